This is an optimization exercise on Yosys and OpenROAD, whose aim is small area, a short achievable clock period and few clock cycles per item, not a production implementation. Where RTL was checked, it was by simulation tests only, not by an equivalence proof against the original. Runs are listed by start time; runs that overlapped did not see each other's results, and the first one shown may already differ from the original design. The series may have gaps, and a smaller design here may also do less where the tests do not look. Function not checked in runs 1, 7, 9, 10, 13, 16, 24 and 32 to 34: the RTL went through the layout flow alone.

## flow/design.v

```verilog
module alu_multi_cycle #(
    parameter OPERAND_BUS_WIDTH = 8,
    parameter OPERAND_MAX_DATA_WIDTH = 32,
    parameter RESULT_BUS_WIDTH = 16,
    parameter RESULT_MAX_DATA_WIDTH = 64
) (
    input   wire                            clk,
    input   wire                            rst,  
    input   wire                            operand_valid,
    input   wire [2:0]                      op,
    input   wire [OPERAND_BUS_WIDTH-1:0]    a,
    input   wire [OPERAND_BUS_WIDTH-1:0]    b,
    input   wire                            operand_last,
    output  reg                             ready,
    output  reg                             result_valid,
    output  reg  [RESULT_BUS_WIDTH-1:0]     result,
    output  reg                             result_last,
    output  reg                             result_rst
);
    typedef enum logic [1:0] {
        IDLE,
        RECEIVE,
        EXECUTE,
        SEND
    } state_t;
    state_t state, next_state;
    reg [OPERAND_MAX_DATA_WIDTH-1:0] operand_a, operand_b;
    reg [RESULT_MAX_DATA_WIDTH-1:0] result_full;
    reg [$clog2(OPERAND_MAX_DATA_WIDTH/OPERAND_BUS_WIDTH):0] operand_shift_cnt;
    reg [$clog2(RESULT_MAX_DATA_WIDTH/RESULT_BUS_WIDTH):0] result_shift_cnt;
    reg [2:0] op_reg;
    always @( * ) begin
        result = result_full[result_shift_cnt*RESULT_BUS_WIDTH +: RESULT_BUS_WIDTH];
        ready = state == IDLE || state == RECEIVE;
    end
    always @(posedge clk) begin
        if (op == 3'b111 && operand_valid || (!rst)) begin
            state <= IDLE;
            result_rst          <= 1'b1;
            result_valid        <= 1'b0;
            result_last         <= 1'b0;
            operand_a           <= '0;
            operand_b           <= '0;
            result_full         <= '0;
            operand_shift_cnt   <= 0;
            result_shift_cnt    <= 0;
            op_reg              <= 3'b000;
        end else begin
            result_rst <= 1'b0;
            case (state)
                IDLE: begin
                    operand_shift_cnt <= 0;
                    operand_a <= '0;
                    operand_b <= '0;
                    result_valid <= 0;
                    result_last <= 0;
                    result_shift_cnt <= 0;
                    result_full         <= '0;
                    if (operand_valid) begin
                        operand_a[OPERAND_BUS_WIDTH-1:0] <= a;
                        operand_b[OPERAND_BUS_WIDTH-1:0] <= b;
                        op_reg <= op;
                        operand_shift_cnt <= 1;
                        if (op == 0) begin
                            state <= IDLE;
                        end else if (operand_last) begin
                            state <= EXECUTE;
                        end else begin 
                            state <= RECEIVE;
                        end
                    end
                end
                RECEIVE: begin
                    if (operand_valid) begin
                        operand_a[operand_shift_cnt*OPERAND_BUS_WIDTH +: OPERAND_BUS_WIDTH] <= a;
                        operand_b[operand_shift_cnt*OPERAND_BUS_WIDTH +: OPERAND_BUS_WIDTH] <= b;
                        operand_shift_cnt <= operand_shift_cnt + 1;
                        if (operand_last) begin
                            state <= EXECUTE;
                        end
                    end
                end
                EXECUTE: begin
                    case (op_reg)
                        3'b000: result_full <= 0;  
                        3'b001: result_full <= operand_a + operand_b;  
                        3'b010: result_full <= operand_a & operand_b;  
                        3'b011: result_full <= operand_a ^ operand_b;  
                        3'b100: result_full <= operand_a * operand_b;  
                        3'b111: result_full <= 0;  
                        default: result_full <= 0;
                    endcase
                    result_shift_cnt <= 0;
                    result_valid <= 1;               
                    if (RESULT_MAX_DATA_WIDTH <= RESULT_BUS_WIDTH) begin 
                        state <= IDLE;
                        result_last <= 1;
                    end else begin 
                        state <= SEND;
                    end
                end
                SEND: begin
                    result_shift_cnt <= result_shift_cnt + 1;
                    result_valid <= 1;
                    if (result_full >> (result_shift_cnt+2)*RESULT_BUS_WIDTH == 0) begin 
                        state <= IDLE;
                        result_last <= 1;
                    end
                end
            endcase
        end
    end
endmodule
```

## flow/run.sh

```bash
#!/bin/bash
# synth_recipe.tcl (not shown) runs the flow's synth.tcl, then flattens the netlist and writes it again
# the make line also repeats each setting of config.mk as NAME=value (left out here)
make -C /OpenROAD-flow-scripts/flow DESIGN_CONFIG=/design/flow/config.mk WORK_HOME=/design/flow/orfs CLKGATE_MAP_FILE= SYNTH_SCRIPT=/design/flow/synth_recipe.tcl finish
```

## flow/config.mk

```make
export PLATFORM = sky130hd
export DESIGN_NAME = alu_multi_cycle
export DESIGN_NICKNAME = alu_multi_cycle
export VERILOG_FILES = /design/flow/design.v
export SDC_FILE = /design/flow/constraint.sdc
export NUM_CORES = 4
export LEC_CHECK = 0
export CAP_MARGIN = 20
export CORE_MARGIN = 2
export CORE_UTILIZATION = 40
export SLEW_MARGIN = 20
```

## flow/constraint.sdc

```tcl
create_clock -name core_clock -period 10.0 [get_ports {clk}]
set_input_delay 2.0000 -clock core_clock [delete_from_list [all_inputs] [get_ports {clk}]]
set_output_delay 2.0000 -clock core_clock [all_outputs]
set_load 0.01 [all_outputs]
```

==> out/qor.tcl, run 1 <==
set qor(layout_overhead_on_the_synthesized_area_pct) 5.91
set qor(tns_ns) 0
set qor(cts.path.max_buffers) 2
set qor(finish.net_count) 5731
set qor(synth_seq_cells) 142
set qor(detail_route.wl_per_cell_um) 21.5
set qor(finalHoldViolCount) 0
set qor(rsz0062_at_grt) {no}
set qor(placement_rows) 117
set qor(worst_clock_skew_ns) 0.0183
set qor(detail-route-antenna-nets) 0
set qor(worstSetupPathType) {flip-flop to flip-flop}
set qor(postPlaceCellArea_um2) 43000
set qor(clock-root-buffer) {clkbuf_16}
set qor(synth.cells.most_frequent) {901 x inv_1, 896 x fa_1, 579 x and2_1, 552 x nand2_1, 308 x ha_1}
set qor(grt_antenna_before_repair) 3
set qor(tritoncts_num_sinks) 142
set qor(timing_max_transition_violations_final) 0
set qor(stdcell_area_um2) 43600
set qor(run_status) {timing/DRC/antenna clean}
set qor(synth.largest_area_cell) {fa_1}
set qor(number_of_drc_violations_after_detailed_routing_iteration_0) 2418
set qor(largest_register_ffs) 64
set qor(vias) 31500
set qor(synthMostInstantiatedCell) {inv_1}
set qor(rr_startpoint) {operand_a[13]}
set qor(registers.top_by_ff_count) {result_full}
set qor(hold_path_startpoint) {result_full[13]}
set qor(startpoint_types) {flip-flop}
set qor(post_synth_and_or_nand_nor_area_fraction) 0.176
set qor(synth_nets) 5853
set qor(postCtsSetupBuffers) 0
set qor(synth_xor_xnor_area_share) 0.0183
set qor(clock_tree.htree_level_count) 4
set qor(post_cts_resized) 0
set qor(critPathLaunch) {operand_a[13]}
set qor(worstReg2RegEnd) {result_full[60]}
set qor(drt_via_density) 5.35
set qor(core_area_um2) 102000
set qor(port-buffer-count) 42
set qor(syn-cell-area_um2) 41200
set qor(cp_data_required_time_ns) 10.32
set qor(global_route.usage.total) 0.246
set qor(number_of_synthesized_flops_with_an_enable_pin) 0
set qor(detailed_place_hpwl_um) 103000
set qor(timing.fmax_ghz) 0.114
set qor(worstSetupEndpointType) {flip-flop}
set qor(die_width_um) 325
set qor(grt_pass1_vias) 33200
set qor(tritoncts.num_buffers) 17
set qor(period_needed_ns) 8.80
set qor(detail_route.first_pass.iterations) 5
set qor(postRouteWirelength_um) 126000
set qor(gp_congestion) 0.969
set qor(io-pin-count) 43
set qor(arrival_ns) 9.13
set qor(layout-drive-gt1-share) 0.0401
set qor(drc) 0
set qor(worst-path-max-fanout) 18
set qor(yosys-mux-area-fraction) 0.0157
set qor(effective_utilization_at_floorplan) 0.404
set qor(clkTransAtPathRegs_ns) 0.08
set qor(grt_first_pass_wirelength_um) 200000
set qor(synthTopCellsByArea) {fa_1 44%, ha_1 9.4%, and2_1 8.8%, inv_1 8.2%, dfxtp_1 6.9%}
set qor(synth.lib_cells_used.distinct) 76
set qor(post_synth.cell_area_avg_um2) 8.91
set qor(global_route.overflow_total) 0
set qor(synth_fa_ha_area_frac) 0.529
set qor(dieHeight_um) 325
set qor(timing.hold.worst.class) {flip-flop to flip-flop}
set qor(clock_insertion_delay_worst_skew_ns) 0.47
set qor(dominant_combinational_cell_family_by_area_after_synthesis) {adder cells}
set qor(postSynthCellCount) 4626
set qor(largest_registers) {result_full: 64 flops, operand_a: 32 flops, operand_b: 32 flops}
set qor(finalSetupViolCount) 0
set qor(synth_sequential_area_ratio) 0.0690
set qor(synth_largest_type_area_fraction) 0.435
set qor(cts_tree) {done}
set qor(crit_path_end) {result_full[60]}
set qor(min_period_over_period) 0.880
set qor(grt_max_degree) 85
set qor(async_reset_ff_frac) 0
set qor(worst_pin_slew_ns) 1.17
set qor(cts.hold.buffers_added) 0
set qor(synth_compound_gate_area_share) 0.0846
set qor(floorplan.die_area_um2) 106000
set qor(ys_warn_count) 1
set qor(cap_violations) 0
set qor(post-route-util) 0.428
set qor(worst-r2r-cell-count) 26
set qor(rrSetupSlack_ns) 1.20
set qor(synth_flop_cell) {dfxtp_1}
set qor(slew_headroom) 0.221
## metal layers
layer  routed length (um)  share of wire  global-route usage  up-vias
li1                     -              -                   -    13900
met1                55200           0.44               0.343    16400
met2                59400           0.47               0.405     1031
met3                 7690          0.061              0.0273      180
met4                 4090          0.032              0.0705        0
met5                    0              0                   0        -
## per-stage QoR
stage / cells / worst slack, ns / hold slack, ns
2_1_floorplan: 4626 / 2.82 / 0.420
3_5_place_dp: 5853 / 1.21 / 0.443
5_1_grt: 5885 / 0.864 / 0.502
3_3_place_gp: 5853 / 1.28 / 0.436
4_1_cts: 5885 / 1.23 / 0.461
6_report: 5887 / 1.20 / 0.464
## kinds of logic (layout without fill, tap and decap cells)
group,Yosys count,in the layout
other cells,0,2
mux,44,44
buf+inv,1179,1070
compound gates,525,525
xor+xnor,86,86
fa+ha+maj,1204,1204
simple gates,1446,1446
flops,142,142
## worst min-delay path by stage
stage | cells after the start | endpoint | slack, ns
final | 2 | result_full[13] | 0.46
after global routing | 2 | result_full[26] | 0.50
after CTS | 2 | result_full[13] | 0.46
after detailed placement | 2 | result_full[13] | 0.44
after global placement | 2 | result_full[13] | 0.44
after floorplan | 2 | result_full[22] | 0.42
## worst max-delay path, stage by stage (launching register included)
cell	delay (ns)
dfxtp_1	1.10
buf_4	0.40
and2_1	0.19
fa_1	0.43
fa_1	0.50
fa_1	0.53
inv_1	0.05
fa_1	0.48
inv_1	0.06
fa_1	0.50
inv_1	0.05
fa_1	0.53
inv_1	0.05
fa_1	0.48
fa_1	0.42
ha_1	0.41
a21oi_1	0.24
o21ai_2	0.10
a21o_1	0.21
a2111oi_4	0.35
a211oi_2	0.17
nor4_1	0.64
nor2_1	0.10
a21oi_1	0.31
o21bai_1	0.14
xnor2_1	0.15
o21ai_1	0.07
## cells in the final DEF, fill, tap and decap left out, types with 11 or more instances in the layout
master and count:
a211oi_1 13, a21o_1 40, a21oi_1 132, a22o_1 11, a22oi_1 70, a31oi_1 12, and2_1 579, and3_1 11
buf_4 95, clkbuf_16 17, clkdlybuf4s50_1 42, dfxtp_1 136, fa_1 896, ha_1 308, inv_1 900, mux2i_1 23
mux4_2 16, nand2_1 552, nand3_1 33, nand4_1 21, nor2_1 154, nor2b_1 31, nor3_1 22, nor4_1 11
o21a_1 13, o21ai_0 92, o21ai_1 27, o21bai_1 15, o22ai_1 18, xnor2_1 57, xor2_1 29
## final cells by class
type,count,area (um^2)
Inverter,901,3380
Timing Repair Buffer,137,1130
Clock buffer,17,425
Fill cell,10200,58400
Antenna cell,2,5.00
Tap cell,1368,1710
Multi-Input combinational cell,3305,33900
Clock inverter,15,211
Sequential cell,142,2850
Power of run 1 is not shown: the default activity estimate is doubtful for this run.
==> run 2: changes to the inputs <==
==> flow/design.v (replaced) <==
module alu_multi_cycle #(
    parameter OPERAND_BUS_WIDTH = 8,
    parameter OPERAND_MAX_DATA_WIDTH = 32,
    parameter RESULT_BUS_WIDTH = 16,
    parameter RESULT_MAX_DATA_WIDTH = 64
) (
    input   wire                            clk,
    input   wire                            rst,  
    input   wire                            operand_valid,
    input   wire [2:0]                      op,
    input   wire [OPERAND_BUS_WIDTH-1:0]    a,
    input   wire [OPERAND_BUS_WIDTH-1:0]    b,
    input   wire                            operand_last,
    output  reg                             ready,
    output  reg                             result_valid,
    output  reg  [RESULT_BUS_WIDTH-1:0]     result,
    output  reg                             result_last,
    output  reg                             result_rst
);
    localparam R = 8;                  
    localparam ND = 32 / R;            
    localparam DPB = 8 / R;            
    reg [31:0] opa, opb;               
    reg [2:0]  opc;                    
    reg [1:0]  nb;                     
    reg        s_recv;                 
    reg        s_full;                 
    reg [63:0] o;                      
    reg        m_busy;                 
    reg [$clog2(ND)-1:0] m_dig;        
    wire flush  = !rst || (operand_valid && op == 3'b111);
    wire accept = operand_valid && ready;    
    wire o_free  = !m_busy && (!result_valid || result_last);
    wire is_mul  = (opc == 3'b100);
    wire xfer    = s_full && o_free;
    wire m_last  = m_busy && (m_dig == 0);
    always @(*) begin
        ready  = !s_full || (xfer && (!is_mul || top_dig == 0)) || m_last;
        result = o[15:0];
    end
    wire [$clog2(ND)-1:0] top_dig = (nb + 1) * DPB - 1;
    wire [$clog2(ND)-1:0] dsel    = xfer ? top_dig : m_dig;
    wire [R-1:0]  digit = opa[dsel*R +: R];
    wire [63:0]   acc   = xfer ? 64'd0 : o;
    wire [R+31:0] pp    = digit * opb;
    wire [63:0]   macc  = {acc[63-R:0], {R{1'b0}}} + {{(32-R){1'b0}}, pp};
    reg [63:0] res;
    always @(*) begin
        case (opc)
            3'b001: res = {31'd0, {1'b0, opa} + {1'b0, opb}};
            3'b010: res = {32'd0, opa & opb};
            3'b011: res = {32'd0, opa ^ opb};
            default: res = 64'd0;
        endcase
    end
    always @(posedge clk) begin
        if (flush) begin
            result_rst   <= 1'b1;
            result_valid <= 1'b0;
            result_last  <= 1'b0;
            s_recv       <= 1'b0;
            s_full       <= 1'b0;
            m_busy       <= 1'b0;
        end else begin
            result_rst <= 1'b0;
            if (result_valid && !result_last) begin
                o           <= o >> 16;
                result_last <= (o[63:32] == 32'd0);
            end else begin
                result_valid <= 1'b0;
                result_last  <= 1'b0;
            end
            if (m_busy) begin
                o     <= macc;
                m_dig <= m_dig - 1'b1;
                if (m_last) begin
                    m_busy       <= 1'b0;
                    s_full       <= 1'b0;
                    result_valid <= 1'b1;
                    result_last  <= 1'b0;
                end
            end
            if (xfer) begin
                if (is_mul) begin
                    o <= macc;
                    if (top_dig == 0) begin
                        s_full       <= 1'b0;
                        result_valid <= 1'b1;
                        result_last  <= 1'b0;
                    end else begin
                        m_busy <= 1'b1;
                        m_dig  <= top_dig - 1'b1;
                    end
                end else begin
                    o            <= res;
                    s_full       <= 1'b0;
                    result_valid <= 1'b1;
                    result_last  <= 1'b0;
                end
            end
            if (accept) begin
                if (!s_recv) begin
                    opa <= {24'd0, a};
                    opb <= {24'd0, b};
                    opc <= op;
                    nb  <= 2'd0;
                    if (op != 3'b000) begin
                        if (operand_last) s_full <= 1'b1;
                        else              s_recv <= 1'b1;
                    end
                end else begin
                    opa[(nb+1)*8 +: 8] <= a;
                    opb[(nb+1)*8 +: 8] <= b;
                    nb <= nb + 1'b1;
                    if (operand_last) begin
                        s_recv <= 1'b0;
                        s_full <= 1'b1;
                    end
                end
            end
        end
    end
endmodule
==> run 2 against run 1 <==
Net effect:
- routed wire length down 51%
- core utilization up 0.72 points
- still clean
- critical endpoint is now o[39]
- sequential share of layout area up 14 points
- count of clock-buffer cells in the layout up 1
- highest routed layer is now met5
- cell count down 55%
- area after synthesis down 54%
- via count down 51%
- die area down 54%
==> out/qor.tcl, run 2 <==
set qor(run_status) {timing/DRC/antenna clean}
set qor(tritoncts_num_sinks) 141 ;# -0.70%
set qor(arrival_ns) 8.76 ;# -0.37 ns
set qor(layout_setup_ws_ns) 1.44 ;# +0.244 ns
set qor(clock-root-buffer) {clkbuf_16}
set qor(finalSetupViolCount) 0 ;# unchanged
set qor(number_of_synthesized_flops_with_an_enable_pin) 135 ;# +135
set qor(drc) 0 ;# unchanged
set qor(timing_max_transition_violations_final) 0 ;# unchanged
set qor(synth_compound_gate_area_share) 0.145 ;# +0.0606
set qor(placement_rows) 79 ;# -32%
set qor(tns_ns) 0 ;# unchanged
set qor(yosys-mux-area-fraction) 0.0361 ;# +0.0204
set qor(dieHeight_um) 221 ;# -32%
set qor(registers.top_by_ff_count) {o}
set qor(synth_xor_xnor_area_share) 0.0285 ;# +0.0102
set qor(post-route-util) 0.435 ;# +0.00724
set qor(synth.largest_area_cell) {fa_1}
set qor(detail_route.first_pass.iterations) 5 ;# unchanged
set qor(largest_register_ffs) 64 ;# unchanged
set qor(io-pin-count) 43 ;# unchanged
set qor(synthTopCellsByArea) {fa_1 23%, edfxtp_1 22%, ha_1 7.1%, and2_1 6.7%, inv_1 5.3%}
set qor(largest_registers) {o: 64 flops, opa: 32 flops, opb: 32 flops}
set qor(post_cts_resized) 0 ;# unchanged
set qor(post_synth.cell_area_avg_um2) 9.19 ;# +3.2%
set qor(worstSetupPathType) {flip-flop to flip-flop}
set qor(cts.path.max_buffers) 2 ;# unchanged
set qor(post_synth_and_or_nand_nor_area_fraction) 0.190 ;# +0.0144
set qor(detail-route-antenna-nets) 0 ;# unchanged
set qor(min_period_over_period) 0.856 ;# -0.0244
set qor(cp_data_required_time_ns) 10.21 ;# -0.11 ns
set qor(finalHoldViolCount) 0 ;# unchanged
set qor(preCtsSetupSlack_ns) 1.50 ;# +0.293 ns
set qor(grt_pass1_vias) 15600 ;# -53%
set qor(timing.fmax_ghz) 0.117 ;# +2.8%
set qor(grt_antenna_before_repair) 2 ;# -1
set qor(synth_flop_cell) {edfxtp_1}
set qor(grt_max_degree) 67 ;# -21%
set qor(syn-cell-area_um2) 18800 ;# -54%
set qor(startpoint_types) {flip-flop}
set qor(synth_seq_cells) 141 ;# -0.70%
set qor(postSynthCellCount) 2041 ;# -56%
set qor(port-buffer-count) 42 ;# unchanged
set qor(ys_warn_count) 1 ;# unchanged
set qor(tritoncts.num_buffers) 17 ;# unchanged
set qor(worst_pin_slew_ns) 0.952 ;# -0.215 ns
set qor(synth_largest_type_area_fraction) 0.226 ;# -0.209
set qor(cts.hold.buffers_added) 0 ;# unchanged
set qor(layout.cells.most_common_list) {263 x inv_1, 212 x fa_1, 205 x nand2_1}
set qor(layout_overhead_on_the_synthesized_area_pct) 7.73
set qor(dominant_combinational_cell_family_by_area_after_synthesis) {adder cells}
set qor(global_route.usage.total) 0.262 ;# +0.0165
set qor(async_reset_ff_frac) 0 ;# unchanged
set qor(layout-drive-gt1-share) 0.0490 ;# +0.00889
set qor(floorplan.die_area_um2) 48600 ;# -54%
set qor(timing.hold.worst.class) {flip-flop to flip-flop}
set qor(slew_headroom) 0.365 ;# +0.144
set qor(number_of_drc_violations_after_detailed_routing_iteration_0) 1600 ;# -34%
set qor(effective_utilization_at_floorplan) 0.404 ;# about the same
set qor(cap_violations) 0 ;# unchanged
set qor(synth_nets) 2383 ;# -59%
set qor(clock_tree.htree_level_count) 4 ;# unchanged
set qor(detail_route.wl_per_cell_um) 23.4 ;# +8.8%
set qor(die_width_um) 221 ;# -32%
set qor(drt_via_density) 5.88 ;# +9.8%
set qor(global_route.overflow_total) 0 ;# unchanged
set qor(synth.cells.most_frequent) {263 x inv_1, 212 x fa_1, 205 x nand2_1, 201 x and2_1, 135 x edfxtp_1}
set qor(synth_sequential_area_ratio) 0.223 ;# +0.154
set qor(postCtsSetupBuffers) 0 ;# unchanged
set qor(detailed_place_hpwl_um) 47100 ;# -54%
set qor(synthMostInstantiatedCell) {inv_1}
set qor(worst-path-max-fanout) 32 ;# +14
set qor(finish.net_count) 2351 ;# -59%
set qor(period_needed_ns) 8.56 ;# -0.244 ns
set qor(vias) 15500 ;# -51%
set qor(core_area_um2) 46500 ;# -54%
set qor(clkTransAtPathRegs_ns) 0.07 ;# about the same
set qor(postRouteWirelength_um) 61500 ;# -51%
set qor(cts_tree) {done}
set qor(grt_first_pass_wirelength_um) 95600 ;# -52%
set qor(rsz0062_at_grt) {no}
set qor(worstSetupEndpointType) {flip-flop}
set qor(worst_clock_skew_ns) 0.0123 ;# -0.00601 ns
set qor(final_common_cell) {inv_1}
set qor(synth_fa_ha_area_frac) 0.298 ;# -0.231
set qor(synth.lib_cells_used.distinct) 81 ;# +6.6%
set qor(gp_congestion) 0.978 ;# +0.93%
set qor(clock_insertion_delay_worst_skew_ns) 0.46 ;# about the same
[run 2: cell types whose count changed in the layout (fill, tap and decap cells not counted), sizes merged, moves of 136 or more]
cell   before  now
and2      579  202
dfxtp     142    6
fa        896  212
ha        308  107
inv       906  273
nand2     552  205
[run 2: kinds of logic (layout without fill, tap and decap cells)]
logic type	count (synthesis)	in the layout
AND/OR/NAND/NOR	689	689
AO/OA/AOI/OAI	402	402
buffers and inverters	373	354
adder cells (fa/ha/maj)	319	319
flip-flops	141	141
XOR/XNOR	61	61
multiplexers	55	55
other	1	3
[run 2: critical path: stages (launching register included)]
cell       delay (ns)
edfxtp_1         0.66
inv_1            0.21
ha_1             0.49
xnor2_1          0.15
nor2_1           0.06
a21oi_2          0.51
mux4_2           0.90
and2_1           0.30
fa_1             0.50
fa_1             0.52
fa_1             0.55
inv_1            0.06
fa_1             0.53
inv_1            0.05
ha_1             0.42
nand4_1          0.26
nor2_1           0.08
a32oi_1          0.53
a2111oi_1        0.26
or4b_1           0.56
a31o_2           0.29
mux2i_1          0.14
a32o_1           0.25
[run 2: final timing paths]
kind / start / end / slack (ns) / cells past startpoint
min reg2reg: o[60] / o[44] / 0.56 / 2
max reg2reg: nb[0] / o[39] / 1.44 / 22
min: o[60] / o[44] / 0.56 / 2
max: nb[0] / o[39] / 1.44 / 22
[run 2: metal layers]
layer	track usage	routed length (um)	share of wire	vias to the layer above
met4	0.0849	1960	0.032	2
li1	-	-	-	6865
met3	0.0337	4140	0.067	115
met1	0.364	26800	0.44	7874
met5	0	12	0.00020	-
met2	0.426	28500	0.46	616
[run 2: per-stage QoR]
stage	std cells	hold slack [ns]	area (um^2)
6_report	2631	0.562	20200
5_1_grt	2629	0.590	20200
4_1_cts	2629	0.564	20200
3_5_place_dp	2597	0.548	19600
3_3_place_gp	2597	0.543	19600
2_1_floorplan	2041	0.511	18800
[run 2: layout make-up]
class / instances / area (um^2)
Clock inverter: 14 / 188
Fill cell: 4634 / 26300
Timing Repair Buffer: 58 / 541
Sequential cell: 141 / 4170
Antenna cell: 2 / 5.00
Inverter: 264 / 991
Tap cell: 607 / 759
Multi-Input combinational cell: 1527 / 13100
Clock buffer: 18 / 429
Testbench counts for the RTL of run 2, summed over its fixed seeds: cycles 25,963, items 8,000.
Power of run 2 is not shown: the default activity estimate is doubtful for this run.
==> run 3: changes to the inputs <==
--- a/flow/config.mk
+++ b/flow/config.mk
@@ -7,2 +7,3 @@
 export LEC_CHECK = 0
+export ABC_CLOCK_PERIOD_IN_PS = 4000
 export CAP_MARGIN = 20
@@ -10,2 +11,3 @@
 export CORE_UTILIZATION = 40
+export SETUP_SLACK_MARGIN = 4
 export SLEW_MARGIN = 20
==> run 3 against run 2 <==
Net effect:
- global-route usage rose by 3.1 points
- flip-flop and latch count did not move
- maximum frequency rose by 22%
- critical path type unchanged
- sequential share of layout area fell by 3.2 points
- die area did not move
- count of clock-buffer cells in the layout fell by 1
==> out/qor.tcl, run 3 <==
set qor(grt_pass1_vias) 17400 ;# +11%
set qor(clock_insertion_delay_worst_skew_ns) 0.46 ;# about the same
set qor(synth_compound_gate_area_share) 0.145 ;# unchanged
set qor(timing.hold.worst.class) {flip-flop to flip-flop}
set qor(whs_path_depth) 2 ;# unchanged
set qor(layout.cells.most_common_list) {241 x inv_1, 203 x fa_1, 192 x nand2_1}
set qor(postSynthCellCount) 2041 ;# unchanged
set qor(detail_route.first_pass.iterations) 5 ;# unchanged
set qor(cts.path.max_buffers) 2 ;# unchanged
set qor(period_needed_ns) 7.02 ;# -1.54 ns
set qor(layout-drive-gt1-share) 0.228 ;# +0.179
set qor(timing.fmax_ghz) 0.142 ;# +22%
set qor(floorplan.die_area_um2) 48600 ;# unchanged
set qor(gp_congestion) 0.933 ;# -4.7%
set qor(rsz0062_at_grt) {yes}
set qor(finalSetupViolCount) 0 ;# unchanged
set qor(number_of_drc_violations_after_detailed_routing_iteration_0) 1854 ;# +16%
set qor(worst_pin_slew_ns) 1.19 ;# +0.233 ns
set qor(port-buffer-count) 42 ;# unchanged
set qor(tritoncts_num_sinks) 141 ;# unchanged
set qor(vias) 17000 ;# +10%
set qor(synth_flop_cell) {edfxtp_1}
set qor(postRouteWirelength_um) 69800 ;# +14%
set qor(detailed_place_hpwl_um) 45900 ;# -2.5%
set qor(grt_antenna_before_repair) 3 ;# +1
set qor(grt_max_degree) 67 ;# unchanged
set qor(detail_route.wl_per_cell_um) 24.9 ;# +6.5%
set qor(global_route.overflow_total) 0 ;# unchanged
set qor(largest_registers) {o: 64 flops, opa: 32 flops, opb: 32 flops}
set qor(synth_xor_xnor_area_share) 0.0285 ;# unchanged
set qor(drt_via_density) 6.08 ;# +3.3%
set qor(yosys-mux-area-fraction) 0.0361 ;# unchanged
set qor(clock_tree.htree_level_count) 4 ;# unchanged
set qor(synth_seq_cells) 141 ;# unchanged
set qor(largest_register_ffs) 64 ;# unchanged
set qor(layout_overhead_on_the_synthesized_area_pct) 27.3
set qor(drc) 0 ;# unchanged
set qor(synthTopCellsByArea) {fa_1 23%, edfxtp_1 22%, ha_1 7.1%, and2_1 6.7%, inv_1 5.3%}
set qor(rrSetupSlack_ns) 2.98 ;# +1.54 ns
set qor(syn-cell-area_um2) 18800 ;# unchanged
set qor(effective_utilization_at_floorplan) 0.404 ;# unchanged
set qor(hold_path_startpoint) {o[60]}
set qor(post_synth_and_or_nand_nor_area_fraction) 0.190 ;# unchanged
set qor(grt_first_pass_wirelength_um) 106000 ;# +10%
set qor(worst-r2r-cell-count) 24 ;# +9.1%
set qor(global_route.usage.total) 0.294 ;# +0.0312
set qor(clkTransAtPathRegs_ns) 0.07 ;# about the same
set qor(synth_nets) 2383 ;# unchanged
set qor(ys_warn_count) 1 ;# unchanged
set qor(final_common_cell) {inv_1}
set qor(worst_clock_skew_ns) 0.0146 ;# +0.00236 ns
set qor(worstReg2RegEnd) {o[39]}
set qor(core_area_um2) 46500 ;# unchanged
set qor(dieHeight_um) 221 ;# unchanged
set qor(synth_fa_ha_area_frac) 0.298 ;# unchanged
set qor(cts.hold.buffers_added) 0 ;# unchanged
set qor(finalHoldViolCount) 0 ;# unchanged
set qor(placement_rows) 79 ;# unchanged
set qor(tns_ns) 0 ;# unchanged
set qor(die_width_um) 221 ;# unchanged
set qor(dominant_combinational_cell_family_by_area_after_synthesis) {adder cells}
set qor(worst_hold_path.endpoint) {o[44]}
set qor(clock-root-buffer) {clkbuf_16}
set qor(worstSetupPathType) {flip-flop to flip-flop}
set qor(startpoint_types) {flip-flop}
set qor(registers.top_by_ff_count) {o}
set qor(critPathLaunch) {nb[0]}
set qor(min_period_over_period) 0.702 ;# -0.154
set qor(finish.net_count) 2522 ;# +7.3%
set qor(arrival_ns) 7.23 ;# -1.53 ns
set qor(worst-path-max-fanout) 8 ;# -75%
set qor(worstSetupEndpointType) {flip-flop}
set qor(number_of_synthesized_flops_with_an_enable_pin) 135 ;# unchanged
set qor(rr_startpoint) {nb[0]}
set qor(synth.cells.most_frequent) {263 x inv_1, 212 x fa_1, 205 x nand2_1, 201 x and2_1, 135 x edfxtp_1}
set qor(io-pin-count) 43 ;# unchanged
set qor(detail-route-antenna-nets) 0 ;# unchanged
set qor(async_reset_ff_frac) 0 ;# unchanged
set qor(cts_tree) {done}
set qor(synth_largest_type_area_fraction) 0.226 ;# unchanged
set qor(slew_headroom) 0.210 ;# -0.156
set qor(synthMostInstantiatedCell) {inv_1}
set qor(cap_violations) 0 ;# unchanged
set qor(cp_data_required_time_ns) 10.21 ;# about the same
set qor(timing_max_transition_violations_final) 0 ;# unchanged
set qor(synth_sequential_area_ratio) 0.223 ;# unchanged
set qor(synth.largest_area_cell) {fa_1}
set qor(synth.lib_cells_used.distinct) 81 ;# unchanged
set qor(post_synth.cell_area_avg_um2) 9.19 ;# unchanged
set qor(tritoncts.num_buffers) 17 ;# unchanged
set qor(run_status) {timing/DRC/antenna clean}
run 3: worst max-delay path by stage:
| stage | to | slack (ns) |
|---|---|---|
| floorplan | o[39] | 3.14 |
| global placement | o[42] | 1.98 |
| detailed placement | o[42] | 1.89 |
| CTS | o[39] | 3.11 |
| global route | o[39] | 2.81 |
| finish | o[39] | 2.98 |
run 3: cell type report:
class / instances / area [um^2]
clock inverters: 14 / 200
well taps: 607 / 759
fillers: 4133 / 22600
multi-input cells: 1539 / 15100
diodes: 6 / 15.0
flip-flops and latches: 141 / 4170
repair buffers: 217 / 2170
clock buffers: 17 / 425
inverters: 264 / 996
run 3: timing repair:
action,CTS,global route
endpoints found under the setup margin,58,56
buffers inserted,110,50
cloned,16,0
resized for setup,212,109
pin swaps,87,98
run 3: cell families (layout without fill, tap and decap cells):
family                     count (synthesis)  after routing
muxes                                     55             67
other                                      1              7
DFF                                      141            141
and+or+nand+nor                          689            689
xor gates and xnor gates                  61             61
buffers and inverters                    373            512
AOI/OAI and AO/OA                        402            402
adders and majority gates                319            319
run 3: per-layer routing:
layer | global-route usage | vias up | part of all wire
met4 | 0.130 | 2 | 0.048
met5 | 0 | - | 0.00019
met1 | 0.390 | 8583 | 0.40
li1 | - | 7261 | -
met3 | 0.0718 | 226 | 0.11
met2 | 0.456 | 974 | 0.45
run 3: critical path, cell delays in order (launching register included):
cell	delay (ns)
edfxtp_1	0.41
clkinv_4	0.08
ha_4	0.31
xnor2_4	0.12
nor2_2	0.07
a21oi_4	0.18
buf_4	0.15
buf_8	0.14
mux4_2	0.67
and2_4	0.23
fa_1	0.55
fa_2	0.45
fa_1	0.56
inv_2	0.05
fa_1	0.53
inv_1	0.06
ha_4	0.24
a21oi_4	0.21
o31ai_1	0.11
a21o_1	0.19
a31o_1	0.24
or4b_4	0.55
a31o_4	0.27
mux2i_1	0.13
a32o_1	0.24
run 3: per-stage QoR:
step | worst slack (ns) | std cells | area, um^2 | hold WS [ns] | utilization
final | 2.98 | 2805 | 23900 | 0.576 | 0.514
after global routing | 2.81 | 2799 | 23900 | 0.620 | 0.514
after CTS | 3.11 | 2749 | 23000 | 0.570 | 0.494
after detailed placement | 1.89 | 2592 | 19900 | 0.550 | 0.429
after global placement | 1.98 | 2591 | 19900 | 0.576 | 0.429
after floorplan | 3.14 | 2041 | 19300 | 0.511 | -
Power of run 3 is left out: the tool's default activity adds up to more than one toggle a clock period on the data nets, which glitch-free logic cannot reach.
==> run 4: changes to the inputs <==
==> flow/design.v (replaced) <==
module alu_multi_cycle #(
    parameter OPERAND_BUS_WIDTH = 8,
    parameter OPERAND_MAX_DATA_WIDTH = 32,
    parameter RESULT_BUS_WIDTH = 16,
    parameter RESULT_MAX_DATA_WIDTH = 64
) (
    input   wire                            clk,
    input   wire                            rst,  
    input   wire                            operand_valid,
    input   wire [2:0]                      op,
    input   wire [OPERAND_BUS_WIDTH-1:0]    a,
    input   wire [OPERAND_BUS_WIDTH-1:0]    b,
    input   wire                            operand_last,
    output  reg                             ready,
    output  reg                             result_valid,
    output  reg  [RESULT_BUS_WIDTH-1:0]     result,
    output  reg                             result_last,
    output  reg                             result_rst
);
    reg [31:0] opa;       
    reg [31:0] opb;       
    reg        c32;       
    reg [2:0]  opc;       
    reg [1:0]  nb;        
    reg        s_recv;    
    reg        s_full;    
    reg        m_busy;    
    reg [2:0]  didx;      
    reg [1:0]  d_one, d_two, d_neg;    
    reg        d_top;     
    reg [63:0] o;         
    wire flush = !rst || (operand_valid && op == 3'b111);
    always @(*) result = o[15:0];
    wire is_mul  = (opc == 3'b100);
    wire o_free  = !m_busy && (!result_valid || result_last);
    wire xfer    = s_full && o_free;
    wire step    = m_busy || (xfer && is_mul);
    wire m_done  = (didx == 3'd0);
    wire accept  = operand_valid && ready;
    wire first   = !s_recv;
    wire lastb   = operand_last || !first && nb == 2'd3;
    wire o_hi0   = (o[63:32] == 32'd0);
    wire [2:0] cur_op = first ? op : opc;
    wire       cin    = !first && opa[{nb, 3'b000}];    
    wire [8:0] bsum   = {1'b0, a} + {1'b0, b} + {8'd0, cin};
    reg  [7:0] rbyte;
    reg        rcarry;
    always @(*) begin
        rcarry = 1'b0;
        case (cur_op)
            3'b001: {rcarry, rbyte} = bsum;
            3'b010: rbyte = a & b;
            3'b011: rbyte = a ^ b;
            3'b100: rbyte = a;
            default: rbyte = 8'd0;
        endcase
    end
    function automatic [6:0] benc(input [4:0] x);    
        integer m;
        reg b2, b1, b0;
        begin
            benc = 7'd0;
            for (m = 0; m < 2; m = m + 1) begin
                b2 = x[2*m+2]; b1 = x[2*m+1]; b0 = x[2*m];
                benc[m]   = b1 ^ b0;
                benc[2+m] = (b2 & !b1 & !b0) | (!b2 & b1 & b0);
                benc[4+m] = b2 & !(b1 & b0);
            end
            benc[6] = x[4];
        end
    endfunction
    wire [2:0] nd_idx = didx - 3'd1;
    wire [4:0] nd_x   = {opa[{nd_idx, 2'b00} +: 4], (nd_idx == 3'd0) ? 1'b0 : opa[{nd_idx, 2'b00} - 1]};
    wire [4:0] fd_x   = {a[7:4], a[3]};
    reg [41:0] row0, row1;
    always @(*) begin
        row0 = {8'd0, !d_neg[0], ((({33{d_one[0]}} & {1'b0, opb}) | ({33{d_two[0]}} & {opb, 1'b0})) ^ {33{d_neg[0]}})};
        row1 = {6'd0, !d_neg[1], ((({33{d_one[1]}} & {1'b0, opb}) | ({33{d_two[1]}} & {opb, 1'b0})) ^ {33{d_neg[1]}}), 2'b00};
    end
    wire [41:0] kon  = 42'h3ffffffffff - 42'h00a00000000 + 42'd1;   
    wire [39:0] accl = m_busy ? {o[35:0], 4'd0} : (d_top ? {4'd0, opb, 4'd0} : 40'd0);
    wire [41:0] arow = {2'd0, accl[39:4], 1'b0, d_neg[1], 1'b0, d_neg[0]};
    function automatic [83:0] csa(input [41:0] x, input [41:0] y, input [41:0] z);
        csa = {((x & y) | (x & z) | (y & z)) << 1, x ^ y ^ z};
    endfunction
    wire [83:0] l1   = csa(row0, row1, arow);
    wire [83:0] l2   = csa(l1[41:0], l1[83:42], kon);
    wire [41:0] lsum = l2[41:0] + l2[83:42];
    wire [23:0] acch = m_busy ? o[59:36] : 24'd0;
    wire [23:0] hinc = acch + 24'd1;
    wire [23:0] hdec = acch - 24'd1;
    wire [23:0] hsum = lsum[41] ? hdec : (lsum[40] ? hinc : acch);
    wire [63:0] macc = {hsum, lsum[39:0]};
    always @(posedge clk) begin
        if (step)
            o <= macc;
        else if (xfer)
            o <= {31'd0, c32, opa};
        else
            o <= {16'd0, o[63:16]};
    end
    always @(posedge clk) begin
        if (accept) begin
            if (first) begin
                opa <= {16'd0, 7'd0, rcarry, rbyte};
                opb <= {24'd0, b};
                c32 <= 1'b0;
            end else begin
                case (nb)
                    2'd1: begin opa[15:8]  <= rbyte; opa[23:16] <= {7'd0, rcarry}; opb[15:8]  <= b; end
                    2'd2: begin opa[23:16] <= rbyte; opa[31:24] <= {7'd0, rcarry}; opb[23:16] <= b; end
                    default: begin opa[31:24] <= rbyte; c32 <= rcarry; opb[31:24] <= b; end
                endcase
            end
        end
    end
    reg        s_recv_n, s_full_n, m_busy_n, rv_n, rl_n;
    reg [2:0]  didx_n, opc_n;
    reg [1:0]  nb_n;
    reg [6:0]  dsel_n;
    always @(*) begin
        s_recv_n = s_recv;
        s_full_n = s_full;
        m_busy_n = m_busy;
        didx_n   = didx;
        opc_n    = opc;
        nb_n     = nb;
        dsel_n   = {d_top, d_neg, d_two, d_one};
        if (result_valid && !result_last) begin
            rv_n = 1'b1;
            rl_n = o_hi0;
        end else begin
            rv_n = 1'b0;
            rl_n = 1'b0;
        end
        if (step) begin
            didx_n   = nd_idx;
            dsel_n   = benc(nd_x);
            m_busy_n = !m_done;
            if (m_done) begin
                s_full_n = 1'b0;
                rv_n     = 1'b1;
                rl_n     = 1'b0;
            end
        end else if (xfer) begin
            s_full_n = 1'b0;
            rv_n     = 1'b1;
            rl_n     = 1'b0;
        end
        if (accept) begin
            if (first) begin
                opc_n = op;
                nb_n  = 2'd1;
                if (op != 3'b000) begin
                    if (operand_last) s_full_n = 1'b1;
                    else              s_recv_n = 1'b1;
                end
            end else begin
                nb_n = nb + 2'd1;
                if (lastb) begin
                    s_recv_n = 1'b0;
                    s_full_n = 1'b1;
                end
            end
            if (lastb) begin
                didx_n = {nb, 1'b1} & {first ? 2'b00 : 2'b11, 1'b1};
                dsel_n = benc(fd_x);
            end
        end
        if (flush) begin
            s_recv_n = 1'b0;
            s_full_n = 1'b0;
            m_busy_n = 1'b0;
            rv_n     = 1'b0;
            rl_n     = 1'b0;
        end
    end
    wire o_free_n = !m_busy_n && (!rv_n || rl_n);
    wire ready_n  = !s_full_n || (o_free_n && opc_n != 3'b100) || (m_busy_n && didx_n == 3'd0);
    always @(posedge clk) begin
        s_recv       <= s_recv_n;
        s_full       <= s_full_n;
        m_busy       <= m_busy_n;
        didx         <= didx_n;
        opc          <= opc_n;
        nb           <= nb_n;
        {d_top, d_neg, d_two, d_one} <= dsel_n;
        result_valid <= rv_n;
        result_last  <= rl_n;
        ready        <= ready_n;
        result_rst   <= flush;
    end
endmodule
--- a/flow/config.mk
+++ b/flow/config.mk
@@ -7,3 +7,2 @@
 export LEC_CHECK = 0
-export ABC_CLOCK_PERIOD_IN_PS = 4000
 export CAP_MARGIN = 20
@@ -11,3 +10,2 @@
 export CORE_UTILIZATION = 40
-export SETUP_SLACK_MARGIN = 4
 export SLEW_MARGIN = 20
==> run 4 against run 3 <==
Net effect:
- design area fell by 43%
- maximum frequency rose by 19%
- hold slack got worse by 0.060 ns
- first-iteration DRC count fell by 41%
- sequential share of layout area rose by 9.5 points
- critical endpoint is now o[58]
- setup slack improved by 1.1 ns
- cell count fell by 37%
==> out/qor.tcl, run 4 <==
set qor(run_status) {timing/DRC/antenna clean}
set qor(synth_sequential_area_ratio) 0.295 ;# +0.0722
set qor(grt_antenna_before_repair) 0 ;# -3
set qor(postCtsSetupBuffers) 0 ;# -100%
set qor(synth_flop_cell) {dfxtp_1}
set qor(clkTransAtPathRegs_ns) 0.07 ;# about the same
set qor(timing.hold.worst.class) {flip-flop to flip-flop}
set qor(clock_tree.htree_level_count) 4 ;# unchanged
set qor(fin_worst_hold_slack_ns) 0.516 ;# -0.0599 ns
set qor(tns_ns) 0 ;# unchanged
set qor(global_route.usage.total) 0.232 ;# -0.0613
set qor(number_of_drc_violations_after_detailed_routing_iteration_0) 1103 ;# -41%
set qor(syn-cell-area_um2) 12500 ;# -33%
set qor(startpoint_types) {flip-flop}
set qor(detail-route-antenna-nets) 0 ;# unchanged
set qor(cts.hold.buffers_added) 0 ;# unchanged
set qor(detailed_place_hpwl_um) 29600 ;# -36%
set qor(clock_insertion_delay_worst_skew_ns) 0.44 ;# -0.02 ns
set qor(synth.largest_area_cell) {edfxtp_1}
set qor(post_cts_resized) 0 ;# -100%
set qor(grt_pass1_vias) 10400 ;# -40%
set qor(wl_met3_um) 2830 ;# -63%
set qor(largest_registers) {o: 64 flops, opa: 32 flops, opb: 32 flops}
set qor(detail_route.wl_per_cell_um) 21.7 ;# -13%
set qor(synth_nets) 1535 ;# -36%
set qor(floorplan.die_area_um2) 32800 ;# -33%
set qor(rrSetupSlack_ns) 4.11 ;# +1.13 ns
set qor(dieHeight_um) 181 ;# -18%
set qor(finalHoldViolCount) 0 ;# unchanged
set qor(drt_via_density) 6.14 ;# +1.0%
set qor(arrival_ns) 6.23 ;# -1.00 ns
set qor(synth.lib_cells_used.distinct) 83 ;# +2.5%
set qor(io-pin-count) 43 ;# unchanged
set qor(vias) 10800 ;# -37%
set qor(period_needed_ns) 5.89 ;# -1.13 ns
set qor(largest_register_ffs) 64 ;# unchanged
set qor(layout_setup_ws_ns) 4.11 ;# +1.13 ns
set qor(preCtsSetupSlack_ns) 4.22 ;# +2.33 ns
set qor(layout.cells.most_common_list) {114 x nand2_1, 100 x a22oi_1, 99 x ha_1}
set qor(route.met2.wl_um) 17300 ;# -45%
set qor(synthMostInstantiatedCell) {nand2_1}
set qor(rr_startpoint) {m_busy}
set qor(async_reset_ff_frac) 0 ;# unchanged
set qor(worstReg2RegEnd) {o[58]}
set qor(worst_pin_slew_ns) 1.09 ;# -0.0936 ns
set qor(core_area_um2) 30700 ;# -34%
set qor(slew_headroom) 0.272 ;# +0.0616
set qor(detail_route.first_pass.iterations) 6 ;# +1
set qor(layout_overhead_on_the_synthesized_area_pct) 9.41
set qor(die_width_um) 181 ;# -18%
set qor(cts_tree) {done}
set qor(grt_max_degree) 60 ;# -10%
set qor(worst_clock_skew_ns) 0.00888 ;# -0.00575 ns
set qor(worstSetupEndpointType) {flip-flop}
set qor(synth.cells.most_frequent) {114 x nand2_1, 100 x a22oi_1, 99 x ha_1, 88 x xnor2_1, 85 x o21ai_0}
set qor(rsz0062_at_grt) {no}
set qor(postRouteWirelength_um) 38200 ;# -45%
set qor(worstSetupPathType) {flip-flop to flip-flop}
set qor(grt_first_pass_wirelength_um) 59600 ;# -44%
set qor(worst-r2r-cell-count) 15 ;# -38%
set qor(final_common_cell) {nand2_1}
set qor(clock-root-buffer) {clkbuf_16}
set qor(number_of_synthesized_flops_with_an_enable_pin) 67 ;# -50%
set qor(placement_rows) 64 ;# -19%
set qor(synth_seq_cells) 151 ;# +7.1%
set qor(effective_utilization_at_floorplan) 0.408 ;# +0.00385
set qor(tritoncts.num_buffers) 17 ;# unchanged
set qor(cts.path.max_buffers) 2 ;# unchanged
set qor(antenna_cells_inserted) 0 ;# -6
set qor(gp_congestion) 0.917 ;# -1.7%
set qor(min_period_over_period) 0.589 ;# -0.113
set qor(synthTopCellsByArea) {edfxtp_1 16%, dfxtp_1 13%, ha_1 9.9%, xnor2_1 6.1%, a22oi_1 6.0%}
set qor(whs_path_depth) 2 ;# unchanged
set qor(layout-drive-gt1-share) 0.0696 ;# -0.158
set qor(registers.top_by_ff_count) {o}
set qor(worst_hold_path.endpoint) {o[39]}
set qor(top_layer_used) {met4}
set qor(port-buffer-count) 42 ;# unchanged
set qor(drc) 0 ;# unchanged
set qor(fillCellCount) 3026 ;# -27%
set qor(finalSetupViolCount) 0 ;# unchanged
set qor(ys_warn_count) 1 ;# unchanged
set qor(worst-path-max-fanout) 36 ;# +28
set qor(timing.fmax_ghz) 0.170 ;# +19%
set qor(hold_path_startpoint) {o[55]}
set qor(synth_largest_type_area_fraction) 0.161 ;# -0.0657
set qor(timing_max_transition_violations_final) 0 ;# unchanged
set qor(global_route.overflow_total) 0 ;# unchanged
set qor(cap_violations) 0 ;# unchanged
set qor(finish.net_count) 1505 ;# -40%
set qor(wl_met1_um) 17000 ;# -38%
set qor(cp_data_required_time_ns) 10.33 ;# +0.12 ns
set qor(postSynthCellCount) 1381 ;# -32%
set qor(post_synth.cell_area_avg_um2) 9.08 ;# -1.2%
set qor(tritoncts_num_sinks) 151 ;# +7.1%
## run 4: changes by cell type in the layout (fill, tap and decap cells not counted), moves of 36 or more
| cell | previous run | this run |
|---|---|---|
| dfxtp_1 | 6 | 81 |
| xnor2_1 | 25 | 88 |
| buf_4 | 118 | 14 |
| nor2b_1 | 44 | 6 |
| fa_1 | 203 | 32 |
| a22oi_1 | 15 | 100 |
| and2_1 | 179 | 19 |
| edfxtp_1 | 135 | 67 |
| o21ai_0 | 37 | 85 |
| buf_6 | 36 | 0 |
| nand2_1 | 192 | 114 |
| inv_1 | 241 | 60 |
## run 4: how the worst max path moves through the flow
stage / endpoint / from / cells past startpoint / slack (ns)
finish: o[58] / m_busy / 15 / 4.11
global route: o[58] / m_busy / 15 / 3.84
CTS: o[58] / m_busy / 15 / 4.19
detailed placement: o[58] / m_busy / 15 / 4.22
global placement: o[58] / m_busy / 15 / 4.33
floorplan: o[58] / m_busy / 20 / 4.71
## run 4: layer usage
layer  vias up  global-route usage
met5         -                   0
met4         0              0.0836
met3        60              0.0351
li1       5057                   -
met2       457               0.370
met1      5231               0.321
## run 4: cell type report
cell class	instances	area, um^2	area share
inverters	61	229	0.0167
repair buffers	56	526	0.0383
clock buffers	17	425	0.0310
multi-input cells	1064	8160	0.595
well taps	396	495	0.0361
flip-flops and latches	151	3700	0.270
clock inverters	15	184	0.0134
## run 4: stage by stage
step	area, um^2	instances	utilization
floorplan	12500	1381	-
global placement	13100	1727	0.426
detailed placement	13100	1728	0.426
CTS	13700	1760	0.446
global route	13700	1760	0.446
finish	13700	1760	0.446
## run 4: worst max-delay path: stages (launching register included)
cell	delay, ns
dfxtp_2	0.91
nor2b_2	0.32
buf_4	0.31
a22o_1	0.24
fa_1	0.44
ha_1	0.31
ha_1	0.44
nand4_1	0.22
nor4_4	0.30
nand3_1	0.12
or4b_4	0.57
a31oi_4	0.28
or2_1	0.49
nand2_4	0.18
o31a_1	0.34
a211o_1	0.26
## run 4: kinds of logic after synthesis
group | synth area share
AO/OA/AOI/OAI | 0.244
multiplexers | 0.0385
XOR/XNOR | 0.0762
adder cells (fa/ha/maj) | 0.150
AND/OR/NAND/NOR | 0.139
flip-flops | 0.295
buffers and inverters | 0.0572
Testbench counts for the RTL of run 4, summed over its fixed seeds: cycles 31,033, items 8,000.
Power of run 4 is not shown: the default activity estimate is doubtful for this run.
==> run 5: changes to the inputs <==
--- a/flow/config.mk
+++ b/flow/config.mk
@@ -10,2 +10,3 @@
 export CORE_UTILIZATION = 40
+export SETUP_SLACK_MARGIN = 5
 export SLEW_MARGIN = 20
==> run 5 against run 4 <==
Net effect:
- critical path type unchanged
- critical endpoint is now o[63]
- highest routed layer is now met5
- design area grew 2.9%
- core utilization increased by 1.3 points
- still clean on timing, DRC and antenna
- clock skew is 0.0040 ns higher
- area after synthesis did not move
==> out/qor.tcl, run 5 <==
set qor(detail_route.first_pass.iterations) 6 ;# unchanged
set qor(layout_overhead_on_the_synthesized_area_pct) 12.6
set qor(drt_via_density) 6.09 ;# -0.85%
set qor(global_route.usage.total) 0.233 ;# +0.000623
set qor(largest_registers) {o: 64 flops, opa: 32 flops, opb: 32 flops}
set qor(grt_pass1_vias) 10200 ;# -2.2%
set qor(detailed_place_hpwl_um) 29100 ;# -1.4%
set qor(startpoint_types) {flip-flop}
set qor(syn-cell-area_um2) 12500 ;# unchanged
set qor(worstSetupPathType) {flip-flop to flip-flop}
set qor(postRouteWirelength_um) 39000 ;# +2.1%
set qor(synth_flop_cell) {dfxtp_1}
set qor(stdcell_area_um2) 14100 ;# +2.9%
set qor(clock_tree.htree_level_count) 4 ;# unchanged
set qor(floorplan.die_area_um2) 32800 ;# unchanged
set qor(clock-root-buffer) {clkbuf_16}
set qor(synth.lib_cells_used.distinct) 83 ;# unchanged
set qor(number_of_drc_violations_after_detailed_routing_iteration_0) 1219 ;# +11%
set qor(detail-route-antenna-nets) 0 ;# unchanged
set qor(fillCellCount) 2966 ;# -2.0%
set qor(cap_violations) 0 ;# unchanged
set qor(rsz0062_at_grt) {yes}
set qor(antenna_cells_inserted) 0 ;# unchanged
set qor(clkTransAtPathRegs_ns) 0.06 ;# about the same
set qor(number_of_synthesized_flops_with_an_enable_pin) 67 ;# unchanged
set qor(timing.fmax_ghz) 0.203 ;# +20%
set qor(io-pin-count) 43 ;# unchanged
set qor(postSynthCellCount) 1381 ;# unchanged
set qor(vias) 10900 ;# +0.73%
set qor(finalHoldViolCount) 0 ;# unchanged
set qor(timing_max_transition_violations_final) 0 ;# unchanged
set qor(global_route.overflow_total) 0 ;# unchanged
set qor(run_status) {timing/DRC/antenna clean}
set qor(grt_max_degree) 63 ;# +5.0%
set qor(grt_first_pass_wirelength_um) 59500 ;# about the same
set qor(cp_data_required_time_ns) 10.29 ;# -0.04 ns
set qor(timing.hold.worst.class) {flip-flop to flip-flop}
set qor(clock_insertion_delay_worst_skew_ns) 0.44 ;# about the same
set qor(synth_nets) 1535 ;# unchanged
set qor(effective_utilization_at_floorplan) 0.408 ;# unchanged
set qor(core_area_um2) 30700 ;# unchanged
set qor(finalSetupViolCount) 0 ;# unchanged
set qor(gp_congestion) 0.906 ;# -1.2%
set qor(synth.cells.most_frequent) {114 x nand2_1, 100 x a22oi_1, 99 x ha_1, 88 x xnor2_1, 85 x o21ai_0}
set qor(detail_route.wl_per_cell_um) 21.8 ;# +0.47%
set qor(slew_headroom) 0.306 ;# +0.0345
set qor(worstSetupEndpointType) {flip-flop}
set qor(cts_tree) {done}
set qor(drc) 0 ;# unchanged
set qor(worst_clock_skew_ns) 0.0129 ;# +0.00403 ns
set qor(synthTopCellsByArea) {edfxtp_1 16%, dfxtp_1 13%, ha_1 9.9%, xnor2_1 6.1%, a22oi_1 6.0%}
set qor(finish.net_count) 1533 ;# +1.9%
set qor(synth.largest_area_cell) {edfxtp_1}
set qor(cts.path.max_buffers) 2 ;# unchanged
set qor(cts.hold.buffers_added) 0 ;# unchanged
set qor(port-buffer-count) 42 ;# unchanged
set qor(tritoncts.num_buffers) 17 ;# unchanged
set qor(die_width_um) 181 ;# unchanged
set qor(postPlaceCellArea_um2) 13100 ;# about the same
set qor(synthMostInstantiatedCell) {nand2_1}
set qor(min_period_over_period) 0.491 ;# -0.0980
set qor(synth_seq_cells) 151 ;# unchanged
set qor(grt_antenna_before_repair) 1 ;# +1
set qor(tns_ns) 0 ;# unchanged
set qor(period_needed_ns) 4.91 ;# -0.980 ns
set qor(dieHeight_um) 181 ;# unchanged
set qor(layout-drive-gt1-share) 0.0991 ;# +0.0295
set qor(layout.cells.most_common_list) {114 x nand2_1, 98 x a22oi_1, 91 x ha_1}
set qor(placement_rows) 64 ;# unchanged
set qor(synth_largest_type_area_fraction) 0.161 ;# unchanged
set qor(post_synth.cell_area_avg_um2) 9.08 ;# unchanged
set qor(arrival_ns) 5.20 ;# -1.03 ns
set qor(ys_warn_count) 1 ;# unchanged
set qor(async_reset_ff_frac) 0 ;# unchanged
set qor(worst_pin_slew_ns) 1.04 ;# -0.0544 ns
set qor(tritoncts_num_sinks) 151 ;# unchanged
set qor(registers.top_by_ff_count) {o}
set qor(final_common_cell) {nand2_1}
set qor(worst-path-max-fanout) 33 ;# -8.3%
set qor(largest_register_ffs) 64 ;# unchanged
set qor(synth_sequential_area_ratio) 0.295 ;# unchanged
==> run 5: cell counts after synthesis <==
Identical to the previous run, type by type.
==> run 5: kinds of logic (layout without fill, tap and decap cells) <==
| family | Yosys count | after routing | synth area share |
|---|---|---|---|
| simple gates | 348 | 349 | 0.139 |
| compound gates | 441 | 441 | 0.244 |
| buf+inv | 166 | 176 | 0.0572 |
| fa+ha+maj | 131 | 131 | 0.150 |
| xor+xnor | 109 | 109 | 0.0762 |
| flops | 151 | 151 | 0.295 |
| mux | 35 | 35 | 0.0385 |
==> run 5: routing by layer <==
layer / up-vias / GRT usage / part of all wire
met1: 5249 / 0.335 / 0.46
met5: - / 0 / 0.00031
met4: 2 / 0.0517 / 0.018
li1: 5129 / - / -
met3: 53 / 0.0320 / 0.070
met2: 451 / 0.372 / 0.46
==> run 5: final cells by class <==
cell class	instances	area, um^2	area share
Clock inverter	14	174	0.0123
Sequential cell	151	3720	0.264
Timing Repair Buffer	83	841	0.0596
Tap cell	396	495	0.0351
Inverter	61	229	0.0162
Clock buffer	18	429	0.0304
Multi-Input combinational cell	1065	8220	0.583
==> run 5: stage by stage <==
step	utilization	hold WS [ns]	setup slack, ns	std cells
after global routing	0.459	0.542	4.94	1788
after global placement	0.426	0.498	4.43	1729
final	0.459	0.517	5.09	1788
after detailed placement	0.426	0.504	4.37	1729
after CTS	0.449	0.513	5.01	1764
after floorplan	-	0.429	5.10	1381
==> run 5: path summary, 6_finish.rpt <==
path                               start    end  slack (ns)  cells past startpoint
worst min-delay path               o[60]  o[44]        0.52                      1
worst max-delay path            d_one[0]  o[63]        5.09                     17
worst min register to register     o[60]  o[44]        0.52                      1
worst max register to register  d_one[0]  o[63]        5.09                     17
==> run 5: critical path, cell delays in order, from the launching register on <==
cell      delay (ns)
dfxtp_1         0.33
buf_12          0.18
a22oi_2         0.25
xnor2_1         0.13
fa_1            0.55
inv_1           0.05
ha_1            0.29
ha_1            0.34
a31oi_2         0.15
a221oi_2        0.37
a311o_2         0.32
or4b_4          0.51
a31oi_4         0.34
nor2_4          0.16
nor3_4          0.36
buf_4           0.18
a31o_2          0.14
a32oi_1         0.10
==> run 5: what timing repair did <==
item                                   CTS  global route
pin swaps                                1             9
gates resized for setup                 15            23
setup endpoints to repair               28            26
cloned                                   0             1
setup buffers                            3            23
endpoints found under the hold margin    0             0
Power of run 5 is not shown: the default activity estimate is doubtful for this run.
==> run 6: changes to the inputs <==
==> flow/flow/run.sh (new file) <==
#!/bin/bash
set -e
cp standard.sh standard_copy.txt
cp config.mk config_orig.txt
echo "export SETUP_SLACK_MARGIN = 6.5" >> config.mk
bash standard.sh > standard.log 2>&1
==> flow/standard.sh (new file) <==
#!/bin/bash
# synth_recipe.tcl (not shown) runs the flow's synth.tcl, then flattens the netlist and writes it again
# the make line also repeats each setting of config.mk as NAME=value (left out here)
make -C /OpenROAD-flow-scripts/flow DESIGN_CONFIG=/design/flow/config.mk WORK_HOME=/design/flow/orfs CLKGATE_MAP_FILE= SYNTH_SCRIPT=/design/flow/synth_recipe.tcl "${@:-finish}"
--- a/flow/config.mk
+++ b/flow/config.mk
@@ -10,3 +10,3 @@
 export CORE_UTILIZATION = 40
-export SETUP_SLACK_MARGIN = 5
 export SLEW_MARGIN = 20
+export SETUP_SLACK_MARGIN = 6.5
removed: flow/run.sh
==> run 6 against run 5 <==
Net effect:
- still clean on timing, DRC and antenna
- synthesized cell count unchanged
- setup slack better by 0.44 ns
- non-clock buffer count grew 81
- die area stayed put
- area after synthesis unchanged
- critical path type unchanged
- highest routed layer unchanged
==> out/qor.tcl, run 6 <==
set qor(run_status) {timing/DRC/antenna clean}
set qor(synth.cells.most_frequent) {114 x nand2_1, 100 x a22oi_1, 99 x ha_1, 88 x xnor2_1, 85 x o21ai_0}
set qor(worst_clock_skew_ns) 0.0104 ;# -0.00251 ns
set qor(grt_antenna_before_repair) 2 ;# +1
set qor(worstSetupEndpointType) {flip-flop}
set qor(layout_overhead_on_the_synthesized_area_pct) 31.5
set qor(worst_pin_slew_ns) 0.938 ;# -0.0993 ns
set qor(async_reset_ff_frac) 0 ;# unchanged
set qor(crit_buf_inv) 3 ;# unchanged
set qor(post_layout_nonfiller_instances) 1872 ;# +4.7%
set qor(arrival_ns) 4.80 ;# -0.40 ns
set qor(detail_route.wl_per_cell_um) 23.2 ;# +6.3%
set qor(fillCellCount) 2652 ;# -11%
set qor(post_synth.cell_area_avg_um2) 9.08 ;# unchanged
set qor(synth.largest_area_cell) {edfxtp_1}
set qor(drt_via_density) 6.22 ;# +2.2%
set qor(tns_ns) 0 ;# unchanged
set qor(cts.path.max_buffers) 2 ;# unchanged
set qor(cp_data_required_time_ns) 10.32 ;# +0.03 ns
set qor(finalHoldViolCount) 0 ;# unchanged
set qor(min_period_over_period) 0.448 ;# -0.0438
set qor(rsz0062_at_grt) {yes}
set qor(cp_cell_sequence) {nor2b_4, buf_12, buf_16, a22o_1, fa_1, ha_4, ha_4, a21o_1, a21o_1, a311o_2, or4b_4, a31oi_4, buf_4, or4_1, o211ai_1, a21oi_2, a311o_1}
set qor(post-route-util) 0.536 ;# +0.0770
set qor(synth_largest_type_area_fraction) 0.161 ;# unchanged
set qor(finalSetupViolCount) 0 ;# unchanged
set qor(synth_nets) 1535 ;# unchanged
set qor(effective_utilization_at_floorplan) 0.408 ;# unchanged
set qor(number_of_drc_violations_after_detailed_routing_iteration_0) 1467 ;# +20%
set qor(grt_pass1_vias) 10800 ;# +5.7%
set qor(die_width_um) 181 ;# unchanged
set qor(grt_first_pass_wirelength_um) 64700 ;# +8.6%
set qor(clkTransAtPathRegs_ns) 0.07 ;# about the same
set qor(slew_headroom) 0.374 ;# +0.0680
set qor(detailed_place_hpwl_um) 29400 ;# +0.92%
set qor(critPathSlowestCell) {or4_1}
set qor(worstSetupPathType) {flip-flop to flip-flop}
set qor(clock_insertion_delay_worst_skew_ns) 0.43 ;# about the same
set qor(largest_registers) {o: 64 flops, opa: 32 flops, opb: 32 flops}
set qor(drc) 0 ;# unchanged
set qor(multiInputGateArea_um2) 9690 ;# +18%
set qor(cts_tree) {done}
set qor(cap_violations) 0 ;# unchanged
set qor(number_of_synthesized_flops_with_an_enable_pin) 67 ;# unchanged
set qor(dpl.cell_count) 1726 ;# -0.17%
set qor(global_route.usage.total) 0.257 ;# +0.0239
set qor(detail-route-antenna-nets) 0 ;# unchanged
set qor(startpoint_types) {flip-flop}
set qor(period_needed_ns) 4.48 ;# -0.438 ns
set qor(postSynthCellCount) 1381 ;# unchanged
set qor(largest_register_ffs) 64 ;# unchanged
set qor(finish.net_count) 1616 ;# +5.4%
set qor(cp_slowest_stage_delay_ns) 0.53 ;# -0.02 ns
set qor(worst-path-max-fanout) 7 ;# -79%
set qor(timing.hold.worst.class) {flip-flop to flip-flop}
set qor(port-buffer-count) 42 ;# unchanged
set qor(timing.fmax_ghz) 0.223 ;# +9.8%
set qor(cts.hold.buffers_added) 0 ;# unchanged
set qor(synth_sequential_area_ratio) 0.295 ;# unchanged
set qor(syn-cell-area_um2) 12500 ;# unchanged
set qor(area.sequential_um2) 3720 ;# +0.17%
set qor(floorplan.die_area_um2) 32800 ;# unchanged
set qor(detail_route.first_pass.iterations) 7 ;# +1
set qor(registers.top_by_ff_count) {o}
set qor(timing_max_transition_violations_final) 0 ;# unchanged
set qor(grt_max_degree) 60 ;# -4.8%
set qor(core_area_um2) 30700 ;# unchanged
set qor(tritoncts.num_buffers) 17 ;# unchanged
set qor(clock-root-buffer) {clkbuf_16}
set qor(layout_setup_ws_ns) 5.52 ;# +0.438 ns
set qor(vias) 11600 ;# +7.0%
set qor(final_common_cell) {nand2_1}
set qor(global_route.overflow_total) 0 ;# unchanged
set qor(kind_of_cell_adding_the_most_delay_to_the_critical_path) {compound AO/OA/AOI/OAI gates}
set qor(gp_congestion) 0.902 ;# -0.45%
set qor(synthTopCellsByArea) {edfxtp_1 16%, dfxtp_1 13%, ha_1 9.9%, xnor2_1 6.1%, a22oi_1 6.0%}
set qor(synth.lib_cells_used.distinct) 83 ;# unchanged
set qor(synthMostInstantiatedCell) {nand2_1}
set qor(dieHeight_um) 181 ;# unchanged
set qor(clock_tree.htree_level_count) 4 ;# unchanged
set qor(placement_rows) 64 ;# unchanged
set qor(ys_warn_count) 1 ;# unchanged
set qor(postRouteWirelength_um) 43400 ;# +11%
set qor(tritoncts_num_sinks) 151 ;# unchanged
set qor(preCtsSetupSlack_ns) 4.47 ;# +0.0988 ns
set qor(layout.cells.most_common_list) {106 x nand2_1, 88 x a22oi_1, 77 x xnor2_1}
set qor(io-pin-count) 43 ;# unchanged
set qor(layout-drive-gt1-share) 0.282 ;# +0.183
set qor(synth_seq_cells) 151 ;# unchanged
set qor(synth_flop_cell) {dfxtp_1}
## run 6: cell counts after synthesis
Identical to the previous run, type by type.
## run 6: through the flow
step / instance area, um^2 / hold WS [ns]
floorplan: 13000 / 0.429
global placement: 13400 / 0.460
detailed placement: 13400 / 0.468
CTS: 15600 / 0.485
global route: 16500 / 0.522
finish: 16500 / 0.480
## run 6: final timing paths
kind	end	slack [ns]	startpoint	cells past startpoint
hold reg to reg	o[32]	0.48	c32	2
setup / recovery	o[55]	5.52	m_busy	17
setup reg to reg	o[55]	5.52	m_busy	17
hold / removal	o[32]	0.48	c32	2
## run 6: routing by layer
metal / up-vias / GRT usage / wire length (um)
met4: 2 / 0.0826 / 1080
met1: 5723 / 0.365 / 19100
li1: 5279 / - / -
met5: - / 0 / 13
met3: 66 / 0.0377 / 3250
met2: 579 / 0.403 / 20000
## run 6: worst register-to-register path: cells and delay by family, from the launching register on
kind,cells,cell delay (ns)
AOI/OAI and AO/OA,8,1.64
and+or+nand+nor,3,0.95
adders and majority gates,3,0.94
buffers and inverters,3,0.45
DFF,1,0.37
## run 6: logic make-up (layout without fill, tap and decap cells)
family                   after synthesis  in the layout  synth area share
buffers and inverters                166            257            0.0572
XOR/XNOR                             109            109            0.0762
AND/OR/NAND/NOR                      348            351             0.139
adder cells (fa/ha/maj)              131            131             0.150
AO/OA/AOI/OAI                        441            441             0.244
other                                  0              1                 0
multiplexers                          35             35            0.0385
flip-flops                           151            151             0.295
## run 6: repair_timing
item / 4_1_cts / 5_1_grt
pin swaps: 80 / 70
setup endpoints to repair: 113 / 100
setup buffers: 73 / 34
cloned: 4 / 2
resized for setup: 192 / 124
## run 6: area by class of cell
| type | instances | share of cell area |
|---|---|---|
| Antenna cell | 1 | 0.000152 |
| Clock buffer | 21 | 0.0292 |
| Timing Repair Buffer | 164 | 0.105 |
| Sequential cell | 151 | 0.226 |
| Multi-Input combinational cell | 1067 | 0.588 |
| Inverter | 61 | 0.0139 |
| Clock inverter | 11 | 0.00813 |
| Tap cell | 396 | 0.0301 |
Power of run 6 is not shown: the default activity estimate is doubtful for this run.
==> run 7: changes to the inputs <==
--- a/flow/design.v
+++ b/flow/design.v
@@ -21,3 +21,3 @@
     reg [31:0] opb;       
-    reg        c32;       
+    reg        cy;        
     reg [2:0]  opc;       
@@ -43,4 +43,5 @@
     wire [2:0] cur_op = first ? op : opc;
-    wire       cin    = !first && opa[{nb, 3'b000}];    
-    wire [8:0] bsum   = {1'b0, a} + {1'b0, b} + {8'd0, cin};
+    wire       cin    = !first && cy;
+    wire [9:0] bsum_x = {1'b0, a, 1'b1} + {1'b0, b, cin};
+    wire [8:0] bsum   = bsum_x[9:1];
     reg  [7:0] rbyte;
@@ -79,16 +80,11 @@
     end
-    wire [41:0] kon  = 42'h3ffffffffff - 42'h00a00000000 + 42'd1;   
-    wire [39:0] accl = m_busy ? {o[35:0], 4'd0} : (d_top ? {4'd0, opb, 4'd0} : 40'd0);
-    wire [41:0] arow = {2'd0, accl[39:4], 1'b0, d_neg[1], 1'b0, d_neg[0]};
-    function automatic [83:0] csa(input [41:0] x, input [41:0] y, input [41:0] z);
+    wire [63:0] kon  = 64'hffffffffffffffff - 64'h0000000a00000000 + 64'd1;   
+    wire [63:0] arow = m_busy ? {o[59:0], 1'b0, d_neg[1], 1'b0, d_neg[0]}
+                              : {24'd0, (d_top ? opb : 32'd0), 1'b0, d_neg[1], 1'b0, d_neg[0]};
+    function automatic [127:0] csa(input [63:0] x, input [63:0] y, input [63:0] z);
         csa = {((x & y) | (x & z) | (y & z)) << 1, x ^ y ^ z};
     endfunction
-    wire [83:0] l1   = csa(row0, row1, arow);
-    wire [83:0] l2   = csa(l1[41:0], l1[83:42], kon);
-    wire [41:0] lsum = l2[41:0] + l2[83:42];
-    wire [23:0] acch = m_busy ? o[59:36] : 24'd0;
-    wire [23:0] hinc = acch + 24'd1;
-    wire [23:0] hdec = acch - 24'd1;
-    wire [23:0] hsum = lsum[41] ? hdec : (lsum[40] ? hinc : acch);
-    wire [63:0] macc = {hsum, lsum[39:0]};
+    wire [127:0] l1  = csa({22'd0, row0}, {22'd0, row1}, arow);
+    wire [127:0] l2  = csa(l1[63:0], l1[127:64], kon);
+    wire [63:0] macc = l2[63:0] + l2[127:64];
     always @(posedge clk) begin
@@ -97,3 +93,4 @@
         else if (xfer)
-            o <= {31'd0, c32, opa};
+            o <= {31'd0, cy && nb == 2'd0, opa[31:25], opa[24] | (cy && nb == 2'd3),
+                  opa[23:17], opa[16] | (cy && nb == 2'd2), opa[15:9], opa[8] | (cy && nb == 2'd1), opa[7:0]};
         else
@@ -103,11 +100,11 @@
         if (accept) begin
+            cy <= rcarry;
             if (first) begin
-                opa <= {16'd0, 7'd0, rcarry, rbyte};
+                opa <= {24'd0, rbyte};
                 opb <= {24'd0, b};
-                c32 <= 1'b0;
             end else begin
                 case (nb)
-                    2'd1: begin opa[15:8]  <= rbyte; opa[23:16] <= {7'd0, rcarry}; opb[15:8]  <= b; end
-                    2'd2: begin opa[23:16] <= rbyte; opa[31:24] <= {7'd0, rcarry}; opb[23:16] <= b; end
-                    default: begin opa[31:24] <= rbyte; c32 <= rcarry; opb[31:24] <= b; end
+                    2'd1: begin opa[15:8]  <= rbyte; opb[15:8]  <= b; end
+                    2'd2: begin opa[23:16] <= rbyte; opb[23:16] <= b; end
+                    default: begin opa[31:24] <= rbyte; opb[31:24] <= b; end
                 endcase
==> flow/run.sh (new file) <==
#!/bin/bash
# synth_recipe.tcl (not shown) runs the flow's synth.tcl, then flattens the netlist and writes it again
# the make line also repeats each setting of config.mk as NAME=value (left out here)
make -C /OpenROAD-flow-scripts/flow DESIGN_CONFIG=/design/flow/config.mk WORK_HOME=/design/flow/orfs CLKGATE_MAP_FILE= SYNTH_SCRIPT=/design/flow/synth_recipe.tcl finish
--- a/flow/config.mk
+++ b/flow/config.mk
@@ -10,3 +10,3 @@
 export CORE_UTILIZATION = 40
+export SETUP_SLACK_MARGIN = 5
 export SLEW_MARGIN = 20
-export SETUP_SLACK_MARGIN = 6.5
removed: flow/flow/run.sh
removed: flow/standard.sh
==> run 7 against run 6 <==
Net effect:
- routed wire length shrank 8.9%
- cell count rose by 0.16%
- critical path depth unchanged
- non-clock buffer count decreased by 101
- area after synthesis is 2.8% higher
- via count shrank 3.5%
- hold slack lost 0.015 ns
- die area increased by 2.7%
- maximum frequency down 5.7%
- global-route usage decreased by 2.4 points
- critical path type unchanged
- critical endpoint is now o[63]
==> out/qor.tcl, run 7 <==
set qor(worst_clock_skew_ns) 0.00776 ;# -0.00264 ns
set qor(number_of_drc_violations_after_detailed_routing_iteration_0) 1160 ;# -21%
set qor(largest_register_ffs) 64 ;# unchanged
set qor(worstSetupEndpointType) {flip-flop}
set qor(synth_sequential_area_ratio) 0.287 ;# -0.00793
set qor(tritoncts.num_buffers) 17 ;# unchanged
set qor(timing.fmax_ghz) 0.211 ;# -5.7%
set qor(fillCellCount) 3100 ;# +17%
set qor(post_synth.cell_area_avg_um2) 8.67 ;# -4.4%
set qor(multiInputGateArea_um2) 8470 ;# -13%
set qor(area.sequential_um2) 3700 ;# -0.64%
set qor(grt_first_pass_wirelength_um) 60400 ;# -6.5%
set qor(postRouteWirelength_um) 39500 ;# -8.9%
set qor(grt_antenna_before_repair) 0 ;# -2
set qor(global_route.usage.total) 0.233 ;# -0.0243
set qor(finalHoldViolCount) 0 ;# unchanged
set qor(dieHeight_um) 183 ;# +1.3%
set qor(cts.hold.buffers_added) 0 ;# unchanged
set qor(grt_max_degree) 68 ;# +13%
set qor(gp_congestion) 0.914 ;# +1.2%
set qor(final_common_cell) {nand2_1}
set qor(registers.top_by_ff_count) {o}
set qor(synth_seq_cells) 151 ;# unchanged
set qor(postSynthCellCount) 1485 ;# +7.5%
set qor(clock_tree.htree_level_count) 4 ;# unchanged
set qor(synth_nets) 1659 ;# +8.1%
set qor(worst_pin_slew_ns) 0.993 ;# +0.0548 ns
set qor(layout.cells.most_common_list) {168 x nand2_1, 120 x ha_1, 112 x a21oi_1}
set qor(drc) 0 ;# unchanged
set qor(detail_route.first_pass.iterations) 6 ;# -1
set qor(syn-cell-area_um2) 12900 ;# +2.8%
set qor(vias) 11200 ;# -3.5%
set qor(finalSetupViolCount) 0 ;# unchanged
set qor(period_needed_ns) 4.75 ;# +0.271 ns
set qor(clock_insertion_delay_worst_skew_ns) 0.43 ;# about the same
set qor(clock-root-buffer) {clkbuf_16}
set qor(effective_utilization_at_floorplan) 0.407 ;# -0.000474
set qor(io-pin-count) 43 ;# unchanged
set qor(number_of_synthesized_flops_with_an_enable_pin) 67 ;# unchanged
set qor(synth.largest_area_cell) {edfxtp_1}
set qor(finish.net_count) 1634 ;# +1.1%
set qor(detail-route-antenna-nets) 0 ;# unchanged
set qor(fin_worst_hold_slack_ns) 0.465 ;# -0.0155 ns
set qor(cts_tree) {done}
set qor(cp_data_required_time_ns) 10.36 ;# +0.04 ns
set qor(timing.hold.worst.class) {flip-flop to flip-flop}
set qor(dpl.cell_count) 1840 ;# +6.6%
set qor(detailed_place_hpwl_um) 30700 ;# +4.5%
set qor(die_width_um) 183 ;# +1.3%
set qor(placement_rows) 65 ;# +1.6%
set qor(synth.lib_cells_used.distinct) 73 ;# -12%
set qor(grt_pass1_vias) 10500 ;# -2.4%
set qor(min_period_over_period) 0.475 ;# +0.0271
set qor(cap_violations) 0 ;# unchanged
set qor(arrival_ns) 5.10 ;# +0.30 ns
set qor(slew_headroom) 0.338 ;# -0.0365
set qor(layout_overhead_on_the_synthesized_area_pct) 10.1
set qor(ys_warn_count) 1 ;# unchanged
set qor(layout-drive-gt1-share) 0.0665 ;# -0.216
set qor(post_layout_nonfiller_instances) 1875 ;# +0.16%
set qor(synthMostInstantiatedCell) {nand2_1}
set qor(synth_largest_type_area_fraction) 0.156 ;# -0.00432
set qor(core_area_um2) 31600 ;# +2.9%
set qor(clkTransAtPathRegs_ns) 0.06 ;# about the same
set qor(global_route.overflow_total) 0 ;# unchanged
set qor(timing_max_transition_violations_final) 0 ;# unchanged
set qor(tritoncts_num_sinks) 151 ;# unchanged
set qor(antenna_cells_inserted) 0 ;# -1
set qor(run_status) {timing/DRC/antenna clean}
set qor(detail_route.wl_per_cell_um) 21.1 ;# -9.1%
set qor(worstSetupPathType) {flip-flop to flip-flop}
set qor(worst-path-max-fanout) 33 ;# +26
set qor(post-route-util) 0.448 ;# -0.0874
set qor(synthTopCellsByArea) {edfxtp_1 16%, dfxtp_1 13%, ha_1 12%, xnor2_1 6.8%, nand2_1 4.9%}
set qor(synth.cells.most_frequent) {168 x nand2_1, 120 x ha_1, 114 x a21oi_1, 100 x xnor2_1, 93 x o21ai_0}
set qor(tns_ns) 0 ;# unchanged
set qor(largest_registers) {o: 64 flops, opa: 32 flops, opb: 32 flops}
set qor(cts.path.max_buffers) 2 ;# unchanged
set qor(rsz0062_at_grt) {no}
set qor(port-buffer-count) 42 ;# unchanged
set qor(floorplan.die_area_um2) 33700 ;# +2.7%
set qor(drt_via_density) 5.99 ;# -3.7%
set qor(async_reset_ff_frac) 0 ;# unchanged
set qor(synth_flop_cell) {dfxtp_1}
set qor(startpoint_types) {flip-flop}
## run 7: cell types whose count changed in the layout (fill, tap and decap cells not counted), sizes merged, moves of 11 or more
cell / delta
nand4: +11
a21oi: +43
and3: -11
a21o: +13
clkdlybuf4s50: +11
buf: -103
o21ai: +15
nor2: +18
a22oi: -22
nand3: -16
xnor2: +12
ha: +21
o21bai: +14
nand2: +52
## run 7: worst paths after layout
path | from | end | slack (ns) | depth (start not counted)
min | o[62] | o[46] | 0.46 | 2
max | d_two[0] | o[63] | 5.25 | 17
max reg2reg | d_two[0] | o[63] | 5.25 | 17
min reg2reg | o[62] | o[46] | 0.46 | 2
## run 7: critical path, stage by stage, from the launching register on
cell and delay, ns:
dfxtp_1 0.31, buf_4 0.34, a22oi_1 0.19, xnor2_1 0.18, fa_1 0.54, inv_1 0.05
ha_1 0.29, ha_1 0.33, a31o_2 0.26, o221ai_2 0.29, o21ai_2 0.18, a311o_1 0.36
o211a_1 0.28, o21a_4 0.24, o21ai_4 0.19, o21ai_2 0.12, a221oi_2 0.29, mux2i_1 0.22
## run 7: through the flow
stage               area (um^2)  setup slack, ns
global placement          13500             4.86
floorplan                 12900             5.68
CTS                       14100             5.08
global route              14200             5.01
detailed placement        13500             4.80
finish                    14200             5.25
## run 7: area by class of cell
type	count	share of cell area
Clock buffer	17	0.0300
Clock inverter	15	0.0125
Inverter	69	0.0183
Multi-Input combinational cell	1158	0.597
Sequential cell	151	0.261
Tap cell	402	0.0355
Timing Repair Buffer	63	0.0456
## run 7: repair_timing
action,CTS,global route
pin swaps,0,1
buffers inserted,0,2
gates cloned,0,1
resized for setup,4,9
setup endpoints to repair,10,18
## run 7: metal layers
metal	wire length [um]	global-route usage	vias to the layer above
li1	-	-	5311
met3	2660	0.0404	54
met2	18100	0.374	401
met4	655	0.0525	0
met1	18100	0.326	5470
met5	0	0	-
## run 7: cell families after synthesis
| group | synth area share |
|---|---|
| adders and majority gates | 0.165 |
| buffers and inverters | 0.0571 |
| xor gates and xnor gates | 0.0836 |
| and+or+nand+nor | 0.139 |
| AOI/OAI and AO/OA | 0.236 |
| muxes | 0.0323 |
| DFF | 0.287 |
Power of run 7 is not shown: the default activity estimate is doubtful for this run.
==> run 8: changes to the inputs <==
--- a/flow/design.v
+++ b/flow/design.v
@@ -75,16 +75,16 @@
     wire [4:0] fd_x   = {a[7:4], a[3]};
-    reg [41:0] row0, row1;
-    always @(*) begin
-        row0 = {8'd0, !d_neg[0], ((({33{d_one[0]}} & {1'b0, opb}) | ({33{d_two[0]}} & {opb, 1'b0})) ^ {33{d_neg[0]}})};
-        row1 = {6'd0, !d_neg[1], ((({33{d_one[1]}} & {1'b0, opb}) | ({33{d_two[1]}} & {opb, 1'b0})) ^ {33{d_neg[1]}}), 2'b00};
-    end
-    wire [63:0] kon  = 64'hffffffffffffffff - 64'h0000000a00000000 + 64'd1;   
-    wire [63:0] arow = m_busy ? {o[59:0], 1'b0, d_neg[1], 1'b0, d_neg[0]}
-                              : {24'd0, (d_top ? opb : 32'd0), 1'b0, d_neg[1], 1'b0, d_neg[0]};
-    function automatic [127:0] csa(input [63:0] x, input [63:0] y, input [63:0] z);
-        csa = {((x & y) | (x & z) | (y & z)) << 1, x ^ y ^ z};
-    endfunction
-    wire [127:0] l1  = csa({22'd0, row0}, {22'd0, row1}, arow);
-    wire [127:0] l2  = csa(l1[63:0], l1[127:64], kon);
-    wire [63:0] macc = l2[63:0] + l2[127:64];
+    wire [32:0] pp0 = (({33{d_one[0]}} & {1'b0, opb}) | ({33{d_two[0]}} & {opb, 1'b0})) ^ {33{d_neg[0]}};
+    wire [32:0] pp1 = (({33{d_one[1]}} & {1'b0, opb}) | ({33{d_two[1]}} & {opb, 1'b0})) ^ {33{d_neg[1]}};
+    wire [41:0] row0 = {6'b111111, !d_neg[0], d_neg[0], d_neg[0], pp0};
+    wire [41:0] row1 = {6'd0, !d_neg[1], pp1, 2'b00};
+    wire [39:0] accl = m_busy ? {o[35:0], 4'd0} : (d_top ? {4'd0, opb, 4'd0} : 40'd0);
+    wire [41:0] arow = {2'd0, accl[39:4], 1'b0, d_neg[1], 1'b0, d_neg[0]};
+    wire [41:0] c1s  = row0 ^ row1 ^ arow;
+    wire [41:0] c1c  = ((row0 & row1) | (row0 & arow) | (row1 & arow)) << 1;
+    wire [41:0] lsum = c1s + c1c;
+    wire [23:0] acch = m_busy ? o[59:36] : 24'd0;
+    wire [23:0] hinc = acch + 24'd1;
+    wire [23:0] hdec = acch - 24'd1;
+    wire [23:0] hsum = lsum[41] ? hdec : (lsum[40] ? hinc : acch);
+    wire [63:0] macc = {hsum, lsum[39:0]};
     always @(posedge clk) begin
==> run 8 against run 7 <==
Net effect:
- clock skew up 0.0086 ns
- maximum frequency fell by 1.3%
- design area is 4.6% lower
- register-to-register slack got worse by 0.06 ns
- via count fell by 1.5%
- critical endpoint is now o[44]
- die area decreased by 4.6%
- highest routed layer unchanged
- area after synthesis is 4.7% lower
- still clean on timing, DRC and antenna
- count of clock-buffer cells in the layout up 1
==> out/qor.tcl, run 8 <==
set qor(min_period_over_period) 0.481 ;# +0.00612
set qor(final_common_cell) {nand2_1}
set qor(drc) 0 ;# unchanged
set qor(synth.cells.most_frequent) {146 x nand2_1, 103 x a21oi_1, 103 x a22oi_1, 95 x nor2_1, 92 x inv_1}
set qor(cts.hold.buffers_added) 0 ;# unchanged
set qor(drt_via_density) 6.06 ;# +1.1%
set qor(timing.fmax_ghz) 0.208 ;# -1.3%
set qor(tritoncts.num_buffers) 17 ;# unchanged
set qor(floorplan.die_area_um2) 32100 ;# -4.6%
set qor(gp_congestion) 0.917 ;# +0.43%
set qor(cap_violations) 0 ;# unchanged
set qor(grt_pass1_vias) 10400 ;# -1.3%
set qor(tns_ns) 0 ;# unchanged
set qor(run_status) {timing/DRC/antenna clean}
set qor(worstSetupEndpointType) {flip-flop}
set qor(detail_route.wl_per_cell_um) 21.6 ;# +2.6%
set qor(number_of_drc_violations_after_detailed_routing_iteration_0) 1108 ;# -4.5%
set qor(multiInputGateArea_um2) 7830 ;# -7.6%
set qor(syn-cell-area_um2) 12300 ;# -4.7%
set qor(synthTopCellsByArea) {edfxtp_1 16%, dfxtp_1 14%, ha_1 6.5%, a22oi_1 6.3%, xor2_1 5.5%}
set qor(worstSetupPathType) {flip-flop to flip-flop}
set qor(synth.lib_cells_used.distinct) 79 ;# +8.2%
set qor(area.sequential_um2) 3700 ;# unchanged
set qor(cp_data_required_time_ns) 10.32 ;# -0.04 ns
set qor(tritoncts_num_sinks) 151 ;# unchanged
set qor(cts_tree) {done}
set qor(post_synth.cell_area_avg_um2) 8.50 ;# -1.9%
set qor(largest_register_ffs) 64 ;# unchanged
set qor(io-pin-count) 43 ;# unchanged
set qor(layout_overhead_on_the_synthesized_area_pct) 10.3
set qor(post_cts_resized) 8 ;# +4
set qor(slew_headroom) 0.337 ;# -0.000374
set qor(global_route.usage.total) 0.249 ;# +0.0159
set qor(vias) 11100 ;# -1.5%
set qor(detail-route-antenna-nets) 0 ;# unchanged
set qor(grt_first_pass_wirelength_um) 60900 ;# +0.78%
set qor(worst-path-max-fanout) 57 ;# +73%
set qor(rr_startpoint) {m_busy}
set qor(worst_clock_skew_ns) 0.0164 ;# +0.00859 ns
set qor(core_area_um2) 30400 ;# -3.8%
set qor(layout.cells.most_common_list) {145 x nand2_1, 103 x a22oi_1, 100 x a21oi_1}
set qor(dieHeight_um) 179 ;# -2.3%
set qor(rsz0062_at_grt) {no}
set qor(postRouteWirelength_um) 39500 ;# about the same
set qor(period_needed_ns) 4.81 ;# +0.0612 ns
set qor(startpoint_types) {flip-flop}
set qor(timing.hold.worst.class) {flip-flop to flip-flop}
set qor(number_of_synthesized_flops_with_an_enable_pin) 67 ;# unchanged
set qor(cts.path.max_buffers) 2 ;# unchanged
set qor(placement_rows) 64 ;# -1.5%
set qor(synthMostInstantiatedCell) {nand2_1}
set qor(hold_path_startpoint) {o[31]}
set qor(postCtsSetupBuffers) 0 ;# unchanged
set qor(arrival_ns) 5.13 ;# +0.03 ns
set qor(synth_nets) 1563 ;# -5.8%
set qor(clock_insertion_delay_worst_skew_ns) 0.43 ;# about the same
set qor(registers.top_by_ff_count) {o}
set qor(grt_antenna_before_repair) 1 ;# +1
set qor(clock_tree.htree_level_count) 4 ;# unchanged
set qor(detailed_place_hpwl_um) 29500 ;# -3.9%
set qor(postSynthCellCount) 1443 ;# -2.8%
set qor(finalSetupViolCount) 0 ;# unchanged
set qor(critPathLaunch) {m_busy}
set qor(finalHoldViolCount) 0 ;# unchanged
set qor(timing_max_transition_violations_final) 0 ;# unchanged
set qor(clkTransAtPathRegs_ns) 0.07 ;# about the same
set qor(clock-root-buffer) {clkbuf_16}
set qor(synth_sequential_area_ratio) 0.301 ;# +0.0142
set qor(synth.largest_area_cell) {edfxtp_1}
set qor(fillCellCount) 3018 ;# -2.6%
set qor(async_reset_ff_frac) 0 ;# unchanged
set qor(synth_largest_type_area_fraction) 0.164 ;# +0.00774
set qor(finish.net_count) 1537 ;# -5.9%
set qor(synth_seq_cells) 151 ;# unchanged
set qor(grt_max_degree) 58 ;# -15%
set qor(layout-drive-gt1-share) 0.0699 ;# +0.00340
set qor(port-buffer-count) 42 ;# unchanged
set qor(worst_pin_slew_ns) 0.985 ;# -0.00746 ns
set qor(largest_registers) {o: 64 flops, opa: 32 flops, opb: 32 flops}
set qor(detail_route.first_pass.iterations) 5 ;# -1
set qor(synth_flop_cell) {dfxtp_1}
set qor(global_route.overflow_total) 0 ;# unchanged
set qor(ys_warn_count) 1 ;# unchanged
set qor(die_width_um) 179 ;# -2.3%
set qor(effective_utilization_at_floorplan) 0.403 ;# -0.00383
run 8: logic make-up after synthesis:
logic type	synth area share
XOR/XNOR	0.0783
AO/OA/AOI/OAI	0.236
flip-flops	0.301
adder cells (fa/ha/maj)	0.119
multiplexers	0.0360
AND/OR/NAND/NOR	0.162
buffers and inverters	0.0671
run 8: layer usage:
layer  global-route usage  routed length (um)  vias up
li1                     -                   -     5161
met1                0.362               17800     5350
met3               0.0390                3220       59
met2                0.384               17700      494
met4               0.0615                 750        0
met5                    0                   0        -
run 8: final cells by class:
cell class | instances | share of cell area
repair buffers | 61 | 0.0430
diodes | 1 | 0.000185
inverters | 92 | 0.0255
well taps | 396 | 0.0366
flip-flops and latches | 151 | 0.273
multi-input cells | 1094 | 0.579
clock buffers | 18 | 0.0317
clock inverters | 14 | 0.0109
run 8: worst paths after layout:
kind | slack (ns) | cells after the start | endpoint
max reg2reg | 5.19 | 15 | o[44]
max | 5.19 | 15 | o[44]
min reg2reg | 0.50 | 2 | o[15]
min | 0.50 | 2 | o[15]
run 8: through the flow:
stage	instance area, um^2	setup WS, ns	utilization	cells	hold slack [ns]
after CTS	13500	5.01	0.443	1826	0.498
after floorplan	12300	5.08	-	1443	0.426
after global routing	13500	5.02	0.445	1826	0.527
final	13500	5.19	0.445	1827	0.505
after detailed placement	12900	4.54	0.423	1794	0.487
after global placement	12900	4.66	0.423	1794	0.476
run 8: critical path, stage by stage (launching register included):
cell and delay [ns]:
dfxtp_4 0.55, buf_8 0.36, a22oi_1 0.20, fa_1 0.51, inv_1 0.04, ha_1 0.39, and2_1 0.23, nand3_1 0.10
or4_1 0.49, or3_1 0.42, a21oi_2 0.24, o21bai_1 0.11, buf_4 0.21, a2111o_1 0.37, o211a_1 0.13, a221o_1 0.32
Testbench counts for the RTL of run 8, summed over its fixed seeds: cycles 31,033, items 8,000.
Power of run 8 is not shown: the default activity estimate is doubtful for this run.
==> run 9: changes to the inputs <==
--- a/flow/design.v
+++ b/flow/design.v
@@ -31,2 +31,6 @@
     reg [63:0] o;         
+    reg        ir_v;      
+    reg [7:0]  ir_a, ir_b;
+    reg [2:0]  ir_op;
+    reg        ir_last;
     wire flush = !rst || (operand_valid && op == 3'b111);
@@ -38,9 +42,11 @@
     wire m_done  = (didx == 3'd0);
-    wire accept  = operand_valid && ready;
+    wire accept  = operand_valid && ready;           
+    wire s_can   = !s_full || (xfer && !is_mul) || (step && m_done);
+    wire take    = ir_v && s_can;                      
     wire first   = !s_recv;
-    wire lastb   = operand_last || !first && nb == 2'd3;
+    wire lastb   = ir_last || !first && nb == 2'd3;
     wire o_hi0   = (o[63:32] == 32'd0);
-    wire [2:0] cur_op = first ? op : opc;
+    wire [2:0] cur_op = first ? ir_op : opc;
     wire       cin    = !first && cy;
-    wire [9:0] bsum_x = {1'b0, a, 1'b1} + {1'b0, b, cin};
+    wire [9:0] bsum_x = {1'b0, ir_a, 1'b1} + {1'b0, ir_b, cin};
     wire [8:0] bsum   = bsum_x[9:1];
@@ -52,5 +58,5 @@
             3'b001: {rcarry, rbyte} = bsum;
-            3'b010: rbyte = a & b;
-            3'b011: rbyte = a ^ b;
-            3'b100: rbyte = a;
+            3'b010: rbyte = ir_a & ir_b;
+            3'b011: rbyte = ir_a ^ ir_b;
+            3'b100: rbyte = ir_a;
             default: rbyte = 8'd0;
@@ -74,3 +80,3 @@
     wire [4:0] nd_x   = {opa[{nd_idx, 2'b00} +: 4], (nd_idx == 3'd0) ? 1'b0 : opa[{nd_idx, 2'b00} - 1]};
-    wire [4:0] fd_x   = {a[7:4], a[3]};
+    wire [4:0] fd_x   = {ir_a[7:4], ir_a[3]};
     wire [32:0] pp0 = (({33{d_one[0]}} & {1'b0, opb}) | ({33{d_two[0]}} & {opb, 1'b0})) ^ {33{d_neg[0]}};
@@ -99,3 +105,9 @@
     always @(posedge clk) begin
-        if (accept) begin
+        if (ready) begin
+            ir_a    <= a;
+            ir_b    <= b;
+            ir_op   <= op;
+            ir_last <= operand_last;
+        end
+        if (take) begin
             cy <= rcarry;
@@ -103,8 +115,8 @@
                 opa <= {24'd0, rbyte};
-                opb <= {24'd0, b};
+                opb <= {24'd0, ir_b};
             end else begin
                 case (nb)
-                    2'd1: begin opa[15:8]  <= rbyte; opb[15:8]  <= b; end
-                    2'd2: begin opa[23:16] <= rbyte; opb[23:16] <= b; end
-                    default: begin opa[31:24] <= rbyte; opb[31:24] <= b; end
+                    2'd1: begin opa[15:8]  <= rbyte; opb[15:8]  <= ir_b; end
+                    2'd2: begin opa[23:16] <= rbyte; opb[23:16] <= ir_b; end
+                    default: begin opa[31:24] <= rbyte; opb[31:24] <= ir_b; end
                 endcase
@@ -146,8 +158,8 @@
         end
-        if (accept) begin
+        if (take) begin
             if (first) begin
-                opc_n = op;
+                opc_n = ir_op;
                 nb_n  = 2'd1;
-                if (op != 3'b000) begin
-                    if (operand_last) s_full_n = 1'b1;
+                if (ir_op != 3'b000) begin
+                    if (ir_last) s_full_n = 1'b1;
                     else              s_recv_n = 1'b1;
@@ -175,3 +187,4 @@
     wire o_free_n = !m_busy_n && (!rv_n || rl_n);
-    wire ready_n  = !s_full_n || (o_free_n && opc_n != 3'b100) || (m_busy_n && didx_n == 3'd0);
+    wire ir_v_n   = !flush && (accept || (ir_v && !take));
+    wire ready_n  = !ir_v_n || !s_full_n || (o_free_n && opc_n != 3'b100) || (m_busy_n && didx_n == 3'd0);
     always @(posedge clk) begin
@@ -187,2 +200,3 @@
         ready        <= ready_n;
+        ir_v         <= ir_v_n;
         result_rst   <= flush;
==> run 9 against run 8 <==
Net effect:
- critical path depth is 1 lower
- sequential share of layout area is 3.3 points higher
- cell count is 2.0% lower
- critical path type unchanged
- routed wire length is 4.0% lower
- non-clock buffer count is 2 lower
- flip-flop and latch count is 21 higher
==> out/qor.tcl, run 9 <==
set qor(grt_max_degree) 71 ;# +22%
set qor(synth.lib_cells_used.distinct) 76 ;# -3.8%
set qor(worst-r2r-cell-count) 14 ;# -1
set qor(placement_rows) 65 ;# +1.6%
set qor(cts.path.max_buffers) 2 ;# unchanged
set qor(synth_seq_cells) 172 ;# +14%
set qor(tritoncts.num_buffers) 17 ;# unchanged
set qor(detail_route.wl_per_cell_um) 21.2 ;# -2.0%
set qor(rrSetupSlack_ns) 5.16 ;# -0.03 ns
set qor(area.sequential_um2) 4320 ;# +17%
set qor(layout_overhead_on_the_synthesized_area_pct) 9.99
set qor(floorplan.die_area_um2) 33500 ;# +4.4%
set qor(preCtsSetupSlack_ns) 4.65 ;# +0.112 ns
set qor(startpoint_types) {flip-flop}
set qor(synth.cells.most_frequent) {132 x nand2_1, 95 x inv_1, 94 x a22oi_1, 87 x edfxtp_1, 85 x dfxtp_1}
set qor(min_period_over_period) 0.484 ;# +0.00299
set qor(ys_warn_count) 1 ;# unchanged
set qor(rsz0062_at_grt) {yes}
set qor(worst-path-max-fanout) 70 ;# +23%
set qor(synth_flop_cell) {edfxtp_1}
set qor(whs_path_depth) 2 ;# unchanged
set qor(tritoncts_num_sinks) 172 ;# +14%
set qor(cap_violations) 0 ;# unchanged
set qor(largest_register_ffs) 64 ;# unchanged
set qor(slew_headroom) 0.278 ;# -0.0589
set qor(worstSetupEndpointType) {flip-flop}
set qor(number_of_synthesized_flops_with_an_enable_pin) 87 ;# +30%
set qor(async_reset_ff_frac) 0 ;# unchanged
set qor(synth_nets) 1513 ;# -3.2%
set qor(finish.net_count) 1494 ;# -2.8%
set qor(tns_ns) 0 ;# unchanged
set qor(layout-drive-gt1-share) 0.0757 ;# +0.00577
set qor(grt_pass1_vias) 10300 ;# -0.71%
set qor(clkTransAtPathRegs_ns) 0.07 ;# about the same
set qor(worst_clock_skew_ns) 0.0182 ;# +0.00180 ns
set qor(fillCellCount) 3025 ;# +0.23%
set qor(cts_tree) {done}
set qor(timing.hold.worst.class) {flip-flop to flip-flop}
set qor(number_of_drc_violations_after_detailed_routing_iteration_0) 1182 ;# +6.7%
set qor(timing.fmax_ghz) 0.207 ;# -0.62%
set qor(synth_sequential_area_ratio) 0.336 ;# +0.0354
set qor(global_route.usage.total) 0.230 ;# -0.0187
set qor(period_needed_ns) 4.84 ;# +0.0299 ns
set qor(worst_pin_slew_ns) 1.08 ;# +0.0974 ns
set qor(crit_path_end) {o[53]}
set qor(clock-root-buffer) {clkbuf_16}
set qor(post_synth.cell_area_avg_um2) 9.21 ;# +8.3%
set qor(worstReg2RegEnd) {o[53]}
set qor(cp_data_required_time_ns) 10.34 ;# +0.02 ns
set qor(drt_via_density) 6.03 ;# -0.38%
set qor(multiInputGateArea_um2) 7750 ;# -0.99%
set qor(detail_route.first_pass.iterations) 6 ;# +1
set qor(run_status) {timing/DRC/antenna clean}
set qor(critPathLaunch) {m_busy}
set qor(port-buffer-count) 42 ;# unchanged
set qor(final_common_cell) {nand2_1}
set qor(finalHoldViolCount) 0 ;# unchanged
set qor(global_route.overflow_total) 0 ;# unchanged
set qor(layout_setup_ws_ns) 5.16 ;# -0.0299 ns
set qor(io-pin-count) 43 ;# unchanged
set qor(postRouteWirelength_um) 37900 ;# -4.0%
set qor(vias) 10800 ;# -2.4%
set qor(gp_congestion) 0.875 ;# -4.6%
set qor(cts.hold.buffers_added) 0 ;# unchanged
set qor(clock_tree.htree_level_count) 4 ;# unchanged
set qor(finalSetupViolCount) 0 ;# unchanged
set qor(grt_antenna_before_repair) 0 ;# -1
set qor(clock_insertion_delay_worst_skew_ns) 0.45 ;# +0.02 ns
set qor(dieHeight_um) 183 ;# +2.2%
set qor(arrival_ns) 5.17 ;# +0.04 ns
set qor(die_width_um) 183 ;# +2.2%
set qor(core_area_um2) 31600 ;# +3.7%
set qor(synth.largest_area_cell) {edfxtp_1}
set qor(syn-cell-area_um2) 12800 ;# +4.5%
set qor(post-route-util) 0.447 ;# +0.00233
set qor(drc) 0 ;# unchanged
set qor(synthMostInstantiatedCell) {nand2_1}
set qor(worstSetupPathType) {flip-flop to flip-flop}
set qor(timing_max_transition_violations_final) 0 ;# unchanged
set qor(postSynthCellCount) 1393 ;# -3.5%
set qor(synth_largest_type_area_fraction) 0.204 ;# +0.0397
set qor(detail-route-antenna-nets) 0 ;# unchanged
set qor(layout.cells.most_common_list) {132 x nand2_1, 95 x inv_1, 94 x a22oi_1}
set qor(synthTopCellsByArea) {edfxtp_1 20%, dfxtp_1 13%, ha_1 6.2%, a22oi_1 5.5%, xor2_1 5.3%}
set qor(dpl.cell_count) 1756 ;# -2.1%
set qor(grt_first_pass_wirelength_um) 59900 ;# -1.7%
set qor(post_layout_nonfiller_instances) 1790 ;# -2.0%
set qor(largest_registers) {o: 64 flops, opa: 32 flops, opb: 32 flops}
set qor(detailed_place_hpwl_um) 28200 ;# -4.6%
set qor(effective_utilization_at_floorplan) 0.406 ;# +0.00317
set qor(rr_startpoint) {m_busy}
set qor(registers.top_by_ff_count) {o}
-- run 9: kinds of logic after synthesis --
| logic type | share of synthesized area |
|---|---|
| AOI/OAI and AO/OA | 0.205 |
| and+or+nand+nor | 0.145 |
| buffers and inverters | 0.0621 |
| DFF | 0.336 |
| xor gates and xnor gates | 0.0783 |
| adders and majority gates | 0.114 |
| muxes | 0.0586 |
-- run 9: critical path: stages, from the launching register on --
cell	delay [ns]
dfxtp_4	0.56
buf_8	0.39
a22oi_1	0.19
fa_1	0.51
inv_1	0.04
ha_1	0.44
and4_1	0.28
nand3_1	0.08
or3b_1	0.38
a31oi_1	0.42
a211oi_2	0.22
mux2_4	0.38
nand4_2	0.17
and4_1	0.24
or3_1	0.35
-- run 9: through the flow --
step | hold slack, ns | cell area [um^2]
after global routing | 0.503 | 14100
after global placement | 0.461 | 13500
after detailed placement | 0.463 | 13500
final | 0.475 | 14100
after CTS | 0.477 | 14100
after floorplan | 0.418 | 12800
-- run 9: final cells by class --
| cell class | instances | share of cell area |
|---|---|---|
| multi-input combinational | 1029 | 0.550 |
| sequential | 172 | 0.307 |
| timing repair buffer | 59 | 0.0399 |
| tap | 402 | 0.0357 |
| clock buffer | 17 | 0.0302 |
| inverter | 95 | 0.0253 |
| clock inverter | 15 | 0.0127 |
| antenna | 1 | 0.000177 |
-- run 9: worst min-delay path by stage --
| stage | to | startpoint | slack [ns] |
|---|---|---|---|
| 3_3_place_gp | d_one[0] | d_one[0] | 0.46 |
| 3_5_place_dp | d_one[0] | d_one[0] | 0.46 |
| 6_report | d_one[0] | d_one[0] | 0.48 |
| 4_1_cts | d_one[0] | d_one[0] | 0.48 |
| 5_1_grt | o[45] | o[61] | 0.50 |
| 2_1_floorplan | o[46] | o[62] | 0.42 |
-- run 9: metal layers --
layer	share of wire	GRT usage	up-vias
met5	0	0	-
met3	0.072	0.0363	58
met2	0.44	0.348	464
met1	0.46	0.334	5236
li1	-	-	5041
met4	0.027	0.0765	0
-- run 9: what timing repair did --
item                       4_1_cts  5_1_grt
setup buffers                    0        1
pin swaps                        0        1
gates resized for setup          4        8
setup endpoints to repair       18       25
Power of run 9 is not shown: the default activity estimate is doubtful for this run.
==> run 10: changes to the inputs <==
--- a/flow/design.v
+++ b/flow/design.v
@@ -31,6 +31,2 @@
     reg [63:0] o;         
-    reg        ir_v;      
-    reg [7:0]  ir_a, ir_b;
-    reg [2:0]  ir_op;
-    reg        ir_last;
     wire flush = !rst || (operand_valid && op == 3'b111);
@@ -42,11 +38,9 @@
     wire m_done  = (didx == 3'd0);
-    wire accept  = operand_valid && ready;           
-    wire s_can   = !s_full || (xfer && !is_mul) || (step && m_done);
-    wire take    = ir_v && s_can;                      
+    wire accept  = operand_valid && ready;
     wire first   = !s_recv;
-    wire lastb   = ir_last || !first && nb == 2'd3;
+    wire lastb   = operand_last || !first && nb == 2'd3;
     wire o_hi0   = (o[63:32] == 32'd0);
-    wire [2:0] cur_op = first ? ir_op : opc;
+    wire [2:0] cur_op = first ? op : opc;
     wire       cin    = !first && cy;
-    wire [9:0] bsum_x = {1'b0, ir_a, 1'b1} + {1'b0, ir_b, cin};
+    wire [9:0] bsum_x = {1'b0, a, 1'b1} + {1'b0, b, cin};
     wire [8:0] bsum   = bsum_x[9:1];
@@ -58,5 +52,5 @@
             3'b001: {rcarry, rbyte} = bsum;
-            3'b010: rbyte = ir_a & ir_b;
-            3'b011: rbyte = ir_a ^ ir_b;
-            3'b100: rbyte = ir_a;
+            3'b010: rbyte = a & b;
+            3'b011: rbyte = a ^ b;
+            3'b100: rbyte = a;
             default: rbyte = 8'd0;
@@ -80,17 +74,12 @@
     wire [4:0] nd_x   = {opa[{nd_idx, 2'b00} +: 4], (nd_idx == 3'd0) ? 1'b0 : opa[{nd_idx, 2'b00} - 1]};
-    wire [4:0] fd_x   = {ir_a[7:4], ir_a[3]};
+    wire [4:0] fd_x   = {a[7:4], a[3]};
     wire [32:0] pp0 = (({33{d_one[0]}} & {1'b0, opb}) | ({33{d_two[0]}} & {opb, 1'b0})) ^ {33{d_neg[0]}};
     wire [32:0] pp1 = (({33{d_one[1]}} & {1'b0, opb}) | ({33{d_two[1]}} & {opb, 1'b0})) ^ {33{d_neg[1]}};
-    wire [41:0] row0 = {6'b111111, !d_neg[0], d_neg[0], d_neg[0], pp0};
-    wire [41:0] row1 = {6'd0, !d_neg[1], pp1, 2'b00};
-    wire [39:0] accl = m_busy ? {o[35:0], 4'd0} : (d_top ? {4'd0, opb, 4'd0} : 40'd0);
-    wire [41:0] arow = {2'd0, accl[39:4], 1'b0, d_neg[1], 1'b0, d_neg[0]};
-    wire [41:0] c1s  = row0 ^ row1 ^ arow;
-    wire [41:0] c1c  = ((row0 & row1) | (row0 & arow) | (row1 & arow)) << 1;
-    wire [41:0] lsum = c1s + c1c;
-    wire [23:0] acch = m_busy ? o[59:36] : 24'd0;
-    wire [23:0] hinc = acch + 24'd1;
-    wire [23:0] hdec = acch - 24'd1;
-    wire [23:0] hsum = lsum[41] ? hdec : (lsum[40] ? hinc : acch);
-    wire [63:0] macc = {hsum, lsum[39:0]};
+    wire [63:0] row0 = {28'hfffffff, !d_neg[0], d_neg[0], d_neg[0], pp0};
+    wire [63:0] row1 = {28'd0, !d_neg[1], pp1, 2'b00};
+    wire [63:0] arow = m_busy ? {o[59:0], 1'b0, d_neg[1], 1'b0, d_neg[0]}
+                              : {24'd0, (d_top ? opb : 32'd0), 1'b0, d_neg[1], 1'b0, d_neg[0]};
+    wire [63:0] c1s  = row0 ^ row1 ^ arow;
+    wire [63:0] c1c  = ((row0 & row1) | (row0 & arow) | (row1 & arow)) << 1;
+    wire [63:0] macc = c1s + c1c;
     always @(posedge clk) begin
@@ -105,9 +94,3 @@
     always @(posedge clk) begin
-        if (ready) begin
-            ir_a    <= a;
-            ir_b    <= b;
-            ir_op   <= op;
-            ir_last <= operand_last;
-        end
-        if (take) begin
+        if (accept) begin
             cy <= rcarry;
@@ -115,8 +98,8 @@
                 opa <= {24'd0, rbyte};
-                opb <= {24'd0, ir_b};
+                opb <= {24'd0, b};
             end else begin
                 case (nb)
-                    2'd1: begin opa[15:8]  <= rbyte; opb[15:8]  <= ir_b; end
-                    2'd2: begin opa[23:16] <= rbyte; opb[23:16] <= ir_b; end
-                    default: begin opa[31:24] <= rbyte; opb[31:24] <= ir_b; end
+                    2'd1: begin opa[15:8]  <= rbyte; opb[15:8]  <= b; end
+                    2'd2: begin opa[23:16] <= rbyte; opb[23:16] <= b; end
+                    default: begin opa[31:24] <= rbyte; opb[31:24] <= b; end
                 endcase
@@ -158,8 +141,8 @@
         end
-        if (take) begin
+        if (accept) begin
             if (first) begin
-                opc_n = ir_op;
+                opc_n = op;
                 nb_n  = 2'd1;
-                if (ir_op != 3'b000) begin
-                    if (ir_last) s_full_n = 1'b1;
+                if (op != 3'b000) begin
+                    if (operand_last) s_full_n = 1'b1;
                     else              s_recv_n = 1'b1;
@@ -187,4 +170,3 @@
     wire o_free_n = !m_busy_n && (!rv_n || rl_n);
-    wire ir_v_n   = !flush && (accept || (ir_v && !take));
-    wire ready_n  = !ir_v_n || !s_full_n || (o_free_n && opc_n != 3'b100) || (m_busy_n && didx_n == 3'd0);
+    wire ready_n  = !s_full_n || (o_free_n && opc_n != 3'b100) || (m_busy_n && didx_n == 3'd0);
     always @(posedge clk) begin
@@ -200,3 +182,2 @@
         ready        <= ready_n;
-        ir_v         <= ir_v_n;
         result_rst   <= flush;
==> run 10 against run 9 <==
Net effect:
- register-to-register slack improved by 0.13 ns
- hold slack got worse by 0.013 ns
- core utilization fell by 0.49 points
- cell count rose by 3.9%
- clock skew fell by 0.0083 ns
- maximum frequency rose by 2.7%
- design area fell by 1.6%
- die area fell by 1.0%
- global-route usage rose by 0.97 points
- via count rose by 3.6%
- routed wire length rose by 5.1%
==> out/qor.tcl, run 10 <==
set qor(min_period_over_period) 0.471 ;# -0.0128
set qor(drt_via_density) 6.01 ;# -0.33%
set qor(layout.cells.most_common_list) {132 x nand2_1, 117 x a22oi_1, 109 x inv_1}
set qor(finish.net_count) 1585 ;# +6.1%
set qor(area.sequential_um2) 3710 ;# -14%
set qor(largest_registers) {o: 64 flops, opa: 32 flops, opb: 32 flops}
set qor(detailed_place_hpwl_um) 30700 ;# +8.9%
set qor(timing.fmax_ghz) 0.212 ;# +2.7%
set qor(vias) 11200 ;# +3.6%
set qor(synth_nets) 1615 ;# +6.7%
set qor(clock-root-buffer) {clkbuf_16}
set qor(clock_insertion_delay_worst_skew_ns) 0.43 ;# -0.02 ns
set qor(synthMostInstantiatedCell) {nand2_1}
set qor(floorplan.die_area_um2) 33200 ;# -1.0%
set qor(effective_utilization_at_floorplan) 0.404 ;# -0.00220
set qor(fin_worst_hold_slack_ns) 0.463 ;# -0.0126 ns
set qor(clock_tree.htree_level_count) 4 ;# unchanged
set qor(period_needed_ns) 4.71 ;# -0.128 ns
set qor(post_synth.cell_area_avg_um2) 8.60 ;# -6.6%
set qor(synth.lib_cells_used.distinct) 75 ;# -1.3%
set qor(grt_antenna_before_repair) 0 ;# unchanged
set qor(layout_setup_ws_ns) 5.29 ;# +0.128 ns
set qor(global_route.overflow_total) 0 ;# unchanged
set qor(layout-drive-gt1-share) 0.0624 ;# -0.0133
set qor(rsz0062_at_grt) {no}
set qor(synthTopCellsByArea) {edfxtp_1 16%, dfxtp_1 13%, ha_1 8.3%, a22oi_1 6.9%, xor2_1 5.6%}
set qor(detail-route-antenna-nets) 0 ;# unchanged
set qor(postPlaceCellArea_um2) 13300 ;# -1.2%
set qor(tritoncts_num_sinks) 151 ;# -12%
set qor(run_status) {timing/DRC/antenna clean}
set qor(synth_largest_type_area_fraction) 0.159 ;# -0.0452
set qor(grt_pass1_vias) 10600 ;# +2.6%
set qor(ys_warn_count) 1 ;# unchanged
set qor(kind_of_cell_adding_the_most_delay_to_the_critical_path) {compound AO/OA/AOI/OAI gates}
set qor(worst-path-max-fanout) 22 ;# -69%
set qor(worst_clock_skew_ns) 0.00982 ;# -0.00834 ns
set qor(slew_headroom) 0.350 ;# +0.0715
set qor(postRouteWirelength_um) 39900 ;# +5.1%
set qor(worst_pin_slew_ns) 0.974 ;# -0.108 ns
set qor(timing.hold.worst.class) {flip-flop to flip-flop}
set qor(finalHoldViolCount) 0 ;# unchanged
set qor(postSynthCellCount) 1475 ;# +5.9%
set qor(grt_first_pass_wirelength_um) 61800 ;# +3.1%
set qor(multiInputGateArea_um2) 8170 ;# +5.4%
set qor(synth_sequential_area_ratio) 0.291 ;# -0.0453
set qor(cp_slowest_stage_delay_ns) 0.61 ;# +0.05 ns
set qor(crit_buf_inv) 3 ;# +1
set qor(die_width_um) 182 ;# -0.52%
set qor(cts.hold.buffers_added) 0 ;# unchanged
set qor(placement_rows) 65 ;# unchanged
set qor(gp_congestion) 0.905 ;# +3.4%
set qor(detail_route.wl_per_cell_um) 21.4 ;# +1.1%
set qor(cap_violations) 0 ;# unchanged
set qor(clkTransAtPathRegs_ns) 0.07 ;# about the same
set qor(preCtsSetupSlack_ns) 4.93 ;# +0.281 ns
set qor(timing_max_transition_violations_final) 0 ;# unchanged
set qor(arrival_ns) 5.01 ;# -0.16 ns
set qor(tns_ns) 0 ;# unchanged
set qor(startpoint_types) {flip-flop}
set qor(cts.path.max_buffers) 2 ;# unchanged
set qor(fillCellCount) 3067 ;# +1.4%
set qor(final_common_cell) {nand2_1}
set qor(crit_path_frequent_cell) {buf_4}
set qor(cp_cell_sequence) {buf_4, a22oi_1, xor2_1, fa_1, inv_1, ha_1, nand4_1, or3_1, o311a_1, o211a_1, o41ai_4, buf_4, a21oi_2, o21ai_0, o311ai_1}
set qor(port-buffer-count) 42 ;# unchanged
set qor(finalSetupViolCount) 0 ;# unchanged
set qor(antenna_cells_inserted) 0 ;# -1
set qor(synth.largest_area_cell) {edfxtp_1}
set qor(worstSetupEndpointType) {flip-flop}
set qor(drc) 0 ;# unchanged
set qor(dieHeight_um) 182 ;# -0.52%
set qor(tritoncts.num_buffers) 17 ;# unchanged
set qor(io-pin-count) 43 ;# unchanged
set qor(core_area_um2) 31400 ;# -0.52%
set qor(syn-cell-area_um2) 12700 ;# -1.1%
set qor(cp_data_required_time_ns) 10.30 ;# -0.04 ns
set qor(layout_overhead_on_the_synthesized_area_pct) 9.38
set qor(worstSetupPathType) {flip-flop to flip-flop}
set qor(grt_max_degree) 74 ;# +4.2%
set qor(synth.cells.most_frequent) {132 x nand2_1, 117 x a22oi_1, 109 x inv_1, 99 x a21oi_1, 91 x o21ai_0}
set qor(cts_tree) {done}
set qor(synth_seq_cells) 151 ;# -12%
set qor(detail_route.first_pass.iterations) 6 ;# unchanged
set qor(global_route.usage.total) 0.240 ;# +0.00973
set qor(registers.top_by_ff_count) {o}
set qor(largest_register_ffs) 64 ;# unchanged
set qor(async_reset_ff_frac) 0 ;# unchanged
set qor(critPathSlowestCell) {fa_1}
set qor(number_of_synthesized_flops_with_an_enable_pin) 67 ;# -23%
set qor(stdcell_area_um2) 13900 ;# -1.6%
set qor(synth_flop_cell) {dfxtp_1}
set qor(number_of_drc_violations_after_detailed_routing_iteration_0) 1164 ;# -1.5%
-- run 10: kinds of logic (layout without fill, tap and decap cells) --
| logic type | Yosys count | in the layout | share of synthesized area |
|---|---|---|---|
| simple gates | 375 | 375 | 0.141 |
| compound gates | 463 | 463 | 0.245 |
| mux | 27 | 27 | 0.0310 |
| flops | 151 | 151 | 0.291 |
| buf+inv | 216 | 199 | 0.0693 |
| fa+ha+maj | 117 | 117 | 0.135 |
| xor+xnor | 126 | 126 | 0.0881 |
-- run 10: repair_timing --
action	CTS	global route
setup endpoints to repair	2	18
pin swaps	0	1
buffers inserted	0	2
gates resized for setup	3	8
-- run 10: metal layers --
metal	vias up	part of all wire	track usage
met2	427	0.45	0.370
met5	-	0	0
met1	5446	0.47	0.355
li1	5283	-	-
met4	0	0.012	0.0494
met3	28	0.069	0.0357
-- run 10: per-stage QoR --
step	instances	util
after floorplan	1475	-
after global placement	1826	0.423
after detailed placement	1826	0.423
after CTS	1858	0.441
after global routing	1860	0.442
final	1860	0.442
-- run 10: layout make-up --
cell class                 count  area share
inverter                     109      0.0295
multi-input combinational   1108       0.589
clock buffer                  18      0.0309
sequential                   151       0.267
clock inverter                14     0.00829
tap                          402      0.0362
timing repair buffer          58      0.0392
-- run 10: worst register-to-register path, stage by stage (launching register included) --
cell	delay (ns)
dfxtp_2	0.48
buf_4	0.34
a22oi_1	0.15
xor2_1	0.19
fa_1	0.61
inv_1	0.05
ha_1	0.39
nand4_1	0.22
or3_1	0.38
o311a_1	0.40
o211a_1	0.33
o41ai_4	0.33
buf_4	0.19
a21oi_2	0.07
o21ai_0	0.30
o311ai_1	0.14
-- run 10: worst paths after layout --
| path | from | to | slack, ns | depth (start not counted) |
|---|---|---|---|---|
| worst max-delay path | d_two[0] | o[62] | 5.29 | 15 |
| worst max register to register | d_two[0] | o[62] | 5.29 | 15 |
| worst min register to register | o[60] | o[44] | 0.46 | 2 |
| worst min-delay path | o[60] | o[44] | 0.46 | 2 |
Power of run 10 is not shown: the default activity estimate is doubtful for this run.
==> run 11: changes to the inputs <==
--- a/flow/design.v
+++ b/flow/design.v
@@ -77,9 +77,14 @@
     wire [32:0] pp1 = (({33{d_one[1]}} & {1'b0, opb}) | ({33{d_two[1]}} & {opb, 1'b0})) ^ {33{d_neg[1]}};
-    wire [63:0] row0 = {28'hfffffff, !d_neg[0], d_neg[0], d_neg[0], pp0};
-    wire [63:0] row1 = {28'd0, !d_neg[1], pp1, 2'b00};
-    wire [63:0] arow = m_busy ? {o[59:0], 1'b0, d_neg[1], 1'b0, d_neg[0]}
-                              : {24'd0, (d_top ? opb : 32'd0), 1'b0, d_neg[1], 1'b0, d_neg[0]};
-    wire [63:0] c1s  = row0 ^ row1 ^ arow;
-    wire [63:0] c1c  = ((row0 & row1) | (row0 & arow) | (row1 & arow)) << 1;
-    wire [63:0] macc = c1s + c1c;
+    wire [41:0] row0 = {6'b111111, !d_neg[0], d_neg[0], d_neg[0], pp0};
+    wire [41:0] row1 = {6'd0, !d_neg[1], pp1, 2'b00};
+    wire [39:0] accl = m_busy ? {o[35:0], 4'd0} : (d_top ? {4'd0, opb, 4'd0} : 40'd0);
+    wire [41:0] arow = {2'd0, accl[39:4], 1'b0, d_neg[1], 1'b0, d_neg[0]};
+    wire [41:0] c1s  = row0 ^ row1 ^ arow;
+    wire [41:0] c1c  = ((row0 & row1) | (row0 & arow) | (row1 & arow)) << 1;
+    wire [41:0] lsum = c1s + c1c;
+    wire [23:0] acch = m_busy ? o[59:36] : 24'd0;
+    wire [23:0] hinc = acch + 24'd1;
+    wire [23:0] hdec = acch - 24'd1;
+    wire [23:0] hsum = lsum[41] ? hdec : (lsum[40] ? hinc : acch);
+    wire [63:0] macc = {hsum, lsum[39:0]};
     always @(posedge clk) begin
--- a/flow/config.mk
+++ b/flow/config.mk
@@ -9,3 +9,4 @@
 export CORE_MARGIN = 2
-export CORE_UTILIZATION = 40
+export CORE_UTILIZATION = 70
+export PLACE_DENSITY = 0.8
 export SETUP_SLACK_MARGIN = 5
==> run 11 against run 10 <==
Net effect:
- hold slack better by 0.050 ns
- critical endpoint is now o[44]
- cell count is 11% lower
- setup slack worse by 0.11 ns
- clock skew is 0.012 ns higher
- via count is 3.4% higher
- synthesized cell count is 2.2% lower
- register-to-register slack worse by 0.11 ns
- flip-flop and latch count stayed put
- still clean
- first-iteration DRC count is 55% higher
- critical path type unchanged
- count of clock-buffer cells in the layout is 1 lower
- area after synthesis is 3.3% lower
==> out/qor.tcl, run 11 <==
set qor(detail_route.wl_per_cell_um) 23.6 ;# +10%
set qor(gp_congestion) 0.983 ;# +8.6%
set qor(die_width_um) 136 ;# -25%
set qor(fillCellCount) 1214 ;# -60%
set qor(vias) 11600 ;# +3.4%
set qor(grt_first_pass_wirelength_um) 59200 ;# -4.2%
set qor(detail-route-antenna-nets) 0 ;# unchanged
set qor(synth.lib_cells_used.distinct) 79 ;# +5.3%
set qor(synth_sequential_area_ratio) 0.301 ;# +0.00994
set qor(cts.path.max_buffers) 2 ;# unchanged
set qor(layout_overhead_on_the_synthesized_area_pct) 8.90
set qor(placement_rows) 48 ;# -26%
set qor(slew_headroom) 0.288 ;# -0.0616
set qor(largest_register_ffs) 64 ;# unchanged
set qor(min_period_over_period) 0.482 ;# +0.0115
set qor(kind_of_cell_adding_the_most_delay_to_the_critical_path) {compound AO/OA/AOI/OAI gates}
set qor(cp_slowest_stage_delay_ns) 0.56 ;# -0.05 ns
set qor(critPathSlowestCell) {fa_1}
set qor(tritoncts_num_sinks) 151 ;# unchanged
set qor(drt_via_density) 6.99 ;# +16%
set qor(antenna_cells_inserted) 0 ;# unchanged
set qor(global_route.overflow_total) 0 ;# unchanged
set qor(crit_buf_inv) 2 ;# -1
set qor(synthTopCellsByArea) {edfxtp_1 16%, dfxtp_1 14%, ha_1 6.5%, a22oi_1 6.3%, xor2_1 5.5%}
set qor(dpl.cell_count) 1620 ;# -11%
set qor(detailed_place_hpwl_um) 27800 ;# -9.5%
set qor(number_of_synthesized_flops_with_an_enable_pin) 67 ;# unchanged
set qor(dieHeight_um) 136 ;# -25%
set qor(finish.net_count) 1536 ;# -3.1%
set qor(synth.cells.most_frequent) {146 x nand2_1, 103 x a21oi_1, 103 x a22oi_1, 95 x nor2_1, 92 x inv_1}
set qor(syn-cell-area_um2) 12300 ;# -3.3%
set qor(layout.cells.most_common_list) {145 x nand2_1, 103 x a22oi_1, 100 x a21oi_1}
set qor(period_needed_ns) 4.82 ;# +0.115 ns
set qor(core_area_um2) 17200 ;# -45%
set qor(worstSetupEndpointType) {flip-flop}
set qor(grt_antenna_before_repair) 0 ;# unchanged
set qor(postRouteWirelength_um) 39000 ;# -2.0%
set qor(number_of_drc_violations_after_detailed_routing_iteration_0) 1800 ;# +55%
set qor(clock_insertion_delay_worst_skew_ns) 0.45 ;# +0.02 ns
set qor(timing_max_transition_violations_final) 0 ;# unchanged
set qor(tns_ns) 0 ;# unchanged
set qor(port-buffer-count) 42 ;# unchanged
set qor(io-pin-count) 43 ;# unchanged
set qor(run_status) {timing/DRC/antenna clean}
set qor(final_common_cell) {nand2_1}
set qor(post_layout_nonfiller_instances) 1654 ;# -11%
set qor(cts.hold.buffers_added) 0 ;# unchanged
set qor(timing.fmax_ghz) 0.207 ;# -2.4%
set qor(synth.largest_area_cell) {edfxtp_1}
set qor(postSynthCellCount) 1443 ;# -2.2%
set qor(post_synth.cell_area_avg_um2) 8.50 ;# -1.2%
set qor(synth_seq_cells) 151 ;# unchanged
set qor(drc) 0 ;# unchanged
set qor(synth_nets) 1563 ;# -3.2%
set qor(layout-drive-gt1-share) 0.0742 ;# +0.0118
set qor(finalHoldViolCount) 0 ;# unchanged
set qor(largest_registers) {o: 64 flops, opa: 32 flops, opb: 32 flops}
set qor(worst_pin_slew_ns) 1.07 ;# +0.0920 ns
set qor(cp_data_required_time_ns) 10.33 ;# +0.03 ns
set qor(synth_largest_type_area_fraction) 0.164 ;# +0.00541
set qor(timing.hold.worst.class) {flip-flop to flip-flop}
set qor(tritoncts.num_buffers) 17 ;# unchanged
set qor(rsz0062_at_grt) {no}
set qor(clock_tree.htree_level_count) 4 ;# unchanged
set qor(rrSetupSlack_ns) 5.18 ;# -0.11 ns
set qor(startpoint_types) {flip-flop}
set qor(async_reset_ff_frac) 0 ;# unchanged
set qor(worst-path-max-fanout) 24 ;# +9.1%
set qor(ys_warn_count) 1 ;# unchanged
set qor(global_route.usage.total) 0.421 ;# +0.182
set qor(synthMostInstantiatedCell) {nand2_1}
set qor(detail_route.first_pass.iterations) 9 ;# +3
set qor(clkTransAtPathRegs_ns) 0.08 ;# about the same
set qor(finalSetupViolCount) 0 ;# unchanged
set qor(cap_violations) 0 ;# unchanged
set qor(grt_pass1_vias) 10500 ;# -0.96%
set qor(grt_max_degree) 59 ;# -20%
set qor(registers.top_by_ff_count) {o}
set qor(worstSetupPathType) {flip-flop to flip-flop}
set qor(worst_clock_skew_ns) 0.0219 ;# +0.0121 ns
set qor(synth_flop_cell) {dfxtp_1}
set qor(cp_cell_sequence) {buf_6, a22oi_1, xor2_1, fa_1, inv_1, ha_1, and2_1, nand3_1, or4_1, or3_1, a21oi_2, o21bai_4, a2111o_1, o211a_1, a221o_1}
set qor(effective_utilization_at_floorplan) 0.712 ;# +0.308
set qor(cts_tree) {done}
set qor(arrival_ns) 5.15 ;# +0.14 ns
set qor(floorplan.die_area_um2) 18600 ;# -44%
set qor(clock-root-buffer) {clkbuf_16}
run 11: cell types whose count changed in the layout (fill, tap and decap cells not counted), sizes merged, moves of 9 or more:
cell,before,now
a22oi,118,103
o21ai,92,82
ha,84,64
or3,10,20
nand2,132,147
nor2,71,95
nor4,16,7
a21o,38,23
nand4,21,11
a31oi,8,17
xnor2,44,30
nor3,28,19
inv,116,100
run 11: path summary, 6_finish.rpt:
path | to | from | cells after the start
setup / recovery | o[44] | d_one[0] | 15
hold / removal | o[15] | o[31] | 2
setup reg to reg | o[44] | d_one[0] | 15
hold reg to reg | o[15] | o[31] | 2
run 11: stage by stage:
step | worst slack [ns] | hold slack, ns | instance area [um^2] | utilization
after floorplan | 5.08 | 0.426 | 12300 | -
after global placement | 4.30 | 0.495 | 12600 | 0.733
after detailed placement | 4.43 | 0.493 | 12600 | 0.733
after CTS | 5.01 | 0.506 | 13300 | 0.771
after global routing | 5.04 | 0.528 | 13400 | 0.775
final | 5.18 | 0.513 | 13400 | 0.775
run 11: kinds of logic (layout without fill, tap and decap cells):
group	after synthesis	count (layout)	synth area share
XOR/XNOR	108	108	0.0783
AND/OR/NAND/NOR	417	417	0.162
AO/OA/AOI/OAI	440	440	0.236
adder cells (fa/ha/maj)	97	97	0.119
flip-flops	151	151	0.301
buffers and inverters	198	184	0.0671
multiplexers	32	32	0.0360
run 11: per-layer routing:
metal / wire [um] / track usage / part of all wire
met5: 0 / 0 / 0
met2: 16900 / 0.630 / 0.43
met3: 5230 / 0.123 / 0.13
met1: 15100 / 0.580 / 0.39
met4: 1750 / 0.159 / 0.045
run 11: worst register-to-register path: cells and delay by family, from the launching register on:
kind / cells / cell delay (ns)
flops: 1 / 0.48
simple gates: 4 / 1.19
xor+xnor: 1 / 0.19
buf+inv: 2 / 0.33
compound gates: 6 / 1.59
fa+ha+maj: 2 / 0.96
run 11: area by class of cell:
| type | instances | area [um^2] | area share |
|---|---|---|---|
| clock buffer | 17 | 425 | 0.0318 |
| clock inverter | 15 | 188 | 0.0140 |
| inverter | 92 | 345 | 0.0258 |
| multi-input combinational | 1094 | 7840 | 0.587 |
| sequential | 151 | 3710 | 0.278 |
| tap | 225 | 282 | 0.0211 |
| timing repair buffer | 60 | 574 | 0.0430 |
run 11: what timing repair did:
item | 4_1_cts | 5_1_grt
resized for setup | 9 | 11
setup endpoints to repair | 24 | 19
setup buffers | 0 | 1
Testbench counts for the RTL of run 11, summed over its fixed seeds: cycles 31,033, items 8,000.
Power of run 11 is not shown: the default activity estimate is doubtful for this run.
==> run 12: changes to the inputs <==
--- a/flow/design.v
+++ b/flow/design.v
@@ -75,2 +75,23 @@
     wire [4:0] fd_x   = {a[7:4], a[3]};
+    function automatic [41:0] add42(input [41:0] x, input [41:0] y);
+        reg [41:0] g, p, g0, p0;
+        integer i, l, j;
+        begin
+            g0 = x & y;
+            p0 = x ^ y;
+            g = g0;
+            p = p0;
+            for (l = 0; l < 6; l = l + 1) begin
+                for (i = 41; i >= 0; i = i - 1) begin
+                    if ((i >> l) & 1) begin
+                        j = ((i >> l) << l) - 1;
+                        g[i] = g[i] | (p[i] & g[j]);
+                        p[i] = p[i] & p[j];
+                    end
+                end
+            end
+            add42[0] = p0[0];
+            for (i = 1; i < 42; i = i + 1) add42[i] = p0[i] ^ g[i-1];
+        end
+    endfunction
     wire [32:0] pp0 = (({33{d_one[0]}} & {1'b0, opb}) | ({33{d_two[0]}} & {opb, 1'b0})) ^ {33{d_neg[0]}};
@@ -83,3 +104,3 @@
     wire [41:0] c1c  = ((row0 & row1) | (row0 & arow) | (row1 & arow)) << 1;
-    wire [41:0] lsum = c1s + c1c;
+    wire [41:0] lsum = add42(c1s, c1c);
     wire [23:0] acch = m_busy ? o[59:36] : 24'd0;
--- a/flow/config.mk
+++ b/flow/config.mk
@@ -9,4 +9,3 @@
 export CORE_MARGIN = 2
-export CORE_UTILIZATION = 70
-export PLACE_DENSITY = 0.8
+export CORE_UTILIZATION = 40
 export SETUP_SLACK_MARGIN = 5
==> run 12 against run 11 <==
Net effect:
- synthesized cell count decreased by 14%
- cell count decreased by 1.7%
- register-to-register slack improved by 0.11 ns
- critical path depth decreased by 1
- critical path type unchanged
- die area increased by 61%
- global-route usage decreased by 19 points
- routed wire length decreased by 9.6%
- flip-flop and latch count unchanged
- clock skew decreased by 0.0089 ns
- still clean
==> out/qor.tcl, run 12 <==
set qor(clock-root-buffer) {clkbuf_16}
set qor(synthMostInstantiatedCell) {a22oi_1}
set qor(synth_nets) 1367 ;# -13%
set qor(rsz0062_at_grt) {yes}
set qor(clkTransAtPathRegs_ns) 0.06 ;# -0.02 ns
set qor(finish.net_count) 1358 ;# -12%
set qor(global_route.usage.total) 0.236 ;# -0.186
set qor(rr_startpoint) {d_neg[0]}
set qor(critPathSlowestCell) {dfxtp_2}
set qor(worst_clock_skew_ns) 0.0131 ;# -0.00885 ns
set qor(largest_registers) {o: 64 flops, opa: 32 flops, opb: 32 flops}
set qor(stdcell_area_um2) 12700 ;# -5.2%
set qor(cts_tree) {done}
set qor(gp_congestion) 0.904 ;# -8.0%
set qor(grt_pass1_vias) 9384 ;# -10%
set qor(min_period_over_period) 0.472 ;# -0.0107
set qor(largest_register_ffs) 64 ;# unchanged
set qor(synth_flop_cell) {dfxtp_1}
set qor(synth_sequential_area_ratio) 0.323 ;# +0.0223
set qor(cp_cell_sequence) {inv_4, xnor2_1, fa_1, inv_1, ha_1, a21oi_1, o221ai_1, a41oi_2, nor3_1, o21ai_2, nand3_2, or4_1, a211o_1, nand3_1}
set qor(detail-route-antenna-nets) 0 ;# unchanged
set qor(postRouteWirelength_um) 35300 ;# -9.6%
set qor(antenna_cells_inserted) 0 ;# unchanged
set qor(floorplan.die_area_um2) 29900 ;# +61%
set qor(finalSetupViolCount) 0 ;# unchanged
set qor(worst-r2r-cell-count) 14 ;# -1
set qor(ys_warn_count) 1 ;# unchanged
set qor(worstSetupEndpointType) {flip-flop}
set qor(die_width_um) 173 ;# +27%
set qor(post-route-util) 0.454 ;# -0.322
set qor(placement_rows) 61 ;# +27%
set qor(registers.top_by_ff_count) {o}
set qor(layout_overhead_on_the_synthesized_area_pct) 10.9
set qor(timing_max_transition_violations_final) 0 ;# unchanged
set qor(grt_first_pass_wirelength_um) 55100 ;# -7.0%
set qor(io-pin-count) 43 ;# unchanged
set qor(cp_data_required_time_ns) 10.36 ;# +0.03 ns
set qor(worstSetupPathType) {flip-flop to flip-flop}
set qor(postSynthCellCount) 1244 ;# -14%
set qor(drc) 0 ;# unchanged
set qor(detailed_place_hpwl_um) 26200 ;# -5.7%
set qor(timing.fmax_ghz) 0.212 ;# +2.3%
set qor(async_reset_ff_frac) 0 ;# unchanged
set qor(clock_tree.htree_level_count) 4 ;# unchanged
set qor(effective_utilization_at_floorplan) 0.409 ;# -0.303
set qor(tritoncts_num_sinks) 151 ;# unchanged
set qor(whs_path_depth) 2 ;# unchanged
set qor(vias) 9768 ;# -16%
set qor(cap_violations) 0 ;# unchanged
set qor(hold_path_startpoint) {o[63]}
set qor(rrSetupSlack_ns) 5.28 ;# +0.11 ns
set qor(startpoint_types) {flip-flop}
set qor(drt_via_density) 6.01 ;# -14%
set qor(timing.hold.worst.class) {flip-flop to flip-flop}
set qor(clock_insertion_delay_worst_skew_ns) 0.43 ;# -0.02 ns
set qor(global_route.overflow_total) 0 ;# unchanged
set qor(synth_largest_type_area_fraction) 0.176 ;# +0.0121
set qor(synth.lib_cells_used.distinct) 73 ;# -7.6%
set qor(final_common_cell) {a22oi_1}
set qor(synthTopCellsByArea) {edfxtp_1 18%, dfxtp_1 15%, a22oi_1 8.0%, ha_1 6.9%, xnor2_1 6.8%}
set qor(dieHeight_um) 173 ;# +27%
set qor(tns_ns) 0 ;# unchanged
set qor(worst_hold_path.endpoint) {o[47]}
set qor(post_synth.cell_area_avg_um2) 9.18 ;# +8.0%
set qor(layout-drive-gt1-share) 0.0713 ;# -0.00286
set qor(finalHoldViolCount) 0 ;# unchanged
set qor(synth.cells.most_frequent) {121 x a22oi_1, 98 x nand2_1, 89 x xnor2_1, 84 x dfxtp_1, 83 x inv_1}
set qor(synth_seq_cells) 151 ;# unchanged
set qor(slew_headroom) 0.349 ;# +0.0603
set qor(number_of_synthesized_flops_with_an_enable_pin) 67 ;# unchanged
set qor(grt_antenna_before_repair) 0 ;# unchanged
set qor(arrival_ns) 5.08 ;# -0.07 ns
set qor(worst-path-max-fanout) 25 ;# +4.2%
set qor(run_status) {timing/DRC/antenna clean}
set qor(cts.path.max_buffers) 2 ;# unchanged
set qor(worstReg2RegEnd) {o[53]}
set qor(synth.largest_area_cell) {edfxtp_1}
set qor(layout.cells.most_common_list) {121 x a22oi_1, 97 x nand2_1, 89 x xnor2_1}
set qor(syn-cell-area_um2) 11400 ;# -6.9%
set qor(worst_pin_slew_ns) 0.976 ;# -0.0901 ns
set qor(period_needed_ns) 4.72 ;# -0.107 ns
set qor(detail_route.wl_per_cell_um) 21.7 ;# -8.0%
set qor(detail_route.first_pass.iterations) 6 ;# -3
set qor(number_of_drc_violations_after_detailed_routing_iteration_0) 1038 ;# -42%
set qor(tritoncts.num_buffers) 17 ;# unchanged
set qor(grt_max_degree) 63 ;# +6.8%
set qor(port-buffer-count) 42 ;# unchanged
set qor(core_area_um2) 27900 ;# +62%
set qor(cp_slowest_stage_delay_ns) 0.65 ;# +0.09 ns
set qor(postPlaceCellArea_um2) 12100 ;# -4.6%
## run 12: logic make-up after synthesis
logic type,count (synthesis),synth area share
xor+xnor,111,0.0864
buf+inv,170,0.0620
fa+ha+maj,100,0.134
simple gates,305,0.134
flops,151,0.323
mux,30,0.0369
compound gates,377,0.224
## run 12: how the worst max path moves through the flow
stage	startpoint	end	slack, ns
floorplan	m_busy	o[53]	5.28
global placement	d_neg[0]	o[58]	4.63
detailed placement	d_neg[0]	o[54]	4.52
CTS	m_busy	o[45]	5.06
global route	d_one[1]	o[43]	4.97
finish	d_neg[0]	o[53]	5.28
## run 12: critical path, delay by kind of cell, from the launching register on
family | cells | cell delay [ns]
adders and majority gates | 2 | 0.93
and+or+nand+nor | 4 | 1.04
AOI/OAI and AO/OA | 5 | 1.39
DFF | 1 | 0.65
xor gates and xnor gates | 1 | 0.26
buffers and inverters | 2 | 0.38
## run 12: layout make-up
| cell class | count | area, um^2 |
|---|---|---|
| fillers | 2732 | 15300 |
| multi-input cells | 923 | 7060 |
| flip-flops and latches | 151 | 3700 |
| repair buffers | 57 | 537 |
| clock buffers | 22 | 497 |
| well taps | 378 | 473 |
| inverters | 85 | 324 |
| clock inverters | 10 | 82.6 |
## run 12: stage by stage
stage	hold slack (ns)	std cells	setup WS (ns)
2_1_floorplan	0.428	1244	5.28
3_3_place_gp	0.470	1593	4.63
3_5_place_dp	0.465	1593	4.52
4_1_cts	0.481	1625	5.06
5_1_grt	0.526	1626	4.97
6_report	0.481	1626	5.28
## run 12: what timing repair did
item,4_1_cts,5_1_grt
setup endpoints to repair,43,30
setup buffers,0,1
pin swaps,0,1
gates resized for setup,5,6
hold buffers,0,0
## run 12: per-layer routing
layer / part of all wire / GRT usage / vias up
li1: - / - / 4518
met2: 0.45 / 0.363 / 459
met4: 0.037 / 0.101 / 0
met5: 0 / 0 / -
met1: 0.43 / 0.324 / 4723
met3: 0.083 / 0.0446 / 68
Testbench counts for the RTL of run 12, summed over its fixed seeds: cycles 31,033, items 8,000.
Power of run 12 is not shown: the default activity estimate is doubtful for this run.
==> run 13: changes to the inputs <==
--- a/flow/design.v
+++ b/flow/design.v
@@ -42,6 +42,25 @@
     wire o_hi0   = (o[63:32] == 32'd0);
+    function automatic [8:0] addc8(input [7:0] x, input [7:0] y, input ci);
+        reg [8:0] g, p, p0;
+        integer i, l, j;
+        begin
+            g  = {x & y, ci};
+            p0 = {x ^ y, 1'b0};
+            p  = p0;
+            for (l = 0; l < 4; l = l + 1) begin
+                for (i = 8; i >= 0; i = i - 1) begin
+                    if ((i >> l) & 1) begin
+                        j = ((i >> l) << l) - 1;
+                        g[i] = g[i] | (p[i] & g[j]);
+                        p[i] = p[i] & p[j];
+                    end
+                end
+            end
+            for (i = 1; i < 9; i = i + 1) addc8[i-1] = p0[i] ^ g[i-1];
+            addc8[8] = g[8];
+        end
+    endfunction
     wire [2:0] cur_op = first ? op : opc;
     wire       cin    = !first && cy;
-    wire [9:0] bsum_x = {1'b0, a, 1'b1} + {1'b0, b, cin};
-    wire [8:0] bsum   = bsum_x[9:1];
+    wire [8:0] bsum   = addc8(a, b, cin);
     reg  [7:0] rbyte;
@@ -100,3 +119,4 @@
     wire [41:0] row1 = {6'd0, !d_neg[1], pp1, 2'b00};
-    wire [39:0] accl = m_busy ? {o[35:0], 4'd0} : (d_top ? {4'd0, opb, 4'd0} : 40'd0);
+    wire        dfirst = !m_busy && d_top;
+    wire [39:0] accl = {o[35:16], o[15:0] & {16{m_busy}}, 4'd0} | {4'd0, opb & {32{dfirst}}, 4'd0};
     wire [41:0] arow = {2'd0, accl[39:4], 1'b0, d_neg[1], 1'b0, d_neg[0]};
@@ -105,3 +125,3 @@
     wire [41:0] lsum = add42(c1s, c1c);
-    wire [23:0] acch = m_busy ? o[59:36] : 24'd0;
+    wire [23:0] acch = o[59:36];
     wire [23:0] hinc = acch + 24'd1;
@@ -116,2 +136,4 @@
                   opa[23:17], opa[16] | (cy && nb == 2'd2), opa[15:9], opa[8] | (cy && nb == 2'd1), opa[7:0]};
+        else if (result_rst)
+            o <= 64'd0;      
         else
==> run 13 against run 12 <==
Net effect:
- maximum frequency fell by 2.4%
- global-route usage fell by 1.7 points
- count of clock-buffer cells in the layout fell by 5
- critical path depth fell by 1
- critical path type is now primary input to flip-flop
==> out/qor.tcl, run 13 <==
set qor(run_status) {timing/DRC/antenna clean}
set qor(slew_headroom) 0.305 ;# -0.0434
set qor(detail_route.wl_per_cell_um) 20.7 ;# -4.9%
set qor(layout_overhead_on_the_synthesized_area_pct) 10.7
set qor(tns_ns) 0 ;# unchanged
set qor(async_reset_ff_frac) 0 ;# unchanged
set qor(cts.hold.buffers_added) 0 ;# unchanged
set qor(grt_max_degree) 53 ;# -16%
set qor(antenna_cells_inserted) 0 ;# unchanged
set qor(post_synth.cell_area_avg_um2) 9.51 ;# +3.6%
set qor(grt_first_pass_wirelength_um) 51700 ;# -6.2%
set qor(global_route.overflow_total) 0 ;# unchanged
set qor(clock-root-buffer) {clkbuf_16}
set qor(worst-path-max-fanout) 4 ;# -84%
set qor(core_area_um2) 28500 ;# +2.2%
set qor(effective_utilization_at_floorplan) 0.403 ;# -0.00580
set qor(die_width_um) 174 ;# +0.36%
set qor(io-pin-count) 43 ;# unchanged
set qor(worst_hold_path.endpoint) {o[26]}
set qor(detail_route.first_pass.iterations) 7 ;# +1
set qor(vias) 9385 ;# -3.9%
set qor(finalSetupViolCount) 0 ;# unchanged
set qor(cts_tree) {done}
set qor(cap_violations) 0 ;# unchanged
set qor(synth.lib_cells_used.distinct) 83 ;# +14%
set qor(timing_max_transition_violations_final) 0 ;# unchanged
set qor(synth_largest_type_area_fraction) 0.175 ;# -0.00130
set qor(finish.net_count) 1328 ;# -2.2%
set qor(registers.top_by_ff_count) {o}
set qor(whs_path_depth) 2 ;# unchanged
set qor(drt_via_density) 5.88 ;# -2.1%
set qor(rsz0062_at_grt) {no}
set qor(worstSetupEndpointType) {flip-flop}
set qor(startpoint_types) {primary input}
set qor(ys_warn_count) 1 ;# unchanged
set qor(global_route.usage.total) 0.219 ;# -0.0167
set qor(worstSetupPathType) {primary input to flip-flop}
set qor(port-buffer-count) 42 ;# unchanged
set qor(floorplan.die_area_um2) 30200 ;# +0.73%
set qor(timing.fmax_ghz) 0.207 ;# -2.4%
set qor(layout-drive-gt1-share) 0.0842 ;# +0.0128
set qor(postRouteWirelength_um) 33000 ;# -6.6%
set qor(timing.hold.worst.class) {flip-flop to flip-flop}
set qor(dieHeight_um) 174 ;# +0.36%
set qor(synth.cells.most_frequent) {99 x a22oi_1, 84 x dfxtp_1, 83 x inv_1, 82 x nand2_1, 67 x edfxtp_1}
set qor(synth_seq_cells) 151 ;# unchanged
set qor(largest_register_ffs) 64 ;# unchanged
set qor(detailed_place_hpwl_um) 24500 ;# -6.3%
set qor(layout.cells.most_common_list) {99 x a22oi_1, 83 x inv_1, 82 x nand2_1}
set qor(fillCellCount) 2803 ;# +2.6%
set qor(multiInputGateArea_um2) 7130 ;# +1.1%
set qor(largest_registers) {o: 64 flops, opa: 32 flops, opb: 32 flops}
set qor(synthTopCellsByArea) {edfxtp_1 17%, dfxtp_1 15%, ha_1 7.2%, fa_1 7.0%, a22oi_1 6.5%}
set qor(gp_congestion) 0.892 ;# -1.3%
set qor(period_needed_ns) 4.83 ;# +0.115 ns
set qor(arrival_ns) 5.02 ;# -0.06 ns
set qor(postSynthCellCount) 1210 ;# -2.7%
set qor(clock_insertion_delay_worst_skew_ns) 0.45 ;# +0.02 ns
set qor(detail-route-antenna-nets) 0 ;# unchanged
set qor(clock_tree.htree_level_count) 4 ;# unchanged
set qor(number_of_drc_violations_after_detailed_routing_iteration_0) 785 ;# -24%
set qor(rr_startpoint) {m_busy}
set qor(grt_pass1_vias) 9062 ;# -3.4%
set qor(worst-r2r-cell-count) 13 ;# -1
set qor(synth_sequential_area_ratio) 0.321 ;# -0.00239
set qor(final_common_cell) {a22oi_1}
set qor(cts.path.max_buffers) 2 ;# unchanged
set qor(hold_path_startpoint) {opa[26]}
set qor(syn-cell-area_um2) 11500 ;# +0.74%
set qor(worst_clock_skew_ns) 0.0209 ;# +0.00780 ns
set qor(rrSetupSlack_ns) 5.22 ;# -0.06 ns
set qor(worst_pin_slew_ns) 1.01 ;# +0.0371 ns
set qor(synth.largest_area_cell) {edfxtp_1}
set qor(cp_data_required_time_ns) 10.19 ;# -0.17 ns
set qor(tritoncts_num_sinks) 151 ;# unchanged
set qor(min_period_over_period) 0.483 ;# +0.0115
set qor(synthMostInstantiatedCell) {a22oi_1}
set qor(placement_rows) 62 ;# +1.6%
set qor(finalHoldViolCount) 0 ;# unchanged
set qor(synth_nets) 1339 ;# -2.0%
set qor(drc) 0 ;# unchanged
set qor(tritoncts.num_buffers) 17 ;# unchanged
set qor(area.sequential_um2) 3700 ;# about the same
set qor(clkTransAtPathRegs_ns) 0.07 ;# about the same
set qor(worstReg2RegEnd) {o[45]}
set qor(number_of_synthesized_flops_with_an_enable_pin) 67 ;# unchanged
set qor(synth_flop_cell) {dfxtp_1}
set qor(grt_antenna_before_repair) 0 ;# unchanged
[run 13: cell count changes after synthesis, moves of 8 or more]
cell,change
a221o_1,+9
a22oi_1,-22
nand2_1,-16
nor2_1,-13
nor3_1,+20
o21a_1,+8
o21ai_0,-22
xnor2_1,-50
xor2_1,+29
[run 13: timing repair]
action / in CTS / in global routing
buffers inserted: 0 / 0
cloned: 0 / 1
setup endpoints to repair: 23 / 18
resized for setup: 2 / 5
pin swaps: 0 / 1
[run 13: critical path, cell delays in order]
cell             delay, ns
clkdlybuf4s50_1       0.53
fa_1                  0.46
a21o_1                0.17
a21oi_1               0.24
o21bai_1              0.13
a21o_1                0.21
a21oi_2               0.20
o21bai_1              0.10
fa_1                  0.43
nand2_1               0.06
o21ai_0               0.08
a22o_1                0.21
and2_1                0.18
[run 13: metal layers]
metal  track usage  up-vias  part of all wire
li1              -     4427                 -
met1         0.289     4559              0.43
met2         0.358      336              0.48
met3        0.0406       63             0.061
met4        0.0823        0             0.033
met5             0        -                 0
[run 13: cell families after synthesis]
kind of cell | count (synthesis) | share of synthesized area
multiplexers | 37 | 0.0428
buffers and inverters | 170 | 0.0640
XOR/XNOR | 91 | 0.0717
AND/OR/NAND/NOR | 308 | 0.143
adder cells (fa/ha/maj) | 106 | 0.141
flip-flops | 151 | 0.321
AO/OA/AOI/OAI | 347 | 0.216
[run 13: area by class of cell]
cell class / instances / area share
clock inverters: 15 / 0.0129
inverters: 83 / 0.0245
flip-flops and latches: 151 / 0.290
repair buffers: 56 / 0.0412
clock buffers: 17 / 0.0334
multi-input cells: 890 / 0.560
well taps: 384 / 0.0377
[run 13: metrics by stage]
step / utilization / setup slack (ns) / hold WS [ns] / cell area (um^2) / cells
after floorplan: - / 5.52 / 0.418 / 11500 / 1210
after global placement: 0.424 / 4.64 / 0.467 / 12100 / 1563
after detailed placement: 0.424 / 4.52 / 0.471 / 12100 / 1563
after CTS: 0.445 / 5.02 / 0.496 / 12700 / 1595
after global routing: 0.446 / 5.03 / 0.521 / 12700 / 1596
final: 0.446 / 5.17 / 0.498 / 12700 / 1596
[run 13: worst max path at each step]
stage,startpoint,endpoint,slack (ns),cells past startpoint
floorplan,a[0],opa[15],5.52,12
finish,b[0],opa[23],5.17,13
global placement,m_busy,o[46],4.64,14
detailed placement,m_busy,o[45],4.52,14
global route,m_busy,o[45],5.03,13
CTS,d_one[1],o[45],5.02,14
Power of run 13 is not shown: the default activity estimate is doubtful for this run.
==> run 14: changes to the inputs <==
--- a/flow/design.v
+++ b/flow/design.v
@@ -42,25 +42,6 @@
     wire o_hi0   = (o[63:32] == 32'd0);
-    function automatic [8:0] addc8(input [7:0] x, input [7:0] y, input ci);
-        reg [8:0] g, p, p0;
-        integer i, l, j;
-        begin
-            g  = {x & y, ci};
-            p0 = {x ^ y, 1'b0};
-            p  = p0;
-            for (l = 0; l < 4; l = l + 1) begin
-                for (i = 8; i >= 0; i = i - 1) begin
-                    if ((i >> l) & 1) begin
-                        j = ((i >> l) << l) - 1;
-                        g[i] = g[i] | (p[i] & g[j]);
-                        p[i] = p[i] & p[j];
-                    end
-                end
-            end
-            for (i = 1; i < 9; i = i + 1) addc8[i-1] = p0[i] ^ g[i-1];
-            addc8[8] = g[8];
-        end
-    endfunction
     wire [2:0] cur_op = first ? op : opc;
     wire       cin    = !first && cy;
-    wire [8:0] bsum   = addc8(a, b, cin);
+    wire [9:0] bsum_x = {1'b0, a, 1'b1} + {1'b0, b, cin};
+    wire [8:0] bsum   = bsum_x[9:1];
     reg  [7:0] rbyte;
@@ -119,4 +100,3 @@
     wire [41:0] row1 = {6'd0, !d_neg[1], pp1, 2'b00};
-    wire        dfirst = !m_busy && d_top;
-    wire [39:0] accl = {o[35:16], o[15:0] & {16{m_busy}}, 4'd0} | {4'd0, opb & {32{dfirst}}, 4'd0};
+    wire [39:0] accl = m_busy ? {o[35:0], 4'd0} : (d_top ? {4'd0, opb, 4'd0} : 40'd0);
     wire [41:0] arow = {2'd0, accl[39:4], 1'b0, d_neg[1], 1'b0, d_neg[0]};
@@ -125,3 +105,3 @@
     wire [41:0] lsum = add42(c1s, c1c);
-    wire [23:0] acch = o[59:36];
+    wire [23:0] acch = m_busy ? o[59:36] : 24'd0;
     wire [23:0] hinc = acch + 24'd1;
@@ -136,4 +116,2 @@
                   opa[23:17], opa[16] | (cy && nb == 2'd2), opa[15:9], opa[8] | (cy && nb == 2'd1), opa[7:0]};
-        else if (result_rst)
-            o <= 64'd0;      
         else
==> flow/flow/run.sh (new file) <==
#!/bin/bash
set -e
echo "export SETUP_SLACK_MARGIN = 5.5" >> config.mk
bash standard.sh > standard.log 2>&1
==> flow/standard.sh (new file) <==
#!/bin/bash
# synth_recipe.tcl (not shown) runs the flow's synth.tcl, then flattens the netlist and writes it again
# the make line also repeats each setting of config.mk as NAME=value (left out here)
make -C /OpenROAD-flow-scripts/flow DESIGN_CONFIG=/design/flow/config.mk WORK_HOME=/design/flow/orfs CLKGATE_MAP_FILE= SYNTH_SCRIPT=/design/flow/synth_recipe.tcl "${@:-finish}"
--- a/flow/config.mk
+++ b/flow/config.mk
@@ -10,3 +10,3 @@
 export CORE_UTILIZATION = 40
-export SETUP_SLACK_MARGIN = 5
 export SLEW_MARGIN = 20
+export SETUP_SLACK_MARGIN = 5.5
removed: flow/run.sh
==> run 14 against run 13 <==
Net effect:
- critical path depth down 2
- register-to-register slack better by 0.46 ns
- maximum frequency up 11%
- synthesized cell count up 2.8%
- first-iteration DRC count up 30%
- cell count up 2.2%
- routed wire length up 9.2%
- area after synthesis down 0.74%
- die area down 0.72%
- non-clock buffer count up 6
- critical endpoint is now opa[29]
==> out/qor.tcl, run 14 <==
set qor(port-buffer-count) 42 ;# unchanged
set qor(largest_register_ffs) 64 ;# unchanged
set qor(final_common_cell) {a22oi_1}
set qor(whs_path_depth) 2 ;# unchanged
set qor(cp_slowest_stage_delay_ns) 0.49 ;# -0.04 ns
set qor(worstSetupEndpointType) {flip-flop}
set qor(layout_overhead_on_the_synthesized_area_pct) 12.0
set qor(post_layout_nonfiller_instances) 1631 ;# +2.2%
set qor(vias) 9776 ;# +4.2%
set qor(detailed_place_hpwl_um) 26200 ;# +6.8%
set qor(worstSetupPathType) {primary input to flip-flop}
set qor(detail_route.wl_per_cell_um) 22.1 ;# +6.9%
set qor(global_route.usage.total) 0.235 ;# +0.0160
set qor(drt_via_density) 5.99 ;# +1.9%
set qor(layout-drive-gt1-share) 0.0822 ;# -0.00196
set qor(worst_pin_slew_ns) 0.935 ;# -0.0783 ns
set qor(synth.lib_cells_used.distinct) 73 ;# -12%
set qor(timing.hold.worst.class) {flip-flop to flip-flop}
set qor(registers.top_by_ff_count) {o}
set qor(worst-path-max-fanout) 3 ;# -1
set qor(layout_setup_ws_ns) 5.66 ;# +0.490 ns
set qor(cap_violations) 0 ;# unchanged
set qor(worst_hold_path.endpoint) {o[45]}
set qor(clock-root-buffer) {clkbuf_16}
set qor(cts_tree) {done}
set qor(synth.largest_area_cell) {edfxtp_1}
set qor(grt_max_degree) 54 ;# +1.9%
set qor(clkTransAtPathRegs_ns) 0.07 ;# about the same
set qor(post_synth.cell_area_avg_um2) 9.18 ;# -3.5%
set qor(gp_congestion) 0.929 ;# +4.1%
set qor(worstReg2RegEnd) {o[42]}
set qor(core_area_um2) 27900 ;# -2.1%
set qor(synth_sequential_area_ratio) 0.323 ;# +0.00239
set qor(die_width_um) 173 ;# -0.36%
set qor(finalHoldViolCount) 0 ;# unchanged
set qor(synth_flop_cell) {dfxtp_1}
set qor(syn-cell-area_um2) 11400 ;# -0.74%
set qor(cp_data_required_time_ns) 10.26 ;# +0.07 ns
set qor(effective_utilization_at_floorplan) 0.409 ;# +0.00580
set qor(rr_startpoint) {m_busy}
set qor(postSynthCellCount) 1244 ;# +2.8%
set qor(kind_of_cell_adding_the_most_delay_to_the_critical_path) {compound AO/OA/AOI/OAI gates}
set qor(ys_warn_count) 1 ;# unchanged
set qor(synth_nets) 1367 ;# +2.1%
set qor(global_route.overflow_total) 0 ;# unchanged
set qor(io-pin-count) 43 ;# unchanged
set qor(crit_buf_inv) 1 ;# unchanged
set qor(synthMostInstantiatedCell) {a22oi_1}
set qor(startpoint_types) {primary input}
set qor(synthTopCellsByArea) {edfxtp_1 18%, dfxtp_1 15%, a22oi_1 8.0%, ha_1 6.9%, xnor2_1 6.8%}
set qor(preCtsSetupSlack_ns) 4.81 ;# +0.290 ns
set qor(floorplan.die_area_um2) 29900 ;# -0.72%
set qor(hold_path_startpoint) {o[61]}
set qor(number_of_synthesized_flops_with_an_enable_pin) 67 ;# unchanged
set qor(async_reset_ff_frac) 0 ;# unchanged
set qor(dpl.cell_count) 1593 ;# +1.9%
set qor(finalSetupViolCount) 0 ;# unchanged
set qor(rrSetupSlack_ns) 5.68 ;# +0.46 ns
set qor(dieHeight_um) 173 ;# -0.36%
set qor(tritoncts_num_sinks) 151 ;# unchanged
set qor(tritoncts.num_buffers) 17 ;# unchanged
set qor(timing.fmax_ghz) 0.230 ;# +11%
set qor(detail-route-antenna-nets) 0 ;# unchanged
set qor(synth.cells.most_frequent) {121 x a22oi_1, 98 x nand2_1, 89 x xnor2_1, 84 x dfxtp_1, 83 x inv_1}
set qor(fillCellCount) 2741 ;# -2.2%
set qor(arrival_ns) 4.61 ;# -0.41 ns
set qor(post-route-util) 0.458 ;# +0.0120
set qor(worst-r2r-cell-count) 15 ;# +2
set qor(number_of_drc_violations_after_detailed_routing_iteration_0) 1018 ;# +30%
set qor(placement_rows) 61 ;# -1.6%
set qor(synth_seq_cells) 151 ;# unchanged
set qor(run_status) {timing/DRC/antenna clean}
set qor(grt_pass1_vias) 9486 ;# +4.7%
set qor(cts.hold.buffers_added) 0 ;# unchanged
set qor(layout.cells.most_common_list) {121 x a22oi_1, 97 x nand2_1, 89 x xnor2_1}
set qor(synth_largest_type_area_fraction) 0.176 ;# +0.00130
set qor(clock_insertion_delay_worst_skew_ns) 0.44 ;# about the same
set qor(largest_registers) {o: 64 flops, opa: 32 flops, opb: 32 flops}
set qor(timing_max_transition_violations_final) 0 ;# unchanged
set qor(grt_antenna_before_repair) 0 ;# unchanged
set qor(period_needed_ns) 4.34 ;# -0.490 ns
set qor(postRouteWirelength_um) 36000 ;# +9.2%
set qor(cp_cell_sequence) {clkdlybuf4s50_1, fa_1, a21o_1, a21o_1, a21o_1, a21o_1, nand2_1, xnor2_1, a22oi_1, o21ai_0, and2_1}
set qor(critPathSlowestCell) {clkdlybuf4s50_1}
set qor(crit_path_frequent_cell) {a21o_1}
set qor(worst_clock_skew_ns) 0.0188 ;# -0.00206 ns
set qor(clock_tree.htree_level_count) 4 ;# unchanged
set qor(detail_route.first_pass.iterations) 6 ;# -1
set qor(finish.net_count) 1363 ;# +2.6%
set qor(antenna_cells_inserted) 0 ;# unchanged
set qor(grt_first_pass_wirelength_um) 55000 ;# +6.5%
set qor(drc) 0 ;# unchanged
set qor(cts.path.max_buffers) 2 ;# unchanged
set qor(slew_headroom) 0.371 ;# +0.0658
set qor(rsz0062_at_grt) {no}
set qor(tns_ns) 0 ;# unchanged
set qor(min_period_over_period) 0.434 ;# -0.0490
==> run 14: cells by family (layout without fill, tap and decap cells) <==
logic type | count (synthesis) | after routing | share of synthesized area
DFF | 151 | 151 | 0.323
and+or+nand+nor | 305 | 305 | 0.134
buffers and inverters | 170 | 179 | 0.0620
muxes | 30 | 30 | 0.0369
xor gates and xnor gates | 111 | 111 | 0.0864
AOI/OAI and AO/OA | 377 | 377 | 0.224
adders and majority gates | 100 | 100 | 0.134
==> run 14: area by class of cell <==
cell class	instances	area [um^2]	area share
Inverter	85	327	0.0255
Multi-Input combinational cell	923	7110	0.555
Tap cell	378	473	0.0369
Clock inverter	15	120	0.00938
Clock buffer	17	425	0.0332
Timing Repair Buffer	62	634	0.0496
Sequential cell	151	3710	0.290
==> run 14: tightest hold or removal path: cells and delay by family (launching register included) <==
kind               cells  cell delay, ns
AOI/OAI and AO/OA      1            0.08
DFF                    1            0.33
and+or+nand+nor        1            0.07
==> run 14: stage by stage <==
stage	hold WS (ns)	area [um^2]
after floorplan	0.428	11400
after global placement	0.493	12100
after detailed placement	0.489	12100
after CTS	0.505	12600
after global routing	0.507	12800
final	0.515	12800
==> run 14: worst max path at each step <==
stage	startpoint	end	slack, ns	cells past startpoint
after detailed placement	d_neg[0]	o[58]	4.81	14
after CTS	m_busy	o[53]	5.49	14
after global placement	d_neg[0]	o[58]	4.95	14
final	a[0]	opa[29]	5.66	11
after floorplan	m_busy	o[53]	5.52	18
after global routing	m_busy	o[43]	5.50	11
==> run 14: routing by layer <==
layer / global-route usage / up-vias / wire length, um / part of all wire
met4: 0.0855 / 0 / 1220 / 0.034
met5: 0 / - / 0 / 0
met3: 0.0356 / 62 / 2870 / 0.080
met1: 0.329 / 4705 / 15700 / 0.44
li1: - / 4539 / - / -
met2: 0.369 / 470 / 16200 / 0.45
==> run 14: repair_timing <==
item,in CTS,in global routing
pin swaps,1,2
gates cloned,0,1
buffers inserted,1,4
setup endpoints to repair,49,37
gates resized for setup,12,21
Testbench counts for the RTL of run 14, summed over its fixed seeds: cycles 31,033, items 8,000.
Power of run 14 is not shown: the default activity estimate is doubtful for this run.
==> run 15: changes to the inputs <==
==> flow/flow/run.sh (replaced) <==
#!/bin/bash
set -e
echo "export SETUP_SLACK_MARGIN = 6.0" >> config.mk
bash standard.sh > standard.log 2>&1
--- a/flow/config.mk
+++ b/flow/config.mk
@@ -11,2 +11,2 @@
 export SLEW_MARGIN = 20
-export SETUP_SLACK_MARGIN = 5.5
+export SETUP_SLACK_MARGIN = 6.0
==> run 15 against run 14 <==
Net effect:
- still clean
- setup slack better by 0.24 ns
- synthesized cell count unchanged
- design area up 10%
- first-iteration DRC count up 21%
- global-route usage up 1.2 points
- critical endpoint is now o[50]
==> out/qor.tcl, run 15 <==
set qor(ys_warn_count) 1 ;# unchanged
set qor(detail_route.wl_per_cell_um) 22.7 ;# +2.8%
set qor(grt_first_pass_wirelength_um) 57600 ;# +4.7%
set qor(timing.hold.worst.class) {flip-flop to flip-flop}
set qor(fillCellCount) 2550 ;# -7.0%
set qor(worstSetupPathType) {flip-flop to flip-flop}
set qor(startpoint_types) {flip-flop}
set qor(post_synth_and_or_nand_nor_area_fraction) 0.134 ;# unchanged
set qor(grt_antenna_before_repair) 0 ;# unchanged
set qor(tritoncts_num_sinks) 151 ;# unchanged
set qor(drc) 0 ;# unchanged
set qor(slew_headroom) 0.315 ;# -0.0557
set qor(detail-route-antenna-nets) 0 ;# unchanged
set qor(dpl.cell_count) 1593 ;# unchanged
set qor(layout.cells.most_common_list) {103 x a22oi_1, 97 x nand2_1, 88 x xnor2_1}
set qor(synth.largest_area_cell) {edfxtp_1}
set qor(async_reset_ff_frac) 0 ;# unchanged
set qor(layout_setup_ws_ns) 5.89 ;# +0.236 ns
set qor(gp_congestion) 0.902 ;# -2.9%
set qor(cts.hold.buffers_added) 0 ;# unchanged
set qor(placement_rows) 61 ;# unchanged
set qor(clock-root-buffer) {clkbuf_16}
set qor(synth.lib_cells_used.distinct) 73 ;# unchanged
set qor(synth_nets) 1367 ;# unchanged
set qor(worst-path-max-fanout) 8 ;# +5
set qor(clock_tree.htree_level_count) 4 ;# unchanged
set qor(syn-cell-area_um2) 11400 ;# unchanged
set qor(cap_violations) 0 ;# unchanged
set qor(timing_max_transition_violations_final) 0 ;# unchanged
set qor(grt_pass1_vias) 9743 ;# +2.7%
set qor(synth.cells.most_frequent) {121 x a22oi_1, 98 x nand2_1, 89 x xnor2_1, 84 x dfxtp_1, 83 x inv_1}
set qor(clock_insertion_delay_worst_skew_ns) 0.43 ;# about the same
set qor(core_area_um2) 27900 ;# unchanged
set qor(post_synth.cell_area_avg_um2) 9.18 ;# unchanged
set qor(tns_ns) 0 ;# unchanged
set qor(grt_max_degree) 51 ;# -5.6%
set qor(number_of_synthesized_flops_with_an_enable_pin) 67 ;# unchanged
set qor(synthTopCellsByArea) {edfxtp_1 18%, dfxtp_1 15%, a22oi_1 8.0%, ha_1 6.9%, xnor2_1 6.8%}
set qor(vias) 10300 ;# +5.5%
set qor(postSynthCellCount) 1244 ;# unchanged
set qor(finish.net_count) 1428 ;# +4.8%
set qor(synth_fa_ha_area_frac) 0.134 ;# unchanged
set qor(cts.path.max_buffers) 2 ;# unchanged
set qor(synth_largest_type_area_fraction) 0.176 ;# unchanged
set qor(synth_flop_cell) {dfxtp_1}
set qor(registers.top_by_ff_count) {o}
set qor(rsz0062_at_grt) {yes}
set qor(worst_clock_skew_ns) 0.0145 ;# -0.00430 ns
set qor(layout_overhead_on_the_synthesized_area_pct) 23.5
set qor(arrival_ns) 4.46 ;# -0.15 ns
set qor(global_route.overflow_total) 0 ;# unchanged
set qor(finalSetupViolCount) 0 ;# unchanged
set qor(synth_xor_xnor_area_share) 0.0864 ;# unchanged
set qor(port-buffer-count) 42 ;# unchanged
set qor(antenna_cells_inserted) 0 ;# unchanged
set qor(global_route.usage.total) 0.247 ;# +0.0124
set qor(largest_register_ffs) 64 ;# unchanged
set qor(io-pin-count) 43 ;# unchanged
set qor(post_layout_nonfiller_instances) 1696 ;# +4.0%
set qor(die_width_um) 173 ;# unchanged
set qor(run_status) {timing/DRC/antenna clean}
set qor(tritoncts.num_buffers) 17 ;# unchanged
set qor(cts_tree) {done}
set qor(effective_utilization_at_floorplan) 0.409 ;# unchanged
set qor(dieHeight_um) 173 ;# unchanged
set qor(period_needed_ns) 4.11 ;# -0.236 ns
set qor(finalHoldViolCount) 0 ;# unchanged
set qor(preCtsSetupSlack_ns) 4.80 ;# -0.00911 ns
set qor(clkTransAtPathRegs_ns) 0.07 ;# about the same
set qor(timing.fmax_ghz) 0.244 ;# +5.8%
set qor(floorplan.die_area_um2) 29900 ;# unchanged
set qor(layout-drive-gt1-share) 0.194 ;# +0.112
set qor(min_period_over_period) 0.411 ;# -0.0236
set qor(final_common_cell) {a22oi_1}
set qor(synthMostInstantiatedCell) {a22oi_1}
set qor(largest_registers) {o: 64 flops, opa: 32 flops, opb: 32 flops}
set qor(number_of_drc_violations_after_detailed_routing_iteration_0) 1227 ;# +21%
set qor(postRouteWirelength_um) 38500 ;# +6.9%
set qor(detail_route.first_pass.iterations) 5 ;# -1
set qor(drt_via_density) 6.08 ;# +1.4%
set qor(synth_compound_gate_area_share) 0.224 ;# unchanged
set qor(worst_pin_slew_ns) 1.03 ;# +0.0911 ns
set qor(dominant_combinational_cell_family_by_area_after_synthesis) {compound AO/OA/AOI/OAI gates}
set qor(detailed_place_hpwl_um) 26500 ;# +1.2%
set qor(cp_data_required_time_ns) 10.35 ;# +0.09 ns
set qor(worstSetupEndpointType) {flip-flop}
set qor(yosys-mux-area-fraction) 0.0369 ;# unchanged
set qor(synth_sequential_area_ratio) 0.323 ;# unchanged
set qor(synth_seq_cells) 151 ;# unchanged
[run 15: changes by cell type in the layout (fill, tap and decap cells not counted), moves of 4 or more]
cell	change
nor2_1	-4
a22oi_2	+18
buf_12	+7
ha_4	+16
o21ai_0	-7
a22oi_1	-18
a21oi_2	+9
nor2_4	+4
ha_1	-19
clkdlybuf4s50_1	-4
buf_4	+49
a21oi_1	-12
[run 15: worst max-delay path, stage by stage, from the launching register on]
cell,delay (ns)
dfxtp_4,0.42
nor2b_4,0.23
clkbuf_16,0.21
a22oi_1,0.10
fa_1,0.58
inv_1,0.08
ha_4,0.30
nand3_2,0.13
nor4_4,0.31
nand3_2,0.16
or3_4,0.36
a21boi_4,0.36
buf_6,0.16
nor3_4,0.04
o2bb2ai_1,0.15
o2bb2a_1,0.28
a21oi_1,0.16
[run 15: path summary, 6_finish.rpt]
| kind | cells after the start | from | endpoint | slack [ns] |
|---|---|---|---|---|
| setup / recovery | 16 | m_busy | o[50] | 5.89 |
| hold / removal | 2 | o[61] | o[45] | 0.50 |
| setup reg to reg | 16 | m_busy | o[50] | 5.89 |
| hold reg to reg | 2 | o[61] | o[45] | 0.50 |
[run 15: layout make-up]
cell class                      instances  area [um^2]  area share
Multi-Input combinational cell        925         7740       0.548
Sequential cell                       151         3720       0.264
Timing Repair Buffer                  125         1300      0.0922
Tap cell                              378          473      0.0335
Clock buffer                           19          433      0.0307
Inverter                               85          332      0.0235
Clock inverter                         13          115     0.00816
[run 15: per-stage QoR]
step | hold WS, ns | util | cell area [um^2]
floorplan | 0.428 | - | 11600
global placement | 0.487 | 0.434 | 12100
detailed placement | 0.481 | 0.434 | 12100
CTS | 0.497 | 0.477 | 13300
global route | 0.550 | 0.505 | 14100
finish | 0.500 | 0.505 | 14100
[run 15: per-layer routing]
| metal | track usage | up-vias | part of all wire |
|---|---|---|---|
| met5 | 0 | - | 0 |
| met2 | 0.376 | 573 | 0.45 |
| li1 | - | 4677 | - |
| met4 | 0.0985 | 0 | 0.039 |
| met1 | 0.351 | 4975 | 0.42 |
| met3 | 0.0387 | 85 | 0.092 |
[run 15: kinds of logic after synthesis]
kind of cell	Yosys count
simple gates	305
buf+inv	170
compound gates	377
xor+xnor	111
flops	151
mux	30
fa+ha+maj	100
[run 15: timing repair]
item	CTS	global route
gates resized for setup	73	91
cloned	4	3
setup buffers	25	39
endpoints found under the setup margin	72	55
pin swaps	12	36
Power of run 15 is not shown: the default activity estimate is doubtful for this run.
==> run 16: changes to the inputs <==
--- a/flow/design.v
+++ b/flow/design.v
@@ -42,6 +42,25 @@
     wire o_hi0   = (o[63:32] == 32'd0);
+    function automatic [8:0] addc8(input [7:0] x, input [7:0] y, input ci);
+        reg [8:0] g, p, p0;
+        integer i, l, j;
+        begin
+            g  = {x & y, ci};
+            p0 = {x ^ y, 1'b0};
+            p  = p0;
+            for (l = 0; l < 4; l = l + 1) begin
+                for (i = 8; i >= 0; i = i - 1) begin
+                    if ((i >> l) & 1) begin
+                        j = ((i >> l) << l) - 1;
+                        g[i] = g[i] | (p[i] & g[j]);
+                        p[i] = p[i] & p[j];
+                    end
+                end
+            end
+            for (i = 1; i < 9; i = i + 1) addc8[i-1] = p0[i] ^ g[i-1];
+            addc8[8] = g[8];
+        end
+    endfunction
     wire [2:0] cur_op = first ? op : opc;
     wire       cin    = !first && cy;
-    wire [9:0] bsum_x = {1'b0, a, 1'b1} + {1'b0, b, cin};
-    wire [8:0] bsum   = bsum_x[9:1];
+    wire [8:0] bsum   = addc8(a, b, cin);
     reg  [7:0] rbyte;
@@ -100,3 +119,4 @@
     wire [41:0] row1 = {6'd0, !d_neg[1], pp1, 2'b00};
-    wire [39:0] accl = m_busy ? {o[35:0], 4'd0} : (d_top ? {4'd0, opb, 4'd0} : 40'd0);
+    wire        dfirst = !m_busy && d_top;
+    wire [39:0] accl = {o[35:16], o[15:0] & {16{m_busy}}, 4'd0} | {4'd0, opb & {32{dfirst}}, 4'd0};
     wire [41:0] arow = {2'd0, accl[39:4], 1'b0, d_neg[1], 1'b0, d_neg[0]};
@@ -105,3 +125,3 @@
     wire [41:0] lsum = add42(c1s, c1c);
-    wire [23:0] acch = m_busy ? o[59:36] : 24'd0;
+    wire [23:0] acch = o[59:36];
     wire [23:0] hinc = acch + 24'd1;
@@ -116,2 +136,4 @@
                   opa[23:17], opa[16] | (cy && nb == 2'd2), opa[15:9], opa[8] | (cy && nb == 2'd1), opa[7:0]};
+        else if (result_rst)
+            o <= 64'd0;      
         else
==> flow/flow/run.sh (replaced) <==
#!/bin/bash
set -e
echo "export SETUP_SLACK_MARGIN = 5.5" >> config.mk
bash standard.sh > standard.log 2>&1
--- a/flow/config.mk
+++ b/flow/config.mk
@@ -11,2 +11,2 @@
 export SLEW_MARGIN = 20
-export SETUP_SLACK_MARGIN = 6.0
+export SETUP_SLACK_MARGIN = 5.5
==> run 16 against run 15 <==
Net effect:
- critical path depth fell by 4
- synthesized cell count fell by 2.7%
- largest cell class unchanged
- still clean
- count of clock-buffer cells in the layout fell by 2
- maximum frequency fell by 6.6%
- design area fell by 8.0%
- via count fell by 8.0%
- highest routed layer unchanged
- setup slack got worse by 0.29 ns
- core utilization fell by 5.0 points
- die area rose by 0.73%
- non-clock buffer count fell by 55
==> out/qor.tcl, run 16 <==
set qor(startpoint_types) {primary input}
set qor(cp_slowest_stage_delay_ns) 0.48 ;# -0.10 ns
set qor(timing_max_transition_violations_final) 0 ;# unchanged
set qor(layout-drive-gt1-share) 0.0986 ;# -0.0956
set qor(ys_warn_count) 1 ;# unchanged
set qor(synth_flop_cell) {dfxtp_1}
set qor(dieHeight_um) 174 ;# +0.36%
set qor(finish.net_count) 1343 ;# -6.0%
set qor(layout.cells.most_common_list) {99 x a22oi_1, 83 x inv_1, 82 x nand2_1}
set qor(detailed_place_hpwl_um) 24500 ;# -7.4%
set qor(synth.largest_area_cell) {edfxtp_1}
set qor(syn-cell-area_um2) 11500 ;# +0.74%
set qor(grt_pass1_vias) 9100 ;# -6.6%
set qor(worstSetupPathType) {primary input to flip-flop}
set qor(tritoncts_num_sinks) 151 ;# unchanged
set qor(clock-root-buffer) {clkbuf_16}
set qor(slew_headroom) 0.303 ;# -0.0123
set qor(floorplan.die_area_um2) 30200 ;# +0.73%
set qor(synthMostInstantiatedCell) {a22oi_1}
set qor(postRouteWirelength_um) 33500 ;# -13%
set qor(grt_first_pass_wirelength_um) 52300 ;# -9.2%
set qor(detail_route.first_pass.iterations) 6 ;# +1
set qor(drt_via_density) 5.89 ;# -3.1%
set qor(gp_congestion) 0.892 ;# -1.1%
set qor(vias) 9489 ;# -8.0%
set qor(area.sequential_um2) 3710 ;# -0.47%
set qor(cp_cell_sequence) {clkdlybuf4s50_1, ha_1, a21oi_2, o21bai_1, a21o_1, a21oi_2, o21bai_1, fa_1, nand2_1, o21ai_0, a22o_1, and2_1}
set qor(cts.hold.buffers_added) 0 ;# unchanged
set qor(cts.path.max_buffers) 2 ;# unchanged
set qor(synth_sequential_area_ratio) 0.321 ;# -0.00239
set qor(finalSetupViolCount) 0 ;# unchanged
set qor(critPathSlowestCell) {clkdlybuf4s50_1}
set qor(synth.lib_cells_used.distinct) 83 ;# +14%
set qor(worst-path-max-fanout) 3 ;# -5
set qor(rsz0062_at_grt) {no}
set qor(largest_register_ffs) 64 ;# unchanged
set qor(io-pin-count) 43 ;# unchanged
set qor(grt_max_degree) 53 ;# +3.9%
set qor(synthTopCellsByArea) {edfxtp_1 17%, dfxtp_1 15%, ha_1 7.2%, fa_1 7.0%, a22oi_1 6.5%}
set qor(synth_seq_cells) 151 ;# unchanged
set qor(detail_route.wl_per_cell_um) 20.8 ;# -8.5%
set qor(core_area_um2) 28500 ;# +2.2%
set qor(detail-route-antenna-nets) 0 ;# unchanged
set qor(worst_clock_skew_ns) 0.0268 ;# +0.0123 ns
set qor(clock_tree.htree_level_count) 4 ;# unchanged
set qor(async_reset_ff_frac) 0 ;# unchanged
set qor(synth.cells.most_frequent) {99 x a22oi_1, 84 x dfxtp_1, 83 x inv_1, 82 x nand2_1, 67 x edfxtp_1}
set qor(placement_rows) 62 ;# +1.6%
set qor(final_common_cell) {a22oi_1}
set qor(port-buffer-count) 42 ;# unchanged
set qor(clkTransAtPathRegs_ns) 0.07 ;# about the same
set qor(run_status) {timing/DRC/antenna clean}
set qor(number_of_synthesized_flops_with_an_enable_pin) 67 ;# unchanged
set qor(post_synth.cell_area_avg_um2) 9.51 ;# +3.6%
set qor(drc) 0 ;# unchanged
set qor(antenna_cells_inserted) 0 ;# unchanged
set qor(registers.top_by_ff_count) {o}
set qor(number_of_drc_violations_after_detailed_routing_iteration_0) 749 ;# -39%
set qor(die_width_um) 174 ;# +0.36%
set qor(synth_largest_type_area_fraction) 0.175 ;# -0.00130
set qor(arrival_ns) 4.59 ;# +0.13 ns
set qor(grt_antenna_before_repair) 0 ;# unchanged
set qor(fillCellCount) 2791 ;# +9.5%
set qor(tns_ns) 0 ;# unchanged
set qor(timing.hold.worst.class) {flip-flop to flip-flop}
set qor(finalHoldViolCount) 0 ;# unchanged
set qor(effective_utilization_at_floorplan) 0.403 ;# -0.00580
set qor(worst_pin_slew_ns) 1.02 ;# -0.00947 ns
set qor(global_route.overflow_total) 0 ;# unchanged
set qor(cts_tree) {done}
set qor(period_needed_ns) 4.40 ;# +0.291 ns
set qor(min_period_over_period) 0.440 ;# +0.0291
set qor(clock_insertion_delay_worst_skew_ns) 0.45 ;# +0.02 ns
set qor(global_route.usage.total) 0.222 ;# -0.0250
set qor(layout_overhead_on_the_synthesized_area_pct) 12.8
set qor(cap_violations) 0 ;# unchanged
set qor(multiInputGateArea_um2) 7190 ;# -7.0%
set qor(timing.fmax_ghz) 0.227 ;# -6.6%
set qor(worstSetupEndpointType) {flip-flop}
set qor(cp_data_required_time_ns) 10.19 ;# -0.16 ns
set qor(synth_nets) 1339 ;# -2.0%
set qor(largest_registers) {o: 64 flops, opa: 32 flops, opb: 32 flops}
set qor(postSynthCellCount) 1210 ;# -2.7%
set qor(tritoncts.num_buffers) 17 ;# unchanged
==> run 16: stage by stage <==
step	worst slack [ns]	utilization	std cells	area, um^2	hold WS [ns]
after floorplan	5.52	-	1210	11500	0.418
after global routing	5.50	0.455	1611	13000	0.521
after detailed placement	4.52	0.424	1563	12100	0.471
final	5.60	0.455	1611	13000	0.500
after CTS	5.51	0.448	1598	12800	0.496
after global placement	4.64	0.424	1563	12100	0.467
==> run 16: metal layers <==
layer	vias to the layer above	part of all wire	routed length, um	track usage
li1	4461	-	-	-
met1	4619	0.43	14200	0.292
met2	361	0.49	16300	0.365
met3	48	0.062	2060	0.0428
met4	0	0.027	903	0.0826
met5	-	0	0	0
==> run 16: repair_timing <==
item / 4_1_cts / 5_1_grt
setup endpoints to repair: 47 / 26
resized for setup: 21 / 13
pin swaps: 3 / 6
setup buffers: 1 / 13
cloned: 2 / 0
endpoints found under the hold margin: 0 / 0
==> run 16: kinds of logic (layout without fill, tap and decap cells) <==
family / Yosys count / count (layout) / synth area share
AND/OR/NAND/NOR: 308 / 308 / 0.143
multiplexers: 37 / 37 / 0.0428
adder cells (fa/ha/maj): 106 / 106 / 0.141
flip-flops: 151 / 151 / 0.321
buffers and inverters: 170 / 185 / 0.0640
AO/OA/AOI/OAI: 347 / 349 / 0.216
XOR/XNOR: 91 / 91 / 0.0717
==> run 16: path summary, 6_finish.rpt <==
kind,start,to,slack (ns),cells after the start
hold reg to reg,opa[26],o[26],0.50,2
hold / removal,opa[26],o[26],0.50,2
setup reg to reg,m_busy,o[45],5.66,14
setup / recovery,b[2],opa[23],5.60,12
==> run 16: area by class of cell <==
type	count	share of cell area
Inverter	83	0.0240
Clock buffer	17	0.0328
Multi-Input combinational cell	891	0.554
Tap cell	384	0.0370
Timing Repair Buffer	70	0.0540
Clock inverter	15	0.0126
Sequential cell	151	0.285
==> run 16: worst max-delay path: cells and delay by family <==
family                   cells  cell delay, ns
AND/OR/NAND/NOR              2            0.24
buffers and inverters        1            0.48
AO/OA/AOI/OAI                7            1.09
adder cells (fa/ha/maj)      2            0.79
Power of run 16 is not shown: the default activity estimate is doubtful for this run.
==> run 17: changes to the inputs <==
--- a/flow/design.v
+++ b/flow/design.v
@@ -42,25 +42,6 @@
     wire o_hi0   = (o[63:32] == 32'd0);
-    function automatic [8:0] addc8(input [7:0] x, input [7:0] y, input ci);
-        reg [8:0] g, p, p0;
-        integer i, l, j;
-        begin
-            g  = {x & y, ci};
-            p0 = {x ^ y, 1'b0};
-            p  = p0;
-            for (l = 0; l < 4; l = l + 1) begin
-                for (i = 8; i >= 0; i = i - 1) begin
-                    if ((i >> l) & 1) begin
-                        j = ((i >> l) << l) - 1;
-                        g[i] = g[i] | (p[i] & g[j]);
-                        p[i] = p[i] & p[j];
-                    end
-                end
-            end
-            for (i = 1; i < 9; i = i + 1) addc8[i-1] = p0[i] ^ g[i-1];
-            addc8[8] = g[8];
-        end
-    endfunction
     wire [2:0] cur_op = first ? op : opc;
     wire       cin    = !first && cy;
-    wire [8:0] bsum   = addc8(a, b, cin);
+    wire [9:0] bsum_x = {1'b0, a, 1'b1} + {1'b0, b, cin};
+    wire [8:0] bsum   = bsum_x[9:1];
     reg  [7:0] rbyte;
@@ -119,4 +100,3 @@
     wire [41:0] row1 = {6'd0, !d_neg[1], pp1, 2'b00};
-    wire        dfirst = !m_busy && d_top;
-    wire [39:0] accl = {o[35:16], o[15:0] & {16{m_busy}}, 4'd0} | {4'd0, opb & {32{dfirst}}, 4'd0};
+    wire [39:0] accl = m_busy ? {o[35:0], 4'd0} : (d_top ? {4'd0, opb, 4'd0} : 40'd0);
     wire [41:0] arow = {2'd0, accl[39:4], 1'b0, d_neg[1], 1'b0, d_neg[0]};
@@ -125,3 +105,3 @@
     wire [41:0] lsum = add42(c1s, c1c);
-    wire [23:0] acch = o[59:36];
+    wire [23:0] acch = m_busy ? o[59:36] : 24'd0;
     wire [23:0] hinc = acch + 24'd1;
@@ -136,4 +116,2 @@
                   opa[23:17], opa[16] | (cy && nb == 2'd2), opa[15:9], opa[8] | (cy && nb == 2'd1), opa[7:0]};
-        else if (result_rst)
-            o <= 64'd0;      
         else
==> flow/flow/run.sh (replaced) <==
#!/bin/bash
set -e
echo "export SETUP_SLACK_MARGIN = 5.75" >> config.mk
bash standard.sh > standard.log 2>&1
--- a/flow/config.mk
+++ b/flow/config.mk
@@ -11,2 +11,2 @@
 export SLEW_MARGIN = 20
-export SETUP_SLACK_MARGIN = 5.5
+export SETUP_SLACK_MARGIN = 5.75
==> run 17 against run 16 <==
Net effect:
- cell count grew 1.7%
- sequential share of layout area rose by 0.11 points
- synthesized cell count is 2.8% higher
- via count is 4.9% higher
- setup slack gained 0.20 ns
- critical path depth is 1 lower
- first-iteration DRC count up 60%
- routed wire length rose by 11%
- global-route usage grew 1.9 points
- non-clock buffer count is the same
- die area is 0.72% lower
==> out/qor.tcl, run 17 <==
set qor(timing_max_transition_violations_final) 0 ;# unchanged
set qor(io-pin-count) 43 ;# unchanged
set qor(registers.top_by_ff_count) {o}
set qor(drt_via_density) 6.07 ;# +3.1%
set qor(slew_headroom) 0.331 ;# +0.0280
set qor(clkTransAtPathRegs_ns) 0.08 ;# about the same
set qor(drc) 0 ;# unchanged
set qor(run_status) {timing/DRC/antenna clean}
set qor(worstSetupPathType) {primary input to flip-flop}
set qor(finalSetupViolCount) 0 ;# unchanged
set qor(largest_registers) {o: 64 flops, opa: 32 flops, opb: 32 flops}
set qor(clock-root-buffer) {clkbuf_16}
set qor(grt_pass1_vias) 9571 ;# +5.2%
set qor(whs_path_depth) 2 ;# unchanged
set qor(detail_route.wl_per_cell_um) 22.6 ;# +8.9%
set qor(cts_tree) {done}
set qor(worst_hold_path.endpoint) {o[47]}
set qor(detailed_place_hpwl_um) 26600 ;# +8.5%
set qor(rr_startpoint) {d_top}
set qor(syn-cell-area_um2) 11400 ;# -0.74%
set qor(postRouteWirelength_um) 37100 ;# +11%
set qor(tns_ns) 0 ;# unchanged
set qor(worst_pin_slew_ns) 1.00 ;# -0.0140 ns
set qor(grt_antenna_before_repair) 0 ;# unchanged
set qor(global_route.usage.total) 0.241 ;# +0.0189
set qor(grt_max_degree) 65 ;# +23%
set qor(synth.lib_cells_used.distinct) 73 ;# -12%
set qor(number_of_synthesized_flops_with_an_enable_pin) 67 ;# unchanged
set qor(synthMostInstantiatedCell) {a22oi_1}
set qor(synth.cells.most_frequent) {121 x a22oi_1, 98 x nand2_1, 89 x xnor2_1, 84 x dfxtp_1, 83 x inv_1}
set qor(rrSetupSlack_ns) 5.88 ;# +0.22 ns
set qor(tritoncts_num_sinks) 151 ;# unchanged
set qor(hold_path_startpoint) {o[63]}
set qor(cap_violations) 0 ;# unchanged
set qor(effective_utilization_at_floorplan) 0.409 ;# +0.00580
set qor(detail-route-antenna-nets) 0 ;# unchanged
set qor(finalHoldViolCount) 0 ;# unchanged
set qor(worstReg2RegEnd) {o[53]}
set qor(worst-path-max-fanout) 3 ;# unchanged
set qor(final_common_cell) {a22oi_1}
set qor(worst-r2r-cell-count) 16 ;# +2
set qor(vias) 9950 ;# +4.9%
set qor(worst_clock_skew_ns) 0.0177 ;# -0.00912 ns
set qor(async_reset_ff_frac) 0 ;# unchanged
set qor(synth_seq_cells) 151 ;# unchanged
set qor(grt_first_pass_wirelength_um) 56200 ;# +7.5%
set qor(worstSetupEndpointType) {flip-flop}
set qor(core_area_um2) 27900 ;# -2.1%
set qor(synth.largest_area_cell) {edfxtp_1}
set qor(synth_nets) 1367 ;# +2.1%
set qor(startpoint_types) {primary input}
set qor(postSynthCellCount) 1244 ;# +2.8%
set qor(rsz0062_at_grt) {yes}
set qor(layout-drive-gt1-share) 0.0952 ;# -0.00345
set qor(min_period_over_period) 0.419 ;# -0.0204
set qor(timing.fmax_ghz) 0.239 ;# +4.9%
set qor(largest_register_ffs) 64 ;# unchanged
set qor(post_synth.cell_area_avg_um2) 9.18 ;# -3.5%
set qor(gp_congestion) 0.880 ;# -1.3%
set qor(clock_tree.htree_level_count) 4 ;# unchanged
set qor(synth_flop_cell) {dfxtp_1}
set qor(die_width_um) 173 ;# -0.36%
set qor(period_needed_ns) 4.19 ;# -0.204 ns
set qor(port-buffer-count) 42 ;# unchanged
set qor(cts.path.max_buffers) 2 ;# unchanged
set qor(tritoncts.num_buffers) 17 ;# unchanged
set qor(timing.hold.worst.class) {flip-flop to flip-flop}
set qor(antenna_cells_inserted) 0 ;# unchanged
set qor(cp_data_required_time_ns) 10.28 ;# +0.09 ns
set qor(synth_sequential_area_ratio) 0.323 ;# +0.00239
set qor(layout.cells.most_common_list) {120 x a22oi_1, 97 x nand2_1, 89 x xnor2_1}
set qor(floorplan.die_area_um2) 29900 ;# -0.72%
set qor(ys_warn_count) 1 ;# unchanged
set qor(finish.net_count) 1371 ;# +2.1%
set qor(layout_overhead_on_the_synthesized_area_pct) 13.6
set qor(arrival_ns) 4.47 ;# -0.12 ns
set qor(dieHeight_um) 173 ;# -0.36%
set qor(number_of_drc_violations_after_detailed_routing_iteration_0) 1198 ;# +60%
set qor(detail_route.first_pass.iterations) 7 ;# +1
set qor(clock_insertion_delay_worst_skew_ns) 0.44 ;# about the same
set qor(placement_rows) 61 ;# -1.6%
set qor(synthTopCellsByArea) {edfxtp_1 18%, dfxtp_1 15%, a22oi_1 8.0%, ha_1 6.9%, xnor2_1 6.8%}
set qor(synth_largest_type_area_fraction) 0.176 ;# +0.00130
set qor(global_route.overflow_total) 0 ;# unchanged
## run 17: changes by cell type in the layout (fill, tap and decap cells not counted), moves of 7 or more
cell and delta:
a22oi_1 +21, nand2_1 +15, nor3_1 -20, o21ai_0 +17, and3_1 -7, nor2_1 +8
o21a_1 -8, xnor2_1 +50, a221o_1 -9, xor2_1 -29
## run 17: kinds of logic (layout without fill, tap and decap cells)
| kind of cell | Yosys count | after routing | share of synthesized area |
|---|---|---|---|
| AND/OR/NAND/NOR | 305 | 305 | 0.134 |
| multiplexers | 30 | 30 | 0.0369 |
| flip-flops | 151 | 151 | 0.323 |
| buffers and inverters | 170 | 187 | 0.0620 |
| adder cells (fa/ha/maj) | 100 | 100 | 0.134 |
| XOR/XNOR | 111 | 111 | 0.0864 |
| AO/OA/AOI/OAI | 377 | 377 | 0.224 |
## run 17: worst max-delay path by stage
stage | start | slack, ns | depth (start not counted) | to
4_1_cts | d_one[1] | 5.75 | 15 | o[53]
2_1_floorplan | m_busy | 5.77 | 18 | o[53]
6_report | a[1] | 5.81 | 11 | opa[21]
3_3_place_gp | d_neg[0] | 4.95 | 14 | o[58]
3_5_place_dp | d_neg[0] | 4.85 | 14 | o[58]
5_1_grt | d_one[1] | 5.69 | 15 | o[38]
## run 17: repair_timing
action | CTS | global route
resized for setup | 30 | 32
hold buffers | 0 | 0
setup endpoints to repair | 66 | 39
pin swaps | 4 | 5
cloned | 0 | 3
buffers inserted | 2 | 9
## run 17: worst max-delay path, stage by stage
cell             delay [ns]
clkdlybuf4s50_1        0.46
ha_1                   0.36
a21o_1                 0.16
a21o_1                 0.18
a21o_1                 0.17
a21o_1                 0.18
nand2_1                0.08
xnor2_1                0.12
a22oi_1                0.08
o21ai_0                0.41
and2_1                 0.26
## run 17: cell type report
type	instances	area [um^2]
fill	2736	15000
multi-input combinational	923	7140
sequential	151	3720
timing repair buffer	70	769
tap	378	473
clock buffer	19	433
inverter	85	329
clock inverter	13	115
## run 17: layer usage
metal / up-vias / track usage / part of all wire
met4: 0 / 0.0989 / 0.033
li1: 4541 / - / -
met2: 507 / 0.375 / 0.44
met3: 71 / 0.0427 / 0.089
met5: - / 0 / 0
met1: 4831 / 0.332 / 0.43
## run 17: stage by stage
step | setup slack [ns] | hold WS (ns) | instances | area (um^2) | utilization
after floorplan | 5.77 | 0.428 | 1244 | 11400 | -
after global placement | 4.95 | 0.493 | 1593 | 12100 | 0.432
after detailed placement | 4.85 | 0.511 | 1593 | 12100 | 0.432
after CTS | 5.75 | 0.528 | 1627 | 12700 | 0.455
after global routing | 5.69 | 0.543 | 1639 | 13000 | 0.465
final | 5.81 | 0.533 | 1639 | 13000 | 0.465
Testbench counts for the RTL of run 17, summed over its fixed seeds: cycles 31,033, items 8,000.
Power of run 17 is not shown: the default activity estimate is doubtful for this run.
==> run 18: changes to the inputs <==
==> flow/flow/run.sh (replaced) <==
#!/bin/bash
set -e
echo "export SETUP_SLACK_MARGIN = 5.85" >> config.mk
bash standard.sh > standard.log 2>&1
--- a/flow/config.mk
+++ b/flow/config.mk
@@ -11,2 +11,2 @@
 export SLEW_MARGIN = 20
-export SETUP_SLACK_MARGIN = 5.75
+export SETUP_SLACK_MARGIN = 5.85
==> run 18 against run 17 <==
Net effect:
- largest cell class unchanged
- clock skew barely moved
- routed wire length rose by 1.6%
- flip-flop and latch count stayed put
- highest routed layer unchanged
- core utilization increased by 1.7 points
- global-route usage grew 0.20 points
- still clean on timing, DRC and antenna
- first-iteration DRC count shrank 8.0%
- count of clock-buffer cells in the layout is 2 higher
- area after synthesis is the same
- maximum frequency increased by 2.6%
- die area did not move
- sequential share of layout area is 0.97 points lower
- synthesized cell count stayed put
==> out/qor.tcl, run 18 <==
set qor(cp_cell_sequence) {dlygate4sd2_1, fa_2, a21o_1, a21o_1, a21o_1, a21o_1, a21o_1, a21oi_2, or3_1, a211oi_1, o21a_1}
set qor(detailed_place_hpwl_um) 26700 ;# +0.27%
set qor(worst-path-max-fanout) 4 ;# +1
set qor(timing.fmax_ghz) 0.245 ;# +2.6%
set qor(period_needed_ns) 4.08 ;# -0.108 ns
set qor(global_route.usage.total) 0.243 ;# +0.00195
set qor(final_common_cell) {a22oi_1}
set qor(postPlaceCellArea_um2) 12100 ;# about the same
set qor(layout-drive-gt1-share) 0.133 ;# +0.0381
set qor(gp_congestion) 0.915 ;# +3.9%
set qor(timing.hold.worst.class) {flip-flop to flip-flop}
set qor(finalSetupViolCount) 0 ;# unchanged
set qor(synth_flop_cell) {dfxtp_1}
set qor(tritoncts.num_buffers) 17 ;# unchanged
set qor(largest_registers) {o: 64 flops, opa: 32 flops, opb: 32 flops}
set qor(synth.cells.most_frequent) {121 x a22oi_1, 98 x nand2_1, 89 x xnor2_1, 84 x dfxtp_1, 83 x inv_1}
set qor(placement_rows) 61 ;# unchanged
set qor(finish.net_count) 1401 ;# +2.2%
set qor(port-buffer-count) 42 ;# unchanged
set qor(syn-cell-area_um2) 11400 ;# unchanged
set qor(dieHeight_um) 173 ;# unchanged
set qor(postRouteWirelength_um) 37700 ;# +1.6%
set qor(largest_register_ffs) 64 ;# unchanged
set qor(drt_via_density) 6.03 ;# -0.75%
set qor(finalHoldViolCount) 0 ;# unchanged
set qor(post_synth.cell_area_avg_um2) 9.18 ;# unchanged
set qor(layout_overhead_on_the_synthesized_area_pct) 17.7
set qor(dpl.cell_count) 1592 ;# -0.063%
set qor(worstSetupEndpointType) {flip-flop}
set qor(detail_route.wl_per_cell_um) 22.6 ;# -0.19%
set qor(synth.largest_area_cell) {edfxtp_1}
set qor(clkTransAtPathRegs_ns) 0.06 ;# -0.02 ns
set qor(effective_utilization_at_floorplan) 0.409 ;# unchanged
set qor(tritoncts_num_sinks) 151 ;# unchanged
set qor(synthTopCellsByArea) {edfxtp_1 18%, dfxtp_1 15%, a22oi_1 8.0%, ha_1 6.9%, xnor2_1 6.8%}
set qor(slew_headroom) 0.341 ;# +0.0103
set qor(clock-root-buffer) {clkbuf_16}
set qor(number_of_synthesized_flops_with_an_enable_pin) 67 ;# unchanged
set qor(min_period_over_period) 0.408 ;# -0.0108
set qor(post-route-util) 0.482 ;# +0.0169
set qor(grt_antenna_before_repair) 0 ;# unchanged
set qor(drc) 0 ;# unchanged
set qor(number_of_drc_violations_after_detailed_routing_iteration_0) 1102 ;# -8.0%
set qor(postSynthCellCount) 1244 ;# unchanged
set qor(crit_buf_inv) 1 ;# unchanged
set qor(post_layout_nonfiller_instances) 1669 ;# +1.8%
set qor(global_route.overflow_total) 0 ;# unchanged
set qor(synth.lib_cells_used.distinct) 73 ;# unchanged
set qor(ys_warn_count) 1 ;# unchanged
set qor(stdcell_area_um2) 13500 ;# +3.6%
set qor(clock_insertion_delay_worst_skew_ns) 0.44 ;# about the same
set qor(run_status) {timing/DRC/antenna clean}
set qor(die_width_um) 173 ;# unchanged
set qor(timing_max_transition_violations_final) 0 ;# unchanged
set qor(cp_data_required_time_ns) 10.17 ;# -0.11 ns
set qor(detail_route.first_pass.iterations) 6 ;# -1
set qor(synth_sequential_area_ratio) 0.323 ;# unchanged
set qor(synth_largest_type_area_fraction) 0.176 ;# unchanged
set qor(layout.cells.most_common_list) {115 x a22oi_1, 97 x nand2_1, 89 x xnor2_1}
set qor(rsz0062_at_grt) {yes}
set qor(floorplan.die_area_um2) 29900 ;# unchanged
set qor(worst_clock_skew_ns) 0.0180 ;# +0.000290 ns
set qor(cp_slowest_stage_delay_ns) 0.40 ;# -0.06 ns
set qor(worst_pin_slew_ns) 0.979 ;# -0.0234 ns
set qor(rrSetupSlack_ns) 5.94 ;# +0.06 ns
set qor(core_area_um2) 27900 ;# unchanged
set qor(worstSetupPathType) {primary input to flip-flop}
set qor(registers.top_by_ff_count) {o}
set qor(async_reset_ff_frac) 0 ;# unchanged
set qor(antenna_cells_inserted) 0 ;# unchanged
set qor(synth_nets) 1367 ;# unchanged
set qor(startpoint_types) {primary input}
set qor(io-pin-count) 43 ;# unchanged
set qor(cts.path.max_buffers) 2 ;# unchanged
set qor(cap_violations) 0 ;# unchanged
set qor(grt_first_pass_wirelength_um) 56400 ;# +0.27%
set qor(grt_max_degree) 65 ;# unchanged
set qor(crit_path_frequent_cell) {a21o_1}
set qor(kind_of_cell_adding_the_most_delay_to_the_critical_path) {compound AO/OA/AOI/OAI gates}
set qor(synth_seq_cells) 151 ;# unchanged
set qor(critPathSlowestCell) {fa_2}
set qor(cts_tree) {done}
set qor(grt_pass1_vias) 9512 ;# -0.62%
set qor(synthMostInstantiatedCell) {a22oi_1}
set qor(tns_ns) 0 ;# unchanged
set qor(clock_tree.htree_level_count) 4 ;# unchanged
set qor(arrival_ns) 4.26 ;# -0.21 ns
set qor(vias) 10100 ;# +1.1%
set qor(detail-route-antenna-nets) 0 ;# unchanged
-- run 18: worst paths after layout --
check,startpoint,end,cells after the start
setup reg to reg,m_busy,o[42],15
hold / removal,opa[26],o[26],2
hold reg to reg,opa[26],o[26],2
setup / recovery,b[0],opa[15],11
-- run 18: repair_timing --
item                                    4_1_cts  5_1_grt
gates cloned                                  1        1
hold buffers                                  0        0
pin swaps                                     5       18
buffers inserted                             13       30
endpoints found under the setup margin       68       44
resized for setup                            40       52
-- run 18: worst reg2reg max path, delay by kind of cell (launching register included) --
| family | cells | cell delay, ns |
|---|---|---|
| compound gates | 5 | 1.13 |
| fa+ha+maj | 2 | 0.86 |
| buf+inv | 2 | 0.30 |
| flops | 1 | 0.45 |
| simple gates | 6 | 1.21 |
-- run 18: kinds of logic after synthesis --
kind of cell,Yosys count,synth area share
mux,30,0.0369
simple gates,305,0.134
fa+ha+maj,100,0.134
xor+xnor,111,0.0864
flops,151,0.323
buf+inv,170,0.0620
compound gates,377,0.224
-- run 18: metal layers --
metal,wire (um),vias to the layer above,track usage
met5,0,-,0
li1,-,4607,-
met3,2950,60,0.0385
met4,1220,0,0.0925
met2,17300,466,0.386
met1,16200,4923,0.334
-- run 18: metrics by stage --
| stage | hold WS (ns) | worst slack [ns] |
|---|---|---|
| 2_1_floorplan | 0.428 | 5.85 |
| 3_3_place_gp | 0.486 | 4.92 |
| 6_report | 0.528 | 5.92 |
| 3_5_place_dp | 0.502 | 4.78 |
| 4_1_cts | 0.519 | 5.86 |
| 5_1_grt | 0.547 | 5.78 |
-- run 18: area by class of cell --
| cell class | instances | area [um^2] |
|---|---|---|
| clock buffers | 21 | 483 |
| clock inverters | 11 | 113 |
| fillers | 2663 | 14500 |
| inverters | 85 | 332 |
| multi-input cells | 924 | 7340 |
| flip-flops and latches | 151 | 3720 |
| well taps | 378 | 473 |
| repair buffers | 99 | 990 |
Power of run 18 is not shown: the default activity estimate is doubtful for this run.
==> run 19: changes to the inputs <==
==> flow/flow/run.sh (replaced) <==
#!/bin/bash
set -e
echo "export SETUP_SLACK_MARGIN = 5.75" >> config.mk
bash standard.sh > standard.log 2>&1
--- a/flow/config.mk
+++ b/flow/config.mk
@@ -10,3 +10,4 @@
 export CORE_UTILIZATION = 40
+export CTS_BUF_LIST = sky130_fd_sc_hd__clkbuf_4 sky130_fd_sc_hd__clkbuf_8
 export SLEW_MARGIN = 20
-export SETUP_SLACK_MARGIN = 5.85
+export SETUP_SLACK_MARGIN = 5.75
==> run 19 against run 18 <==
Net effect:
- flip-flop and latch count did not move
- first-iteration DRC count shrank 4.5%
- critical path type unchanged
- cell count is 1.7% lower
==> out/qor.tcl, run 19 <==
set qor(layout-drive-gt1-share) 0.0982 ;# -0.0351
set qor(port-buffer-count) 42 ;# unchanged
set qor(clkTransAtPathRegs_ns) 0.10 ;# +0.04 ns
set qor(tritoncts_num_sinks) 151 ;# unchanged
set qor(synth_sequential_area_ratio) 0.323 ;# unchanged
set qor(timing_max_transition_violations_final) 0 ;# unchanged
set qor(floorplan.die_area_um2) 29900 ;# unchanged
set qor(gp_congestion) 0.880 ;# -3.8%
set qor(drt_via_density) 6.03 ;# +0.15%
set qor(synthTopCellsByArea) {edfxtp_1 18%, dfxtp_1 15%, a22oi_1 8.0%, ha_1 6.9%, xnor2_1 6.8%}
set qor(async_reset_ff_frac) 0 ;# unchanged
set qor(detail_route.wl_per_cell_um) 22.3 ;# -1.1%
set qor(synth_flop_cell) {dfxtp_1}
set qor(clock_tree.htree_level_count) 4 ;# unchanged
set qor(number_of_synthesized_flops_with_an_enable_pin) 67 ;# unchanged
set qor(vias) 9902 ;# -1.5%
set qor(global_route.usage.total) 0.240 ;# -0.00370
set qor(tns_ns) 0 ;# unchanged
set qor(worstSetupPathType) {primary input to flip-flop}
set qor(core_area_um2) 27900 ;# unchanged
set qor(global_route.overflow_total) 0 ;# unchanged
set qor(finish.net_count) 1373 ;# -2.0%
set qor(cts.path.max_buffers) 2 ;# unchanged
set qor(grt_antenna_before_repair) 0 ;# unchanged
set qor(post-route-util) 0.458 ;# -0.0236
set qor(period_needed_ns) 4.13 ;# +0.0488 ns
set qor(timing.fmax_ghz) 0.242 ;# -1.2%
set qor(grt_pass1_vias) 9596 ;# +0.88%
set qor(largest_register_ffs) 64 ;# unchanged
set qor(registers.top_by_ff_count) {o}
set qor(startpoint_types) {primary input}
set qor(final_common_cell) {a22oi_1}
set qor(min_period_over_period) 0.413 ;# +0.00488
set qor(die_width_um) 173 ;# unchanged
set qor(drc) 0 ;# unchanged
set qor(arrival_ns) 4.42 ;# +0.16 ns
set qor(number_of_drc_violations_after_detailed_routing_iteration_0) 1052 ;# -4.5%
set qor(cp_data_required_time_ns) 10.29 ;# +0.12 ns
set qor(antenna_cells_inserted) 0 ;# unchanged
set qor(worst-path-max-fanout) 3 ;# -1
set qor(worst_pin_slew_ns) 1.00 ;# +0.0221 ns
set qor(run_status) {timing/DRC/antenna clean}
set qor(dieHeight_um) 173 ;# unchanged
set qor(timing.hold.worst.class) {flip-flop to flip-flop}
set qor(synth_seq_cells) 151 ;# unchanged
set qor(placement_rows) 61 ;# unchanged
set qor(layout.cells.most_common_list) {120 x a22oi_1, 97 x nand2_1, 89 x xnor2_1}
set qor(slew_headroom) 0.332 ;# -0.00944
set qor(detail_route.first_pass.iterations) 6 ;# unchanged
set qor(post_synth.cell_area_avg_um2) 9.18 ;# unchanged
set qor(finalHoldViolCount) 0 ;# unchanged
set qor(finalSetupViolCount) 0 ;# unchanged
set qor(synth_largest_type_area_fraction) 0.176 ;# unchanged
set qor(synthMostInstantiatedCell) {a22oi_1}
set qor(rsz0062_at_grt) {yes}
set qor(detail-route-antenna-nets) 0 ;# unchanged
set qor(io-pin-count) 43 ;# unchanged
set qor(cap_violations) 0 ;# unchanged
set qor(syn-cell-area_um2) 11400 ;# unchanged
set qor(clock_insertion_delay_worst_skew_ns) 0.47 ;# +0.03 ns
set qor(effective_utilization_at_floorplan) 0.409 ;# unchanged
set qor(worst_clock_skew_ns) 0.0271 ;# +0.00908 ns
set qor(synth.cells.most_frequent) {121 x a22oi_1, 98 x nand2_1, 89 x xnor2_1, 84 x dfxtp_1, 83 x inv_1}
set qor(worstSetupEndpointType) {flip-flop}
set qor(detailed_place_hpwl_um) 26600 ;# -0.27%
set qor(largest_registers) {o: 64 flops, opa: 32 flops, opb: 32 flops}
set qor(grt_first_pass_wirelength_um) 56000 ;# -0.62%
set qor(postSynthCellCount) 1244 ;# unchanged
set qor(ys_warn_count) 1 ;# unchanged
set qor(cts_tree) {done}
set qor(grt_max_degree) 65 ;# unchanged
set qor(clock-root-buffer) {clkbuf_8}
set qor(synth.largest_area_cell) {edfxtp_1}
set qor(synth_nets) 1367 ;# unchanged
set qor(tritoncts.num_buffers) 17 ;# unchanged
set qor(synth.lib_cells_used.distinct) 73 ;# unchanged
set qor(layout_overhead_on_the_synthesized_area_pct) 11.9
set qor(postRouteWirelength_um) 36700 ;# -2.7%
[run 19: changes by cell type in the layout (fill, tap and decap cells not counted), moves of 6 or more]
| cell | delta |
|---|---|
| clkbuf_16 | -18 |
| buf_4 | -25 |
| ha_1 | +6 |
| clkbuf_8 | +17 |
| ha_4 | -6 |
[run 19: cell type report]
type / instances / area, um^2
fill: 2768 / 15100
sequential: 151 / 3720
multi-input combinational: 923 / 7140
clock buffer: 19 / 249
tap: 378 / 473
timing repair buffer: 72 / 762
clock inverter: 13 / 115
inverter: 85 / 329
[run 19: path summary, 6_finish.rpt]
check | slack [ns] | end | start | cells after the start
max | 5.87 | opa[29] | a[1] | 11
min | 0.53 | o[45] | o[61] | 2
max reg2reg | 5.87 | o[53] | d_top | 16
min reg2reg | 0.53 | o[45] | o[61] | 2
[run 19: timing repair]
| item | 4_1_cts | 5_1_grt |
|---|---|---|
| setup endpoints to repair | 61 | 37 |
| resized for setup | 31 | 29 |
| pin swaps | 4 | 8 |
| gates cloned | 0 | 2 |
| hold buffers | 0 | 0 |
| setup buffers | 2 | 12 |
[run 19: metal layers]
layer / up-vias / wire [um] / global-route usage
met1: 4820 / 16100 / 0.330
met5: - / 0 / 0
met4: 0 / 1330 / 0.102
met3: 70 / 2940 / 0.0400
met2: 470 / 16300 / 0.372
li1: 4542 / - / -
[run 19: metrics by stage]
step,worst slack (ns),hold WS [ns],area [um^2],std cells
6_report,5.87,0.534,12800,1641
5_1_grt,5.67,0.535,12800,1641
4_1_cts,5.76,0.534,12500,1627
3_5_place_dp,4.85,0.511,12100,1593
3_3_place_gp,4.95,0.493,12100,1593
2_1_floorplan,5.77,0.428,11400,1244
[run 19: critical path, cell delays in order]
cell and delay, ns:
clkdlybuf4s50_1 0.46, ha_1 0.36, a21o_1 0.16, a21o_1 0.18, a21o_1 0.17, a21o_1 0.18
nand2_1 0.08, xnor2_1 0.12, a22oi_1 0.07, o21ai_0 0.38, and2_1 0.25
[run 19: logic make-up (layout without fill, tap and decap cells)]
| kind of cell | Yosys count | count (layout) | synth area share |
|---|---|---|---|
| simple gates | 305 | 305 | 0.134 |
| mux | 30 | 30 | 0.0369 |
| compound gates | 377 | 377 | 0.224 |
| buf+inv | 170 | 189 | 0.0620 |
| flops | 151 | 151 | 0.323 |
| fa+ha+maj | 100 | 100 | 0.134 |
| xor+xnor | 111 | 111 | 0.0864 |
Power of run 19 is not shown: the default activity estimate is doubtful for this run.
==> run 20: changes to the inputs <==
--- a/flow/config.mk
+++ b/flow/config.mk
@@ -11,2 +11,3 @@
 export CTS_BUF_LIST = sky130_fd_sc_hd__clkbuf_4 sky130_fd_sc_hd__clkbuf_8
+export CTS_CLUSTER_SIZE = 30
 export SLEW_MARGIN = 20
==> run 20 against run 19 <==
Net effect:
- non-clock buffer count did not move
- via count did not move
- flip-flop and latch count did not move
- count of clock-buffer cells in the layout did not move
- critical endpoint unchanged
- clock skew did not move
- core utilization did not move
- global-route usage did not move
- critical path depth did not move
- first-iteration DRC count did not move
- synthesized cell count did not move
==> out/qor.tcl, run 20 <==
set qor(run_status) {timing/DRC/antenna clean}
set qor(preCtsSetupSlack_ns) 4.85 ;# unchanged
set qor(yosys-mux-area-fraction) 0.0369 ;# unchanged
set qor(detail_route.wl_per_cell_um) 22.3 ;# unchanged
set qor(grt_max_degree) 65 ;# unchanged
set qor(fin_worst_hold_slack_ns) 0.534 ;# unchanged
set qor(hold_path_startpoint) {o[61]}
set qor(worst-path-max-fanout) 3 ;# unchanged
set qor(gp_congestion) 0.880 ;# unchanged
set qor(post_synth_and_or_nand_nor_area_fraction) 0.134 ;# unchanged
set qor(grt_pass1_vias) 9596 ;# unchanged
set qor(tritoncts.num_buffers) 17 ;# unchanged
set qor(clock_insertion_delay_worst_skew_ns) 0.47 ;# about the same
set qor(detail_route.first_pass.iterations) 6 ;# unchanged
set qor(worst_clock_skew_ns) 0.0271 ;# unchanged
set qor(drc) 0 ;# unchanged
set qor(finish.net_count) 1373 ;# unchanged
set qor(synth.cells.most_frequent) {121 x a22oi_1, 98 x nand2_1, 89 x xnor2_1, 84 x dfxtp_1, 83 x inv_1}
set qor(rr_startpoint) {d_top}
set qor(synth_nets) 1367 ;# unchanged
set qor(antenna_cells_inserted) 0 ;# unchanged
set qor(io-pin-count) 43 ;# unchanged
set qor(clkTransAtPathRegs_ns) 0.10 ;# about the same
set qor(worstSetupPathType) {primary input to flip-flop}
set qor(clock-root-buffer) {clkbuf_8}
set qor(tritoncts_num_sinks) 151 ;# unchanged
set qor(detailed_place_hpwl_um) 26600 ;# unchanged
set qor(post_synth.cell_area_avg_um2) 9.18 ;# unchanged
set qor(layout_overhead_on_the_synthesized_area_pct) 11.9 ;# unchanged
set qor(cts_tree) {done}
set qor(synth_compound_gate_area_share) 0.224 ;# unchanged
set qor(layout-drive-gt1-share) 0.0982 ;# unchanged
set qor(dieHeight_um) 173 ;# unchanged
set qor(clock_tree.htree_level_count) 4 ;# unchanged
set qor(core_area_um2) 27900 ;# unchanged
set qor(period_needed_ns) 4.13 ;# unchanged
set qor(startpoint_types) {primary input}
set qor(ys_warn_count) 1 ;# unchanged
set qor(registers.top_by_ff_count) {o}
set qor(rrSetupSlack_ns) 5.87 ;# about the same
set qor(rsz0062_at_grt) {yes}
set qor(synthTopCellsByArea) {edfxtp_1 18%, dfxtp_1 15%, a22oi_1 8.0%, ha_1 6.9%, xnor2_1 6.8%}
set qor(postSynthCellCount) 1244 ;# unchanged
set qor(worstReg2RegEnd) {o[53]}
set qor(layout.cells.most_common_list) {120 x a22oi_1, 97 x nand2_1, 89 x xnor2_1}
set qor(post_layout_nonfiller_instances) 1641 ;# unchanged
set qor(largest_register_ffs) 64 ;# unchanged
set qor(grt_antenna_before_repair) 0 ;# unchanged
set qor(finalHoldViolCount) 0 ;# unchanged
set qor(timing.fmax_ghz) 0.242 ;# unchanged
set qor(synth_seq_cells) 151 ;# unchanged
set qor(arrival_ns) 4.42 ;# about the same
set qor(effective_utilization_at_floorplan) 0.409 ;# unchanged
set qor(synth_fa_ha_area_frac) 0.134 ;# unchanged
set qor(synth.largest_area_cell) {edfxtp_1}
set qor(global_route.overflow_total) 0 ;# unchanged
set qor(async_reset_ff_frac) 0 ;# unchanged
set qor(fillCellCount) 2768 ;# unchanged
set qor(grt_first_pass_wirelength_um) 56000 ;# unchanged
set qor(final_common_cell) {a22oi_1}
set qor(cap_violations) 0 ;# unchanged
set qor(synth_flop_cell) {dfxtp_1}
set qor(placement_rows) 61 ;# unchanged
set qor(min_period_over_period) 0.413 ;# unchanged
set qor(dominant_combinational_cell_family_by_area_after_synthesis) {compound AO/OA/AOI/OAI gates}
set qor(largest_registers) {o: 64 flops, opa: 32 flops, opb: 32 flops}
set qor(layout_setup_ws_ns) 5.87 ;# unchanged
set qor(timing_max_transition_violations_final) 0 ;# unchanged
set qor(timing.hold.worst.class) {flip-flop to flip-flop}
set qor(tns_ns) 0 ;# unchanged
set qor(worstSetupEndpointType) {flip-flop}
set qor(finalSetupViolCount) 0 ;# unchanged
set qor(synth_largest_type_area_fraction) 0.176 ;# unchanged
set qor(drt_via_density) 6.03 ;# unchanged
set qor(global_route.usage.total) 0.240 ;# unchanged
set qor(die_width_um) 173 ;# unchanged
set qor(critPathLaunch) {a[1]}
set qor(postRouteWirelength_um) 36700 ;# unchanged
set qor(synth_sequential_area_ratio) 0.323 ;# unchanged
set qor(worst_pin_slew_ns) 1.00 ;# unchanged
set qor(cp_data_required_time_ns) 10.29 ;# about the same
set qor(detail-route-antenna-nets) 0 ;# unchanged
set qor(dpl.cell_count) 1593 ;# unchanged
set qor(vias) 9902 ;# unchanged
set qor(synthMostInstantiatedCell) {a22oi_1}
set qor(syn-cell-area_um2) 11400 ;# unchanged
set qor(synth_xor_xnor_area_share) 0.0864 ;# unchanged
set qor(number_of_synthesized_flops_with_an_enable_pin) 67 ;# unchanged
set qor(port-buffer-count) 42 ;# unchanged
set qor(floorplan.die_area_um2) 29900 ;# unchanged
set qor(cts.path.max_buffers) 2 ;# unchanged
set qor(worst-r2r-cell-count) 16 ;# unchanged
set qor(synth.lib_cells_used.distinct) 73 ;# unchanged
set qor(worst_hold_path.endpoint) {o[45]}
set qor(number_of_drc_violations_after_detailed_routing_iteration_0) 1052 ;# unchanged
set qor(slew_headroom) 0.332 ;# unchanged
set qor(whs_path_depth) 2 ;# unchanged
==> run 20: cell counts after synthesis <==
No cell type changed its count.
==> run 20: kinds of logic (layout without fill, tap and decap cells) <==
family / Yosys count / in the layout
compound gates: 377 / 377
simple gates: 305 / 305
buf+inv: 170 / 189
flops: 151 / 151
xor+xnor: 111 / 111
fa+ha+maj: 100 / 100
mux: 30 / 30
==> run 20: final cells by class <==
| class | count | area [um^2] | area share |
|---|---|---|---|
| flip-flops and latches | 151 | 3720 | 0.291 |
| repair buffers | 72 | 762 | 0.0596 |
| clock inverters | 13 | 115 | 0.00900 |
| inverters | 85 | 329 | 0.0257 |
| multi-input cells | 923 | 7140 | 0.559 |
| well taps | 378 | 473 | 0.0370 |
| clock buffers | 19 | 249 | 0.0195 |
==> run 20: worst max path at each step <==
stage / end / cells past startpoint / slack (ns)
floorplan: o[53] / 18 / 5.77
global placement: o[58] / 14 / 4.95
detailed placement: o[58] / 14 / 4.85
CTS: o[53] / 15 / 5.76
global route: o[42] / 15 / 5.67
finish: opa[29] / 11 / 5.87
==> run 20: metrics by stage <==
stage                     instance area (um^2)   util
after floorplan                          11400      -
after global placement                   12100  0.432
after detailed placement                 12100  0.432
after CTS                                12500  0.449
after global routing                     12800  0.458
final                                    12800  0.458
==> run 20: metal layers <==
| metal | share of wire | wire [um] | GRT usage | vias to the layer above |
|---|---|---|---|---|
| met5 | 0 | 0 | 0 | - |
| met1 | 0.44 | 16100 | 0.330 | 4820 |
| met2 | 0.45 | 16300 | 0.372 | 470 |
| met4 | 0.036 | 1330 | 0.102 | 0 |
| li1 | - | - | - | 4542 |
| met3 | 0.080 | 2940 | 0.0400 | 70 |
==> run 20: repair_timing <==
action,4_1_cts,5_1_grt
pin swaps,4,8
hold buffers,0,0
resized for setup,31,29
endpoints found under the setup margin,61,37
gates cloned,0,2
setup buffers,2,12
==> run 20: worst max-delay path: stages <==
cell,delay [ns]
clkdlybuf4s50_1,0.46
ha_1,0.36
a21o_1,0.16
a21o_1,0.18
a21o_1,0.17
a21o_1,0.18
nand2_1,0.08
xnor2_1,0.12
a22oi_1,0.07
o21ai_0,0.38
and2_1,0.25
Power of run 20 is not shown: the default activity estimate is doubtful for this run.
==> run 21: changes to the inputs <==
--- a/flow/config.mk
+++ b/flow/config.mk
@@ -9,5 +9,4 @@
 export CORE_MARGIN = 2
-export CORE_UTILIZATION = 40
+export CORE_UTILIZATION = 60
 export CTS_BUF_LIST = sky130_fd_sc_hd__clkbuf_4 sky130_fd_sc_hd__clkbuf_8
-export CTS_CLUSTER_SIZE = 30
 export SLEW_MARGIN = 20
==> run 21 against run 20 <==
Net effect:
- count of clock-buffer cells in the layout shrank 2
- highest routed layer unchanged
- global-route usage is 11 points higher
- routed wire length shrank 2.7%
- still clean
- maximum frequency decreased by 0.43%
- critical path depth increased by 6
==> out/qor.tcl, run 21 <==
set qor(drt_via_density) 6.63 ;# +9.9%
set qor(synth_largest_type_area_fraction) 0.176 ;# unchanged
set qor(cts.hold.buffers_added) 0 ;# unchanged
set qor(ys_warn_count) 1 ;# unchanged
set qor(global_route.usage.total) 0.349 ;# +0.109
set qor(grt_first_pass_wirelength_um) 53400 ;# -4.7%
set qor(synth_nets) 1367 ;# unchanged
set qor(timing.hold.worst.class) {flip-flop to flip-flop}
set qor(tritoncts.num_buffers) 17 ;# unchanged
set qor(synth_seq_cells) 151 ;# unchanged
set qor(core_area_um2) 18700 ;# -33%
set qor(largest_register_ffs) 64 ;# unchanged
set qor(grt_antenna_before_repair) 0 ;# unchanged
set qor(clock_insertion_delay_worst_skew_ns) 0.48 ;# about the same
set qor(synth.cells.most_frequent) {121 x a22oi_1, 98 x nand2_1, 89 x xnor2_1, 84 x dfxtp_1, 83 x inv_1}
set qor(grt_max_degree) 67 ;# +3.1%
set qor(detail_route.first_pass.iterations) 6 ;# unchanged
set qor(period_needed_ns) 4.15 ;# +0.0180 ns
set qor(min_period_over_period) 0.415 ;# +0.00180
set qor(synth.largest_area_cell) {edfxtp_1}
set qor(io-pin-count) 43 ;# unchanged
set qor(fillCellCount) 1445 ;# -48%
set qor(global_route.overflow_total) 0 ;# unchanged
set qor(drc) 0 ;# unchanged
set qor(synth.lib_cells_used.distinct) 73 ;# unchanged
set qor(dpl.cell_count) 1451 ;# -8.9%
set qor(cp_data_required_time_ns) 10.33 ;# +0.04 ns
set qor(number_of_drc_violations_after_detailed_routing_iteration_0) 1238 ;# +18%
set qor(syn-cell-area_um2) 11400 ;# unchanged
set qor(largest_registers) {o: 64 flops, opa: 32 flops, opb: 32 flops}
set qor(postRouteWirelength_um) 35700 ;# -2.7%
set qor(rsz0062_at_grt) {yes}
set qor(cap_violations) 0 ;# unchanged
set qor(die_width_um) 142 ;# -18%
set qor(detail-route-antenna-nets) 0 ;# unchanged
set qor(cts_tree) {done}
set qor(grt_pass1_vias) 9309 ;# -3.0%
set qor(finalSetupViolCount) 0 ;# unchanged
set qor(placement_rows) 50 ;# -18%
set qor(arrival_ns) 4.48 ;# +0.06 ns
set qor(startpoint_types) {flip-flop}
set qor(port-buffer-count) 42 ;# unchanged
set qor(synth_flop_cell) {dfxtp_1}
set qor(clkTransAtPathRegs_ns) 0.09 ;# about the same
set qor(dieHeight_um) 142 ;# -18%
set qor(worst-path-max-fanout) 9 ;# +6
set qor(timing_max_transition_violations_final) 0 ;# unchanged
set qor(finalHoldViolCount) 0 ;# unchanged
set qor(worst_pin_slew_ns) 0.828 ;# -0.174 ns
set qor(detailed_place_hpwl_um) 24900 ;# -6.5%
set qor(antenna_cells_inserted) 0 ;# unchanged
set qor(timing.fmax_ghz) 0.241 ;# -0.43%
set qor(layout-drive-gt1-share) 0.121 ;# +0.0224
set qor(run_status) {timing/DRC/antenna clean}
set qor(detail_route.wl_per_cell_um) 23.6 ;# +5.6%
set qor(synth_sequential_area_ratio) 0.323 ;# unchanged
set qor(cts.path.max_buffers) 2 ;# unchanged
set qor(synthMostInstantiatedCell) {a22oi_1}
set qor(final_common_cell) {a22oi_1}
set qor(vias) 10000 ;# +1.2%
set qor(tns_ns) 0 ;# unchanged
set qor(post_synth.cell_area_avg_um2) 9.18 ;# unchanged
set qor(synthTopCellsByArea) {edfxtp_1 18%, dfxtp_1 15%, a22oi_1 8.0%, ha_1 6.9%, xnor2_1 6.8%}
set qor(layout.cells.most_common_list) {118 x a22oi_1, 97 x nand2_1, 89 x xnor2_1}
set qor(effective_utilization_at_floorplan) 0.611 ;# +0.202
set qor(async_reset_ff_frac) 0 ;# unchanged
set qor(slew_headroom) 0.443 ;# +0.111
set qor(post_layout_nonfiller_instances) 1511 ;# -7.9%
set qor(clock-root-buffer) {clkbuf_8}
set qor(layout_overhead_on_the_synthesized_area_pct) 13.4
set qor(registers.top_by_ff_count) {o}
set qor(worstSetupPathType) {flip-flop to flip-flop}
set qor(postSynthCellCount) 1244 ;# unchanged
set qor(floorplan.die_area_um2) 20200 ;# -33%
set qor(worst_clock_skew_ns) 0.0172 ;# -0.00981 ns
set qor(clock_tree.htree_level_count) 4 ;# unchanged
set qor(tritoncts_num_sinks) 151 ;# unchanged
set qor(worstSetupEndpointType) {flip-flop}
set qor(finish.net_count) 1387 ;# +1.0%
set qor(number_of_synthesized_flops_with_an_enable_pin) 67 ;# unchanged
set qor(gp_congestion) 0.935 ;# +6.2%
## run 21: what timing repair did
item	4_1_cts	5_1_grt
resized for setup	34	57
setup buffers	6	19
cloned	1	2
pin swaps	3	15
setup endpoints to repair	60	42
## run 21: path summary, 6_finish.rpt
kind / slack [ns] / depth (start not counted) / to / startpoint
min: 0.51 / 2 / o[25] / opa[25]
max reg2reg: 5.85 / 17 / o[23] / d_top
max: 5.85 / 17 / o[23] / d_top
min reg2reg: 0.51 / 2 / o[25] / opa[25]
## run 21: critical path: stages (launching register included)
cell and delay (ns):
dfxtp_4 0.38, nor2b_4 0.19, buf_12 0.16, buf_6 0.16, a22oi_1 0.12, fa_1 0.58
inv_1 0.05, ha_1 0.33, a21oi_2 0.17, o221ai_1 0.15, a41oi_2 0.20, buf_6 0.17
o211ai_1 0.13, a31oi_1 0.34, nor2_1 0.09, a211oi_1 0.28, xor2_1 0.35, o21ai_0 0.15
## run 21: layer usage
layer	vias up	track usage	part of all wire
li1	4573	-	-
met1	4821	0.503	0.42
met2	544	0.528	0.45
met3	80	0.0619	0.10
met4	0	0.125	0.030
met5	-	0	0
## run 21: layout make-up
class,instances,area (um^2),share of cell area
clock inverter,15,160,0.0124
sequential,151,3710,0.286
clock buffer,17,234,0.0181
inverter,85,332,0.0256
multi-input combinational,923,7310,0.565
timing repair buffer,86,911,0.0703
tap,234,293,0.0226
## run 21: kinds of logic after synthesis
| kind of cell | share of synthesized area |
|---|---|
| compound gates | 0.224 |
| xor+xnor | 0.0864 |
| fa+ha+maj | 0.134 |
| buf+inv | 0.0620 |
| flops | 0.323 |
| mux | 0.0369 |
| simple gates | 0.134 |
## run 21: per-stage QoR
stage | hold slack [ns] | cell area (um^2) | util | setup WS, ns
6_report | 0.513 | 13000 | 0.693 | 5.85
4_1_cts | 0.511 | 12500 | 0.667 | 5.76
3_5_place_dp | 0.497 | 11900 | 0.636 | 4.87
3_3_place_gp | 0.483 | 11900 | 0.636 | 4.90
5_1_grt | 0.549 | 13000 | 0.693 | 5.70
2_1_floorplan | 0.428 | 11400 | - | 5.77
Power of run 21 is not shown: the default activity estimate is doubtful for this run.
==> run 22: changes to the inputs <==
==> flow/flow/run.sh (replaced) <==
#!/bin/bash
set -e
echo "export SETUP_SLACK_MARGIN = 5.9" >> config.mk
bash standard.sh > standard.log 2>&1
--- a/flow/config.mk
+++ b/flow/config.mk
@@ -9,5 +9,5 @@
 export CORE_MARGIN = 2
-export CORE_UTILIZATION = 60
+export CORE_UTILIZATION = 40
 export CTS_BUF_LIST = sky130_fd_sc_hd__clkbuf_4 sky130_fd_sc_hd__clkbuf_8
 export SLEW_MARGIN = 20
-export SETUP_SLACK_MARGIN = 5.75
+export SETUP_SLACK_MARGIN = 5.9
==> run 22 against run 21 <==
Net effect:
- still clean
- core utilization down 21 points
- hold slack better by 0.015 ns
- global-route usage down 11 points
- sequential share of layout area down 1.0 points
- synthesized cell count unchanged
- routed wire length up 7.1%
- first-iteration DRC count up 3.8%
- register-to-register slack worse by 0.03 ns
- flip-flop and latch count unchanged
- critical path depth down 1
- via count up 1.8%
- clock skew down 0.0026 ns
- critical path type unchanged
- critical endpoint is now o[42]
- highest routed layer unchanged
==> out/qor.tcl, run 22 <==
set qor(critPathSlowestCell) {fa_1}
set qor(detail_route.first_pass.iterations) 5 ;# -1
set qor(worst_clock_skew_ns) 0.0147 ;# -0.00258 ns
set qor(worst_pin_slew_ns) 1.03 ;# +0.197 ns
set qor(registers.top_by_ff_count) {o}
set qor(postRouteWirelength_um) 38200 ;# +7.1%
set qor(worstSetupPathType) {flip-flop to flip-flop}
set qor(startpoint_types) {flip-flop}
set qor(worst_hold_path.endpoint) {o[25]}
set qor(die_width_um) 173 ;# +22%
set qor(detail_route.wl_per_cell_um) 22.8 ;# -3.3%
set qor(drc) 0 ;# unchanged
set qor(tns_ns) 0 ;# unchanged
set qor(finalSetupViolCount) 0 ;# unchanged
set qor(placement_rows) 61 ;# +22%
set qor(largest_registers) {o: 64 flops, opa: 32 flops, opb: 32 flops}
set qor(layout-drive-gt1-share) 0.156 ;# +0.0353
set qor(run_status) {timing/DRC/antenna clean}
set qor(cts.path.max_buffers) 2 ;# unchanged
set qor(cp_slowest_stage_delay_ns) 0.49 ;# -0.09 ns
set qor(timing.fmax_ghz) 0.239 ;# -0.66%
set qor(cp_cell_sequence) {nor2b_4, buf_6, buf_16, a22o_4, fa_1, ha_4, nand4_1, nor4_4, nand3_2, or3_4, a21boi_4, buf_12, nor2_4, a22o_1, a32o_1, o21bai_1}
set qor(syn-cell-area_um2) 11400 ;# unchanged
set qor(post_layout_nonfiller_instances) 1674 ;# +11%
set qor(whs_path_depth) 2 ;# unchanged
set qor(layout.cells.most_common_list) {111 x a22oi_1, 97 x nand2_1, 89 x xnor2_1}
set qor(effective_utilization_at_floorplan) 0.409 ;# -0.202
set qor(grt_pass1_vias) 9353 ;# +0.47%
set qor(finalHoldViolCount) 0 ;# unchanged
set qor(clkTransAtPathRegs_ns) 0.10 ;# about the same
set qor(tritoncts_num_sinks) 151 ;# unchanged
set qor(hold_path_startpoint) {opa[25]}
set qor(grt_first_pass_wirelength_um) 56000 ;# +5.0%
set qor(worst-path-max-fanout) 15 ;# +6
set qor(finish.net_count) 1406 ;# +1.4%
set qor(grt_antenna_before_repair) 0 ;# unchanged
set qor(floorplan.die_area_um2) 29900 ;# +48%
set qor(synth_nets) 1367 ;# unchanged
set qor(clock-root-buffer) {clkbuf_8}
set qor(worstSetupEndpointType) {flip-flop}
set qor(io-pin-count) 43 ;# unchanged
set qor(timing.hold.worst.class) {flip-flop to flip-flop}
set qor(kind_of_cell_adding_the_most_delay_to_the_critical_path) {simple AND/OR/NAND/NOR gates}
set qor(clock_tree.htree_level_count) 4 ;# unchanged
set qor(drt_via_density) 6.09 ;# -8.1%
set qor(rsz0062_at_grt) {yes}
set qor(gp_congestion) 0.901 ;# -3.6%
set qor(synthTopCellsByArea) {edfxtp_1 18%, dfxtp_1 15%, a22oi_1 8.0%, ha_1 6.9%, xnor2_1 6.8%}
set qor(ys_warn_count) 1 ;# unchanged
set qor(detail-route-antenna-nets) 0 ;# unchanged
set qor(arrival_ns) 4.53 ;# +0.05 ns
set qor(number_of_synthesized_flops_with_an_enable_pin) 67 ;# unchanged
set qor(postSynthCellCount) 1244 ;# unchanged
set qor(cts.hold.buffers_added) 0 ;# unchanged
set qor(cts_tree) {done}
set qor(tritoncts.num_buffers) 17 ;# unchanged
set qor(dieHeight_um) 173 ;# +22%
set qor(antenna_cells_inserted) 0 ;# unchanged
set qor(synth.lib_cells_used.distinct) 73 ;# unchanged
set qor(largest_register_ffs) 64 ;# unchanged
set qor(slew_headroom) 0.316 ;# -0.127
set qor(post-route-util) 0.482 ;# -0.211
set qor(layout_overhead_on_the_synthesized_area_pct) 17.8
set qor(synth_flop_cell) {dfxtp_1}
set qor(synth_sequential_area_ratio) 0.323 ;# unchanged
set qor(dpl.cell_count) 1593 ;# +9.8%
set qor(crit_buf_inv) 3 ;# -1
set qor(synth_largest_type_area_fraction) 0.176 ;# unchanged
set qor(cp_data_required_time_ns) 10.36 ;# +0.03 ns
set qor(number_of_drc_violations_after_detailed_routing_iteration_0) 1285 ;# +3.8%
set qor(rr_startpoint) {m_busy}
set qor(async_reset_ff_frac) 0 ;# unchanged
set qor(core_area_um2) 27900 ;# +49%
set qor(vias) 10200 ;# +1.8%
set qor(port-buffer-count) 42 ;# unchanged
set qor(synth.largest_area_cell) {edfxtp_1}
set qor(min_period_over_period) 0.418 ;# +0.00277
set qor(period_needed_ns) 4.18 ;# +0.0277 ns
set qor(cap_violations) 0 ;# unchanged
set qor(final_common_cell) {a22oi_1}
set qor(clock_insertion_delay_worst_skew_ns) 0.46 ;# -0.02 ns
set qor(rrSetupSlack_ns) 5.82 ;# -0.03 ns
set qor(worstReg2RegEnd) {o[42]}
set qor(timing_max_transition_violations_final) 0 ;# unchanged
set qor(grt_max_degree) 63 ;# -6.0%
set qor(synth.cells.most_frequent) {121 x a22oi_1, 98 x nand2_1, 89 x xnor2_1, 84 x dfxtp_1, 83 x inv_1}
set qor(synthMostInstantiatedCell) {a22oi_1}
set qor(detailed_place_hpwl_um) 26500 ;# +6.6%
set qor(worst-r2r-cell-count) 16 ;# -1
set qor(global_route.overflow_total) 0 ;# unchanged
set qor(synth_seq_cells) 151 ;# unchanged
set qor(post_synth.cell_area_avg_um2) 9.18 ;# unchanged
set qor(global_route.usage.total) 0.240 ;# -0.108
run 22: cell counts after synthesis:
No cell type changed its count.
run 22: per-stage QoR:
step                setup WS (ns)  instance area (um^2)  hold WS [ns]
finish                       5.82                 13500         0.528
global route                 5.71                 13500         0.541
CTS                          5.86                 12700         0.526
detailed placement           4.85                 12100         0.506
global placement             4.94                 12100         0.495
floorplan                    5.92                 11500         0.428
run 22: final cells by class:
| cell class | instances | area [um^2] |
|---|---|---|
| fillers | 2697 | 14500 |
| multi-input cells | 924 | 7520 |
| flip-flops and latches | 151 | 3720 |
| repair buffers | 104 | 1070 |
| well taps | 378 | 473 |
| inverters | 85 | 332 |
| clock buffers | 17 | 234 |
| clock inverters | 15 | 120 |
run 22: layer usage:
| metal | vias to the layer above | global-route usage | part of all wire |
|---|---|---|---|
| li1 | 4613 | - | - |
| met1 | 4955 | 0.337 | 0.42 |
| met2 | 565 | 0.370 | 0.45 |
| met3 | 69 | 0.0409 | 0.094 |
| met4 | 0 | 0.0915 | 0.033 |
| met5 | - | 0 | 0 |
run 22: worst register-to-register path, delay by kind of cell (launching register included):
kind	cells	cell delay [ns]
AOI/OAI and AO/OA	5	1.15
adders and majority gates	2	0.80
buffers and inverters	3	0.45
DFF	1	0.41
and+or+nand+nor	6	1.27
run 22: worst max path at each step:
stage | start | depth (start not counted) | end | slack (ns)
6_report | m_busy | 16 | o[42] | 5.82
5_1_grt | opb[18] | 14 | o[42] | 5.71
4_1_cts | m_busy | 16 | o[57] | 5.86
3_5_place_dp | d_neg[0] | 14 | o[58] | 4.85
3_3_place_gp | m_busy | 14 | o[43] | 4.94
2_1_floorplan | m_busy | 19 | o[49] | 5.92
run 22: timing repair:
action / 4_1_cts / 5_1_grt
setup endpoints to repair: 68 / 45
gates resized for setup: 46 / 82
gates cloned: 1 / 4
pin swaps: 7 / 27
buffers inserted: 9 / 35
run 22: cell families after synthesis:
kind of cell             after synthesis  synth area share
buffers and inverters                170            0.0620
multiplexers                          30            0.0369
AND/OR/NAND/NOR                      305             0.134
flip-flops                           151             0.323
XOR/XNOR                             111            0.0864
adder cells (fa/ha/maj)              100             0.134
AO/OA/AOI/OAI                        377             0.224
Power of run 22 is not shown: the default activity estimate is doubtful for this run.
==> run 23: changes to the inputs <==
==> flow/flow/run.sh (replaced) <==
#!/bin/bash
set -e
echo "export SETUP_SLACK_MARGIN = 5.75" >> config.mk
echo "export BUFFER_PORTS_ARGS = -buffer_cell sky130_fd_sc_hd__buf_2" >> config.mk
bash standard.sh > standard.log 2>&1
--- a/flow/config.mk
+++ b/flow/config.mk
@@ -7,3 +7,3 @@
 export LEC_CHECK = 0
-export CAP_MARGIN = 20
+export CAP_MARGIN = 10
 export CORE_MARGIN = 2
@@ -11,3 +11,4 @@
 export CTS_BUF_LIST = sky130_fd_sc_hd__clkbuf_4 sky130_fd_sc_hd__clkbuf_8
-export SLEW_MARGIN = 20
-export SETUP_SLACK_MARGIN = 5.9
+export SLEW_MARGIN = 10
+export SETUP_SLACK_MARGIN = 5.75
+export BUFFER_PORTS_ARGS = -buffer_cell sky130_fd_sc_hd__buf_2
==> run 23 against run 22 <==
Net effect:
- clock skew increased by 0.0058 ns
- cell count decreased by 1.2%
- first-iteration DRC count decreased by 16%
- still clean on timing, DRC and antenna
- core utilization decreased by 2.6 points
- die area unchanged
- flip-flop and latch count unchanged
- largest cell class unchanged
- register-to-register slack improved by 0.05 ns
- setup slack improved by 0.050 ns
- non-clock buffer count decreased by 20
- critical path depth decreased by 2
- design area decreased by 5.4%
- via count decreased by 2.1%
==> out/qor.tcl, run 23 <==
set qor(worst-path-max-fanout) 16 ;# +1
set qor(layout.cells.most_common_list) {114 x a22oi_1, 97 x nand2_1, 89 x xnor2_1}
set qor(worst_clock_skew_ns) 0.0204 ;# +0.00577 ns
set qor(vias) 9984 ;# -2.1%
set qor(async_reset_ff_frac) 0 ;# unchanged
set qor(layout_overhead_on_the_synthesized_area_pct) 11.5
set qor(post_synth.cell_area_avg_um2) 9.18 ;# unchanged
set qor(tritoncts.num_buffers) 17 ;# unchanged
set qor(kind_of_cell_adding_the_most_delay_to_the_critical_path) {simple AND/OR/NAND/NOR gates}
set qor(gp_congestion) 0.918 ;# +1.9%
set qor(drc) 0 ;# unchanged
set qor(number_of_synthesized_flops_with_an_enable_pin) 67 ;# unchanged
set qor(synthMostInstantiatedCell) {a22oi_1}
set qor(run_status) {timing/DRC/antenna clean}
set qor(largest_registers) {o: 64 flops, opa: 32 flops, opb: 32 flops}
set qor(global_route.usage.total) 0.238 ;# -0.00267
set qor(worst_pin_slew_ns) 1.01 ;# -0.0141 ns
set qor(final_common_cell) {a22oi_1}
set qor(dieHeight_um) 173 ;# unchanged
set qor(clock-root-buffer) {clkbuf_8}
set qor(crit_buf_inv) 2 ;# -1
set qor(rrSetupSlack_ns) 5.87 ;# +0.05 ns
set qor(timing.hold.worst.class) {flip-flop to flip-flop}
set qor(timing_max_transition_violations_final) 0 ;# unchanged
set qor(cp_slowest_stage_delay_ns) 0.51 ;# +0.02 ns
set qor(synth.cells.most_frequent) {121 x a22oi_1, 98 x nand2_1, 89 x xnor2_1, 84 x dfxtp_1, 83 x inv_1}
set qor(timing.fmax_ghz) 0.242 ;# +1.2%
set qor(finalSetupViolCount) 0 ;# unchanged
set qor(detail_route.first_pass.iterations) 8 ;# +3
set qor(clock_tree.htree_level_count) 4 ;# unchanged
set qor(registers.top_by_ff_count) {o}
set qor(synth_seq_cells) 151 ;# unchanged
set qor(tritoncts_num_sinks) 151 ;# unchanged
set qor(number_of_drc_violations_after_detailed_routing_iteration_0) 1083 ;# -16%
set qor(detail_route.wl_per_cell_um) 22.2 ;# -2.8%
set qor(synthTopCellsByArea) {edfxtp_1 18%, dfxtp_1 15%, a22oi_1 8.0%, ha_1 6.9%, xnor2_1 6.8%}
set qor(critPathSlowestCell) {fa_1}
set qor(cts.hold.buffers_added) 0 ;# unchanged
set qor(area.sequential_um2) 3710 ;# -0.17%
set qor(placement_rows) 61 ;# unchanged
set qor(synth_flop_cell) {dfxtp_1}
set qor(startpoint_types) {flip-flop}
set qor(grt_pass1_vias) 9360 ;# +0.075%
set qor(fillCellCount) 2731 ;# +1.3%
set qor(cts_tree) {done}
set qor(arrival_ns) 4.54 ;# about the same
set qor(drt_via_density) 6.04 ;# -0.95%
set qor(core_area_um2) 27900 ;# unchanged
set qor(tns_ns) 0 ;# unchanged
set qor(postRouteWirelength_um) 36700 ;# -4.0%
set qor(layout-drive-gt1-share) 0.142 ;# -0.0140
set qor(finish.net_count) 1386 ;# -1.4%
set qor(worstSetupPathType) {flip-flop to flip-flop}
set qor(die_width_um) 173 ;# unchanged
set qor(cp_cell_sequence) {nor2b_4, buf_12, a22o_1, fa_1, ha_1, nand4_1, nor4_2, nand3_1, nor3_1, o21ai_2, buf_4, a21o_1, or4_1, nand3_1}
set qor(grt_antenna_before_repair) 0 ;# unchanged
set qor(synth.largest_area_cell) {edfxtp_1}
set qor(finalHoldViolCount) 0 ;# unchanged
set qor(synth_nets) 1367 ;# unchanged
set qor(syn-cell-area_um2) 11400 ;# unchanged
set qor(io-pin-count) 43 ;# unchanged
set qor(synth_largest_type_area_fraction) 0.176 ;# unchanged
set qor(clkTransAtPathRegs_ns) 0.10 ;# about the same
set qor(largest_register_ffs) 64 ;# unchanged
set qor(detailed_place_hpwl_um) 26100 ;# -1.6%
set qor(synth.lib_cells_used.distinct) 73 ;# unchanged
set qor(antenna_cells_inserted) 0 ;# unchanged
set qor(detail-route-antenna-nets) 0 ;# unchanged
set qor(cap_violations) 0 ;# unchanged
set qor(crit_path_frequent_cell) {nand3_1}
set qor(synth_sequential_area_ratio) 0.323 ;# unchanged
set qor(worstSetupEndpointType) {flip-flop}
set qor(grt_max_degree) 65 ;# +3.2%
set qor(effective_utilization_at_floorplan) 0.409 ;# unchanged
set qor(clock_insertion_delay_worst_skew_ns) 0.48 ;# +0.02 ns
set qor(global_route.overflow_total) 0 ;# unchanged
set qor(floorplan.die_area_um2) 29900 ;# unchanged
set qor(ys_warn_count) 1 ;# unchanged
set qor(postSynthCellCount) 1244 ;# unchanged
set qor(min_period_over_period) 0.413 ;# -0.00498
set qor(slew_headroom) 0.325 ;# +0.00941
set qor(cts.path.max_buffers) 2 ;# unchanged
set qor(cp_data_required_time_ns) 10.41 ;# +0.05 ns
set qor(multiInputGateArea_um2) 7190 ;# -4.3%
set qor(port-buffer-count) 42 ;# unchanged
set qor(rsz0062_at_grt) {yes}
set qor(grt_first_pass_wirelength_um) 55400 ;# -1.1%
set qor(period_needed_ns) 4.13 ;# -0.0498 ns
-- run 23: tightest hold or removal path, cell delays in order, from the launching register on --
cell and delay [ns]:
edfxtp_1 0.34, a22oi_1 0.08, o21ai_0 0.08
-- run 23: worst paths after layout --
| check | end | depth (start not counted) | start |
|---|---|---|---|
| max | o[60] | 14 | m_busy |
| min | o[22] | 2 | opa[22] |
| max reg2reg | o[60] | 14 | m_busy |
| min reg2reg | o[22] | 2 | opa[22] |
-- run 23: through the flow --
stage	setup slack (ns)	cells	util	hold slack, ns	instance area (um^2)
floorplan	5.77	1244	-	0.428	11400
global placement	4.91	1592	0.424	0.502	11800
detailed placement	4.80	1592	0.424	0.500	11800
CTS	5.75	1634	0.443	0.520	12400
global route	5.69	1654	0.456	0.543	12700
finish	5.87	1654	0.456	0.524	12700
-- run 23: cell type report --
cell class | count | share of cell area
multi-input combinational | 924 | 0.565
sequential | 151 | 0.292
timing repair buffer | 84 | 0.0523
tap | 378 | 0.0371
inverter | 85 | 0.0260
clock buffer | 18 | 0.0190
clock inverter | 14 | 0.00933
-- run 23: kinds of logic after synthesis --
logic type | count (synthesis) | share of synthesized area
and+or+nand+nor | 305 | 0.134
AOI/OAI and AO/OA | 377 | 0.224
buffers and inverters | 170 | 0.0620
xor gates and xnor gates | 111 | 0.0864
DFF | 151 | 0.323
muxes | 30 | 0.0369
adders and majority gates | 100 | 0.134
-- run 23: routing by layer --
metal,vias to the layer above,share of wire,routed length (um),track usage
li1,4566,-,-,-
met1,4812,0.43,15700,0.330
met2,529,0.45,16500,0.373
met3,77,0.091,3320,0.0433
met4,0,0.030,1120,0.0802
met5,-,0,0,0
-- run 23: timing repair --
item                       CTS  global route
setup buffers                9            17
cloned                       1             2
setup endpoints to repair   56            40
pin swaps                    1             7
resized for setup           24            38
hold endpoints to repair     0             0
Power of run 23 is not shown: the default activity estimate is doubtful for this run.
==> run 24: changes to the inputs <==
--- a/flow/design.v
+++ b/flow/design.v
@@ -31,2 +31,3 @@
     reg [63:0] o;         
+    reg [1:0]  corr;      
     wire flush = !rst || (operand_valid && op == 3'b111);
@@ -41,3 +42,5 @@
     wire lastb   = operand_last || !first && nb == 2'd3;
-    wire o_hi0   = (o[63:32] == 32'd0);
+    wire [23:0] ohi  = o[63:40];
+    wire [23:0] ofix = corr[1] ? ohi - 24'd1 : (corr[0] ? ohi + 24'd1 : ohi);
+    wire o_hi0   = ({ofix, o[39:32]} == 32'd0);
     wire [2:0] cur_op = first ? op : opc;
@@ -105,7 +108,4 @@
     wire [41:0] lsum = add42(c1s, c1c);
-    wire [23:0] acch = m_busy ? o[59:36] : 24'd0;
-    wire [23:0] hinc = acch + 24'd1;
-    wire [23:0] hdec = acch - 24'd1;
-    wire [23:0] hsum = lsum[41] ? hdec : (lsum[40] ? hinc : acch);
-    wire [63:0] macc = {hsum, lsum[39:0]};
+    wire [23:0] acch = m_busy ? {ofix[19:0], o[39:36]} : 24'd0;
+    wire [63:0] macc = {acch, lsum[39:0]};
     always @(posedge clk) begin
@@ -117,3 +117,7 @@
         else
-            o <= {16'd0, o[63:16]};
+            o <= {16'd0, ofix, o[39:16]};
+        if (flush || !step)
+            corr <= 2'b00;
+        else
+            corr <= lsum[41:40];
     end
--- a/flow/config.mk
+++ b/flow/config.mk
@@ -7,3 +7,3 @@
 export LEC_CHECK = 0
-export CAP_MARGIN = 10
+export CAP_MARGIN = 20
 export CORE_MARGIN = 2
@@ -11,3 +11,3 @@
 export CTS_BUF_LIST = sky130_fd_sc_hd__clkbuf_4 sky130_fd_sc_hd__clkbuf_8
-export SLEW_MARGIN = 10
+export SLEW_MARGIN = 20
 export SETUP_SLACK_MARGIN = 5.75
==> run 24 against run 23 <==
Net effect:
- die area decreased by 1.8%
- core utilization is 1.7 points lower
- critical path depth decreased by 1
- largest cell class unchanged
- cell count fell by 4.1%
- count of clock-buffer cells in the layout is the same
- flip-flop and latch count grew 2
==> out/qor.tcl, run 24 <==
set qor(run_status) {timing/DRC/antenna clean}
set qor(worstSetupPathType) {flip-flop to flip-flop}
set qor(floorplan.die_area_um2) 29400 ;# -1.8%
set qor(detail-route-antenna-nets) 0 ;# unchanged
set qor(largest_registers) {o: 64 flops, opa: 32 flops, opb: 32 flops}
set qor(synth_seq_cells) 153 ;# +1.3%
set qor(finish.net_count) 1318 ;# -4.9%
set qor(cp_data_required_time_ns) 10.37 ;# -0.04 ns
set qor(clock-root-buffer) {clkbuf_8}
set qor(antenna_cells_inserted) 0 ;# unchanged
set qor(rrSetupSlack_ns) 5.83 ;# -0.04 ns
set qor(clkTransAtPathRegs_ns) 0.11 ;# about the same
set qor(finalSetupViolCount) 0 ;# unchanged
set qor(async_reset_ff_frac) 0 ;# unchanged
set qor(dieHeight_um) 171 ;# -0.90%
set qor(worst_clock_skew_ns) 0.0199 ;# -0.000497 ns
set qor(detail_route.wl_per_cell_um) 20.9 ;# -5.5%
set qor(grt_max_degree) 61 ;# -6.2%
set qor(synth_largest_type_area_fraction) 0.179 ;# +0.00328
set qor(cts.path.max_buffers) 2 ;# unchanged
set qor(synth_nets) 1322 ;# -3.3%
set qor(cp_slowest_stage_delay_ns) 0.52 ;# about the same
set qor(synthMostInstantiatedCell) {nand2_1}
set qor(synth_sequential_area_ratio) 0.333 ;# +0.00959
set qor(number_of_drc_violations_after_detailed_routing_iteration_0) 1059 ;# -2.2%
set qor(drt_via_density) 5.83 ;# -3.4%
set qor(cp_cell_sequence) {clkbuf_8, a22o_1, fa_1, ha_1, a21oi_1, o21ai_0, o41ai_2, o21ai_0, a221oi_2, o21ai_1, a21oi_1, o21bai_1, mux2_1}
set qor(postSynthCellCount) 1199 ;# -3.6%
set qor(clock_insertion_delay_worst_skew_ns) 0.47 ;# about the same
set qor(crit_path_end) {corr[0]}
set qor(detail_route.first_pass.iterations) 6 ;# -2
set qor(drc) 0 ;# unchanged
set qor(cts_tree) {done}
set qor(critPathSlowestCell) {fa_1}
set qor(layout_overhead_on_the_synthesized_area_pct) 8.43
set qor(synth_flop_cell) {dfxtp_1}
set qor(layout-drive-gt1-share) 0.113 ;# -0.0284
set qor(worstReg2RegEnd) {corr[0]}
set qor(effective_utilization_at_floorplan) 0.405 ;# -0.00416
set qor(vias) 9248 ;# -7.4%
set qor(critPathLaunch) {m_busy}
set qor(ys_warn_count) 1 ;# unchanged
set qor(period_needed_ns) 4.17 ;# +0.0434 ns
set qor(port-buffer-count) 42 ;# unchanged
set qor(largest_register_ffs) 64 ;# unchanged
set qor(syn-cell-area_um2) 11200 ;# -1.8%
set qor(gp_congestion) 0.898 ;# -2.1%
set qor(fillCellCount) 2684 ;# -1.7%
set qor(timing_max_transition_violations_final) 0 ;# unchanged
set qor(post_synth.cell_area_avg_um2) 9.36 ;# +1.9%
set qor(io-pin-count) 43 ;# unchanged
set qor(cap_violations) 0 ;# unchanged
set qor(detailed_place_hpwl_um) 24800 ;# -5.0%
set qor(synth.lib_cells_used.distinct) 75 ;# +2.7%
set qor(die_width_um) 171 ;# -0.90%
set qor(timing.fmax_ghz) 0.240 ;# -1.0%
set qor(worst-r2r-cell-count) 13 ;# -1
set qor(global_route.usage.total) 0.232 ;# -0.00563
set qor(finalHoldViolCount) 0 ;# unchanged
set qor(tritoncts_num_sinks) 153 ;# +1.3%
set qor(timing.hold.worst.class) {flip-flop to flip-flop}
set qor(layout.cells.most_common_list) {116 x nand2_1, 103 x xnor2_1, 84 x dfxtp_1}
set qor(arrival_ns) 4.54 ;# about the same
set qor(rsz0062_at_grt) {yes}
set qor(startpoint_types) {flip-flop}
set qor(grt_antenna_before_repair) 0 ;# unchanged
set qor(core_area_um2) 27700 ;# -0.82%
set qor(worstSetupEndpointType) {flip-flop}
set qor(postRouteWirelength_um) 33200 ;# -9.4%
set qor(synth.cells.most_frequent) {116 x nand2_1, 103 x xnor2_1, 86 x dfxtp_1, 78 x a22oi_1, 68 x nor2_1}
set qor(clock_tree.htree_level_count) 4 ;# unchanged
set qor(cts.hold.buffers_added) 0 ;# unchanged
set qor(slew_headroom) 0.404 ;# +0.0786
set qor(rr_startpoint) {m_busy}
set qor(final_common_cell) {nand2_1}
set qor(worst-path-max-fanout) 60 ;# +44
set qor(placement_rows) 61 ;# unchanged
set qor(registers.top_by_ff_count) {o}
set qor(number_of_synthesized_flops_with_an_enable_pin) 67 ;# unchanged
set qor(synth.largest_area_cell) {edfxtp_1}
set qor(synthTopCellsByArea) {edfxtp_1 18%, dfxtp_1 15%, xnor2_1 8.0%, ha_1 7.0%, fa_1 6.6%}
set qor(global_route.overflow_total) 0 ;# unchanged
set qor(grt_first_pass_wirelength_um) 51800 ;# -6.4%
set qor(grt_pass1_vias) 8692 ;# -7.1%
set qor(worst_pin_slew_ns) 0.891 ;# -0.120 ns
set qor(tritoncts.num_buffers) 17 ;# unchanged
set qor(tns_ns) 0 ;# unchanged
set qor(min_period_over_period) 0.417 ;# +0.00434
==> run 24: logic make-up (layout without fill, tap and decap cells) <==
kind of cell               Yosys count  count (layout)  synth area share
buffers and inverters              131             140            0.0521
and+or+nand+nor                    345             345             0.155
xor gates and xnor gates           127             127             0.100
DFF                                153             153             0.333
AOI/OAI and AO/OA                  317             317             0.189
adders and majority gates          100             100             0.136
muxes                               26              26            0.0339
==> run 24: worst min-delay path by stage <==
stage,from,end,slack (ns),depth (start not counted)
detailed placement,o[23],o[7],0.51,2
global placement,o[39],o[43],0.51,2
global route,o[21],o[5],0.55,2
floorplan,o[39],o[43],0.44,2
CTS,o[29],o[13],0.52,2
finish,o[29],o[13],0.52,2
==> run 24: repair_timing <==
item | in CTS | in global routing
endpoints found under the setup margin | 25 | 12
gates resized for setup | 6 | 17
buffers inserted | 1 | 1
pin swaps | 0 | 0
endpoints found under the hold margin | 0 | 0
==> run 24: through the flow <==
| stage | instance area (um^2) | instances | setup WS [ns] | utilization | hold slack (ns) |
|---|---|---|---|---|---|
| final | 12200 | 1586 | 5.83 | 0.439 | 0.521 |
| after floorplan | 11200 | 1199 | 5.79 | - | 0.441 |
| after detailed placement | 11600 | 1552 | 5.03 | 0.420 | 0.510 |
| after global placement | 11600 | 1552 | 5.16 | 0.420 | 0.506 |
| after CTS | 12100 | 1585 | 5.67 | 0.437 | 0.520 |
| after global routing | 12200 | 1586 | 5.68 | 0.439 | 0.549 |
==> run 24: final cells by class <==
cell class	count	area [um^2]	area share
multi-input cells	915	6940	0.570
clock buffers	18	248	0.0204
well taps	378	473	0.0389
clock inverters	14	175	0.0144
repair buffers	61	414	0.0341
flip-flops and latches	153	3740	0.307
inverters	47	176	0.0145
==> run 24: layer usage <==
metal  track usage  vias up  wire length [um]
met5             0        -                 0
met4        0.0678        0               670
met3        0.0267       44              2070
met2         0.365      353             15300
met1         0.335     4520             15100
li1              -     4331                 -
==> run 24: critical path: cells and delay by family (launching register included) <==
kind            cells  cell delay (ns)
compound gates      9             2.22
fa+ha+maj           2             0.87
flops               1             0.35
mux                 1             0.32
buf+inv             1             0.29
Power of run 24 is not shown: the default activity estimate is doubtful for this run.
==> run 25: changes to the inputs <==
--- a/flow/design.v
+++ b/flow/design.v
@@ -31,3 +31,2 @@
     reg [63:0] o;         
-    reg [1:0]  corr;      
     wire flush = !rst || (operand_valid && op == 3'b111);
@@ -42,5 +41,3 @@
     wire lastb   = operand_last || !first && nb == 2'd3;
-    wire [23:0] ohi  = o[63:40];
-    wire [23:0] ofix = corr[1] ? ohi - 24'd1 : (corr[0] ? ohi + 24'd1 : ohi);
-    wire o_hi0   = ({ofix, o[39:32]} == 32'd0);
+    wire o_hi0   = (o[63:32] == 32'd0);
     wire [2:0] cur_op = first ? op : opc;
@@ -108,4 +105,7 @@
     wire [41:0] lsum = add42(c1s, c1c);
-    wire [23:0] acch = m_busy ? {ofix[19:0], o[39:36]} : 24'd0;
-    wire [63:0] macc = {acch, lsum[39:0]};
+    wire [23:0] acch = m_busy ? o[59:36] : 24'd0;
+    wire [23:0] hinc = acch + 24'd1;
+    wire [23:0] hdec = acch - 24'd1;
+    wire [23:0] hsum = lsum[41] ? hdec : (lsum[40] ? hinc : acch);
+    wire [63:0] macc = {hsum, lsum[39:0]};
     always @(posedge clk) begin
@@ -117,7 +117,3 @@
         else
-            o <= {16'd0, ofix, o[39:16]};
-        if (flush || !step)
-            corr <= 2'b00;
-        else
-            corr <= lsum[41:40];
+            o <= {16'd0, o[63:16]};
     end
==> run 25 against run 24 <==
Net effect:
- still clean on timing, DRC and antenna
- design area grew 4.6%
- non-clock buffer count grew 18
- first-iteration DRC count shrank 1.1%
- critical path depth grew 3
- critical path type unchanged
- hold slack is essentially flat
- core utilization grew 1.6 points
- register-to-register slack gained 0.03 ns
==> out/qor.tcl, run 25 <==
set qor(run_status) {timing/DRC/antenna clean}
set qor(grt_first_pass_wirelength_um) 55700 ;# +7.5%
set qor(largest_registers) {o: 64 flops, opa: 32 flops, opb: 32 flops}
set qor(layout_overhead_on_the_synthesized_area_pct) 11.3
set qor(clkTransAtPathRegs_ns) 0.10 ;# about the same
set qor(period_needed_ns) 4.14 ;# -0.0300 ns
set qor(detail_route.wl_per_cell_um) 22.0 ;# +5.0%
set qor(finalHoldViolCount) 0 ;# unchanged
set qor(finish.net_count) 1381 ;# +4.8%
set qor(cts.hold.buffers_added) 0 ;# unchanged
set qor(core_area_um2) 27900 ;# +0.83%
set qor(global_route.overflow_total) 0 ;# unchanged
set qor(postSynthCellCount) 1244 ;# +3.8%
set qor(synth_sequential_area_ratio) 0.323 ;# -0.00959
set qor(synth.cells.most_frequent) {121 x a22oi_1, 98 x nand2_1, 89 x xnor2_1, 84 x dfxtp_1, 83 x inv_1}
set qor(global_route.usage.met3) 0.0350 ;# +0.00827
set qor(timing_max_transition_violations_final) 0 ;# unchanged
set qor(detailed_place_hpwl_um) 26100 ;# +5.2%
set qor(synth.largest_area_cell) {edfxtp_1}
set qor(grt_max_degree) 65 ;# +6.6%
set qor(async_reset_ff_frac) 0 ;# unchanged
set qor(drc) 0 ;# unchanged
set qor(synth.lib_cells_used.distinct) 73 ;# -2.7%
set qor(layout-drive-gt1-share) 0.141 ;# +0.0274
set qor(die_width_um) 173 ;# +0.90%
set qor(cts_tree) {done}
set qor(whs_path_depth) 2 ;# unchanged
set qor(detail_route.first_pass.iterations) 6 ;# unchanged
set qor(synthTopCellsByArea) {edfxtp_1 18%, dfxtp_1 15%, a22oi_1 8.0%, ha_1 6.9%, xnor2_1 6.8%}
set qor(ys_warn_count) 1 ;# unchanged
set qor(tritoncts.num_buffers) 17 ;# unchanged
set qor(final_common_cell) {a22oi_1}
set qor(slew_headroom) 0.318 ;# -0.0856
set qor(startpoint_types) {flip-flop}
set qor(cap_violations) 0 ;# unchanged
set qor(clock-root-buffer) {clkbuf_8}
set qor(global_route.usage.total) 0.238 ;# +0.00579
set qor(synthMostInstantiatedCell) {a22oi_1}
set qor(synth_nets) 1367 ;# +3.4%
set qor(groute.layer.met2.usage) 0.377 ;# +0.0115
set qor(clock_tree.htree_level_count) 4 ;# unchanged
set qor(vias) 9983 ;# +7.9%
set qor(registers.top_by_ff_count) {o}
set qor(critPathSlowestCell) {fa_1}
set qor(placement_rows) 61 ;# unchanged
set qor(postRouteWirelength_um) 36200 ;# +9.1%
set qor(number_of_synthesized_flops_with_an_enable_pin) 67 ;# unchanged
set qor(io-pin-count) 43 ;# unchanged
set qor(port-buffer-count) 42 ;# unchanged
set qor(floorplan.die_area_um2) 29900 ;# +1.8%
set qor(finalSetupViolCount) 0 ;# unchanged
set qor(timing.fmax_ghz) 0.241 ;# +0.73%
set qor(worst-path-max-fanout) 16 ;# -73%
set qor(min_period_over_period) 0.414 ;# -0.00300
set qor(synth_seq_cells) 151 ;# -1.3%
set qor(cts.path.max_buffers) 2 ;# unchanged
set qor(tns_ns) 0 ;# unchanged
set qor(cp_data_required_time_ns) 10.40 ;# +0.03 ns
set qor(grt_busiest_layer) {met2}
set qor(effective_utilization_at_floorplan) 0.409 ;# +0.00416
set qor(post_synth.cell_area_avg_um2) 9.18 ;# -1.8%
set qor(timing.hold.worst.class) {flip-flop to flip-flop}
set qor(worst_clock_skew_ns) 0.0240 ;# +0.00404 ns
set qor(gp_congestion) 0.918 ;# +2.2%
set qor(crit_path_frequent_cell) {buf_12}
set qor(synth_flop_cell) {dfxtp_1}
set qor(largest_register_ffs) 64 ;# unchanged
set qor(worstSetupEndpointType) {flip-flop}
set qor(number_of_drc_violations_after_detailed_routing_iteration_0) 1047 ;# -1.1%
set qor(grt_pass1_vias) 9324 ;# +7.3%
set qor(crit_buf_inv) 4 ;# +3
set qor(rsz0062_at_grt) {no}
set qor(cp_slowest_stage_delay_ns) 0.55 ;# +0.03 ns
set qor(arrival_ns) 4.55 ;# about the same
set qor(worst-r2r-cell-count) 16 ;# +3
set qor(worst_pin_slew_ns) 1.02 ;# +0.130 ns
set qor(dieHeight_um) 173 ;# +0.90%
set qor(layout.cells.most_common_list) {119 x a22oi_1, 97 x nand2_1, 89 x xnor2_1}
set qor(groute.layer.met1.usage) 0.339 ;# +0.00403
set qor(detail-route-antenna-nets) 0 ;# unchanged
set qor(cp.depth) 16 ;# +3
set qor(syn-cell-area_um2) 11400 ;# +1.9%
set qor(kind_of_cell_adding_the_most_delay_to_the_critical_path) {simple AND/OR/NAND/NOR gates}
set qor(clock_insertion_delay_worst_skew_ns) 0.48 ;# about the same
set qor(antenna_cells_inserted) 0 ;# unchanged
set qor(drt_via_density) 6.05 ;# +3.8%
set qor(synth_largest_type_area_fraction) 0.176 ;# -0.00328
set qor(grt_antenna_before_repair) 0 ;# unchanged
set qor(rrSetupSlack_ns) 5.86 ;# +0.03 ns
set qor(worstSetupPathType) {flip-flop to flip-flop}
set qor(cp_cell_sequence) {buf_12, nor2b_4, buf_12, a22oi_1, fa_1, inv_1, ha_1, nand4_1, nor4_4, nand3_2, o211ai_1, o21ai_2, buf_4, a21o_1, or4_1, nand3_1}
set qor(tritoncts_num_sinks) 151 ;# -1.3%
run 25: cell count changes in the layout (fill, tap and decap cells not counted), moves of 6 or more:
cell	change
a21oi_1	-8
a22o_1	-17
a22oi_1	+41
a31oi_1	-10
and2_1	-6
buf_4	+15
dfxtp_1	-6
inv_1	+38
nand2_1	-19
nor2_1	-18
o211ai_1	+6
o21ai_0	+21
xnor2_1	-14
run 25: final timing paths:
check          start  endpoint
max           m_busy     o[60]
min          opa[26]     o[26]
max reg2reg   m_busy     o[60]
min reg2reg  opa[26]     o[26]
run 25: kinds of logic after synthesis:
| kind of cell | Yosys count | share of synthesized area |
|---|---|---|
| compound gates | 377 | 0.224 |
| xor+xnor | 111 | 0.0864 |
| simple gates | 305 | 0.134 |
| flops | 151 | 0.323 |
| fa+ha+maj | 100 | 0.134 |
| mux | 30 | 0.0369 |
| buf+inv | 170 | 0.0620 |
run 25: stage by stage:
step	hold WS [ns]	std cells	setup slack, ns	area (um^2)	util
after global routing	0.545	1649	5.70	12700	0.455
after floorplan	0.428	1244	5.77	11400	-
after CTS	0.516	1635	5.75	12400	0.444
after detailed placement	0.499	1592	4.79	11900	0.424
final	0.521	1649	5.86	12700	0.455
after global placement	0.502	1592	4.91	11800	0.424
run 25: per-layer routing:
metal  vias to the layer above  routed length [um]
met1                      4882               15900
li1                       4562                   -
met5                         -                   0
met2                       489               16500
met4                         0                 783
met3                        50                2960
run 25: worst min-delay path: cells and delay by family (launching register included):
family / cells / cell delay (ns)
flops: 1 / 0.36
compound gates: 2 / 0.13
run 25: final cells by class:
type                       count  area [um^2]
clock buffer                  18          241
inverter                      85          332
sequential                   151         3710
fill                        2718        15200
timing repair buffer          79          613
multi-input combinational    924         7230
tap                          378          473
clock inverter                14          119
run 25: what timing repair did:
item                                    CTS  global route
buffers inserted                         10            14
gates resized for setup                  24            41
endpoints found under the setup margin   56            41
gates cloned                              1             0
pin swaps                                 1             6
Testbench counts for the RTL of run 25, summed over its fixed seeds: cycles 31,033, items 8,000.
Power of run 25 is not shown: the default activity estimate is doubtful for this run.
==> run 26: changes to the inputs <==
--- a/flow/design.v
+++ b/flow/design.v
@@ -31,2 +31,3 @@
     reg [63:0] o;         
+    reg [1:0]  corr;      
     wire flush = !rst || (operand_valid && op == 3'b111);
@@ -41,3 +42,5 @@
     wire lastb   = operand_last || !first && nb == 2'd3;
-    wire o_hi0   = (o[63:32] == 32'd0);
+    wire [23:0] ohi  = o[63:40];
+    wire [23:0] ofix = corr[1] ? ohi - 24'd1 : (corr[0] ? ohi + 24'd1 : ohi);
+    wire o_hi0   = ({ofix, o[39:32]} == 32'd0);
     wire [2:0] cur_op = first ? op : opc;
@@ -100,3 +103,3 @@
     wire [41:0] row1 = {6'd0, !d_neg[1], pp1, 2'b00};
-    wire [39:0] accl = m_busy ? {o[35:0], 4'd0} : (d_top ? {4'd0, opb, 4'd0} : 40'd0);
+    wire [39:0] accl = {o[35:16], o[15:0] & {16{m_busy}}, 4'd0} | {4'd0, opb & {32{d_top}}, 4'd0};
     wire [41:0] arow = {2'd0, accl[39:4], 1'b0, d_neg[1], 1'b0, d_neg[0]};
@@ -105,7 +108,4 @@
     wire [41:0] lsum = add42(c1s, c1c);
-    wire [23:0] acch = m_busy ? o[59:36] : 24'd0;
-    wire [23:0] hinc = acch + 24'd1;
-    wire [23:0] hdec = acch - 24'd1;
-    wire [23:0] hsum = lsum[41] ? hdec : (lsum[40] ? hinc : acch);
-    wire [63:0] macc = {hsum, lsum[39:0]};
+    wire [23:0] acch = {ofix[19:0], o[39:36]};
+    wire [63:0] macc = {acch, lsum[39:0]};
     always @(posedge clk) begin
@@ -116,4 +116,10 @@
                   opa[23:17], opa[16] | (cy && nb == 2'd2), opa[15:9], opa[8] | (cy && nb == 2'd1), opa[7:0]};
+        else if (result_rst)
+            o <= 64'd0;      
         else
-            o <= {16'd0, o[63:16]};
+            o <= {16'd0, ofix, o[39:16]};
+        if (flush || !step)
+            corr <= 2'b00;
+        else
+            corr <= lsum[41:40];
     end
@@ -155,3 +161,3 @@
             didx_n   = nd_idx;
-            dsel_n   = benc(nd_x);
+            dsel_n   = benc(nd_x) & 7'b0111111;
             m_busy_n = !m_done;
@@ -195,4 +201,23 @@
     end
-    wire o_free_n = !m_busy_n && (!rv_n || rl_n);
-    wire ready_n  = !s_full_n || (o_free_n && opc_n != 3'b100) || (m_busy_n && didx_n == 3'd0);
+    reg rv_k, rl_k;
+    always @(*) begin
+        if (step && m_done || xfer && !is_mul) begin
+            rv_k = 1'b1;
+            rl_k = 1'b0;
+        end else if (result_valid && !result_last) begin
+            rv_k = 1'b1;
+            rl_k = o_hi0;
+        end else begin
+            rv_k = 1'b0;
+            rl_k = 1'b0;
+        end
+    end
+    wire mb_k     = step ? !m_done : m_busy;
+    wire mdone_k  = step && !m_done && didx == 3'd1;
+    wire o_free_k = !mb_k && (!rv_k || rl_k);
+    wire s_keep   = s_full && !(xfer && !is_mul) && !(step && m_done);
+    wire comp     = accept && (first ? (op != 3'b000 && operand_last) : lastb);
+    wire newmul   = (cur_op == 3'b100);
+    wire ready_n  = flush || (comp ? (!newmul && o_free_k) || mdone_k
+                                   : !s_keep || (!is_mul && o_free_k) || mdone_k);
     always @(posedge clk) begin
==> run 26 against run 25 <==
Net effect:
- largest cell class unchanged
- critical path type unchanged
- via count shrank 9.8%
- global-route usage shrank 1.1 points
- cell count shrank 6.4%
- first-iteration DRC count shrank 16%
- routed wire length shrank 10%
==> out/qor.tcl, run 26 <==
set qor(die_width_um) 170 ;# -1.5%
set qor(async_reset_ff_frac) 0 ;# unchanged
set qor(antenna_cells_inserted) 0 ;# unchanged
set qor(worstReg2RegEnd) {o[33]}
set qor(worst-r2r-cell-count) 15 ;# -1
set qor(detailed_place_hpwl_um) 24200 ;# -7.3%
set qor(ys_warn_count) 1 ;# unchanged
set qor(timing.fmax_ghz) 0.245 ;# +1.5%
set qor(drc) 0 ;# unchanged
set qor(io-pin-count) 43 ;# unchanged
set qor(fin_worst_hold_slack_ns) 0.521 ;# +0.000173 ns
set qor(post_synth.cell_area_avg_um2) 9.52 ;# +3.7%
set qor(core_area_um2) 27100 ;# -3.0%
set qor(dieHeight_um) 170 ;# -1.5%
set qor(crit_buf_inv) 1 ;# -3
set qor(whs_path_depth) 2 ;# unchanged
set qor(number_of_synthesized_flops_with_an_enable_pin) 70 ;# +4.5%
set qor(fillCellCount) 2629 ;# -3.3%
set qor(cp_cell_sequence) {buf_6, a22oi_1, xnor2_1, fa_1, ha_1, a21o_1, a21o_1, a2111o_1, nand4_1, nand2_2, nand4_1, nand2_1, fa_1, xnor2_1, o22ai_1}
set qor(critPathSlowestCell) {fa_1}
set qor(finalHoldViolCount) 0 ;# unchanged
set qor(registers.top_by_ff_count) {o}
set qor(timing_max_transition_violations_final) 0 ;# unchanged
set qor(cp_data_required_time_ns) 10.34 ;# -0.06 ns
set qor(drt_via_density) 5.83 ;# -3.7%
set qor(synth.lib_cells_used.distinct) 74 ;# +1.4%
set qor(worst_pin_slew_ns) 0.977 ;# -0.0448 ns
set qor(synth_seq_cells) 153 ;# +1.3%
set qor(tritoncts.num_buffers) 17 ;# unchanged
set qor(kind_of_cell_adding_the_most_delay_to_the_critical_path) {adder cells}
set qor(rr_startpoint) {d_two[1]}
set qor(worstSetupPathType) {flip-flop to flip-flop}
set qor(synth_largest_type_area_fraction) 0.190 ;# +0.0135
set qor(tns_ns) 0 ;# unchanged
set qor(finish.net_count) 1284 ;# -7.0%
set qor(cts.hold.buffers_added) 0 ;# unchanged
set qor(slew_headroom) 0.347 ;# +0.0292
set qor(tritoncts_num_sinks) 153 ;# +1.3%
set qor(grt_antenna_before_repair) 0 ;# unchanged
set qor(synth.largest_area_cell) {edfxtp_1}
set qor(finalSetupViolCount) 0 ;# unchanged
set qor(min_period_over_period) 0.408 ;# -0.00630
set qor(largest_register_ffs) 64 ;# unchanged
set qor(worstSetupEndpointType) {flip-flop}
set qor(cts.path.max_buffers) 2 ;# unchanged
set qor(global_route.overflow_total) 0 ;# unchanged
set qor(synthMostInstantiatedCell) {a22oi_1}
set qor(synthTopCellsByArea) {edfxtp_1 19%, dfxtp_1 15%, ha_1 7.3%, fa_1 6.7%, a22oi_1 6.4%}
set qor(placement_rows) 60 ;# -1.6%
set qor(synth.cells.most_frequent) {94 x a22oi_1, 90 x inv_1, 83 x dfxtp_1, 70 x edfxtp_1, 69 x nand2_1}
set qor(detail_route.wl_per_cell_um) 21.1 ;# -4.2%
set qor(run_status) {timing/DRC/antenna clean}
set qor(number_of_drc_violations_after_detailed_routing_iteration_0) 880 ;# -16%
set qor(startpoint_types) {flip-flop}
set qor(cts_tree) {done}
set qor(period_needed_ns) 4.08 ;# -0.0630 ns
set qor(final_common_cell) {a22oi_1}
set qor(layout-drive-gt1-share) 0.113 ;# -0.0282
set qor(clkTransAtPathRegs_ns) 0.10 ;# about the same
set qor(floorplan.die_area_um2) 29100 ;# -2.9%
set qor(timing.hold.worst.class) {flip-flop to flip-flop}
set qor(clock-root-buffer) {clkbuf_8}
set qor(detail-route-antenna-nets) 0 ;# unchanged
set qor(global_route.usage.total) 0.227 ;# -0.0112
set qor(syn-cell-area_um2) 11100 ;# -3.0%
set qor(arrival_ns) 4.42 ;# -0.13 ns
set qor(layout.cells.most_common_list) {94 x a22oi_1, 90 x inv_1, 80 x dfxtp_1}
set qor(layout_overhead_on_the_synthesized_area_pct) 8.13
set qor(worst-path-max-fanout) 32 ;# +16
set qor(grt_pass1_vias) 8543 ;# -8.4%
set qor(vias) 9001 ;# -9.8%
set qor(clock_insertion_delay_worst_skew_ns) 0.49 ;# about the same
set qor(gp_congestion) 0.934 ;# +1.7%
set qor(port-buffer-count) 42 ;# unchanged
set qor(cp_slowest_stage_delay_ns) 0.49 ;# -0.06 ns
set qor(grt_first_pass_wirelength_um) 50000 ;# -10%
set qor(postRouteWirelength_um) 32500 ;# -10%
set qor(worst_hold_path.endpoint) {o[43]}
set qor(detail_route.first_pass.iterations) 6 ;# unchanged
set qor(cap_violations) 0 ;# unchanged
set qor(worst_clock_skew_ns) 0.0293 ;# +0.00535 ns
set qor(rrSetupSlack_ns) 5.92 ;# +0.06 ns
set qor(synth_flop_cell) {dfxtp_1}
set qor(hold_path_startpoint) {o[39]}
set qor(postSynthCellCount) 1164 ;# -6.4%
set qor(synth_sequential_area_ratio) 0.339 ;# +0.0162
set qor(rsz0062_at_grt) {yes}
set qor(clock_tree.htree_level_count) 4 ;# unchanged
set qor(largest_registers) {o: 64 flops, opa: 32 flops, opb: 32 flops}
set qor(synth_nets) 1289 ;# -5.7%
set qor(effective_utilization_at_floorplan) 0.409 ;# about the same
set qor(grt_max_degree) 51 ;# -22%
[run 26: changes by cell type in the layout (fill, tap and decap cells not counted), moves of 8 or more]
cell / change
inv_1: +8
nor2_1: +9
xnor2_1: -34
a22oi_1: -25
o22ai_1: +12
o21ai_0: -21
nand2_1: -29
xor2_1: +45
buf_4: -18
[run 26: worst max path at each step]
stage | startpoint | endpoint | slack [ns] | depth (start not counted)
6_report | d_two[1] | o[33] | 5.92 | 15
5_1_grt | d_two[1] | o[33] | 5.69 | 15
3_5_place_dp | a[0] | opa[31] | 5.37 | 11
4_1_cts | d_one[1] | o[33] | 5.78 | 15
2_1_floorplan | d_neg[0] | o[33] | 5.77 | 15
3_3_place_gp | d_one[0] | o[36] | 5.23 | 14
[run 26: per-layer routing]
layer,vias up,track usage,routed length (um)
met5,-,0,0
met2,343,0.365,15200
met3,62,0.0279,1990
met1,4375,0.312,14300
met4,0,0.0847,1030
li1,4221,-,-
[run 26: cell families after synthesis]
family / share of synthesized area
flip-flops: 0.339
XOR/XNOR: 0.0976
adder cells (fa/ha/maj): 0.140
AO/OA/AOI/OAI: 0.200
buffers and inverters: 0.0633
multiplexers: 0.0344
AND/OR/NAND/NOR: 0.125
[run 26: through the flow]
stage               cell area, um^2  worst slack [ns]   util  instances
global route                  12000              5.69  0.442       1544
CTS                           11900              5.78  0.440       1542
detailed placement            11500              5.37  0.425       1510
global placement              11500              5.23  0.425       1510
finish                        12000              5.92  0.442       1544
floorplan                     11100              5.77      -       1164
[run 26: worst reg2reg max path, stage by stage, from the launching register on]
cell and delay [ns]:
dfxtp_1 0.35, buf_6 0.29, a22oi_1 0.14, xnor2_1 0.21
fa_1 0.49, ha_1 0.34, a21o_1 0.17, a21o_1 0.19
a2111o_1 0.46, nand4_1 0.23, nand2_2 0.17, nand4_1 0.13
nand2_1 0.09, fa_1 0.44, xnor2_1 0.16, o22ai_1 0.09
[run 26: layout make-up]
cell class	instances	area [um^2]	area share
inverters	90	338	0.0282
clock inverters	14	158	0.0132
multi-input cells	841	6670	0.556
flip-flops and latches	153	3770	0.315
repair buffers	56	347	0.0289
clock buffers	18	241	0.0201
well taps	372	465	0.0388
[run 26: repair_timing]
action                                  4_1_cts  5_1_grt
buffers inserted                              0        2
resized for setup                             4        6
pin swaps                                     0        0
endpoints found under the setup margin       19       15
gates cloned                                  0        0
Testbench counts for the RTL of run 26, summed over its fixed seeds: cycles 31,033, items 8,000.
Power of run 26 is not shown: the default activity estimate is doubtful for this run.
==> run 27: changes to the inputs <==
==> flow/flow/run.sh (replaced) <==
#!/bin/bash
set -e
echo "export SETUP_SLACK_MARGIN = 6.25" >> config.mk
echo "export BUFFER_PORTS_ARGS = -buffer_cell sky130_fd_sc_hd__buf_2" >> config.mk
bash standard.sh > standard.log 2>&1
--- a/flow/config.mk
+++ b/flow/config.mk
@@ -12,3 +12,3 @@
 export SLEW_MARGIN = 20
-export SETUP_SLACK_MARGIN = 5.75
+export SETUP_SLACK_MARGIN = 6.25
 export BUFFER_PORTS_ARGS = -buffer_cell sky130_fd_sc_hd__buf_2
==> run 27 against run 26 <==
Net effect:
- still clean on timing, DRC and antenna
- die area stayed put
- synthesized cell count stayed put
- hold slack lost 0.033 ns
- critical path type is now primary input to flip-flop
- highest routed layer unchanged
==> out/qor.tcl, run 27 <==
set qor(run_status) {timing/DRC/antenna clean}
set qor(synth_largest_type_area_fraction) 0.190 ;# unchanged
set qor(detail_route.wl_per_cell_um) 21.9 ;# +4.0%
set qor(cts.path.max_buffers) 2 ;# unchanged
set qor(global_route.usage.total) 0.238 ;# +0.0109
set qor(layout.cells.most_common_list) {85 x inv_1, 74 x dfxtp_1, 71 x a22oi_1}
set qor(number_of_drc_violations_after_detailed_routing_iteration_0) 945 ;# +7.4%
set qor(clock_tree.htree_level_count) 4 ;# unchanged
set qor(effective_utilization_at_floorplan) 0.409 ;# unchanged
set qor(timing_max_transition_violations_final) 0 ;# unchanged
set qor(global_route.overflow_total) 0 ;# unchanged
set qor(io-pin-count) 43 ;# unchanged
set qor(drc) 0 ;# unchanged
set qor(synthTopCellsByArea) {edfxtp_1 19%, dfxtp_1 15%, ha_1 7.3%, fa_1 6.7%, a22oi_1 6.4%}
set qor(synth_seq_cells) 153 ;# unchanged
set qor(placement_rows) 60 ;# unchanged
set qor(tns_ns) 0 ;# unchanged
set qor(largest_registers) {o: 64 flops, opa: 32 flops, opb: 32 flops}
set qor(grt_first_pass_wirelength_um) 52300 ;# +4.5%
set qor(number_of_synthesized_flops_with_an_enable_pin) 70 ;# unchanged
set qor(detail_route.first_pass.iterations) 7 ;# +1
set qor(postSynthCellCount) 1164 ;# unchanged
set qor(worst_clock_skew_ns) 0.0271 ;# -0.00223 ns
set qor(postRouteWirelength_um) 34900 ;# +7.5%
set qor(synthMostInstantiatedCell) {a22oi_1}
set qor(layout_setup_ws_ns) 6.17 ;# +0.253 ns
set qor(post_synth.cell_area_avg_um2) 9.52 ;# unchanged
set qor(core_area_um2) 27100 ;# unchanged
set qor(preCtsSetupSlack_ns) 5.46 ;# +0.0862 ns
set qor(antenna_cells_inserted) 0 ;# unchanged
set qor(slew_headroom) 0.266 ;# -0.0817
set qor(drt_via_density) 5.95 ;# +2.0%
set qor(synth_sequential_area_ratio) 0.339 ;# unchanged
set qor(grt_pass1_vias) 8940 ;# +4.6%
set qor(cap_violations) 0 ;# unchanged
set qor(syn-cell-area_um2) 11100 ;# unchanged
set qor(worst_pin_slew_ns) 1.10 ;# +0.123 ns
set qor(period_needed_ns) 3.83 ;# -0.253 ns
set qor(worst-path-max-fanout) 4 ;# -88%
set qor(clkTransAtPathRegs_ns) 0.09 ;# about the same
set qor(die_width_um) 170 ;# unchanged
set qor(cp_data_required_time_ns) 10.34 ;# about the same
set qor(min_period_over_period) 0.383 ;# -0.0253
set qor(startpoint_types) {primary input}
set qor(cp_cell_sequence) {buf_12, fa_2, a21o_1, a21oi_2, o21bai_1, a21o_1, a21o_1, a21oi_2, xnor2_1, nand3_1, a311oi_2, buf_4}
set qor(ys_warn_count) 1 ;# unchanged
set qor(finish.net_count) 1336 ;# +4.0%
set qor(async_reset_ff_frac) 0 ;# unchanged
set qor(critPathSlowestCell) {fa_2}
set qor(arrival_ns) 4.17 ;# -0.25 ns
set qor(synth.lib_cells_used.distinct) 74 ;# unchanged
set qor(layout_overhead_on_the_synthesized_area_pct) 18.4
set qor(tritoncts_num_sinks) 153 ;# unchanged
set qor(clock_insertion_delay_worst_skew_ns) 0.48 ;# about the same
set qor(rrSetupSlack_ns) 6.24 ;# +0.32 ns
set qor(cts.hold.buffers_added) 0 ;# unchanged
set qor(detailed_place_hpwl_um) 24400 ;# +0.73%
set qor(tritoncts.num_buffers) 17 ;# unchanged
set qor(whs_path_depth) 2 ;# unchanged
set qor(synth_nets) 1289 ;# unchanged
set qor(fillCellCount) 2506 ;# -4.7%
set qor(largest_register_ffs) 64 ;# unchanged
set qor(layout-drive-gt1-share) 0.217 ;# +0.105
set qor(floorplan.die_area_um2) 29100 ;# unchanged
set qor(worst-r2r-cell-count) 11 ;# -4
set qor(vias) 9489 ;# +5.4%
set qor(timing.fmax_ghz) 0.261 ;# +6.6%
set qor(worstSetupPathType) {primary input to flip-flop}
set qor(worstSetupEndpointType) {flip-flop}
set qor(dieHeight_um) 170 ;# unchanged
set qor(gp_congestion) 0.909 ;# -2.6%
set qor(clock-root-buffer) {clkbuf_8}
set qor(crit_path_frequent_cell) {a21o_1}
set qor(registers.top_by_ff_count) {o}
set qor(grt_antenna_before_repair) 0 ;# unchanged
set qor(timing.hold.worst.class) {flip-flop to flip-flop}
set qor(cp_slowest_stage_delay_ns) 0.36 ;# -0.13 ns
set qor(synth.cells.most_frequent) {94 x a22oi_1, 90 x inv_1, 83 x dfxtp_1, 70 x edfxtp_1, 69 x nand2_1}
set qor(post-route-util) 0.484 ;# +0.0419
set qor(grt_max_degree) 59 ;# +16%
set qor(rsz0062_at_grt) {yes}
set qor(synth.largest_area_cell) {edfxtp_1}
set qor(port-buffer-count) 42 ;# unchanged
set qor(cts_tree) {done}
set qor(finalHoldViolCount) 0 ;# unchanged
set qor(finalSetupViolCount) 0 ;# unchanged
set qor(final_common_cell) {inv_1}
set qor(detail-route-antenna-nets) 0 ;# unchanged
set qor(synth_flop_cell) {dfxtp_1}
==> run 27: changes by cell type in the layout (fill, tap and decap cells not counted), moves of 8 or more <==
cell / before / now
buf_4: 8 / 47
a22oi_1: 94 / 71
ha_4: 0 / 12
o21ai_0: 55 / 45
a22oi_2: 0 / 23
a21oi_1: 55 / 47
ha_1: 65 / 52
==> run 27: what timing repair did <==
item,CTS,global route
cloned,4,1
setup endpoints to repair,52,46
pin swaps,15,56
buffers inserted,26,24
hold endpoints to repair,0,0
gates resized for setup,56,80
==> run 27: area by class of cell <==
cell class,count,area [um^2],area share
timing repair buffer,108,975,0.0743
inverter,90,338,0.0257
tap,372,465,0.0355
clock inverter,13,131,0.0100
clock buffer,19,255,0.0195
multi-input combinational,841,7170,0.547
sequential,153,3780,0.288
==> run 27: metrics by stage <==
step	hold slack (ns)	instance area, um^2	instances
after floorplan	0.430	11100	1164
after global placement	0.466	11600	1509
after detailed placement	0.478	11600	1509
after CTS	0.484	12500	1571
after global routing	0.510	13100	1596
final	0.488	13100	1596
==> run 27: cells by family after synthesis <==
family                   count (synthesis)  synth area share
multiplexers                            26            0.0344
buffers and inverters                  170            0.0633
adder cells (fa/ha/maj)                102             0.140
AO/OA/AOI/OAI                          323             0.200
XOR/XNOR                               122            0.0976
flip-flops                             153             0.339
AND/OR/NAND/NOR                        268             0.125
==> run 27: worst paths after layout <==
path                 start      end
hold / removal     opa[26]    o[26]
setup / recovery      b[0]  opa[23]
hold reg to reg    opa[26]    o[26]
setup reg to reg  d_one[0]     o[8]
==> run 27: metal layers <==
| layer | GRT usage | part of all wire | vias to the layer above |
|---|---|---|---|
| met5 | 0 | 0 | - |
| met3 | 0.0374 | 0.063 | 77 |
| met2 | 0.378 | 0.47 | 415 |
| met4 | 0.104 | 0.040 | 0 |
| li1 | - | - | 4319 |
| met1 | 0.320 | 0.43 | 4678 |
==> run 27: critical path, delay by kind of cell <==
family          cells  cell delay, ns
simple gates        1            0.13
xor+xnor            1            0.15
buf+inv             2            0.29
fa+ha+maj           1            0.36
compound gates      7            1.23
Power of run 27 is not shown: the default activity estimate is doubtful for this run.
==> run 28: changes to the inputs <==
==> flow/flow/run.sh (replaced) <==
#!/bin/bash
set -e
echo "export SETUP_SLACK_MARGIN = 6.0" >> config.mk
echo "export BUFFER_PORTS_ARGS = -buffer_cell sky130_fd_sc_hd__buf_2" >> config.mk
bash standard.sh > standard.log 2>&1
--- a/flow/config.mk
+++ b/flow/config.mk
@@ -12,3 +12,3 @@
 export SLEW_MARGIN = 20
-export SETUP_SLACK_MARGIN = 6.25
+export SETUP_SLACK_MARGIN = 6.0
 export BUFFER_PORTS_ARGS = -buffer_cell sky130_fd_sc_hd__buf_2
==> run 28 against run 27 <==
Net effect:
- still clean on timing, DRC and antenna
- cell count down 2.9%
- sequential share of layout area up 2.2 points
- die area unchanged
- count of clock-buffer cells in the layout down 2
- setup slack worse by 0.10 ns
- maximum frequency down 2.6%
- critical path type is now flip-flop to flip-flop
- critical endpoint is now o[22]
==> out/qor.tcl, run 28 <==
set qor(run_status) {timing/DRC/antenna clean}
set qor(cts_tree) {done}
set qor(period_needed_ns) 3.93 ;# +0.102 ns
set qor(clock-root-buffer) {clkbuf_8}
set qor(post_synth.cell_area_avg_um2) 9.52 ;# unchanged
set qor(port-buffer-count) 42 ;# unchanged
set qor(postRouteWirelength_um) 32800 ;# -6.1%
set qor(layout-drive-gt1-share) 0.124 ;# -0.0934
set qor(grt_max_degree) 59 ;# unchanged
set qor(placement_rows) 60 ;# unchanged
set qor(floorplan.die_area_um2) 29100 ;# unchanged
set qor(worst_clock_skew_ns) 0.0208 ;# -0.00626 ns
set qor(synth_sequential_area_ratio) 0.339 ;# unchanged
set qor(worstSetupEndpointType) {flip-flop}
set qor(critPathSlowestCell) {fa_1}
set qor(number_of_drc_violations_after_detailed_routing_iteration_0) 774 ;# -18%
set qor(registers.top_by_ff_count) {o}
set qor(tritoncts_num_sinks) 153 ;# unchanged
set qor(synth_nets) 1289 ;# unchanged
set qor(synthMostInstantiatedCell) {a22oi_1}
set qor(antenna_cells_inserted) 0 ;# unchanged
set qor(cp_cell_sequence) {buf_12, a22oi_1, xor2_1, fa_1, inv_1, ha_1, and4_1, a2111o_1, nand2_1, o31ai_1, a21oi_1, nor2b_1, o311ai_0, nand2_1}
set qor(worstSetupPathType) {flip-flop to flip-flop}
set qor(fin_worst_hold_slack_ns) 0.494 ;# +0.00645 ns
set qor(drt_via_density) 5.85 ;# -1.6%
set qor(finalSetupViolCount) 0 ;# unchanged
set qor(worst_pin_slew_ns) 1.07 ;# -0.0342 ns
set qor(timing.hold.worst.class) {flip-flop to flip-flop}
set qor(tritoncts.num_buffers) 17 ;# unchanged
set qor(largest_registers) {o: 64 flops, opa: 32 flops, opb: 32 flops}
set qor(grt_antenna_before_repair) 0 ;# unchanged
set qor(multiInputGateArea_um2) 6710 ;# -6.5%
set qor(largest_register_ffs) 64 ;# unchanged
set qor(kind_of_cell_adding_the_most_delay_to_the_critical_path) {compound AO/OA/AOI/OAI gates}
set qor(synthTopCellsByArea) {edfxtp_1 19%, dfxtp_1 15%, ha_1 7.3%, fa_1 6.7%, a22oi_1 6.4%}
set qor(final_common_cell) {a22oi_1}
set qor(arrival_ns) 4.25 ;# +0.08 ns
set qor(vias) 9071 ;# -4.4%
set qor(tns_ns) 0 ;# unchanged
set qor(detail_route.wl_per_cell_um) 21.2 ;# -3.4%
set qor(min_period_over_period) 0.393 ;# +0.0102
set qor(cp_slowest_stage_delay_ns) 0.54 ;# +0.18 ns
set qor(synth_largest_type_area_fraction) 0.190 ;# unchanged
set qor(slew_headroom) 0.288 ;# +0.0220
set qor(clock_tree.htree_level_count) 4 ;# unchanged
set qor(timing_max_transition_violations_final) 0 ;# unchanged
set qor(grt_first_pass_wirelength_um) 50700 ;# -3.1%
set qor(layout_overhead_on_the_synthesized_area_pct) 9.41
set qor(synth_seq_cells) 153 ;# unchanged
set qor(startpoint_types) {flip-flop}
set qor(detailed_place_hpwl_um) 24100 ;# -0.97%
set qor(syn-cell-area_um2) 11100 ;# unchanged
set qor(gp_congestion) 0.844 ;# -7.2%
set qor(global_route.usage.total) 0.230 ;# -0.00783
set qor(cts.hold.buffers_added) 0 ;# unchanged
set qor(timing.fmax_ghz) 0.255 ;# -2.6%
set qor(finish.net_count) 1290 ;# -3.4%
set qor(grt_pass1_vias) 8765 ;# -2.0%
set qor(clock_insertion_delay_worst_skew_ns) 0.47 ;# about the same
set qor(area.sequential_um2) 3770 ;# -0.40%
set qor(async_reset_ff_frac) 0 ;# unchanged
set qor(cp_data_required_time_ns) 10.32 ;# -0.02 ns
set qor(die_width_um) 170 ;# unchanged
set qor(core_area_um2) 27100 ;# unchanged
set qor(fillCellCount) 2643 ;# +5.5%
set qor(dieHeight_um) 170 ;# unchanged
set qor(worst-path-max-fanout) 17 ;# +13
set qor(cts.path.max_buffers) 2 ;# unchanged
set qor(post-route-util) 0.448 ;# -0.0366
set qor(drc) 0 ;# unchanged
set qor(crit_buf_inv) 2 ;# unchanged
set qor(detail_route.first_pass.iterations) 7 ;# unchanged
set qor(layout.cells.most_common_list) {92 x a22oi_1, 90 x inv_1, 80 x dfxtp_1}
set qor(finalHoldViolCount) 0 ;# unchanged
set qor(io-pin-count) 43 ;# unchanged
set qor(effective_utilization_at_floorplan) 0.409 ;# unchanged
set qor(detail-route-antenna-nets) 0 ;# unchanged
set qor(global_route.overflow_total) 0 ;# unchanged
set qor(rsz0062_at_grt) {yes}
set qor(cap_violations) 0 ;# unchanged
set qor(crit_path_frequent_cell) {nand2_1}
set qor(clkTransAtPathRegs_ns) 0.11 ;# +0.02 ns
set qor(ys_warn_count) 1 ;# unchanged
set qor(synth_flop_cell) {dfxtp_1}
set qor(synth.largest_area_cell) {edfxtp_1}
set qor(number_of_synthesized_flops_with_an_enable_pin) 70 ;# unchanged
set qor(postSynthCellCount) 1164 ;# unchanged
set qor(synth.lib_cells_used.distinct) 74 ;# unchanged
set qor(synth.cells.most_frequent) {94 x a22oi_1, 90 x inv_1, 83 x dfxtp_1, 70 x edfxtp_1, 69 x nand2_1}
run 28: worst reg2reg max path, stage by stage (launching register included):
cell and delay, ns:
dfxtp_4 0.38, buf_12 0.16, a22oi_1 0.22, xor2_1 0.12, fa_1 0.54, inv_1 0.04, ha_1 0.33, and4_1 0.22
a2111o_1 0.51, nand2_1 0.20, o31ai_1 0.15, a21oi_1 0.25, nor2b_1 0.08, o311ai_0 0.49, nand2_1 0.12
run 28: cell families (layout without fill, tap and decap cells):
kind of cell,count (synthesis),in the layout,share of synthesized area
xor+xnor,122,122,0.0976
fa+ha+maj,102,102,0.140
compound gates,323,323,0.200
buf+inv,170,184,0.0633
simple gates,268,268,0.125
flops,153,153,0.339
mux,26,26,0.0344
run 28: area by class of cell:
class | count | share of cell area
timing repair buffer | 62 | 0.0371
sequential | 153 | 0.311
tap | 372 | 0.0384
multi-input combinational | 841 | 0.553
inverter | 90 | 0.0278
clock buffer | 17 | 0.0193
clock inverter | 15 | 0.0134
run 28: worst paths after layout:
check | from | end | slack, ns | depth (start not counted)
setup / recovery | d_one[0] | o[22] | 6.07 | 14
hold / removal | o[39] | o[43] | 0.49 | 2
setup reg to reg | d_one[0] | o[22] | 6.07 | 14
hold reg to reg | o[39] | o[43] | 0.49 | 2
run 28: metrics by stage:
step	cells	setup WS, ns	instance area (um^2)
after floorplan	1164	6.04	11100
after global placement	1512	5.60	11500
after detailed placement	1512	5.60	11500
after CTS	1544	5.90	12000
after global routing	1550	5.91	12100
final	1550	6.07	12100
run 28: what timing repair did:
action                                  4_1_cts  5_1_grt
pin swaps                                     0        7
setup buffers                                 0        5
gates resized for setup                      11       22
cloned                                        0        1
endpoints found under the setup margin       19       36
run 28: routing by layer:
metal	global-route usage	part of all wire
met2	0.364	0.46
met3	0.0288	0.060
met1	0.311	0.44
met5	0	0
met4	0.111	0.042
Power of run 28 is not shown: the default activity estimate is doubtful for this run.
==> run 29: changes to the inputs <==
--- a/flow/config.mk
+++ b/flow/config.mk
@@ -11,2 +11,3 @@
 export CTS_BUF_LIST = sky130_fd_sc_hd__clkbuf_4 sky130_fd_sc_hd__clkbuf_8
+export PLACE_DENSITY = 0.5
 export SLEW_MARGIN = 20
==> run 29 against run 28 <==
Net effect:
- hold slack better by 0.012 ns
- count of clock-buffer cells in the layout is 2 higher
- design area is 1.5% higher
- core utilization is 0.67 points higher
==> out/qor.tcl, run 29 <==
set qor(cts_tree) {done}
set qor(stdcell_area_um2) 12300 ;# +1.5%
set qor(worst_clock_skew_ns) 0.0240 ;# +0.00315 ns
set qor(synth_flop_cell) {dfxtp_1}
set qor(syn-cell-area_um2) 11100 ;# unchanged
set qor(registers.top_by_ff_count) {o}
set qor(period_needed_ns) 3.90 ;# -0.0282 ns
set qor(clock-root-buffer) {clkbuf_8}
set qor(synth.lib_cells_used.distinct) 74 ;# unchanged
set qor(timing.hold.worst.class) {flip-flop to flip-flop}
set qor(arrival_ns) 4.27 ;# +0.02 ns
set qor(grt_max_degree) 39 ;# -34%
set qor(synth_xor_xnor_area_share) 0.0976 ;# unchanged
set qor(slew_headroom) 0.325 ;# +0.0367
set qor(dieHeight_um) 170 ;# unchanged
set qor(dominant_combinational_cell_family_by_area_after_synthesis) {compound AO/OA/AOI/OAI gates}
set qor(grt_pass1_vias) 8492 ;# -3.1%
set qor(synth.largest_area_cell) {edfxtp_1}
set qor(cts.path.max_buffers) 2 ;# unchanged
set qor(worstSetupPathType) {flip-flop to flip-flop}
set qor(final_common_cell) {inv_1}
set qor(layout-drive-gt1-share) 0.144 ;# +0.0201
set qor(vias) 8914 ;# -1.7%
set qor(tritoncts.num_buffers) 17 ;# unchanged
set qor(detail_route.wl_per_cell_um) 22.0 ;# +3.9%
set qor(core_area_um2) 27100 ;# unchanged
set qor(startpoint_types) {flip-flop}
set qor(effective_utilization_at_floorplan) 0.409 ;# unchanged
set qor(largest_registers) {o: 64 flops, opa: 32 flops, opb: 32 flops}
set qor(post_synth_and_or_nand_nor_area_fraction) 0.125 ;# unchanged
set qor(worst_pin_slew_ns) 1.01 ;# -0.0549 ns
set qor(floorplan.die_area_um2) 29100 ;# unchanged
set qor(postRouteWirelength_um) 34300 ;# +4.5%
set qor(synth_fa_ha_area_frac) 0.140 ;# unchanged
set qor(min_period_over_period) 0.390 ;# -0.00283
set qor(number_of_synthesized_flops_with_an_enable_pin) 70 ;# unchanged
set qor(rsz0062_at_grt) {yes}
set qor(placement_rows) 60 ;# unchanged
set qor(synthMostInstantiatedCell) {a22oi_1}
set qor(multiInputGateArea_um2) 6790 ;# +1.2%
set qor(largest_register_ffs) 64 ;# unchanged
set qor(detailed_place_hpwl_um) 25300 ;# +4.8%
set qor(run_status) {timing/DRC/antenna clean}
set qor(antenna_cells_inserted) 0 ;# unchanged
set qor(cap_violations) 0 ;# unchanged
set qor(layout_overhead_on_the_synthesized_area_pct) 11.0
set qor(layout.cells.most_common_list) {90 x inv_1, 87 x a22oi_1, 76 x dfxtp_1}
set qor(cp_data_required_time_ns) 10.37 ;# +0.05 ns
set qor(timing_max_transition_violations_final) 0 ;# unchanged
set qor(synth_seq_cells) 153 ;# unchanged
set qor(finalHoldViolCount) 0 ;# unchanged
set qor(port-buffer-count) 42 ;# unchanged
set qor(worstSetupEndpointType) {flip-flop}
set qor(grt_first_pass_wirelength_um) 51800 ;# +2.4%
set qor(detail_route.first_pass.iterations) 5 ;# -2
set qor(gp_congestion) 0.853 ;# +1.1%
set qor(worst-path-max-fanout) 17 ;# unchanged
set qor(drt_via_density) 5.72 ;# -2.3%
set qor(tritoncts_num_sinks) 153 ;# unchanged
set qor(postPlaceCellArea_um2) 11600 ;# about the same
set qor(number_of_drc_violations_after_detailed_routing_iteration_0) 859 ;# +11%
set qor(synthTopCellsByArea) {edfxtp_1 19%, dfxtp_1 15%, ha_1 7.3%, fa_1 6.7%, a22oi_1 6.4%}
set qor(postSynthCellCount) 1164 ;# unchanged
set qor(io-pin-count) 43 ;# unchanged
set qor(synth_compound_gate_area_share) 0.200 ;# unchanged
set qor(fillCellCount) 2659 ;# +0.61%
set qor(global_route.overflow_total) 0 ;# unchanged
set qor(grt_antenna_before_repair) 0 ;# unchanged
set qor(synth.cells.most_frequent) {94 x a22oi_1, 90 x inv_1, 83 x dfxtp_1, 70 x edfxtp_1, 69 x nand2_1}
set qor(global_route.usage.total) 0.238 ;# +0.00868
set qor(detail-route-antenna-nets) 0 ;# unchanged
set qor(synth_largest_type_area_fraction) 0.190 ;# unchanged
set qor(clock_insertion_delay_worst_skew_ns) 0.47 ;# about the same
set qor(finalSetupViolCount) 0 ;# unchanged
set qor(yosys-mux-area-fraction) 0.0344 ;# unchanged
set qor(clkTransAtPathRegs_ns) 0.10 ;# about the same
set qor(clock_tree.htree_level_count) 4 ;# unchanged
set qor(synth_nets) 1289 ;# unchanged
set qor(ys_warn_count) 1 ;# unchanged
set qor(tns_ns) 0 ;# unchanged
set qor(synth_sequential_area_ratio) 0.339 ;# unchanged
set qor(area.sequential_um2) 3780 ;# +0.33%
set qor(finish.net_count) 1299 ;# +0.70%
set qor(post_synth.cell_area_avg_um2) 9.52 ;# unchanged
set qor(die_width_um) 170 ;# unchanged
set qor(timing.fmax_ghz) 0.256 ;# +0.72%
set qor(drc) 0 ;# unchanged
set qor(cts.hold.buffers_added) 0 ;# unchanged
set qor(async_reset_ff_frac) 0 ;# unchanged
==> run 29: cell types whose count changed in the layout (fill, tap and decap cells not counted), moves of 3 or more <==
cell / change
a22oi_1: -5
a22oi_2: +5
buf_4: +5
dfxtp_1: -4
buf_8: +3
clkinv_4: -3
dfxtp_4: +3
ha_1: -3
ha_4: +3
inv_8: +3
==> run 29: metal layers <==
metal	track usage	routed length, um	share of wire	vias to the layer above
met3	0.0323	1650	0.048	35
met5	0	0	0	-
met1	0.332	15800	0.46	4353
met2	0.387	16100	0.47	277
li1	-	-	-	4249
met4	0.0687	745	0.022	0
==> run 29: cell type report <==
class	count	area share
Clock buffer	19	0.0207
Clock inverter	13	0.00894
Inverter	90	0.0274
Multi-Input combinational cell	841	0.552
Sequential cell	153	0.307
Tap cell	372	0.0378
Timing Repair Buffer	71	0.0462
==> run 29: timing repair <==
action | in CTS | in global routing
pin swaps | 3 | 15
hold endpoints to repair | 0 | 0
setup buffers | 1 | 10
setup endpoints to repair | 27 | 37
resized for setup | 23 | 34
gates cloned | 0 | 3
==> run 29: cells by family (layout without fill, tap and decap cells) <==
kind of cell    count (synthesis)  in the layout
compound gates                323            323
simple gates                  268            268
buf+inv                       170            193
flops                         153            153
xor+xnor                      122            122
fa+ha+maj                     102            102
mux                            26             26
==> run 29: through the flow <==
step                 util  setup WS [ns]  cells  hold WS [ns]
detailed placement  0.426           5.43   1513         0.493
global placement    0.426           5.44   1513         0.492
finish              0.454           6.10   1559         0.506
CTS                 0.443           6.05   1546         0.514
floorplan               -           6.04   1164         0.430
global route        0.454           5.95   1559         0.523
==> run 29: critical path: stages (launching register included) <==
cell and delay, ns:
dfxtp_4 0.38, buf_12 0.16, a22oi_2 0.16, xnor2_1 0.12
fa_1 0.62, ha_1 0.26, a21o_1 0.16, a21o_1 0.18
a2111o_1 0.45, nand3_1 0.13, o211ai_1 0.14, a21o_1 0.22
a31oi_1 0.22, mux2_2 0.39, o21ai_0 0.21
==> run 29: worst paths after layout <==
| path | startpoint | endpoint | slack, ns | cells past startpoint |
|---|---|---|---|---|
| setup / recovery | d_two[0] | o[19] | 6.10 | 14 |
| hold / removal | o[35] | corr[1] | 0.51 | 1 |
| setup reg to reg | d_two[0] | o[19] | 6.10 | 14 |
| hold reg to reg | o[35] | corr[1] | 0.51 | 1 |
Power of run 29 is not shown: the default activity estimate is doubtful for this run.
==> run 30: changes to the inputs <==
--- a/flow/config.mk
+++ b/flow/config.mk
@@ -11,3 +11,3 @@
 export CTS_BUF_LIST = sky130_fd_sc_hd__clkbuf_4 sky130_fd_sc_hd__clkbuf_8
-export PLACE_DENSITY = 0.5
+export PLACE_DENSITY = 0.7
 export SLEW_MARGIN = 20
==> run 30 against run 29 <==
Net effect:
- die area is the same
- sequential share of layout area shrank 0.18 points
- first-iteration DRC count grew 14%
- largest cell class unchanged
==> out/qor.tcl, run 30 <==
set qor(run_status) {timing/DRC/antenna clean}
set qor(vias) 9293 ;# +4.3%
set qor(min_period_over_period) 0.390 ;# -0.000535
set qor(registers.top_by_ff_count) {o}
set qor(port-buffer-count) 42 ;# unchanged
set qor(io-pin-count) 43 ;# unchanged
set qor(timing.hold.worst.class) {flip-flop to flip-flop}
set qor(synth.lib_cells_used.distinct) 74 ;# unchanged
set qor(worstReg2RegEnd) {o[32]}
set qor(detailed_place_hpwl_um) 23400 ;# -7.5%
set qor(rrSetupSlack_ns) 6.10 ;# about the same
set qor(cp_cell_sequence) {buf_4, a22oi_1, fa_1, inv_1, ha_1, and4_1, a2111o_1, nand4_1, buf_4, nand2_4, nand4_1, nand2_1, fa_1, nand2_1, o21ai_0}
set qor(rsz0062_at_grt) {yes}
set qor(antenna_cells_inserted) 0 ;# unchanged
set qor(drc) 0 ;# unchanged
set qor(worstSetupPathType) {flip-flop to flip-flop}
set qor(global_route.overflow_total) 0 ;# unchanged
set qor(detail_route.first_pass.iterations) 5 ;# unchanged
set qor(period_needed_ns) 3.90 ;# -0.00535 ns
set qor(postRouteWirelength_um) 32500 ;# -5.2%
set qor(synth.cells.most_frequent) {94 x a22oi_1, 90 x inv_1, 83 x dfxtp_1, 70 x edfxtp_1, 69 x nand2_1}
set qor(timing.fmax_ghz) 0.257 ;# +0.14%
set qor(synth.largest_area_cell) {edfxtp_1}
set qor(detail_route.wl_per_cell_um) 20.8 ;# -5.5%
set qor(grt_antenna_before_repair) 0 ;# unchanged
set qor(postPlaceCellArea_um2) 11500 ;# about the same
set qor(worst-r2r-cell-count) 15 ;# +1
set qor(fillCellCount) 2538 ;# -4.6%
set qor(clock_tree.htree_level_count) 4 ;# unchanged
set qor(cts.hold.buffers_added) 0 ;# unchanged
set qor(finalHoldViolCount) 0 ;# unchanged
set qor(finalSetupViolCount) 0 ;# unchanged
set qor(number_of_synthesized_flops_with_an_enable_pin) 70 ;# unchanged
set qor(worst_pin_slew_ns) 1.03 ;# +0.0167 ns
set qor(largest_register_ffs) 64 ;# unchanged
set qor(arrival_ns) 4.23 ;# -0.04 ns
set qor(grt_max_degree) 40 ;# +2.6%
set qor(timing_max_transition_violations_final) 0 ;# unchanged
set qor(core_area_um2) 27100 ;# unchanged
set qor(floorplan.die_area_um2) 29100 ;# unchanged
set qor(crit_path_end) {o[32]}
set qor(synth_sequential_area_ratio) 0.339 ;# unchanged
set qor(largest_registers) {o: 64 flops, opa: 32 flops, opb: 32 flops}
set qor(synth_largest_type_area_fraction) 0.190 ;# unchanged
set qor(dieHeight_um) 170 ;# unchanged
set qor(finish.net_count) 1304 ;# +0.38%
set qor(gp_congestion) 0.956 ;# +12%
set qor(ys_warn_count) 1 ;# unchanged
set qor(tns_ns) 0 ;# unchanged
set qor(grt_first_pass_wirelength_um) 49900 ;# -3.8%
set qor(slew_headroom) 0.314 ;# -0.0104
set qor(synthMostInstantiatedCell) {a22oi_1}
set qor(grt_pass1_vias) 8890 ;# +4.7%
set qor(clock-root-buffer) {clkbuf_8}
set qor(layout.cells.most_common_list) {90 x inv_1, 85 x a22oi_1, 76 x dfxtp_1}
set qor(worst_clock_skew_ns) 0.0142 ;# -0.00976 ns
set qor(async_reset_ff_frac) 0 ;# unchanged
set qor(layout-drive-gt1-share) 0.148 ;# +0.00359
set qor(startpoint_types) {flip-flop}
set qor(layout_overhead_on_the_synthesized_area_pct) 11.8
set qor(postSynthCellCount) 1164 ;# unchanged
set qor(cap_violations) 0 ;# unchanged
set qor(drt_via_density) 5.94 ;# +3.9%
set qor(critPathSlowestCell) {fa_1}
set qor(die_width_um) 170 ;# unchanged
set qor(synth_nets) 1289 ;# unchanged
set qor(placement_rows) 60 ;# unchanged
set qor(effective_utilization_at_floorplan) 0.409 ;# unchanged
set qor(number_of_drc_violations_after_detailed_routing_iteration_0) 975 ;# +14%
set qor(cp_data_required_time_ns) 10.33 ;# -0.04 ns
set qor(cp_slowest_stage_delay_ns) 0.52 ;# -0.10 ns
set qor(tritoncts.num_buffers) 17 ;# unchanged
set qor(synth_flop_cell) {dfxtp_1}
set qor(worst-path-max-fanout) 24 ;# +7
set qor(global_route.usage.total) 0.223 ;# -0.0155
set qor(post_synth.cell_area_avg_um2) 9.52 ;# unchanged
set qor(cts_tree) {done}
set qor(rr_startpoint) {m_busy}
set qor(fin_worst_hold_slack_ns) 0.503 ;# -0.00315 ns
set qor(clkTransAtPathRegs_ns) 0.09 ;# about the same
set qor(stdcell_area_um2) 12400 ;# +0.64%
set qor(final_common_cell) {inv_1}
set qor(worstSetupEndpointType) {flip-flop}
set qor(tritoncts_num_sinks) 153 ;# unchanged
set qor(critPathLaunch) {m_busy}
set qor(detail-route-antenna-nets) 0 ;# unchanged
set qor(cts.path.max_buffers) 2 ;# unchanged
set qor(clock_insertion_delay_worst_skew_ns) 0.48 ;# about the same
set qor(synth_seq_cells) 153 ;# unchanged
set qor(synthTopCellsByArea) {edfxtp_1 19%, dfxtp_1 15%, ha_1 7.3%, fa_1 6.7%, a22oi_1 6.4%}
set qor(syn-cell-area_um2) 11100 ;# unchanged
## run 30: worst min-delay path by stage
stage	startpoint	end	slack [ns]	cells past startpoint
after floorplan	o[35]	corr[1]	0.43	1
after global placement	opa[26]	o[26]	0.46	2
after detailed placement	opa[26]	o[26]	0.47	2
after CTS	opa[26]	o[26]	0.49	2
after global routing	o[35]	corr[1]	0.53	1
final	opa[26]	o[26]	0.50	2
## run 30: critical path, delay by kind of cell, from the launching register on
family | cells | cell delay (ns)
AO/OA/AOI/OAI | 3 | 0.83
adder cells (fa/ha/maj) | 3 | 1.34
buffers and inverters | 3 | 0.50
flip-flops | 1 | 0.31
AND/OR/NAND/NOR | 6 | 0.77
## run 30: layer usage
| layer | routed length [um] | vias up | global-route usage |
|---|---|---|---|
| met5 | 0 | - | 0 |
| met4 | 1390 | 0 | 0.112 |
| met3 | 2570 | 74 | 0.0326 |
| met2 | 14900 | 449 | 0.353 |
| met1 | 13600 | 4521 | 0.298 |
| li1 | - | 4249 | - |
## run 30: logic make-up (layout without fill, tap and decap cells)
logic type / count (synthesis) / count (layout) / share of synthesized area
adder cells (fa/ha/maj): 102 / 102 / 0.140
flip-flops: 153 / 153 / 0.339
buffers and inverters: 170 / 198 / 0.0633
AND/OR/NAND/NOR: 268 / 268 / 0.125
XOR/XNOR: 122 / 122 / 0.0976
multiplexers: 26 / 26 / 0.0344
AO/OA/AOI/OAI: 323 / 323 / 0.200
## run 30: what timing repair did
| item | CTS | global route |
|---|---|---|
| pin swaps | 1 | 11 |
| setup endpoints to repair | 19 | 33 |
| setup buffers | 0 | 16 |
| resized for setup | 19 | 40 |
| gates cloned | 0 | 4 |
## run 30: final cells by class
class                           instances  area (um^2)  area share
Clock buffer                           19          255      0.0206
Timing Repair Buffer                   76          613      0.0495
Inverter                               90          338      0.0273
Tap cell                              372          465      0.0376
Sequential cell                       153         3780       0.305
Multi-Input combinational cell        841         6790       0.548
Clock inverter                         13          143      0.0115
## run 30: stage by stage
step / cells / util / setup WS (ns)
5_1_grt: 1564 / 0.457 / 5.92
3_3_place_gp: 1512 / 0.426 / 5.66
3_5_place_dp: 1512 / 0.426 / 5.62
4_1_cts: 1544 / 0.444 / 6.01
6_report: 1564 / 0.457 / 6.10
2_1_floorplan: 1164 / - / 6.04
Power of run 30 is not shown: the default activity estimate is doubtful for this run.
==> run 31: changes to the inputs <==
==> flow/flow/run.sh (replaced) <==
#!/bin/bash
set -e
echo "export SETUP_SLACK_MARGIN = 6.1" >> config.mk
echo "export BUFFER_PORTS_ARGS = -buffer_cell sky130_fd_sc_hd__buf_2" >> config.mk
bash standard.sh > standard.log 2>&1
--- a/flow/config.mk
+++ b/flow/config.mk
@@ -11,5 +11,4 @@
 export CTS_BUF_LIST = sky130_fd_sc_hd__clkbuf_4 sky130_fd_sc_hd__clkbuf_8
-export PLACE_DENSITY = 0.7
 export SLEW_MARGIN = 20
-export SETUP_SLACK_MARGIN = 6.0
+export SETUP_SLACK_MARGIN = 6.1
 export BUFFER_PORTS_ARGS = -buffer_cell sky130_fd_sc_hd__buf_2
==> run 31 against run 30 <==
Net effect:
- flip-flop and latch count stayed put
- sequential share of layout area shrank 0.81 points
- clock skew up 0.0068 ns
- synthesized cell count did not move
- cell count is 0.64% higher
- non-clock buffer count rose by 10
- design area increased by 2.6%
- setup slack got worse by 0.0048 ns
- area after synthesis stayed put
==> out/qor.tcl, run 31 <==
set qor(preCtsSetupSlack_ns) 5.51 ;# -0.111 ns
set qor(synthMostInstantiatedCell) {a22oi_1}
set qor(cp_data_required_time_ns) 10.32 ;# about the same
set qor(synth_largest_type_area_fraction) 0.190 ;# unchanged
set qor(timing.fmax_ghz) 0.256 ;# -0.12%
set qor(layout_setup_ws_ns) 6.10 ;# -0.00481 ns
set qor(synth.largest_area_cell) {edfxtp_1}
set qor(dieHeight_um) 170 ;# unchanged
set qor(rr_startpoint) {d_one[1]}
set qor(postPlaceCellArea_um2) 11500 ;# about the same
set qor(detailed_place_hpwl_um) 24200 ;# +3.6%
set qor(cap_violations) 0 ;# unchanged
set qor(post_synth.cell_area_avg_um2) 9.52 ;# unchanged
set qor(syn-cell-area_um2) 11100 ;# unchanged
set qor(cts_tree) {done}
set qor(vias) 9386 ;# +1.0%
set qor(period_needed_ns) 3.90 ;# +0.00481 ns
set qor(finalHoldViolCount) 0 ;# unchanged
set qor(core_area_um2) 27100 ;# unchanged
set qor(clock_insertion_delay_worst_skew_ns) 0.48 ;# about the same
set qor(final_common_cell) {inv_1}
set qor(number_of_drc_violations_after_detailed_routing_iteration_0) 852 ;# -13%
set qor(placement_rows) 60 ;# unchanged
set qor(cts.path.max_buffers) 2 ;# unchanged
set qor(floorplan.die_area_um2) 29100 ;# unchanged
set qor(layout-drive-gt1-share) 0.181 ;# +0.0329
set qor(postSynthCellCount) 1164 ;# unchanged
set qor(startpoint_types) {flip-flop}
set qor(clock-root-buffer) {clkbuf_8}
set qor(layout.cells.most_common_list) {89 x inv_1, 77 x dfxtp_1, 76 x a22oi_1}
set qor(worst-path-max-fanout) 16 ;# -33%
set qor(tritoncts_num_sinks) 153 ;# unchanged
set qor(synth.cells.most_frequent) {94 x a22oi_1, 90 x inv_1, 83 x dfxtp_1, 70 x edfxtp_1, 69 x nand2_1}
set qor(synth_flop_cell) {dfxtp_1}
set qor(global_route.usage.total) 0.235 ;# +0.0123
set qor(timing.hold.worst.class) {flip-flop to flip-flop}
set qor(ys_warn_count) 1 ;# unchanged
set qor(min_period_over_period) 0.390 ;# +0.000481
set qor(async_reset_ff_frac) 0 ;# unchanged
set qor(largest_registers) {o: 64 flops, opa: 32 flops, opb: 32 flops}
set qor(number_of_synthesized_flops_with_an_enable_pin) 70 ;# unchanged
set qor(worstSetupPathType) {flip-flop to flip-flop}
set qor(detail_route.first_pass.iterations) 8 ;# +3
set qor(rsz0062_at_grt) {yes}
set qor(drt_via_density) 5.96 ;# +0.36%
set qor(kind_of_cell_adding_the_most_delay_to_the_critical_path) {adder cells}
set qor(critPathLaunch) {d_one[1]}
set qor(port-buffer-count) 42 ;# unchanged
set qor(grt_antenna_before_repair) 0 ;# unchanged
set qor(worst_clock_skew_ns) 0.0210 ;# +0.00676 ns
set qor(effective_utilization_at_floorplan) 0.409 ;# unchanged
set qor(synth_sequential_area_ratio) 0.339 ;# unchanged
set qor(largest_register_ffs) 64 ;# unchanged
set qor(registers.top_by_ff_count) {o}
set qor(gp_congestion) 0.936 ;# -2.1%
set qor(drc) 0 ;# unchanged
set qor(global_route.overflow_total) 0 ;# unchanged
set qor(tns_ns) 0 ;# unchanged
set qor(cp_slowest_stage_delay_ns) 0.49 ;# -0.03 ns
set qor(timing_max_transition_violations_final) 0 ;# unchanged
set qor(tritoncts.num_buffers) 17 ;# unchanged
set qor(clkTransAtPathRegs_ns) 0.09 ;# about the same
set qor(run_status) {timing/DRC/antenna clean}
set qor(detail-route-antenna-nets) 0 ;# unchanged
set qor(synth_nets) 1289 ;# unchanged
set qor(io-pin-count) 43 ;# unchanged
set qor(grt_pass1_vias) 9022 ;# +1.5%
set qor(layout_overhead_on_the_synthesized_area_pct) 14.7
set qor(slew_headroom) 0.265 ;# -0.0490
set qor(critPathSlowestCell) {fa_1}
set qor(die_width_um) 170 ;# unchanged
set qor(worst_pin_slew_ns) 1.10 ;# +0.0734 ns
set qor(finish.net_count) 1314 ;# +0.77%
set qor(postRouteWirelength_um) 34300 ;# +5.5%
set qor(worstSetupEndpointType) {flip-flop}
set qor(crit_buf_inv) 1 ;# -2
set qor(antenna_cells_inserted) 0 ;# unchanged
set qor(synthTopCellsByArea) {edfxtp_1 19%, dfxtp_1 15%, ha_1 7.3%, fa_1 6.7%, a22oi_1 6.4%}
set qor(synth.lib_cells_used.distinct) 74 ;# unchanged
set qor(detail_route.wl_per_cell_um) 21.8 ;# +4.8%
set qor(cp_cell_sequence) {buf_12, a22oi_2, xnor2_2, fa_1, ha_1, a21o_1, a21o_1, a2111o_1, nand4_1, nand2_4, nand4_1, nand2_1, fa_1, xnor2_1, o22ai_1}
set qor(synth_seq_cells) 153 ;# unchanged
set qor(grt_max_degree) 59 ;# +48%
set qor(arrival_ns) 4.22 ;# about the same
set qor(clock_tree.htree_level_count) 4 ;# unchanged
set qor(post-route-util) 0.469 ;# +0.0120
set qor(grt_first_pass_wirelength_um) 52300 ;# +4.8%
set qor(finalSetupViolCount) 0 ;# unchanged
set qor(hold_path_startpoint) {d_top}
set qor(stdcell_area_um2) 12700 ;# +2.6%
[run 31: cell counts after synthesis]
No cell type changed its count.
[run 31: logic make-up after synthesis]
group	Yosys count	share of synthesized area
compound gates	323	0.200
xor+xnor	122	0.0976
fa+ha+maj	102	0.140
buf+inv	170	0.0633
flops	153	0.339
mux	26	0.0344
simple gates	268	0.125
[run 31: cell type report]
class	count	area, um^2
Fill cell	2557	14400
Multi-Input combinational cell	841	6990
Sequential cell	153	3780
Timing Repair Buffer	86	747
Tap cell	372	465
Inverter	90	338
Clock buffer	17	234
Clock inverter	15	161
[run 31: routing by layer]
layer | part of all wire | global-route usage | wire [um] | vias to the layer above
met3 | 0.063 | 0.0298 | 2150 | 81
li1 | - | - | - | 4268
met1 | 0.43 | 0.321 | 14600 | 4616
met4 | 0.040 | 0.0907 | 1360 | 0
met2 | 0.47 | 0.381 | 16200 | 421
met5 | 0 | 0 | 0 | -
[run 31: final timing paths]
| path | endpoint | slack [ns] | cells past startpoint |
|---|---|---|---|
| setup reg to reg | o[33] | 6.10 | 15 |
| hold reg to reg | d_top | 0.48 | 2 |
| setup / recovery | o[33] | 6.10 | 15 |
| hold / removal | d_top | 0.48 | 2 |
[run 31: repair_timing]
item | CTS | global route
gates cloned | 4 | 0
setup endpoints to repair | 31 | 30
gates resized for setup | 25 | 71
pin swaps | 6 | 33
buffers inserted | 5 | 22
hold buffers | 0 | 0
[run 31: worst min-delay path: cells and delay by family, from the launching register on]
family             cells  cell delay (ns)
AOI/OAI and AO/OA      1             0.06
DFF                    1             0.32
and+or+nand+nor        1             0.05
[run 31: through the flow]
stage,hold slack (ns),instances
after global routing,0.521,1574
after CTS,0.467,1552
final,0.481,1574
after detailed placement,0.456,1511
after floorplan,0.430,1164
after global placement,0.446,1511
Power of run 31 is not shown: the default activity estimate is doubtful for this run.
==> run 32: changes to the inputs <==
--- a/flow/design.v
+++ b/flow/design.v
@@ -32,2 +32,6 @@
     reg [1:0]  corr;      
+    reg        ir_v;      
+    reg [7:0]  ir_a, ir_b;
+    reg [2:0]  ir_op;
+    reg        ir_last;
     wire flush = !rst || (operand_valid && op == 3'b111);
@@ -39,5 +43,7 @@
     wire m_done  = (didx == 3'd0);
-    wire accept  = operand_valid && ready;
+    wire accept  = operand_valid && ready;            
+    wire s_can   = !s_full || (xfer && !is_mul) || (step && m_done);
+    wire take    = ir_v && s_can;                       
     wire first   = !s_recv;
-    wire lastb   = operand_last || !first && nb == 2'd3;
+    wire lastb   = ir_last || !first && nb == 2'd3;
     wire [23:0] ohi  = o[63:40];
@@ -45,5 +51,5 @@
     wire o_hi0   = ({ofix, o[39:32]} == 32'd0);
-    wire [2:0] cur_op = first ? op : opc;
+    wire [2:0] cur_op = first ? ir_op : opc;
     wire       cin    = !first && cy;
-    wire [9:0] bsum_x = {1'b0, a, 1'b1} + {1'b0, b, cin};
+    wire [9:0] bsum_x = {1'b0, ir_a, 1'b1} + {1'b0, ir_b, cin};
     wire [8:0] bsum   = bsum_x[9:1];
@@ -55,5 +61,5 @@
             3'b001: {rcarry, rbyte} = bsum;
-            3'b010: rbyte = a & b;
-            3'b011: rbyte = a ^ b;
-            3'b100: rbyte = a;
+            3'b010: rbyte = ir_a & ir_b;
+            3'b011: rbyte = ir_a ^ ir_b;
+            3'b100: rbyte = ir_a;
             default: rbyte = 8'd0;
@@ -77,3 +83,3 @@
     wire [4:0] nd_x   = {opa[{nd_idx, 2'b00} +: 4], (nd_idx == 3'd0) ? 1'b0 : opa[{nd_idx, 2'b00} - 1]};
-    wire [4:0] fd_x   = {a[7:4], a[3]};
+    wire [4:0] fd_x   = {ir_a[7:4], ir_a[3]};
     function automatic [41:0] add42(input [41:0] x, input [41:0] y);
@@ -126,3 +132,9 @@
     always @(posedge clk) begin
-        if (accept) begin
+        if (ready) begin
+            ir_a    <= a;
+            ir_b    <= b;
+            ir_op   <= op;
+            ir_last <= operand_last;
+        end
+        if (take) begin
             cy <= rcarry;
@@ -130,8 +142,8 @@
                 opa <= {24'd0, rbyte};
-                opb <= {24'd0, b};
+                opb <= {24'd0, ir_b};
             end else begin
                 case (nb)
-                    2'd1: begin opa[15:8]  <= rbyte; opb[15:8]  <= b; end
-                    2'd2: begin opa[23:16] <= rbyte; opb[23:16] <= b; end
-                    default: begin opa[31:24] <= rbyte; opb[31:24] <= b; end
+                    2'd1: begin opa[15:8]  <= rbyte; opb[15:8]  <= ir_b; end
+                    2'd2: begin opa[23:16] <= rbyte; opb[23:16] <= ir_b; end
+                    default: begin opa[31:24] <= rbyte; opb[31:24] <= ir_b; end
                 endcase
@@ -173,8 +185,8 @@
         end
-        if (accept) begin
+        if (take) begin
             if (first) begin
-                opc_n = op;
+                opc_n = ir_op;
                 nb_n  = 2'd1;
-                if (op != 3'b000) begin
-                    if (operand_last) s_full_n = 1'b1;
+                if (ir_op != 3'b000) begin
+                    if (ir_last) s_full_n = 1'b1;
                     else              s_recv_n = 1'b1;
@@ -201,23 +213,6 @@
     end
-    reg rv_k, rl_k;
-    always @(*) begin
-        if (step && m_done || xfer && !is_mul) begin
-            rv_k = 1'b1;
-            rl_k = 1'b0;
-        end else if (result_valid && !result_last) begin
-            rv_k = 1'b1;
-            rl_k = o_hi0;
-        end else begin
-            rv_k = 1'b0;
-            rl_k = 1'b0;
-        end
-    end
-    wire mb_k     = step ? !m_done : m_busy;
-    wire mdone_k  = step && !m_done && didx == 3'd1;
-    wire o_free_k = !mb_k && (!rv_k || rl_k);
-    wire s_keep   = s_full && !(xfer && !is_mul) && !(step && m_done);
-    wire comp     = accept && (first ? (op != 3'b000 && operand_last) : lastb);
-    wire newmul   = (cur_op == 3'b100);
-    wire ready_n  = flush || (comp ? (!newmul && o_free_k) || mdone_k
-                                   : !s_keep || (!is_mul && o_free_k) || mdone_k);
+    wire ir_v_k   = accept || (ir_v && !take);
+    wire o_free_n = !m_busy_n && (!rv_n || rl_n);
+    wire ready_n  = flush || !ir_v_k || !s_full_n || (o_free_n && opc_n != 3'b100) ||
+                    (m_busy_n && didx_n == 3'd0);
     always @(posedge clk) begin
@@ -233,2 +228,3 @@
         ready        <= ready_n;
+        ir_v         <= !flush && ir_v_k;
         result_rst   <= flush;
==> flow/flow/run.sh (replaced) <==
#!/bin/bash
set -e
echo "export SETUP_SLACK_MARGIN = 6.0" >> config.mk
echo "export BUFFER_PORTS_ARGS = -buffer_cell sky130_fd_sc_hd__buf_2" >> config.mk
bash standard.sh > standard.log 2>&1
--- a/flow/config.mk
+++ b/flow/config.mk
@@ -12,3 +12,3 @@
 export SLEW_MARGIN = 20
-export SETUP_SLACK_MARGIN = 6.1
+export SETUP_SLACK_MARGIN = 6.0
 export BUFFER_PORTS_ARGS = -buffer_cell sky130_fd_sc_hd__buf_2
==> run 32 against run 31 <==
Net effect:
- global-route usage decreased by 2.5 points
- highest routed layer unchanged
- flip-flop and latch count rose by 21
- clock skew is 0.0018 ns higher
- synthesized cell count rose by 2.8%
==> out/qor.tcl, run 32 <==
set qor(effective_utilization_at_floorplan) 0.403 ;# -0.00597
set qor(clock_tree.htree_level_count) 4 ;# unchanged
set qor(synth_nets) 1322 ;# +2.6%
set qor(postPlaceCellArea_um2) 12300 ;# +6.6%
set qor(timing_max_transition_violations_final) 0 ;# unchanged
set qor(startpoint_types) {flip-flop}
set qor(post_synth.cell_area_avg_um2) 9.90 ;# +4.0%
set qor(finish.net_count) 1331 ;# +1.3%
set qor(detail_route.first_pass.iterations) 7 ;# -1
set qor(synthTopCellsByArea) {edfxtp_1 22%, dfxtp_1 15%, ha_1 6.9%, fa_1 6.2%, a22oi_1 6.2%}
set qor(cts.hold.buffers_added) 0 ;# unchanged
set qor(synth.cells.most_frequent) {98 x a22oi_1, 87 x dfxtp_1, 87 x edfxtp_1, 85 x inv_1, 75 x xor2_1}
set qor(wl_met3_um) 2150 ;# -0.32%
set qor(io-pin-count) 43 ;# unchanged
set qor(grt_antenna_before_repair) 0 ;# unchanged
set qor(fillCellCount) 2814 ;# +10%
set qor(largest_register_ffs) 64 ;# unchanged
set qor(synth.lib_cells_used.distinct) 76 ;# +2.7%
set qor(worstSetupPathType) {flip-flop to flip-flop}
set qor(port-buffer-count) 42 ;# unchanged
set qor(cap_violations) 0 ;# unchanged
set qor(min_period_over_period) 0.386 ;# -0.00442
set qor(final_common_cell) {a22oi_1}
set qor(synth_flop_cell) {edfxtp_1}
set qor(worstSetupEndpointType) {flip-flop}
set qor(detail_route.wl_per_cell_um) 20.4 ;# -6.4%
set qor(stdcell_area_um2) 13000 ;# +2.4%
set qor(finalSetupViolCount) 0 ;# unchanged
set qor(layout.cells.most_common_list) {94 x a22oi_1, 87 x edfxtp_1, 85 x inv_1}
set qor(core_area_um2) 29400 ;# +8.5%
set qor(synth_sequential_area_ratio) 0.367 ;# +0.0279
set qor(tns_ns) 0 ;# unchanged
set qor(async_reset_ff_frac) 0 ;# unchanged
set qor(syn-cell-area_um2) 11900 ;# +6.9%
set qor(drt_via_density) 5.77 ;# -3.2%
set qor(detail-route-antenna-nets) 0 ;# unchanged
set qor(die_width_um) 176 ;# +3.3%
set qor(number_of_synthesized_flops_with_an_enable_pin) 87 ;# +24%
set qor(timing.fmax_ghz) 0.259 ;# +1.1%
set qor(worst_clock_skew_ns) 0.0228 ;# +0.00180 ns
set qor(period_needed_ns) 3.86 ;# -0.0442 ns
set qor(grt_pass1_vias) 8938 ;# -0.93%
set qor(cts_tree) {done}
set qor(timing.hold.worst.class) {flip-flop to flip-flop}
set qor(rrSetupSlack_ns) 6.14 ;# +0.04 ns
set qor(ys_warn_count) 1 ;# unchanged
set qor(global_route.usage.total) 0.211 ;# -0.0245
set qor(synth_seq_cells) 174 ;# +14%
set qor(postRouteWirelength_um) 32800 ;# -4.4%
set qor(cp_data_required_time_ns) 10.34 ;# +0.02 ns
set qor(worst_pin_slew_ns) 0.992 ;# -0.109 ns
set qor(grt_max_degree) 61 ;# +3.4%
set qor(detailed_place_hpwl_um) 24300 ;# +0.34%
set qor(floorplan.die_area_um2) 31000 ;# +6.7%
set qor(synth_largest_type_area_fraction) 0.220 ;# +0.0308
set qor(dieHeight_um) 176 ;# +3.3%
set qor(gp_congestion) 0.900 ;# -3.8%
set qor(postSynthCellCount) 1197 ;# +2.8%
set qor(number_of_drc_violations_after_detailed_routing_iteration_0) 816 ;# -4.2%
set qor(slew_headroom) 0.337 ;# +0.0718
set qor(global_route.overflow_total) 0 ;# unchanged
set qor(cts.path.max_buffers) 2 ;# unchanged
set qor(grt_first_pass_wirelength_um) 50400 ;# -3.5%
set qor(registers.top_by_ff_count) {o}
set qor(placement_rows) 63 ;# +5.0%
set qor(drc) 0 ;# unchanged
set qor(run_status) {timing/DRC/antenna clean}
set qor(clock_insertion_delay_worst_skew_ns) 0.48 ;# about the same
set qor(largest_registers) {o: 64 flops, opa: 32 flops, opb: 32 flops}
set qor(finalHoldViolCount) 0 ;# unchanged
set qor(top_layer_used) {met4}
set qor(clock-root-buffer) {clkbuf_8}
set qor(rsz0062_at_grt) {no}
set qor(tritoncts.num_buffers) 17 ;# unchanged
set qor(clkTransAtPathRegs_ns) 0.10 ;# about the same
set qor(layout-drive-gt1-share) 0.138 ;# -0.0427
set qor(synth.largest_area_cell) {edfxtp_1}
set qor(worst-path-max-fanout) 5 ;# -11
set qor(wl_met1_um) 14900 ;# +2.1%
set qor(antenna_cells_inserted) 0 ;# unchanged
set qor(vias) 9285 ;# -1.1%
set qor(arrival_ns) 4.20 ;# -0.02 ns
set qor(route.met2.wl_um) 14800 ;# -8.7%
set qor(layout_overhead_on_the_synthesized_area_pct) 9.87
set qor(synthMostInstantiatedCell) {a22oi_1}
set qor(tritoncts_num_sinks) 174 ;# +14%
## run 32: cell count changes in the layout (fill, tap and decap cells not counted), sizes merged, moves of 5 or more
cell	previous run	this run
edfxtp	70	87
buf	82	69
xor2	66	75
nand2	69	61
nor3	11	18
a221o	1	7
xnor2	55	49
a22oi	94	99
nand4	17	12
nor2b	4	9
## run 32: routing by layer
metal | vias up | global-route usage
met3 | 42 | 0.0295
met5 | - | 0
met4 | 0 | 0.0799
met2 | 366 | 0.327
met1 | 4513 | 0.299
li1 | 4364 | -
## run 32: layout make-up
type / count / area [um^2] / area share
multi-input cells: 857 / 6940 / 0.533
flip-flops and latches: 174 / 4380 / 0.336
repair buffers: 71 / 508 / 0.0390
well taps: 390 / 488 / 0.0375
inverters: 85 / 319 / 0.0245
clock buffers: 18 / 241 / 0.0185
clock inverters: 14 / 150 / 0.0115
## run 32: final timing paths
path,from,end,cells past startpoint
worst max-delay path,opb[5],o[8],10
worst min-delay path,opc[0],opc[0],2
worst max register to register,opb[5],o[8],10
worst min register to register,opc[0],opc[0],2
## run 32: cell families (layout without fill, tap and decap cells)
logic type,Yosys count,in the layout,share of synthesized area
AOI/OAI and AO/OA,334,334,0.198
xor gates and xnor gates,125,125,0.0936
adders and majority gates,102,102,0.131
buffers and inverters,166,188,0.0587
DFF,174,174,0.367
muxes,31,31,0.0365
and+or+nand+nor,265,265,0.115
## run 32: timing repair
item | in CTS | in global routing
setup endpoints to repair | 28 | 23
hold endpoints to repair | 0 | 0
cloned | 0 | 1
gates resized for setup | 17 | 28
setup buffers | 0 | 14
pin swaps | 0 | 10
## run 32: through the flow
step | worst slack (ns) | hold slack [ns] | cells | util
CTS | 6.02 | 0.519 | 1594 | 0.434
global route | 5.99 | 0.540 | 1609 | 0.443
finish | 6.14 | 0.515 | 1609 | 0.443
detailed placement | 5.50 | 0.490 | 1562 | 0.418
global placement | 5.61 | 0.464 | 1562 | 0.418
floorplan | 6.11 | 0.433 | 1197 | -
## run 32: critical path, cell delays in order, from the launching register on
cell and delay, ns:
edfxtp_1 0.50, a22oi_1 0.26, xor2_1 0.12, fa_1 0.54
inv_1 0.04, ha_1 0.34, and3_1 0.25, and4_1 0.21
a221oi_1 0.48, fa_1 0.60, o221ai_1 0.39
Power of run 32 is not shown: the default activity estimate is doubtful for this run.
==> run 33: changes to the inputs <==
==> flow/flow/run.sh (replaced) <==
#!/bin/bash
set -e
echo "export SETUP_SLACK_MARGIN = 6.25" >> config.mk
echo "export BUFFER_PORTS_ARGS = -buffer_cell sky130_fd_sc_hd__buf_2" >> config.mk
bash standard.sh > standard.log 2>&1
--- a/flow/config.mk
+++ b/flow/config.mk
@@ -12,3 +12,3 @@
 export SLEW_MARGIN = 20
-export SETUP_SLACK_MARGIN = 6.0
+export SETUP_SLACK_MARGIN = 6.25
 export BUFFER_PORTS_ARGS = -buffer_cell sky130_fd_sc_hd__buf_2
==> run 33 against run 32 <==
Net effect:
- still clean on timing, DRC and antenna
- first-iteration DRC count rose by 11%
- maximum frequency grew 1.4%
- via count is 2.5% higher
- sequential share of layout area is 1.7 points lower
- hold slack lost 0.022 ns
- critical path depth increased by 4
- routed wire length increased by 4.5%
- core utilization is 2.3 points higher
- area after synthesis unchanged
- die area is the same
- critical path type unchanged
- largest cell class unchanged
==> out/qor.tcl, run 33 <==
set qor(slew_headroom) 0.321 ;# -0.0158
set qor(die_width_um) 176 ;# unchanged
set qor(port-buffer-count) 42 ;# unchanged
set qor(detailed_place_hpwl_um) 24100 ;# -0.79%
set qor(timing.fmax_ghz) 0.263 ;# +1.4%
set qor(tritoncts.num_buffers) 17 ;# unchanged
set qor(detail-route-antenna-nets) 0 ;# unchanged
set qor(number_of_synthesized_flops_with_an_enable_pin) 87 ;# unchanged
set qor(synth_largest_type_area_fraction) 0.220 ;# unchanged
set qor(min_period_over_period) 0.380 ;# -0.00525
set qor(post-route-util) 0.466 ;# +0.0229
set qor(drt_via_density) 5.81 ;# +0.71%
set qor(arrival_ns) 4.18 ;# -0.02 ns
set qor(cts_tree) {done}
set qor(global_route.usage.met3) 0.0422 ;# +0.0127
set qor(grt_pass1_vias) 9153 ;# +2.4%
set qor(clkTransAtPathRegs_ns) 0.09 ;# about the same
set qor(largest_registers) {o: 64 flops, opa: 32 flops, opb: 32 flops}
set qor(clock-root-buffer) {clkbuf_8}
set qor(worstSetupEndpointType) {flip-flop}
set qor(layout.cells.most_common_list) {87 x edfxtp_1, 83 x inv_1, 80 x a22oi_1, 80 x dfxtp_1, 70 x xor2_1}
set qor(synth.largest_area_cell) {edfxtp_1}
set qor(ys_warn_count) 1 ;# unchanged
set qor(drc) 0 ;# unchanged
set qor(run_status) {timing/DRC/antenna clean}
set qor(synth_nets) 1322 ;# unchanged
set qor(worst_clock_skew_ns) 0.0146 ;# -0.00816 ns
set qor(synth_sequential_area_ratio) 0.367 ;# unchanged
set qor(stdcell_area_um2) 13700 ;# +5.2%
set qor(cap_violations) 0 ;# unchanged
set qor(registers.top_by_ff_count) {o}
set qor(synth_flop_cell) {edfxtp_1}
set qor(dieHeight_um) 176 ;# unchanged
set qor(postSynthCellCount) 1197 ;# unchanged
set qor(synthTopCellsByArea) {edfxtp_1 22%, dfxtp_1 15%, ha_1 6.9%, fa_1 6.2%, a22oi_1 6.2%}
set qor(tritoncts_num_sinks) 174 ;# unchanged
set qor(groute.layer.met2.usage) 0.352 ;# +0.0253
set qor(cp_cell_sequence) {buf_6, a22oi_2, xor2_2, fa_1, inv_2, ha_4, nand3_4, or3_4, nor3_4, o2111ai_4, a21boi_4, a21o_1, a2111oi_4, a31o_1}
set qor(layout_overhead_on_the_synthesized_area_pct) 15.5
set qor(layout-drive-gt1-share) 0.203 ;# +0.0649
set qor(worstReg2RegEnd) {corr[0]}
set qor(grt_antenna_before_repair) 0 ;# unchanged
set qor(effective_utilization_at_floorplan) 0.403 ;# unchanged
set qor(kind_of_cell_adding_the_most_delay_to_the_critical_path) {compound AO/OA/AOI/OAI gates}
set qor(antenna_cells_inserted) 0 ;# unchanged
set qor(syn-cell-area_um2) 11900 ;# unchanged
set qor(io-pin-count) 43 ;# unchanged
set qor(timing_max_transition_violations_final) 0 ;# unchanged
set qor(largest_register_ffs) 64 ;# unchanged
set qor(cts.hold.buffers_added) 0 ;# unchanged
set qor(grt_busiest_layer) {met2}
set qor(number_of_drc_violations_after_detailed_routing_iteration_0) 903 ;# +11%
set qor(placement_rows) 63 ;# unchanged
set qor(async_reset_ff_frac) 0 ;# unchanged
set qor(synthMostInstantiatedCell) {a22oi_1}
set qor(global_route.usage.total) 0.218 ;# +0.00752
set qor(floorplan.die_area_um2) 31000 ;# unchanged
set qor(tns_ns) 0 ;# unchanged
set qor(worst-r2r-cell-count) 14 ;# +4
set qor(finish.net_count) 1360 ;# +2.2%
set qor(cp_slowest_stage_delay_ns) 0.58 ;# -0.02 ns
set qor(detail_route.first_pass.iterations) 6 ;# -1
set qor(worst-path-max-fanout) 5 ;# unchanged
set qor(synth_seq_cells) 174 ;# unchanged
set qor(rrSetupSlack_ns) 6.20 ;# +0.05 ns
set qor(clock_insertion_delay_worst_skew_ns) 0.48 ;# about the same
set qor(synth.cells.most_frequent) {98 x a22oi_1, 87 x dfxtp_1, 87 x edfxtp_1, 85 x inv_1, 75 x xor2_1}
set qor(worstSetupPathType) {flip-flop to flip-flop}
set qor(critPathLaunch) {opb[17]}
set qor(postRouteWirelength_um) 34200 ;# +4.5%
set qor(core_area_um2) 29400 ;# unchanged
set qor(critPathSlowestCell) {fa_1}
set qor(post_synth.cell_area_avg_um2) 9.90 ;# unchanged
set qor(grt_max_degree) 61 ;# unchanged
set qor(worst_pin_slew_ns) 1.02 ;# +0.0236 ns
set qor(post_layout_nonfiller_instances) 1638 ;# +1.8%
set qor(final_common_cell) {edfxtp_1}
set qor(synth.lib_cells_used.distinct) 76 ;# unchanged
set qor(postPlaceCellArea_um2) 12300 ;# about the same
set qor(finalSetupViolCount) 0 ;# unchanged
set qor(vias) 9519 ;# +2.5%
set qor(global_route.overflow_total) 0 ;# unchanged
set qor(cp_data_required_time_ns) 10.37 ;# +0.03 ns
set qor(dpl.cell_count) 1561 ;# -0.064%
set qor(crit_path_end) {corr[0]}
set qor(detail_route.wl_per_cell_um) 20.9 ;# +2.6%
set qor(finalHoldViolCount) 0 ;# unchanged
set qor(rsz0062_at_grt) {yes}
set qor(rr_startpoint) {opb[17]}
set qor(gp_congestion) 0.894 ;# -0.66%
set qor(cp.depth) 14 ;# +4
set qor(crit_buf_inv) 2 ;# +1
set qor(grt_first_pass_wirelength_um) 51900 ;# +3.0%
set qor(period_needed_ns) 3.80 ;# -0.0525 ns
set qor(groute.layer.met1.usage) 0.296 ;# -0.00259
set qor(startpoint_types) {flip-flop}
set qor(clock_tree.htree_level_count) 4 ;# unchanged
set qor(timing.hold.worst.class) {flip-flop to flip-flop}
set qor(cts.path.max_buffers) 2 ;# unchanged
==> run 33: logic make-up after synthesis <==
family	synth area share
simple gates	0.115
fa+ha+maj	0.131
flops	0.367
mux	0.0365
buf+inv	0.0587
xor+xnor	0.0936
compound gates	0.198
==> run 33: what timing repair did <==
action,CTS,global route
endpoints found under the setup margin,33,66
pin swaps,16,23
setup buffers,17,26
gates cloned,2,0
gates resized for setup,49,72
==> run 33: how the worst min path moves through the flow <==
stage | from | to | cells past startpoint
after floorplan | o[24] | o[8] | 2
final | opa[25] | o[25] | 2
after global routing | opa[25] | o[25] | 2
after CTS | opa[25] | o[25] | 2
after global placement | opa[25] | o[25] | 2
after detailed placement | opa[25] | o[25] | 2
==> run 33: metal layers <==
metal | routed length, um | vias to the layer above | part of all wire
met5 | 0 | - | 0
met4 | 858 | 0 | 0.025
met3 | 2450 | 46 | 0.071
met2 | 16000 | 404 | 0.47
met1 | 14900 | 4645 | 0.44
li1 | - | 4424 | -
==> run 33: cell type report <==
type,instances,area (um^2)
clock buffer,20,263
tap,390,488
multi-input combinational,857,7320
timing repair buffer,100,823
inverter,85,319
fill,2723,15700
clock inverter,12,109
sequential,174,4370
==> run 33: tightest hold or removal path, cell delays in order, from the launching register on <==
cell and delay [ns]:
edfxtp_1 0.36, nand2_1 0.05, o221ai_1 0.06
==> run 33: stage by stage <==
| step | hold WS (ns) | setup slack, ns |
|---|---|---|
| 6_report | 0.493 | 6.20 |
| 5_1_grt | 0.519 | 5.98 |
| 4_1_cts | 0.489 | 6.25 |
| 3_5_place_dp | 0.467 | 5.39 |
| 3_3_place_gp | 0.467 | 5.44 |
| 2_1_floorplan | 0.433 | 6.25 |
Power of run 33 is not shown: the default activity estimate is doubtful for this run.
==> run 34: changes to the inputs <==
--- a/flow/design.v
+++ b/flow/design.v
@@ -32,6 +32,2 @@
     reg [1:0]  corr;      
-    reg        ir_v;      
-    reg [7:0]  ir_a, ir_b;
-    reg [2:0]  ir_op;
-    reg        ir_last;
     wire flush = !rst || (operand_valid && op == 3'b111);
@@ -43,13 +39,11 @@
     wire m_done  = (didx == 3'd0);
-    wire accept  = operand_valid && ready;            
-    wire s_can   = !s_full || (xfer && !is_mul) || (step && m_done);
-    wire take    = ir_v && s_can;                       
+    wire accept  = operand_valid && ready;
     wire first   = !s_recv;
-    wire lastb   = ir_last || !first && nb == 2'd3;
-    wire [23:0] ohi  = o[63:40];
-    wire [23:0] ofix = corr[1] ? ohi - 24'd1 : (corr[0] ? ohi + 24'd1 : ohi);
-    wire o_hi0   = ({ofix, o[39:32]} == 32'd0);
-    wire [2:0] cur_op = first ? ir_op : opc;
+    wire lastb   = operand_last || !first && nb == 2'd3;
+    wire [27:0] ohi  = o[63:36];
+    wire [27:0] ofix = corr[1] ? ohi - 28'd1 : (corr[0] ? ohi + 28'd1 : ohi);
+    wire o_hi0   = ({ofix, o[35:32]} == 32'd0);
+    wire [2:0] cur_op = first ? op : opc;
     wire       cin    = !first && cy;
-    wire [9:0] bsum_x = {1'b0, ir_a, 1'b1} + {1'b0, ir_b, cin};
+    wire [9:0] bsum_x = {1'b0, a, 1'b1} + {1'b0, b, cin};
     wire [8:0] bsum   = bsum_x[9:1];
@@ -61,5 +55,5 @@
             3'b001: {rcarry, rbyte} = bsum;
-            3'b010: rbyte = ir_a & ir_b;
-            3'b011: rbyte = ir_a ^ ir_b;
-            3'b100: rbyte = ir_a;
+            3'b010: rbyte = a & b;
+            3'b011: rbyte = a ^ b;
+            3'b100: rbyte = a;
             default: rbyte = 8'd0;
@@ -83,5 +77,5 @@
     wire [4:0] nd_x   = {opa[{nd_idx, 2'b00} +: 4], (nd_idx == 3'd0) ? 1'b0 : opa[{nd_idx, 2'b00} - 1]};
-    wire [4:0] fd_x   = {ir_a[7:4], ir_a[3]};
-    function automatic [41:0] add42(input [41:0] x, input [41:0] y);
-        reg [41:0] g, p, g0, p0;
+    wire [4:0] fd_x   = {a[7:4], a[3]};
+    function automatic [37:0] add38(input [37:0] x, input [37:0] y);
+        reg [37:0] g, p, g0, p0;
         integer i, l, j;
@@ -93,3 +87,3 @@
             for (l = 0; l < 6; l = l + 1) begin
-                for (i = 41; i >= 0; i = i - 1) begin
+                for (i = 37; i >= 0; i = i - 1) begin
                     if ((i >> l) & 1) begin
@@ -101,4 +95,4 @@
             end
-            add42[0] = p0[0];
-            for (i = 1; i < 42; i = i + 1) add42[i] = p0[i] ^ g[i-1];
+            add38[0] = p0[0];
+            for (i = 1; i < 38; i = i + 1) add38[i] = p0[i] ^ g[i-1];
         end
@@ -107,11 +101,11 @@
     wire [32:0] pp1 = (({33{d_one[1]}} & {1'b0, opb}) | ({33{d_two[1]}} & {opb, 1'b0})) ^ {33{d_neg[1]}};
-    wire [41:0] row0 = {6'b111111, !d_neg[0], d_neg[0], d_neg[0], pp0};
-    wire [41:0] row1 = {6'd0, !d_neg[1], pp1, 2'b00};
-    wire [39:0] accl = {o[35:16], o[15:0] & {16{m_busy}}, 4'd0} | {4'd0, opb & {32{d_top}}, 4'd0};
-    wire [41:0] arow = {2'd0, accl[39:4], 1'b0, d_neg[1], 1'b0, d_neg[0]};
-    wire [41:0] c1s  = row0 ^ row1 ^ arow;
-    wire [41:0] c1c  = ((row0 & row1) | (row0 & arow) | (row1 & arow)) << 1;
-    wire [41:0] lsum = add42(c1s, c1c);
-    wire [23:0] acch = {ofix[19:0], o[39:36]};
-    wire [63:0] macc = {acch, lsum[39:0]};
+    wire [37:0] row0 = {2'b11, !d_neg[0], d_neg[0], d_neg[0], pp0};
+    wire [37:0] row1 = {2'd0, !d_neg[1], pp1, 2'b00};
+    wire [35:0] accl = {o[31:16], o[15:0] & {16{m_busy}}, 4'd0} | {opb & {32{d_top}}, 4'd0};
+    wire [37:0] arow = {2'd0, accl[35:4], 1'b0, d_neg[1], 1'b0, d_neg[0]};
+    wire [37:0] c1s  = row0 ^ row1 ^ arow;
+    wire [37:0] c1c  = ((row0 & row1) | (row0 & arow) | (row1 & arow)) << 1;
+    wire [37:0] lsum = add38(c1s, c1c);
+    wire [27:0] acch = {ofix[23:0], o[35:32]};
+    wire [63:0] macc = {acch, lsum[35:0]};
     always @(posedge clk) begin
@@ -125,3 +119,3 @@
         else
-            o <= {16'd0, ofix, o[39:16]};
+            o <= {16'd0, ofix, o[35:16]};
         if (flush || !step)
@@ -129,12 +123,6 @@
         else
-            corr <= lsum[41:40];
+            corr <= lsum[37:36];
     end
     always @(posedge clk) begin
-        if (ready) begin
-            ir_a    <= a;
-            ir_b    <= b;
-            ir_op   <= op;
-            ir_last <= operand_last;
-        end
-        if (take) begin
+        if (accept) begin
             cy <= rcarry;
@@ -142,8 +130,8 @@
                 opa <= {24'd0, rbyte};
-                opb <= {24'd0, ir_b};
+                opb <= {24'd0, b};
             end else begin
                 case (nb)
-                    2'd1: begin opa[15:8]  <= rbyte; opb[15:8]  <= ir_b; end
-                    2'd2: begin opa[23:16] <= rbyte; opb[23:16] <= ir_b; end
-                    default: begin opa[31:24] <= rbyte; opb[31:24] <= ir_b; end
+                    2'd1: begin opa[15:8]  <= rbyte; opb[15:8]  <= b; end
+                    2'd2: begin opa[23:16] <= rbyte; opb[23:16] <= b; end
+                    default: begin opa[31:24] <= rbyte; opb[31:24] <= b; end
                 endcase
@@ -185,8 +173,8 @@
         end
-        if (take) begin
+        if (accept) begin
             if (first) begin
-                opc_n = ir_op;
+                opc_n = op;
                 nb_n  = 2'd1;
-                if (ir_op != 3'b000) begin
-                    if (ir_last) s_full_n = 1'b1;
+                if (op != 3'b000) begin
+                    if (operand_last) s_full_n = 1'b1;
                     else              s_recv_n = 1'b1;
@@ -213,6 +201,23 @@
     end
-    wire ir_v_k   = accept || (ir_v && !take);
-    wire o_free_n = !m_busy_n && (!rv_n || rl_n);
-    wire ready_n  = flush || !ir_v_k || !s_full_n || (o_free_n && opc_n != 3'b100) ||
-                    (m_busy_n && didx_n == 3'd0);
+    reg rv_k, rl_k;
+    always @(*) begin
+        if (step && m_done || xfer && !is_mul) begin
+            rv_k = 1'b1;
+            rl_k = 1'b0;
+        end else if (result_valid && !result_last) begin
+            rv_k = 1'b1;
+            rl_k = o_hi0;
+        end else begin
+            rv_k = 1'b0;
+            rl_k = 1'b0;
+        end
+    end
+    wire mb_k     = step ? !m_done : m_busy;
+    wire mdone_k  = step && !m_done && didx == 3'd1;
+    wire o_free_k = !mb_k && (!rv_k || rl_k);
+    wire s_keep   = s_full && !(xfer && !is_mul) && !(step && m_done);
+    wire comp     = accept && (first ? (op != 3'b000 && operand_last) : lastb);
+    wire newmul   = (cur_op == 3'b100);
+    wire ready_n  = flush || (comp ? (!newmul && o_free_k) || mdone_k
+                                   : !s_keep || (!is_mul && o_free_k) || mdone_k);
     always @(posedge clk) begin
@@ -228,3 +233,2 @@
         ready        <= ready_n;
-        ir_v         <= !flush && ir_v_k;
         result_rst   <= flush;
==> flow/flow/run.sh (replaced) <==
#!/bin/bash
set -e
echo "export SETUP_SLACK_MARGIN = 6.0" >> config.mk
echo "export BUFFER_PORTS_ARGS = -buffer_cell sky130_fd_sc_hd__buf_2" >> config.mk
bash standard.sh > standard.log 2>&1
--- a/flow/config.mk
+++ b/flow/config.mk
@@ -12,3 +12,3 @@
 export SLEW_MARGIN = 20
-export SETUP_SLACK_MARGIN = 6.25
+export SETUP_SLACK_MARGIN = 6.0
 export BUFFER_PORTS_ARGS = -buffer_cell sky130_fd_sc_hd__buf_2
==> run 34 against run 33 <==
Net effect:
- register-to-register slack worse by 0.09 ns
- design area down 7.2%
- global-route usage up 0.54 points
- critical path depth up 1
- first-iteration DRC count up 7.5%
- flip-flop and latch count down 21
- sequential share of layout area down 2.1 points
- synthesized cell count up 3.3%
- core utilization down 1.2 points
- routed wire length up 0.63%
- highest routed layer unchanged
==> out/qor.tcl, run 34 <==
set qor(run_status) {timing/DRC/antenna clean}
set qor(cts.path.max_buffers) 2 ;# unchanged
set qor(port-buffer-count) 42 ;# unchanged
set qor(fillCellCount) 2696 ;# -0.99%
set qor(die_width_um) 173 ;# -1.6%
set qor(synth_seq_cells) 153 ;# -12%
set qor(layout.cells.most_common_list) {95 x xnor2_1, 78 x a21oi_1, 77 x a22oi_1}
set qor(global_route.usage.total) 0.224 ;# +0.00542
set qor(cp_data_required_time_ns) 10.34 ;# -0.03 ns
set qor(clock-root-buffer) {clkbuf_8}
set qor(synth_nets) 1356 ;# +2.6%
set qor(rsz0062_at_grt) {no}
set qor(postRouteWirelength_um) 34500 ;# +0.63%
set qor(drc) 0 ;# unchanged
set qor(layout_overhead_on_the_synthesized_area_pct) 10.8
set qor(cp_slowest_stage_delay_ns) 0.46 ;# -0.12 ns
set qor(drt_via_density) 5.94 ;# +2.2%
set qor(clock_tree.htree_level_count) 4 ;# unchanged
set qor(multiInputGateArea_um2) 7170 ;# -2.0%
set qor(global_route.overflow_total) 0 ;# unchanged
set qor(detail_route.wl_per_cell_um) 21.1 ;# +1.0%
set qor(cap_violations) 0 ;# unchanged
set qor(ys_warn_count) 1 ;# unchanged
set qor(timing_max_transition_violations_final) 0 ;# unchanged
set qor(finalSetupViolCount) 0 ;# unchanged
set qor(synthMostInstantiatedCell) {xnor2_1}
set qor(min_period_over_period) 0.390 ;# +0.00922
set qor(grt_first_pass_wirelength_um) 52500 ;# +1.0%
set qor(worst_clock_skew_ns) 0.0169 ;# +0.00228 ns
set qor(synth_sequential_area_ratio) 0.328 ;# -0.0392
set qor(dieHeight_um) 173 ;# -1.6%
set qor(cts_tree) {done}
set qor(finish.net_count) 1360 ;# unchanged
set qor(kind_of_cell_adding_the_most_delay_to_the_critical_path) {adder cells}
set qor(tritoncts.num_buffers) 17 ;# unchanged
set qor(synth_flop_cell) {dfxtp_1}
set qor(detail-route-antenna-nets) 0 ;# unchanged
set qor(finalHoldViolCount) 0 ;# unchanged
set qor(registers.top_by_ff_count) {o}
set qor(arrival_ns) 4.23 ;# +0.05 ns
set qor(vias) 9694 ;# +1.8%
set qor(fin_worst_hold_slack_ns) 0.508 ;# +0.0145 ns
set qor(synthTopCellsByArea) {edfxtp_1 18%, dfxtp_1 14%, xnor2_1 7.3%, fa_1 6.5%, ha_1 6.4%}
set qor(timing.hold.worst.class) {flip-flop to flip-flop}
set qor(crit_buf_inv) 2 ;# unchanged
set qor(worstSetupEndpointType) {flip-flop}
set qor(detail_route.first_pass.iterations) 5 ;# -1
set qor(largest_registers) {o: 64 flops, opa: 32 flops, opb: 32 flops}
set qor(async_reset_ff_frac) 0 ;# unchanged
set qor(grt_max_degree) 80 ;# +31%
set qor(worst_pin_slew_ns) 0.950 ;# -0.0664 ns
set qor(critPathSlowestCell) {edfxtp_1}
set qor(placement_rows) 61 ;# -3.2%
set qor(final_common_cell) {xnor2_1}
set qor(postSynthCellCount) 1237 ;# +3.3%
set qor(worstSetupPathType) {flip-flop to flip-flop}
set qor(synth.cells.most_frequent) {96 x xnor2_1, 84 x a22oi_1, 83 x a21oi_1, 83 x dfxtp_1, 76 x inv_1}
set qor(synth.lib_cells_used.distinct) 77 ;# +1.3%
set qor(clock_insertion_delay_worst_skew_ns) 0.46 ;# -0.02 ns
set qor(gp_congestion) 0.879 ;# -1.8%
set qor(cp_cell_sequence) {buf_4, a22oi_1, xnor2_1, fa_1, inv_1, ha_2, nand4_1, nor3_1, o311a_1, a211o_1, o21ai_2, nand2_1, fa_1, xnor2_1, o22ai_1}
set qor(io-pin-count) 43 ;# unchanged
set qor(synth.largest_area_cell) {edfxtp_1}
set qor(timing.fmax_ghz) 0.257 ;# -2.4%
set qor(tns_ns) 0 ;# unchanged
set qor(clkTransAtPathRegs_ns) 0.09 ;# about the same
set qor(startpoint_types) {flip-flop}
set qor(tritoncts_num_sinks) 153 ;# -12%
set qor(grt_pass1_vias) 8988 ;# -1.8%
set qor(largest_register_ffs) 64 ;# unchanged
set qor(post_synth.cell_area_avg_um2) 9.27 ;# -6.4%
set qor(preCtsSetupSlack_ns) 4.93 ;# -0.461 ns
set qor(area.sequential_um2) 3790 ;# -13%
set qor(layout_setup_ws_ns) 6.10 ;# -0.0922 ns
set qor(synth_largest_type_area_fraction) 0.183 ;# -0.0371
set qor(worst-path-max-fanout) 4 ;# -1
set qor(syn-cell-area_um2) 11500 ;# -3.2%
set qor(number_of_synthesized_flops_with_an_enable_pin) 70 ;# -20%
set qor(floorplan.die_area_um2) 30000 ;# -3.2%
set qor(layout-drive-gt1-share) 0.141 ;# -0.0616
set qor(period_needed_ns) 3.90 ;# +0.0922 ns
set qor(core_area_um2) 28000 ;# -4.7%
set qor(detailed_place_hpwl_um) 25900 ;# +7.4%
set qor(number_of_drc_violations_after_detailed_routing_iteration_0) 971 ;# +7.5%
set qor(slew_headroom) 0.366 ;# +0.0451
set qor(effective_utilization_at_floorplan) 0.409 ;# +0.00636
set qor(antenna_cells_inserted) 0 ;# unchanged
set qor(grt_antenna_before_repair) 1 ;# +1
[run 34: per-layer routing]
metal | share of wire | global-route usage | vias to the layer above | routed length [um]
met4 | 0.023 | 0.0593 | 0 | 803
met5 | 0 | 0 | - | 0
met2 | 0.46 | 0.362 | 435 | 15900
met1 | 0.44 | 0.317 | 4684 | 15200
met3 | 0.073 | 0.0259 | 54 | 2500
li1 | - | - | 4521 | -
[run 34: logic make-up (layout without fill, tap and decap cells)]
group / count (synthesis) / in the layout / share of synthesized area
multiplexers: 24 / 24 / 0.0312
XOR/XNOR: 114 / 114 / 0.0883
AO/OA/AOI/OAI: 351 / 351 / 0.206
buffers and inverters: 164 / 181 / 0.0605
adder cells (fa/ha/maj): 96 / 96 / 0.129
AND/OR/NAND/NOR: 335 / 335 / 0.157
flip-flops: 153 / 153 / 0.328
[run 34: tightest hold or removal path: cells and delay by family (launching register included)]
family             cells  cell delay, ns
AOI/OAI and AO/OA      1            0.06
DFF                    1            0.34
and+or+nand+nor        1            0.07
[run 34: final cells by class]
| cell class | count | share of cell area |
|---|---|---|
| multi-input combinational | 920 | 0.565 |
| sequential | 153 | 0.298 |
| timing repair buffer | 71 | 0.0435 |
| tap | 378 | 0.0372 |
| inverter | 78 | 0.0238 |
| clock buffer | 18 | 0.0190 |
| clock inverter | 14 | 0.0136 |
[run 34: path summary, 6_finish.rpt]
kind	from	to	slack, ns	cells past startpoint
setup / recovery	opb[9]	o[33]	6.10	15
hold / removal	o[34]	o[38]	0.51	2
setup reg to reg	opb[9]	o[33]	6.10	15
hold reg to reg	o[34]	o[38]	0.51	2
[run 34: per-stage QoR]
step                      instances   util  instance area [um^2]
after floorplan                1237      -                 11500
after global placement         1587  0.424                 11900
after detailed placement       1587  0.424                 11900
after CTS                      1621  0.443                 12400
after global routing           1632  0.454                 12700
final                          1632  0.454                 12700
[run 34: timing repair]
item,CTS,global route
gates cloned,1,2
resized for setup,23,39
pin swaps,1,10
hold buffers,0,0
setup buffers,1,9
setup endpoints to repair,30,21
Power of run 34 is not shown: the default activity estimate is doubtful for this run.

==> re-timing with driven ports <==
How much do the figures lean on ideal ports? The routed layouts below were timed once more, with nothing changed but the port constraints.
Step 1 assumes that a clkbuf_16 drives the clock port and a buf_2 every other input.
Step 2 times the ports against the registers' clock, not the clock port: input delays grow and output delays shrink by t, the midpoint of the rising clock arrivals with the driver on.
Slacks: no drivers / after step 1 / after step 2; pairs: no drivers / after step 1.
| run | t (ns) | slack for setup (ns) | hold WS [ns] | cell pins on the clock port's net |
|---|---|---|---|---|
| run 1 | 0.510 | 1.199 / 1.199 / 1.199 | 0.464 / 0.464 / 0.464 | 1 |
| run 2 | 0.502 | 1.443 / 1.443 / 1.443 | 0.562 / 0.562 / 0.562 | 1 |
| run 3 | 0.498 | 2.980 / 2.980 / 2.980 | 0.576 / 0.576 / 0.576 | 1 |
| run 4 | 0.488 | 4.106 / 4.106 / 4.106 | 0.516 / 0.516 / 0.516 | 1 |
| run 5 | 0.487 | 5.086 / 5.086 / 4.727 | 0.517 / 0.517 / 0.517 | 1 |
| run 6 | 0.474 | 5.524 / 5.524 / 5.524 | 0.480 / 0.480 / 0.480 | 1 |
| run 7 | 0.475 | 5.253 / 5.253 / 5.014 | 0.465 / 0.465 / 0.465 | 1 |
| run 8 | 0.475 | 5.192 / 5.192 / 5.158 | 0.505 / 0.505 / 0.505 | 1 |
| run 9 | 0.494 | 5.162 / 5.162 / 5.162 | 0.475 / 0.475 / 0.475 | 1 |
| run 10 | 0.478 | 5.290 / 5.290 / 5.131 | 0.463 / 0.463 / 0.463 | 1 |
| run 11 | 0.486 | 5.175 / 5.175 / 4.940 | 0.513 / 0.513 / 0.513 | 1 |
| run 12 | 0.475 | 5.282 / 5.282 / 5.144 | 0.481 / 0.481 / 0.481 | 1 |
| run 13 | 0.483 | 5.167 / 5.193 / 4.710 | 0.498 / 0.498 / 0.498 | 1 |
| run 14 | 0.483 | 5.658 / 5.682 / 5.206 | 0.515 / 0.515 / 0.515 | 1 |
| run 15 | 0.476 | 5.894 / 5.894 / 5.636 | 0.500 / 0.500 / 0.500 | 1 |
| run 16 | 0.484 | 5.603 / 5.627 / 5.143 | 0.500 / 0.500 / 0.500 | 1 |
| run 17 | 0.484 | 5.807 / 5.839 / 5.355 | 0.533 / 0.533 / 0.533 | 1 |
| run 18 | 0.482 | 5.915 / 5.940 / 5.464 | 0.528 / 0.528 / 0.528 | 1 |
| run 19 | 0.499 | 5.866 / 5.871 / 5.393 | 0.534 / 0.534 / 0.534 | 1 |
| run 20 | 0.499 | 5.866 / 5.871 / 5.393 | 0.534 / 0.534 / 0.534 | 1 |
| run 21 | 0.518 | 5.848 / 5.848 / 5.441 | 0.513 / 0.513 / 0.513 | 1 |
| run 22 | 0.498 | 5.821 / 5.821 / 5.603 | 0.528 / 0.528 / 0.528 | 1 |
| run 23 | 0.516 | 5.870 / 5.870 / 5.544 | 0.524 / 0.524 / 0.524 | 1 |
| run 24 | 0.498 | 5.827 / 5.827 / 5.484 | 0.521 / 0.521 / 0.521 | 1 |
| run 25 | 0.511 | 5.857 / 5.857 / 5.524 | 0.521 / 0.521 / 0.521 | 1 |
| run 26 | 0.510 | 5.920 / 5.920 / 5.481 | 0.521 / 0.521 / 0.521 | 1 |
| run 27 | 0.504 | 6.173 / 6.168 / 5.663 | 0.488 / 0.488 / 0.488 | 1 |
| run 28 | 0.504 | 6.071 / 6.071 / 5.661 | 0.494 / 0.494 / 0.494 | 1 |
| run 29 | 0.508 | 6.099 / 6.099 / 5.643 | 0.506 / 0.506 / 0.506 | 1 |
| run 30 | 0.512 | 6.105 / 6.105 / 5.657 | 0.503 / 0.503 / 0.503 | 1 |
| run 31 | 0.512 | 6.100 / 6.100 / 5.733 | 0.481 / 0.481 / 0.481 | 1 |
| run 32 | 0.510 | 6.144 / 6.144 / 5.839 | 0.515 / 0.515 / 0.515 | 1 |
| run 33 | 0.521 | 6.197 / 6.197 / 6.013 | 0.493 / 0.493 / 0.493 | 1 |
| run 34 | 0.493 | 6.105 / 6.105 / 5.757 | 0.508 / 0.508 / 0.508 | 1 |
After both steps every run listed still meets setup and hold. The setup slack of run 27, which loses most, moves by -0.005 ns with the drivers and by -0.510 ns with both steps.
